What follows belongs to an exercise in optimizing a design on an open flow for small area and a short achievable clock period; a production flow would make more cautious choices. RTL that was checked went through simulation tests only; none was proved equivalent to the original. Order is by start time. A run may have started before the one above it ended, and the first run may already hold edits. Not every run is shown, and edits may drop behaviour that the tests do not exercise. For runs 2, 4 to 9, 14, 16, 19, 20, 22 to 31, 34, 35, 39, 40, 42, 43, 45, 47, 48, 50, 51, 53 to 56, 58, 61, 72 and 76 to 79, only the layout was checked, not whether the RTL still works.

### flow/design.v
`timescale 1ns / 1ps
module mod (
    input logic clk,
    input logic reset,
    input logic [15:0] samp,
    output logic pull,
    output logic pdata
);
    localparam logic signed [39:0] THRESHOLD = 28'h14CCCCC;
    typedef enum logic {
        RESET = 1'b0,
        SET = 1'b1
    } set_rest;
    set_rest state, next_state;
    logic [7:0] oversample_counter, next_oversample_oversample_counter;
    logic signed [39:0] sample_reg, next_sample_reg;
    logic dout, next_dout;
    logic signed [39:0] integrator_1, next_integrator_1;
    logic signed [39:0] integrator_2, next_integrator_2;
    logic signed [39:0] delta_1, delta_2;
    always_ff @(posedge clk or posedge reset) begin
        if (reset) begin
            state <= RESET;
            oversample_counter <= 0;
            sample_reg <= 0;
            integrator_1 <= 0;
            integrator_2 <= 0;
            dout <= 0;
        end else begin
            state <= next_state;
            oversample_counter <= next_oversample_oversample_counter;
            sample_reg <= next_sample_reg;
            integrator_1 <= next_integrator_1;
            integrator_2 <= next_integrator_2;
            dout <= next_dout;
        end
    end
    always @(*) begin
        next_state = state;
        if (state == RESET) begin
            next_state = SET;
        end 
    end
    always @(*) begin
        next_oversample_oversample_counter = oversample_counter;
        next_sample_reg = sample_reg;
        if (state == RESET) begin
            next_sample_reg = {16'b0, samp, 8'b0};
        end else if (state == SET) begin
            if (oversample_counter == 8'b11111111) begin
                next_oversample_oversample_counter = '0;
                next_sample_reg = {16'b0, samp, 8'b0};
            end else begin
                next_oversample_oversample_counter = oversample_counter + 1;
            end
        end
    end
    always @(*) begin
        next_integrator_1 = integrator_1;
        next_integrator_2 = integrator_2;
        next_dout = dout;
        delta_1 = 0;
        delta_2 = 0;
        if (state == SET) begin
            if (integrator_2 >= THRESHOLD) begin
                delta_2 = -THRESHOLD;
                delta_1 = -(2**24);
                next_dout = 1;
            end else begin
                delta_2 = 0;
                delta_1 = 0;
                next_dout = 0;
        end
        next_integrator_2 = integrator_2 + integrator_1 + delta_2;
        next_integrator_1 = integrator_1 + sample_reg + delta_1;
        end
    end
    assign pull = (state == RESET) || (oversample_counter == 8'hFF);
    assign pdata = dout;
endmodule
### flow/run.sh
#!/bin/bash
# synth_recipe.tcl (not shown) runs the flow's synth.tcl, then flattens the netlist and writes it again
# the make line also repeats each setting of config.mk as NAME=value (left out here)
make -C /OpenROAD-flow-scripts/flow DESIGN_CONFIG=/design/flow/config.mk WORK_HOME=/design/flow/orfs CLKGATE_MAP_FILE= SYNTH_SCRIPT=/design/flow/synth_recipe.tcl finish
### flow/config.mk
export PLATFORM = sky130hd
export DESIGN_NAME = mod
export DESIGN_NICKNAME = mod
export VERILOG_FILES = /design/flow/design.v
export SDC_FILE = /design/flow/constraint.sdc
export NUM_CORES = 4
export LEC_CHECK = 0
export CAP_MARGIN = 20
export CORE_MARGIN = 2
export CORE_UTILIZATION = 40
export SLEW_MARGIN = 20
### flow/constraint.sdc
create_clock -name core_clock -period 5.2 [get_ports {clk}]
set_input_delay 1.0400 -clock core_clock [delete_from_list [all_inputs] [get_ports {clk}]]
set_output_delay 1.0400 -clock core_clock [all_outputs]
set_load 0.01 [all_outputs]
==> results of run 1 <==
## Yosys cell counts (16+ instances only)
cell | count | area (µm²)
fa_1 | 24 | 480
a21o_1 | 33 | 248
o21ai_0 | 41 | 205
clkbuf_1 | 16 | 60.1
inv_1 | 84 | 315
nor2_1 | 43 | 161
ha_1 | 78 | 976
xor2_1 | 23 | 201
xnor2_1 | 36 | 315
nand2_1 | 62 | 233
a21oi_1 | 67 | 335
mux2_2 | 41 | 462
dfrtp_1 | 96 | 2400
## per-stage QoR
step	util (%)	std cells	worst slack [ns]	cell area (µm²)	hold WS, ns
2_1_floorplan	-	845	0.0763	7860	0.446
3_3_place_gp	43.3	1119	0.245	8400	0.471
3_5_place_dp	43.3	1119	0.189	8400	0.495
4_1_cts	44.9	1135	0.124	8710	0.511
5_1_grt	45.1	1135	0.0185	8740	0.534
6_report	45.1	1135	0.306	8740	0.497
## worst paths after layout
path / start / to / slack, ns / cells past startpoint
setup reg to reg: integrator_2[32] / integrator_2[38] / 0.31 / 19
hold reg to reg: oversample_counter[7] / oversample_counter[7] / 0.50 / 1
min in group asynchronous: reset / integrator_1[34] / 1.08 / 2
max in group asynchronous: reset / integrator_2[9] / 3.29 / 3
setup / recovery: integrator_2[32] / integrator_2[38] / 0.31 / 19
hold / removal: oversample_counter[7] / oversample_counter[7] / 0.50 / 1
## area by class of cell
type / count / area, µm²
flip-flops and latches: 96 / 2410
inverters: 84 / 318
fillers: 1911 / 10700
clock inverters: 6 / 67.6
repair buffers: 32 / 288
clock buffers: 10 / 239
well taps: 265 / 332
multi-input cells: 642 / 5090
## metal layers
layer / up-vias / GRT usage [%]
li1: 3045 / -
met1: 2840 / 24.5
met2: 70 / 28.8
met3: 16 / 2.35
met4: 0 / 4.91
met5: - / 0
## critical path: stages, from the launching register on
cell     delay, ns
dfrtp_1       0.39
nor4_2        0.28
buf_4         0.16
nand4_1       0.13
nor4_2        0.35
o21ai_0       0.14
a21oi_1       0.16
a41o_2        0.12
buf_4         0.21
buf_4         0.29
fa_1          0.46
ha_1          0.38
a21oi_1       0.22
o21ai_1       0.11
a31oi_1       0.24
o21ai_0       0.17
or4b_1        0.48
a31oi_1       0.21
xor2_1        0.16
mux2i_1       0.08
## cell families (layout without fill, tap and decap cells)
family | count (synthesis) | count (layout) | share of synthesized area [%]
buf+inv | 107 | 132 | 5.14
xor+xnor | 59 | 59 | 6.57
other cells | 2 | 2 | 0.0955
mux | 52 | 52 | 7.27
simple gates | 195 | 195 | 12.1
flops | 96 | 96 | 30.6
fa+ha+maj | 102 | 102 | 18.5
compound gates | 232 | 232 | 19.7
## placed cells by master, fill, tap and decap left out, drive strengths merged, types with 3 or more instances in the layout
master and n:
clkinv 6, and2 3, ha 78, a21o 33, a221oi 3, xnor2 36, buf 13, o31ai 10
nor2 43, nor2b 5, a21oi 70, o21a 10, nand2b 7, nand3 14, a31oi 10, xor2 23
or3 6, o21bai 11, a211oi 7, nor4 6, nor3 12, and3 6, nand4 15, fa 24
mux2 41, clkbuf 10, dfrtp 96, o21ai 46, nand2 62, a21boi 4, inv 84, mux2i 11
clkdlybuf4s50 19
==> results_dict.tcl, run 1 <==
set metrics [dict create \
    status "no timing/DRC/antenna violations" \
    cts_max_level 3 \
    routed.top_layer "met4" \
    fin_crit_sh_pct 94.1 \
    syn_avg_cell_area_um2 9.30 \
    dpl.hpwl_um 12900 \
    yosysWarnings 1 \
    clk_latency_ns 0.36 \
    fmax_mhz 204 \
    setup_viol 0 \
    post_drt_wl_per_cell_um 14.9 \
    rows 51 \
    synth_cell_type_count 70 \
    critPathRequiredTime_ns 5.41 \
    routed_via_density 5.26 \
    hold_path_class "flip-flop to flip-flop" \
    final-max-slew-violation-count 0 \
    nets 985 \
    ios 20 \
    drt-pass1-iter-count 5 \
    cts_setup_buffers 0 \
    globalRouteOverflowTotal 0 \
    root_buffer "clkbuf_16" \
    async_flop_share_pct 100 \
    grt_usage_pct 17.6 \
    crit_fanout 19 \
    io_buffers 19 \
    yosys_most_used_dff "dfrtp_1" \
    route.vias.total 5971 \
    syn_inst 845 \
    cts_made_buffers 9 \
    skew_ns 0.0136 \
    diodes 0 \
    gp_congestion 0.814 \
    fp.dieW_um 144 \
    synth_edf_count 0 \
    tns_ns 0 \
    worst_pin_slew_ns 0.922 \
    wl_met1_um 8580 \
    drv_cap 0 \
    grt_max_degree 66 \
    die-area_um2 20800 \
    ys_seq_area_share_pct 30.6 \
    syn_nets 965 \
    ant_nets 0 \
    cts.sinks 96 \
    grt_pass1_vias 5879 \
    ctsResizeCount 0 \
    period_minus_slack_ns 4.89 \
    start_kind "flip-flop" \
    largest_register_ffs 38 \
    timing_hold_violations_final 0 \
    antenna_found_initial 0 \
    cts_tree "built" \
    wl_met2_um 7730 \
    coreArea_um2 19400 \
    clk_pin_slew_ns 0.08 \
    slew_headroom_pct 38.4 \
    layout-drive-gt1-share_pct 10.8 \
    worst-setup-path-type "flip-flop to flip-flop" \
    arrival_ns 5.11 \
    rsz0062_at_grt "false" \
    syn2layout_area_growth_pct 11.2 \
    ys_seq_elements 96 \
    grt_pass1_wl_um 29200 \
    cts.path.max_buffers 2 \
    synth_area_um2 7860 \
    die_h_um 144 \
    initialDrtViolationCount 342 \
    hold_buffers 0 \
    start_util_pct 40.5 \
    drc 0 \
    drt_wl_total_um 17000 \
    dr_wl_met3_um 401 \
    endpoint_kind "flip-flop" \
]
Power of run 1 is not shown: default switching activity piles up to over one toggle a cycle in this logic, so the estimate is an artifact.
==> inputs of run 2 (changes only) <==
==> flow/design.v (replaced) <==
`timescale 1ns / 1ps
module mod (
    input logic clk,
    input logic reset,
    input logic [15:0] samp,
    output logic pull,
    output logic pdata
);
    localparam logic [39:0] TH  = 40'h00014CCCCC;
    localparam logic [39:0] ONE = 40'h0001000000;
    localparam logic [39:0] K   = ~(TH + ONE) + 40'd1;    
    logic [7:0]  cnt;
    logic [15:0] sv;
    logic [39:2] x;
    logic [39:8] p;
    logic        q;
    logic        c0, c1, q_n;
    logic [39:2] x_n;
    logic [39:8] p_n;
    assign c0 = ({x, 2'b00} >= TH) && !x[39];
    assign c1 = ({x, 2'b00} >= (TH << 1)) && ({x, 2'b00} < (40'h8000000000 + TH));
    assign q_n = q ? c1 : c0;
    assign x_n = x + {p, 6'b0} + (q ? K[39:2] : 38'd0);
    assign p_n = p + {{16{q}}, sv};
    always_ff @(posedge clk or posedge reset) begin
        if (reset) begin
            cnt <= 8'hFF;
            sv  <= '0;
            x   <= '0;
            p   <= '0;
            q   <= 1'b0;
        end else begin
            cnt <= cnt + 8'd1;
            if (cnt == 8'hFF) sv <= samp;
            x <= x_n;
            p <= p_n;
            q <= q_n;
        end
    end
    assign pull  = (cnt == 8'hFF);
    assign pdata = q;
endmodule
==> run 2 against run 1 <==
  * Still clean on timing, DRC and antenna
  * Global-route usage up 0.33 points
  * Clock skew down 0.0014 ns
  * Via count down 6.8%
  * Synthesized cell count down 11%
  * Register-to-register slack better by 1.3 ns
  * Count of clock-buffer cells in the layout unchanged
  * Worst hold slack worse by 0.034 ns
  * Wire length down 3.5%
  * Area after synthesis down 8.0%
  * Highest routed layer unchanged
==> results_dict.tcl, run 2 <==
set metrics [dict create \
    status "no timing/DRC/antenna violations" \
    nets 891 \
    fin_crit_sh_pct 69.9 \
    synth_most_common_cell "dfrtp_1" \
    gp_congestion 0.874 \
    cts.path.max_buffers 2 \
    root_buffer "clkbuf_16" \
    ys_top_cells_by_area "dfrtp_1 30%, ha_1 13%, fa_1 6.6%" \
    synth_top_family_by_area "compound AO/OA/AOI/OAI gates" \
    clk_latency_ns 0.36 \
    route.vias.total 5567 \
    syn_avg_cell_area_um2 9.61 \
    synth_cell_type_count 68 \
    cts.sinks 95 \
    syn_inst 753 \
    synth-simple-area-share_pct 12.7 \
    synthAdderAreaFrac_pct 20.0 \
    worst_pin_slew_ns 0.817 \
    diodes 0 \
    max_stage_delay_ns 0.54 \
    drt_wl_total_um 16400 \
    stdcell_count 1006 \
    dpl.hpwl_um 12700 \
    final_cell_mix "86 x dfrtp_1, 77 x ha_1, 67 x a21oi_1" \
    path_cells "buf_4 -> fa_1 -> ha_1 -> nand3_1 -> a2111oi_2 -> o311ai_1 -> a32oi_1 -> nand3_1 -> a311oi_2 -> xor2_1" \
    ant_nets 0 \
    path_delay_family "compound AO/OA/AOI/OAI gates" \
    endpoint_kind "flip-flop" \
    timing_hold_violations_final 0 \
    largest_register_ffs 38 \
    grt_usage_pct 17.9 \
    grt_pass1_wl_um 27900 \
    crit_end "x[37]" \
    worst-setup-path-type "flip-flop to flip-flop" \
    cts_made_buffers 9 \
    worstReg2RegStart "q" \
    muxShareOfSynthArea_pct 2.77 \
    yosysWarnings 1 \
    drc 0 \
    synth_edf_count 0 \
    start_kind "flip-flop" \
    syn2layout_area_growth_pct 10.5 \
    mostFrequentLayoutCell "dfrtp_1" \
    final_util_pct 44.8 \
    timing.critical_path.from "q" \
    cp_slowest_cell "buf_4" \
    die-area_um2 19200 \
    ys_seq_area_share_pct 33.0 \
    ys_seq_elements 95 \
]
==> run 2: layout make-up <==
type	instances	area (µm²)	area share [%]
clock buffer	10	229	2.86
sequential	95	2390	29.9
clock inverter	6	80.1	1.00
multi-input combinational	594	4610	57.6
timing repair buffer	22	213	2.66
tap	229	287	3.58
inverter	50	190	2.38
==> run 2: worst min path at each step <==
stage	startpoint	endpoint	cells past startpoint	slack, ns
6_report	cnt[0]	cnt[0]	1	0.46
5_1_grt	cnt[0]	cnt[0]	1	0.48
4_1_cts	cnt[0]	cnt[0]	1	0.47
3_5_place_dp	cnt[0]	cnt[0]	1	0.45
3_3_place_gp	cnt[0]	cnt[0]	1	0.44
2_1_floorplan	cnt[0]	cnt[0]	1	0.43
==> run 2: layer usage <==
metal  global-route usage [%]  vias to the layer above  routed length, µm
met1                     26.8                     2675               8450
met2                     26.9                       85               7080
met4                     5.42                        0                313
met5                        0                        -                  0
met3                     2.60                       24                509
li1                         -                     2783                  -
==> run 2: worst register-to-register path, cell delays in order, from the launching register on <==
cell and delay (ns):
dfrtp_2 0.35, buf_4 0.54, fa_1 0.53, ha_1 0.40, nand3_1 0.14, a2111oi_2 0.29, o311ai_1 0.19, a32oi_1 0.53
nand3_1 0.19, a311oi_2 0.25, xor2_1 0.16
Power of run 2 is not shown: the default activity estimate is doubtful for this run.
==> inputs of run 3 (changes only) <==
==> flow/design.v (replaced) <==
`timescale 1ns / 1ps
module mod (
    input logic clk,
    input logic reset,
    input logic [15:0] samp,
    output logic pull,
    output logic pdata
);
    localparam logic [39:0] TH = 40'h00014CCCCC;
    logic [7:0]  cnt;
    logic [15:0] sv;
    logic [39:2] xb;
    logic [39:8] pb;
    logic [0:0] q;
    logic [5:1] cx, cx_n;
    logic [3:1] cp, cp_n;
    wire [39:0] xt = {xb, 2'b00} + ({39'd0, cx[1]} << 8) + ({39'd0, cx[2]} << 14) + ({39'd0, cx[3]} << 20) + ({39'd0, cx[4]} << 26) + ({39'd0, cx[5]} << 32);
    wire c0 = (xt >= TH) && !xt[39];
    wire c1 = (xt >= (TH << 1)) && (xt < (40'h8000000000 + TH));
    wire s1 = xb[8] ^ pb[8] ^ q[0];
    wire c2 = (xb[8] & pb[8]) | (xb[8] & q[0]) | (pb[8] & q[0]);
    wire s3 = xb[9] ^ pb[9] ^ q[0];
    wire c4 = (xb[9] & pb[9]) | (xb[9] & q[0]) | (pb[9] & q[0]);
    wire s5 = xb[10] ^ pb[10];
    wire c6 = xb[10] & pb[10];
    wire s7 = xb[11] ^ pb[11];
    wire c8 = xb[11] & pb[11];
    wire s9 = xb[12] ^ pb[12] ^ q[0];
    wire c10 = (xb[12] & pb[12]) | (xb[12] & q[0]) | (pb[12] & q[0]);
    wire s11 = xb[13] ^ pb[13] ^ q[0];
    wire c12 = (xb[13] & pb[13]) | (xb[13] & q[0]) | (pb[13] & q[0]);
    wire s13 = xb[14] ^ pb[14] ^ cp[1];
    wire c14 = (xb[14] & pb[14]) | (xb[14] & cp[1]) | (pb[14] & cp[1]);
    wire s15 = xb[15] ^ pb[15];
    wire c16 = xb[15] & pb[15];
    wire s17 = xb[16] ^ pb[16] ^ q[0];
    wire c18 = (xb[16] & pb[16]) | (xb[16] & q[0]) | (pb[16] & q[0]);
    wire s19 = xb[17] ^ pb[17] ^ q[0];
    wire c20 = (xb[17] & pb[17]) | (xb[17] & q[0]) | (pb[17] & q[0]);
    wire s21 = xb[18] ^ pb[18];
    wire c22 = xb[18] & pb[18];
    wire s23 = xb[19] ^ pb[19] ^ cp[2];
    wire c24 = (xb[19] & pb[19]) | (xb[19] & cp[2]) | (pb[19] & cp[2]);
    wire s25 = xb[20] ^ pb[20] ^ q[0];
    wire c26 = (xb[20] & pb[20]) | (xb[20] & q[0]) | (pb[20] & q[0]);
    wire s27 = xb[21] ^ pb[21] ^ q[0];
    wire c28 = (xb[21] & pb[21]) | (xb[21] & q[0]) | (pb[21] & q[0]);
    wire s29 = xb[22] ^ pb[22];
    wire c30 = xb[22] & pb[22];
    wire s31 = xb[23] ^ pb[23] ^ q[0];
    wire c32 = (xb[23] & pb[23]) | (xb[23] & q[0]) | (pb[23] & q[0]);
    wire s33 = xb[24] ^ pb[24] ^ q[0];
    wire c34 = (xb[24] & pb[24]) | (xb[24] & q[0]) | (pb[24] & q[0]);
    wire s35 = xb[25] ^ pb[25] ^ cp[3];
    wire c36 = (xb[25] & pb[25]) | (xb[25] & cp[3]) | (pb[25] & cp[3]);
    wire s37 = xb[26] ^ pb[26] ^ q[0];
    wire c38 = (xb[26] & pb[26]) | (xb[26] & q[0]) | (pb[26] & q[0]);
    wire s39 = xb[27] ^ pb[27] ^ q[0];
    wire c40 = (xb[27] & pb[27]) | (xb[27] & q[0]) | (pb[27] & q[0]);
    wire s41 = xb[28] ^ pb[28] ^ q[0];
    wire c42 = (xb[28] & pb[28]) | (xb[28] & q[0]) | (pb[28] & q[0]);
    wire s43 = xb[29] ^ pb[29] ^ q[0];
    wire c44 = (xb[29] & pb[29]) | (xb[29] & q[0]) | (pb[29] & q[0]);
    wire s45 = xb[30] ^ pb[30] ^ q[0];
    wire c46 = (xb[30] & pb[30]) | (xb[30] & q[0]) | (pb[30] & q[0]);
    wire s47 = xb[31] ^ pb[31] ^ q[0];
    wire c48 = (xb[31] & pb[31]) | (xb[31] & q[0]) | (pb[31] & q[0]);
    wire s49 = xb[32] ^ pb[32] ^ q[0];
    wire c50 = (xb[32] & pb[32]) | (xb[32] & q[0]) | (pb[32] & q[0]);
    wire s51 = xb[33] ^ pb[33] ^ q[0];
    wire c52 = (xb[33] & pb[33]) | (xb[33] & q[0]) | (pb[33] & q[0]);
    wire s53 = xb[34] ^ pb[34] ^ q[0];
    wire c54 = (xb[34] & pb[34]) | (xb[34] & q[0]) | (pb[34] & q[0]);
    wire s55 = xb[35] ^ pb[35] ^ q[0];
    wire c56 = (xb[35] & pb[35]) | (xb[35] & q[0]) | (pb[35] & q[0]);
    wire s57 = xb[36] ^ pb[36] ^ q[0];
    wire c58 = (xb[36] & pb[36]) | (xb[36] & q[0]) | (pb[36] & q[0]);
    wire s59 = xb[37] ^ pb[37] ^ q[0];
    wire c60 = (xb[37] & pb[37]) | (xb[37] & q[0]) | (pb[37] & q[0]);
    wire s61 = xb[38] ^ pb[38] ^ q[0];
    wire c62 = (xb[38] & pb[38]) | (xb[38] & q[0]) | (pb[38] & q[0]);
    wire s63 = xb[39] ^ pb[39] ^ q[0];
    wire c64 = (xb[39] & pb[39]) | (xb[39] & q[0]) | (pb[39] & q[0]);
    wire [6:0] xs65 = {1'b0, xb[7], xb[6], xb[5], xb[4], xb[3], xb[2]} + {1'b0, 1'b0, 1'b0, q[0], q[0], 1'b0, q[0]} + 7'(1'b0);
    assign cx_n[1] = xs65[6];
    wire [6:0] xs66 = {1'b0, s11, s9, s7, s5, s3, s1} + {1'b0, c10, c8, c6, c4, c2, 1'b0} + 7'(cx[1]);
    assign cx_n[2] = xs66[6];
    wire [6:0] xs67 = {1'b0, s23, s21, s19, s17, s15, s13} + {1'b0, c22, c20, c18, c16, c14, c12} + 7'(cx[2]);
    assign cx_n[3] = xs67[6];
    wire [6:0] xs68 = {1'b0, s35, s33, s31, s29, s27, s25} + {1'b0, c34, c32, c30, c28, c26, c24} + 7'(cx[3]);
    assign cx_n[4] = xs68[6];
    wire [6:0] xs69 = {1'b0, s47, s45, s43, s41, s39, s37} + {1'b0, c46, c44, c42, c40, c38, c36} + 7'(cx[4]);
    assign cx_n[5] = xs69[6];
    wire [8:0] xs70 = {1'b0, s63, s61, s59, s57, s55, s53, s51, s49} + {1'b0, c62, c60, c58, c56, c54, c52, c50, c48} + 9'(cx[5]);
    wire [6:0] ps71 = {1'b0, pb[13], pb[12], pb[11], pb[10], pb[9], pb[8]} + {1'b0, sv[5], sv[4], sv[3], sv[2], sv[1], sv[0]} + 7'(1'b0);
    assign cp_n[1] = ps71[6];
    wire [5:0] ps72 = {1'b0, pb[18], pb[17], pb[16], pb[15], pb[14]} + {1'b0, sv[10], sv[9], sv[8], sv[7], sv[6]} + 6'(cp[1]);
    assign cp_n[2] = ps72[5];
    wire [6:0] ps73 = {1'b0, pb[24], pb[23], pb[22], pb[21], pb[20], pb[19]} + {1'b0, q[0], sv[15], sv[14], sv[13], sv[12], sv[11]} + 7'(cp[2]);
    assign cp_n[3] = ps73[6];
    wire [15:0] ps74 = {1'b0, pb[39], pb[38], pb[37], pb[36], pb[35], pb[34], pb[33], pb[32], pb[31], pb[30], pb[29], pb[28], pb[27], pb[26], pb[25]} + {1'b0, q[0], q[0], q[0], q[0], q[0], q[0], q[0], q[0], q[0], q[0], q[0], q[0], q[0], q[0], q[0]} + 16'(cp[3]);
    wire [39:2] xb_n = {xs70[7], xs70[6], xs70[5], xs70[4], xs70[3], xs70[2], xs70[1], xs70[0], xs69[5], xs69[4], xs69[3], xs69[2], xs69[1], xs69[0], xs68[5], xs68[4], xs68[3], xs68[2], xs68[1], xs68[0], xs67[5], xs67[4], xs67[3], xs67[2], xs67[1], xs67[0], xs66[5], xs66[4], xs66[3], xs66[2], xs66[1], xs66[0], xs65[5], xs65[4], xs65[3], xs65[2], xs65[1], xs65[0]};
    wire [39:8] pb_n = {ps74[14], ps74[13], ps74[12], ps74[11], ps74[10], ps74[9], ps74[8], ps74[7], ps74[6], ps74[5], ps74[4], ps74[3], ps74[2], ps74[1], ps74[0], ps73[5], ps73[4], ps73[3], ps73[2], ps73[1], ps73[0], ps72[4], ps72[3], ps72[2], ps72[1], ps72[0], ps71[5], ps71[4], ps71[3], ps71[2], ps71[1], ps71[0]};
    always_ff @(posedge clk or posedge reset) begin
        if (reset) begin
            cnt <= 8'hFF;
            sv  <= '0;
            xb  <= '0;
            pb  <= '0;
            q   <= '0;
            cx  <= '0;
            cp  <= '0;
        end else begin
            cnt <= cnt + 8'd1;
            if (cnt == 8'hFF) sv <= samp;
            xb  <= xb_n;
            pb  <= pb_n;
            cx  <= cx_n;
            cp  <= cp_n;
            q[0] <= q[0] ? c1 : c0;
        end
    end
    assign pull  = (cnt == 8'hFF);
    assign pdata = q[0];
endmodule
==> run 3 against run 2 <==
  * Final area about the same
  * Global-route usage fell by 1.8 points
  * Worst setup slack lost 0.45 ns
  * Largest cell class unchanged
  * Wire length shrank 15%
  * Maximum frequency shrank 11%
  * Count of clock-buffer cells in the layout unchanged
  * Worst hold slack gained 0.0078 ns
  * Critical path type is now flip-flop to output pin
  * Critical path depth down 5
  * Final cell count is 5.9% lower
  * Register-to-register slack improved by 0.30 ns
==> results_dict.tcl, run 3 <==
set metrics [dict create \
    yosys-top-cells-count "95 x dfrtp_1, 72 x ha_1, 72 x inv_1" \
    wl_met2_um 6880 \
    final_util_pct 45.8 \
    antenna_found_initial 0 \
    slew_headroom_pct 37.7 \
    period_minus_slack_ns 4.08 \
    routed_via_density 5.24 \
    ys_seq_area_share_pct 36.1 \
    final-max-slew-violation-count 0 \
    worst-setup-path-type "flip-flop to output pin" \
    ys_top_cells_by_area "dfrtp_1 33%, ha_1 13%, fa_1 12%" \
    drc 0 \
    status "no timing/DRC/antenna violations" \
    syn_avg_cell_area_um2 10.3 \
    rsz0062_at_grt "false" \
    start_util_pct 41.2 \
    start_kind "flip-flop" \
    place_ws_ns 1.49 \
    crit_fanout 20 \
    cts.sinks 103 \
    yosysWarnings 1 \
    grt_usage_pct 16.2 \
    cts_setup_buffers 0 \
    ff2ff_path_depth 13 \
    endpoint_kind "output pin" \
    synth_most_common_cell "dfrtp_1" \
    grt_pass1_wl_um 24100 \
    syn2layout_area_growth_pct 11.4 \
    io_buffers 19 \
    synth_edf_count 0 \
    critPathRequiredTime_ns 4.16 \
    cp.depth 5 \
    path_delay_family "buffers and inverters" \
    die-area_um2 19000 \
    async_flop_share_pct 100 \
    num-fill-cells 1628 \
    hold_buffers 0 \
    wl_met1_um 6560 \
    initialDrtViolationCount 225 \
    timing.critical_path.from "cnt[2]" \
    top_usage_layer "met2" \
    ys_seq_elements 103 \
    clk_latency_ns 0.36 \
    synth_area_um2 7170 \
    grt_max_degree 71 \
    crit_end "pull" \
    final_cell_mix "94 x dfrtp_1, 72 x ha_1, 71 x inv_1" \
    cts_tree "built" \
    hold_path_depth 1 \
]
## run 3: cell count changes after synthesis, sizes merged, moves of 8 or more
| cell | previous run | this run |
|---|---|---|
| a21o | 24 | 35 |
| a21oi | 68 | 40 |
| clkbuf | 12 | 4 |
| dfrtp | 87 | 95 |
| fa | 24 | 42 |
| inv | 50 | 72 |
| mux2 | 16 | 1 |
| nand2 | 55 | 65 |
| nor2 | 49 | 28 |
| o211ai | 15 | 5 |
## run 3: logic make-up after synthesis
kind of cell             Yosys count  synth area share, %
adder cells (fa/ha/maj)          114                 24.3
flip-flops                       103                 36.1
buffers and inverters             80                 4.50
XOR/XNOR                          66                 8.06
AND/OR/NAND/NOR                  169                 11.8
AO/OA/AOI/OAI                    157                 14.6
multiplexers                       4                0.576
## run 3: stage by stage
step,hold WS [ns],area (µm²)
2_1_floorplan,0.440,7170
3_3_place_gp,0.453,7610
3_5_place_dp,0.459,7610
4_1_cts,0.475,7990
5_1_grt,0.481,7990
6_report,0.471,7990
## run 3: final cells by class
class	instances	area, µm²	share of cell area, %
sequential	103	2590	32.4
multi-input combinational	510	4260	53.4
clock inverter	6	138	1.72
timing repair buffer	21	205	2.57
inverter	72	273	3.42
tap	225	282	3.53
clock buffer	10	239	2.99
Power of run 3 is not shown: the default activity estimate is doubtful for this run.
==> inputs of run 4 (changes only) <==
==> flow/design.v (replaced) <==
`timescale 1ns / 1ps
module mod (
    input logic clk,
    input logic reset,
    input logic [15:0] samp,
    output logic pull,
    output logic pdata
);
    localparam logic [39:0] TH = 40'h00014CCCCC;
    logic [7:0]  cnt;
    logic [15:0] sv;
    logic [39:2] xb;
    logic [39:8] pb;
    logic [0:0] q;
    logic [1:1] cx, cx_n;
    logic [1:1] cp, cp_n;
    wire [39:0] xt = {xb, 2'b00} + ({39'd0, cx[1]} << 22);
    wire c0 = (xt >= TH) && !xt[39];
    wire c1 = (xt >= (TH << 1)) && (xt < (40'h8000000000 + TH));
    wire s1 = xb[8] ^ pb[8] ^ q[0];
    wire c2 = (xb[8] & pb[8]) | (xb[8] & q[0]) | (pb[8] & q[0]);
    wire s3 = xb[9] ^ pb[9] ^ q[0];
    wire c4 = (xb[9] & pb[9]) | (xb[9] & q[0]) | (pb[9] & q[0]);
    wire s5 = xb[10] ^ pb[10];
    wire c6 = xb[10] & pb[10];
    wire s7 = xb[11] ^ pb[11];
    wire c8 = xb[11] & pb[11];
    wire s9 = xb[12] ^ pb[12] ^ q[0];
    wire c10 = (xb[12] & pb[12]) | (xb[12] & q[0]) | (pb[12] & q[0]);
    wire s11 = xb[13] ^ pb[13] ^ q[0];
    wire c12 = (xb[13] & pb[13]) | (xb[13] & q[0]) | (pb[13] & q[0]);
    wire s13 = xb[14] ^ pb[14];
    wire c14 = xb[14] & pb[14];
    wire s15 = xb[15] ^ pb[15];
    wire c16 = xb[15] & pb[15];
    wire s17 = xb[16] ^ pb[16] ^ q[0];
    wire c18 = (xb[16] & pb[16]) | (xb[16] & q[0]) | (pb[16] & q[0]);
    wire s19 = xb[17] ^ pb[17] ^ q[0];
    wire c20 = (xb[17] & pb[17]) | (xb[17] & q[0]) | (pb[17] & q[0]);
    wire s21 = xb[18] ^ pb[18];
    wire c22 = xb[18] & pb[18];
    wire s23 = xb[19] ^ pb[19];
    wire c24 = xb[19] & pb[19];
    wire s25 = xb[20] ^ pb[20] ^ q[0];
    wire c26 = (xb[20] & pb[20]) | (xb[20] & q[0]) | (pb[20] & q[0]);
    wire s27 = xb[21] ^ pb[21] ^ q[0];
    wire c28 = (xb[21] & pb[21]) | (xb[21] & q[0]) | (pb[21] & q[0]);
    wire s29 = xb[22] ^ pb[22] ^ cp[1];
    wire c30 = (xb[22] & pb[22]) | (xb[22] & cp[1]) | (pb[22] & cp[1]);
    wire s31 = xb[23] ^ pb[23] ^ q[0];
    wire c32 = (xb[23] & pb[23]) | (xb[23] & q[0]) | (pb[23] & q[0]);
    wire s33 = xb[24] ^ pb[24] ^ q[0];
    wire c34 = (xb[24] & pb[24]) | (xb[24] & q[0]) | (pb[24] & q[0]);
    wire s35 = xb[25] ^ pb[25];
    wire c36 = xb[25] & pb[25];
    wire s37 = xb[26] ^ pb[26] ^ q[0];
    wire c38 = (xb[26] & pb[26]) | (xb[26] & q[0]) | (pb[26] & q[0]);
    wire s39 = xb[27] ^ pb[27] ^ q[0];
    wire c40 = (xb[27] & pb[27]) | (xb[27] & q[0]) | (pb[27] & q[0]);
    wire s41 = xb[28] ^ pb[28] ^ q[0];
    wire c42 = (xb[28] & pb[28]) | (xb[28] & q[0]) | (pb[28] & q[0]);
    wire s43 = xb[29] ^ pb[29] ^ q[0];
    wire c44 = (xb[29] & pb[29]) | (xb[29] & q[0]) | (pb[29] & q[0]);
    wire s45 = xb[30] ^ pb[30] ^ q[0];
    wire c46 = (xb[30] & pb[30]) | (xb[30] & q[0]) | (pb[30] & q[0]);
    wire s47 = xb[31] ^ pb[31] ^ q[0];
    wire c48 = (xb[31] & pb[31]) | (xb[31] & q[0]) | (pb[31] & q[0]);
    wire s49 = xb[32] ^ pb[32] ^ q[0];
    wire c50 = (xb[32] & pb[32]) | (xb[32] & q[0]) | (pb[32] & q[0]);
    wire s51 = xb[33] ^ pb[33] ^ q[0];
    wire c52 = (xb[33] & pb[33]) | (xb[33] & q[0]) | (pb[33] & q[0]);
    wire s53 = xb[34] ^ pb[34] ^ q[0];
    wire c54 = (xb[34] & pb[34]) | (xb[34] & q[0]) | (pb[34] & q[0]);
    wire s55 = xb[35] ^ pb[35] ^ q[0];
    wire c56 = (xb[35] & pb[35]) | (xb[35] & q[0]) | (pb[35] & q[0]);
    wire s57 = xb[36] ^ pb[36] ^ q[0];
    wire c58 = (xb[36] & pb[36]) | (xb[36] & q[0]) | (pb[36] & q[0]);
    wire s59 = xb[37] ^ pb[37] ^ q[0];
    wire c60 = (xb[37] & pb[37]) | (xb[37] & q[0]) | (pb[37] & q[0]);
    wire s61 = xb[38] ^ pb[38] ^ q[0];
    wire c62 = (xb[38] & pb[38]) | (xb[38] & q[0]) | (pb[38] & q[0]);
    wire s63 = xb[39] ^ pb[39] ^ q[0];
    wire c64 = (xb[39] & pb[39]) | (xb[39] & q[0]) | (pb[39] & q[0]);
    wire [20:0] xs65 = {1'b0, s27, s25, s23, s21, s19, s17, s15, s13, s11, s9, s7, s5, s3, s1, xb[7], xb[6], xb[5], xb[4], xb[3], xb[2]} + {1'b0, c26, c24, c22, c20, c18, c16, c14, c12, c10, c8, c6, c4, c2, 1'b0, 1'b0, 1'b0, q[0], q[0], 1'b0, q[0]} + 21'(1'b0);
    assign cx_n[1] = xs65[20];
    wire [18:0] xs66 = {1'b0, s63, s61, s59, s57, s55, s53, s51, s49, s47, s45, s43, s41, s39, s37, s35, s33, s31, s29} + {1'b0, c62, c60, c58, c56, c54, c52, c50, c48, c46, c44, c42, c40, c38, c36, c34, c32, c30, c28} + 19'(cx[1]);
    wire [14:0] ps67 = {1'b0, pb[21], pb[20], pb[19], pb[18], pb[17], pb[16], pb[15], pb[14], pb[13], pb[12], pb[11], pb[10], pb[9], pb[8]} + {1'b0, sv[13], sv[12], sv[11], sv[10], sv[9], sv[8], sv[7], sv[6], sv[5], sv[4], sv[3], sv[2], sv[1], sv[0]} + 15'(1'b0);
    assign cp_n[1] = ps67[14];
    wire [18:0] ps68 = {1'b0, pb[39], pb[38], pb[37], pb[36], pb[35], pb[34], pb[33], pb[32], pb[31], pb[30], pb[29], pb[28], pb[27], pb[26], pb[25], pb[24], pb[23], pb[22]} + {1'b0, q[0], q[0], q[0], q[0], q[0], q[0], q[0], q[0], q[0], q[0], q[0], q[0], q[0], q[0], q[0], q[0], sv[15], sv[14]} + 19'(cp[1]);
    wire [39:2] xb_n = {xs66[17], xs66[16], xs66[15], xs66[14], xs66[13], xs66[12], xs66[11], xs66[10], xs66[9], xs66[8], xs66[7], xs66[6], xs66[5], xs66[4], xs66[3], xs66[2], xs66[1], xs66[0], xs65[19], xs65[18], xs65[17], xs65[16], xs65[15], xs65[14], xs65[13], xs65[12], xs65[11], xs65[10], xs65[9], xs65[8], xs65[7], xs65[6], xs65[5], xs65[4], xs65[3], xs65[2], xs65[1], xs65[0]};
    wire [39:8] pb_n = {ps68[17], ps68[16], ps68[15], ps68[14], ps68[13], ps68[12], ps68[11], ps68[10], ps68[9], ps68[8], ps68[7], ps68[6], ps68[5], ps68[4], ps68[3], ps68[2], ps68[1], ps68[0], ps67[13], ps67[12], ps67[11], ps67[10], ps67[9], ps67[8], ps67[7], ps67[6], ps67[5], ps67[4], ps67[3], ps67[2], ps67[1], ps67[0]};
    always_ff @(posedge clk or posedge reset) begin
        if (reset) begin
            cnt <= 8'hFF;
            sv  <= '0;
            xb  <= '0;
            pb  <= '0;
            q   <= '0;
            cx  <= '0;
            cp  <= '0;
        end else begin
            cnt <= cnt + 8'd1;
            if (cnt == 8'hFF) sv <= samp;
            xb  <= xb_n;
            pb  <= pb_n;
            cx  <= cx_n;
            cp  <= cp_n;
            q[0] <= q[0] ? c1 : c0;
        end
    end
    assign pull  = (cnt == 8'hFF);
    assign pdata = q[0];
endmodule
==> run 4 against run 3 <==
  * Clock skew rose by 0.0028 ns
  * Final cell count decreased by 6.7%
  * Critical endpoint unchanged
  * Area after synthesis shrank 6.1%
  * Critical path type unchanged
  * Wire length fell by 3.7%
  * First-iteration DRC count is the same
  * Largest cell class unchanged
==> results_dict.tcl, run 4 <==
set metrics [dict create \
    status "no timing/DRC/antenna violations" \
    ios 20 \
    mostFrequentLayoutCell "dfrtp_1" \
    synth_top_family_by_area "adder cells" \
    clk_latency_ns 0.36 \
    worst-setup-path-type "flip-flop to output pin" \
    largest_register_ffs 38 \
    stdcell_area_um2 7510 \
    grt_pass1_vias 5037 \
    final-max-slew-violation-count 0 \
    die-area_um2 17900 \
    drt-pass1-iter-count 5 \
    slew_headroom_pct 40.9 \
    critPathRequiredTime_ns 4.16 \
    cts_tree "built" \
    globalRouteOverflowTotal 0 \
    cts_setup_buffers 0 \
    start_kind "flip-flop" \
    endpoint_kind "output pin" \
    tns_ns 0 \
    timing.critical_path.from "cnt[2]" \
    synth_cell_type_count 65 \
    route.vias.total 4783 \
    fmax_mhz 263 \
    whs_ns 0.473 \
    synth-simple-area-share_pct 10.6 \
    fin_crit_sh_pct 73.0 \
    max_stage_delay_ns 0.80 \
    muxShareOfSynthArea_pct 3.01 \
    layout-drive-gt1-share_pct 7.68 \
    hold_path_class "flip-flop to flip-flop" \
    final_cell_mix "88 x dfrtp_1, 73 x ha_1, 58 x a21oi_1" \
    reg2reg_to "xb[38]" \
    yosysWarnings 1 \
    cts.path.max_buffers 2 \
    crit_fanout 19 \
    die_h_um 134 \
    ys_seq_elements 97 \
    place_area_um2 7200 \
    num-fill-cells 1518 \
    skew_ns 0.0123 \
    gp_congestion 0.830 \
    hold_path_depth 1 \
    grt_max_degree 71 \
    yosysTopAreaCell "dfrtp_1" \
    start_util_pct 40.8 \
    ctsResizeCount 0 \
    synth_compound_area_share_pct 17.0 \
    dp.cells 868 \
    timing_hold_violations_final 0 \
    ys_top_cells_by_area "dfrtp_1 33%, ha_1 14%, fa_1 8.6%" \
    async_flop_share_pct 100 \
    synthAdderAreaFrac_pct 22.2 \
    min-delay-start "cnt[0]" \
    drv_cap 0 \
    diodes 0 \
    clk_pin_slew_ns 0.08 \
    setup_viol 0 \
    dpl.hpwl_um 9980 \
    cp_slowest_cell "and4_1" \
    io_buffers 19 \
    drt_wl_total_um 13400 \
    routed_via_density 5.41 \
    coreArea_um2 16500 \
    fp.dieW_um 134 \
    hold_buffers 0 \
    synth_most_common_cell "dfrtp_1" \
    worst_pin_slew_ns 0.886 \
    yosysTopAreaCellShare_pct 33.1 \
    period_minus_slack_ns 3.80 \
    syn_inst 631 \
]
-- run 4: metal layers --
layer  part of all wire [%]  global-route usage [%]  vias to the layer above
met4                    2.8                    6.03                        0
met3                    2.2                    3.23                       26
met2                     48                    27.8                       65
met5                      0                       0                        -
li1                       -                       -                     2371
met1                     47                    20.3                     2321
-- run 4: worst max path at each step --
| stage | end | slack (ns) | depth (start not counted) |
|---|---|---|---|
| 2_1_floorplan | xb[38] | 0.78 | 12 |
| 3_3_place_gp | xb[38] | 1.52 | 12 |
| 3_5_place_dp | xb[38] | 1.45 | 12 |
| 4_1_cts | pull | 1.33 | 4 |
| 5_1_grt | xb[38] | 1.13 | 12 |
| 6_report | pull | 1.40 | 4 |
-- run 4: area by class of cell --
type | instances | share of cell area, %
Multi-Input combinational cell | 492 | 55.0
Sequential cell | 97 | 32.5
Tap cell | 220 | 3.67
Clock buffer | 10 | 3.18
Timing Repair Buffer | 21 | 2.73
Inverter | 38 | 1.93
Clock inverter | 6 | 0.983
-- run 4: critical path, delay by kind of cell (launching register included) --
family        cells  cell delay, ns
simple gates      3            1.15
buf+inv           1            0.68
flops             1            0.56
Power of run 4 is not shown: the default activity estimate is doubtful for this run.
==> inputs of run 5 (changes only) <==
--- a/flow/config.mk
+++ b/flow/config.mk
@@ -9,3 +9,4 @@
 export CORE_MARGIN = 2
 export CORE_UTILIZATION = 40
+export SETUP_SLACK_MARGIN = 2.5
 export SLEW_MARGIN = 20
==> run 5 against run 4 <==
  * Still clean on timing, DRC and antenna
  * Critical path depth increased by 6
  * Area after synthesis unchanged
  * Wire length is 9.9% higher
  * Worst setup slack improved by 0.88 ns
  * Maximum frequency grew 30%
  * Critical endpoint is now xb[38]
==> results_dict.tcl, run 5 <==
set metrics [dict create \
    status "no timing/DRC/antenna violations" \
    slew_headroom_pct 61.8 \
    path_delay_family "compound AO/OA/AOI/OAI gates" \
    synth_area_um2 6730 \
    fmax_mhz 343 \
    whs_ns 0.474 \
    drt_wl_total_um 14800 \
    wl_met2_um 7470 \
    ys_seq_area_share_pct 36.2 \
    drv_cap 0 \
    fp.dieW_um 134 \
    route.vias.total 4955 \
    syn_inst 631 \
    post_drt_wl_per_cell_um 16.1 \
    dpl.hpwl_um 10600 \
    routed.top_layer "met4" \
    endpoint_kind "flip-flop" \
    synth_most_common_cell "dfrtp_1" \
    max_stage_delay_ns 0.53 \
    timing.critical_path.from "q" \
    fin_crit_sh_pct 56.1 \
    coreArea_um2 16500 \
    clk_pin_slew_ns 0.07 \
    stdcell_area_um2 8320 \
    worst-setup-path-type "flip-flop to flip-flop" \
    wl_met1_um 6530 \
    cts_max_level 3 \
    use_met1_pct 22.2 \
    root_buffer "clkbuf_16" \
    ff2ff_path_depth 10 \
    crit_end "xb[38]" \
    start_util_pct 40.8 \
    gp_congestion 0.869 \
    cts_made_buffers 9 \
    routed_via_density 5.40 \
    yosysTopAreaCell "dfrtp_1" \
    layout-drive-gt1-share_pct 23.4 \
    path_cells "buf_12 -> fa_1 -> ha_4 -> o21a_1 -> o2111ai_1 -> o311ai_2 -> nand2_1 -> a21oi_2 -> nor4_1 -> a311o_1" \
    die-area_um2 17900 \
    die_h_um 134 \
    clk_latency_ns 0.36 \
    cts.sinks 97 \
    holdPathEnd "cnt[0]" \
    ys_seq_elements 97 \
    yosysWarnings 1 \
    setup_viol 0 \
    grt_max_degree 32 \
    hold_buffers 0 \
    top_usage_layer "met2" \
]
## run 5: changes by cell type in the layout (fill, tap and decap cells not counted), moves of 7 or more
| cell | change |
|---|---|
| a21oi_1 | -18 |
| fa_1 | -9 |
| fa_2 | +9 |
| buf_4 | +28 |
| o21ai_0 | -11 |
| ha_4 | +16 |
| a21oi_2 | +17 |
| o21ai_2 | +7 |
| ha_1 | -18 |
## run 5: layout make-up
cell class | count | area (µm²)
clock buffers | 10 | 229
clock inverters | 6 | 75.1
fillers | 1460 | 8200
inverters | 38 | 149
multi-input cells | 492 | 4640
flip-flops and latches | 97 | 2440
well taps | 220 | 275
repair buffers | 55 | 515
## run 5: kinds of logic (layout without fill, tap and decap cells)
logic type	after synthesis	count (layout)	synth area share, %
AOI/OAI and AO/OA	173	173	17.0
and+or+nand+nor	133	133	10.6
adders and majority gates	102	102	22.2
DFF	97	97	36.2
xor gates and xnor gates	66	66	8.58
buffers and inverters	42	109	2.45
muxes	18	18	3.01
## run 5: worst reg2reg max path, delay by kind of cell, from the launching register on
family,cells,cell delay [ns]
AO/OA/AOI/OAI,5,1.10
adder cells (fa/ha/maj),2,0.79
flip-flops,1,0.53
AND/OR/NAND/NOR,2,0.22
buffers and inverters,1,0.16
Power of run 5 is not shown: the default activity estimate is doubtful for this run.
==> inputs of run 6 (changes only) <==
--- a/flow/config.mk
+++ b/flow/config.mk
@@ -9,4 +9,4 @@
 export CORE_MARGIN = 2
 export CORE_UTILIZATION = 40
-export SETUP_SLACK_MARGIN = 2.5
+export SETUP_SLACK_MARGIN = 1.5
 export SLEW_MARGIN = 20
==> run 6 against run 5 <==
  * Register-to-register slack lost 0.37 ns
  * First-iteration DRC count shrank 4.8%
  * Maximum frequency shrank 11%
  * Largest cell class unchanged
  * Final area shrank 8.6%
  * Die area is the same
  * Non-clock buffer count shrank 27
==> results_dict.tcl, run 6 <==
set metrics [dict create \
    dp.cells 870 \
    synth_most_common_cell "dfrtp_1" \
    dr_wl_met3_um 270 \
    timing_hold_violations_final 0 \
    worst-path-buf-inv 1 \
    place_ws_ns 1.48 \
    setup_viol 0 \
    syn_nets 751 \
    status "no timing/DRC/antenna violations" \
    place_area_um2 7210 \
    path_cells "buf_4 -> fa_1 -> ha_1 -> a211oi_1 -> o21ai_0 -> a211oi_1 -> a21oi_1 -> a41oi_1 -> mux2i_1 -> nand2_1" \
    fmax_mhz 304 \
    critPathRequiredTime_ns 5.45 \
    root_buffer "clkbuf_16" \
    met2_usage_pct 26.7 \
    grt_pass1_wl_um 23300 \
    path_delay_family "compound AO/OA/AOI/OAI gates" \
    max_stage_delay_ns 0.59 \
    die_h_um 134 \
    clk_latency_ns 0.35 \
    start_util_pct 40.8 \
    ios 20 \
    diodes 0 \
    drt_wl_total_um 13700 \
    globalRouteOverflowTotal 0 \
    cts_max_level 3 \
    ys_seq_elements 97 \
    initialDrtViolationCount 200 \
    cp_common_cell "a211oi_1" \
    hold_buffers 0 \
    yosysWarnings 1 \
    wl_met1_um 6600 \
    yosysTopAreaCellShare_pct 33.1 \
    mostFrequentLayoutCell "dfrtp_1" \
    yosys_most_used_dff "dfrtp_1" \
    period_minus_slack_ns 3.29 \
    syn_inst 631 \
    final-max-slew-violation-count 0 \
    routed.top_layer "met4" \
    grt_usage_pct 16.4 \
    rows 47 \
    cp_slowest_cell "fa_1" \
    grt_max_degree 39 \
    yosys-top-cells-count "89 x dfrtp_1, 73 x ha_1, 58 x a21oi_1" \
    crit_fanout 8 \
    post_drt_wl_per_cell_um 15.4 \
    ant_nets 0 \
    drt-pass1-iter-count 4 \
    syn2layout_area_growth_pct 13.0 \
    start_kind "flip-flop" \
    cts.sinks 97 \
    endpoint_kind "flip-flop" \
    gp_congestion 0.842 \
    io_buffers 19 \
    final_util_pct 46.0 \
    layout-drive-gt1-share_pct 8.64 \
    use_met3_pct 2.55 \
    fp.dieW_um 134 \
    cts_tree "built" \
    die-area_um2 17900 \
    antenna_found_initial 0 \
    syn_avg_cell_area_um2 10.7 \
    fin_ws_ns 1.91 \
    synth_edf_count 0 \
    tns_ns 0 \
    route.vias.total 4771 \
    dpl.hpwl_um 10600 \
    hold_path_class "flip-flop to flip-flop" \
    routed_via_density 5.35 \
    drv_cap 0 \
    yosysTopAreaCell "dfrtp_1" \
]
[run 6: worst paths after layout]
check / from / endpoint / slack (ns) / cells after the start
setup / recovery: q / xb[39] / 1.91 / 10
hold / removal: cnt[0] / cnt[0] / 0.47 / 1
setup reg to reg: q / xb[39] / 1.91 / 10
hold reg to reg: cnt[0] / cnt[0] / 0.47 / 1
max in group asynchronous: reset / q / 3.18 / 3
min in group asynchronous: reset / pb[33] / 1.11 / 2
[run 6: what timing repair did]
| item | 4_1_cts | 5_1_grt |
|---|---|---|
| setup endpoints to repair | 1 | 3 |
| resized for setup | 1 | 1 |
| setup buffers | 0 | 5 |
[run 6: cells by family (layout without fill, tap and decap cells)]
family	Yosys count	after routing	share of synthesized area [%]
AO/OA/AOI/OAI	173	173	17.0
AND/OR/NAND/NOR	133	133	10.6
adder cells (fa/ha/maj)	102	102	22.2
flip-flops	97	97	36.2
XOR/XNOR	66	66	8.58
buffers and inverters	42	82	2.45
multiplexers	18	18	3.01
[run 6: area by class of cell]
class	instances	area [µm²]
Clock buffer	10	239
Clock inverter	6	114
Fill cell	1547	8920
Inverter	38	146
Multi-Input combinational cell	492	4130
Sequential cell	97	2440
Tap cell	220	275
Timing Repair Buffer	28	262
Power of run 6 is not shown: the default activity estimate is doubtful for this run.
==> inputs of run 7 (changes only) <==
==> flow/design.v (replaced) <==
`timescale 1ns / 1ps
module mod (
    input logic clk,
    input logic reset,
    input logic [15:0] samp,
    output logic pull,
    output logic pdata
);
    localparam logic [39:0] TH  = 40'h00014CCCCC;
    localparam logic [39:0] ONE = 40'h0001000000;
    localparam logic [39:0] K   = ~(TH + ONE) + 40'd1;    
    logic [7:0]  cnt;
    logic [15:0] sv;
    logic [39:2] x;
    logic [39:8] p;
    logic        q;
    logic        c0, c1, q_n;
    logic [39:2] x_n;
    logic [39:8] p_n;
    assign c0 = ({x, 2'b00} >= TH) && !x[39];
    assign c1 = ({x, 2'b00} >= (TH << 1)) && ({x, 2'b00} < (40'h8000000000 + TH));
    assign q_n = q ? c1 : c0;
    assign x_n = x + {p, 6'b0} + (q ? K[39:2] : 38'd0);
    assign p_n = p + {{16{q}}, sv};
    always_ff @(posedge clk or posedge reset) begin
        if (reset) begin
            cnt <= 8'hFF;
            sv  <= '0;
            x   <= '0;
            p   <= '0;
            q   <= 1'b0;
        end else begin
            cnt <= cnt + 8'd1;
            if (cnt == 8'hFF) sv <= samp;
            x <= x_n;
            p <= p_n;
            q <= q_n;
        end
    end
    assign pull  = (cnt == 8'hFF);
    assign pdata = q;
endmodule
--- a/flow/config.mk
+++ b/flow/config.mk
@@ -9,4 +9,4 @@
 export CORE_MARGIN = 2
 export CORE_UTILIZATION = 40
-export SETUP_SLACK_MARGIN = 1.5
+export SETUP_SLACK_MARGIN = 2.5
 export SLEW_MARGIN = 20
==> run 7 against run 6 <==
  * Wire length rose by 33%
  * Non-clock buffer count grew 40
  * Final area grew 19%
  * Register-to-register slack improved by 0.08 ns
  * Die area rose by 7.2%
  * Sequential share of layout area fell by 5.7 points
  * Maximum frequency grew 2.5%
  * Via count up 24%
  * Utilization increased by 4.8 points
  * Area after synthesis is 7.4% higher
  * First-iteration DRC count rose by 34%
  * Largest cell class unchanged
==> results_dict.tcl, run 7 <==
set metrics [dict create \
    status "no timing/DRC/antenna violations" \
    grt_pass1_wl_um 29200 \
    ys_seq_elements 95 \
    path_cells "clkinvlp_4 -> buf_6 -> fa_1 -> inv_2 -> ha_4 -> and4_1 -> buf_4 -> buf_4 -> nand3_1 -> o21ai_2 -> a31oi_4 -> o211a_1 -> a311oi_1" \
    area_dominant_class "multi-input gates" \
    async_flop_share_pct 100 \
    post_drt_wl_per_cell_um 17.3 \
    initialDrtViolationCount 267 \
    tns_ns 0 \
    crit_end "x[39]" \
    layout-drive-gt1-share_pct 23.2 \
    drt-pass1-iter-count 5 \
    worst-setup-path-type "flip-flop to flip-flop" \
    worst_pin_slew_ns 0.657 \
    yosysTopAreaCell "dfrtp_1" \
    synth_cell_type_count 68 \
    cts_made_buffers 9 \
    cp_slowest_cell "fa_1" \
    period_minus_slack_ns 3.21 \
    path_delay_family "compound AO/OA/AOI/OAI gates" \
    hold_path_class "flip-flop to flip-flop" \
    ff_latch_area_um2 2390 \
    yosys_most_used_dff "dfrtp_1" \
    crit_fanout 6 \
    cts.path.max_buffers 2 \
    worst-path-buf-inv 5 \
    yosys-top-cells-count "87 x dfrtp_1, 77 x ha_1, 67 x a21oi_1" \
    tap_cells 229 \
    slew_headroom_pct 56.1 \
    yosysWarnings 1 \
    ys_seq_area_share_pct 33.0 \
    inverters 50 \
    globalRouteOverflowTotal 0 \
    cts.sinks 95 \
    antenna_found_initial 1 \
    nets 937 \
    grt_max_degree 41 \
    worstReg2RegStart "q" \
    sh_seq_area_pct 26.4 \
    fp.dieW_um 138 \
    drc 0 \
    r2r_slack_ns 1.99 \
    hold_path_depth 1 \
    multi_input_area_share_pct 58.4 \
    start_util_pct 40.5 \
    hold_buffers 0 \
    timing_hold_violations_final 0 \
    reg2reg_to "x[39]" \
    num-fill-cells 1545 \
]
run 7: per-layer routing:
layer / vias to the layer above / global-route usage, % / routed length, µm
met5: - / 0 / 0
met4: 0 / 7.41 / 477
met3: 27 / 2.49 / 732
met2: 147 / 28.4 / 8180
met1: 2865 / 27.4 / 8850
li1: 2881 / - / -
run 7: per-stage QoR:
stage / instances / setup WS (ns) / hold slack [ns] / util, %
after floorplan: 753 / 1.35 / 0.432 / -
after global placement: 991 / 1.51 / 0.444 / 43.1
after detailed placement: 991 / 1.38 / 0.446 / 43.1
after CTS: 1030 / 2.04 / 0.499 / 47.8
after global routing: 1052 / 1.89 / 0.518 / 50.8
final: 1053 / 1.99 / 0.503 / 50.9
run 7: repair_timing:
action / 4_1_cts / 5_1_grt
buffers inserted: 23 / 22
pin swaps: 34 / 41
endpoints found under the setup margin: 37 / 35
resized for setup: 76 / 74
run 7: logic make-up after synthesis:
group | Yosys count | share of synthesized area [%]
compound gates | 218 | 20.2
simple gates | 191 | 12.7
fa+ha+maj | 101 | 20.0
flops | 95 | 33.0
xor+xnor | 66 | 7.99
buf+inv | 64 | 3.32
mux | 18 | 2.77
Power of run 7 is not shown: the default activity estimate is doubtful for this run.
==> inputs of run 8 (changes only) <==
==> flow/design.v: back to that of run 4 <==
--- a/flow/config.mk
+++ b/flow/config.mk
@@ -9,4 +9,4 @@
 export CORE_MARGIN = 2
 export CORE_UTILIZATION = 40
-export SETUP_SLACK_MARGIN = 2.5
+export SETUP_SLACK_MARGIN = 3.0
 export SLEW_MARGIN = 20
==> run 8 against run 7 <==
  * Die area shrank 6.7%
  * Still clean
  * Register-to-register slack gained 0.24 ns
  * Critical path depth shrank 2
  * Synthesized cell count shrank 16%
  * First-iteration DRC count shrank 5.2%
  * Worst hold slack lost 0.029 ns
  * Critical endpoint is now xb[36]
==> results_dict.tcl, run 8 <==
set metrics [dict create \
    die-area_um2 17900 \
    start_util_pct 40.8 \
    fp.dieW_um 134 \
    synth-simple-area-share_pct 10.6 \
    final-max-slew-violation-count 0 \
    clk_pin_slew_ns 0.07 \
    final_cell_mix "88 x dfrtp_1, 56 x buf_4, 48 x ha_1" \
    synth_xor_xnor_area_share_pct 8.58 \
    cts_max_level 3 \
    slew_headroom_pct 53.2 \
    synth_area_um2 6730 \
    rows 47 \
    route.vias.total 5226 \
    stdcell_area_um2 8990 \
    yosysWarnings 1 \
    drt_wl_total_um 16500 \
    antenna_found_initial 0 \
    endpoint_kind "flip-flop" \
    mostFrequentLayoutCell "dfrtp_1" \
    die_h_um 134 \
    cts_tree "built" \
    yosys-top-cells-count "89 x dfrtp_1, 73 x ha_1, 58 x a21oi_1" \
    yosys_most_used_dff "dfrtp_1" \
    synth_edf_count 0 \
    synth_top_family_by_area "adder cells" \
    worst_pin_slew_ns 0.700 \
    hold_buffers 0 \
    syn_nets 751 \
    crit_fanout 2 \
    rsz0062_at_grt "true" \
    worst-setup-path-type "flip-flop to flip-flop" \
    status "no timing/DRC/antenna violations" \
    post_drt_wl_per_cell_um 17.1 \
    fin_crit_sh_pct 57.1 \
    clk_latency_ns 0.35 \
    synth_compound_area_share_pct 17.0 \
    grt_max_degree 44 \
    drv_cap 0 \
    yosysTopAreaCellShare_pct 33.1 \
    hold_path_class "flip-flop to flip-flop" \
    period_minus_slack_ns 2.97 \
    drc 0 \
    yosysTopAreaCell "dfrtp_1" \
    hold_path_depth 1 \
    drt-pass1-iter-count 4 \
    synth_cell_type_count 65 \
    diodes 0 \
    tns_ns 0 \
    cts.path.max_buffers 2 \
]
==> run 8: critical path, stage by stage, from the launching register on <==
cell and delay, ns:
dfrtp_1 0.41, fa_1 0.52, fa_2 0.39, fa_2 0.39, a211oi_2 0.28, o21a_1 0.24, o311ai_4 0.13, nand2_2 0.11
buf_4 0.10, nand2b_1 0.06, a21oi_2 0.13, xnor2_1 0.12
==> run 8: path summary, 6_finish.rpt <==
path / from / to
min reg2reg: cnt[0] / cnt[0]
max: xb[22] / xb[36]
min: cnt[0] / cnt[0]
max reg2reg: xb[22] / xb[36]
max in group asynchronous: reset / q
min in group asynchronous: reset / sv[14]
==> run 8: stage by stage <==
stage	hold slack [ns]	setup slack (ns)	util (%)	instances
after floorplan	0.440	2.01	-	631
after global placement	0.455	1.77	44.8	870
after detailed placement	0.460	1.69	44.8	870
after CTS	0.477	2.26	50.7	926
after global routing	0.495	2.11	54.4	965
final	0.474	2.23	54.4	965
==> run 8: layout make-up <==
class,count,area (µm²)
clock buffer,11,233
clock inverter,5,33.8
multi-input combinational,492,4890
inverter,38,149
sequential,97,2440
fill,1384,7530
tap,220,275
timing repair buffer,102,963
==> run 8: layer usage <==
metal / track usage, % / part of all wire, %
met2: 32.8 / 50
met4: 6.32 / 2.9
met3: 2.51 / 2.3
met1: 23.2 / 44
met5: 0 / 0
Power of run 8 is not shown: the default activity estimate is doubtful for this run.
==> inputs of run 9 (changes only) <==
--- a/flow/design.v
+++ b/flow/design.v
@@ -13,7 +13,7 @@
     logic [39:8] pb;
     logic [0:0] q;
-    logic [1:1] cx, cx_n;
-    logic [1:1] cp, cp_n;
-    wire [39:0] xt = {xb, 2'b00} + ({39'd0, cx[1]} << 22);
+    logic [2:1] cx, cx_n;
+    logic [2:1] cp, cp_n;
+    wire [39:0] xt = {xb, 2'b00} + ({39'd0, cx[1]} << 15) + ({39'd0, cx[2]} << 28);
     wire c0 = (xt >= TH) && !xt[39];
     wire c1 = (xt >= (TH << 1)) && (xt < (40'h8000000000 + TH));
@@ -32,6 +32,6 @@
     wire s13 = xb[14] ^ pb[14];
     wire c14 = xb[14] & pb[14];
-    wire s15 = xb[15] ^ pb[15];
-    wire c16 = xb[15] & pb[15];
+    wire s15 = xb[15] ^ pb[15] ^ cp[1];
+    wire c16 = (xb[15] & pb[15]) | (xb[15] & cp[1]) | (pb[15] & cp[1]);
     wire s17 = xb[16] ^ pb[16] ^ q[0];
     wire c18 = (xb[16] & pb[16]) | (xb[16] & q[0]) | (pb[16] & q[0]);
@@ -46,12 +46,12 @@
     wire s27 = xb[21] ^ pb[21] ^ q[0];
     wire c28 = (xb[21] & pb[21]) | (xb[21] & q[0]) | (pb[21] & q[0]);
-    wire s29 = xb[22] ^ pb[22] ^ cp[1];
-    wire c30 = (xb[22] & pb[22]) | (xb[22] & cp[1]) | (pb[22] & cp[1]);
+    wire s29 = xb[22] ^ pb[22];
+    wire c30 = xb[22] & pb[22];
     wire s31 = xb[23] ^ pb[23] ^ q[0];
     wire c32 = (xb[23] & pb[23]) | (xb[23] & q[0]) | (pb[23] & q[0]);
     wire s33 = xb[24] ^ pb[24] ^ q[0];
     wire c34 = (xb[24] & pb[24]) | (xb[24] & q[0]) | (pb[24] & q[0]);
-    wire s35 = xb[25] ^ pb[25];
-    wire c36 = xb[25] & pb[25];
+    wire s35 = xb[25] ^ pb[25] ^ cp[2];
+    wire c36 = (xb[25] & pb[25]) | (xb[25] & cp[2]) | (pb[25] & cp[2]);
     wire s37 = xb[26] ^ pb[26] ^ q[0];
     wire c38 = (xb[26] & pb[26]) | (xb[26] & q[0]) | (pb[26] & q[0]);
@@ -82,12 +82,16 @@
     wire s63 = xb[39] ^ pb[39] ^ q[0];
     wire c64 = (xb[39] & pb[39]) | (xb[39] & q[0]) | (pb[39] & q[0]);
-    wire [20:0] xs65 = {1'b0, s27, s25, s23, s21, s19, s17, s15, s13, s11, s9, s7, s5, s3, s1, xb[7], xb[6], xb[5], xb[4], xb[3], xb[2]} + {1'b0, c26, c24, c22, c20, c18, c16, c14, c12, c10, c8, c6, c4, c2, 1'b0, 1'b0, 1'b0, q[0], q[0], 1'b0, q[0]} + 21'(1'b0);
-    assign cx_n[1] = xs65[20];
-    wire [18:0] xs66 = {1'b0, s63, s61, s59, s57, s55, s53, s51, s49, s47, s45, s43, s41, s39, s37, s35, s33, s31, s29} + {1'b0, c62, c60, c58, c56, c54, c52, c50, c48, c46, c44, c42, c40, c38, c36, c34, c32, c30, c28} + 19'(cx[1]);
-    wire [14:0] ps67 = {1'b0, pb[21], pb[20], pb[19], pb[18], pb[17], pb[16], pb[15], pb[14], pb[13], pb[12], pb[11], pb[10], pb[9], pb[8]} + {1'b0, sv[13], sv[12], sv[11], sv[10], sv[9], sv[8], sv[7], sv[6], sv[5], sv[4], sv[3], sv[2], sv[1], sv[0]} + 15'(1'b0);
-    assign cp_n[1] = ps67[14];
-    wire [18:0] ps68 = {1'b0, pb[39], pb[38], pb[37], pb[36], pb[35], pb[34], pb[33], pb[32], pb[31], pb[30], pb[29], pb[28], pb[27], pb[26], pb[25], pb[24], pb[23], pb[22]} + {1'b0, q[0], q[0], q[0], q[0], q[0], q[0], q[0], q[0], q[0], q[0], q[0], q[0], q[0], q[0], q[0], q[0], sv[15], sv[14]} + 19'(cp[1]);
-    wire [39:2] xb_n = {xs66[17], xs66[16], xs66[15], xs66[14], xs66[13], xs66[12], xs66[11], xs66[10], xs66[9], xs66[8], xs66[7], xs66[6], xs66[5], xs66[4], xs66[3], xs66[2], xs66[1], xs66[0], xs65[19], xs65[18], xs65[17], xs65[16], xs65[15], xs65[14], xs65[13], xs65[12], xs65[11], xs65[10], xs65[9], xs65[8], xs65[7], xs65[6], xs65[5], xs65[4], xs65[3], xs65[2], xs65[1], xs65[0]};
-    wire [39:8] pb_n = {ps68[17], ps68[16], ps68[15], ps68[14], ps68[13], ps68[12], ps68[11], ps68[10], ps68[9], ps68[8], ps68[7], ps68[6], ps68[5], ps68[4], ps68[3], ps68[2], ps68[1], ps68[0], ps67[13], ps67[12], ps67[11], ps67[10], ps67[9], ps67[8], ps67[7], ps67[6], ps67[5], ps67[4], ps67[3], ps67[2], ps67[1], ps67[0]};
+    wire [13:0] xs65 = {1'b0, s13, s11, s9, s7, s5, s3, s1, xb[7], xb[6], xb[5], xb[4], xb[3], xb[2]} + {1'b0, c12, c10, c8, c6, c4, c2, 1'b0, 1'b0, 1'b0, q[0], q[0], 1'b0, q[0]} + 14'(1'b0);
+    assign cx_n[1] = xs65[13];
+    wire [13:0] xs66 = {1'b0, s39, s37, s35, s33, s31, s29, s27, s25, s23, s21, s19, s17, s15} + {1'b0, c38, c36, c34, c32, c30, c28, c26, c24, c22, c20, c18, c16, c14} + 14'(cx[1]);
+    assign cx_n[2] = xs66[13];
+    wire [12:0] xs67 = {1'b0, s63, s61, s59, s57, s55, s53, s51, s49, s47, s45, s43, s41} + {1'b0, c62, c60, c58, c56, c54, c52, c50, c48, c46, c44, c42, c40} + 13'(cx[2]);
+    wire [7:0] ps68 = {1'b0, pb[14], pb[13], pb[12], pb[11], pb[10], pb[9], pb[8]} + {1'b0, sv[6], sv[5], sv[4], sv[3], sv[2], sv[1], sv[0]} + 8'(1'b0);
+    assign cp_n[1] = ps68[7];
+    wire [10:0] ps69 = {1'b0, pb[24], pb[23], pb[22], pb[21], pb[20], pb[19], pb[18], pb[17], pb[16], pb[15]} + {1'b0, q[0], sv[15], sv[14], sv[13], sv[12], sv[11], sv[10], sv[9], sv[8], sv[7]} + 11'(cp[1]);
+    assign cp_n[2] = ps69[10];
+    wire [15:0] ps70 = {1'b0, pb[39], pb[38], pb[37], pb[36], pb[35], pb[34], pb[33], pb[32], pb[31], pb[30], pb[29], pb[28], pb[27], pb[26], pb[25]} + {1'b0, q[0], q[0], q[0], q[0], q[0], q[0], q[0], q[0], q[0], q[0], q[0], q[0], q[0], q[0], q[0]} + 16'(cp[2]);
+    wire [39:2] xb_n = {xs67[11], xs67[10], xs67[9], xs67[8], xs67[7], xs67[6], xs67[5], xs67[4], xs67[3], xs67[2], xs67[1], xs67[0], xs66[12], xs66[11], xs66[10], xs66[9], xs66[8], xs66[7], xs66[6], xs66[5], xs66[4], xs66[3], xs66[2], xs66[1], xs66[0], xs65[12], xs65[11], xs65[10], xs65[9], xs65[8], xs65[7], xs65[6], xs65[5], xs65[4], xs65[3], xs65[2], xs65[1], xs65[0]};
+    wire [39:8] pb_n = {ps70[14], ps70[13], ps70[12], ps70[11], ps70[10], ps70[9], ps70[8], ps70[7], ps70[6], ps70[5], ps70[4], ps70[3], ps70[2], ps70[1], ps70[0], ps69[9], ps69[8], ps69[7], ps69[6], ps69[5], ps69[4], ps69[3], ps69[2], ps69[1], ps69[0], ps68[6], ps68[5], ps68[4], ps68[3], ps68[2], ps68[1], ps68[0]};
     always_ff @(posedge clk or posedge reset) begin
         if (reset) begin
--- a/flow/config.mk
+++ b/flow/config.mk
@@ -9,4 +9,4 @@
 export CORE_MARGIN = 2
 export CORE_UTILIZATION = 40
-export SETUP_SLACK_MARGIN = 3.0
+export SETUP_SLACK_MARGIN = 2.5
 export SLEW_MARGIN = 20
==> run 9 against run 8 <==
  * Worst setup slack gained 0.0087 ns
  * Critical path depth unchanged
  * Final area fell by 9.3%
  * Utilization decreased by 5.1 points
  * Count of clock-buffer cells in the layout decreased by 2
  * Global-route usage shrank 1.8 points
  * Sequential cell count rose by 2
  * Non-clock buffer count decreased by 40
  * Die area up 0.27%
  * Via count decreased by 4.1%
  * Final cell count shrank 1.1%
  * Wire length fell by 14%
  * Critical path type unchanged
  * Critical endpoint is now xb[25]
==> results_dict.tcl, run 9 <==
set metrics [dict create \
    muxShareOfSynthArea_pct 0.148 \
    endpoint_kind "flip-flop" \
    synth_xor_xnor_area_share_pct 9.34 \
    grt_pass1_wl_um 24300 \
    reg2reg_to "xb[25]" \
    slew_headroom_pct 48.7 \
    routed_via_density 5.25 \
    yosysTopAreaCellShare_pct 33.7 \
    fp.dieW_um 134 \
    place_area_um2 7260 \
    min-delay-start "cnt[0]" \
    io_buffers 19 \
    synth-simple-area-share_pct 13.5 \
    cts_made_buffers 9 \
    synth_compound_area_share_pct 14.0 \
    synth_edf_count 0 \
    drt-pass1-iter-count 4 \
    drv_cap 0 \
    cts_max_level 3 \
    status "no timing/DRC/antenna violations" \
    drc 0 \
    r2r_slack_ns 2.24 \
    hold_path_depth 1 \
    tns_ns 0 \
    post_drt_wl_per_cell_um 14.9 \
    yosys-top-cells-count "91 x dfrtp_1, 80 x nand2_1, 71 x ha_1" \
    fin_crit_sh_pct 57.0 \
    worst_pin_slew_ns 0.770 \
    yosysTopAreaCell "dfrtp_1" \
    skew_ns 0.00720 \
    path_cells "fa_1 -> fa_2 -> fa_2 -> a21o_1 -> a21oi_2 -> nor2b_2 -> o211ai_1 -> nand2_1 -> a41oi_2 -> nor2b_4 -> xnor2_1" \
    cts_tree "built" \
    hold_path_class "flip-flop to flip-flop" \
    setup_viol 0 \
    start_kind "flip-flop" \
    coreArea_um2 16500 \
    yosysWarnings 1 \
    die-area_um2 17900 \
    holdPathEnd "cnt[0]" \
    max_stage_delay_ns 0.50 \
    ant_nets 0 \
    cts_setup_buffers 16 \
    ff2ff_path_depth 11 \
    ctsResizeCount 26 \
    nets 852 \
    gp_congestion 0.864 \
    grt_pass1_vias 5175 \
    ys_top_cells_by_area "dfrtp_1 34%, ha_1 13%, fa_1 10%" \
    fmax_mhz 338 \
]
-- run 9: per-layer routing --
layer  share of wire [%]  global-route usage (%)  vias to the layer above
li1                    -                       -                     2465
met1                  47                    22.3                     2450
met2                  49                    27.7                       75
met3                 2.4                    2.65                       23
met4                 1.9                    5.79                        0
met5                   0                       0                        -
-- run 9: per-stage QoR --
stage               cells  hold slack (ns)  utilization (%)  setup slack, ns
floorplan             665            0.433                -             1.71
global placement      899            0.442             43.9             1.75
detailed placement    899            0.444             43.9             1.69
CTS                   931            0.465             47.1             2.21
global route          954            0.494             49.3             2.06
finish                954            0.463             49.3             2.24
-- run 9: worst max-delay path by stage --
stage | to | slack, ns | start
floorplan | xb[38] | 1.71 | q
global placement | xb[38] | 1.75 | q
detailed placement | xb[38] | 1.69 | q
CTS | xb[38] | 2.21 | q
global route | xb[25] | 2.06 | xb[15]
finish | xb[25] | 2.24 | xb[15]
-- run 9: final cells by class --
class                   instances  area (µm²)
clock buffers                   9         225
well taps                     220         275
repair buffers                 62         578
flip-flops and latches         99        2490
inverters                      41         161
clock inverters                 7         104
fillers                      1433        8370
multi-input cells             516        4320
Power of run 9 is not shown: the default activity estimate is doubtful for this run.
==> inputs of run 10 (changes only) <==
==> flow/design.v: back to that of run 3 <==
==> run 10 against run 9 <==
  * Worst hold slack better by 0.026 ns
  * Final area up 3.9%
  * Count of clock-buffer cells in the layout unchanged
  * Non-clock buffer count down 9
  * Synthesized cell count up 4.2%
  * Wire length up 1.7%
  * Via count up 0.90%
  * Global-route usage down 0.17 points
  * Register-to-register slack better by 0.18 ns
  * Still clean on timing, DRC and antenna
==> results_dict.tcl, run 10 <==
set metrics [dict create \
    status "no timing/DRC/antenna violations" \
    skew_ns 0.0122 \
    clock_area_share_pct 3.51 \
    routed_via_density 5.16 \
    nMultiInputCombCells 510 \
    largest_register_ffs 38 \
    drc 0 \
    synth_cell_type_count 64 \
    rsz0062_at_grt "true" \
    ff_latch_area_um2 2600 \
    post_drt_wl_per_cell_um 14.8 \
    crit_fanout 5 \
    drv_cap 0 \
    rows 48 \
    start_util_pct 41.2 \
    dpl.hpwl_um 10200 \
    multi_input_area_share_pct 53.2 \
    grt_usage_pct 16.6 \
    synth_edf_count 0 \
    fp.dieW_um 138 \
    path_cells "ha_4 -> and4_4 -> a211oi_4 -> nor2_4 -> a221o_1 -> o31a_1 -> or4_4 -> o22a_1" \
    cts_made_buffers 9 \
    stdcell_count 980 \
    worst_pin_slew_ns 0.937 \
    ys_seq_elements 103 \
    hold_path_depth 1 \
    slew_headroom_pct 37.4 \
    final_cell_mix "89 x dfrtp_1, 67 x inv_1, 66 x ha_1" \
    synth-simple-area-share_pct 11.8 \
    syn_inst 693 \
    multiInputGateArea_um2 4510 \
    antenna_found_initial 0 \
    synth_most_common_cell "dfrtp_1" \
    synthAdderAreaFrac_pct 24.3 \
    place_area_um2 7680 \
    fmax_mhz 359 \
    final_util_pct 48.6 \
    die_h_um 138 \
    clk_pin_slew_ns 0.08 \
    syn2layout_area_growth_pct 18.2 \
    cts_tree "built" \
    root_buffer "clkbuf_16" \
    ys_top_cells_by_area "dfrtp_1 33%, ha_1 13%, fa_1 12%" \
    yosysTopAreaCell "dfrtp_1" \
    cts.path.max_buffers 2 \
    ios 20 \
    max_stage_delay_ns 0.54 \
    synth_area_um2 7170 \
    initialDrtViolationCount 303 \
]
## run 10: path summary, 6_finish.rpt
| kind | start | endpoint | slack [ns] |
|---|---|---|---|
| max | cx[2] | q | 2.42 |
| min | cnt[0] | cnt[0] | 0.49 |
| max reg2reg | cx[2] | q | 2.42 |
| min reg2reg | cnt[0] | cnt[0] | 0.49 |
| max in group asynchronous | reset | cnt[6] | 3.03 |
| min in group asynchronous | reset | pb[27] | 1.21 |
## run 10: timing repair
action | 4_1_cts | 5_1_grt
hold buffers | 0 | 0
gates resized for setup | 26 | 33
setup endpoints to repair | 21 | 12
pin swaps | 21 | 19
cloned | 1 | 1
setup buffers | 20 | 10
endpoints found under the hold margin | 0 | 0
## run 10: per-layer routing
layer / track usage (%) / vias up / part of all wire (%) / wire length (µm)
met5: 0 / - / 0 / 0
met1: 23.2 / 2488 / 47 / 6870
met3: 2.27 / 13 / 2.8 / 401
met4: 5.39 / 0 / 1.4 / 205
met2: 26.6 / 52 / 48 / 6990
li1: - / 2505 / - / -
## run 10: worst max-delay path: cells and delay by family, from the launching register on
| family | cells | cell delay [ns] |
|---|---|---|
| fa+ha+maj | 1 | 0.25 |
| simple gates | 3 | 0.76 |
| flops | 1 | 0.42 |
| compound gates | 4 | 1.23 |
Power of run 10 is not shown: the default activity estimate is doubtful for this run.
==> inputs of run 11 (changes only) <==
--- a/flow/config.mk
+++ b/flow/config.mk
@@ -8,5 +8,5 @@
 export CAP_MARGIN = 20
 export CORE_MARGIN = 2
-export CORE_UTILIZATION = 40
+export CORE_UTILIZATION = 60
 export SETUP_SLACK_MARGIN = 2.5
 export SLEW_MARGIN = 20
==> run 11 against run 10 <==
  * Still clean on timing, DRC and antenna
  * Non-clock buffer count grew 26
  * Final cell count shrank 5.7%
  * Sequential share of layout area shrank 0.52 points
  * Global-route usage grew 8.4 points
  * Synthesized cell count is the same
  * Utilization grew 26 points
  * Critical path depth is the same
  * First-iteration DRC count shrank 12%
  * Critical endpoint unchanged
  * Largest cell class unchanged
==> results_dict.tcl, run 11 <==
set metrics [dict create \
    clk_pin_slew_ns 0.07 \
    synth_edf_count 0 \
    dpl.hpwl_um 10100 \
    cp.depth 8 \
    fp.dieW_um 113 \
    synth_most_common_cell "dfrtp_1" \
    async_flop_share_pct 100 \
    final_cell_mix "89 x dfrtp_1, 66 x inv_1, 65 x nand2_1" \
    period_minus_slack_ns 2.77 \
    nets 908 \
    routed_via_density 5.70 \
    cts_max_level 3 \
    drv_cap 0 \
    holdPathEnd "cnt[0]" \
    worst-path-buf-inv 0 \
    fin_crit_sh_pct 53.3 \
    skew_ns 0.00899 \
    worst_pin_slew_ns 0.522 \
    post_drt_wl_per_cell_um 16.5 \
    slew_headroom_pct 65.2 \
    path_delay_family "compound AO/OA/AOI/OAI gates" \
    globalRouteOverflowTotal 0 \
    yosys_most_used_dff "dfrtp_1" \
    cts.sinks 103 \
    grt_max_degree 95 \
    status "no timing/DRC/antenna violations" \
    min-delay-start "cnt[0]" \
    ys_seq_area_share_pct 36.1 \
    mostFrequentLayoutCell "dfrtp_1" \
    coreArea_um2 11600 \
    gp_congestion 0.817 \
    rows 39 \
    antenna_found_initial 0 \
    endpoint_kind "flip-flop" \
    cts_tree "built" \
    worst-setup-path-type "flip-flop to flip-flop" \
    timing_hold_violations_final 0 \
    max_stage_delay_ns 0.53 \
    yosysWarnings 1 \
    arrival_ns 3.02 \
    worstReg2RegStart "cx[2]" \
    layout-drive-gt1-share_pct 20.9 \
    timing.critical_path.from "cx[2]" \
    rsz0062_at_grt "true" \
    ios 20 \
    drt_wl_total_um 15200 \
    grt_usage_pct 25.0 \
    yosys-top-cells-count "95 x dfrtp_1, 72 x ha_1, 72 x inv_1" \
    io_buffers 19 \
]
run 11: repair_timing:
action                     in CTS  in global routing
cloned                          1                  0
hold endpoints to repair        0                  0
setup endpoints to repair      24                 13
gates resized for setup        32                 43
setup buffers                  38                 20
pin swaps                      20                 18
run 11: layout make-up:
class	instances	area [µm²]
Timing Repair inverter	1	5.00
Fill cell	833	2950
Clock buffer	9	225
Timing Repair Buffer	79	702
Inverter	72	283
Sequential cell	103	2600
Clock inverter	7	53.8
Multi-Input combinational cell	510	4570
Tap cell	143	179
run 11: layer usage:
metal	vias up	global-route usage [%]	wire length (µm)
met1	2619	34.6	7100
met2	63	41.1	7550
met5	-	0	0
met4	0	6.67	201
li1	2565	-	-
met3	19	4.34	379
run 11: stage by stage:
step	hold WS [ns]	setup WS [ns]	utilization, %	area, µm²	instances
final	0.492	2.43	74.5	8620	924
after global routing	0.507	2.30	74.5	8620	924
after CTS	0.490	2.45	71.8	8310	904
after detailed placement	0.456	1.50	65.6	7580	849
after global placement	0.454	1.58	65.6	7580	849
after floorplan	0.440	2.12	-	7240	693
run 11: cell families after synthesis:
logic type / after synthesis / share of synthesized area, %
simple gates: 169 / 11.8
buf+inv: 80 / 4.50
flops: 103 / 36.1
mux: 4 / 0.576
fa+ha+maj: 114 / 24.3
xor+xnor: 66 / 8.06
compound gates: 157 / 14.6
Power of run 11 is not shown: the default activity estimate is doubtful for this run.
==> inputs of run 12 (changes only) <==
--- a/flow/config.mk
+++ b/flow/config.mk
@@ -8,5 +8,5 @@
 export CAP_MARGIN = 20
 export CORE_MARGIN = 2
-export CORE_UTILIZATION = 60
-export SETUP_SLACK_MARGIN = 2.5
+export CORE_UTILIZATION = 40
+export SETUP_SLACK_MARGIN = 2.0
 export SLEW_MARGIN = 20
==> run 12 against run 11 <==
  * Die area up 48%
  * Non-clock buffer count down 50
  * Final cell count up 3.5%
  * Clock skew down 0.00055 ns
  * Maximum frequency down 10%
  * Critical path depth up 5
  * First-iteration DRC count up 5.6%
  * Critical endpoint is now pb[39]
==> results_dict.tcl, run 12 <==
set metrics [dict create \
    clk_latency_ns 0.36 \
    gp_congestion 0.795 \
    largest_register_ffs 38 \
    num-fill-cells 1604 \
    yosys-top-cells-count "95 x dfrtp_1, 72 x ha_1, 72 x inv_1" \
    ff_latch_area_um2 2590 \
    timing_hold_violations_final 0 \
    coreArea_um2 17400 \
    routed_via_density 5.19 \
    synth_most_common_cell "dfrtp_1" \
    place_ws_ns 1.50 \
    hold_buffers 0 \
    dp.cells 932 \
    dpl.hpwl_um 10200 \
    yosysTopAreaCellShare_pct 33.2 \
    synth_edf_count 0 \
    yosysTopAreaCell "dfrtp_1" \
    fin_crit_sh_pct 59.2 \
    min-delay-start "cnt[0]" \
    grt_max_degree 41 \
    hold_path_depth 1 \
    r2r_slack_ns 2.12 \
    cts_made_buffers 9 \
    reg2reg_to "pb[39]" \
    root_buffer "clkbuf_16" \
    setup_viol 0 \
    wl_met1_um 6640 \
    crit_end "pb[39]" \
    endpoint_kind "flip-flop" \
    die_h_um 138 \
    worstReg2RegStart "q" \
    slew_headroom_pct 51.1 \
    grt_pass1_wl_um 24200 \
    io_buffers 19 \
    final_cell_mix "94 x dfrtp_1, 70 x ha_1, 69 x inv_1" \
    status "no timing/DRC/antenna violations" \
    globalRouteOverflowTotal 0 \
    yosys_most_used_dff "dfrtp_1" \
    async_flop_share_pct 100 \
    cts_tree "built" \
    routed.top_layer "met4" \
    drt-pass1-iter-count 4 \
    ios 20 \
    nets 858 \
    ant_nets 0 \
    diodes 0 \
    yosysWarnings 1 \
    synth_area_um2 7170 \
    hold_path_class "flip-flop to flip-flop" \
    final_util_pct 46.0 \
    cts.sinks 103 \
    use_met1_pct 22.2 \
    crit_fanout 4 \
    start_util_pct 41.2 \
    met2_usage_pct 26.0 \
    syn_inst 693 \
    holdPathEnd "cnt[0]" \
    tns_ns 0 \
    post_drt_wl_per_cell_um 14.5 \
    ctsResizeCount 3 \
    cts_max_level 3 \
    grt_usage_pct 16.1 \
    drc 0 \
    mostFrequentLayoutCell "dfrtp_1" \
    layout-drive-gt1-share_pct 8.34 \
    dr_wl_met3_um 330 \
    antenna_found_initial 0 \
    synth_cell_type_count 64 \
    syn_avg_cell_area_um2 10.3 \
    use_met3_pct 2.96 \
    cts_setup_buffers 3 \
]
[run 12: cell counts after synthesis]
Identical to the previous run, type by type.
[run 12: cell type report]
class / instances / share of cell area [%]
repair inverters: 1 / 0.0624
repair buffers: 29 / 3.34
multi-input cells: 510 / 53.6
clock buffers: 9 / 2.81
well taps: 225 / 3.51
clock inverters: 7 / 0.889
flip-flops and latches: 103 / 32.3
inverters: 72 / 3.49
[run 12: worst max-delay path, cell delays in order (launching register included)]
cell,delay [ns]
dfrtp_4,0.51
inv_4,0.12
fa_1,0.20
inv_1,0.06
fa_1,0.40
a21o_1,0.21
a21oi_2,0.18
o21bai_1,0.11
a31oi_2,0.23
o21ai_0,0.17
o41ai_2,0.37
o21bai_1,0.11
a21oi_1,0.17
xor2_1,0.16
[run 12: logic make-up after synthesis]
kind of cell,after synthesis,share of synthesized area [%]
and+or+nand+nor,169,11.8
AOI/OAI and AO/OA,157,14.6
adders and majority gates,114,24.3
DFF,103,36.1
buffers and inverters,80,4.50
xor gates and xnor gates,66,8.06
muxes,4,0.576
[run 12: through the flow]
step                hold slack (ns)  cell area, µm²
floorplan                     0.440            7180
global placement              0.451            7620
detailed placement            0.459            7620
CTS                           0.479            7960
global route                  0.494            8020
finish                        0.479            8020
Power of run 12 is not shown: the default activity estimate is doubtful for this run.
==> inputs of run 13 (changes only) <==
--- a/flow/config.mk
+++ b/flow/config.mk
@@ -9,4 +9,5 @@
 export CORE_MARGIN = 2
 export CORE_UTILIZATION = 40
-export SETUP_SLACK_MARGIN = 2.0
+export CTS_BUF_LIST = sky130_fd_sc_hd__clkbuf_4 sky130_fd_sc_hd__clkbuf_8
+export SETUP_SLACK_MARGIN = 2.5
 export SLEW_MARGIN = 20
==> run 13 against run 12 <==
  * Clock skew grew 0.0087 ns
  * Critical path depth is the same
  * Synthesized cell count is the same
  * Register-to-register slack gained 0.26 ns
  * Critical endpoint unchanged
  * Wire length grew 5.9%
  * Area after synthesis is the same
  * Count of clock-buffer cells in the layout is the same
  * Die area is the same
==> results_dict.tcl, run 13 <==
set metrics [dict create \
    synth-simple-area-share_pct 11.8 \
    period_minus_slack_ns 2.83 \
    ant_nets 0 \
    max_stage_delay_ns 0.55 \
    status "no timing/DRC/antenna violations" \
    clk_latency_ns 0.40 \
    setup_viol 0 \
    final_cell_mix "86 x dfrtp_1, 65 x nand2_1, 65 x ha_1" \
    stdcell_area_um2 8540 \
    critPathRequiredTime_ns 5.53 \
    syn_nets 825 \
    grt_pass1_wl_um 25100 \
    start_kind "flip-flop" \
    path_delay_family "compound AO/OA/AOI/OAI gates" \
    syn2layout_area_growth_pct 19.1 \
    globalRouteOverflowTotal 0 \
    antenna_found_initial 0 \
    ff2ff_path_depth 13 \
    synth_area_um2 7170 \
    final_util_pct 49.0 \
    dpl.hpwl_um 10200 \
    largest_register_ffs 38 \
    drc 0 \
    diodes 0 \
    ys_seq_elements 103 \
    fmax_mhz 354 \
    cp_common_cell "buf_4" \
    synth_cell_type_count 64 \
    routed_via_density 5.18 \
    cts.sinks 103 \
    syn_inst 693 \
    synthAdderAreaFrac_pct 24.3 \
    rows 48 \
    skew_ns 0.0171 \
    clk_pin_slew_ns 0.12 \
    cp_slowest_cell "dfrtp_4" \
    post_drt_wl_per_cell_um 14.8 \
    worst-path-buf-inv 3 \
    synth_top_family_by_area "adder cells" \
    grt_pass1_vias 5241 \
    yosys_most_used_dff "dfrtp_1" \
    cts_made_buffers 9 \
    timing_hold_violations_final 0 \
    worst-setup-path-type "flip-flop to flip-flop" \
    fin_ws_ns 2.38 \
    ff_latch_area_um2 2600 \
    cp.depth 13 \
    fp.dieW_um 138 \
    die_h_um 138 \
]
run 13: path summary, 6_finish.rpt:
path / start / endpoint / slack (ns)
worst min register to register: cnt[7] / cnt[7] / 0.51
worst max register to register: q / pb[39] / 2.38
min in group asynchronous: reset / pb[27] / 1.16
max in group asynchronous: reset / cnt[6] / 3.08
worst min-delay path: cnt[7] / cnt[7] / 0.51
worst max-delay path: q / pb[39] / 2.38
run 13: cell type report:
type | instances | area share [%]
flip-flops and latches | 103 | 30.5
inverters | 72 | 3.34
well taps | 225 | 3.30
repair inverters | 1 | 0.0586
clock inverters | 7 | 0.850
multi-input cells | 510 | 53.5
clock buffers | 9 | 1.45
repair buffers | 61 | 7.06
run 13: worst register-to-register path, delay by kind of cell, from the launching register on:
kind / cells / cell delay (ns)
flops: 1 / 0.55
fa+ha+maj: 1 / 0.35
compound gates: 8 / 1.20
buf+inv: 3 / 0.50
xor+xnor: 1 / 0.16
run 13: repair_timing:
action | 4_1_cts | 5_1_grt
resized for setup | 33 | 54
setup endpoints to repair | 21 | 18
pin swaps | 31 | 38
cloned | 2 | 0
buffers inserted | 27 | 11
run 13: layer usage:
metal	part of all wire (%)	track usage, %	vias up
li1	-	-	2520
met1	48	23.5	2532
met5	0	0	-
met4	1.6	5.84	0
met3	2.5	2.30	15
met2	48	27.1	52
Power of run 13 is not shown: the default activity estimate is doubtful for this run.
==> inputs of run 14 (changes only) <==
==> flow/design.v (replaced) <==
`timescale 1ns / 1ps
module mod (
    input logic clk,
    input logic reset,
    input logic [15:0] samp,
    output logic pull,
    output logic pdata
);
    localparam logic [39:0] TH = 40'h00014CCCCC;
    logic [7:0]  cnt;
    logic [15:0] sv;
    logic [39:2] xb;
    logic [39:8] pb;
    logic [1:0] q;
    logic [5:1] cx, cx_n;
    logic [3:1] cp, cp_n;
    logic        pull_r;    
    wire [39:0] xt = {xb, 2'b00} + ({39'd0, cx[1]} << 8) + ({39'd0, cx[2]} << 14) + ({39'd0, cx[3]} << 20) + ({39'd0, cx[4]} << 26) + ({39'd0, cx[5]} << 32);
    wire c0 = (xt >= TH) && !xt[39];
    wire c1 = (xt >= (TH << 1)) && (xt < (40'h8000000000 + TH));
    wire s1 = xb[8] ^ pb[8] ^ q[0];
    wire c2 = (xb[8] & pb[8]) | (xb[8] & q[0]) | (pb[8] & q[0]);
    wire s3 = xb[9] ^ pb[9] ^ q[1];
    wire c4 = (xb[9] & pb[9]) | (xb[9] & q[1]) | (pb[9] & q[1]);
    wire s5 = xb[10] ^ pb[10];
    wire c6 = xb[10] & pb[10];
    wire s7 = xb[11] ^ pb[11];
    wire c8 = xb[11] & pb[11];
    wire s9 = xb[12] ^ pb[12] ^ q[0];
    wire c10 = (xb[12] & pb[12]) | (xb[12] & q[0]) | (pb[12] & q[0]);
    wire s11 = xb[13] ^ pb[13] ^ q[1];
    wire c12 = (xb[13] & pb[13]) | (xb[13] & q[1]) | (pb[13] & q[1]);
    wire s13 = xb[14] ^ pb[14] ^ cp[1];
    wire c14 = (xb[14] & pb[14]) | (xb[14] & cp[1]) | (pb[14] & cp[1]);
    wire s15 = xb[15] ^ pb[15];
    wire c16 = xb[15] & pb[15];
    wire s17 = xb[16] ^ pb[16] ^ q[0];
    wire c18 = (xb[16] & pb[16]) | (xb[16] & q[0]) | (pb[16] & q[0]);
    wire s19 = xb[17] ^ pb[17] ^ q[1];
    wire c20 = (xb[17] & pb[17]) | (xb[17] & q[1]) | (pb[17] & q[1]);
    wire s21 = xb[18] ^ pb[18];
    wire c22 = xb[18] & pb[18];
    wire s23 = xb[19] ^ pb[19] ^ cp[2];
    wire c24 = (xb[19] & pb[19]) | (xb[19] & cp[2]) | (pb[19] & cp[2]);
    wire s25 = xb[20] ^ pb[20] ^ q[0];
    wire c26 = (xb[20] & pb[20]) | (xb[20] & q[0]) | (pb[20] & q[0]);
    wire s27 = xb[21] ^ pb[21] ^ q[1];
    wire c28 = (xb[21] & pb[21]) | (xb[21] & q[1]) | (pb[21] & q[1]);
    wire s29 = xb[22] ^ pb[22];
    wire c30 = xb[22] & pb[22];
    wire s31 = xb[23] ^ pb[23] ^ q[1];
    wire c32 = (xb[23] & pb[23]) | (xb[23] & q[1]) | (pb[23] & q[1]);
    wire s33 = xb[24] ^ pb[24] ^ q[0];
    wire c34 = (xb[24] & pb[24]) | (xb[24] & q[0]) | (pb[24] & q[0]);
    wire s35 = xb[25] ^ pb[25] ^ cp[3];
    wire c36 = (xb[25] & pb[25]) | (xb[25] & cp[3]) | (pb[25] & cp[3]);
    wire s37 = xb[26] ^ pb[26] ^ q[0];
    wire c38 = (xb[26] & pb[26]) | (xb[26] & q[0]) | (pb[26] & q[0]);
    wire s39 = xb[27] ^ pb[27] ^ q[1];
    wire c40 = (xb[27] & pb[27]) | (xb[27] & q[1]) | (pb[27] & q[1]);
    wire s41 = xb[28] ^ pb[28] ^ q[0];
    wire c42 = (xb[28] & pb[28]) | (xb[28] & q[0]) | (pb[28] & q[0]);
    wire s43 = xb[29] ^ pb[29] ^ q[1];
    wire c44 = (xb[29] & pb[29]) | (xb[29] & q[1]) | (pb[29] & q[1]);
    wire s45 = xb[30] ^ pb[30] ^ q[0];
    wire c46 = (xb[30] & pb[30]) | (xb[30] & q[0]) | (pb[30] & q[0]);
    wire s47 = xb[31] ^ pb[31] ^ q[1];
    wire c48 = (xb[31] & pb[31]) | (xb[31] & q[1]) | (pb[31] & q[1]);
    wire s49 = xb[32] ^ pb[32] ^ q[0];
    wire c50 = (xb[32] & pb[32]) | (xb[32] & q[0]) | (pb[32] & q[0]);
    wire s51 = xb[33] ^ pb[33] ^ q[1];
    wire c52 = (xb[33] & pb[33]) | (xb[33] & q[1]) | (pb[33] & q[1]);
    wire s53 = xb[34] ^ pb[34] ^ q[0];
    wire c54 = (xb[34] & pb[34]) | (xb[34] & q[0]) | (pb[34] & q[0]);
    wire s55 = xb[35] ^ pb[35] ^ q[1];
    wire c56 = (xb[35] & pb[35]) | (xb[35] & q[1]) | (pb[35] & q[1]);
    wire s57 = xb[36] ^ pb[36] ^ q[0];
    wire c58 = (xb[36] & pb[36]) | (xb[36] & q[0]) | (pb[36] & q[0]);
    wire s59 = xb[37] ^ pb[37] ^ q[1];
    wire c60 = (xb[37] & pb[37]) | (xb[37] & q[1]) | (pb[37] & q[1]);
    wire s61 = xb[38] ^ pb[38] ^ q[0];
    wire c62 = (xb[38] & pb[38]) | (xb[38] & q[0]) | (pb[38] & q[0]);
    wire s63 = xb[39] ^ pb[39] ^ q[1];
    wire c64 = (xb[39] & pb[39]) | (xb[39] & q[1]) | (pb[39] & q[1]);
    wire [6:0] xs65 = {1'b0, xb[7], xb[6], xb[5], xb[4], xb[3], xb[2]} + {1'b0, 1'b0, 1'b0, q[1], q[0], 1'b0, q[0]} + 7'(1'b0);
    assign cx_n[1] = xs65[6];
    wire [6:0] xs66 = {1'b0, s11, s9, s7, s5, s3, s1} + {1'b0, c10, c8, c6, c4, c2, 1'b0} + 7'(cx[1]);
    assign cx_n[2] = xs66[6];
    wire [6:0] xs67 = {1'b0, s23, s21, s19, s17, s15, s13} + {1'b0, c22, c20, c18, c16, c14, c12} + 7'(cx[2]);
    assign cx_n[3] = xs67[6];
    wire [6:0] xs68 = {1'b0, s35, s33, s31, s29, s27, s25} + {1'b0, c34, c32, c30, c28, c26, c24} + 7'(cx[3]);
    assign cx_n[4] = xs68[6];
    wire [6:0] xs69 = {1'b0, s47, s45, s43, s41, s39, s37} + {1'b0, c46, c44, c42, c40, c38, c36} + 7'(cx[4]);
    assign cx_n[5] = xs69[6];
    wire [8:0] xs70 = {1'b0, s63, s61, s59, s57, s55, s53, s51, s49} + {1'b0, c62, c60, c58, c56, c54, c52, c50, c48} + 9'(cx[5]);
    wire [6:0] ps71 = {1'b0, pb[13], pb[12], pb[11], pb[10], pb[9], pb[8]} + {1'b0, sv[5], sv[4], sv[3], sv[2], sv[1], sv[0]} + 7'(1'b0);
    assign cp_n[1] = ps71[6];
    wire [5:0] ps72 = {1'b0, pb[18], pb[17], pb[16], pb[15], pb[14]} + {1'b0, sv[10], sv[9], sv[8], sv[7], sv[6]} + 6'(cp[1]);
    assign cp_n[2] = ps72[5];
    wire [6:0] ps73 = {1'b0, pb[24], pb[23], pb[22], pb[21], pb[20], pb[19]} + {1'b0, q[1], sv[15], sv[14], sv[13], sv[12], sv[11]} + 7'(cp[2]);
    assign cp_n[3] = ps73[6];
    wire [15:0] ps74 = {1'b0, pb[39], pb[38], pb[37], pb[36], pb[35], pb[34], pb[33], pb[32], pb[31], pb[30], pb[29], pb[28], pb[27], pb[26], pb[25]} + {1'b0, q[1], q[1], q[1], q[1], q[1], q[1], q[1], q[1], q[1], q[1], q[1], q[1], q[1], q[1], q[1]} + 16'(cp[3]);
    wire [39:2] xb_n = {xs70[7], xs70[6], xs70[5], xs70[4], xs70[3], xs70[2], xs70[1], xs70[0], xs69[5], xs69[4], xs69[3], xs69[2], xs69[1], xs69[0], xs68[5], xs68[4], xs68[3], xs68[2], xs68[1], xs68[0], xs67[5], xs67[4], xs67[3], xs67[2], xs67[1], xs67[0], xs66[5], xs66[4], xs66[3], xs66[2], xs66[1], xs66[0], xs65[5], xs65[4], xs65[3], xs65[2], xs65[1], xs65[0]};
    wire [39:8] pb_n = {ps74[14], ps74[13], ps74[12], ps74[11], ps74[10], ps74[9], ps74[8], ps74[7], ps74[6], ps74[5], ps74[4], ps74[3], ps74[2], ps74[1], ps74[0], ps73[5], ps73[4], ps73[3], ps73[2], ps73[1], ps73[0], ps72[4], ps72[3], ps72[2], ps72[1], ps72[0], ps71[5], ps71[4], ps71[3], ps71[2], ps71[1], ps71[0]};
    always_ff @(posedge clk or posedge reset) begin
        if (reset) begin
            cnt <= 8'hFF;
            pull_r <= 1'b1;
            sv  <= '0;
            xb  <= '0;
            pb  <= '0;
            q   <= '0;
            cx  <= '0;
            cp  <= '0;
        end else begin
            cnt <= cnt + 8'd1;
            pull_r <= (cnt == 8'hFE);
            if (cnt == 8'hFF) sv <= samp;
            xb  <= xb_n;
            pb  <= pb_n;
            cx  <= cx_n;
            cp  <= cp_n;
            q[0] <= q[0] ? c1 : c0;
            q[1] <= q[1] ? c1 : c0;
        end
    end
    assign pull  = pull_r;
    assign pdata = q[0];
endmodule
--- a/flow/config.mk
+++ b/flow/config.mk
@@ -9,5 +9,4 @@
 export CORE_MARGIN = 2
 export CORE_UTILIZATION = 40
-export CTS_BUF_LIST = sky130_fd_sc_hd__clkbuf_4 sky130_fd_sc_hd__clkbuf_8
 export SETUP_SLACK_MARGIN = 2.5
 export SLEW_MARGIN = 20
==> run 14 against run 13 <==
  * Register-to-register slack better by 0.11 ns
  * Worst hold slack worse by 0.016 ns
  * Non-clock buffer count down 12
  * First-iteration DRC count unchanged
  * Final cell count up 6.4%
  * Area after synthesis up 8.0%
  * Clock skew down 0.0032 ns
  * Global-route usage up 1.2 points
  * Count of clock-buffer cells in the layout up 1
  * Maximum frequency up 3.9%
  * Die area up 7.8%
==> results_dict.tcl, run 14 <==
set metrics [dict create \
    status "no timing/DRC/antenna violations" \
    ant_nets 0 \
    critPathRequiredTime_ns 5.43 \
    setup_viol 0 \
    syn_avg_cell_area_um2 10.4 \
    tns_ns 0 \
    cp_slowest_cell "or3_4" \
    grt_max_degree 43 \
    fmax_mhz 368 \
    reg2reg_to "q[0]" \
    synth_most_common_cell "dfrtp_1" \
    grt_usage_pct 18.0 \
    crit_fanout 6 \
    drt-pass1-iter-count 5 \
    fp.dieW_um 143 \
    place_ws_ns 1.94 \
    yosys_most_used_dff "dfrtp_1" \
    dpl.hpwl_um 12200 \
    yosysWarnings 1 \
    holdPathEnd "cnt[6]" \
    timing_hold_violations_final 0 \
    ff2ff_path_depth 9 \
    yosysTopAreaCell "dfrtp_1" \
    start_kind "flip-flop" \
    syn2layout_area_growth_pct 15.5 \
    gp_congestion 0.879 \
    antenna_found_initial 0 \
    cts_max_level 3 \
    cts_made_buffers 9 \
    route.vias.total 5658 \
    globalRouteOverflowTotal 0 \
    ys_top_cells_by_area "dfrtp_1 31%, ha_1 12%, fa_1 11%" \
    die-area_um2 20500 \
    cts.path.max_buffers 2 \
    fin_ws_ns 2.48 \
    ios 20 \
    clk_latency_ns 0.36 \
    slew_headroom_pct 39.4 \
    die_h_um 143 \
    initialDrtViolationCount 345 \
    crit_end "q[0]" \
    final-max-slew-violation-count 0 \
    async_flop_share_pct 100 \
    ys_seq_elements 105 \
    rows 50 \
    synth_cell_type_count 69 \
    root_buffer "clkbuf_16" \
    synth_area_um2 7740 \
    routed_via_density 5.38 \
]
==> run 14: cell families (layout without fill, tap and decap cells) <==
group,after synthesis,in the layout,synth area share (%)
AO/OA/AOI/OAI,173,173,15.4
adder cells (fa/ha/maj),115,115,22.7
AND/OR/NAND/NOR,184,184,13.2
XOR/XNOR,64,64,7.24
buffers and inverters,84,129,4.52
flip-flops,105,105,34.1
multiplexers,21,21,2.97
==> run 14: layout make-up <==
type	instances	share of cell area, %
repair buffers	49	4.91
flip-flops and latches	105	29.7
clock buffers	10	2.67
well taps	260	3.64
inverters	64	2.76
multi-input cells	557	55.6
clock inverters	6	0.728
==> run 14: what timing repair did <==
action	CTS	global route
gates resized for setup	27	38
endpoints found under the setup margin	20	10
hold buffers	0	0
pin swaps	8	24
buffers inserted	16	12
hold endpoints to repair	0	0
==> run 14: through the flow <==
stage / util (%) / hold WS (ns)
after floorplan: - / 0.462
after global placement: 43.4 / 0.475
after detailed placement: 43.4 / 0.475
after CTS: 46.2 / 0.491
after global routing: 47.5 / 0.497
final: 47.5 / 0.489
==> run 14: metal layers <==
metal	up-vias	part of all wire, %	track usage [%]
met3	13	3.3	2.98
met2	81	48	28.6
met1	2812	48	25.4
met4	0	1.3	5.47
li1	2752	-	-
met5	-	0	0
Power of run 14 is not shown: the default activity estimate is doubtful for this run.
==> inputs of run 15 (changes only) <==
==> flow/design.v: back to that of run 3 <==
--- a/flow/config.mk
+++ b/flow/config.mk
@@ -6,4 +6,5 @@
 export NUM_CORES = 4
 export LEC_CHECK = 0
+export ABC_AREA = 1
 export CAP_MARGIN = 20
 export CORE_MARGIN = 2
==> run 15 against run 14 <==
  * Die area fell by 0.40%
  * Highest routed layer unchanged
  * Still clean on timing, DRC and antenna
  * Sequential share of layout area decreased by 0.14 points
  * Global-route usage is 2.0 points lower
  * Wire length decreased by 13%
  * Non-clock buffer count decreased by 16
  * Area after synthesis shrank 0.42%
==> results_dict.tcl, run 15 <==
set metrics [dict create \
    status "no timing/DRC/antenna violations" \
    r2r_slack_ns 2.66 \
    die-area_um2 20400 \
    yosysTopAreaCellShare_pct 30.8 \
    stdcell_area_um2 8770 \
    tns_ns 0 \
    fin_crit_sh_pct 51.5 \
    arrival_ns 1.64 \
    mostFrequentLayoutCell "nand2_1" \
    tap_cells 260 \
    drc 0 \
    crit_fanout 3 \
    crit_end "pull" \
    die_h_um 143 \
    stdcell_count 1236 \
    cts_made_buffers 9 \
    syn_nets 1061 \
    holdPathEnd "cnt[0]" \
    worstReg2RegStart "q" \
    async_flop_share_pct 100 \
    sh_seq_area_pct 29.5 \
    syn2layout_area_growth_pct 13.7 \
    critPathRequiredTime_ns 4.16 \
    ant_nets 0 \
    yosysTopAreaCell "dfrtp_1" \
    worst-setup-path-type "flip-flop to output pin" \
    setup_viol 0 \
    diodes 0 \
    route.vias.total 5671 \
    synth_edf_count 0 \
    ios 20 \
    num-fill-cells 1862 \
    root_buffer "clkbuf_16" \
    buf_share_pct 3.64 \
    yosys_most_used_dff "dfrtp_1" \
    drt_wl_total_um 14700 \
    globalRouteOverflowTotal 0 \
    ys_top_cells_by_area "dfrtp_1 31%, ha_1 12%, nand2_1 12%" \
    start_kind "flip-flop" \
    timing_hold_violations_final 0 \
    worst_pin_slew_ns 0.897 \
    timing.critical_path.from "cnt[0]" \
    place_area_um2 8300 \
    buffers 33 \
    fmax_mhz 374 \
    io_buffers 19 \
    layout-drive-gt1-share_pct 9.94 \
    antenna_found_initial 0 \
    hold_buffers 0 \
    rsz0062_at_grt "true" \
    nets 1103 \
    cts_max_level 3 \
    final-max-slew-violation-count 0 \
    yosysWarnings 1 \
    inverters 149 \
    clk_pin_slew_ns 0.07 \
    yosys-top-cells-count "240 x nand2_1, 145 x inv_1, 95 x dfrtp_1" \
    seq_cells 103 \
    coreArea_um2 18800 \
    cts.path.max_buffers 2 \
    period_minus_slack_ns 2.68 \
    ff_latch_area_um2 2590 \
    gp_congestion 0.857 \
    initialDrtViolationCount 246 \
    fin_ws_ns 2.52 \
    skew_ns 0.00921 \
    grt_pass1_wl_um 26200 \
    dp.cells 1208 \
    post_drt_wl_per_cell_um 11.9 \
    grt_max_degree 66 \
    grt_usage_pct 16.1 \
]
run 15: critical path, cell delays in order (launching register included):
cell and delay [ns]:
dfstp_2 0.55, ha_2 0.22, nand3_4 0.10, nor2_4 0.13, nand3_4 0.10, clkinvlp_4 0.08
clkbuf_2 0.12
run 15: repair_timing:
item,in CTS,in global routing
resized for setup,10,15
setup endpoints to repair,12,9
setup buffers,7,4
pin swaps,2,5
cloned,1,0
run 15: layer usage:
| layer | share of wire (%) | routed length (µm) | vias to the layer above | global-route usage [%] |
|---|---|---|---|---|
| met5 | 0 | 0 | - | 0 |
| met4 | 1.4 | 205 | 0 | 5.16 |
| met3 | 2.1 | 309 | 11 | 1.61 |
| met2 | 46 | 6770 | 43 | 26.3 |
| met1 | 50 | 7420 | 2591 | 22.5 |
| li1 | - | - | 3026 | - |
run 15: logic make-up (layout without fill, tap and decap cells):
| logic type | Yosys count | after routing | share of synthesized area [%] |
|---|---|---|---|
| AND/OR/NAND/NOR | 414 | 414 | 23.4 |
| buffers and inverters | 151 | 198 | 7.35 |
| adder cells (fa/ha/maj) | 114 | 114 | 22.6 |
| flip-flops | 103 | 103 | 33.6 |
| AO/OA/AOI/OAI | 86 | 86 | 6.15 |
| XOR/XNOR | 61 | 61 | 6.93 |
Power of run 15 is not shown: the default activity estimate is doubtful for this run.
==> inputs of run 16 (changes only) <==
--- a/flow/design.v
+++ b/flow/design.v
@@ -15,7 +15,99 @@
     logic [5:1] cx, cx_n;
     logic [3:1] cp, cp_n;
-    wire [39:0] xt = {xb, 2'b00} + ({39'd0, cx[1]} << 8) + ({39'd0, cx[2]} << 14) + ({39'd0, cx[3]} << 20) + ({39'd0, cx[4]} << 26) + ({39'd0, cx[5]} << 32);
-    wire c0 = (xt >= TH) && !xt[39];
-    wire c1 = (xt >= (TH << 1)) && (xt < (40'h8000000000 + TH));
+    wire [5:0] d0_0 = xb[7:2];
+    wire o0 = 1'b0;
+    wire [5:0] d1_0 = xb[13:8];
+    wire [5:0] d1_1 = xb[13:8] + 6'd1;
+    wire [5:0] d1_2 = xb[13:8] + 6'd2;
+    wire a1_1 = &xb[13:8];
+    wire a2_1 = &xb[13:9];
+    wire g1 = a1_1 & cx[1];
+    wire p1 = (a1_1 & !cx[1]) | (a2_1 & !xb[8] & cx[1]);
+    wire o1 = g1 | (p1 & o0);
+    wire [5:0] d2_0 = xb[19:14];
+    wire [5:0] d2_1 = xb[19:14] + 6'd1;
+    wire [5:0] d2_2 = xb[19:14] + 6'd2;
+    wire a1_2 = &xb[19:14];
+    wire a2_2 = &xb[19:15];
+    wire g2 = a1_2 & cx[2];
+    wire p2 = (a1_2 & !cx[2]) | (a2_2 & !xb[14] & cx[2]);
+    wire o2 = g2 | (p2 & o1);
+    wire [5:0] d3_0 = xb[25:20];
+    wire [5:0] d3_1 = xb[25:20] + 6'd1;
+    wire [5:0] d3_2 = xb[25:20] + 6'd2;
+    wire a1_3 = &xb[25:20];
+    wire a2_3 = &xb[25:21];
+    wire g3 = a1_3 & cx[3];
+    wire p3 = (a1_3 & !cx[3]) | (a2_3 & !xb[20] & cx[3]);
+    wire o3 = g3 | (p3 & o2);
+    wire [5:0] d4_0 = xb[31:26];
+    wire [5:0] d4_1 = xb[31:26] + 6'd1;
+    wire [5:0] d4_2 = xb[31:26] + 6'd2;
+    wire a1_4 = &xb[31:26];
+    wire a2_4 = &xb[31:27];
+    wire g4 = a1_4 & cx[4];
+    wire p4 = (a1_4 & !cx[4]) | (a2_4 & !xb[26] & cx[4]);
+    wire o4 = g4 | (p4 & o3);
+    wire [7:0] d5_0 = xb[39:32];
+    wire [7:0] d5_1 = xb[39:32] + 8'd1;
+    wire [7:0] d5_2 = xb[39:32] + 8'd2;
+    wire s395_0 = d5_0[7];
+    wire s395_1 = d5_1[7];
+    wire s395_2 = d5_2[7];
+    wire x39 = (o4 ? (cx[5] ? s395_2 : s395_1) : (cx[5] ? s395_1 : s395_0));
+    wire z24_0 = ~|d4_0[5:0];
+    wire z24_1 = ~|d4_1[5:0];
+    wire z24_2 = ~|d4_2[5:0];
+    wire z25_0 = ~|d5_0[6:0];
+    wire z25_1 = ~|d5_1[6:0];
+    wire z25_2 = ~|d5_2[6:0];
+    wire z2 = (o3 ? (cx[4] ? z24_2 : z24_1) : (cx[4] ? z24_1 : z24_0)) & (o4 ? (cx[5] ? z25_2 : z25_1) : (cx[5] ? z25_1 : z25_0));
+    wire z253_0 = ~|d3_0[5:5];
+    wire z253_1 = ~|d3_1[5:5];
+    wire z253_2 = ~|d3_2[5:5];
+    wire z25 = (o2 ? (cx[3] ? z253_2 : z253_1) : (cx[3] ? z253_1 : z253_0));
+    wire z1 = z2 & z25;
+    wire thge0_0 = d0_0[5:0] >= 6'd51;
+    wire thgt1_0 = d1_0[5:0] > 6'd12;
+    wire theq1_0 = d1_0[5:0] == 6'd12;
+    wire thgt1_1 = d1_1[5:0] > 6'd12;
+    wire theq1_1 = d1_1[5:0] == 6'd12;
+    wire thgt1_2 = d1_2[5:0] > 6'd12;
+    wire theq1_2 = d1_2[5:0] == 6'd12;
+    wire thgt2_0 = d2_0[5:0] > 6'd51;
+    wire theq2_0 = d2_0[5:0] == 6'd51;
+    wire thgt2_1 = d2_1[5:0] > 6'd51;
+    wire theq2_1 = d2_1[5:0] == 6'd51;
+    wire thgt2_2 = d2_2[5:0] > 6'd51;
+    wire theq2_2 = d2_2[5:0] == 6'd51;
+    wire thgt3_0 = d3_0[4:0] > 5'd20;
+    wire theq3_0 = d3_0[4:0] == 5'd20;
+    wire thgt3_1 = d3_1[4:0] > 5'd20;
+    wire theq3_1 = d3_1[4:0] == 5'd20;
+    wire thgt3_2 = d3_2[4:0] > 5'd20;
+    wire theq3_2 = d3_2[4:0] == 5'd20;
+    wire th = ((o2 ? (cx[3] ? thgt3_2 : thgt3_1) : (cx[3] ? thgt3_1 : thgt3_0)) | ((o2 ? (cx[3] ? theq3_2 : theq3_1) : (cx[3] ? theq3_1 : theq3_0)) & ((o1 ? (cx[2] ? thgt2_2 : thgt2_1) : (cx[2] ? thgt2_1 : thgt2_0)) | ((o1 ? (cx[2] ? theq2_2 : theq2_1) : (cx[2] ? theq2_1 : theq2_0)) & ((o0 ? (cx[1] ? thgt1_2 : thgt1_1) : (cx[1] ? thgt1_1 : thgt1_0)) | ((o0 ? (cx[1] ? theq1_2 : theq1_1) : (cx[1] ? theq1_1 : theq1_0)) & thge0_0))))));
+    wire ttge0_0 = d0_0[5:0] >= 6'd38;
+    wire ttgt1_0 = d1_0[5:0] > 6'd25;
+    wire tteq1_0 = d1_0[5:0] == 6'd25;
+    wire ttgt1_1 = d1_1[5:0] > 6'd25;
+    wire tteq1_1 = d1_1[5:0] == 6'd25;
+    wire ttgt1_2 = d1_2[5:0] > 6'd25;
+    wire tteq1_2 = d1_2[5:0] == 6'd25;
+    wire ttgt2_0 = d2_0[5:0] > 6'd38;
+    wire tteq2_0 = d2_0[5:0] == 6'd38;
+    wire ttgt2_1 = d2_1[5:0] > 6'd38;
+    wire tteq2_1 = d2_1[5:0] == 6'd38;
+    wire ttgt2_2 = d2_2[5:0] > 6'd38;
+    wire tteq2_2 = d2_2[5:0] == 6'd38;
+    wire ttgt3_0 = d3_0[5:0] > 6'd41;
+    wire tteq3_0 = d3_0[5:0] == 6'd41;
+    wire ttgt3_1 = d3_1[5:0] > 6'd41;
+    wire tteq3_1 = d3_1[5:0] == 6'd41;
+    wire ttgt3_2 = d3_2[5:0] > 6'd41;
+    wire tteq3_2 = d3_2[5:0] == 6'd41;
+    wire tt = ((o2 ? (cx[3] ? ttgt3_2 : ttgt3_1) : (cx[3] ? ttgt3_1 : ttgt3_0)) | ((o2 ? (cx[3] ? tteq3_2 : tteq3_1) : (cx[3] ? tteq3_1 : tteq3_0)) & ((o1 ? (cx[2] ? ttgt2_2 : ttgt2_1) : (cx[2] ? ttgt2_1 : ttgt2_0)) | ((o1 ? (cx[2] ? tteq2_2 : tteq2_1) : (cx[2] ? tteq2_1 : tteq2_0)) & ((o0 ? (cx[1] ? ttgt1_2 : ttgt1_1) : (cx[1] ? ttgt1_1 : ttgt1_0)) | ((o0 ? (cx[1] ? tteq1_2 : tteq1_1) : (cx[1] ? tteq1_1 : tteq1_0)) & ttge0_0))))));
+    wire c0 = !x39 & (!z1 | th);
+    wire c1 = (x39 | !z2 | tt) & (!x39 | (z1 & !th));
     wire s1 = xb[8] ^ pb[8] ^ q[0];
     wire c2 = (xb[8] & pb[8]) | (xb[8] & q[0]) | (pb[8] & q[0]);
--- a/flow/config.mk
+++ b/flow/config.mk
@@ -6,5 +6,4 @@
 export NUM_CORES = 4
 export LEC_CHECK = 0
-export ABC_AREA = 1
 export CAP_MARGIN = 20
 export CORE_MARGIN = 2
==> run 16 against run 15 <==
  * Still clean
  * Worst hold slack better by 0.019 ns
  * Final cell count shrank 17%
  * Area after synthesis shrank 1.1%
  * Clock skew hardly changed
  * Critical endpoint is now xb[39]
  * Highest routed layer unchanged
==> results_dict.tcl, run 16 <==
set metrics [dict create \
    status "no timing/DRC/antenna violations" \
    r2r_slack_ns 2.51 \
    synthAdderAreaFrac_pct 23.7 \
    worst-setup-path-type "flip-flop to flip-flop" \
    routed.top_layer "met4" \
    ys_top_cells_by_area "dfrtp_1 31%, ha_1 13%, fa_1 11%" \
    use_met3_pct 2.42 \
    hold_path_class "flip-flop to flip-flop" \
    die-area_um2 20200 \
    io_buffers 19 \
    grt_pass1_wl_um 27000 \
    dp.cells 978 \
    place_ws_ns 1.87 \
    syn_avg_cell_area_um2 10.3 \
    wl_met2_um 7370 \
    period_minus_slack_ns 2.69 \
    ys_seq_area_share_pct 33.9 \
    grt_max_degree 46 \
    yosys_most_used_dff "dfrtp_1" \
    final-max-slew-violation-count 0 \
    drv_cap 0 \
    slew_headroom_pct 66.1 \
    wl_met1_um 7790 \
    initialDrtViolationCount 301 \
    ff_latch_area_um2 2600 \
    final_cell_mix "89 x dfrtp_1, 72 x ha_1, 71 x inv_1" \
    drt_wl_total_um 15700 \
    mostFrequentLayoutCell "dfrtp_1" \
    fp.dieW_um 142 \
    cts.sinks 103 \
    timing_hold_violations_final 0 \
    ant_nets 0 \
    cts_max_level 3 \
    syn_nets 875 \
    synth_cell_type_count 73 \
    yosysTopAreaCell "dfrtp_1" \
    tns_ns 0 \
    met2_usage_pct 26.5 \
    yosysWarnings 1 \
    root_buffer "clkbuf_16" \
    ctsResizeCount 21 \
    skew_ns 0.00968 \
    nets 918 \
    clk_pin_slew_ns 0.08 \
    cts_setup_buffers 12 \
    cts_made_buffers 9 \
    diodes 0 \
    syn2layout_area_growth_pct 15.4 \
    dpl.hpwl_um 11400 \
    top_usage_layer "met2" \
    post_drt_wl_per_cell_um 15.4 \
    grt_pass1_vias 5640 \
    async_flop_share_pct 100 \
    critPathRequiredTime_ns 5.44 \
    globalRouteOverflowTotal 0 \
    fin_crit_sh_pct 51.8 \
    start_util_pct 40.8 \
    synth_most_common_cell "dfrtp_1" \
    muxShareOfSynthArea_pct 2.46 \
    start_kind "flip-flop" \
    largest_register_ffs 38 \
    stdcell_count 1020 \
    ios 20 \
    rows 50 \
    coreArea_um2 18700 \
    synth_area_um2 7630 \
    drt-pass1-iter-count 4 \
    num-fill-cells 1698 \
    endpoint_kind "flip-flop" \
    gp_congestion 0.818 \
    arrival_ns 2.93 \
]
[run 16: worst paths after layout]
kind	startpoint	depth (start not counted)	endpoint
worst max-delay path	q	11	xb[39]
worst min-delay path	cnt[0]	1	cnt[0]
worst max register to register	q	11	xb[39]
worst min register to register	cnt[0]	1	cnt[0]
max in group asynchronous	reset	4	xb[15]
min in group asynchronous	reset	2	xb[20]
[run 16: cells by family after synthesis]
kind of cell / Yosys count
AND/OR/NAND/NOR: 173
AO/OA/AOI/OAI: 169
adder cells (fa/ha/maj): 119
flip-flops: 103
buffers and inverters: 94
XOR/XNOR: 63
multiplexers: 17
[run 16: layout make-up]
class,count,share of cell area [%]
multi-input combinational,542,55.2
timing repair buffer,48,4.97
clock inverter,7,1.11
tap,234,3.32
inverter,77,3.37
sequential,103,29.5
clock buffer,9,2.56
[run 16: worst max-delay path, stage by stage (launching register included)]
cell	delay, ns
dfrtp_4	0.53
buf_6	0.15
fa_1	0.47
fa_2	0.38
a21o_1	0.18
a21oi_2	0.17
o21bai_1	0.10
a21oi_2	0.18
nor2b_1	0.06
o21ai_1	0.12
nand2b_1	0.08
xnor2_1	0.13
[run 16: through the flow]
stage	utilization [%]	cell area [µm²]
after floorplan	-	7720
after global routing	47.1	8810
final	47.1	8810
after CTS	46.1	8630
after detailed placement	43.5	8140
after global placement	43.5	8140
Power of run 16 is not shown: the default activity estimate is doubtful for this run.
==> inputs of run 17 (changes only) <==
==> flow/design.v: back to that of run 3 <==
--- a/flow/config.mk
+++ b/flow/config.mk
@@ -9,4 +9,4 @@
 export CORE_MARGIN = 2
 export CORE_UTILIZATION = 40
-export SETUP_SLACK_MARGIN = 2.5
+export SETUP_SLACK_MARGIN = 2.7
 export SLEW_MARGIN = 20
==> run 17 against run 16 <==
  * Still clean
  * Wire length down 5.6%
  * Critical path type unchanged
  * Die area is 5.8% lower
  * Synthesized cell count fell by 6.1%
  * Largest cell class unchanged
==> results_dict.tcl, run 17 <==
set metrics [dict create \
    status "no timing/DRC/antenna violations" \
    tns_ns 0 \
    layout-drive-gt1-share_pct 24.2 \
    cts_made_buffers 9 \
    final_cell_mix "89 x dfrtp_1, 65 x nand2_1, 60 x inv_1, 60 x ha_1, 56 x buf_4" \
    drc 0 \
    diodes 0 \
    yosysWarnings 1 \
    holdPathEnd "sv[10]" \
    drt-pass1-iter-count 4 \
    cts.sinks 103 \
    drv_cap 0 \
    die_h_um 138 \
    worst-path-buf-inv 2 \
    die-area_um2 19000 \
    yosys-top-cells-count "95 x dfrtp_1, 72 x ha_1, 72 x inv_1" \
    rsz0062_at_grt "true" \
    ff2ff_path_depth 13 \
    dpl.hpwl_um 10300 \
    final_util_pct 51.6 \
    arrival_ns 3.11 \
    max_stage_delay_ns 0.54 \
    ys_seq_elements 103 \
    synth_cell_type_count 64 \
    fmax_mhz 353 \
    cts_max_level 3 \
    worst-setup-path-type "flip-flop to flip-flop" \
    worstReg2RegStart "q" \
    hold_path_class "flip-flop to flip-flop" \
    largest_register_ffs 38 \
    fp.dieW_um 138 \
    mostFrequentLayoutCell "dfrtp_1" \
    async_flop_share_pct 100 \
    rows 48 \
    route.vias.total 5294 \
    post_drt_wl_per_cell_um 14.6 \
    yosysTopAreaCell "dfrtp_1" \
    critPathRequiredTime_ns 5.48 \
    place_ws_ns 1.52 \
    ant_nets 0 \
    timing_hold_violations_final 0 \
    yosys_most_used_dff "dfrtp_1" \
    fin_crit_sh_pct 54.5 \
    crit_fanout 4 \
    hold_buffers 0 \
    gp_congestion 0.796 \
    cp_slowest_cell "dfrtp_4" \
    antenna_found_initial 0 \
    cp.depth 13 \
    cts_tree "built" \
    path_cells "inv_8 -> fa_2 -> inv_2 -> fa_2 -> a21o_1 -> a21oi_2 -> o21bai_1 -> a31oi_1 -> o21ai_1 -> o41ai_2 -> o21bai_1 -> a21oi_2 -> xor2_1" \
    routed_via_density 5.20 \
    clk_latency_ns 0.36 \
    syn_nets 825 \
    synth_area_um2 7170 \
    grt_pass1_wl_um 25100 \
    ys_seq_area_share_pct 36.1 \
    setup_viol 0 \
    clk_pin_slew_ns 0.08 \
    crit_end "pb[39]" \
    worst_pin_slew_ns 0.795 \
    drt_wl_total_um 14900 \
    hold_path_depth 2 \
    final-max-slew-violation-count 0 \
    cts.path.max_buffers 2 \
    ys_top_cells_by_area "dfrtp_1 33%, ha_1 13%, fa_1 12%" \
    grt_max_degree 38 \
    slew_headroom_pct 46.9 \
    yosysTopAreaCellShare_pct 33.2 \
    nets 920 \
    skew_ns 0.0120 \
]
[run 17: logic make-up after synthesis]
logic type      synth area share, %
flops                          36.1
compound gates                 14.6
buf+inv                        4.50
mux                           0.576
xor+xnor                       8.06
simple gates                   11.8
fa+ha+maj                      24.3
[run 17: cell type report]
type / count / area (µm²)
repair inverters: 1 / 5.00
multi-input cells: 510 / 4640
inverters: 72 / 285
well taps: 225 / 282
repair buffers: 91 / 873
clock buffers: 9 / 225
clock inverters: 7 / 75.1
fillers: 1535 / 8430
flip-flops and latches: 103 / 2600
[run 17: timing repair]
item	CTS	global route
gates cloned	3	0
endpoints found under the setup margin	26	23
pin swaps	43	40
buffers inserted	41	26
gates resized for setup	42	39
[run 17: metal layers]
layer  track usage [%]  wire [µm]  part of all wire, %
met4              5.90        270                  1.8
met3              2.78        301                  2.0
met1              23.5       7200                   48
met2              26.5       7090                   48
met5                 0          0                    0
[run 17: per-stage QoR]
stage	cell area [µm²]	hold slack [ns]	std cells
after floorplan	7310	0.440	693
after global placement	7750	0.453	932
after detailed placement	7750	0.454	932
after CTS	8610	0.478	992
after global routing	8990	0.515	1018
final	8990	0.492	1018
Power of run 17 is not shown: the default activity estimate is doubtful for this run.
==> inputs of run 18 (changes only) <==
--- a/flow/config.mk
+++ b/flow/config.mk
@@ -9,4 +9,5 @@
 export CORE_MARGIN = 2
 export CORE_UTILIZATION = 40
-export SETUP_SLACK_MARGIN = 2.7
+export PLACE_DENSITY = 0.75
+export SETUP_SLACK_MARGIN = 2.5
 export SLEW_MARGIN = 20
==> run 18 against run 17 <==
  * Count of clock-buffer cells in the layout up 2
  * Area after synthesis unchanged
  * Clock skew shrank 0.0024 ns
  * First-iteration DRC count is 39% higher
  * Critical endpoint unchanged
  * Sequential cell count unchanged
  * Synthesized cell count is the same
  * Worst setup slack better by 0.030 ns
  * Sequential share of layout area is 1.0 points higher
  * Die area is the same
  * Utilization is 1.7 points lower
  * Global-route usage shrank 0.61 points
  * Critical path depth unchanged
==> results_dict.tcl, run 18 <==
set metrics [dict create \
    status "no timing/DRC/antenna violations" \
    start_util_pct 41.2 \
    clk_pin_slew_ns 0.07 \
    io_buffers 19 \
    ant_nets 0 \
    yosys-top-cells-count "95 x dfrtp_1, 72 x ha_1, 72 x inv_1" \
    mostFrequentLayoutCell "dfrtp_1" \
    rsz0062_at_grt "true" \
    stdcell_count 1001 \
    drt-pass1-iter-count 6 \
    synth_most_common_cell "dfrtp_1" \
    syn_inst 693 \
    grt_usage_pct 16.2 \
    synth_area_um2 7170 \
    holdPathEnd "sv[4]" \
    largest_register_ffs 38 \
    nMultiInputCombCells 510 \
    crit_fanout 5 \
    dp.cells 933 \
    timing_hold_violations_final 0 \
    initialDrtViolationCount 326 \
    syn_avg_cell_area_um2 10.3 \
    timing.critical_path.from "q" \
    nets 903 \
    place_ws_ns 2.02 \
    tap_cells 225 \
    ys_top_cells_by_area "dfrtp_1 33%, ha_1 13%, fa_1 12%" \
    start_kind "flip-flop" \
    multi_input_area_share_pct 52.2 \
    root_buffer "clkbuf_16" \
    r2r_slack_ns 2.40 \
    dr_wl_met3_um 283 \
    rows 48 \
    yosysTopAreaCellShare_pct 33.2 \
    die_h_um 138 \
    final_cell_mix "86 x dfrtp_1, 67 x inv_1, 64 x nand2_1" \
    die-area_um2 19000 \
    place_area_um2 7700 \
    dpl.hpwl_um 9810 \
    cts_made_buffers 9 \
    slew_headroom_pct 70.7 \
    num-fill-cells 1513 \
    final_util_pct 49.9 \
    buf_share_pct 7.64 \
    ff_latch_area_um2 2600 \
    drt_wl_total_um 14600 \
    yosysWarnings 1 \
    clock_area_share_pct 3.80 \
    synth_edf_count 0 \
    fin_ws_ns 2.40 \
    grt_pass1_vias 5266 \
    ios 20 \
    wl_met1_um 6660 \
    cts_max_level 3 \
    cts.path.max_buffers 2 \
    seq_cells 103 \
    hold_path_depth 2 \
    route.vias.total 5225 \
    syn_nets 825 \
    diodes 0 \
    hold_path_class "flip-flop to flip-flop" \
    top_usage_layer "met2" \
    drc 0 \
    buffers 75 \
    antenna_found_initial 0 \
    area_dominant_class "multi-input gates" \
    met2_usage_pct 27.1 \
    sh_seq_area_pct 29.9 \
    worst_pin_slew_ns 0.438 \
    use_met1_pct 21.7 \
    endpoint_kind "flip-flop" \
]
[run 18: cell counts after synthesis]
Identical to the previous run, type by type.
[run 18: cell families after synthesis]
| logic type | Yosys count | share of synthesized area, % |
|---|---|---|
| flip-flops | 103 | 36.1 |
| buffers and inverters | 80 | 4.50 |
| adder cells (fa/ha/maj) | 114 | 24.3 |
| XOR/XNOR | 66 | 8.06 |
| AO/OA/AOI/OAI | 157 | 14.6 |
| multiplexers | 4 | 0.576 |
| AND/OR/NAND/NOR | 169 | 11.8 |
[run 18: critical path, stage by stage, from the launching register on]
cell and delay, ns:
dfrtp_4 0.53, clkinv_4 0.07, fa_2 0.20, inv_2 0.04, fa_2 0.33, a21o_1 0.17, a21oi_2 0.15, o21bai_1 0.10
a31oi_1 0.22, o21ai_1 0.13, o41ai_2 0.27, o21bai_1 0.16, a21oi_1 0.20, xor2_1 0.17
[run 18: what timing repair did]
| item | CTS | global route |
|---|---|---|
| setup endpoints to repair | 28 | 11 |
| setup buffers | 33 | 18 |
| cloned | 0 | 0 |
| gates resized for setup | 34 | 36 |
| endpoints found under the hold margin | 0 | 0 |
| pin swaps | 24 | 17 |
Power of run 18 is not shown: the default activity estimate is doubtful for this run.
==> inputs of run 19 (changes only) <==
==> flow/design.v: back to that of run 9 <==
--- a/flow/config.mk
+++ b/flow/config.mk
@@ -6,8 +6,8 @@
 export NUM_CORES = 4
 export LEC_CHECK = 0
+export ABC_AREA = 1
 export CAP_MARGIN = 20
 export CORE_MARGIN = 2
 export CORE_UTILIZATION = 40
-export PLACE_DENSITY = 0.75
 export SETUP_SLACK_MARGIN = 2.5
 export SLEW_MARGIN = 20
==> run 19 against run 18 <==
  * Global-route usage up 0.19 points
  * Sequential share of layout area down 0.56 points
  * Count of clock-buffer cells in the layout down 1
  * Worst hold slack worse by 0.0072 ns
  * Register-to-register slack better by 0.02 ns
  * Final area down 2.4%
  * Critical path depth down 7
  * Non-clock buffer count down 11
  * Maximum frequency down 2.7%
  * First-iteration DRC count down 44%
==> results_dict.tcl, run 19 <==
set metrics [dict create \
    cts.sinks 99 \
    hold_path_depth 2 \
    root_buffer "clkbuf_16" \
    skew_ns 0.0112 \
    clk_latency_ns 0.37 \
    stdcell_count 1090 \
    cts.path.max_buffers 2 \
    cts_made_buffers 9 \
    hold_path_class "flip-flop to flip-flop" \
    timing.critical_path.from "cnt[1]" \
    setup_viol 0 \
    antenna_found_initial 0 \
    synth_compound_area_share_pct 8.84 \
    worst_pin_slew_ns 0.948 \
    grt_pass1_vias 5063 \
    reg2reg_to "sv[12]" \
    nets 983 \
    grt_usage_pct 16.4 \
    crit_end "pull" \
    dpl.hpwl_um 10200 \
    synth_most_common_cell "nand2_1" \
    cp_slowest_cell "dfstp_2" \
    synth_xor_xnor_area_share_pct 9.21 \
    worst-setup-path-type "flip-flop to output pin" \
    status "no timing/DRC/antenna violations" \
    drt_wl_total_um 14100 \
    synth-simple-area-share_pct 19.2 \
    yosys_most_used_dff "dfrtp_1" \
    critPathRequiredTime_ns 4.16 \
    arrival_ns 1.84 \
    syn_inst 788 \
    min-delay-start "sv[10]" \
    async_flop_share_pct 100 \
    routed_via_density 4.77 \
    clk_pin_slew_ns 0.08 \
    yosys-top-cells-count "180 x nand2_1, 91 x dfrtp_1, 88 x inv_1" \
    rsz0062_at_grt "true" \
    ios 20 \
    synth_cell_type_count 39 \
    synthAdderAreaFrac_pct 22.3 \
    grt_pass1_wl_um 23900 \
    start_util_pct 40.8 \
    slew_headroom_pct 36.7 \
    drc 0 \
    endpoint_kind "output pin" \
    stdcell_area_um2 8490 \
    place_area_um2 7610 \
    fin_crit_sh_pct 55.4 \
    path_delay_family "flip-flops" \
]
-- run 19: changes by cell type after synthesis, moves of 11 or more --
cell / previous run / this run
a21o_1: 34 / 3
a21oi_1: 40 / 53
inv_1: 72 / 88
nand2_1: 65 / 180
nand2_2: 0 / 11
nand3_1: 13 / 35
nor2_1: 27 / 47
xnor2_1: 43 / 20
xor2_1: 23 / 54
-- run 19: cells by family after synthesis --
group | after synthesis
fa+ha+maj | 105
simple gates | 307
flops | 99
buf+inv | 95
xor+xnor | 74
compound gates | 108
-- run 19: layer usage --
metal | part of all wire, % | GRT usage, % | routed length [µm]
met2 | 44 | 25.0 | 6190
met3 | 2.8 | 2.52 | 388
met4 | 1.6 | 5.79 | 227
met5 | 0 | 0 | 0
met1 | 52 | 23.7 | 7280
-- run 19: layout make-up --
| class | count | area (µm²) |
|---|---|---|
| Multi-Input combinational cell | 594 | 4420 |
| Inverter | 92 | 354 |
| Clock buffer | 10 | 239 |
| Clock inverter | 6 | 53.8 |
| Sequential cell | 99 | 2490 |
| Fill cell | 1571 | 8750 |
| Timing Repair Buffer | 64 | 647 |
| Tap cell | 225 | 282 |
-- run 19: repair_timing --
action	4_1_cts	5_1_grt
gates resized for setup	12	55
endpoints found under the setup margin	31	20
gates cloned	1	1
pin swaps	2	16
buffers inserted	21	18
Power of run 19 is not shown: the default activity estimate is doubtful for this run.
==> inputs of run 20 (changes only) <==
==> flow/design.v: back to that of run 16 <==
==> run 20 against run 19 <==
  * Worst setup slack gained 0.19 ns
  * Clock skew down 0.0028 ns
  * Maximum frequency up 6.9%
  * Die area rose by 9.8%
  * Non-clock buffer count down 24
  * Count of clock-buffer cells in the layout down 1
  * Worst hold slack worse by 0.00069 ns
  * Sequential share of layout area rose by 0.22 points
  * Global-route usage down 0.24 points
  * Largest cell class unchanged
==> results_dict.tcl, run 20 <==
set metrics [dict create \
    syn_nets 1038 \
    fmax_mhz 371 \
    reg2reg_to "xb[38]" \
    dpl.hpwl_um 11300 \
    final_util_pct 46.5 \
    clk_pin_slew_ns 0.07 \
    yosys_most_used_dff "dfrtp_1" \
    globalRouteOverflowTotal 0 \
    holdPathEnd "sv[13]" \
    die_h_um 143 \
    diodes 0 \
    routed_via_density 4.75 \
    worst-setup-path-type "flip-flop to output pin" \
    start_kind "flip-flop" \
    r2r_slack_ns 2.59 \
    cts_tree "built" \
    timing_hold_violations_final 0 \
    endpoint_kind "output pin" \
    status "no timing/DRC/antenna violations" \
    route.vias.total 5745 \
    cts.sinks 103 \
    synthAdderAreaFrac_pct 23.3 \
    drv_cap 0 \
    final-max-slew-violation-count 0 \
    min-delay-start "sv[13]" \
    worst_pin_slew_ns 0.908 \
    rows 50 \
    mostFrequentLayoutCell "nand2_1" \
    ys_seq_elements 103 \
    rsz0062_at_grt "true" \
    synth-simple-area-share_pct 20.1 \
    ant_nets 0 \
    yosysWarnings 1 \
    ys_seq_area_share_pct 33.4 \
    grt_usage_pct 16.2 \
    stdcell_count 1210 \
    dp.cells 1178 \
    arrival_ns 1.65 \
    syn_inst 901 \
    ys_top_cells_by_area "dfrtp_1 31%, ha_1 12%, fa_1 11%" \
    drt_wl_total_um 14700 \
    coreArea_um2 18800 \
    async_flop_share_pct 100 \
    grt_pass1_wl_um 26700 \
    worstReg2RegStart "q" \
    place_ws_ns 2.36 \
    synth_area_um2 7740 \
    muxShareOfSynthArea_pct 0 \
    ios 20 \
]
## run 20: worst max path at each step
stage | startpoint | endpoint | slack (ns) | cells after the start
5_1_grt | q | pdata | 2.44 | 2
3_5_place_dp | cnt[0] | pull | 2.36 | 6
3_3_place_gp | cnt[0] | pull | 2.40 | 6
4_1_cts | cnt[1] | pull | 2.43 | 6
2_1_floorplan | q | pb[37] | 1.95 | 15
6_report | q | pdata | 2.51 | 2
## run 20: critical path, cell delays in order (launching register included)
cell and delay (ns):
dfrtp_2 0.43, buf_6 0.26, clkdlybuf4s50_1 0.59
## run 20: area by class of cell
class	instances	area, µm²
clock buffer	9	225
clock inverter	7	63.8
fill	1790	10100
inverter	140	533
multi-input combinational	651	4670
sequential	103	2590
tap	260	325
timing repair buffer	40	359
## run 20: layer usage
layer | part of all wire, % | global-route usage (%) | routed length, µm | vias up
met4 | 1.7 | 5.78 | 255 | 0
met3 | 2.1 | 1.64 | 302 | 16
li1 | - | - | - | 3001
met2 | 43 | 24.7 | 6370 | 64
met5 | 0 | 0 | 0 | -
met1 | 53 | 23.8 | 7730 | 2664
## run 20: timing repair
action | in CTS | in global routing
setup endpoints to repair | 4 | 7
gates resized for setup | 12 | 13
buffers inserted | 12 | 4
pin swaps | 4 | 7
Power of run 20 is not shown: the default activity estimate is doubtful for this run.
==> inputs of run 21 (changes only) <==
==> flow/design.v: back to that of run 3 <==
--- a/flow/config.mk
+++ b/flow/config.mk
@@ -10,4 +10,4 @@
 export CORE_MARGIN = 2
 export CORE_UTILIZATION = 40
-export SETUP_SLACK_MARGIN = 2.5
+export SETUP_SLACK_MARGIN = 2.7
 export SLEW_MARGIN = 20
==> run 21 against run 20 <==
  * Register-to-register slack better by 0.13 ns
  * Area after synthesis down 0.42%
  * Final area up 3.7%
  * Worst setup slack better by 0.086 ns
  * Final cell count up 3.0%
  * Worst hold slack better by 0.0067 ns
  * Count of clock-buffer cells in the layout unchanged
  * Sequential share of layout area down 1.0 points
==> results_dict.tcl, run 21 <==
set metrics [dict create \
    gp_congestion 0.897 \
    fmax_mhz 384 \
    critPathRequiredTime_ns 4.16 \
    yosys_most_used_dff "dfrtp_1" \
    holdPathEnd "sv[9]" \
    clock_area_share_pct 3.58 \
    yosys-top-cells-count "240 x nand2_1, 145 x inv_1, 95 x dfrtp_1" \
    syn_inst 929 \
    cp_slowest_cell "dfstp_2" \
    tap_cells 260 \
    stdcell_area_um2 9080 \
    multiInputGateArea_um2 4850 \
    stdcell_count 1246 \
    yosysTopAreaCellShare_pct 30.8 \
    slew_headroom_pct 54.5 \
    dpl.hpwl_um 12200 \
    routed_via_density 4.70 \
    status "no timing/DRC/antenna violations" \
    cp.depth 6 \
    inverters 149 \
    ff_latch_area_um2 2590 \
    worst-path-buf-inv 2 \
    coreArea_um2 18800 \
    period_minus_slack_ns 2.61 \
    cts.sinks 103 \
    drc 0 \
    reg2reg_to "xb[38]" \
    setup_viol 0 \
    synth_edf_count 0 \
    num-fill-cells 1805 \
    endpoint_kind "output pin" \
    yosysWarnings 1 \
    arrival_ns 1.57 \
    timing.critical_path.from "cnt[1]" \
    io_buffers 19 \
    post_drt_wl_per_cell_um 12.9 \
    async_flop_share_pct 100 \
    area_dominant_class "multi-input gates" \
    drt-pass1-iter-count 4 \
    ant_nets 0 \
    top_usage_layer "met2" \
    cts_tree "built" \
    drt_wl_total_um 16100 \
    cp_common_cell "nand3_4" \
    synth_area_um2 7710 \
    tns_ns 0 \
    route.vias.total 5855 \
    yosysTopAreaCell "dfrtp_1" \
    layout-drive-gt1-share_pct 14.1 \
    largest_register_ffs 38 \
    ff2ff_path_depth 11 \
    use_met3_pct 1.98 \
    ys_top_cells_by_area "dfrtp_1 31%, ha_1 12%, nand2_1 12%" \
    grt_max_degree 43 \
    worstReg2RegStart "q" \
    grt_pass1_vias 5739 \
    syn_avg_cell_area_um2 8.30 \
    nMultiInputCombCells 675 \
    syn_nets 1061 \
    clk_pin_slew_ns 0.08 \
    synth_cell_type_count 31 \
    ios 20 \
    path_delay_family "flip-flops" \
    buffers 43 \
    skew_ns 0.0114 \
    whs_ns 0.490 \
    clock_buffers 9 \
    place_area_um2 8350 \
    diodes 0 \
    fin_crit_sh_pct 50.1 \
    sh_seq_area_pct 28.5 \
]
## run 21: changes by cell type after synthesis, sizes merged, moves of 9 or more
cell	before	now
nand2	194	252
nor2	55	78
o21ai	37	24
xor2	62	50
nand4	20	9
inv	139	148
nor3	15	6
## run 21: repair_timing
item                                    CTS  global route
hold buffers                              0             0
resized for setup                        26            33
cloned                                    1             0
endpoints found under the hold margin     0             0
buffers inserted                         10            11
pin swaps                                 6            18
endpoints found under the setup margin   34            14
## run 21: per-layer routing
metal,part of all wire [%],up-vias,routed length (µm)
met3,2.3,13,372
met4,1.5,0,245
li1,-,3050,-
met1,50,2726,8020
met2,46,66,7420
met5,0,-,0
## run 21: tightest hold or removal path: stages, from the launching register on
cell and delay, ns:
dfrtp_1 0.35, nand2_1 0.06, nand2_1 0.05
## run 21: kinds of logic (layout without fill, tap and decap cells)
logic type      count (synthesis)  count (layout)  share of synthesized area, %
flops                         103             103                          33.6
simple gates                  414             414                          23.4
buf+inv                       151             208                          7.35
compound gates                 86              86                          6.15
xor+xnor                       61              61                          6.93
fa+ha+maj                     114             114                          22.6
Power of run 21 is not shown: the default activity estimate is doubtful for this run.
==> inputs of run 22 (changes only) <==
==> flow/design.v: back to that of run 4 <==
--- a/flow/config.mk
+++ b/flow/config.mk
@@ -10,4 +10,4 @@
 export CORE_MARGIN = 2
 export CORE_UTILIZATION = 40
-export SETUP_SLACK_MARGIN = 2.7
+export SETUP_SLACK_MARGIN = 2.5
 export SLEW_MARGIN = 20
==> run 22 against run 21 <==
  * Still clean
  * Via count down 0.97%
  * Final area down 5.6%
  * First-iteration DRC count up 19%
  * Non-clock buffer count is 4 lower
  * Die area down 5.6%
  * Final cell count shrank 7.9%
  * Synthesized cell count shrank 6.6%
  * Maximum frequency decreased by 4.1%
  * Worst setup slack worse by 0.11 ns
  * Critical endpoint unchanged
  * Largest cell class unchanged
  * Highest routed layer unchanged
==> results_dict.tcl, run 22 <==
set metrics [dict create \
    status "no timing/DRC/antenna violations" \
    setup_viol 0 \
    wl_met1_um 8670 \
    drc 0 \
    grt_pass1_wl_um 28600 \
    grt_max_degree 42 \
    met2_usage_pct 28.0 \
    nets 1034 \
    arrival_ns 1.68 \
    routed.top_layer "met4" \
    diodes 0 \
    clk_pin_slew_ns 0.07 \
    yosysTopAreaCellShare_pct 30.7 \
    cts_tree "built" \
    synth_cell_type_count 35 \
    route.vias.total 5798 \
    gp_congestion 0.838 \
    worst_pin_slew_ns 0.928 \
    timing_hold_violations_final 0 \
    final_util_pct 47.9 \
    ys_top_cells_by_area "dfrtp_1 31%, ha_1 13%, nand2_1 11%" \
    syn_avg_cell_area_um2 8.37 \
    use_met1_pct 27.2 \
    grt_pass1_vias 5823 \
    hold_path_class "flip-flop to flip-flop" \
    tns_ns 0 \
    critPathRequiredTime_ns 4.16 \
    dr_wl_met3_um 476 \
    dpl.hpwl_um 12500 \
    routed_via_density 5.05 \
    globalRouteOverflowTotal 0 \
    holdPathEnd "cnt[0]" \
    clk_latency_ns 0.36 \
    fmax_mhz 368 \
    crit_fanout 3 \
    place_area_um2 7930 \
    synth_area_um2 7270 \
    rsz0062_at_grt "true" \
    slew_headroom_pct 38.0 \
    cts.path.max_buffers 2 \
    post_drt_wl_per_cell_um 14.5 \
    yosys_most_used_dff "dfrtp_1" \
    syn_inst 868 \
    drt-pass1-iter-count 4 \
    start_kind "flip-flop" \
    synthAdderAreaFrac_pct 20.6 \
    drt_wl_total_um 16700 \
    worstReg2RegStart "pb[22]" \
    reg2reg_to "xb[38]" \
]
==> run 22: layout make-up <==
type | count | area (µm²) | share of cell area, %
timing repair buffer | 39 | 370 | 4.32
multi-input combinational | 679 | 4820 | 56.2
clock buffer | 10 | 239 | 2.79
tap | 229 | 287 | 3.34
sequential | 97 | 2440 | 28.5
inverter | 88 | 339 | 3.95
clock inverter | 6 | 80.1 | 0.933
==> run 22: worst max-delay path: stages, from the launching register on <==
cell	delay [ns]
dfstp_2	0.56
ha_4	0.14
nand2_2	0.06
nor2_4	0.11
nand3_4	0.09
nor3_4	0.15
buf_6	0.13
buf_6	0.09
==> run 22: worst max path at each step <==
stage	start	slack (ns)	to
final	cnt[0]	2.48	pull
after global routing	cnt[0]	2.40	pull
after CTS	cnt[0]	2.41	pull
after detailed placement	q	2.00	xb[36]
after global placement	q	2.06	xb[36]
after floorplan	q	2.40	xb[38]
==> run 22: per-stage QoR <==
step                std cells  setup slack, ns  hold slack, ns
floorplan                 868             2.40           0.425
global placement         1116             2.06           0.435
detailed placement       1116             2.00           0.440
CTS                      1142             2.41           0.475
global route             1148             2.40           0.488
finish                   1148             2.48           0.471
==> run 22: what timing repair did <==
item,4_1_cts,5_1_grt
hold buffers,0,0
gates cloned,1,0
resized for setup,14,23
buffers inserted,9,6
pin swaps,5,6
endpoints found under the setup margin,35,19
Power of run 22 is not shown: the default activity estimate is doubtful for this run.
==> inputs of run 23 (changes only) <==
==> flow/design.v (replaced) <==
`timescale 1ns / 1ps
module mod (
    input logic clk,
    input logic reset,
    input logic [15:0] samp,
    output logic pull,
    output logic pdata
);
    localparam logic [39:0] TH = 40'h00014CCCCC;
    logic [7:0]  cnt;
    logic [15:0] sv;
    logic [39:2] xb;
    logic [39:8] pb;
    logic [0:0] q;
    logic [5:1] cx, cx_n;
    logic [3:1] cp, cp_n;
    logic        q_out;     
    logic        pull_r;    
    wire [39:0] xt = {xb, 2'b00} + ({39'd0, cx[1]} << 8) + ({39'd0, cx[2]} << 14) + ({39'd0, cx[3]} << 20) + ({39'd0, cx[4]} << 26) + ({39'd0, cx[5]} << 32);
    wire c0 = (xt >= TH) && !xt[39];
    wire c1 = (xt >= (TH << 1)) && (xt < (40'h8000000000 + TH));
    wire s1 = xb[8] ^ pb[8] ^ q[0];
    wire c2 = (xb[8] & pb[8]) | (xb[8] & q[0]) | (pb[8] & q[0]);
    wire s3 = xb[9] ^ pb[9] ^ q[0];
    wire c4 = (xb[9] & pb[9]) | (xb[9] & q[0]) | (pb[9] & q[0]);
    wire s5 = xb[10] ^ pb[10];
    wire c6 = xb[10] & pb[10];
    wire s7 = xb[11] ^ pb[11];
    wire c8 = xb[11] & pb[11];
    wire s9 = xb[12] ^ pb[12] ^ q[0];
    wire c10 = (xb[12] & pb[12]) | (xb[12] & q[0]) | (pb[12] & q[0]);
    wire s11 = xb[13] ^ pb[13] ^ q[0];
    wire c12 = (xb[13] & pb[13]) | (xb[13] & q[0]) | (pb[13] & q[0]);
    wire s13 = xb[14] ^ pb[14] ^ cp[1];
    wire c14 = (xb[14] & pb[14]) | (xb[14] & cp[1]) | (pb[14] & cp[1]);
    wire s15 = xb[15] ^ pb[15];
    wire c16 = xb[15] & pb[15];
    wire s17 = xb[16] ^ pb[16] ^ q[0];
    wire c18 = (xb[16] & pb[16]) | (xb[16] & q[0]) | (pb[16] & q[0]);
    wire s19 = xb[17] ^ pb[17] ^ q[0];
    wire c20 = (xb[17] & pb[17]) | (xb[17] & q[0]) | (pb[17] & q[0]);
    wire s21 = xb[18] ^ pb[18];
    wire c22 = xb[18] & pb[18];
    wire s23 = xb[19] ^ pb[19] ^ cp[2];
    wire c24 = (xb[19] & pb[19]) | (xb[19] & cp[2]) | (pb[19] & cp[2]);
    wire s25 = xb[20] ^ pb[20] ^ q[0];
    wire c26 = (xb[20] & pb[20]) | (xb[20] & q[0]) | (pb[20] & q[0]);
    wire s27 = xb[21] ^ pb[21] ^ q[0];
    wire c28 = (xb[21] & pb[21]) | (xb[21] & q[0]) | (pb[21] & q[0]);
    wire s29 = xb[22] ^ pb[22];
    wire c30 = xb[22] & pb[22];
    wire s31 = xb[23] ^ pb[23] ^ q[0];
    wire c32 = (xb[23] & pb[23]) | (xb[23] & q[0]) | (pb[23] & q[0]);
    wire s33 = xb[24] ^ pb[24] ^ q[0];
    wire c34 = (xb[24] & pb[24]) | (xb[24] & q[0]) | (pb[24] & q[0]);
    wire s35 = xb[25] ^ pb[25] ^ cp[3];
    wire c36 = (xb[25] & pb[25]) | (xb[25] & cp[3]) | (pb[25] & cp[3]);
    wire s37 = xb[26] ^ pb[26] ^ q[0];
    wire c38 = (xb[26] & pb[26]) | (xb[26] & q[0]) | (pb[26] & q[0]);
    wire s39 = xb[27] ^ pb[27] ^ q[0];
    wire c40 = (xb[27] & pb[27]) | (xb[27] & q[0]) | (pb[27] & q[0]);
    wire s41 = xb[28] ^ pb[28] ^ q[0];
    wire c42 = (xb[28] & pb[28]) | (xb[28] & q[0]) | (pb[28] & q[0]);
    wire s43 = xb[29] ^ pb[29] ^ q[0];
    wire c44 = (xb[29] & pb[29]) | (xb[29] & q[0]) | (pb[29] & q[0]);
    wire s45 = xb[30] ^ pb[30] ^ q[0];
    wire c46 = (xb[30] & pb[30]) | (xb[30] & q[0]) | (pb[30] & q[0]);
    wire s47 = xb[31] ^ pb[31] ^ q[0];
    wire c48 = (xb[31] & pb[31]) | (xb[31] & q[0]) | (pb[31] & q[0]);
    wire s49 = xb[32] ^ pb[32] ^ q[0];
    wire c50 = (xb[32] & pb[32]) | (xb[32] & q[0]) | (pb[32] & q[0]);
    wire s51 = xb[33] ^ pb[33] ^ q[0];
    wire c52 = (xb[33] & pb[33]) | (xb[33] & q[0]) | (pb[33] & q[0]);
    wire s53 = xb[34] ^ pb[34] ^ q[0];
    wire c54 = (xb[34] & pb[34]) | (xb[34] & q[0]) | (pb[34] & q[0]);
    wire s55 = xb[35] ^ pb[35] ^ q[0];
    wire c56 = (xb[35] & pb[35]) | (xb[35] & q[0]) | (pb[35] & q[0]);
    wire s57 = xb[36] ^ pb[36] ^ q[0];
    wire c58 = (xb[36] & pb[36]) | (xb[36] & q[0]) | (pb[36] & q[0]);
    wire s59 = xb[37] ^ pb[37] ^ q[0];
    wire c60 = (xb[37] & pb[37]) | (xb[37] & q[0]) | (pb[37] & q[0]);
    wire s61 = xb[38] ^ pb[38] ^ q[0];
    wire c62 = (xb[38] & pb[38]) | (xb[38] & q[0]) | (pb[38] & q[0]);
    wire s63 = xb[39] ^ pb[39] ^ q[0];
    wire c64 = (xb[39] & pb[39]) | (xb[39] & q[0]) | (pb[39] & q[0]);
    wire [6:0] xs65 = {1'b0, xb[7], xb[6], xb[5], xb[4], xb[3], xb[2]} + {1'b0, 1'b0, 1'b0, q[0], q[0], 1'b0, q[0]} + 7'(1'b0);
    assign cx_n[1] = xs65[6];
    wire [6:0] xs66 = {1'b0, s11, s9, s7, s5, s3, s1} + {1'b0, c10, c8, c6, c4, c2, 1'b0} + 7'(cx[1]);
    assign cx_n[2] = xs66[6];
    wire [6:0] xs67 = {1'b0, s23, s21, s19, s17, s15, s13} + {1'b0, c22, c20, c18, c16, c14, c12} + 7'(cx[2]);
    assign cx_n[3] = xs67[6];
    wire [6:0] xs68 = {1'b0, s35, s33, s31, s29, s27, s25} + {1'b0, c34, c32, c30, c28, c26, c24} + 7'(cx[3]);
    assign cx_n[4] = xs68[6];
    wire [6:0] xs69 = {1'b0, s47, s45, s43, s41, s39, s37} + {1'b0, c46, c44, c42, c40, c38, c36} + 7'(cx[4]);
    assign cx_n[5] = xs69[6];
    wire [8:0] xs70 = {1'b0, s63, s61, s59, s57, s55, s53, s51, s49} + {1'b0, c62, c60, c58, c56, c54, c52, c50, c48} + 9'(cx[5]);
    wire [6:0] ps71 = {1'b0, pb[13], pb[12], pb[11], pb[10], pb[9], pb[8]} + {1'b0, sv[5], sv[4], sv[3], sv[2], sv[1], sv[0]} + 7'(1'b0);
    assign cp_n[1] = ps71[6];
    wire [5:0] ps72 = {1'b0, pb[18], pb[17], pb[16], pb[15], pb[14]} + {1'b0, sv[10], sv[9], sv[8], sv[7], sv[6]} + 6'(cp[1]);
    assign cp_n[2] = ps72[5];
    wire [6:0] ps73 = {1'b0, pb[24], pb[23], pb[22], pb[21], pb[20], pb[19]} + {1'b0, q[0], sv[15], sv[14], sv[13], sv[12], sv[11]} + 7'(cp[2]);
    assign cp_n[3] = ps73[6];
    wire [15:0] ps74 = {1'b0, pb[39], pb[38], pb[37], pb[36], pb[35], pb[34], pb[33], pb[32], pb[31], pb[30], pb[29], pb[28], pb[27], pb[26], pb[25]} + {1'b0, q[0], q[0], q[0], q[0], q[0], q[0], q[0], q[0], q[0], q[0], q[0], q[0], q[0], q[0], q[0]} + 16'(cp[3]);
    wire [39:2] xb_n = {xs70[7], xs70[6], xs70[5], xs70[4], xs70[3], xs70[2], xs70[1], xs70[0], xs69[5], xs69[4], xs69[3], xs69[2], xs69[1], xs69[0], xs68[5], xs68[4], xs68[3], xs68[2], xs68[1], xs68[0], xs67[5], xs67[4], xs67[3], xs67[2], xs67[1], xs67[0], xs66[5], xs66[4], xs66[3], xs66[2], xs66[1], xs66[0], xs65[5], xs65[4], xs65[3], xs65[2], xs65[1], xs65[0]};
    wire [39:8] pb_n = {ps74[14], ps74[13], ps74[12], ps74[11], ps74[10], ps74[9], ps74[8], ps74[7], ps74[6], ps74[5], ps74[4], ps74[3], ps74[2], ps74[1], ps74[0], ps73[5], ps73[4], ps73[3], ps73[2], ps73[1], ps73[0], ps72[4], ps72[3], ps72[2], ps72[1], ps72[0], ps71[5], ps71[4], ps71[3], ps71[2], ps71[1], ps71[0]};
    always_ff @(posedge clk or posedge reset) begin
        if (reset) begin
            cnt <= 8'hFF;
            pull_r <= 1'b1;
            sv  <= '0;
            xb  <= '0;
            pb  <= '0;
            q   <= '0;
            q_out <= 1'b0;
            cx  <= '0;
            cp  <= '0;
        end else begin
            cnt <= cnt + 8'd1;
            pull_r <= (cnt == 8'hFE);
            if (cnt == 8'hFF) sv <= samp;
            xb  <= xb_n;
            pb  <= pb_n;
            cx  <= cx_n;
            cp  <= cp_n;
            q[0] <= q[0] ? c1 : c0;
            q_out <= q_out ? c1 : c0;
        end
    end
    assign pull  = pull_r;
    assign pdata = q_out;
endmodule
==> run 23 against run 22 <==
  * Still clean
  * Maximum frequency increased by 4.9%
  * Sequential cell count grew 8
  * Synthesized cell count grew 4.5%
  * Global-route usage decreased by 1.8 points
  * Critical path type is now flip-flop to flip-flop
  * Highest routed layer unchanged
==> results_dict.tcl, run 23 <==
set metrics [dict create \
    grt_pass1_wl_um 26700 \
    endpoint_kind "flip-flop" \
    layout-drive-gt1-share_pct 8.11 \
    cts_tree "built" \
    min-delay-start "cnt[0]" \
    route.vias.total 5683 \
    synth_most_common_cell "nand2_1" \
    yosys-top-cells-count "207 x nand2_1, 136 x inv_1, 96 x dfrtp_1" \
    start_util_pct 41.1 \
    whs_ns 0.477 \
    cp_common_cell "fa_2" \
    tns_ns 0 \
    period_minus_slack_ns 2.59 \
    cts_made_buffers 9 \
    worst_pin_slew_ns 0.922 \
    hold_path_class "flip-flop to flip-flop" \
    status "no timing/DRC/antenna violations" \
    yosys_most_used_dff "dfrtp_1" \
    timing.critical_path.from "q" \
    worst-setup-path-type "flip-flop to flip-flop" \
    die-area_um2 20500 \
    fmax_mhz 386 \
    post_drt_wl_per_cell_um 12.2 \
    fp.dieW_um 143 \
    antenna_found_initial 0 \
    drc 0 \
    final_util_pct 46.0 \
    synth_cell_type_count 31 \
    ios 20 \
    yosysWarnings 1 \
    timing_hold_violations_final 0 \
    nets 1077 \
    synth_xor_xnor_area_share_pct 7.47 \
    place_ws_ns 2.27 \
    drv_cap 0 \
    clk_latency_ns 0.36 \
    cts_max_level 3 \
    worst-path-buf-inv 1 \
    coreArea_um2 18800 \
    ant_nets 0 \
    max_stage_delay_ns 0.53 \
    skew_ns 0.00979 \
    synth_area_um2 7740 \
    drt-pass1-iter-count 4 \
    routed.top_layer "met4" \
    synth_edf_count 0 \
    ys_seq_area_share_pct 34.1 \
    slew_headroom_pct 38.3 \
    largest_register_ffs 38 \
]
[run 23: cell count changes in the layout (fill, tap and decap cells not counted), sizes merged, moves of 6 or more]
cell	previous run	this run
o21ai	33	20
nor3	15	4
mux2	0	13
o21bai	13	4
fa	29	42
buf	21	8
nor2	73	86
a21oi	68	51
nand2	206	214
dfrtp	89	96
nor4	6	0
o31ai	8	1
inv	91	141
[run 23: repair_timing]
action | CTS | global route
pin swaps | 0 | 1
gates resized for setup | 2 | 8
endpoints found under the setup margin | 8 | 10
buffers inserted | 2 | 3
[run 23: final timing paths]
check	endpoint	slack (ns)	depth (start not counted)
max	xb[38]	2.61	9
min	cnt[0]	0.48	1
max reg2reg	xb[38]	2.61	9
min reg2reg	cnt[0]	0.48	1
max in group asynchronous	q	3.30	3
min in group asynchronous	sv[10]	0.98	2
[run 23: area by class of cell]
type	instances	area, µm²
tap	260	325
timing repair buffer	27	258
inverter	139	526
fill	1859	10200
multi-input combinational	662	4610
sequential	105	2640
clock buffer	9	225
clock inverter	7	72.6
[run 23: kinds of logic after synthesis]
logic type | count (synthesis)
AO/OA/AOI/OAI | 91
AND/OR/NAND/NOR | 377
flip-flops | 105
adder cells (fa/ha/maj) | 115
buffers and inverters | 140
XOR/XNOR | 66
multiplexers | 13
Power of run 23 is not shown: the default activity estimate is doubtful for this run.
==> inputs of run 24 (changes only) <==
--- a/flow/config.mk
+++ b/flow/config.mk
@@ -10,4 +10,4 @@
 export CORE_MARGIN = 2
 export CORE_UTILIZATION = 40
-export SETUP_SLACK_MARGIN = 2.5
+export SETUP_SLACK_MARGIN = 2.8
 export SLEW_MARGIN = 20
==> run 24 against run 23 <==
  * Still clean on timing, DRC and antenna
  * Area after synthesis stayed put
  * Utilization grew 4.3 points
  * Die area did not move
  * First-iteration DRC count shrank 19%
  * Non-clock buffer count is 30 higher
  * Via count up 1.7%
  * Final cell count increased by 2.5%
  * Sequential share of layout area down 2.6 points
  * Sequential cell count unchanged
  * Critical endpoint is now xb[39]
  * Highest routed layer unchanged
==> results_dict.tcl, run 24 <==
set metrics [dict create \
    hold_path_class "flip-flop to flip-flop" \
    use_met1_pct 23.7 \
    place_area_um2 8340 \
    ys_seq_area_share_pct 34.1 \
    syn_avg_cell_area_um2 8.53 \
    wl_met1_um 8080 \
    layout-drive-gt1-share_pct 19.7 \
    multiInputGateArea_um2 5070 \
    clock_area_share_pct 3.26 \
    root_buffer "clkbuf_16" \
    timing_hold_violations_final 0 \
    seq_cells 105 \
    area_dominant_class "multi-input gates" \
    synth_top_family_by_area "adder cells" \
    syn_inst 907 \
    synth_edf_count 0 \
    cts_made_buffers 9 \
    yosysWarnings 1 \
    skew_ns 0.0124 \
    mostFrequentLayoutCell "nand2_1" \
    wl_met2_um 7240 \
    largest_register_ffs 38 \
    synth_area_um2 7740 \
    dpl.hpwl_um 11900 \
    yosysTopAreaCellShare_pct 31.0 \
    clk_latency_ns 0.36 \
    cts_max_level 3 \
    status "no timing/DRC/antenna violations" \
    start_kind "flip-flop" \
    initialDrtViolationCount 215 \
    slew_headroom_pct 66.9 \
    nets 1107 \
    drc 0 \
    grt_pass1_vias 5591 \
    antenna_found_initial 0 \
    final-max-slew-violation-count 0 \
    drt_wl_total_um 15900 \
    start_util_pct 41.1 \
    sh_seq_area_pct 28.0 \
    dr_wl_met3_um 300 \
    synth-simple-area-share_pct 20.7 \
    rsz0062_at_grt "true" \
    grt_max_degree 33 \
    routed.top_layer "met4" \
    tap_cells 260 \
    synth_xor_xnor_area_share_pct 7.47 \
    ios 20 \
    fp.dieW_um 143 \
    nMultiInputCombCells 662 \
]
run 24: worst paths after layout:
path                       slack, ns     end  startpoint  depth (start not counted)
max in group asynchronous       3.41  cnt[0]       reset                          3
min reg2reg                     0.48  cnt[0]      cnt[0]                          1
max                             2.68  xb[39]           q                         11
max reg2reg                     2.68  xb[39]           q                         11
min                             0.48  cnt[0]      cnt[0]                          1
min in group asynchronous       1.04  pb[30]       reset                          2
run 24: worst max-delay path: stages (launching register included):
cell and delay (ns):
dfrtp_4 0.54, buf_12 0.16, fa_2 0.56, ha_4 0.23
a21oi_2 0.13, nand2_1 0.09, a21oi_1 0.15, nor2_1 0.05
nor2_1 0.14, o21ai_1 0.08, a21oi_1 0.18, xnor2_1 0.13
run 24: stage by stage:
step	instances	util (%)	hold WS [ns]
2_1_floorplan	907	-	0.448
3_3_place_gp	1188	44.2	0.461
3_5_place_dp	1189	44.3	0.465
4_1_cts	1210	46.6	0.484
5_1_grt	1239	50.3	0.499
6_report	1239	50.3	0.480
run 24: what timing repair did:
| action | in CTS | in global routing |
|---|---|---|
| setup endpoints to repair | 37 | 32 |
| cloned | 0 | 2 |
| pin swaps | 2 | 46 |
| buffers inserted | 5 | 27 |
| resized for setup | 23 | 106 |
Power of run 24 is left out: the tool's default activity adds up to more than one toggle a clock period on the data nets, which glitch-free logic cannot reach.
==> inputs of run 25 (changes only) <==
==> flow/flow/run.sh (new file) <==
#!/bin/bash
# The standard layout (standard.sh), but without Yosys's full-adder
# extraction (ADDER_MAP_FILE empty): ABC then maps the adders itself, into
# faster gates than the fixed sky130 fa/ha cells. Registers are unchanged.
set -euo pipefail
bash standard.sh ADDER_MAP_FILE=  finish > standard_flow.log 2>&1
==> flow/standard.sh (new file) <==
#!/bin/bash
# synth_recipe.tcl (not shown) runs the flow's synth.tcl, then flattens the netlist and writes it again
# the make line also repeats each setting of config.mk as NAME=value (left out here)
make -C /OpenROAD-flow-scripts/flow DESIGN_CONFIG=/design/flow/config.mk WORK_HOME=/design/flow/orfs CLKGATE_MAP_FILE= SYNTH_SCRIPT=/design/flow/synth_recipe.tcl "${@:-finish}"
--- a/flow/config.mk
+++ b/flow/config.mk
@@ -10,4 +10,4 @@
 export CORE_MARGIN = 2
 export CORE_UTILIZATION = 40
-export SETUP_SLACK_MARGIN = 2.8
+export SETUP_SLACK_MARGIN = 2.5
 export SLEW_MARGIN = 20
removed: flow/run.sh
==> run 25 against run 24 <==
  * Non-clock buffer count shrank 35
  * Still clean
  * Final area shrank 6.8%
  * Largest cell class unchanged
  * Maximum frequency grew 1.1%
  * First-iteration DRC count grew 51%
==> results_dict.tcl, run 25 <==
set metrics [dict create \
    min-delay-start "cnt[0]" \
    drt-pass1-iter-count 5 \
    initialDrtViolationCount 325 \
    timing.critical_path.from "xb[19]" \
    top_usage_layer "met2" \
    use_met3_pct 2.70 \
    ys_seq_area_share_pct 32.8 \
    endpoint_kind "flip-flop" \
    nets 1240 \
    synth_xor_xnor_area_share_pct 11.2 \
    hold_path_class "flip-flop to flip-flop" \
    start_kind "flip-flop" \
    synth_area_um2 8050 \
    fmax_mhz 401 \
    io_buffers 19 \
    drc 0 \
    stdcell_area_um2 8830 \
    stdcell_count 1492 \
    cp_slowest_cell "dfrtp_1" \
    diodes 0 \
    period_minus_slack_ns 2.49 \
    cts_tree "built" \
    wl_met1_um 8510 \
    async_flop_share_pct 100 \
    mostFrequentLayoutCell "nand2_1" \
    cts_setup_buffers 0 \
    synth-simple-area-share_pct 40.3 \
    yosys-top-cells-count "401 x nand2_1, 145 x nor2_1, 135 x inv_1" \
    hold_buffers 0 \
    clk_latency_ns 0.36 \
    synth_compound_area_share_pct 6.17 \
    met2_usage_pct 26.9 \
    cts.path.max_buffers 2 \
    clk_pin_slew_ns 0.08 \
    die-area_um2 21300 \
    ant_nets 0 \
    place_area_um2 8510 \
    ys_seq_elements 105 \
    use_met1_pct 23.5 \
    muxShareOfSynthArea_pct 0 \
    slew_headroom_pct 43.0 \
    num-fill-cells 2000 \
    synth_most_common_cell "nand2_1" \
    synth_cell_type_count 45 \
    fin_crit_sh_pct 47.9 \
    ios 20 \
    layout-drive-gt1-share_pct 12.1 \
    post_drt_wl_per_cell_um 11.2 \
    grt_pass1_vias 6468 \
    ff2ff_path_depth 15 \
    skew_ns 0.0104 \
    wl_met2_um 7290 \
    status "no timing/DRC/antenna violations" \
    routed_via_density 4.66 \
    grt_usage_pct 16.9 \
    cts.sinks 105 \
    drv_cap 0 \
    final_cell_mix "401 x nand2_1, 145 x nor2_1, 134 x inv_1" \
    dp.cells 1476 \
    route.vias.total 6954 \
    worst-setup-path-type "flip-flop to flip-flop" \
    cts_made_buffers 9 \
    yosysTopAreaCellShare_pct 29.8 \
    dpl.hpwl_um 13100 \
    yosys_most_used_dff "dfrtp_1" \
    final-max-slew-violation-count 0 \
    grt_pass1_wl_um 30000 \
    hold_path_depth 1 \
    synth_edf_count 0 \
    dr_wl_met3_um 526 \
    coreArea_um2 19600 \
]
run 25: cell count changes after synthesis, sizes merged, moves of 15 or more:
| cell | delta |
|---|---|
| xor2 | +31 |
| nor2 | +89 |
| ha | -73 |
| inv | +19 |
| fa | -42 |
| or2 | +16 |
| nor3 | +15 |
| nand2 | +215 |
run 25: worst max-delay path, delay by kind of cell (launching register included):
kind                   cells  cell delay (ns)
buffers and inverters      1             0.07
AND/OR/NAND/NOR           14             1.69
flip-flops                 1             0.58
run 25: metrics by stage:
step                      hold slack [ns]  setup WS, ns  util [%]
final                               0.491          2.71      45.1
after global routing                0.502          2.52      45.1
after CTS                           0.490          2.58      45.0
after detailed placement            0.468          2.60      43.4
after global placement              0.463          2.65      43.4
after floorplan                     0.454          2.91         -
run 25: final cells by class:
type	instances	area, µm²	area share (%)
clock buffers	9	225	2.55
clock inverters	7	87.6	0.992
inverters	162	616	6.97
multi-input cells	922	4700	53.2
flip-flops and latches	105	2640	29.9
well taps	265	332	3.76
repair buffers	22	229	2.59
run 25: worst paths after layout:
kind,end,slack [ns]
max in group asynchronous,cnt[7],3.17
min reg2reg,cnt[0],0.49
max reg2reg,q,2.71
max,q,2.71
min in group asynchronous,pb[9],1.19
min,cnt[0],0.49
Power of run 25 is not shown: the default activity estimate is doubtful for this run.
==> inputs of run 26 (changes only) <==
--- a/flow/config.mk
+++ b/flow/config.mk
@@ -6,5 +6,4 @@
 export NUM_CORES = 4
 export LEC_CHECK = 0
-export ABC_AREA = 1
 export CAP_MARGIN = 20
 export CORE_MARGIN = 2
==> run 26 against run 25 <==
  * Final area is 1.8% higher
  * Non-clock buffer count is 84 higher
  * Clock skew is 0.0020 ns lower
  * First-iteration DRC count is 14% lower
  * Maximum frequency is 18% lower
  * Worst hold slack worse by 0.0061 ns
  * Highest routed layer unchanged
  * Critical path depth is 5 lower
  * Sequential share of layout area is 0.29 points lower
  * Count of clock-buffer cells in the layout is 1 higher
==> results_dict.tcl, run 26 <==
set metrics [dict create \
    globalRouteOverflowTotal 0 \
    initialDrtViolationCount 281 \
    worstReg2RegStart "pb[14]" \
    hold_path_class "flip-flop to flip-flop" \
    ff_latch_area_um2 2660 \
    route.vias.total 5925 \
    r2r_slack_ns 2.17 \
    rsz0062_at_grt "true" \
    synth_xor_xnor_area_share_pct 20.4 \
    top_usage_layer "met2" \
    synth-simple-area-share_pct 14.6 \
    rows 48 \
    worst_pin_slew_ns 0.911 \
    synth_edf_count 0 \
    path_cells "xor3_1 -> maj3_2 -> or2_4 -> o21a_1 -> a22o_1 -> maj3_2 -> o21a_4 -> maj3_2 -> o221ai_2 -> xnor2_1" \
    mostFrequentLayoutCell "xnor2_1" \
    drt-pass1-iter-count 5 \
    grt_usage_pct 17.1 \
    num-fill-cells 1530 \
    gp_congestion 0.792 \
    met2_usage_pct 28.4 \
    start_util_pct 41.1 \
    dr_wl_met3_um 476 \
    drt_wl_total_um 16600 \
    cp_common_cell "maj3_2" \
    timing_hold_violations_final 0 \
    synth_top_family_by_area "XOR/XNOR gates" \
    routed_via_density 5.50 \
    die_h_um 137 \
    nets 866 \
    synth_most_common_cell "xnor2_1" \
    syn_inst 782 \
    cts.sinks 105 \
    yosysWarnings 1 \
    ff2ff_path_depth 10 \
    synth_area_um2 7130 \
    crit_fanout 5 \
    min-delay-start "cnt[3]" \
    status "no timing/DRC/antenna violations" \
    yosys-top-cells-count "122 x xnor2_1, 96 x dfrtp_1, 69 x nand2_1" \
    routed.top_layer "met4" \
    dpl.hpwl_um 10000 \
    yosysTopAreaCellShare_pct 33.7 \
    fp.dieW_um 137 \
    final_cell_mix "121 x xnor2_1, 78 x dfrtp_1, 72 x buf_4" \
    period_minus_slack_ns 3.03 \
    skew_ns 0.00836 \
    ant_nets 0 \
    place_area_um2 7530 \
]
==> run 26: changes by cell type after synthesis, moves of 17 or more <==
cell and delta:
mux2_2 +17, o21ai_0 +33, inv_2 -21, xor2_1 -43, maj3_1 +35, xnor2_1 +101, nand2_2 -22, nor2_2 -22
inv_1 -121, nor2_1 -83, nand2_1 -332, nand3_1 -43, clkbuf_1 +29
==> run 26: logic make-up (layout without fill, tap and decap cells) <==
group,count (synthesis),count (layout)
and+or+nand+nor,221,221
AOI/OAI and AO/OA,170,170
xor gates and xnor gates,162,162
DFF,105,105
buffers and inverters,65,136
adders and majority gates,40,40
muxes,19,19
==> run 26: stage by stage <==
stage	setup slack, ns	utilization, %
after detailed placement	1.65	43.4
after global routing	2.02	51.8
after CTS	2.19	47.5
final	2.17	51.8
after global placement	1.82	43.4
after floorplan	2.22	-
==> run 26: what timing repair did <==
item,in CTS,in global routing
endpoints found under the setup margin,25,19
gates cloned,0,5
pin swaps,15,35
buffers inserted,30,46
gates resized for setup,50,62
==> run 26: cell type report <==
type | instances | area share, %
well taps | 225 | 3.13
clock inverters | 6 | 0.933
inverters | 14 | 0.668
multi-input cells | 612 | 51.7
clock buffers | 10 | 2.55
repair buffers | 106 | 11.4
flip-flops and latches | 105 | 29.6
Power of run 26 is not shown: default switching activity piles up to over one toggle a cycle in this logic, so the estimate is an artifact.
==> inputs of run 27 (changes only) <==
--- a/flow/config.mk
+++ b/flow/config.mk
@@ -6,7 +6,8 @@
 export NUM_CORES = 4
 export LEC_CHECK = 0
+export ABC_AREA = 1
 export CAP_MARGIN = 20
 export CORE_MARGIN = 2
 export CORE_UTILIZATION = 40
-export SETUP_SLACK_MARGIN = 2.5
+export SETUP_SLACK_MARGIN = 2.8
 export SLEW_MARGIN = 20
==> run 27 against run 26 <==
  * Utilization is 5.0 points lower
  * Count of clock-buffer cells in the layout down 1
  * Final cell count rose by 41%
  * Still clean on timing, DRC and antenna
  * Worst hold slack improved by 0.0060 ns
  * Sequential share of layout area shrank 0.55 points
  * Register-to-register slack gained 0.76 ns
  * Wire length rose by 2.7%
  * Highest routed layer unchanged
  * Critical endpoint is now pdata
  * Area after synthesis rose by 13%
==> results_dict.tcl, run 27 <==
set metrics [dict create \
    syn_avg_cell_area_um2 6.70 \
    dr_wl_met3_um 605 \
    use_met3_pct 2.70 \
    worst_pin_slew_ns 0.853 \
    yosysWarnings 1 \
    die_h_um 146 \
    crit_fanout 3 \
    yosysTopAreaCell "dfrtp_1" \
    yosys-top-cells-count "401 x nand2_1, 145 x nor2_1, 135 x inv_1" \
    slew_headroom_pct 43.0 \
    diodes 0 \
    syn_nets 1219 \
    ys_top_cells_by_area "dfrtp_1 30%, nand2_1 19%, xor2_1 8.7%" \
    arrival_ns 1.26 \
    synth_edf_count 0 \
    ios 20 \
    worstReg2RegStart "q" \
    cts_made_buffers 9 \
    cts.sinks 105 \
    ys_seq_elements 105 \
    start_kind "flip-flop" \
    critPathRequiredTime_ns 4.16 \
    status "no timing/DRC/antenna violations" \
    ys_seq_area_share_pct 32.8 \
    grt_pass1_wl_um 30000 \
    cts_max_level 3 \
    rows 51 \
    hold_buffers 0 \
    grt_usage_pct 16.9 \
    wl_met1_um 8550 \
    yosys_most_used_dff "dfrtp_1" \
    grt_max_degree 71 \
    route.vias.total 7051 \
    min-delay-start "cnt[0]" \
    dpl.hpwl_um 13100 \
    path_delay_family "buffers and inverters" \
    synth-simple-area-share_pct 40.3 \
    syn_inst 1201 \
    skew_ns 0.0101 \
    antenna_found_initial 0 \
    yosysTopAreaCellShare_pct 29.8 \
    grt_pass1_vias 6484 \
    routed.top_layer "met4" \
    use_met1_pct 23.5 \
    drt-pass1-iter-count 5 \
    timing.critical_path.from "q_out" \
    drt_wl_total_um 17100 \
    ant_nets 0 \
    period_minus_slack_ns 2.30 \
]
## run 27: cell count changes after synthesis, sizes merged, moves of 14 or more
cell	previous run	this run
nand2	69	429
inv	14	157
nor2	62	175
xnor2	122	21
nand3	15	67
xor2	38	81
maj3	40	5
clkbuf	33	2
o21ai	44	20
mux2	17	0
a21oi	40	54
## run 27: layout make-up
class                      instances  area [µm²]
clock buffer                       9         225
clock inverter                     7        87.6
fill                            1978       10400
inverter                         162         618
multi-input combinational        922        4810
sequential                       105        2670
tap                              265         332
timing repair buffer              45         428
## run 27: per-stage QoR
step / instance area (µm²) / setup slack, ns / hold WS (ns) / utilization (%) / std cells
global route: 9160 / 2.77 / 0.502 / 46.8 / 1515
global placement: 8510 / 2.65 / 0.463 / 43.4 / 1476
detailed placement: 8510 / 2.60 / 0.468 / 43.4 / 1476
finish: 9160 / 2.90 / 0.491 / 46.8 / 1515
CTS: 8830 / 2.79 / 0.490 / 45.1 / 1492
floorplan: 8050 / 2.91 / 0.454 / - / 1201
## run 27: timing repair
action | CTS | global route
resized for setup | 5 | 52
setup endpoints to repair | 14 | 20
hold endpoints to repair | 0 | 0
buffers inserted | 0 | 23
pin swaps | 0 | 14
Power of run 27 is not shown: the default activity estimate is doubtful for this run.
==> inputs of run 28 (changes only) <==
--- a/flow/config.mk
+++ b/flow/config.mk
@@ -10,4 +10,4 @@
 export CORE_MARGIN = 2
 export CORE_UTILIZATION = 40
-export SETUP_SLACK_MARGIN = 2.8
+export SETUP_SLACK_MARGIN = 3.1
 export SLEW_MARGIN = 20
==> run 28 against run 27 <==
  * Utilization rose by 9.0 points
  * Highest routed layer unchanged
  * Area after synthesis did not move
  * Global-route usage rose by 0.86 points
  * Largest cell class unchanged
  * Sequential cell count did not move
  * Die area did not move
  * Worst setup slack improved by 0.089 ns
  * Non-clock buffer count rose by 101
==> results_dict.tcl, run 28 <==
set metrics [dict create \
    status "no timing/DRC/antenna violations" \
    gp_congestion 0.936 \
    final-max-slew-violation-count 0 \
    yosysTopAreaCellShare_pct 29.8 \
    cp_slowest_cell "dfrtp_4" \
    crit_end "xb[39]" \
    yosysTopAreaCell "dfrtp_1" \
    synth-simple-area-share_pct 40.3 \
    yosysWarnings 1 \
    largest_register_ffs 38 \
    reg2reg_to "xb[39]" \
    drt_wl_total_um 20900 \
    io_buffers 19 \
    grt_max_degree 71 \
    arrival_ns 2.50 \
    post_drt_wl_per_cell_um 12.9 \
    layout-drive-gt1-share_pct 35.2 \
    route.vias.total 7773 \
    muxShareOfSynthArea_pct 0 \
    rsz0062_at_grt "true" \
    slew_headroom_pct 37.1 \
    max_stage_delay_ns 0.53 \
    worst_pin_slew_ns 0.938 \
    coreArea_um2 19600 \
    syn_avg_cell_area_um2 6.70 \
    synth_edf_count 0 \
    hold_buffers 0 \
    yosys_most_used_dff "dfrtp_1" \
    ant_nets 0 \
    clk_latency_ns 0.36 \
    drv_cap 0 \
    timing_hold_violations_final 0 \
    syn_nets 1219 \
    synth_top_family_by_area "simple AND/OR/NAND/NOR gates" \
    cts_max_level 3 \
    diodes 0 \
    critPathRequiredTime_ns 5.49 \
    r2r_slack_ns 2.99 \
    synth_xor_xnor_area_share_pct 11.2 \
    ys_seq_area_share_pct 32.8 \
    syn2layout_area_growth_pct 35.7 \
    drc 0 \
    hold_path_class "flip-flop to flip-flop" \
    dpl.hpwl_um 13100 \
    yosys-top-cells-count "401 x nand2_1, 145 x nor2_1, 135 x inv_1" \
    root_buffer "clkbuf_16" \
    grt_usage_pct 17.8 \
    drt-pass1-iter-count 5 \
    initialDrtViolationCount 433 \
    fp.dieW_um 146 \
    ys_seq_elements 105 \
    die_h_um 146 \
    start_kind "flip-flop" \
    start_util_pct 41.1 \
    synthAdderAreaFrac_pct 0.668 \
    async_flop_share_pct 100 \
    worst-path-buf-inv 3 \
    crit_fanout 7 \
    synth_compound_area_share_pct 6.17 \
    cts_setup_buffers 37 \
    cts.sinks 105 \
    routed_via_density 4.80 \
    endpoint_kind "flip-flop" \
    ios 20 \
    ctsResizeCount 82 \
    synth_area_um2 8050 \
    grt_pass1_wl_um 31400 \
    syn_inst 1201 \
    period_minus_slack_ns 2.21 \
    worstReg2RegStart "q" \
    clk_pin_slew_ns 0.08 \
]
[run 28: cell counts after synthesis]
No cell type changed its count.
[run 28: layout make-up]
cell class / count / area (µm²)
Fill cell: 1763 / 8670
Multi-Input combinational cell: 922 / 5570
Sequential cell: 105 / 2670
Timing Repair Buffer: 146 / 1360
Inverter: 162 / 651
Tap cell: 265 / 332
Clock buffer: 9 / 225
Clock inverter: 7 / 87.6
Timing Repair inverter: 3 / 32.5
[run 28: metrics by stage]
stage | worst slack, ns | cell area, µm² | instances | utilization (%) | hold WS, ns
after floorplan | 2.91 | 8050 | 1201 | - | 0.454
after CTS | 3.04 | 9370 | 1530 | 47.8 | 0.490
final | 2.99 | 10900 | 1619 | 55.8 | 0.489
after global placement | 2.65 | 8510 | 1476 | 43.4 | 0.463
after detailed placement | 2.60 | 8510 | 1476 | 43.4 | 0.468
after global routing | 2.88 | 10900 | 1619 | 55.8 | 0.503
[run 28: metal layers]
metal / share of wire, % / vias up / global-route usage, %
li1: - / 4002 / -
met1: 46 / 3577 / 24.0
met2: 48 / 158 / 29.1
met3: 3.6 / 36 / 2.73
met4: 2.4 / 0 / 5.78
met5: 0 / - / 0
Power of run 28 is not shown: the default activity estimate is doubtful for this run.
==> inputs of run 29 (changes only) <==
--- a/flow/design.v
+++ b/flow/design.v
@@ -13,9 +13,9 @@
     logic [39:8] pb;
     logic [0:0] q;
-    logic [5:1] cx, cx_n;
+    logic [4:1] cx, cx_n;
     logic [3:1] cp, cp_n;
     logic        q_out;     
     logic        pull_r;    
-    wire [39:0] xt = {xb, 2'b00} + ({39'd0, cx[1]} << 8) + ({39'd0, cx[2]} << 14) + ({39'd0, cx[3]} << 20) + ({39'd0, cx[4]} << 26) + ({39'd0, cx[5]} << 32);
+    wire [39:0] xt = {xb, 2'b00} + ({39'd0, cx[1]} << 10) + ({39'd0, cx[2]} << 18) + ({39'd0, cx[3]} << 26) + ({39'd0, cx[4]} << 33);
     wire c0 = (xt >= TH) && !xt[39];
     wire c1 = (xt >= (TH << 1)) && (xt < (40'h8000000000 + TH));
@@ -32,8 +32,8 @@
     wire s11 = xb[13] ^ pb[13] ^ q[0];
     wire c12 = (xb[13] & pb[13]) | (xb[13] & q[0]) | (pb[13] & q[0]);
-    wire s13 = xb[14] ^ pb[14] ^ cp[1];
-    wire c14 = (xb[14] & pb[14]) | (xb[14] & cp[1]) | (pb[14] & cp[1]);
-    wire s15 = xb[15] ^ pb[15];
-    wire c16 = xb[15] & pb[15];
+    wire s13 = xb[14] ^ pb[14];
+    wire c14 = xb[14] & pb[14];
+    wire s15 = xb[15] ^ pb[15] ^ cp[1];
+    wire c16 = (xb[15] & pb[15]) | (xb[15] & cp[1]) | (pb[15] & cp[1]);
     wire s17 = xb[16] ^ pb[16] ^ q[0];
     wire c18 = (xb[16] & pb[16]) | (xb[16] & q[0]) | (pb[16] & q[0]);
@@ -42,12 +42,12 @@
     wire s21 = xb[18] ^ pb[18];
     wire c22 = xb[18] & pb[18];
-    wire s23 = xb[19] ^ pb[19] ^ cp[2];
-    wire c24 = (xb[19] & pb[19]) | (xb[19] & cp[2]) | (pb[19] & cp[2]);
+    wire s23 = xb[19] ^ pb[19];
+    wire c24 = xb[19] & pb[19];
     wire s25 = xb[20] ^ pb[20] ^ q[0];
     wire c26 = (xb[20] & pb[20]) | (xb[20] & q[0]) | (pb[20] & q[0]);
     wire s27 = xb[21] ^ pb[21] ^ q[0];
     wire c28 = (xb[21] & pb[21]) | (xb[21] & q[0]) | (pb[21] & q[0]);
-    wire s29 = xb[22] ^ pb[22];
-    wire c30 = xb[22] & pb[22];
+    wire s29 = xb[22] ^ pb[22] ^ cp[2];
+    wire c30 = (xb[22] & pb[22]) | (xb[22] & cp[2]) | (pb[22] & cp[2]);
     wire s31 = xb[23] ^ pb[23] ^ q[0];
     wire c32 = (xb[23] & pb[23]) | (xb[23] & q[0]) | (pb[23] & q[0]);
@@ -84,24 +84,22 @@
     wire s63 = xb[39] ^ pb[39] ^ q[0];
     wire c64 = (xb[39] & pb[39]) | (xb[39] & q[0]) | (pb[39] & q[0]);
-    wire [6:0] xs65 = {1'b0, xb[7], xb[6], xb[5], xb[4], xb[3], xb[2]} + {1'b0, 1'b0, 1'b0, q[0], q[0], 1'b0, q[0]} + 7'(1'b0);
-    assign cx_n[1] = xs65[6];
-    wire [6:0] xs66 = {1'b0, s11, s9, s7, s5, s3, s1} + {1'b0, c10, c8, c6, c4, c2, 1'b0} + 7'(cx[1]);
-    assign cx_n[2] = xs66[6];
-    wire [6:0] xs67 = {1'b0, s23, s21, s19, s17, s15, s13} + {1'b0, c22, c20, c18, c16, c14, c12} + 7'(cx[2]);
-    assign cx_n[3] = xs67[6];
-    wire [6:0] xs68 = {1'b0, s35, s33, s31, s29, s27, s25} + {1'b0, c34, c32, c30, c28, c26, c24} + 7'(cx[3]);
-    assign cx_n[4] = xs68[6];
-    wire [6:0] xs69 = {1'b0, s47, s45, s43, s41, s39, s37} + {1'b0, c46, c44, c42, c40, c38, c36} + 7'(cx[4]);
-    assign cx_n[5] = xs69[6];
-    wire [8:0] xs70 = {1'b0, s63, s61, s59, s57, s55, s53, s51, s49} + {1'b0, c62, c60, c58, c56, c54, c52, c50, c48} + 9'(cx[5]);
-    wire [6:0] ps71 = {1'b0, pb[13], pb[12], pb[11], pb[10], pb[9], pb[8]} + {1'b0, sv[5], sv[4], sv[3], sv[2], sv[1], sv[0]} + 7'(1'b0);
-    assign cp_n[1] = ps71[6];
-    wire [5:0] ps72 = {1'b0, pb[18], pb[17], pb[16], pb[15], pb[14]} + {1'b0, sv[10], sv[9], sv[8], sv[7], sv[6]} + 6'(cp[1]);
-    assign cp_n[2] = ps72[5];
-    wire [6:0] ps73 = {1'b0, pb[24], pb[23], pb[22], pb[21], pb[20], pb[19]} + {1'b0, q[0], sv[15], sv[14], sv[13], sv[12], sv[11]} + 7'(cp[2]);
-    assign cp_n[3] = ps73[6];
-    wire [15:0] ps74 = {1'b0, pb[39], pb[38], pb[37], pb[36], pb[35], pb[34], pb[33], pb[32], pb[31], pb[30], pb[29], pb[28], pb[27], pb[26], pb[25]} + {1'b0, q[0], q[0], q[0], q[0], q[0], q[0], q[0], q[0], q[0], q[0], q[0], q[0], q[0], q[0], q[0]} + 16'(cp[3]);
-    wire [39:2] xb_n = {xs70[7], xs70[6], xs70[5], xs70[4], xs70[3], xs70[2], xs70[1], xs70[0], xs69[5], xs69[4], xs69[3], xs69[2], xs69[1], xs69[0], xs68[5], xs68[4], xs68[3], xs68[2], xs68[1], xs68[0], xs67[5], xs67[4], xs67[3], xs67[2], xs67[1], xs67[0], xs66[5], xs66[4], xs66[3], xs66[2], xs66[1], xs66[0], xs65[5], xs65[4], xs65[3], xs65[2], xs65[1], xs65[0]};
-    wire [39:8] pb_n = {ps74[14], ps74[13], ps74[12], ps74[11], ps74[10], ps74[9], ps74[8], ps74[7], ps74[6], ps74[5], ps74[4], ps74[3], ps74[2], ps74[1], ps74[0], ps73[5], ps73[4], ps73[3], ps73[2], ps73[1], ps73[0], ps72[4], ps72[3], ps72[2], ps72[1], ps72[0], ps71[5], ps71[4], ps71[3], ps71[2], ps71[1], ps71[0]};
+    wire [8:0] xs65 = {1'b0, s3, s1, xb[7], xb[6], xb[5], xb[4], xb[3], xb[2]} + {1'b0, c2, 1'b0, 1'b0, 1'b0, q[0], q[0], 1'b0, q[0]} + 9'(1'b0);
+    assign cx_n[1] = xs65[8];
+    wire [8:0] xs66 = {1'b0, s19, s17, s15, s13, s11, s9, s7, s5} + {1'b0, c18, c16, c14, c12, c10, c8, c6, c4} + 9'(cx[1]);
+    assign cx_n[2] = xs66[8];
+    wire [8:0] xs67 = {1'b0, s35, s33, s31, s29, s27, s25, s23, s21} + {1'b0, c34, c32, c30, c28, c26, c24, c22, c20} + 9'(cx[2]);
+    assign cx_n[3] = xs67[8];
+    wire [7:0] xs68 = {1'b0, s49, s47, s45, s43, s41, s39, s37} + {1'b0, c48, c46, c44, c42, c40, c38, c36} + 8'(cx[3]);
+    assign cx_n[4] = xs68[7];
+    wire [7:0] xs69 = {1'b0, s63, s61, s59, s57, s55, s53, s51} + {1'b0, c62, c60, c58, c56, c54, c52, c50} + 8'(cx[4]);
+    wire [7:0] ps70 = {1'b0, pb[14], pb[13], pb[12], pb[11], pb[10], pb[9], pb[8]} + {1'b0, sv[6], sv[5], sv[4], sv[3], sv[2], sv[1], sv[0]} + 8'(1'b0);
+    assign cp_n[1] = ps70[7];
+    wire [7:0] ps71 = {1'b0, pb[21], pb[20], pb[19], pb[18], pb[17], pb[16], pb[15]} + {1'b0, sv[13], sv[12], sv[11], sv[10], sv[9], sv[8], sv[7]} + 8'(cp[1]);
+    assign cp_n[2] = ps71[7];
+    wire [3:0] ps72 = {1'b0, pb[24], pb[23], pb[22]} + {1'b0, q[0], sv[15], sv[14]} + 4'(cp[2]);
+    assign cp_n[3] = ps72[3];
+    wire [15:0] ps73 = {1'b0, pb[39], pb[38], pb[37], pb[36], pb[35], pb[34], pb[33], pb[32], pb[31], pb[30], pb[29], pb[28], pb[27], pb[26], pb[25]} + {1'b0, q[0], q[0], q[0], q[0], q[0], q[0], q[0], q[0], q[0], q[0], q[0], q[0], q[0], q[0], q[0]} + 16'(cp[3]);
+    wire [39:2] xb_n = {xs69[6], xs69[5], xs69[4], xs69[3], xs69[2], xs69[1], xs69[0], xs68[6], xs68[5], xs68[4], xs68[3], xs68[2], xs68[1], xs68[0], xs67[7], xs67[6], xs67[5], xs67[4], xs67[3], xs67[2], xs67[1], xs67[0], xs66[7], xs66[6], xs66[5], xs66[4], xs66[3], xs66[2], xs66[1], xs66[0], xs65[7], xs65[6], xs65[5], xs65[4], xs65[3], xs65[2], xs65[1], xs65[0]};
+    wire [39:8] pb_n = {ps73[14], ps73[13], ps73[12], ps73[11], ps73[10], ps73[9], ps73[8], ps73[7], ps73[6], ps73[5], ps73[4], ps73[3], ps73[2], ps73[1], ps73[0], ps72[2], ps72[1], ps72[0], ps71[6], ps71[5], ps71[4], ps71[3], ps71[2], ps71[1], ps71[0], ps70[6], ps70[5], ps70[4], ps70[3], ps70[2], ps70[1], ps70[0]};
     always_ff @(posedge clk or posedge reset) begin
         if (reset) begin
--- a/flow/config.mk
+++ b/flow/config.mk
@@ -10,4 +10,4 @@
 export CORE_MARGIN = 2
 export CORE_UTILIZATION = 40
-export SETUP_SLACK_MARGIN = 3.1
+export SETUP_SLACK_MARGIN = 2.8
 export SLEW_MARGIN = 20
==> run 29 against run 28 <==
  * Still clean
  * Clock skew decreased by 0.0050 ns
  * Sequential share of layout area rose by 5.6 points
  * First-iteration DRC count decreased by 31%
  * Maximum frequency fell by 5.3%
  * Non-clock buffer count down 115
  * Utilization is 11 points lower
  * Via count down 12%
  * Largest cell class unchanged
  * Highest routed layer unchanged
==> results_dict.tcl, run 29 <==
set metrics [dict create \
    cts_made_buffers 9 \
    stdcell_count 1464 \
    ant_nets 0 \
    final_util_pct 45.3 \
    syn_nets 1182 \
    yosysTopAreaCell "dfrtp_1" \
    ys_seq_area_share_pct 33.3 \
    num-fill-cells 2005 \
    route.vias.total 6814 \
    reg2reg_to "xb[32]" \
    worst-setup-path-type "flip-flop to output pin" \
    diodes 0 \
    largest_register_ffs 38 \
    antenna_found_initial 0 \
    post_drt_wl_per_cell_um 11.5 \
    cts.path.max_buffers 2 \
    hold_path_depth 1 \
    rsz0062_at_grt "true" \
    skew_ns 0.00655 \
    min-delay-start "cnt[0]" \
    hold_path_class "flip-flop to flip-flop" \
    grt_pass1_wl_um 29000 \
    drt-pass1-iter-count 4 \
    clk_latency_ns 0.37 \
    grt_usage_pct 17.5 \
    ys_top_cells_by_area "dfrtp_1 30%, nand2_1 19%, xor2_1 9.3%" \
    critPathRequiredTime_ns 4.16 \
    fin_ws_ns 2.87 \
    tns_ns 0 \
    io_buffers 19 \
    r2r_slack_ns 2.96 \
    worst-path-buf-inv 1 \
    ios 20 \
    status "no timing/DRC/antenna violations" \
    drc 0 \
    yosysWarnings 1 \
    cts_max_level 3 \
    final-max-slew-violation-count 0 \
    period_minus_slack_ns 2.33 \
    timing.critical_path.from "q_out" \
    stdcell_area_um2 8750 \
    drv_cap 0 \
    grt_max_degree 67 \
    synth_edf_count 0 \
    yosysTopAreaCellShare_pct 30.3 \
    start_util_pct 40.5 \
    crit_fanout 3 \
    rows 51 \
    final_cell_mix "402 x nand2_1, 129 x inv_1, 117 x nor2_1" \
    die-area_um2 20700 \
    path_cells "clkdlybuf4s50_1" \
    timing_hold_violations_final 0 \
    cts.sinks 104 \
    ys_seq_elements 104 \
    ff_latch_area_um2 2630 \
    holdPathEnd "cnt[0]" \
    clk_pin_slew_ns 0.08 \
    layout-drive-gt1-share_pct 12.3 \
    multiInputGateArea_um2 4590 \
    die_h_um 144 \
    coreArea_um2 19300 \
    nets 1212 \
    gp_congestion 0.890 \
    syn_inst 1164 \
    root_buffer "clkbuf_16" \
    synth_area_um2 7840 \
    async_flop_share_pct 100 \
    routed.top_layer "met4" \
    start_kind "flip-flop" \
    mostFrequentLayoutCell "nand2_1" \
    cp_slowest_cell "clkdlybuf4s50_1" \
]
[run 29: cell type report]
class,count,area share [%]
clock inverter,6,0.686
tap,265,3.79
clock buffer,10,2.62
inverter,153,6.69
timing repair buffer,31,3.65
multi-input combinational,895,52.5
sequential,104,30.1
[run 29: per-layer routing]
layer,global-route usage (%),vias to the layer above
met1,22.9,3040
met4,5.73,0
met3,3.41,23
li1,-,3673
met2,29.0,78
met5,0,-
[run 29: kinds of logic after synthesis]
family,share of synthesized area (%)
adder cells (fa/ha/maj),0.255
XOR/XNOR,12.4
AO/OA/AOI/OAI,6.78
flip-flops,33.3
buffers and inverters,8.57
AND/OR/NAND/NOR,38.7
[run 29: worst max-delay path by stage]
stage,depth (start not counted),endpoint,slack [ns]
after floorplan,1,cp[1],2.92
after global placement,13,pb[36],2.64
after detailed placement,13,pb[36],2.61
after CTS,14,pb[37],2.82
after global routing,16,xb[30],2.79
final,1,pdata,2.87
[run 29: repair_timing]
| item | in CTS | in global routing |
|---|---|---|
| setup endpoints to repair | 35 | 21 |
| cloned | 0 | 0 |
| gates resized for setup | 4 | 20 |
| buffers inserted | 0 | 10 |
Power of run 29 is not shown: the default activity estimate is doubtful for this run.
--- run 30: outline of the changes from run 29 ---
flow/design.v: 129 -> 177 lines; modules unchanged: 0
  mod: edited, 128 -> 176 lines, not shown
==> run 30 against run 29 <==
  * Still clean on timing, DRC and antenna
  * Synthesized cell count fell by 3.9%
  * Wire length shrank 2.1%
  * Final area shrank 5.1%
  * Global-route usage increased by 0.20 points
  * Non-clock buffer count shrank 6
  * Worst hold slack got worse by 0.015 ns
  * Largest cell class unchanged
==> results_dict.tcl, run 30 <==
set metrics [dict create \
    stdcell_count 1380 \
    route.vias.total 6640 \
    clk_pin_slew_ns 0.08 \
    yosysWarnings 1 \
    layout-drive-gt1-share_pct 8.81 \
    holdPathEnd "pb[8]" \
    drc 0 \
    rsz0062_at_grt "false" \
    grt_pass1_vias 6387 \
    setup_viol 0 \
    worst-path-buf-inv 1 \
    mostFrequentLayoutCell "nand2_1" \
    endpoint_kind "output pin" \
    rows 50 \
    status "no timing/DRC/antenna violations" \
    path_cells "clkdlybuf4s50_1" \
    worstReg2RegStart "q" \
    period_minus_slack_ns 2.35 \
    clk_latency_ns 0.36 \
    io_buffers 19 \
    fmax_mhz 425 \
    crit_end "pdata" \
    yosysTopAreaCellShare_pct 30.7 \
    cts_tree "built" \
    cp.depth 1 \
    die-area_um2 20000 \
    final-max-slew-violation-count 0 \
    cp_slowest_cell "clkdlybuf4s50_1" \
    cts_made_buffers 9 \
    start_util_pct 40.6 \
    whs_ns 0.476 \
    num-fill-cells 1941 \
    tns_ns 0 \
    dp.cells 1361 \
    fp.dieW_um 142 \
    initialDrtViolationCount 320 \
    syn_avg_cell_area_um2 6.77 \
    ios 20 \
    antenna_found_initial 0 \
    yosys_most_used_dff "dfrtp_1" \
    place_area_um2 7970 \
    hold_path_class "flip-flop to flip-flop" \
    async_flop_share_pct 100 \
    drt-pass1-iter-count 5 \
    coreArea_um2 18600 \
    cts.path.max_buffers 2 \
    diodes 0 \
    arrival_ns 1.31 \
    ys_seq_elements 102 \
    ys_seq_area_share_pct 33.9 \
    drv_cap 0 \
    synth_edf_count 0 \
    worst_pin_slew_ns 0.668 \
    routed_via_density 4.81 \
    hold_path_depth 1 \
    crit_fanout 3 \
    dpl.hpwl_um 12600 \
    cts_max_level 3 \
    gp_congestion 0.888 \
    stdcell_area_um2 8300 \
    r2r_slack_ns 3.07 \
    syn_nets 1137 \
    ys_top_cells_by_area "dfrtp_1 31%, nand2_1 18%, xor2_1 8.2%" \
    grt_usage_pct 17.7 \
    timing_hold_violations_final 0 \
    syn_inst 1119 \
    post_drt_wl_per_cell_um 12.0 \
    fin_crit_sh_pct 45.2 \
    ff2ff_path_depth 11 \
    synth_area_um2 7570 \
    reg2reg_to "xb[24]" \
]
==> run 30: cell count changes after synthesis, moves of 13 or more <==
cell / change
nor2_1: +28
nand2_2: -13
nand2_1: -48
mux2_2: +14
==> run 30: metal layers <==
layer	vias to the layer above	global-route usage, %	part of all wire [%]	wire, µm
li1	3535	-	-	-
met1	3010	22.6	48	7940
met2	78	31.0	48	7940
met3	17	2.77	2.3	381
met4	0	4.95	1.4	238
met5	-	0	0	0
==> run 30: layout make-up <==
cell class	count	area [µm²]	share of cell area, %
clock buffer	10	239	2.88
timing repair buffer	25	245	2.95
sequential	102	2570	30.9
tap	234	293	3.53
multi-input combinational	860	4360	52.5
inverter	143	541	6.51
clock inverter	6	60.1	0.723
==> run 30: timing repair <==
action                                  CTS  global route
endpoints found under the setup margin   22            11
buffers inserted                          1             2
resized for setup                         2             2
==> run 30: logic make-up (layout without fill, tap and decap cells) <==
group | count (synthesis) | in the layout | share of synthesized area, %
AO/OA/AOI/OAI | 106 | 106 | 7.93
XOR/XNOR | 98 | 98 | 11.6
buffers and inverters | 157 | 184 | 8.59
flip-flops | 102 | 102 | 33.9
multiplexers | 14 | 14 | 2.08
AND/OR/NAND/NOR | 642 | 642 | 35.9
Power of run 30 is left out: the tool's default activity adds up to more than one toggle a clock period on the data nets, which glitch-free logic cannot reach.
==> inputs of run 31 (changes only) <==
==> flow/design.v (replaced) <==
`timescale 1ns / 1ps
module mod (
    input logic clk,
    input logic reset,
    input logic [15:0] samp,
    output logic pull,
    output logic pdata
);
    localparam logic [39:0] TH = 40'h00014CCCCC;
    logic [7:0]  cnt;
    logic [15:0] sv;
    logic [39:2] xb;
    logic [39:8] pb;
    logic [0:0] q;
    logic [2:1] cx, cx_n;
    logic [1:1] cp, cp_n;
    logic        q_out;     
    logic        pull_r;    
    wire [23:0] d0_0 = xb[25:2];
    wire o0 = 1'b0;
    wire [6:0] d1_0 = xb[32:26];
    wire [6:0] d1_1 = xb[32:26] + 7'd1;
    wire [6:0] d1_2 = xb[32:26] + 7'd2;
    wire a1_1 = &xb[32:26];
    wire a2_1 = &xb[32:27];
    wire g1 = a1_1 & cx[1];
    wire p1 = (a1_1 & !cx[1]) | (a2_1 & !xb[26] & cx[1]);
    wire o1 = g1 | (p1 & o0);
    wire [6:0] d2_0 = xb[39:33];
    wire [6:0] d2_1 = xb[39:33] + 7'd1;
    wire [6:0] d2_2 = xb[39:33] + 7'd2;
    wire s392_0 = d2_0[6];
    wire s392_1 = d2_1[6];
    wire s392_2 = d2_2[6];
    wire x39 = (o1 ? (cx[2] ? s392_2 : s392_1) : (cx[2] ? s392_1 : s392_0));
    wire z21_0 = ~|d1_0[6:0];
    wire z21_1 = ~|d1_1[6:0];
    wire z21_2 = ~|d1_2[6:0];
    wire z22_0 = ~|d2_0[5:0];
    wire z22_1 = ~|d2_1[5:0];
    wire z22_2 = ~|d2_2[5:0];
    wire z2 = (o0 ? (cx[1] ? z21_2 : z21_1) : (cx[1] ? z21_1 : z21_0)) & (o1 ? (cx[2] ? z22_2 : z22_1) : (cx[2] ? z22_1 : z22_0));
    wire z250_0 = ~|d0_0[23:23];
    wire z25 = z250_0;
    wire z1 = z2 & z25;
    wire thge0_0 = d0_0[22:0] >= 23'd5452595;
    wire th = thge0_0;
    wire ttge0_0 = d0_0[23:0] >= 24'd10905190;
    wire tt = ttge0_0;
    wire c0 = !x39 & (!z1 | th);
    wire c1 = (x39 | !z2 | tt) & (!x39 | (z1 & !th));
    wire s1 = xb[8] ^ pb[8] ^ q[0];
    wire c2 = (xb[8] & pb[8]) | (xb[8] & q[0]) | (pb[8] & q[0]);
    wire s3 = xb[9] ^ pb[9] ^ q[0];
    wire c4 = (xb[9] & pb[9]) | (xb[9] & q[0]) | (pb[9] & q[0]);
    wire s5 = xb[10] ^ pb[10];
    wire c6 = xb[10] & pb[10];
    wire s7 = xb[11] ^ pb[11];
    wire c8 = xb[11] & pb[11];
    wire s9 = xb[12] ^ pb[12] ^ q[0];
    wire c10 = (xb[12] & pb[12]) | (xb[12] & q[0]) | (pb[12] & q[0]);
    wire s11 = xb[13] ^ pb[13] ^ q[0];
    wire c12 = (xb[13] & pb[13]) | (xb[13] & q[0]) | (pb[13] & q[0]);
    wire s13 = xb[14] ^ pb[14];
    wire c14 = xb[14] & pb[14];
    wire s15 = xb[15] ^ pb[15];
    wire c16 = xb[15] & pb[15];
    wire s17 = xb[16] ^ pb[16] ^ q[0];
    wire c18 = (xb[16] & pb[16]) | (xb[16] & q[0]) | (pb[16] & q[0]);
    wire s19 = xb[17] ^ pb[17] ^ q[0];
    wire c20 = (xb[17] & pb[17]) | (xb[17] & q[0]) | (pb[17] & q[0]);
    wire s21 = xb[18] ^ pb[18];
    wire c22 = xb[18] & pb[18];
    wire s23 = xb[19] ^ pb[19];
    wire c24 = xb[19] & pb[19];
    wire s25 = xb[20] ^ pb[20] ^ q[0];
    wire c26 = (xb[20] & pb[20]) | (xb[20] & q[0]) | (pb[20] & q[0]);
    wire s27 = xb[21] ^ pb[21] ^ q[0];
    wire c28 = (xb[21] & pb[21]) | (xb[21] & q[0]) | (pb[21] & q[0]);
    wire s29 = xb[22] ^ pb[22];
    wire c30 = xb[22] & pb[22];
    wire s31 = xb[23] ^ pb[23] ^ q[0];
    wire c32 = (xb[23] & pb[23]) | (xb[23] & q[0]) | (pb[23] & q[0]);
    wire s33 = xb[24] ^ pb[24] ^ q[0];
    wire c34 = (xb[24] & pb[24]) | (xb[24] & q[0]) | (pb[24] & q[0]);
    wire s35 = xb[25] ^ pb[25] ^ cp[1];
    wire c36 = (xb[25] & pb[25]) | (xb[25] & cp[1]) | (pb[25] & cp[1]);
    wire s37 = xb[26] ^ pb[26] ^ q[0];
    wire c38 = (xb[26] & pb[26]) | (xb[26] & q[0]) | (pb[26] & q[0]);
    wire s39 = xb[27] ^ pb[27] ^ q[0];
    wire c40 = (xb[27] & pb[27]) | (xb[27] & q[0]) | (pb[27] & q[0]);
    wire s41 = xb[28] ^ pb[28] ^ q[0];
    wire c42 = (xb[28] & pb[28]) | (xb[28] & q[0]) | (pb[28] & q[0]);
    wire s43 = xb[29] ^ pb[29] ^ q[0];
    wire c44 = (xb[29] & pb[29]) | (xb[29] & q[0]) | (pb[29] & q[0]);
    wire s45 = xb[30] ^ pb[30] ^ q[0];
    wire c46 = (xb[30] & pb[30]) | (xb[30] & q[0]) | (pb[30] & q[0]);
    wire s47 = xb[31] ^ pb[31] ^ q[0];
    wire c48 = (xb[31] & pb[31]) | (xb[31] & q[0]) | (pb[31] & q[0]);
    wire s49 = xb[32] ^ pb[32] ^ q[0];
    wire c50 = (xb[32] & pb[32]) | (xb[32] & q[0]) | (pb[32] & q[0]);
    wire s51 = xb[33] ^ pb[33] ^ q[0];
    wire c52 = (xb[33] & pb[33]) | (xb[33] & q[0]) | (pb[33] & q[0]);
    wire s53 = xb[34] ^ pb[34] ^ q[0];
    wire c54 = (xb[34] & pb[34]) | (xb[34] & q[0]) | (pb[34] & q[0]);
    wire s55 = xb[35] ^ pb[35] ^ q[0];
    wire c56 = (xb[35] & pb[35]) | (xb[35] & q[0]) | (pb[35] & q[0]);
    wire s57 = xb[36] ^ pb[36] ^ q[0];
    wire c58 = (xb[36] & pb[36]) | (xb[36] & q[0]) | (pb[36] & q[0]);
    wire s59 = xb[37] ^ pb[37] ^ q[0];
    wire c60 = (xb[37] & pb[37]) | (xb[37] & q[0]) | (pb[37] & q[0]);
    wire s61 = xb[38] ^ pb[38] ^ q[0];
    wire c62 = (xb[38] & pb[38]) | (xb[38] & q[0]) | (pb[38] & q[0]);
    wire s63 = xb[39] ^ pb[39] ^ q[0];
    wire c64 = (xb[39] & pb[39]) | (xb[39] & q[0]) | (pb[39] & q[0]);
    wire [24:0] xs65 = {1'b0, s35, s33, s31, s29, s27, s25, s23, s21, s19, s17, s15, s13, s11, s9, s7, s5, s3, s1, xb[7], xb[6], xb[5], xb[4], xb[3], xb[2]} + {1'b0, c34, c32, c30, c28, c26, c24, c22, c20, c18, c16, c14, c12, c10, c8, c6, c4, c2, 1'b0, 1'b0, 1'b0, q[0], q[0], 1'b0, q[0]} + 25'(1'b0);
    assign cx_n[1] = xs65[24];
    wire [7:0] xs66 = {1'b0, s49, s47, s45, s43, s41, s39, s37} + {1'b0, c48, c46, c44, c42, c40, c38, c36} + 8'(cx[1]);
    assign cx_n[2] = xs66[7];
    wire [7:0] xs67 = {1'b0, s63, s61, s59, s57, s55, s53, s51} + {1'b0, c62, c60, c58, c56, c54, c52, c50} + 8'(cx[2]);
    wire [17:0] ps68 = {1'b0, pb[24], pb[23], pb[22], pb[21], pb[20], pb[19], pb[18], pb[17], pb[16], pb[15], pb[14], pb[13], pb[12], pb[11], pb[10], pb[9], pb[8]} + {1'b0, q[0], sv[15], sv[14], sv[13], sv[12], sv[11], sv[10], sv[9], sv[8], sv[7], sv[6], sv[5], sv[4], sv[3], sv[2], sv[1], sv[0]} + 18'(1'b0);
    assign cp_n[1] = ps68[17];
    wire [15:0] ps69 = {1'b0, pb[39], pb[38], pb[37], pb[36], pb[35], pb[34], pb[33], pb[32], pb[31], pb[30], pb[29], pb[28], pb[27], pb[26], pb[25]} + {1'b0, q[0], q[0], q[0], q[0], q[0], q[0], q[0], q[0], q[0], q[0], q[0], q[0], q[0], q[0], q[0]} + 16'(cp[1]);
    wire [39:2] xb_n = {xs67[6], xs67[5], xs67[4], xs67[3], xs67[2], xs67[1], xs67[0], xs66[6], xs66[5], xs66[4], xs66[3], xs66[2], xs66[1], xs66[0], xs65[23], xs65[22], xs65[21], xs65[20], xs65[19], xs65[18], xs65[17], xs65[16], xs65[15], xs65[14], xs65[13], xs65[12], xs65[11], xs65[10], xs65[9], xs65[8], xs65[7], xs65[6], xs65[5], xs65[4], xs65[3], xs65[2], xs65[1], xs65[0]};
    wire [39:8] pb_n = {ps69[14], ps69[13], ps69[12], ps69[11], ps69[10], ps69[9], ps69[8], ps69[7], ps69[6], ps69[5], ps69[4], ps69[3], ps69[2], ps69[1], ps69[0], ps68[16], ps68[15], ps68[14], ps68[13], ps68[12], ps68[11], ps68[10], ps68[9], ps68[8], ps68[7], ps68[6], ps68[5], ps68[4], ps68[3], ps68[2], ps68[1], ps68[0]};
    always_ff @(posedge clk or posedge reset) begin
        if (reset) begin
            cnt <= 8'hFF;
            pull_r <= 1'b1;
            sv  <= '0;
            xb  <= '0;
            pb  <= '0;
            q   <= '0;
            q_out <= 1'b0;
            cx  <= '0;
            cp  <= '0;
        end else begin
            cnt <= cnt + 8'd1;
            pull_r <= (cnt == 8'hFE);
            if (cnt == 8'hFF) sv <= samp;
            xb  <= xb_n;
            pb  <= pb_n;
            cx  <= cx_n;
            cp  <= cp_n;
            q[0] <= q[0] ? c1 : c0;
            q_out <= q_out ? c1 : c0;
        end
    end
    assign pull  = pull_r;
    assign pdata = q_out;
endmodule
==> run 31 against run 30 <==
  * Still clean
  * Wire length rose by 12%
  * Sequential share of layout area is 1.3 points lower
  * Register-to-register slack worse by 0.02 ns
  * Non-clock buffer count grew 3
  * Final cell count rose by 5.8%
  * Global-route usage up 1.4 points
  * Utilization is 0.73 points higher
  * Clock skew is essentially flat
  * Die area rose by 1.6%
  * First-iteration DRC count up 26%
  * Largest cell class unchanged
  * Highest routed layer unchanged
==> results_dict.tcl, run 31 <==
set metrics [dict create \
    status "no timing/DRC/antenna violations" \
    path_cells "clkdlybuf4s50_1" \
    min-delay-start "cnt[0]" \
    slew_headroom_pct 32.8 \
    yosysTopAreaCell "dfrtp_1" \
    arrival_ns 1.29 \
    place_area_um2 8110 \
    rsz0062_at_grt "false" \
    grt_max_degree 41 \
    skew_ns 0.0110 \
    dp.cells 1437 \
    nets 1239 \
    die_h_um 143 \
    dpl.hpwl_um 14300 \
    syn2layout_area_growth_pct 10.4 \
    hold_path_depth 1 \
    whs_ns 0.488 \
    drt-pass1-iter-count 6 \
    antenna_found_initial 0 \
    ys_seq_elements 100 \
    syn_inst 1190 \
    cts.path.max_buffers 2 \
    endpoint_kind "output pin" \
    setup_viol 0 \
    place_ws_ns 2.38 \
    routed.top_layer "met4" \
    route.vias.total 7048 \
    ant_nets 0 \
    stdcell_count 1460 \
    yosysTopAreaCellShare_pct 29.6 \
    clk_pin_slew_ns 0.08 \
    final_cell_mix "379 x nand2_1, 184 x inv_1, 156 x nor2_1" \
    use_met1_pct 24.8 \
    grt_pass1_vias 6633 \
    globalRouteOverflowTotal 0 \
    synth_area_um2 7690 \
    rows 50 \
    synth_cell_type_count 48 \
    fin_crit_sh_pct 44.8 \
    hold_buffers 0 \
    top_usage_layer "met2" \
    syn_nets 1208 \
    ys_seq_area_share_pct 32.7 \
    start_util_pct 41.0 \
    final_util_pct 45.3 \
    start_kind "flip-flop" \
    die-area_um2 20400 \
    layout-drive-gt1-share_pct 8.08 \
    post_drt_wl_per_cell_um 12.7 \
    cts_made_buffers 9 \
    diodes 0 \
    mostFrequentLayoutCell "nand2_1" \
    grt_usage_pct 19.1 \
    largest_register_ffs 38 \
    timing_hold_violations_final 0 \
    final-max-slew-violation-count 0 \
    yosysWarnings 1 \
    timing.critical_path.from "q_out" \
    drt_wl_total_um 18500 \
    synth_most_common_cell "nand2_1" \
    hold_path_class "flip-flop to flip-flop" \
    synth_edf_count 0 \
    root_buffer "clkbuf_16" \
    crit_fanout 2 \
    worst_pin_slew_ns 1.00 \
    cts_max_level 3 \
    max_stage_delay_ns 0.55 \
    crit_end "pdata" \
    async_flop_share_pct 100 \
    fp.dieW_um 143 \
    wl_met2_um 8890 \
]
[run 31: worst min-delay path by stage]
stage	slack [ns]	to
2_1_floorplan	0.45	cnt[0]
3_3_place_gp	0.46	cnt[0]
5_1_grt	0.52	pull_r
3_5_place_dp	0.47	cnt[0]
4_1_cts	0.49	cnt[0]
6_report	0.49	cnt[0]
[run 31: layout make-up]
cell class / count / area [µm²]
Fill cell: 1959 / 10300
Multi-Input combinational cell: 891 / 4380
Sequential cell: 100 / 2520
Inverter: 190 / 729
Tap cell: 234 / 293
Timing Repair Buffer: 28 / 275
Clock buffer: 9 / 225
Clock inverter: 7 / 75.1
Timing Repair inverter: 1 / 5.00
[run 31: cell families (layout without fill, tap and decap cells)]
| logic type | after synthesis | after routing | synth area share, % |
|---|---|---|---|
| simple gates | 690 | 690 | 37.9 |
| buf+inv | 199 | 235 | 10.5 |
| compound gates | 112 | 112 | 8.13 |
| flops | 100 | 100 | 32.7 |
| xor+xnor | 74 | 74 | 8.62 |
| mux | 15 | 15 | 2.20 |
[run 31: what timing repair did]
action | 4_1_cts | 5_1_grt
endpoints found under the setup margin | 40 | 66
endpoints found under the hold margin | 0 | 0
cloned | 0 | 1
buffers inserted | 1 | 5
resized for setup | 4 | 4
Power of run 31 is left out for the same reason.
==> run 32: too many edits to list; what changed since run 31 <==
flow/design.v: 151 -> 223 lines; modules unchanged: 0
  mod: edited, 150 -> 222 lines, shown in part
==> module mod, changes in run 32, first 24 of 193 lines <==
@@ -12,39 +12,101 @@
     logic [39:8] pb;
     logic [0:0] q;
-    logic [2:1] cx, cx_n;
-    logic [1:1] cp, cp_n;
+    logic [5:1] cx, cx_n;
+    logic [3:1] cp, cp_n;
     logic        q_out;     
     logic        pull_r;    
-    wire [23:0] d0_0 = xb[25:2];
+    wire [5:0] d0_0 = xb[7:2];
     wire o0 = 1'b0;
-    wire [6:0] d1_0 = xb[32:26];
-    wire [6:0] d1_1 = xb[32:26] + 7'd1;
-    wire [6:0] d1_2 = xb[32:26] + 7'd2;
-    wire a1_1 = &xb[32:26];
-    wire a2_1 = &xb[32:27];
+    wire [5:0] d1_0 = xb[13:8];
+    wire [5:0] d1_1 = xb[13:8] + 6'd1;
+    wire [5:0] d1_2 = xb[13:8] + 6'd2;
+    wire a1_1 = &xb[13:8];
+    wire a2_1 = &xb[13:9];
     wire g1 = a1_1 & cx[1];
-    wire p1 = (a1_1 & !cx[1]) | (a2_1 & !xb[26] & cx[1]);
==> run 32 against run 31 <==
  * Critical path depth did not move
  * Synthesized cell count fell by 8.2%
  * Non-clock buffer count did not move
  * Final cell count fell by 7.5%
  * Sequential share of layout area rose by 2.1 points
  * Wire length fell by 15%
  * Global-route usage fell by 2.3 points
  * Maximum frequency barely moved
  * Largest cell class unchanged
  * Highest routed layer unchanged
==> results_dict.tcl, run 32 <==
set metrics [dict create \
    synthAdderAreaFrac_pct 0.131 \
    start_kind "flip-flop" \
    timing_hold_violations_final 0 \
    syn_inst 1093 \
    stdcell_count 1350 \
    grt_max_degree 45 \
    skew_ns 0.00851 \
    root_buffer "clkbuf_16" \
    final_util_pct 44.7 \
    fin_crit_sh_pct 44.8 \
    path_cells "clkdlybuf4s50_1" \
    nets 1129 \
    yosysTopAreaCellShare_pct 31.6 \
    worst-setup-path-type "flip-flop to output pin" \
    tns_ns 0 \
    yosysTopAreaCell "dfrtp_1" \
    synth_edf_count 0 \
    multiInputGateArea_um2 4350 \
    antenna_found_initial 0 \
    setup_viol 0 \
    synth_top_family_by_area "simple AND/OR/NAND/NOR gates" \
    die-area_um2 20100 \
    critPathRequiredTime_ns 4.16 \
    place_area_um2 7990 \
    rsz0062_at_grt "true" \
    cts_made_buffers 9 \
    dp.cells 1328 \
    largest_register_ffs 38 \
    post_drt_wl_per_cell_um 11.7 \
    hold_path_depth 1 \
    cts_max_level 3 \
    drt_wl_total_um 15700 \
    place_ws_ns 2.45 \
    worst_pin_slew_ns 0.656 \
    ctsResizeCount 6 \
    ys_top_cells_by_area "dfrtp_1 32%, nand2_1 17%, xor2_1 10%" \
    yosys_most_used_dff "dfrtp_1" \
    synth_cell_type_count 48 \
    fmax_mhz 429 \
    fp.dieW_um 142 \
    drv_cap 0 \
    routed_via_density 4.79 \
    globalRouteOverflowTotal 0 \
    status "no timing/DRC/antenna violations" \
    drt-pass1-iter-count 4 \
    coreArea_um2 18700 \
    arrival_ns 1.29 \
    cp_slowest_cell "clkdlybuf4s50_1" \
    drc 0 \
]
==> run 32: cell types whose count changed after synthesis, sizes merged, moves of 8 or more <==
| cell | before | now |
|---|---|---|
| xor2 | 52 | 88 |
| a21oi | 47 | 39 |
| inv | 190 | 130 |
| or2 | 10 | 23 |
| nor2 | 166 | 124 |
| nand2 | 396 | 347 |
==> run 32: cell families (layout without fill, tap and decap cells) <==
logic type      count (synthesis)  after routing
mux                            16             16
simple gates                  608            608
fa+ha+maj                       1              1
xor+xnor                      112            112
compound gates                 98             98
flops                         105            105
buf+inv                       153            176
==> run 32: cell type report <==
type | instances | area share (%)
Clock buffer | 9 | 2.69
Clock inverter | 7 | 0.808
Inverter | 132 | 6.06
Multi-Input combinational cell | 835 | 52.1
Sequential cell | 105 | 31.7
Tap cell | 234 | 3.50
Timing Repair Buffer | 28 | 3.16
==> run 32: path summary, 6_finish.rpt <==
path	startpoint	end
setup / recovery	q_out	pdata
hold / removal	cnt[0]	cnt[0]
setup reg to reg	q	xb[39]
hold reg to reg	cnt[0]	cnt[0]
max in group asynchronous	reset	q
min in group asynchronous	reset	xb[29]
==> run 32: layer usage <==
metal	global-route usage [%]	routed length (µm)	vias to the layer above
met5	0	0	-
met4	4.68	220	0
met3	2.73	392	16
met2	27.0	7040	67
met1	23.5	8080	2917
li1	-	-	3472
Power of run 32 is not shown: the default activity estimate is doubtful for this run.
==> inputs of run 33 (changes only) <==
--- a/flow/config.mk
+++ b/flow/config.mk
@@ -10,4 +10,4 @@
 export CORE_MARGIN = 2
 export CORE_UTILIZATION = 40
-export SETUP_SLACK_MARGIN = 2.8
+export SETUP_SLACK_MARGIN = 3.0
 export SLEW_MARGIN = 20
==> run 33 against run 32 <==
  * Via count rose by 3.2%
  * Still clean
  * Critical path type is now flip-flop to flip-flop
  * Critical endpoint is now xb[30]
  * Critical path depth up 14
  * Final cell count is 2.4% higher
  * Largest cell class unchanged
  * First-iteration DRC count rose by 7.0%
  * Global-route usage up 0.084 points
  * Wire length grew 7.4%
  * Utilization up 2.8 points
  * Register-to-register slack gained 0.11 ns
  * Sequential share of layout area down 1.8 points
  * Non-clock buffer count up 31
  * Area after synthesis unchanged
==> results_dict.tcl, run 33 <==
set metrics [dict create \
    dp.cells 1328 \
    grt_pass1_wl_um 27700 \
    fp.dieW_um 142 \
    routed_via_density 4.83 \
    crit_fanout 7 \
    cts_tree "built" \
    nets 1161 \
    die-area_um2 20100 \
    synth_area_um2 7610 \
    num-fill-cells 1883 \
    critPathRequiredTime_ns 5.46 \
    place_area_um2 7990 \
    ys_top_cells_by_area "dfrtp_1 32%, nand2_1 17%, xor2_1 10%" \
    clk_latency_ns 0.36 \
    fin_ws_ns 3.02 \
    hold_path_class "flip-flop to flip-flop" \
    setup_viol 0 \
    status "no timing/DRC/antenna violations" \
    rows 50 \
    drc 0 \
    synth_cell_type_count 48 \
    whs_ns 0.488 \
    use_met3_pct 2.73 \
    reg2reg_to "xb[30]" \
    skew_ns 0.00871 \
    die_h_um 142 \
    syn_nets 1111 \
    drt-pass1-iter-count 5 \
    root_buffer "clkbuf_16" \
    hold_path_depth 1 \
    worst_pin_slew_ns 0.612 \
    mostFrequentLayoutCell "nand2_1" \
    yosysTopAreaCell "dfrtp_1" \
    cts.sinks 105 \
    final_cell_mix "318 x nand2_1, 124 x inv_1, 107 x nor2_1" \
    timing_hold_violations_final 0 \
    slew_headroom_pct 59.0 \
    use_met1_pct 23.7 \
    r2r_slack_ns 3.02 \
    final-max-slew-violation-count 0 \
    cts_made_buffers 9 \
    syn_avg_cell_area_um2 6.96 \
    ff_latch_area_um2 2660 \
    ys_seq_elements 105 \
    yosys-top-cells-count "340 x nand2_1, 129 x inv_1, 115 x nor2_1" \
    post_drt_wl_per_cell_um 12.2 \
    crit_end "xb[30]" \
    synth_most_common_cell "nand2_1" \
    async_flop_share_pct 100 \
]
==> run 33: cell counts after synthesis <==
No cell type changed its count.
==> run 33: area by class of cell <==
cell class	instances	area share [%]
flip-flops and latches	105	29.9
clock inverters	7	0.761
repair inverters	1	0.0563
repair buffers	59	6.07
multi-input cells	835	51.3
well taps	234	3.30
clock buffers	9	2.54
inverters	132	6.03
==> run 33: worst max-delay path, cell delays in order (launching register included) <==
cell,delay (ns)
dfrtp_4,0.54
buf_12,0.18
nand2_8,0.08
inv_4,0.04
nor2_4,0.13
nor2_2,0.07
o21ai_2,0.23
nand2_2,0.12
o21ai_4,0.20
nand2_1,0.07
nand2_1,0.09
nand2_1,0.07
nand2_2,0.08
nand2_2,0.06
nand4_1,0.07
nand2_1,0.05
==> run 33: logic make-up after synthesis <==
family	synth area share, %
AO/OA/AOI/OAI	7.41
multiplexers	2.37
buffers and inverters	8.20
flip-flops	34.7
XOR/XNOR	13.2
AND/OR/NAND/NOR	34.0
adder cells (fa/ha/maj)	0.131
==> run 33: timing repair <==
item                       in CTS  in global routing
buffers inserted                3                 32
gates resized for setup        17                 78
gates cloned                    0                  3
pin swaps                       0                 20
setup endpoints to repair      59                 45
==> run 33: per-layer routing <==
metal	wire length, µm	vias up
li1	-	3528
met1	8400	3059
met2	7830	71
met3	415	20
met4	255	0
met5	0	-
Power of run 33 is not shown: the default activity estimate is doubtful for this run.
==> inputs of run 34 (changes only) <==
==> flow/design.v: back to that of run 31 <==
==> run 34 against run 33 <==
  * Wire length rose by 11%
  * Sequential share of layout area shrank 0.83 points
  * Utilization shrank 1.4 points
  * Non-clock buffer count shrank 29
  * Synthesized cell count up 8.9%
  * Final cell count rose by 5.8%
  * Worst hold slack barely moved
  * Via count up 6.7%
  * Register-to-register slack improved by 0.08 ns
  * Count of clock-buffer cells in the layout unchanged
  * Sequential cell count down 5
  * Worst setup slack gained 0.033 ns
  * Critical path type is now flip-flop to output pin
==> results_dict.tcl, run 34 <==
set metrics [dict create \
    status "no timing/DRC/antenna violations" \
    synth_area_um2 7690 \
    timing_hold_violations_final 0 \
    multi_input_area_share_pct 52.1 \
    endpoint_kind "output pin" \
    grt_pass1_wl_um 31400 \
    area_dominant_class "multi-input gates" \
    period_minus_slack_ns 2.15 \
    synth_cell_type_count 48 \
    synth-simple-area-share_pct 37.9 \
    path_delay_family "flip-flops" \
    worst-path-buf-inv 1 \
    arrival_ns 1.11 \
    syn_inst 1190 \
    critPathRequiredTime_ns 4.16 \
    diodes 0 \
    worst_pin_slew_ns 0.983 \
    tap_cells 234 \
    globalRouteOverflowTotal 0 \
    fmax_mhz 466 \
    dpl.hpwl_um 14300 \
    ys_seq_area_share_pct 32.7 \
    ios 20 \
    clock_buffers 9 \
    die-area_um2 20400 \
    start_kind "flip-flop" \
    crit_fanout 1 \
    route.vias.total 7126 \
    skew_ns 0.00980 \
    max_stage_delay_ns 0.52 \
    final-max-slew-violation-count 0 \
    drv_cap 0 \
    synth_xor_xnor_area_share_pct 8.62 \
    cts_tree "built" \
    setup_viol 0 \
    ys_seq_elements 100 \
    syn_nets 1208 \
    rows 50 \
    tns_ns 0 \
    grt_pass1_vias 6660 \
    yosysWarnings 1 \
    syn2layout_area_growth_pct 12.4 \
    buf_share_pct 3.36 \
    synth_top_family_by_area "simple AND/OR/NAND/NOR gates" \
    start_util_pct 41.0 \
    yosys-top-cells-count "379 x nand2_1, 185 x inv_1, 156 x nor2_1" \
    post_drt_wl_per_cell_um 12.8 \
    layout-drive-gt1-share_pct 11.0 \
    nMultiInputCombCells 891 \
]
## run 34: cell types whose count changed in the layout (fill, tap and decap cells not counted), moves of 8 or more
cell / delta
or2_2: -13
a21oi_1: +8
buf_4: -25
xor2_1: -36
nand2_1: +47
nor2_1: +42
dfrtp_1: +9
inv_1: +59
dfrtp_2: -14
## run 34: routing by layer
layer	GRT usage, %	up-vias	part of all wire, %
met4	4.48	0	1.1
li1	-	3779	-
met1	25.2	3243	48
met3	2.98	14	2.7
met5	0	-	0
met2	34.1	90	48
## run 34: final timing paths
path	startpoint	to	cells after the start
hold reg to reg	cnt[0]	cnt[0]	1
min in group asynchronous	reset	pb[34]	2
setup reg to reg	q	xb[39]	14
hold / removal	cnt[0]	cnt[0]	1
max in group asynchronous	reset	q	3
setup / recovery	pull_r	pull	1
## run 34: per-stage QoR
| step | setup slack (ns) | util [%] | cell area, µm² | hold WS (ns) |
|---|---|---|---|---|
| after global placement | 2.45 | 43.2 | 8110 | 0.464 |
| after global routing | 2.95 | 46.1 | 8650 | 0.524 |
| after CTS | 3.00 | 45.2 | 8480 | 0.492 |
| final | 3.05 | 46.1 | 8650 | 0.488 |
| after detailed placement | 2.38 | 43.2 | 8110 | 0.470 |
| after floorplan | 2.98 | - | 7700 | 0.454 |
Power of run 34 is not shown: default switching activity piles up to over one toggle a cycle in this logic, so the estimate is an artifact.
--- run 35: outline of the changes from run 34 ---
flow/design.v: 151 -> 225 lines; modules unchanged: 0
  mod: edited, 150 -> 224 lines, shown in part
==> module mod, changes in run 35, first 20 of 265 lines <==
@@ -11,46 +11,108 @@
     logic [39:2] xb;
     logic [39:8] pb;
-    logic [0:0] q;
-    logic [2:1] cx, cx_n;
-    logic [1:1] cp, cp_n;
+    logic [2:0] q;
+    logic [5:1] cx, cx_n;
+    logic [3:1] cp, cp_n;
     logic        q_out;     
     logic        pull_r;    
-    wire [23:0] d0_0 = xb[25:2];
+    wire [5:0] d0_0 = xb[7:2];
     wire o0 = 1'b0;
-    wire [6:0] d1_0 = xb[32:26];
-    wire [6:0] d1_1 = xb[32:26] + 7'd1;
-    wire [6:0] d1_2 = xb[32:26] + 7'd2;
-    wire a1_1 = &xb[32:26];
-    wire a2_1 = &xb[32:27];
+    wire [5:0] d1_0 = xb[13:8];
--- a/flow/config.mk
+++ b/flow/config.mk
@@ -10,4 +10,4 @@
 export CORE_MARGIN = 2
 export CORE_UTILIZATION = 40
-export SETUP_SLACK_MARGIN = 3.0
+export SETUP_SLACK_MARGIN = 2.8
 export SLEW_MARGIN = 20
==> run 35 against run 34 <==
  * Maximum frequency fell by 1.5%
  * Final cell count decreased by 0.96%
  * Synthesized cell count is 2.0% lower
  * Global-route usage down 3.0 points
  * Utilization down 1.3 points
  * Critical endpoint unchanged
==> results_dict.tcl, run 35 <==
set metrics [dict create \
    drt-pass1-iter-count 5 \
    reg2reg_to "pb[39]" \
    critPathRequiredTime_ns 4.16 \
    status "no timing/DRC/antenna violations" \
    final_cell_mix "415 x nand2_1, 125 x inv_1, 118 x nor2_1" \
    hold_path_depth 1 \
    cts_tree "built" \
    synth_xor_xnor_area_share_pct 12.3 \
    layout-drive-gt1-share_pct 8.37 \
    nets 1196 \
    synth_compound_area_share_pct 6.98 \
    drc 0 \
    arrival_ns 1.14 \
    cts.sinks 107 \
    tns_ns 0 \
    fmax_mhz 459 \
    yosys_most_used_dff "dfrtp_1" \
    ys_seq_area_share_pct 33.7 \
    initialDrtViolationCount 375 \
    ios 20 \
    path_delay_family "flip-flops" \
    multiInputGateArea_um2 4640 \
    routed_via_density 4.69 \
    globalRouteOverflowTotal 0 \
    muxShareOfSynthArea_pct 2.25 \
    start_util_pct 40.9 \
    largest_register_ffs 38 \
    synth_top_family_by_area "simple AND/OR/NAND/NOR gates" \
    rows 51 \
    endpoint_kind "output pin" \
    grt_usage_pct 16.5 \
    final_util_pct 44.8 \
    yosysTopAreaCellShare_pct 30.7 \
    start_kind "flip-flop" \
    ys_top_cells_by_area "dfrtp_1 31%, nand2_1 19%, xor2_1 11%" \
    hold_path_class "flip-flop to flip-flop" \
    syn_nets 1184 \
    diodes 0 \
    io_buffers 19 \
    slew_headroom_pct 40.7 \
    drv_cap 0 \
    grt_pass1_wl_um 29000 \
    ys_seq_elements 107 \
    fp.dieW_um 145 \
    clk_pin_slew_ns 0.07 \
    worstReg2RegStart "q[2]" \
    stdcell_area_um2 8740 \
    grt_pass1_vias 6303 \
    grt_max_degree 49 \
]
## run 35: cell count changes in the layout (fill, tap and decap cells not counted), sizes merged, moves of 13 or more
cell,before,now
or2,10,28
nand2,396,426
xor2,52,96
inv,194,134
nand3,71,58
nor2,166,124
## run 35: stage by stage
stage	std cells	hold slack (ns)
after floorplan	1166	0.454
after global placement	1431	0.471
after detailed placement	1431	0.472
after CTS	1447	0.491
after global routing	1448	0.501
final	1448	0.486
## run 35: cell type report
cell class | instances | area share, %
clock buffer | 11 | 3.15
inverter | 135 | 5.86
clock inverter | 5 | 0.473
timing repair buffer | 25 | 2.81
sequential | 107 | 30.8
multi-input combinational | 900 | 53.2
tap | 265 | 3.79
## run 35: how the worst max path moves through the flow
| stage | from | endpoint | slack (ns) | depth (start not counted) |
|---|---|---|---|---|
| after CTS | reset | sv[12] | 2.89 | 3 |
| after global routing | q[2] | pb[37] | 2.80 | 12 |
| final | pull_r | pull | 3.02 | 1 |
| after global placement | reset | sv[12] | 2.50 | 3 |
| after floorplan | reset | cp[1] | 2.88 | 1 |
| after detailed placement | reset | sv[12] | 2.49 | 3 |
## run 35: layer usage
metal	vias to the layer above	track usage [%]	wire length, µm
met5	-	0	0
met4	0	4.95	257
met3	15	2.60	640
met2	85	27.0	7710
met1	3038	22.6	8160
li1	3656	-	-
Power of run 35 is not shown: the default activity estimate is doubtful for this run.
==> inputs of run 36 (changes only) <==
--- a/flow/design.v
+++ b/flow/design.v
@@ -12,5 +12,5 @@
     logic [39:2] xb;
     logic [39:8] pb;
-    logic [2:0] q;
+    logic [1:0] q;
     logic [5:1] cx, cx_n;
     logic [3:1] cp, cp_n;
@@ -114,6 +114,6 @@
     wire s1 = xb[8] ^ pb[8] ^ q[0];
     wire c2 = (xb[8] & pb[8]) | (xb[8] & q[0]) | (pb[8] & q[0]);
-    wire s3 = xb[9] ^ pb[9] ^ q[1];
-    wire c4 = (xb[9] & pb[9]) | (xb[9] & q[1]) | (pb[9] & q[1]);
+    wire s3 = xb[9] ^ pb[9] ^ q[0];
+    wire c4 = (xb[9] & pb[9]) | (xb[9] & q[0]) | (pb[9] & q[0]);
     wire s5 = xb[10] ^ pb[10];
     wire c6 = xb[10] & pb[10];
@@ -122,6 +122,6 @@
     wire s9 = xb[12] ^ pb[12] ^ q[0];
     wire c10 = (xb[12] & pb[12]) | (xb[12] & q[0]) | (pb[12] & q[0]);
-    wire s11 = xb[13] ^ pb[13] ^ q[1];
-    wire c12 = (xb[13] & pb[13]) | (xb[13] & q[1]) | (pb[13] & q[1]);
+    wire s11 = xb[13] ^ pb[13] ^ q[0];
+    wire c12 = (xb[13] & pb[13]) | (xb[13] & q[0]) | (pb[13] & q[0]);
     wire s13 = xb[14] ^ pb[14] ^ cp[1];
     wire c14 = (xb[14] & pb[14]) | (xb[14] & cp[1]) | (pb[14] & cp[1]);
@@ -130,6 +130,6 @@
     wire s17 = xb[16] ^ pb[16] ^ q[0];
     wire c18 = (xb[16] & pb[16]) | (xb[16] & q[0]) | (pb[16] & q[0]);
-    wire s19 = xb[17] ^ pb[17] ^ q[1];
-    wire c20 = (xb[17] & pb[17]) | (xb[17] & q[1]) | (pb[17] & q[1]);
+    wire s19 = xb[17] ^ pb[17] ^ q[0];
+    wire c20 = (xb[17] & pb[17]) | (xb[17] & q[0]) | (pb[17] & q[0]);
     wire s21 = xb[18] ^ pb[18];
     wire c22 = xb[18] & pb[18];
@@ -138,10 +138,10 @@
     wire s25 = xb[20] ^ pb[20] ^ q[0];
     wire c26 = (xb[20] & pb[20]) | (xb[20] & q[0]) | (pb[20] & q[0]);
-    wire s27 = xb[21] ^ pb[21] ^ q[1];
-    wire c28 = (xb[21] & pb[21]) | (xb[21] & q[1]) | (pb[21] & q[1]);
+    wire s27 = xb[21] ^ pb[21] ^ q[0];
+    wire c28 = (xb[21] & pb[21]) | (xb[21] & q[0]) | (pb[21] & q[0]);
     wire s29 = xb[22] ^ pb[22];
     wire c30 = xb[22] & pb[22];
-    wire s31 = xb[23] ^ pb[23] ^ q[1];
-    wire c32 = (xb[23] & pb[23]) | (xb[23] & q[1]) | (pb[23] & q[1]);
+    wire s31 = xb[23] ^ pb[23] ^ q[0];
+    wire c32 = (xb[23] & pb[23]) | (xb[23] & q[0]) | (pb[23] & q[0]);
     wire s33 = xb[24] ^ pb[24] ^ q[0];
     wire c34 = (xb[24] & pb[24]) | (xb[24] & q[0]) | (pb[24] & q[0]);
@@ -150,31 +150,31 @@
     wire s37 = xb[26] ^ pb[26] ^ q[0];
     wire c38 = (xb[26] & pb[26]) | (xb[26] & q[0]) | (pb[26] & q[0]);
-    wire s39 = xb[27] ^ pb[27] ^ q[1];
-    wire c40 = (xb[27] & pb[27]) | (xb[27] & q[1]) | (pb[27] & q[1]);
+    wire s39 = xb[27] ^ pb[27] ^ q[0];
+    wire c40 = (xb[27] & pb[27]) | (xb[27] & q[0]) | (pb[27] & q[0]);
     wire s41 = xb[28] ^ pb[28] ^ q[0];
     wire c42 = (xb[28] & pb[28]) | (xb[28] & q[0]) | (pb[28] & q[0]);
-    wire s43 = xb[29] ^ pb[29] ^ q[1];
-    wire c44 = (xb[29] & pb[29]) | (xb[29] & q[1]) | (pb[29] & q[1]);
+    wire s43 = xb[29] ^ pb[29] ^ q[0];
+    wire c44 = (xb[29] & pb[29]) | (xb[29] & q[0]) | (pb[29] & q[0]);
     wire s45 = xb[30] ^ pb[30] ^ q[0];
     wire c46 = (xb[30] & pb[30]) | (xb[30] & q[0]) | (pb[30] & q[0]);
-    wire s47 = xb[31] ^ pb[31] ^ q[1];
-    wire c48 = (xb[31] & pb[31]) | (xb[31] & q[1]) | (pb[31] & q[1]);
+    wire s47 = xb[31] ^ pb[31] ^ q[0];
+    wire c48 = (xb[31] & pb[31]) | (xb[31] & q[0]) | (pb[31] & q[0]);
     wire s49 = xb[32] ^ pb[32] ^ q[0];
     wire c50 = (xb[32] & pb[32]) | (xb[32] & q[0]) | (pb[32] & q[0]);
-    wire s51 = xb[33] ^ pb[33] ^ q[1];
-    wire c52 = (xb[33] & pb[33]) | (xb[33] & q[1]) | (pb[33] & q[1]);
+    wire s51 = xb[33] ^ pb[33] ^ q[0];
+    wire c52 = (xb[33] & pb[33]) | (xb[33] & q[0]) | (pb[33] & q[0]);
     wire s53 = xb[34] ^ pb[34] ^ q[0];
     wire c54 = (xb[34] & pb[34]) | (xb[34] & q[0]) | (pb[34] & q[0]);
-    wire s55 = xb[35] ^ pb[35] ^ q[1];
-    wire c56 = (xb[35] & pb[35]) | (xb[35] & q[1]) | (pb[35] & q[1]);
+    wire s55 = xb[35] ^ pb[35] ^ q[0];
+    wire c56 = (xb[35] & pb[35]) | (xb[35] & q[0]) | (pb[35] & q[0]);
     wire s57 = xb[36] ^ pb[36] ^ q[0];
     wire c58 = (xb[36] & pb[36]) | (xb[36] & q[0]) | (pb[36] & q[0]);
-    wire s59 = xb[37] ^ pb[37] ^ q[1];
-    wire c60 = (xb[37] & pb[37]) | (xb[37] & q[1]) | (pb[37] & q[1]);
+    wire s59 = xb[37] ^ pb[37] ^ q[0];
+    wire c60 = (xb[37] & pb[37]) | (xb[37] & q[0]) | (pb[37] & q[0]);
     wire s61 = xb[38] ^ pb[38] ^ q[0];
     wire c62 = (xb[38] & pb[38]) | (xb[38] & q[0]) | (pb[38] & q[0]);
-    wire s63 = xb[39] ^ pb[39] ^ q[1];
-    wire c64 = (xb[39] & pb[39]) | (xb[39] & q[1]) | (pb[39] & q[1]);
-    wire [6:0] xs65 = {1'b0, xb[7], xb[6], xb[5], xb[4], xb[3], xb[2]} + {1'b0, 1'b0, 1'b0, q[1], q[0], 1'b0, q[0]} + 7'(1'b0);
+    wire s63 = xb[39] ^ pb[39] ^ q[0];
+    wire c64 = (xb[39] & pb[39]) | (xb[39] & q[0]) | (pb[39] & q[0]);
+    wire [6:0] xs65 = {1'b0, xb[7], xb[6], xb[5], xb[4], xb[3], xb[2]} + {1'b0, 1'b0, 1'b0, q[0], q[0], 1'b0, q[0]} + 7'(1'b0);
     assign cx_n[1] = xs65[6];
     wire [6:0] xs66 = {1'b0, s11, s9, s7, s5, s3, s1} + {1'b0, c10, c8, c6, c4, c2, 1'b0} + 7'(cx[1]);
@@ -191,7 +191,7 @@
     wire [5:0] ps72 = {1'b0, pb[18], pb[17], pb[16], pb[15], pb[14]} + {1'b0, sv[10], sv[9], sv[8], sv[7], sv[6]} + 6'(cp[1]);
     assign cp_n[2] = ps72[5];
-    wire [6:0] ps73 = {1'b0, pb[24], pb[23], pb[22], pb[21], pb[20], pb[19]} + {1'b0, q[2], sv[15], sv[14], sv[13], sv[12], sv[11]} + 7'(cp[2]);
+    wire [6:0] ps73 = {1'b0, pb[24], pb[23], pb[22], pb[21], pb[20], pb[19]} + {1'b0, q[1], sv[15], sv[14], sv[13], sv[12], sv[11]} + 7'(cp[2]);
     assign cp_n[3] = ps73[6];
-    wire [15:0] ps74 = {1'b0, pb[39], pb[38], pb[37], pb[36], pb[35], pb[34], pb[33], pb[32], pb[31], pb[30], pb[29], pb[28], pb[27], pb[26], pb[25]} + {1'b0, q[2], q[2], q[2], q[2], q[2], q[2], q[2], q[2], q[2], q[2], q[2], q[2], q[2], q[2], q[2]} + 16'(cp[3]);
+    wire [15:0] ps74 = {1'b0, pb[39], pb[38], pb[37], pb[36], pb[35], pb[34], pb[33], pb[32], pb[31], pb[30], pb[29], pb[28], pb[27], pb[26], pb[25]} + {1'b0, q[1], q[1], q[1], q[1], q[1], q[1], q[1], q[1], q[1], q[1], q[1], q[1], q[1], q[1], q[1]} + 16'(cp[3]);
     wire [39:2] xb_n = {xs70[7], xs70[6], xs70[5], xs70[4], xs70[3], xs70[2], xs70[1], xs70[0], xs69[5], xs69[4], xs69[3], xs69[2], xs69[1], xs69[0], xs68[5], xs68[4], xs68[3], xs68[2], xs68[1], xs68[0], xs67[5], xs67[4], xs67[3], xs67[2], xs67[1], xs67[0], xs66[5], xs66[4], xs66[3], xs66[2], xs66[1], xs66[0], xs65[5], xs65[4], xs65[3], xs65[2], xs65[1], xs65[0]};
     wire [39:8] pb_n = {ps74[14], ps74[13], ps74[12], ps74[11], ps74[10], ps74[9], ps74[8], ps74[7], ps74[6], ps74[5], ps74[4], ps74[3], ps74[2], ps74[1], ps74[0], ps73[5], ps73[4], ps73[3], ps73[2], ps73[1], ps73[0], ps72[4], ps72[3], ps72[2], ps72[1], ps72[0], ps71[5], ps71[4], ps71[3], ps71[2], ps71[1], ps71[0]};
@@ -217,5 +217,4 @@
             q[0] <= q[0] ? c1 : c0;
             q[1] <= q[1] ? c1 : c0;
-            q[2] <= q[2] ? c1 : c0;
             q_out <= q_out ? c1 : c0;
         end
==> run 36 against run 35 <==
  * Worst setup slack worse by 0.0025 ns
  * Synthesized cell count down 1.0%
  * Still clean on timing, DRC and antenna
  * First-iteration DRC count down 2.4%
  * Wire length down 2.5%
  * Non-clock buffer count down 2
  * Via count down 0.35%
  * Clock skew up 0.0021 ns
  * Maximum frequency down 0.12%
  * Critical path depth unchanged
  * Sequential share of layout area up 1.0 points
==> results_dict.tcl, run 36 <==
set metrics [dict create \
    clk_pin_slew_ns 0.07 \
    fin_ws_ns 3.02 \
    synth_area_um2 7720 \
    syn_nets 1172 \
    mostFrequentLayoutCell "nand2_1" \
    drv_cap 0 \
    whs_ns 0.494 \
    critPathRequiredTime_ns 4.16 \
    dr_wl_met3_um 380 \
    routed_via_density 4.74 \
    diodes 0 \
    syn2layout_area_growth_pct 9.01 \
    rows 50 \
    wl_met1_um 8390 \
    route.vias.total 6770 \
    ant_nets 0 \
    syn_avg_cell_area_um2 6.69 \
    gp_congestion 0.859 \
    routed.top_layer "met4" \
    yosysTopAreaCell "dfrtp_1" \
    die-area_um2 20400 \
    yosysWarnings 1 \
    endpoint_kind "output pin" \
    status "no timing/DRC/antenna violations" \
    antenna_found_initial 0 \
    ios 20 \
    rsz0062_at_grt "false" \
    max_stage_delay_ns 0.52 \
    place_area_um2 8090 \
    place_ws_ns 2.62 \
    grt_max_degree 45 \
    worst-path-buf-inv 1 \
    die_h_um 143 \
    stdcell_count 1428 \
    drt-pass1-iter-count 7 \
    drc 0 \
    final_util_pct 44.7 \
    cts_made_buffers 9 \
    timing_hold_violations_final 0 \
    synth_cell_type_count 48 \
    grt_pass1_wl_um 28800 \
    ys_top_cells_by_area "dfrtp_1 31%, nand2_1 20%, xor2_1 8.7%" \
    start_util_pct 41.0 \
    hold_buffers 0 \
    yosys_most_used_dff "dfrtp_1" \
    cts.sinks 106 \
    period_minus_slack_ns 2.18 \
    start_kind "flip-flop" \
    largest_register_ffs 38 \
]
-- run 36: repair_timing --
action / CTS / global route
setup endpoints to repair: 19 / 6
pin swaps: 0 / 0
cloned: 0 / 0
setup buffers: 0 / 1
gates resized for setup: 3 / 9
-- run 36: final timing paths --
kind	startpoint	endpoint	slack, ns	cells past startpoint
worst max-delay path	pull_r	pull	3.02	1
worst min-delay path	xb[2]	xb[2]	0.49	1
worst max register to register	cx[2]	q[0]	3.07	12
worst min register to register	xb[2]	xb[2]	0.49	1
max in group asynchronous	reset	cnt[7]	3.11	3
min in group asynchronous	reset	pb[29]	1.13	2
-- run 36: metal layers --
layer	vias up	GRT usage (%)
met4	0	6.72
met3	12	1.78
met2	83	28.2
met5	-	0
li1	3648	-
met1	3027	23.9
-- run 36: cells by family after synthesis --
group | Yosys count | synth area share [%]
AOI/OAI and AO/OA | 114 | 8.49
xor gates and xnor gates | 96 | 10.9
adders and majority gates | 2 | 0.259
buffers and inverters | 143 | 7.94
DFF | 106 | 34.5
and+or+nand+nor | 693 | 37.9
-- run 36: layout make-up --
cell class	instances	area (µm²)
Fill cell	1967	10400
Multi-Input combinational cell	905	4450
Sequential cell	106	2670
Inverter	118	454
Tap cell	260	325
Clock buffer	10	229
Timing Repair Buffer	23	225
Clock inverter	6	55.1
Power of run 36 is not shown: the default activity estimate is doubtful for this run.
==> inputs of run 37 (changes only) <==
--- a/flow/design.v
+++ b/flow/design.v
@@ -12,5 +12,5 @@
     logic [39:2] xb;
     logic [39:8] pb;
-    logic [1:0] q;
+    logic [0:0] q;
     logic [5:1] cx, cx_n;
     logic [3:1] cp, cp_n;
@@ -191,7 +191,7 @@
     wire [5:0] ps72 = {1'b0, pb[18], pb[17], pb[16], pb[15], pb[14]} + {1'b0, sv[10], sv[9], sv[8], sv[7], sv[6]} + 6'(cp[1]);
     assign cp_n[2] = ps72[5];
-    wire [6:0] ps73 = {1'b0, pb[24], pb[23], pb[22], pb[21], pb[20], pb[19]} + {1'b0, q[1], sv[15], sv[14], sv[13], sv[12], sv[11]} + 7'(cp[2]);
+    wire [6:0] ps73 = {1'b0, pb[24], pb[23], pb[22], pb[21], pb[20], pb[19]} + {1'b0, q[0], sv[15], sv[14], sv[13], sv[12], sv[11]} + 7'(cp[2]);
     assign cp_n[3] = ps73[6];
-    wire [15:0] ps74 = {1'b0, pb[39], pb[38], pb[37], pb[36], pb[35], pb[34], pb[33], pb[32], pb[31], pb[30], pb[29], pb[28], pb[27], pb[26], pb[25]} + {1'b0, q[1], q[1], q[1], q[1], q[1], q[1], q[1], q[1], q[1], q[1], q[1], q[1], q[1], q[1], q[1]} + 16'(cp[3]);
+    wire [15:0] ps74 = {1'b0, pb[39], pb[38], pb[37], pb[36], pb[35], pb[34], pb[33], pb[32], pb[31], pb[30], pb[29], pb[28], pb[27], pb[26], pb[25]} + {1'b0, q[0], q[0], q[0], q[0], q[0], q[0], q[0], q[0], q[0], q[0], q[0], q[0], q[0], q[0], q[0]} + 16'(cp[3]);
     wire [39:2] xb_n = {xs70[7], xs70[6], xs70[5], xs70[4], xs70[3], xs70[2], xs70[1], xs70[0], xs69[5], xs69[4], xs69[3], xs69[2], xs69[1], xs69[0], xs68[5], xs68[4], xs68[3], xs68[2], xs68[1], xs68[0], xs67[5], xs67[4], xs67[3], xs67[2], xs67[1], xs67[0], xs66[5], xs66[4], xs66[3], xs66[2], xs66[1], xs66[0], xs65[5], xs65[4], xs65[3], xs65[2], xs65[1], xs65[0]};
     wire [39:8] pb_n = {ps74[14], ps74[13], ps74[12], ps74[11], ps74[10], ps74[9], ps74[8], ps74[7], ps74[6], ps74[5], ps74[4], ps74[3], ps74[2], ps74[1], ps74[0], ps73[5], ps73[4], ps73[3], ps73[2], ps73[1], ps73[0], ps72[4], ps72[3], ps72[2], ps72[1], ps72[0], ps71[5], ps71[4], ps71[3], ps71[2], ps71[1], ps71[0]};
@@ -216,5 +216,4 @@
             cp  <= cp_n;
             q[0] <= q[0] ? c1 : c0;
-            q[1] <= q[1] ? c1 : c0;
             q_out <= q_out ? c1 : c0;
         end
--- a/flow/config.mk
+++ b/flow/config.mk
@@ -10,4 +10,5 @@
 export CORE_MARGIN = 2
 export CORE_UTILIZATION = 40
+export CTS_BUF_LIST = sky130_fd_sc_hd__clkbuf_8
 export SETUP_SLACK_MARGIN = 2.8
 export SLEW_MARGIN = 20
==> run 37 against run 36 <==
  * Critical path type is now flip-flop to flip-flop
  * Still clean on timing, DRC and antenna
  * Critical endpoint is now xb[39]
  * Area after synthesis shrank 1.4%
  * Clock skew grew 0.0045 ns
  * Worst hold slack lost 0.00083 ns
==> results_dict.tcl, run 37 <==
set metrics [dict create \
    status "no timing/DRC/antenna violations" \
    dp.cells 1328 \
    post_drt_wl_per_cell_um 11.7 \
    largest_register_ffs 38 \
    ant_nets 0 \
    period_minus_slack_ns 2.29 \
    synth_cell_type_count 48 \
    ff_latch_area_um2 2650 \
    routed_via_density 4.79 \
    root_buffer "clkbuf_8" \
    die_h_um 142 \
    r2r_slack_ns 2.91 \
    arrival_ns 2.57 \
    clk_pin_slew_ns 0.11 \
    grt_usage_pct 16.7 \
    io_buffers 19 \
    globalRouteOverflowTotal 0 \
    whs_ns 0.493 \
    routed.top_layer "met4" \
    antenna_found_initial 0 \
    final_util_pct 44.3 \
    cts_max_level 3 \
    tns_ns 0 \
    worstReg2RegStart "q" \
    cp_slowest_cell "dfrtp_4" \
    yosys-top-cells-count "340 x nand2_1, 129 x inv_1, 115 x nor2_1" \
    worst-path-buf-inv 2 \
    cts_tree "built" \
    dr_wl_met3_um 338 \
    start_kind "flip-flop" \
    start_util_pct 40.7 \
    cts.path.max_buffers 2 \
    path_cells "buf_8 -> inv_8 -> nand2_1 -> nand2_1 -> nor2_1 -> o21bai_2 -> nand2_1 -> o21ai_2 -> nand2_1 -> nand2_2 -> nand2_1 -> nand2_1 -> nand3_1 -> nand3b_1 -> nand2_1" \
    drt-pass1-iter-count 5 \
    cp_common_cell "nand2_1" \
    ctsResizeCount 4 \
    min-delay-start "sv[0]" \
    syn_nets 1111 \
    drc 0 \
    gp_congestion 0.857 \
    fin_crit_sh_pct 44.0 \
    route.vias.total 6471 \
    syn_avg_cell_area_um2 6.96 \
    wl_met2_um 7070 \
    fmax_mhz 437 \
    fp.dieW_um 142 \
    ys_seq_elements 105 \
    synth_edf_count 0 \
    holdPathEnd "pb[8]" \
]
## run 37: logic make-up after synthesis
| logic type | count (synthesis) | share of synthesized area, % |
|---|---|---|
| AND/OR/NAND/NOR | 608 | 34.0 |
| buffers and inverters | 153 | 8.20 |
| XOR/XNOR | 112 | 13.2 |
| flip-flops | 105 | 34.7 |
| AO/OA/AOI/OAI | 98 | 7.41 |
| multiplexers | 16 | 2.37 |
| adder cells (fa/ha/maj) | 1 | 0.131 |
## run 37: worst max path at each step
stage / startpoint / endpoint / slack, ns
floorplan: reset / cp[1] / 2.91
global placement: q / xb[39] / 2.51
detailed placement: q / xb[39] / 2.45
CTS: q / xb[39] / 2.68
global route: q / xb[39] / 2.67
finish: q / xb[39] / 2.91
## run 37: metrics by stage
stage / setup slack, ns / cell area [µm²]
2_1_floorplan: 2.91 / 7620
5_1_grt: 2.67 / 8280
6_report: 2.91 / 8280
3_3_place_gp: 2.51 / 7990
4_1_cts: 2.68 / 8200
3_5_place_dp: 2.45 / 7990
## run 37: area by class of cell
class                   instances  share of cell area (%)
flip-flops and latches        105                    32.0
clock inverters                 7                   0.816
inverters                     132                    6.12
repair buffers                 30                    3.37
multi-input cells             835                    52.6
well taps                     234                    3.54
clock buffers                   9                    1.50
Power of run 37 is not shown: the default activity estimate is doubtful for this run.
==> inputs of run 38 (changes only) <==
--- a/flow/config.mk
+++ b/flow/config.mk
@@ -9,6 +9,5 @@
 export CAP_MARGIN = 20
 export CORE_MARGIN = 2
-export CORE_UTILIZATION = 40
-export CTS_BUF_LIST = sky130_fd_sc_hd__clkbuf_8
+export CORE_UTILIZATION = 55
 export SETUP_SLACK_MARGIN = 2.8
 export SLEW_MARGIN = 20
==> run 38 against run 37 <==
  * Via count is 0.22% higher
  * Non-clock buffer count is 6 lower
  * Wire length shrank 2.9%
  * Area after synthesis stayed put
  * Synthesized cell count unchanged
  * Utilization increased by 18 points
  * Maximum frequency fell by 1.7%
  * Global-route usage up 6.0 points
  * Critical endpoint is now pdata
  * Critical path depth shrank 14
  * Count of clock-buffer cells in the layout unchanged
  * Sequential cell count did not move
==> results_dict.tcl, run 38 <==
set metrics [dict create \
    final_cell_mix "338 x nand2_1, 128 x inv_1, 112 x nor2_1" \
    die-area_um2 14800 \
    endpoint_kind "output pin" \
    worst-setup-path-type "flip-flop to output pin" \
    skew_ns 0.0117 \
    routed.top_layer "met4" \
    fp.dieW_um 122 \
    yosys_most_used_dff "dfrtp_1" \
    yosysTopAreaCell "dfrtp_1" \
    drc 0 \
    synth_cell_type_count 48 \
    cts_made_buffers 9 \
    timing_hold_violations_final 0 \
    cts_tree "built" \
    ys_seq_elements 105 \
    rows 42 \
    ant_nets 0 \
    grt_pass1_wl_um 27100 \
    ys_top_cells_by_area "dfrtp_1 32%, nand2_1 17%, xor2_1 10%" \
    grt_max_degree 106 \
    clk_pin_slew_ns 0.08 \
    final_util_pct 61.9 \
    post_drt_wl_per_cell_um 11.9 \
    syn_inst 1093 \
    top_usage_layer "met2" \
    syn_nets 1111 \
    slew_headroom_pct 59.8 \
    final-max-slew-violation-count 0 \
    status "no timing/DRC/antenna violations" \
    synth_edf_count 0 \
    use_met3_pct 4.31 \
    place_ws_ns 2.58 \
    wl_met1_um 7930 \
    fmax_mhz 430 \
    yosys-top-cells-count "340 x nand2_1, 129 x inv_1, 115 x nor2_1" \
    path_delay_family "buffers and inverters" \
    start_kind "flip-flop" \
    period_minus_slack_ns 2.33 \
    use_met1_pct 32.0 \
    initialDrtViolationCount 414 \
    met2_usage_pct 36.6 \
    rsz0062_at_grt "true" \
    crit_fanout 2 \
    syn_avg_cell_area_um2 6.96 \
    tns_ns 0 \
    grt_pass1_vias 6030 \
    layout-drive-gt1-share_pct 9.17 \
    route.vias.total 6485 \
    path_cells "clkdlybuf4s50_1" \
]
[run 38: kinds of logic after synthesis]
logic type / synth area share, %
simple gates: 34.0
mux: 2.37
compound gates: 7.41
buf+inv: 8.20
flops: 34.7
xor+xnor: 13.2
fa+ha+maj: 0.131
[run 38: area by class of cell]
cell class	count	area, µm²
fill	1292	5100
clock buffer	9	225
sequential	105	2640
timing repair buffer	24	250
clock inverter	7	78.8
multi-input combinational	835	4370
tap	176	220
inverter	132	504
[run 38: metrics by stage]
stage / hold slack (ns) / std cells
2_1_floorplan: 0.452 / 1093
3_3_place_gp: 0.467 / 1269
3_5_place_dp: 0.470 / 1269
4_1_cts: 0.492 / 1285
5_1_grt: 0.515 / 1288
6_report: 0.488 / 1288
[run 38: final timing paths]
kind                              from     end  slack [ns]  depth (start not counted)
worst max-delay path             q_out   pdata        2.87                          1
worst min-delay path            cnt[0]  cnt[0]        0.49                          1
worst max register to register       q  xb[38]        2.97                         10
worst min register to register  cnt[0]  cnt[0]        0.49                          1
max in group asynchronous        reset  xb[11]        3.52                          3
min in group asynchronous        reset   sv[0]        1.14                          3
[run 38: timing repair]
action | CTS | global route
resized for setup | 5 | 10
cloned | 0 | 0
setup buffers | 0 | 3
pin swaps | 0 | 1
endpoints found under the setup margin | 31 | 18
Power of run 38 is not shown: the default activity estimate is doubtful for this run.
==> inputs of run 39 (changes only) <==
==> flow/design.v (replaced) <==
`timescale 1ns / 1ps
module mod (
    input logic clk,
    input logic reset,
    input logic [15:0] samp,
    output logic pull,
    output logic pdata
);
    localparam logic [39:0] TH = 40'h00014CCCCC;
    logic [7:0]  cnt;
    logic [15:0] sv;
    logic [39:2] xb;
    logic [39:8] pb;
    logic [0:0] q;
    logic [1:1] cx, cx_n;
    logic [1:1] cp, cp_n;
    logic        q_out;     
    logic        pull_r;    
    wire [23:0] d0_0 = xb[25:2];
    wire o0 = 1'b0;
    wire [13:0] d1_0 = xb[39:26];
    wire [13:0] d1_1 = xb[39:26] + 14'd1;
    wire [13:0] d1_2 = xb[39:26] + 14'd2;
    wire s391_0 = d1_0[13];
    wire s391_1 = d1_1[13];
    wire s391_2 = d1_2[13];
    wire x39 = (o0 ? (cx[1] ? s391_2 : s391_1) : (cx[1] ? s391_1 : s391_0));
    wire z21_0 = ~|d1_0[12:0];
    wire z21_1 = ~|d1_1[12:0];
    wire z21_2 = ~|d1_2[12:0];
    wire z2 = (o0 ? (cx[1] ? z21_2 : z21_1) : (cx[1] ? z21_1 : z21_0));
    wire z250_0 = ~|d0_0[23:23];
    wire z25 = z250_0;
    wire z1 = z2 & z25;
    wire thge0_0 = d0_0[22:0] >= 23'd5452595;
    wire th = thge0_0;
    wire ttge0_0 = d0_0[23:0] >= 24'd10905190;
    wire tt = ttge0_0;
    wire c0 = !x39 & (!z1 | th);
    wire c1 = (x39 | !z2 | tt) & (!x39 | (z1 & !th));
    wire s1 = xb[8] ^ pb[8] ^ q[0];
    wire c2 = (xb[8] & pb[8]) | (xb[8] & q[0]) | (pb[8] & q[0]);
    wire s3 = xb[9] ^ pb[9] ^ q[0];
    wire c4 = (xb[9] & pb[9]) | (xb[9] & q[0]) | (pb[9] & q[0]);
    wire s5 = xb[10] ^ pb[10];
    wire c6 = xb[10] & pb[10];
    wire s7 = xb[11] ^ pb[11];
    wire c8 = xb[11] & pb[11];
    wire s9 = xb[12] ^ pb[12] ^ q[0];
    wire c10 = (xb[12] & pb[12]) | (xb[12] & q[0]) | (pb[12] & q[0]);
    wire s11 = xb[13] ^ pb[13] ^ q[0];
    wire c12 = (xb[13] & pb[13]) | (xb[13] & q[0]) | (pb[13] & q[0]);
    wire s13 = xb[14] ^ pb[14];
    wire c14 = xb[14] & pb[14];
    wire s15 = xb[15] ^ pb[15];
    wire c16 = xb[15] & pb[15];
    wire s17 = xb[16] ^ pb[16] ^ q[0];
    wire c18 = (xb[16] & pb[16]) | (xb[16] & q[0]) | (pb[16] & q[0]);
    wire s19 = xb[17] ^ pb[17] ^ q[0];
    wire c20 = (xb[17] & pb[17]) | (xb[17] & q[0]) | (pb[17] & q[0]);
    wire s21 = xb[18] ^ pb[18];
    wire c22 = xb[18] & pb[18];
    wire s23 = xb[19] ^ pb[19];
    wire c24 = xb[19] & pb[19];
    wire s25 = xb[20] ^ pb[20] ^ q[0];
    wire c26 = (xb[20] & pb[20]) | (xb[20] & q[0]) | (pb[20] & q[0]);
    wire s27 = xb[21] ^ pb[21] ^ q[0];
    wire c28 = (xb[21] & pb[21]) | (xb[21] & q[0]) | (pb[21] & q[0]);
    wire s29 = xb[22] ^ pb[22];
    wire c30 = xb[22] & pb[22];
    wire s31 = xb[23] ^ pb[23] ^ q[0];
    wire c32 = (xb[23] & pb[23]) | (xb[23] & q[0]) | (pb[23] & q[0]);
    wire s33 = xb[24] ^ pb[24] ^ q[0];
    wire c34 = (xb[24] & pb[24]) | (xb[24] & q[0]) | (pb[24] & q[0]);
    wire s35 = xb[25] ^ pb[25] ^ cp[1];
    wire c36 = (xb[25] & pb[25]) | (xb[25] & cp[1]) | (pb[25] & cp[1]);
    wire s37 = xb[26] ^ pb[26] ^ q[0];
    wire c38 = (xb[26] & pb[26]) | (xb[26] & q[0]) | (pb[26] & q[0]);
    wire s39 = xb[27] ^ pb[27] ^ q[0];
    wire c40 = (xb[27] & pb[27]) | (xb[27] & q[0]) | (pb[27] & q[0]);
    wire s41 = xb[28] ^ pb[28] ^ q[0];
    wire c42 = (xb[28] & pb[28]) | (xb[28] & q[0]) | (pb[28] & q[0]);
    wire s43 = xb[29] ^ pb[29] ^ q[0];
    wire c44 = (xb[29] & pb[29]) | (xb[29] & q[0]) | (pb[29] & q[0]);
    wire s45 = xb[30] ^ pb[30] ^ q[0];
    wire c46 = (xb[30] & pb[30]) | (xb[30] & q[0]) | (pb[30] & q[0]);
    wire s47 = xb[31] ^ pb[31] ^ q[0];
    wire c48 = (xb[31] & pb[31]) | (xb[31] & q[0]) | (pb[31] & q[0]);
    wire s49 = xb[32] ^ pb[32] ^ q[0];
    wire c50 = (xb[32] & pb[32]) | (xb[32] & q[0]) | (pb[32] & q[0]);
    wire s51 = xb[33] ^ pb[33] ^ q[0];
    wire c52 = (xb[33] & pb[33]) | (xb[33] & q[0]) | (pb[33] & q[0]);
    wire s53 = xb[34] ^ pb[34] ^ q[0];
    wire c54 = (xb[34] & pb[34]) | (xb[34] & q[0]) | (pb[34] & q[0]);
    wire s55 = xb[35] ^ pb[35] ^ q[0];
    wire c56 = (xb[35] & pb[35]) | (xb[35] & q[0]) | (pb[35] & q[0]);
    wire s57 = xb[36] ^ pb[36] ^ q[0];
    wire c58 = (xb[36] & pb[36]) | (xb[36] & q[0]) | (pb[36] & q[0]);
    wire s59 = xb[37] ^ pb[37] ^ q[0];
    wire c60 = (xb[37] & pb[37]) | (xb[37] & q[0]) | (pb[37] & q[0]);
    wire s61 = xb[38] ^ pb[38] ^ q[0];
    wire c62 = (xb[38] & pb[38]) | (xb[38] & q[0]) | (pb[38] & q[0]);
    wire s63 = xb[39] ^ pb[39] ^ q[0];
    wire c64 = (xb[39] & pb[39]) | (xb[39] & q[0]) | (pb[39] & q[0]);
    wire [24:0] xs65 = {1'b0, s35, s33, s31, s29, s27, s25, s23, s21, s19, s17, s15, s13, s11, s9, s7, s5, s3, s1, xb[7], xb[6], xb[5], xb[4], xb[3], xb[2]} + {1'b0, c34, c32, c30, c28, c26, c24, c22, c20, c18, c16, c14, c12, c10, c8, c6, c4, c2, 1'b0, 1'b0, 1'b0, q[0], q[0], 1'b0, q[0]} + 25'(1'b0);
    assign cx_n[1] = xs65[24];
    wire [14:0] xs66 = {1'b0, s63, s61, s59, s57, s55, s53, s51, s49, s47, s45, s43, s41, s39, s37} + {1'b0, c62, c60, c58, c56, c54, c52, c50, c48, c46, c44, c42, c40, c38, c36} + 15'(cx[1]);
    wire [17:0] ps67 = {1'b0, pb[24], pb[23], pb[22], pb[21], pb[20], pb[19], pb[18], pb[17], pb[16], pb[15], pb[14], pb[13], pb[12], pb[11], pb[10], pb[9], pb[8]} + {1'b0, q[0], sv[15], sv[14], sv[13], sv[12], sv[11], sv[10], sv[9], sv[8], sv[7], sv[6], sv[5], sv[4], sv[3], sv[2], sv[1], sv[0]} + 18'(1'b0);
    assign cp_n[1] = ps67[17];
    wire [15:0] ps68 = {1'b0, pb[39], pb[38], pb[37], pb[36], pb[35], pb[34], pb[33], pb[32], pb[31], pb[30], pb[29], pb[28], pb[27], pb[26], pb[25]} + {1'b0, q[0], q[0], q[0], q[0], q[0], q[0], q[0], q[0], q[0], q[0], q[0], q[0], q[0], q[0], q[0]} + 16'(cp[1]);
    wire [39:2] xb_n = {xs66[13], xs66[12], xs66[11], xs66[10], xs66[9], xs66[8], xs66[7], xs66[6], xs66[5], xs66[4], xs66[3], xs66[2], xs66[1], xs66[0], xs65[23], xs65[22], xs65[21], xs65[20], xs65[19], xs65[18], xs65[17], xs65[16], xs65[15], xs65[14], xs65[13], xs65[12], xs65[11], xs65[10], xs65[9], xs65[8], xs65[7], xs65[6], xs65[5], xs65[4], xs65[3], xs65[2], xs65[1], xs65[0]};
    wire [39:8] pb_n = {ps68[14], ps68[13], ps68[12], ps68[11], ps68[10], ps68[9], ps68[8], ps68[7], ps68[6], ps68[5], ps68[4], ps68[3], ps68[2], ps68[1], ps68[0], ps67[16], ps67[15], ps67[14], ps67[13], ps67[12], ps67[11], ps67[10], ps67[9], ps67[8], ps67[7], ps67[6], ps67[5], ps67[4], ps67[3], ps67[2], ps67[1], ps67[0]};
    always_ff @(posedge clk or posedge reset) begin
        if (reset) begin
            cnt <= 8'hFF;
            pull_r <= 1'b1;
            sv  <= '0;
            xb  <= '0;
            pb  <= '0;
            q   <= '0;
            q_out <= 1'b0;
            cx  <= '0;
            cp  <= '0;
        end else begin
            cnt <= cnt + 8'd1;
            pull_r <= (cnt == 8'hFE);
            if (cnt == 8'hFF) sv <= samp;
            xb  <= xb_n;
            pb  <= pb_n;
            cx  <= cx_n;
            cp  <= cp_n;
            q[0] <= q[0] ? c1 : c0;
            q_out <= q_out ? c1 : c0;
        end
    end
    assign pull  = pull_r;
    assign pdata = q_out;
endmodule
--- a/flow/config.mk
+++ b/flow/config.mk
@@ -9,5 +9,5 @@
 export CAP_MARGIN = 20
 export CORE_MARGIN = 2
-export CORE_UTILIZATION = 55
-export SETUP_SLACK_MARGIN = 2.8
+export CORE_UTILIZATION = 40
+export SETUP_SLACK_MARGIN = 3.0
 export SLEW_MARGIN = 20
==> run 39 against run 38 <==
  * Final area rose by 16%
  * Die area grew 47%
  * Critical endpoint is now pull
  * Sequential cell count decreased by 6
  * Count of clock-buffer cells in the layout unchanged
  * Non-clock buffer count rose by 21
  * Worst hold slack better by 0.0037 ns
  * Utilization fell by 14 points
==> results_dict.tcl, run 39 <==
set metrics [dict create \
    cp.depth 1 \
    setup_viol 0 \
    start_kind "flip-flop" \
    dpl.hpwl_um 16800 \
    hold_path_class "flip-flop to flip-flop" \
    grt_usage_pct 20.8 \
    syn_nets 1353 \
    status "no timing/DRC/antenna violations" \
    cts.sinks 99 \
    ys_top_cells_by_area "dfrtp_1 27%, nand2_1 21%, inv_1 9.4%" \
    gp_congestion 0.916 \
    worstReg2RegStart "q" \
    async_flop_share_pct 100 \
    slew_headroom_pct 64.4 \
    path_delay_family "flip-flops" \
    grt_pass1_vias 7417 \
    stdcell_count 1655 \
    coreArea_um2 20200 \
    final-max-slew-violation-count 0 \
    drc 0 \
    dp.cells 1615 \
    stdcell_area_um2 9640 \
    hold_path_depth 1 \
    ff2ff_path_depth 14 \
    start_util_pct 40.7 \
    place_area_um2 8680 \
    cts.path.max_buffers 2 \
    ys_seq_elements 99 \
    grt_pass1_wl_um 36200 \
    drt_wl_total_um 22100 \
    period_minus_slack_ns 2.16 \
    min-delay-start "cnt[0]" \
    fin_ws_ns 3.04 \
    yosysWarnings 1 \
    tns_ns 0 \
    reg2reg_to "xb[39]" \
    synth_edf_count 0 \
    die_h_um 147 \
    diodes 0 \
    num-fill-cells 2107 \
    worst_pin_slew_ns 0.529 \
    rsz0062_at_grt "true" \
    initialDrtViolationCount 527 \
    clk_pin_slew_ns 0.07 \
    fmax_mhz 462 \
    grt_max_degree 60 \
    critPathRequiredTime_ns 4.16 \
    routed_via_density 4.90 \
    ant_nets 0 \
    die-area_um2 21700 \
    synth_most_common_cell "nand2_1" \
    worst-path-buf-inv 1 \
    yosysTopAreaCellShare_pct 27.4 \
    yosysTopAreaCell "dfrtp_1" \
    drv_cap 0 \
    clk_latency_ns 0.36 \
    cts_made_buffers 9 \
    timing_hold_violations_final 0 \
    antenna_found_initial 0 \
    synth_area_um2 8230 \
    route.vias.total 8114 \
    crit_end "pull" \
    mostFrequentLayoutCell "nand2_1" \
    place_ws_ns 2.35 \
    globalRouteOverflowTotal 0 \
    r2r_slack_ns 3.07 \
    post_drt_wl_per_cell_um 13.3 \
    endpoint_kind "output pin" \
    layout-drive-gt1-share_pct 15.5 \
    whs_ns 0.492 \
    cts_tree "built" \
]
## run 39: layout make-up
| class | count | area, µm² | area share (%) |
|---|---|---|---|
| multi-input combinational | 1013 | 5190 | 53.8 |
| sequential | 99 | 2490 | 25.9 |
| inverter | 212 | 826 | 8.57 |
| timing repair buffer | 45 | 507 | 5.26 |
| tap | 270 | 338 | 3.51 |
| clock buffer | 9 | 225 | 2.34 |
| clock inverter | 7 | 62.6 | 0.649 |
## run 39: repair_timing
action,4_1_cts,5_1_grt
setup endpoints to repair,63,32
hold buffers,0,0
gates resized for setup,19,124
cloned,1,1
pin swaps,1,24
setup buffers,6,15
## run 39: layer usage
layer  share of wire [%]  vias to the layer above  global-route usage [%]  wire length [µm]
li1                    -                     4289                       -                 -
met1                  50                     3672                    30.5             11000
met2                  45                      142                    33.1              9870
met3                 4.5                       11                    2.10              1000
met4                0.84                        0                    4.90               185
met5                   0                        -                       0                 0
## run 39: cell families after synthesis
family | after synthesis | synth area share, %
compound gates | 129 | 8.93
xor+xnor | 61 | 6.49
buf+inv | 223 | 11.0
flops | 99 | 30.2
mux | 16 | 2.19
simple gates | 807 | 41.1
Power of run 39 is not shown: default switching activity piles up to over one toggle a cycle in this logic, so the estimate is an artifact.
==> inputs of run 40 (changes only) <==
==> flow/design.v: back to that of run 31 <==
--- a/flow/config.mk
+++ b/flow/config.mk
@@ -10,4 +10,4 @@
 export CORE_MARGIN = 2
 export CORE_UTILIZATION = 40
-export SETUP_SLACK_MARGIN = 3.0
+export SETUP_SLACK_MARGIN = 3.2
 export SLEW_MARGIN = 20
==> run 40 against run 39 <==
  * Utilization rose by 0.74 points
  * Count of clock-buffer cells in the layout did not move
  * Global-route usage fell by 1.1 points
  * Area after synthesis fell by 6.6%
  * Final area fell by 5.8%
  * Wire length fell by 13%
  * Worst hold slack got worse by 0.0034 ns
  * Non-clock buffer count rose by 10
  * Final cell count fell by 10%
==> results_dict.tcl, run 40 <==
set metrics [dict create \
    fin_ws_ns 3.17 \
    yosysTopAreaCellShare_pct 29.6 \
    die_h_um 143 \
    wl_met2_um 9500 \
    syn_avg_cell_area_um2 6.47 \
    io_buffers 19 \
    multiInputGateArea_um2 4730 \
    initialDrtViolationCount 394 \
    synth_compound_area_share_pct 8.13 \
    top_usage_layer "met2" \
    drv_cap 0 \
    grt_usage_pct 19.7 \
    buf_share_pct 5.37 \
    coreArea_um2 18800 \
    synth_top_family_by_area "simple AND/OR/NAND/NOR gates" \
    worst_pin_slew_ns 0.973 \
    clk_pin_slew_ns 0.08 \
    fp.dieW_um 143 \
    slew_headroom_pct 34.8 \
    holdPathEnd "cnt[0]" \
    use_met1_pct 25.4 \
    sh_seq_area_pct 27.8 \
    synth_most_common_cell "nand2_1" \
    tap_cells 234 \
    area_dominant_class "multi-input gates" \
    skew_ns 0.00986 \
    status "no timing/DRC/antenna violations" \
    start_kind "flip-flop" \
    ys_seq_area_share_pct 32.7 \
    r2r_slack_ns 3.17 \
    clock_buffers 9 \
    antenna_found_initial 0 \
    multi_input_area_share_pct 52.1 \
    reg2reg_to "xb[24]" \
    ff_latch_area_um2 2520 \
    nets 1267 \
    ff2ff_path_depth 14 \
    setup_viol 0 \
    grt_pass1_wl_um 31900 \
    rsz0062_at_grt "true" \
    clk_latency_ns 0.37 \
    grt_max_degree 41 \
    cts.sinks 100 \
    yosys-top-cells-count "379 x nand2_1, 185 x inv_1, 156 x nor2_1" \
    synth_xor_xnor_area_share_pct 8.62 \
    ys_seq_elements 100 \
    synth_edf_count 0 \
    final_util_pct 48.4 \
    final-max-slew-violation-count 0 \
    die-area_um2 20400 \
    fin_crit_sh_pct 39.1 \
    hold_buffers 0 \
    endpoint_kind "flip-flop" \
    crit_fanout 6 \
    rows 50 \
    cts_made_buffers 9 \
    whs_ns 0.488 \
    gp_congestion 0.915 \
    dp.cells 1437 \
    syn_nets 1208 \
    nMultiInputCombCells 891 \
    yosysWarnings 1 \
    synthAdderAreaFrac_pct 0 \
    largest_register_ffs 38 \
    cts_max_level 3 \
    grt_pass1_vias 6788 \
    dpl.hpwl_um 14300 \
    post_drt_wl_per_cell_um 12.9 \
    place_ws_ns 2.38 \
    use_met3_pct 2.98 \
    synth_area_um2 7690 \
]
==> run 40: cell types whose count changed in the layout (fill, tap and decap cells not counted), moves of 6 or more <==
| cell | delta |
|---|---|
| inv_1 | -19 |
| nand3_1 | -31 |
| a21oi_1 | -8 |
| buf_4 | +15 |
| nand2_2 | -15 |
| a21oi_2 | -7 |
| nand2_1 | -74 |
| nand4_1 | -6 |
==> run 40: worst max path at each step <==
stage | start | to | slack [ns] | depth (start not counted)
CTS | q | xb[32] | 3.12 | 13
floorplan | reset | cp | 2.98 | 1
global route | q | xb[24] | 3.03 | 14
finish | q | xb[24] | 3.17 | 14
detailed placement | q | xb[32] | 2.38 | 14
global placement | q | xb[32] | 2.45 | 14
==> run 40: repair_timing <==
action,in CTS,in global routing
cloned,2,0
resized for setup,49,84
pin swaps,13,27
buffers inserted,15,18
endpoints found under the setup margin,116,57
==> run 40: critical path: stages (launching register included) <==
cell and delay (ns):
dfrtp_4 0.50, buf_6 0.15, buf_4 0.15, nand2_1 0.07, nand3_2 0.10, nand2_2 0.10
inv_2 0.07, nor2_4 0.13, nand2_2 0.08, o21ai_2 0.17, nand2_1 0.09, nand3_2 0.10
nand2_1 0.09, nand3_1 0.08, nand2_1 0.05
Power of run 40 is left out for the same reason.
==> inputs of run 41 (changes only) <==
==> flow/design.v: back to that of run 36 <==
--- a/flow/config.mk
+++ b/flow/config.mk
@@ -10,4 +10,4 @@
 export CORE_MARGIN = 2
 export CORE_UTILIZATION = 40
-export SETUP_SLACK_MARGIN = 3.2
+export SETUP_SLACK_MARGIN = 3.0
 export SLEW_MARGIN = 20
==> run 41 against run 40 <==
  * Still clean
  * Synthesized cell count fell by 3.0%
  * Sequential share of layout area is 3.5 points higher
  * Count of clock-buffer cells in the layout up 1
  * Global-route usage down 2.3 points
  * Maximum frequency down 5.4%
  * Utilization fell by 2.8 points
==> results_dict.tcl, run 41 <==
set metrics [dict create \
    status "no timing/DRC/antenna violations" \
    die-area_um2 20400 \
    top_usage_layer "met2" \
    cts_made_buffers 9 \
    ys_top_cells_by_area "dfrtp_1 31%, nand2_1 20%, xor2_1 8.7%" \
    skew_ns 0.00921 \
    r2r_slack_ns 3.16 \
    ff2ff_path_depth 14 \
    antenna_found_initial 0 \
    worst-setup-path-type "flip-flop to output pin" \
    grt_usage_pct 17.4 \
    hold_path_class "flip-flop to flip-flop" \
    drv_cap 0 \
    place_area_um2 8090 \
    ys_seq_elements 106 \
    path_delay_family "flip-flops" \
    stdcell_count 1445 \
    wl_met2_um 7620 \
    synth_cell_type_count 48 \
    layout-drive-gt1-share_pct 9.70 \
    drt_wl_total_um 16900 \
    wl_met1_um 8650 \
    grt_pass1_wl_um 28800 \
    grt_pass1_vias 6411 \
    yosys_most_used_dff "dfrtp_1" \
    setup_viol 0 \
    hold_path_depth 1 \
    fin_ws_ns 3.05 \
    tns_ns 0 \
    worst-path-buf-inv 1 \
    start_util_pct 41.0 \
    syn_avg_cell_area_um2 6.69 \
    crit_fanout 1 \
    mostFrequentLayoutCell "nand2_1" \
    cts_tree "built" \
    rows 50 \
    syn2layout_area_growth_pct 11.3 \
    max_stage_delay_ns 0.52 \
    final-max-slew-violation-count 0 \
    slew_headroom_pct 48.8 \
    critPathRequiredTime_ns 4.16 \
    worst_pin_slew_ns 0.764 \
    dp.cells 1411 \
    arrival_ns 1.11 \
    use_met1_pct 23.9 \
    fmax_mhz 465 \
    drt-pass1-iter-count 5 \
    post_drt_wl_per_cell_um 11.7 \
    synth_most_common_cell "nand2_1" \
    start_kind "flip-flop" \
    ios 20 \
    routed.top_layer "met4" \
    met2_usage_pct 28.2 \
    yosysTopAreaCellShare_pct 31.4 \
    endpoint_kind "output pin" \
    globalRouteOverflowTotal 0 \
    dr_wl_met3_um 418 \
    period_minus_slack_ns 2.15 \
    route.vias.total 6901 \
    worstReg2RegStart "xb[14]" \
    min-delay-start "xb[2]" \
    syn_nets 1172 \
    io_buffers 19 \
    diodes 0 \
    num-fill-cells 1954 \
    die_h_um 143 \
    use_met3_pct 1.78 \
    fp.dieW_um 143 \
    dpl.hpwl_um 12400 \
    synth_area_um2 7720 \
    ant_nets 0 \
]
==> run 41: cell type report <==
class                           count  area (µm²)  area share, %
Multi-Input combinational cell    905        4460           52.0
Sequential cell                   106        2680           31.2
Timing Repair inverter              2        13.8          0.160
Timing Repair Buffer               38         343           3.99
Tap cell                          260         325           3.79
Inverter                          118         478           5.56
Clock buffer                       10         229           2.67
Clock inverter                      6        55.1          0.641
==> run 41: worst max-delay path by stage <==
stage / cells after the start / end / startpoint
finish: 1 / pull / pull_r
global route: 10 / pb[39] / q[1]
CTS: 15 / q[0] / xb[15]
detailed placement: 3 / cnt[6] / reset
global placement: 3 / cnt[7] / reset
floorplan: 1 / cp[1] / reset
==> run 41: repair_timing <==
action	4_1_cts	5_1_grt
setup buffers	0	16
setup endpoints to repair	31	113
resized for setup	10	23
cloned	0	2
pin swaps	0	1
==> run 41: cell families (layout without fill, tap and decap cells) <==
kind of cell	after synthesis	after routing	share of synthesized area, %
adder cells (fa/ha/maj)	2	2	0.259
flip-flops	106	106	34.5
XOR/XNOR	96	96	10.9
buffers and inverters	143	174	7.94
AO/OA/AOI/OAI	114	114	8.49
AND/OR/NAND/NOR	693	693	37.9
Power of run 41 is not shown: the default activity estimate is doubtful for this run.
--- run 42: outline of the changes from run 41 ---
flow/design.v: 224 -> 152 lines; modules unchanged: 0
  mod: edited, 223 -> 151 lines, shown in part
==> module mod, changes in run 42, first 24 of 193 lines <==
@@ -12,101 +12,39 @@
     logic [39:8] pb;
     logic [1:0] q;
-    logic [5:1] cx, cx_n;
-    logic [3:1] cp, cp_n;
+    logic [2:1] cx, cx_n;
+    logic [1:1] cp, cp_n;
     logic        q_out;     
     logic        pull_r;    
-    wire [5:0] d0_0 = xb[7:2];
+    wire [23:0] d0_0 = xb[25:2];
     wire o0 = 1'b0;
-    wire [5:0] d1_0 = xb[13:8];
-    wire [5:0] d1_1 = xb[13:8] + 6'd1;
-    wire [5:0] d1_2 = xb[13:8] + 6'd2;
-    wire a1_1 = &xb[13:8];
-    wire a2_1 = &xb[13:9];
+    wire [6:0] d1_0 = xb[32:26];
+    wire [6:0] d1_1 = xb[32:26] + 7'd1;
+    wire [6:0] d1_2 = xb[32:26] + 7'd2;
+    wire a1_1 = &xb[32:26];
+    wire a2_1 = &xb[32:27];
     wire g1 = a1_1 & cx[1];
-    wire p1 = (a1_1 & !cx[1]) | (a2_1 & !xb[8] & cx[1]);
==> run 42 against run 41 <==
  * Utilization down 0.55 points
  * Global-route usage up 1.3 points
  * First-iteration DRC count down 4.8%
  * Synthesized cell count up 10%
  * Final cell count up 9.0%
  * Critical path type unchanged
  * Critical endpoint unchanged
  * Highest routed layer unchanged
==> results_dict.tcl, run 42 <==
set metrics [dict create \
    status "no timing/DRC/antenna violations" \
    inverters 200 \
    rows 52 \
    slew_headroom_pct 51.5 \
    skew_ns 0.0107 \
    grt_max_degree 48 \
    mostFrequentLayoutCell "nand2_1" \
    critPathRequiredTime_ns 4.16 \
    buf_share_pct 3.62 \
    timing_hold_violations_final 0 \
    hold_path_class "flip-flop to flip-flop" \
    initialDrtViolationCount 360 \
    root_buffer "clkbuf_16" \
    r2r_slack_ns 3.20 \
    reg2reg_to "xb[39]" \
    crit_end "pull" \
    coreArea_um2 20100 \
    diodes 0 \
    endpoint_kind "output pin" \
    syn_avg_cell_area_um2 6.42 \
    arrival_ns 1.09 \
    io_buffers 19 \
    worst_pin_slew_ns 0.721 \
    yosysWarnings 1 \
    path_delay_family "flip-flops" \
    multiInputGateArea_um2 4770 \
    start_util_pct 40.6 \
    drt-pass1-iter-count 5 \
    antenna_found_initial 0 \
    layout-drive-gt1-share_pct 11.3 \
    yosysTopAreaCellShare_pct 28.2 \
    routed_via_density 4.79 \
    clk_latency_ns 0.35 \
    ys_seq_area_share_pct 31.1 \
    setup_viol 0 \
    timing.critical_path.from "pull_r" \
    route.vias.total 7545 \
    drv_cap 0 \
    globalRouteOverflowTotal 0 \
    cts_max_level 3 \
    sh_seq_area_pct 28.1 \
    dpl.hpwl_um 15200 \
    final_cell_mix "427 x nand2_1, 184 x inv_1, 147 x nor2_1" \
    grt_pass1_vias 7181 \
    worst-setup-path-type "flip-flop to output pin" \
    max_stage_delay_ns 0.52 \
    place_ws_ns 2.69 \
    largest_register_ffs 38 \
    ios 20 \
    drc 0 \
    final-max-slew-violation-count 0 \
    grt_pass1_wl_um 32800 \
    yosys-top-cells-count "429 x nand2_1, 186 x inv_1, 147 x nor2_1" \
    min-delay-start "cnt[0]" \
    worstReg2RegStart "q[0]" \
    cp.depth 1 \
    period_minus_slack_ns 2.13 \
    cts.sinks 101 \
    syn2layout_area_growth_pct 11.0 \
    syn_inst 1271 \
    fp.dieW_um 147 \
    die-area_um2 21600 \
    hold_buffers 0 \
    synth_cell_type_count 45 \
    hold_path_depth 1 \
    syn_nets 1289 \
    yosys_most_used_dff "dfrtp_1" \
    ctsResizeCount 7 \
    rsz0062_at_grt "true" \
    gp_congestion 0.874 \
    ff2ff_path_depth 12 \
]
run 42: cell count changes in the layout (fill, tap and decap cells not counted), sizes merged, moves of 11 or more:
cell,before,now
buf,19,8
or2,25,13
mux2,0,15
nand3,64,93
xor2,77,55
nand2,420,455
nor2,137,168
inv,121,199
run 42: cells by family (layout without fill, tap and decap cells):
group                     after synthesis  count (layout)  synth area share [%]
and+or+nand+nor                       769             769                  41.1
buffers and inverters                 211             245                  10.7
AOI/OAI and AO/OA                     107             107                  7.72
DFF                                   101             101                  31.1
xor gates and xnor gates               68              68                  7.39
muxes                                  15              15                  2.07
run 42: routing by layer:
metal / global-route usage, % / wire, µm / up-vias
li1: - / - / 4007
met1: 22.7 / 9130 / 3428
met4: 5.49 / 308 / 0
met2: 34.5 / 9980 / 89
met5: 0 / 0 / -
met3: 2.36 / 404 / 21
run 42: stage by stage:
step                      instance area [µm²]  util [%]  std cells  hold slack, ns
after floorplan                          8170         -       1271           0.454
after global placement                   8600      42.8       1551           0.470
after detailed placement                 8600      42.8       1551           0.476
after CTS                                8940      44.5       1569           0.494
after global routing                     9060      45.1       1575           0.509
final                                    9060      45.1       1575           0.491
Power of run 42 is not shown: default switching activity piles up to over one toggle a cycle in this logic, so the estimate is an artifact.
==> inputs of run 43 (changes only) <==
--- a/flow/design.v
+++ b/flow/design.v
@@ -116,12 +116,25 @@
     wire [24:0] xs65 = {1'b0, s35, s33, s31, s29, s27, s25, s23, s21, s19, s17, s15, s13, s11, s9, s7, s5, s3, s1, xb[7], xb[6], xb[5], xb[4], xb[3], xb[2]} + {1'b0, c34, c32, c30, c28, c26, c24, c22, c20, c18, c16, c14, c12, c10, c8, c6, c4, c2, 1'b0, 1'b0, 1'b0, q[0], q[0], 1'b0, q[0]} + 25'(1'b0);
     assign cx_n[1] = xs65[24];
-    wire [7:0] xs66 = {1'b0, s49, s47, s45, s43, s41, s39, s37} + {1'b0, c48, c46, c44, c42, c40, c38, c36} + 8'(cx[1]);
-    assign cx_n[2] = xs66[7];
-    wire [7:0] xs67 = {1'b0, s63, s61, s59, s57, s55, s53, s51} + {1'b0, c62, c60, c58, c56, c54, c52, c50} + 8'(cx[2]);
-    wire [17:0] ps68 = {1'b0, pb[24], pb[23], pb[22], pb[21], pb[20], pb[19], pb[18], pb[17], pb[16], pb[15], pb[14], pb[13], pb[12], pb[11], pb[10], pb[9], pb[8]} + {1'b0, q[1], sv[15], sv[14], sv[13], sv[12], sv[11], sv[10], sv[9], sv[8], sv[7], sv[6], sv[5], sv[4], sv[3], sv[2], sv[1], sv[0]} + 18'(1'b0);
-    assign cp_n[1] = ps68[17];
-    wire [15:0] ps69 = {1'b0, pb[39], pb[38], pb[37], pb[36], pb[35], pb[34], pb[33], pb[32], pb[31], pb[30], pb[29], pb[28], pb[27], pb[26], pb[25]} + {1'b0, q[1], q[1], q[1], q[1], q[1], q[1], q[1], q[1], q[1], q[1], q[1], q[1], q[1], q[1], q[1]} + 16'(cp[1]);
-    wire [39:2] xb_n = {xs67[6], xs67[5], xs67[4], xs67[3], xs67[2], xs67[1], xs67[0], xs66[6], xs66[5], xs66[4], xs66[3], xs66[2], xs66[1], xs66[0], xs65[23], xs65[22], xs65[21], xs65[20], xs65[19], xs65[18], xs65[17], xs65[16], xs65[15], xs65[14], xs65[13], xs65[12], xs65[11], xs65[10], xs65[9], xs65[8], xs65[7], xs65[6], xs65[5], xs65[4], xs65[3], xs65[2], xs65[1], xs65[0]};
-    wire [39:8] pb_n = {ps69[14], ps69[13], ps69[12], ps69[11], ps69[10], ps69[9], ps69[8], ps69[7], ps69[6], ps69[5], ps69[4], ps69[3], ps69[2], ps69[1], ps69[0], ps68[16], ps68[15], ps68[14], ps68[13], ps68[12], ps68[11], ps68[10], ps68[9], ps68[8], ps68[7], ps68[6], ps68[5], ps68[4], ps68[3], ps68[2], ps68[1], ps68[0]};
+    wire s66 = s37 ^ c36 ^ cx[1];
+    wire c67 = (s37 & c36) | (s37 & cx[1]) | (c36 & cx[1]);
+    wire s68 = s39 ^ c38 ^ c67;
+    wire c69 = (s39 & c38) | (s39 & c67) | (c38 & c67);
+    wire s70 = s41 ^ c40 ^ c69;
+    wire c71 = (s41 & c40) | (s41 & c69) | (c40 & c69);
+    wire s72 = s43 ^ c42 ^ c71;
+    wire c73 = (s43 & c42) | (s43 & c71) | (c42 & c71);
+    wire s74 = s45 ^ c44 ^ c73;
+    wire c75 = (s45 & c44) | (s45 & c73) | (c44 & c73);
+    wire s76 = s47 ^ c46 ^ c75;
+    wire c77 = (s47 & c46) | (s47 & c75) | (c46 & c75);
+    wire s78 = s49 ^ c48 ^ c77;
+    wire c79 = (s49 & c48) | (s49 & c77) | (c48 & c77);
+    assign cx_n[2] = c79;
+    wire [7:0] xs80 = {1'b0, s63, s61, s59, s57, s55, s53, s51} + {1'b0, c62, c60, c58, c56, c54, c52, c50} + 8'(cx[2]);
+    wire [17:0] ps81 = {1'b0, pb[24], pb[23], pb[22], pb[21], pb[20], pb[19], pb[18], pb[17], pb[16], pb[15], pb[14], pb[13], pb[12], pb[11], pb[10], pb[9], pb[8]} + {1'b0, q[1], sv[15], sv[14], sv[13], sv[12], sv[11], sv[10], sv[9], sv[8], sv[7], sv[6], sv[5], sv[4], sv[3], sv[2], sv[1], sv[0]} + 18'(1'b0);
+    assign cp_n[1] = ps81[17];
+    wire [15:0] ps82 = {1'b0, pb[39], pb[38], pb[37], pb[36], pb[35], pb[34], pb[33], pb[32], pb[31], pb[30], pb[29], pb[28], pb[27], pb[26], pb[25]} + {1'b0, q[1], q[1], q[1], q[1], q[1], q[1], q[1], q[1], q[1], q[1], q[1], q[1], q[1], q[1], q[1]} + 16'(cp[1]);
+    wire [39:2] xb_n = {xs80[6], xs80[5], xs80[4], xs80[3], xs80[2], xs80[1], xs80[0], s78, s76, s74, s72, s70, s68, s66, xs65[23], xs65[22], xs65[21], xs65[20], xs65[19], xs65[18], xs65[17], xs65[16], xs65[15], xs65[14], xs65[13], xs65[12], xs65[11], xs65[10], xs65[9], xs65[8], xs65[7], xs65[6], xs65[5], xs65[4], xs65[3], xs65[2], xs65[1], xs65[0]};
+    wire [39:8] pb_n = {ps82[14], ps82[13], ps82[12], ps82[11], ps82[10], ps82[9], ps82[8], ps82[7], ps82[6], ps82[5], ps82[4], ps82[3], ps82[2], ps82[1], ps82[0], ps81[16], ps81[15], ps81[14], ps81[13], ps81[12], ps81[11], ps81[10], ps81[9], ps81[8], ps81[7], ps81[6], ps81[5], ps81[4], ps81[3], ps81[2], ps81[1], ps81[0]};
     always_ff @(posedge clk or posedge reset) begin
         if (reset) begin
--- a/flow/config.mk
+++ b/flow/config.mk
@@ -10,4 +10,5 @@
 export CORE_MARGIN = 2
 export CORE_UTILIZATION = 40
+export CTS_BUF_LIST = sky130_fd_sc_hd__clkbuf_8
 export SETUP_SLACK_MARGIN = 3.0
 export SLEW_MARGIN = 20
==> run 43 against run 42 <==
  * Final area down 8.6%
  * Final cell count down 12%
  * Clock skew up 0.0057 ns
  * Critical path type unchanged
  * Critical endpoint is now pdata
  * Highest routed layer unchanged
==> results_dict.tcl, run 43 <==
set metrics [dict create \
    status "no timing/DRC/antenna violations" \
    stdcell_area_um2 8280 \
    routed_via_density 4.85 \
    fp.dieW_um 141 \
    critPathRequiredTime_ns 4.16 \
    yosysTopAreaCell "dfrtp_1" \
    synth_most_common_cell "nand2_1" \
    grt_pass1_vias 6419 \
    cp.depth 1 \
    crit_end "pdata" \
    root_buffer "clkbuf_8" \
    hold_path_depth 1 \
    rsz0062_at_grt "true" \
    cts_tree "built" \
    period_minus_slack_ns 2.14 \
    final_util_pct 45.6 \
    skew_ns 0.0164 \
    place_area_um2 7880 \
    syn_inst 1116 \
    syn2layout_area_growth_pct 10.9 \
    min-delay-start "sv[0]" \
    worst-path-buf-inv 1 \
    drv_cap 0 \
    timing.critical_path.from "q_out" \
    mostFrequentLayoutCell "nand2_1" \
    clk_pin_slew_ns 0.11 \
    layout-drive-gt1-share_pct 10.6 \
    yosysWarnings 1 \
    cts_max_level 3 \
    async_flop_share_pct 100 \
    synth_cell_type_count 44 \
    initialDrtViolationCount 313 \
    largest_register_ffs 38 \
    max_stage_delay_ns 0.42 \
    cts.path.max_buffers 2 \
    ff2ff_path_depth 11 \
    reg2reg_to "xb[39]" \
    ys_seq_elements 101 \
    antenna_found_initial 0 \
    grt_usage_pct 17.9 \
    place_ws_ns 2.47 \
    ant_nets 0 \
    dp.cells 1355 \
    syn_avg_cell_area_um2 6.69 \
    hold_path_class "flip-flop to flip-flop" \
    crit_fanout 2 \
    gp_congestion 0.896 \
    drt-pass1-iter-count 4 \
    whs_ns 0.492 \
    final_cell_mix "334 x nand2_1, 157 x nor2_1, 142 x inv_1" \
    synth_edf_count 0 \
    timing_hold_violations_final 0 \
    cts_made_buffers 9 \
    post_drt_wl_per_cell_um 12.5 \
    globalRouteOverflowTotal 0 \
    io_buffers 19 \
    worst_pin_slew_ns 0.586 \
    ios 20 \
    drt_wl_total_um 17300 \
    stdcell_count 1384 \
    grt_pass1_wl_um 29000 \
    coreArea_um2 18100 \
    worst-setup-path-type "flip-flop to output pin" \
    die_h_um 141 \
    clk_latency_ns 0.40 \
    cts.sinks 101 \
    yosys-top-cells-count "338 x nand2_1, 160 x nor2_1, 142 x inv_1" \
    slew_headroom_pct 60.9 \
    setup_viol 0 \
    diodes 0 \
    yosys_most_used_dff "dfrtp_1" \
]
run 43: kinds of logic after synthesis:
| group | after synthesis | synth area share (%) |
|---|---|---|
| AND/OR/NAND/NOR | 637 | 35.8 |
| buffers and inverters | 158 | 8.69 |
| AO/OA/AOI/OAI | 126 | 10.0 |
| multiplexers | 15 | 2.26 |
| XOR/XNOR | 79 | 9.26 |
| flip-flops | 101 | 34.0 |
run 43: per-layer routing:
layer | vias to the layer above | track usage (%) | routed length [µm]
met5 | - | 0 | 0
met4 | 0 | 4.74 | 255
met3 | 19 | 3.09 | 365
met2 | 56 | 31.7 | 8400
met1 | 3040 | 22.5 | 8310
li1 | 3601 | - | -
run 43: layout make-up:
type	instances	area, µm²
Fill cell	1885	9870
Multi-Input combinational cell	857	4350
Sequential cell	101	2540
Inverter	147	568
Timing Repair Buffer	33	332
Tap cell	229	287
Clock buffer	9	124
Clock inverter	7	68.8
Timing Repair inverter	1	8.76
run 43: what timing repair did:
| action | CTS | global route |
|---|---|---|
| pin swaps | 0 | 4 |
| endpoints found under the setup margin | 37 | 47 |
| resized for setup | 10 | 29 |
| buffers inserted | 1 | 10 |
| hold buffers | 0 | 0 |
| cloned | 0 | 2 |
Power of run 43 is left out for the same reason.
==> inputs of run 44 (changes only) <==
==> flow/design.v: back to that of run 36 <==
==> run 44 against run 43 <==
  * Maximum frequency is 0.17% higher
  * Final cell count is 5.1% higher
  * Largest cell class unchanged
  * Non-clock buffer count is 14 higher
  * Still clean on timing, DRC and antenna
==> results_dict.tcl, run 44 <==
set metrics [dict create \
    drt-pass1-iter-count 5 \
    skew_ns 0.0137 \
    worst-setup-path-type "flip-flop to output pin" \
    grt_usage_pct 17.3 \
    max_stage_delay_ns 0.41 \
    syn_inst 1154 \
    fp.dieW_um 143 \
    final_util_pct 45.5 \
    tns_ns 0 \
    multi_input_area_share_pct 52.4 \
    antenna_found_initial 0 \
    multiInputGateArea_um2 4490 \
    syn_avg_cell_area_um2 6.69 \
    clk_latency_ns 0.40 \
    drc 0 \
    cts_tree "built" \
    ff_latch_area_um2 2690 \
    rsz0062_at_grt "true" \
    grt_max_degree 45 \
    stdcell_count 1454 \
    die_h_um 143 \
    syn2layout_area_growth_pct 11.1 \
    num-fill-cells 1964 \
    fmax_mhz 468 \
    grt_pass1_vias 6401 \
    yosysWarnings 1 \
    post_drt_wl_per_cell_um 11.5 \
    status "no timing/DRC/antenna violations" \
    dp.cells 1411 \
    drv_cap 0 \
    buf_share_pct 4.73 \
    grt_pass1_wl_um 28700 \
    setup_viol 0 \
    nMultiInputCombCells 905 \
    sh_seq_area_pct 31.3 \
    coreArea_um2 18800 \
    routed_via_density 4.74 \
    critPathRequiredTime_ns 4.16 \
    final-max-slew-violation-count 0 \
    io_buffers 19 \
    yosysTopAreaCellShare_pct 31.4 \
    hold_buffers 0 \
    buffers 47 \
    worst-path-buf-inv 1 \
    place_ws_ns 2.62 \
    async_flop_share_pct 100 \
    stdcell_area_um2 8570 \
    synth_edf_count 0 \
    timing_hold_violations_final 0 \
    yosysTopAreaCell "dfrtp_1" \
    synth_cell_type_count 48 \
    root_buffer "clkbuf_8" \
    largest_register_ffs 38 \
    cts.sinks 106 \
    clock_buffers 9 \
    start_kind "flip-flop" \
    layout-drive-gt1-share_pct 11.3 \
    rows 50 \
    clk_pin_slew_ns 0.10 \
    syn_nets 1172 \
    ctsResizeCount 13 \
    tap_cells 260 \
    diodes 0 \
    synth_most_common_cell "nand2_1" \
    inverters 120 \
    cts_setup_buffers 1 \
    slew_headroom_pct 49.4 \
    gp_congestion 0.859 \
    synth_area_um2 7720 \
    period_minus_slack_ns 2.14 \
    cts_max_level 3 \
]
## run 44: cell types whose count changed in the layout (fill, tap and decap cells not counted), sizes merged, moves of 8 or more
cell / before / now
nand2: 345 / 420
nor2: 168 / 137
inv: 148 / 122
xor2: 55 / 77
buf: 14 / 29
mux2: 15 / 0
a21oi: 58 / 47
o21ai: 39 / 47
## run 44: logic make-up (layout without fill, tap and decap cells)
kind of cell               count (synthesis)  count (layout)  synth area share [%]
AOI/OAI and AO/OA                        114             114                  8.49
xor gates and xnor gates                  96              96                  10.9
adders and majority gates                  2               2                 0.259
buffers and inverters                    143             183                  7.94
DFF                                      106             106                  34.5
and+or+nand+nor                          693             693                  37.9
## run 44: layer usage
metal,vias up,GRT usage [%],part of all wire [%]
li1,3697,-,-
met1,3112,23.8,52
met2,65,28.2,45
met3,13,1.58,1.9
met4,0,6.57,1.5
met5,-,0,0
## run 44: final timing paths
check                      start      to  slack, ns  depth (start not counted)
min reg2reg                xb[2]   xb[2]       0.50                          1
max in group asynchronous  reset   xb[9]       3.24                          3
max reg2reg                 q[1]  pb[39]       3.13                         10
max                        q_out   pdata       3.06                          1
min in group asynchronous  reset  xb[38]       1.12                          2
min                        xb[2]   xb[2]       0.50                          1
Power of run 44 is not shown: the default activity estimate is doubtful for this run.
--- run 45: outline of the changes from run 44 ---
flow/design.v: 224 -> 325 lines; modules unchanged: 0
  mod: edited, 223 -> 324 lines, shown in part
==> module mod, changes in run 45, first 11 of 146 lines <==
@@ -175,24 +175,125 @@
     wire s63 = xb[39] ^ pb[39] ^ q[0];
     wire c64 = (xb[39] & pb[39]) | (xb[39] & q[0]) | (pb[39] & q[0]);
-    wire [6:0] xs65 = {1'b0, xb[7], xb[6], xb[5], xb[4], xb[3], xb[2]} + {1'b0, 1'b0, 1'b0, q[0], q[0], 1'b0, q[0]} + 7'(1'b0);
-    assign cx_n[1] = xs65[6];
-    wire [6:0] xs66 = {1'b0, s11, s9, s7, s5, s3, s1} + {1'b0, c10, c8, c6, c4, c2, 1'b0} + 7'(cx[1]);
-    assign cx_n[2] = xs66[6];
-    wire [6:0] xs67 = {1'b0, s23, s21, s19, s17, s15, s13} + {1'b0, c22, c20, c18, c16, c14, c12} + 7'(cx[2]);
-    assign cx_n[3] = xs67[6];
-    wire [6:0] xs68 = {1'b0, s35, s33, s31, s29, s27, s25} + {1'b0, c34, c32, c30, c28, c26, c24} + 7'(cx[3]);
-    assign cx_n[4] = xs68[6];
==> run 45 against run 44 <==
  * Global-route usage shrank 1.2 points
  * Still clean
  * Final cell count fell by 6.1%
  * Register-to-register slack got worse by 0.05 ns
==> results_dict.tcl, run 45 <==
set metrics [dict create \
    status "no timing/DRC/antenna violations" \
    syn_nets 1096 \
    syn_inst 1078 \
    yosysWarnings 1 \
    clk_pin_slew_ns 0.11 \
    io_buffers 19 \
    setup_viol 0 \
    max_stage_delay_ns 0.43 \
    route.vias.total 6624 \
    gp_congestion 0.830 \
    critPathRequiredTime_ns 4.16 \
    cts_made_buffers 9 \
    mostFrequentLayoutCell "nand2_1" \
    layout-drive-gt1-share_pct 15.8 \
    ant_nets 0 \
    yosysTopAreaCellShare_pct 32.4 \
    drv_cap 0 \
    drt-pass1-iter-count 5 \
    worst_pin_slew_ns 0.878 \
    grt_pass1_vias 5848 \
    ys_seq_elements 106 \
    cts_tree "built" \
    stdcell_count 1365 \
    routed_via_density 4.85 \
    yosysTopAreaCell "dfrtp_1" \
    multiInputGateArea_um2 4340 \
    hold_path_class "flip-flop to flip-flop" \
    synth_compound_area_share_pct 10.6 \
    ys_top_cells_by_area "dfrtp_1 32%, nand2_1 18%, xor2_1 6.2%" \
    antenna_found_initial 0 \
    cp_slowest_cell "dfrtp_1" \
    drt_wl_total_um 15900 \
    place_ws_ns 2.49 \
    place_area_um2 7870 \
    synthAdderAreaFrac_pct 0 \
    syn2layout_area_growth_pct 13.7 \
    rsz0062_at_grt "true" \
    initialDrtViolationCount 400 \
    worst-path-buf-inv 1 \
    worst-setup-path-type "flip-flop to output pin" \
    final_util_pct 46.0 \
    post_drt_wl_per_cell_um 11.7 \
    period_minus_slack_ns 2.15 \
    whs_ns 0.498 \
    dpl.hpwl_um 11200 \
    endpoint_kind "output pin" \
    die_h_um 141 \
    grt_pass1_wl_um 26300 \
    nets 1144 \
    root_buffer "clkbuf_8" \
    skew_ns 0.0138 \
    grt_max_degree 54 \
    final_cell_mix "347 x nand2_1, 120 x nor2_1, 109 x inv_1" \
    ff_latch_area_um2 2690 \
    slew_headroom_pct 41.1 \
    synth-simple-area-share_pct 35.2 \
    drc 0 \
    fin_ws_ns 3.05 \
    timing_hold_violations_final 0 \
    diodes 0 \
    rows 50 \
    final-max-slew-violation-count 0 \
    path_cells "dlygate4sd2_1" \
    arrival_ns 1.11 \
    cts.sinks 106 \
    largest_register_ffs 38 \
    synth_cell_type_count 55 \
    synth_top_family_by_area "simple AND/OR/NAND/NOR gates" \
    ios 20 \
    hold_buffers 0 \
    fmax_mhz 466 \
]
[run 45: path summary, 6_finish.rpt]
path / startpoint / end / slack [ns] / cells past startpoint
min in group asynchronous: reset / xb[8] / 1.16 / 2
setup / recovery: q_out / pdata / 3.05 / 1
hold reg to reg: xb[2] / xb[2] / 0.50 / 1
setup reg to reg: q[1] / pb[36] / 3.08 / 9
max in group asynchronous: reset / q[0] / 3.21 / 3
hold / removal: xb[2] / xb[2] / 0.50 / 1
[run 45: repair_timing]
item / CTS / global route
cloned: 1 / 2
pin swaps: 1 / 15
setup endpoints to repair: 71 / 55
buffers inserted: 4 / 26
resized for setup: 10 / 50
[run 45: layer usage]
metal	global-route usage [%]	wire length, µm	vias up
met1	21.8	7860	3041
met5	0	0	-
met2	26.8	7560	69
met4	3.95	155	0
li1	-	-	3504
met3	2.82	335	10
[run 45: layout make-up]
class / count / share of cell area, %
multi-input cells: 836 / 51.0
inverters: 117 / 5.54
clock buffers: 9 / 1.46
clock inverters: 7 / 1.13
well taps: 234 / 3.44
flip-flops and latches: 106 / 31.6
repair buffers: 53 / 5.54
repair inverters: 3 / 0.323
Power of run 45 is not shown: the default activity estimate is doubtful for this run.
==> inputs of run 46 (changes only) <==
==> flow/design.v: back to that of run 36 <==
==> flow/flow/run.sh (replaced) <==
#!/bin/bash
# The standard layout (standard.sh), but without Yosys's full-adder
# extraction (ADDER_MAP_FILE empty): ABC then maps the adders itself, into
# faster gates than the fixed sky130 fa/ha cells. Registers are unchanged.
# The port buffers are the smallest buffer cell (buffer_ports -buffer_cell).
set -euo pipefail
bash standard.sh ADDER_MAP_FILE= 'BUFFER_PORTS_ARGS=-buffer_cell sky130_fd_sc_hd__buf_1'  finish > standard_flow.log 2>&1
==> run 46 against run 45 <==
  * Still clean
  * Maximum frequency is 1.9% higher
  * Global-route usage up 1.1 points
  * Non-clock buffer count down 11
  * Worst setup slack better by 0.040 ns
  * Synthesized cell count rose by 7.1%
  * Final cell count grew 6.0%
  * Wire length grew 2.9%
  * Die area up 3.0%
  * Worst hold slack worse by 0.0021 ns
  * Critical path type unchanged
  * Critical endpoint is now pull
==> results_dict.tcl, run 46 <==
set metrics [dict create \
    path_cells "buf_1" \
    path_delay_family "flip-flops" \
    stdcell_area_um2 8460 \
    ys_top_cells_by_area "dfrtp_1 31%, nand2_1 20%, xor2_1 8.7%" \
    nets 1200 \
    status "no timing/DRC/antenna violations" \
    cts_max_level 3 \
    die_h_um 143 \
    drv_cap 0 \
    rsz0062_at_grt "false" \
    hold_path_depth 1 \
    top_usage_layer "met2" \
    fin_crit_sh_pct 40.5 \
    clock_area_share_pct 2.56 \
    yosys-top-cells-count "411 x nand2_1, 134 x nor2_1, 115 x inv_1" \
    syn_inst 1154 \
    hold_buffers 0 \
    endpoint_kind "output pin" \
    synth_most_common_cell "nand2_1" \
    io_buffers 19 \
    synth_cell_type_count 48 \
    drt_wl_total_um 16400 \
    cts_setup_buffers 0 \
    tns_ns 0 \
    dr_wl_met3_um 429 \
    ios 20 \
    layout-drive-gt1-share_pct 11.3 \
    final_cell_mix "407 x nand2_1, 130 x nor2_1, 113 x inv_1" \
    drt-pass1-iter-count 5 \
    fp.dieW_um 143 \
    dp.cells 1411 \
    place_area_um2 7980 \
    post_drt_wl_per_cell_um 11.3 \
    globalRouteOverflowTotal 0 \
    hold_path_class "flip-flop to flip-flop" \
    sh_seq_area_pct 31.8 \
    clock_buffers 10 \
    routed.top_layer "met4" \
    multiInputGateArea_um2 4520 \
    wl_met1_um 8480 \
    cts_made_buffers 9 \
    coreArea_um2 18800 \
    syn_nets 1172 \
    antenna_found_initial 0 \
    nMultiInputCombCells 905 \
    clk_latency_ns 0.40 \
    wl_met2_um 7280 \
    area_dominant_class "multi-input gates" \
    root_buffer "clkbuf_8" \
]
==> run 46: cell count changes after synthesis, moves of 12 or more <==
cell / before / now
nand2_1: 353 / 411
xnor2_1: 36 / 19
nor2_1: 121 / 134
xor2_1: 53 / 77
nand3_1: 43 / 61
nand4_1: 10 / 22
o21ai_0: 48 / 33
==> run 46: worst paths after layout <==
| check | from | endpoint | slack [ns] |
|---|---|---|---|
| max in group asynchronous | reset | xb[23] | 3.40 |
| setup / recovery | pull_r | pull | 3.09 |
| hold / removal | xb[2] | xb[2] | 0.50 |
| min in group asynchronous | reset | xb[29] | 0.78 |
| setup reg to reg | xb[22] | q_out | 3.11 |
| hold reg to reg | xb[2] | xb[2] | 0.50 |
==> run 46: metrics by stage <==
| stage | hold slack, ns | utilization [%] | worst slack [ns] |
|---|---|---|---|
| after floorplan | 0.454 | - | 2.89 |
| after global placement | 0.476 | 42.4 | 2.71 |
| after detailed placement | 0.478 | 42.4 | 2.72 |
| after CTS | 0.502 | 43.6 | 3.01 |
| after global routing | 0.520 | 44.9 | 2.99 |
| final | 0.496 | 44.9 | 3.09 |
==> run 46: cell families after synthesis <==
kind of cell    Yosys count  synth area share (%)
flops                   106                  34.5
compound gates          114                  8.49
xor+xnor                 96                  10.9
simple gates            693                  37.9
buf+inv                 143                  7.94
fa+ha+maj                 2                 0.259
Power of run 46 is not shown: the default activity estimate is doubtful for this run.
--- run 47: outline of the changes from run 46 ---
flow/design.v: 224 -> 294 lines; modules unchanged: 0
  mod: edited, 223 -> 293 lines, not shown
==> flow/flow/run.sh (replaced) <==
#!/bin/bash
# The standard layout (standard.sh), but without Yosys's full-adder
# extraction (ADDER_MAP_FILE empty): ABC then maps the adders itself, into
# faster gates than the fixed sky130 fa/ha cells. Registers are unchanged.
set -euo pipefail
bash standard.sh ADDER_MAP_FILE=  finish > standard_flow.log 2>&1
--- a/flow/config.mk
+++ b/flow/config.mk
@@ -10,5 +10,4 @@
 export CORE_MARGIN = 2
 export CORE_UTILIZATION = 40
-export CTS_BUF_LIST = sky130_fd_sc_hd__clkbuf_8
 export SETUP_SLACK_MARGIN = 3.0
 export SLEW_MARGIN = 20
==> run 47 against run 46 <==
  * Final cell count shrank 10%
  * First-iteration DRC count fell by 37%
  * Clock skew about the same
  * Global-route usage down 1.5 points
  * Still clean on timing, DRC and antenna
  * Critical path type unchanged
  * Utilization increased by 3.2 points
  * Maximum frequency down 2.4%
==> results_dict.tcl, run 47 <==
set metrics [dict create \
    setup_viol 0 \
    diodes 0 \
    multiInputGateArea_um2 4400 \
    ctsResizeCount 10 \
    ff_latch_area_um2 2680 \
    yosysTopAreaCell "dfrtp_1" \
    ff2ff_path_depth 13 \
    cp.depth 1 \
    fin_ws_ns 3.04 \
    mostFrequentLayoutCell "nand2_1" \
    rows 49 \
    yosys_most_used_dff "dfrtp_1" \
    ios 20 \
    initialDrtViolationCount 284 \
    async_flop_share_pct 100 \
    routed_via_density 4.85 \
    ys_seq_area_share_pct 36.0 \
    fmax_mhz 463 \
    path_delay_family "flip-flops" \
    rsz0062_at_grt "true" \
    r2r_slack_ns 3.13 \
    gp_congestion 0.852 \
    path_cells "clkdlybuf4s15_1" \
    syn_avg_cell_area_um2 7.33 \
    worst_pin_slew_ns 0.766 \
    stdcell_count 1299 \
    grt_pass1_vias 5561 \
    root_buffer "clkbuf_16" \
    route.vias.total 6300 \
    cts_tree "built" \
    max_stage_delay_ns 0.52 \
    cts.path.max_buffers 2 \
    worst-setup-path-type "flip-flop to output pin" \
    ys_seq_elements 106 \
    grt_usage_pct 15.6 \
    place_area_um2 7750 \
    arrival_ns 1.12 \
    slew_headroom_pct 48.7 \
    post_drt_wl_per_cell_um 12.0 \
    cts_made_buffers 9 \
    reg2reg_to "q[1]" \
    synth_most_common_cell "nand2_1" \
    layout-drive-gt1-share_pct 19.5 \
    tns_ns 0 \
    grt_max_degree 53 \
    timing.critical_path.from "pull_r" \
    final_util_pct 48.1 \
    cts_setup_buffers 7 \
    io_buffers 19 \
    hold_buffers 0 \
    crit_end "pull" \
    syn_inst 1009 \
    ant_nets 0 \
    final_cell_mix "257 x nand2_1, 116 x nor2_1, 92 x inv_1" \
    drv_cap 0 \
    drc 0 \
    ys_top_cells_by_area "dfrtp_1 33%, nand2_1 14%, xor2_1 8.2%" \
    critPathRequiredTime_ns 4.16 \
    synth_cell_type_count 56 \
    dp.cells 1239 \
    syn2layout_area_growth_pct 17.3 \
    final-max-slew-violation-count 0 \
    status "no timing/DRC/antenna violations" \
    synth_area_um2 7390 \
    clk_latency_ns 0.37 \
    yosysTopAreaCellShare_pct 32.8 \
    nets 1083 \
    skew_ns 0.0182 \
    worstReg2RegStart "xb[11]" \
    cts.sinks 106 \
    start_kind "flip-flop" \
]
-- run 47: cell count changes in the layout (fill, tap and decap cells not counted), moves of 16 or more --
cell,delta
buf_1,-19
buf_4,+20
clkdlybuf4s50_1,+17
inv_1,-21
mux2_2,+16
nand2_1,-150
nand2_2,+21
nand4_1,-16
xnor2_1,+17
-- run 47: cell type report --
| cell class | count | area share [%] |
|---|---|---|
| well taps | 229 | 3.30 |
| clock inverters | 7 | 1.14 |
| flip-flops and latches | 106 | 30.9 |
| repair buffers | 64 | 6.29 |
| multi-input cells | 780 | 50.7 |
| inverters | 102 | 4.80 |
| repair inverters | 2 | 0.187 |
| clock buffers | 9 | 2.60 |
-- run 47: cell families after synthesis --
kind of cell / share of synthesized area [%]
adder cells (fa/ha/maj): 0.677
flip-flops: 36.0
multiplexers: 2.44
buffers and inverters: 7.16
AO/OA/AOI/OAI: 9.95
AND/OR/NAND/NOR: 30.8
XOR/XNOR: 13.0
-- run 47: layer usage --
metal  vias up  wire length [µm]  part of all wire (%)  global-route usage (%)
li1       3341                 -                     -                       -
met1      2881              7630                    49                    21.3
met2        65              7370                    47                    25.8
met3        13               392                   2.5                    2.56
met4         0               209                   1.3                    4.58
met5         -                 0                     0                       0
Power of run 47 is not shown: the default activity estimate is doubtful for this run.
==> inputs of run 48 (changes only) <==
==> flow/flow/run.sh (replaced) <==
#!/bin/bash
# The standard layout (standard.sh), but without Yosys's full-adder
# extraction (ADDER_MAP_FILE empty): ABC then maps the adders itself, into
# faster gates than the fixed sky130 fa/ha cells. Registers are unchanged.
# The port buffers are the smallest buffer cell (buffer_ports -buffer_cell).
set -euo pipefail
bash standard.sh ADDER_MAP_FILE= 'BUFFER_PORTS_ARGS=-buffer_cell sky130_fd_sc_hd__buf_1'  finish > standard_flow.log 2>&1
--- a/flow/config.mk
+++ b/flow/config.mk
@@ -10,4 +10,5 @@
 export CORE_MARGIN = 2
 export CORE_UTILIZATION = 40
+export CTS_BUF_LIST = sky130_fd_sc_hd__clkbuf_8
 export SETUP_SLACK_MARGIN = 3.0
 export SLEW_MARGIN = 20
==> run 48 against run 47 <==
  * Still clean on timing, DRC and antenna
  * Critical path depth is the same
  * Final cell count shrank 0.38%
  * Maximum frequency grew 1.8%
  * Highest routed layer unchanged
==> results_dict.tcl, run 48 <==
set metrics [dict create \
    status "no timing/DRC/antenna violations" \
    diodes 0 \
    r2r_slack_ns 3.14 \
    route.vias.total 6269 \
    cts.path.max_buffers 2 \
    grt_pass1_vias 5498 \
    die_h_um 140 \
    place_area_um2 7630 \
    syn_inst 1009 \
    drc 0 \
    slew_headroom_pct 52.5 \
    coreArea_um2 18000 \
    root_buffer "clkbuf_8" \
    cts.sinks 106 \
    final_cell_mix "266 x nand2_1, 117 x nor2_1, 91 x inv_1" \
    yosysTopAreaCellShare_pct 32.8 \
    final_util_pct 46.4 \
    skew_ns 0.0172 \
    arrival_ns 1.08 \
    cts_max_level 3 \
    worst-path-buf-inv 1 \
    clock_buffers 9 \
    period_minus_slack_ns 2.12 \
    tap_cells 229 \
    ys_seq_area_share_pct 36.0 \
    endpoint_kind "output pin" \
    globalRouteOverflowTotal 0 \
    drt-pass1-iter-count 5 \
    synth_edf_count 0 \
    rsz0062_at_grt "true" \
    worstReg2RegStart "q[0]" \
    cp_slowest_cell "dfstp_2" \
    multi_input_area_share_pct 51.6 \
    synth_cell_type_count 56 \
    place_ws_ns 2.40 \
    cts_tree "built" \
    syn2layout_area_growth_pct 13.2 \
    timing_hold_violations_final 0 \
    yosys_most_used_dff "dfrtp_1" \
    final-max-slew-violation-count 0 \
    sh_seq_area_pct 32.1 \
    inverters 104 \
    worst_pin_slew_ns 0.711 \
    mostFrequentLayoutCell "nand2_1" \
    fin_crit_sh_pct 40.8 \
    initialDrtViolationCount 299 \
    drt_wl_total_um 15500 \
    nets 1078 \
    ant_nets 0 \
    clock_area_share_pct 2.39 \
    gp_congestion 0.854 \
    timing.critical_path.from "pull_r" \
    min-delay-start "sv[0]" \
    ff_latch_area_um2 2680 \
    grt_max_degree 53 \
    die-area_um2 19600 \
    path_cells "buf_1" \
    multiInputGateArea_um2 4320 \
    setup_viol 0 \
    stdcell_area_um2 8370 \
    fmax_mhz 472 \
    dp.cells 1239 \
    buf_share_pct 5.19 \
    clk_pin_slew_ns 0.12 \
    buffers 59 \
    nMultiInputCombCells 780 \
    grt_usage_pct 15.4 \
    synth_area_um2 7390 \
    fin_ws_ns 3.08 \
    drv_cap 0 \
    start_util_pct 41.0 \
]
==> run 48: cell counts after synthesis <==
No cell type changed its count.
==> run 48: routing by layer <==
metal | GRT usage [%] | vias up | part of all wire, %
met4 | 4.05 | 0 | 1.2
met2 | 24.4 | 80 | 46
li1 | - | 3329 | -
met3 | 3.59 | 17 | 2.9
met1 | 21.2 | 2843 | 50
met5 | 0 | - | 0
==> run 48: kinds of logic (layout without fill, tap and decap cells) <==
family / count (synthesis) / count (layout) / share of synthesized area, %
buffers and inverters: 123 / 179 / 7.16
flip-flops: 106 / 106 / 36.0
AND/OR/NAND/NOR: 527 / 527 / 30.8
AO/OA/AOI/OAI: 125 / 125 / 9.95
multiplexers: 16 / 16 / 2.44
XOR/XNOR: 107 / 107 / 13.0
adder cells (fa/ha/maj): 5 / 5 / 0.677
==> run 48: worst paths after layout <==
kind	endpoint	cells past startpoint
max	pull	1
min	pb[8]	1
max reg2reg	xb[25]	14
min reg2reg	pb[8]	1
max in group asynchronous	xb[23]	3
min in group asynchronous	xb[36]	2
==> run 48: repair_timing <==
item	in CTS	in global routing
resized for setup	13	50
gates cloned	0	3
setup endpoints to repair	33	17
pin swaps	2	11
setup buffers	7	28
Power of run 48 is not shown: the default activity estimate is doubtful for this run.
--- run 49: outline of the changes from run 48 ---
flow/design.v: 294 -> 284 lines; modules unchanged: 0
  mod: edited, 293 -> 283 lines, not shown
==> flow/flow/run.sh (replaced) <==
#!/bin/bash
# The standard layout (standard.sh), but without Yosys's full-adder
# extraction (ADDER_MAP_FILE empty): ABC then maps the adders itself, into
# faster gates than the fixed sky130 fa/ha cells. Registers are unchanged.
set -euo pipefail
bash standard.sh ADDER_MAP_FILE=  finish > standard_flow.log 2>&1
==> run 49 against run 48 <==
  * Non-clock buffer count decreased by 3
  * Clock skew down 0.0074 ns
  * Critical path depth unchanged
  * Final area down 2.7%
  * Global-route usage grew 0.70 points
  * Area after synthesis shrank 4.5%
  * Critical path type unchanged
  * Critical endpoint is now pdata
  * Largest cell class unchanged
==> results_dict.tcl, run 49 <==
set metrics [dict create \
    grt_max_degree 58 \
    route.vias.total 6032 \
    mostFrequentLayoutCell "nand2_1" \
    coreArea_um2 17300 \
    crit_fanout 2 \
    syn_avg_cell_area_um2 7.18 \
    die_h_um 137 \
    hold_path_depth 1 \
    wl_met2_um 6800 \
    synth_xor_xnor_area_share_pct 12.9 \
    routed_via_density 4.77 \
    fmax_mhz 471 \
    rows 48 \
    synth-simple-area-share_pct 31.5 \
    tns_ns 0 \
    num-fill-cells 1727 \
    ant_nets 0 \
    drv_cap 0 \
    drt_wl_total_um 14400 \
    grt_pass1_wl_um 24500 \
    slew_headroom_pct 48.7 \
    ff2ff_path_depth 15 \
    cts.sinks 106 \
    path_cells "clkdlybuf4s15_1" \
    worst-path-buf-inv 1 \
    initialDrtViolationCount 314 \
    critPathRequiredTime_ns 4.16 \
    diodes 0 \
    syn_inst 983 \
    antenna_found_initial 0 \
    ys_top_cells_by_area "dfrtp_1 34%, nand2_1 17%, xor2_1 8.6%" \
    post_drt_wl_per_cell_um 11.4 \
    grt_pass1_vias 5606 \
    drc 0 \
    timing.critical_path.from "q_out" \
    fp.dieW_um 137 \
    cts_tree "built" \
    globalRouteOverflowTotal 0 \
    grt_usage_pct 16.1 \
    worst-setup-path-type "flip-flop to output pin" \
    yosysTopAreaCellShare_pct 34.4 \
    holdPathEnd "cnt[0]" \
    root_buffer "clkbuf_8" \
    fin_crit_sh_pct 40.9 \
    async_flop_share_pct 100 \
    synth_compound_area_share_pct 10.4 \
    r2r_slack_ns 3.14 \
    min-delay-start "cnt[0]" \
    status "no timing/DRC/antenna violations" \
]
run 49: cell families (layout without fill, tap and decap cells):
family,Yosys count,after routing
simple gates,534,534
compound gates,125,125
buf+inv,109,166
flops,106,106
xor+xnor,104,104
fa+ha+maj,5,5
run 49: metal layers:
metal | up-vias | global-route usage [%]
met5 | - | 0
met1 | 2700 | 20.8
met2 | 79 | 27.1
li1 | 3236 | -
met4 | 0 | 4.18
met3 | 17 | 3.67
run 49: through the flow:
step                hold WS [ns]  area (µm²)  util [%]  setup WS, ns
floorplan                  0.454        7060         -          2.89
global placement           0.469        7440      43.0          2.28
detailed placement         0.471        7440      43.0          2.18
CTS                        0.501        7690      44.5          3.00
global route               0.516        8150      47.1          2.97
finish                     0.494        8150      47.1          3.08
run 49: final cells by class:
type / count / area, µm² / share of cell area [%]
clock buffer: 9 / 124 / 1.52
clock inverter: 7 / 78.8 / 0.967
inverter: 91 / 374 / 4.59
multi-input combinational: 768 / 4090 / 50.2
sequential: 106 / 2690 / 33.0
tap: 225 / 282 / 3.46
timing repair buffer: 56 / 478 / 5.87
timing repair inverter: 3 / 33.8 / 0.415
run 49: what timing repair did:
item / in CTS / in global routing
hold endpoints to repair: 0 / 0
resized for setup: 16 / 62
gates cloned: 0 / 3
setup endpoints to repair: 44 / 19
pin swaps: 0 / 13
buffers inserted: 3 / 30
Power of run 49 is not shown: the default activity estimate is doubtful for this run.
==> inputs of run 50 (changes only) <==
--- a/flow/design.v
+++ b/flow/design.v
@@ -253,7 +253,38 @@
     wire [6:0] ps143 = {1'b0, pb[24], pb[23], pb[22], pb[21], pb[20], pb[19]} + {1'b0, q[1], sv[15], sv[14], sv[13], sv[12], sv[11]} + 7'(cp[2]);
     assign cp_n[3] = ps143[6];
-    wire [15:0] ps144 = {1'b0, pb[39], pb[38], pb[37], pb[36], pb[35], pb[34], pb[33], pb[32], pb[31], pb[30], pb[29], pb[28], pb[27], pb[26], pb[25]} + {1'b0, q[1], q[1], q[1], q[1], q[1], q[1], q[1], q[1], q[1], q[1], q[1], q[1], q[1], q[1], q[1]} + 16'(cp[3]);
+    wire inc144 = cp[3] & !q[1];
+    wire dec145 = q[1] & !cp[3];
+    wire t146 = inc144 | dec145;
+    wire s147 = pb[25] ^ t146;
+    wire t148 = (inc144 & pb[25]) | (dec145 & !(pb[25]));
+    wire s149 = pb[26] ^ t148;
+    wire t150 = (inc144 & pb[25] & pb[26]) | (dec145 & !(pb[25] | pb[26]));
+    wire s151 = pb[27] ^ t150;
+    wire t152 = (inc144 & pb[25] & pb[26] & pb[27]) | (dec145 & !(pb[25] | pb[26] | pb[27]));
+    wire s153 = pb[28] ^ t152;
+    wire t154 = (inc144 & pb[25] & pb[26] & pb[27] & pb[28]) | (dec145 & !(pb[25] | pb[26] | pb[27] | pb[28]));
+    wire s155 = pb[29] ^ t154;
+    wire t156 = (inc144 & pb[25] & pb[26] & pb[27] & pb[28] & pb[29]) | (dec145 & !(pb[25] | pb[26] | pb[27] | pb[28] | pb[29]));
+    wire s157 = pb[30] ^ t156;
+    wire t158 = (inc144 & pb[25] & pb[26] & pb[27] & pb[28] & pb[29] & pb[30]) | (dec145 & !(pb[25] | pb[26] | pb[27] | pb[28] | pb[29] | pb[30]));
+    wire s159 = pb[31] ^ t158;
+    wire t160 = (inc144 & pb[25] & pb[26] & pb[27] & pb[28] & pb[29] & pb[30] & pb[31]) | (dec145 & !(pb[25] | pb[26] | pb[27] | pb[28] | pb[29] | pb[30] | pb[31]));
+    wire s161 = pb[32] ^ t160;
+    wire t162 = (inc144 & pb[25] & pb[26] & pb[27] & pb[28] & pb[29] & pb[30] & pb[31] & pb[32]) | (dec145 & !(pb[25] | pb[26] | pb[27] | pb[28] | pb[29] | pb[30] | pb[31] | pb[32]));
+    wire s163 = pb[33] ^ t162;
+    wire t164 = (inc144 & pb[25] & pb[26] & pb[27] & pb[28] & pb[29] & pb[30] & pb[31] & pb[32] & pb[33]) | (dec145 & !(pb[25] | pb[26] | pb[27] | pb[28] | pb[29] | pb[30] | pb[31] | pb[32] | pb[33]));
+    wire s165 = pb[34] ^ t164;
+    wire t166 = (inc144 & pb[25] & pb[26] & pb[27] & pb[28] & pb[29] & pb[30] & pb[31] & pb[32] & pb[33] & pb[34]) | (dec145 & !(pb[25] | pb[26] | pb[27] | pb[28] | pb[29] | pb[30] | pb[31] | pb[32] | pb[33] | pb[34]));
+    wire s167 = pb[35] ^ t166;
+    wire t168 = (inc144 & pb[25] & pb[26] & pb[27] & pb[28] & pb[29] & pb[30] & pb[31] & pb[32] & pb[33] & pb[34] & pb[35]) | (dec145 & !(pb[25] | pb[26] | pb[27] | pb[28] | pb[29] | pb[30] | pb[31] | pb[32] | pb[33] | pb[34] | pb[35]));
+    wire s169 = pb[36] ^ t168;
+    wire t170 = (inc144 & pb[25] & pb[26] & pb[27] & pb[28] & pb[29] & pb[30] & pb[31] & pb[32] & pb[33] & pb[34] & pb[35] & pb[36]) | (dec145 & !(pb[25] | pb[26] | pb[27] | pb[28] | pb[29] | pb[30] | pb[31] | pb[32] | pb[33] | pb[34] | pb[35] | pb[36]));
+    wire s171 = pb[37] ^ t170;
+    wire t172 = (inc144 & pb[25] & pb[26] & pb[27] & pb[28] & pb[29] & pb[30] & pb[31] & pb[32] & pb[33] & pb[34] & pb[35] & pb[36] & pb[37]) | (dec145 & !(pb[25] | pb[26] | pb[27] | pb[28] | pb[29] | pb[30] | pb[31] | pb[32] | pb[33] | pb[34] | pb[35] | pb[36] | pb[37]));
+    wire s173 = pb[38] ^ t172;
+    wire t174 = (inc144 & pb[25] & pb[26] & pb[27] & pb[28] & pb[29] & pb[30] & pb[31] & pb[32] & pb[33] & pb[34] & pb[35] & pb[36] & pb[37] & pb[38]) | (dec145 & !(pb[25] | pb[26] | pb[27] | pb[28] | pb[29] | pb[30] | pb[31] | pb[32] | pb[33] | pb[34] | pb[35] | pb[36] | pb[37] | pb[38]));
+    wire s175 = pb[39] ^ t174;
     wire [39:2] xb_n = {s139, s137, s135, s133, s131, s129, s127, s125, s123, s121, s119, s117, s115, s113, s111, s109, s107, s105, s103, s101, s99, s97, s95, s93, s91, s89, s87, s85, s83, s81, s79, s77, s75, s73, s71, s69, s67, s65};
-    wire [39:8] pb_n = {ps144[14], ps144[13], ps144[12], ps144[11], ps144[10], ps144[9], ps144[8], ps144[7], ps144[6], ps144[5], ps144[4], ps144[3], ps144[2], ps144[1], ps144[0], ps143[5], ps143[4], ps143[3], ps143[2], ps143[1], ps143[0], ps142[4], ps142[3], ps142[2], ps142[1], ps142[0], ps141[5], ps141[4], ps141[3], ps141[2], ps141[1], ps141[0]};
+    wire [39:8] pb_n = {s175, s173, s171, s169, s167, s165, s163, s161, s159, s157, s155, s153, s151, s149, s147, ps143[5], ps143[4], ps143[3], ps143[2], ps143[1], ps143[0], ps142[4], ps142[3], ps142[2], ps142[1], ps142[0], ps141[5], ps141[4], ps141[3], ps141[2], ps141[1], ps141[0]};
     always_ff @(posedge clk or posedge reset) begin
         if (reset) begin
--- a/flow/config.mk
+++ b/flow/config.mk
@@ -10,5 +10,4 @@
 export CORE_MARGIN = 2
 export CORE_UTILIZATION = 40
-export CTS_BUF_LIST = sky130_fd_sc_hd__clkbuf_8
 export SETUP_SLACK_MARGIN = 3.0
 export SLEW_MARGIN = 20
==> run 50 against run 49 <==
  * Sequential cell count is the same
  * First-iteration DRC count shrank 5.1%
  * Still clean on timing, DRC and antenna
  * Largest cell class unchanged
  * Wire length shrank 5.2%
==> results_dict.tcl, run 50 <==
set metrics [dict create \
    timing_hold_violations_final 0 \
    synth_edf_count 0 \
    reg2reg_to "pb[39]" \
    rows 48 \
    setup_viol 0 \
    cts_made_buffers 9 \
    gp_congestion 0.819 \
    drc 0 \
    stdcell_area_um2 8050 \
    syn2layout_area_growth_pct 15.4 \
    slew_headroom_pct 63.1 \
    min-delay-start "sv[0]" \
    final_cell_mix "274 x nand2_1, 102 x nor2_1, 74 x dfrtp_1" \
    arrival_ns 1.10 \
    post_drt_wl_per_cell_um 11.4 \
    synth_compound_area_share_pct 9.28 \
    fin_ws_ns 3.06 \
    ff2ff_path_depth 13 \
    tns_ns 0 \
    start_kind "flip-flop" \
    cts.path.max_buffers 2 \
    grt_usage_pct 15.7 \
    async_flop_share_pct 100 \
    synth_area_um2 6970 \
    synth_cell_type_count 51 \
    synth-simple-area-share_pct 32.2 \
    clk_latency_ns 0.36 \
    ys_top_cells_by_area "dfrtp_1 35%, nand2_1 15%, xor2_1 7.3%" \
    dpl.hpwl_um 9660 \
    hold_path_depth 1 \
    die_h_um 136 \
    path_cells "clkdlybuf4s15_1" \
    root_buffer "clkbuf_16" \
    yosysWarnings 1 \
    layout-drive-gt1-share_pct 18.5 \
    rsz0062_at_grt "true" \
    synth_xor_xnor_area_share_pct 11.3 \
    status "no timing/DRC/antenna violations" \
    cts_tree "built" \
    path_delay_family "flip-flops" \
    yosysTopAreaCell "dfrtp_1" \
    place_area_um2 7350 \
    hold_buffers 0 \
    initialDrtViolationCount 298 \
    skew_ns 0.00777 \
    worst_pin_slew_ns 0.553 \
    max_stage_delay_ns 0.52 \
    antenna_found_initial 0 \
    grt_pass1_vias 5330 \
    syn_nets 950 \
    die-area_um2 18500 \
    ys_seq_area_share_pct 38.2 \
    whs_ns 0.478 \
    place_ws_ns 2.23 \
    endpoint_kind "output pin" \
    worst-setup-path-type "flip-flop to output pin" \
    period_minus_slack_ns 2.14 \
    routed_via_density 4.79 \
    muxShareOfSynthArea_pct 2.73 \
    globalRouteOverflowTotal 0 \
    critPathRequiredTime_ns 4.16 \
    nets 990 \
    worst-path-buf-inv 1 \
    diodes 0 \
    timing.critical_path.from "pull_r" \
    cp_slowest_cell "dfstp_2" \
    crit_fanout 1 \
    largest_register_ffs 38 \
    drt-pass1-iter-count 4 \
    fmax_mhz 468 \
    coreArea_um2 17200 \
]
-- run 50: cell type report --
cell class	instances	area (µm²)	share of cell area [%]
inverters	76	318	3.95
multi-input cells	730	4030	50.0
clock buffers	10	239	2.97
repair buffers	46	395	4.91
clock inverters	6	61.3	0.762
repair inverters	3	30.0	0.373
flip-flops and latches	106	2700	33.5
well taps	225	282	3.50
-- run 50: worst max path at each step --
| stage | end | cells past startpoint |
|---|---|---|
| detailed placement | xb[39] | 17 |
| finish | pull | 1 |
| floorplan | cp[1] | 1 |
| CTS | xb[39] | 17 |
| global route | pb[39] | 13 |
| global placement | xb[39] | 16 |
-- run 50: repair_timing --
item	CTS	global route
gates cloned	1	2
endpoints found under the setup margin	77	63
pin swaps	0	11
gates resized for setup	8	50
endpoints found under the hold margin	0	0
setup buffers	1	24
-- run 50: metal layers --
layer / vias up / routed length (µm) / GRT usage, %
met3: 15 / 342 / 3.02
li1: 3061 / - / -
met5: - / 0 / 0
met4: 0 / 237 / 5.38
met2: 62 / 6410 / 26.8
met1: 2624 / 6690 / 19.8
-- run 50: per-stage QoR --
step                instances  util, %
floorplan                 932        -
global placement         1158     42.8
detailed placement       1158     42.8
CTS                      1176     44.7
global route             1202     46.8
finish                   1202     46.8
Power of run 50 is not shown: the default activity estimate is doubtful for this run.
==> inputs of run 51 (changes only) <==
==> flow/flow/run.sh (replaced) <==
#!/bin/bash
# The standard layout (standard.sh), but without Yosys's full-adder
# extraction (ADDER_MAP_FILE empty): ABC then maps the adders itself, into
# faster gates than the fixed sky130 fa/ha cells. Registers are unchanged.
# The port buffers are the smallest buffer cell (buffer_ports -buffer_cell).
set -euo pipefail
bash standard.sh ADDER_MAP_FILE= 'BUFFER_PORTS_ARGS=-buffer_cell sky130_fd_sc_hd__buf_1'  finish > standard_flow.log 2>&1
==> run 51 against run 50 <==
  * Global-route usage increased by 0.10 points
  * Final cell count increased by 0.33%
  * Utilization decreased by 0.52 points
  * Non-clock buffer count increased by 4
  * Sequential share of layout area increased by 0.35 points
  * Synthesized cell count unchanged
  * Maximum frequency decreased by 2.7%
  * Register-to-register slack got worse by 0.09 ns
  * Final area decreased by 1.1%
  * Count of clock-buffer cells in the layout unchanged
  * Via count increased by 0.85%
  * Largest cell class unchanged
==> results_dict.tcl, run 51 <==
set metrics [dict create \
    max_stage_delay_ns 0.45 \
    drt_wl_total_um 14000 \
    num-fill-cells 1775 \
    rows 48 \
    dpl.hpwl_um 9580 \
    coreArea_um2 17200 \
    start_util_pct 40.6 \
    stdcell_area_um2 7960 \
    status "no timing/DRC/antenna violations" \
    synth_top_family_by_area "simple AND/OR/NAND/NOR gates" \
    die_h_um 136 \
    hold_path_class "flip-flop to flip-flop" \
    grt_pass1_vias 5278 \
    diodes 0 \
    yosys-top-cells-count "277 x nand2_1, 105 x nor2_1, 97 x dfrtp_1" \
    place_area_um2 7230 \
    grt_usage_pct 15.8 \
    io_buffers 19 \
    cp_common_cell "nor2_4" \
    arrival_ns 2.48 \
    final-max-slew-violation-count 0 \
    final_util_pct 46.3 \
    synth_compound_area_share_pct 9.28 \
    initialDrtViolationCount 330 \
    setup_viol 0 \
    worst-path-buf-inv 0 \
    grt_max_degree 44 \
    clk_latency_ns 0.35 \
    critPathRequiredTime_ns 5.48 \
    syn_avg_cell_area_um2 7.48 \
    skew_ns 0.00730 \
    root_buffer "clkbuf_16" \
    yosysWarnings 1 \
    fp.dieW_um 136 \
    route.vias.total 5811 \
    largest_register_ffs 38 \
    synth_most_common_cell "nand2_1" \
    ant_nets 0 \
    cts_max_level 3 \
    fin_crit_sh_pct 42.3 \
    synth_edf_count 0 \
    ys_seq_area_share_pct 38.2 \
    ys_top_cells_by_area "dfrtp_1 35%, nand2_1 15%, xor2_1 7.3%" \
    min-delay-start "cnt[0]" \
    mostFrequentLayoutCell "nand2_1" \
    post_drt_wl_per_cell_um 11.6 \
    async_flop_share_pct 100 \
    cts.sinks 106 \
    antenna_found_initial 0 \
]
-- run 51: cell counts after synthesis --
Identical to the previous run, type by type.
-- run 51: final cells by class --
type,count,area [µm²],area share (%)
sequential,106,2690,33.8
multi-input combinational,730,4060,51.0
clock buffer,10,229,2.88
tap,225,282,3.54
clock inverter,6,58.8,0.739
inverter,76,308,3.87
timing repair buffer,50,302,3.79
timing repair inverter,3,26.3,0.330
-- run 51: through the flow --
stage	cells	hold WS, ns
2_1_floorplan	932	0.454
3_3_place_gp	1158	0.464
3_5_place_dp	1158	0.472
4_1_cts	1175	0.489
5_1_grt	1206	0.506
6_report	1206	0.486
-- run 51: path summary, 6_finish.rpt --
kind	to	slack [ns]	cells past startpoint
min in group asynchronous	sv[8]	0.79	2
min	cnt[0]	0.49	1
max	pb[39]	3.00	13
max reg2reg	pb[39]	3.00	13
max in group asynchronous	q[0]	3.33	3
min reg2reg	cnt[0]	0.49	1
-- run 51: what timing repair did --
item	CTS	global route
hold endpoints to repair	0	0
cloned	1	2
resized for setup	8	53
setup buffers	0	29
pin swaps	0	12
endpoints found under the setup margin	36	19
-- run 51: routing by layer --
layer  GRT usage [%]  up-vias  share of wire [%]
li1                -     3081                  -
met1            20.3     2641                 47
met2            27.1       75                 49
met3            3.06       14                2.8
met4            4.40        0                1.7
met5               0        -                  0
Power of run 51 is not shown: the default activity estimate is doubtful for this run.
==> inputs of run 52 (changes only) <==
==> flow/design.v: back to that of run 49 <==
==> flow/flow/run.sh (replaced) <==
#!/bin/bash
# The standard layout (standard.sh), but without Yosys's full-adder
# extraction (ADDER_MAP_FILE empty): ABC then maps the adders itself, into
# faster gates than the fixed sky130 fa/ha cells. Registers are unchanged.
set -euo pipefail
bash standard.sh ADDER_MAP_FILE=  finish > standard_flow.log 2>&1
==> run 52 against run 51 <==
  * Critical path type is now flip-flop to output pin
  * Highest routed layer unchanged
  * Critical path depth fell by 12
  * Critical endpoint is now pull
  * Register-to-register slack improved by 0.14 ns
  * Worst hold slack is essentially flat
  * Final area up 1.6%
  * Largest cell class unchanged
  * Via count rose by 3.0%
==> results_dict.tcl, run 52 <==
set metrics [dict create \
    slew_headroom_pct 49.7 \
    endpoint_kind "output pin" \
    ff_latch_area_um2 2680 \
    grt_usage_pct 16.0 \
    fin_ws_ns 3.05 \
    cts.path.max_buffers 2 \
    root_buffer "clkbuf_16" \
    cp_slowest_cell "dfstp_2" \
    tap_cells 225 \
    yosys-top-cells-count "319 x nand2_1, 120 x nor2_1, 97 x dfrtp_1" \
    clock_area_share_pct 3.76 \
    rsz0062_at_grt "true" \
    die_h_um 137 \
    syn_avg_cell_area_um2 7.18 \
    place_ws_ns 2.18 \
    cts_tree "built" \
    cts_made_buffers 9 \
    buf_share_pct 4.89 \
    grt_max_degree 58 \
    final_util_pct 46.7 \
    syn_nets 1001 \
    synth_most_common_cell "nand2_1" \
    sh_seq_area_pct 33.2 \
    layout-drive-gt1-share_pct 13.5 \
    globalRouteOverflowTotal 0 \
    seq_cells 106 \
    worst-setup-path-type "flip-flop to output pin" \
    gp_congestion 0.835 \
    post_drt_wl_per_cell_um 11.2 \
    drt_wl_total_um 14000 \
    drc 0 \
    fin_crit_sh_pct 41.3 \
    yosysWarnings 1 \
    initialDrtViolationCount 292 \
    tns_ns 0 \
    start_util_pct 40.8 \
    synth_area_um2 7060 \
    dpl.hpwl_um 9900 \
    fp.dieW_um 137 \
    worst-path-buf-inv 1 \
    cts_max_level 3 \
    status "no timing/DRC/antenna violations" \
    area_dominant_class "multi-input gates" \
    mostFrequentLayoutCell "nand2_1" \
    dp.cells 1213 \
    yosysTopAreaCell "dfrtp_1" \
    setup_viol 0 \
    buffers 46 \
    inverters 92 \
]
==> run 52: cell count changes in the layout (fill, tap and decap cells not counted), sizes merged, moves of 5 or more <==
cell	delta
nand2	+31
buf	-23
clkdlybuf4s50	+17
mux2	-16
inv	+11
xor2	+10
nor2	+8
nand3	-5
xnor2	+5
==> run 52: repair_timing <==
item	in CTS	in global routing
gates cloned	0	1
pin swaps	0	7
resized for setup	12	45
setup endpoints to repair	44	20
buffers inserted	3	20
==> run 52: worst paths after layout <==
path | start | to | cells after the start
setup / recovery | pull_r | pull | 1
hold / removal | cnt[0] | cnt[0] | 1
setup reg to reg | q[0] | xb[39] | 17
hold reg to reg | cnt[0] | cnt[0] | 1
max in group asynchronous | reset | q[0] | 3
min in group asynchronous | reset | pb[25] | 3
==> run 52: routing by layer <==
layer | up-vias | wire [µm] | global-route usage, %
met5 | - | 0 | 0
met4 | 0 | 244 | 4.58
met3 | 18 | 354 | 3.15
met2 | 60 | 6510 | 27.1
met1 | 2700 | 6900 | 20.8
li1 | 3209 | - | -
==> run 52: cell families after synthesis <==
family	share of synthesized area, %
AO/OA/AOI/OAI	10.4
XOR/XNOR	12.9
adder cells (fa/ha/maj)	0.709
buffers and inverters	6.73
flip-flops	37.7
AND/OR/NAND/NOR	31.5
Power of run 52 is not shown: the default activity estimate is doubtful for this run.
==> inputs of run 53 (changes only) <==
==> flow/design.v: back to that of run 50 <==
--- a/flow/config.mk
+++ b/flow/config.mk
@@ -10,4 +10,4 @@
 export CORE_MARGIN = 2
 export CORE_UTILIZATION = 40
-export SETUP_SLACK_MARGIN = 3.0
+export SETUP_SLACK_MARGIN = 3.1
 export SLEW_MARGIN = 20
==> run 53 against run 52 <==
  * First-iteration DRC count shrank 0.68%
  * Largest cell class unchanged
  * Maximum frequency grew 1.7%
  * Count of clock-buffer cells in the layout stayed put
  * Wire length increased by 3.6%
  * Highest routed layer unchanged
  * Final area grew 3.4%
  * Via count down 0.84%
==> results_dict.tcl, run 53 <==
set metrics [dict create \
    status "no timing/DRC/antenna violations" \
    fin_ws_ns 3.09 \
    clk_latency_ns 0.36 \
    syn_avg_cell_area_um2 7.48 \
    grt_usage_pct 15.9 \
    ctsResizeCount 24 \
    diodes 0 \
    root_buffer "clkbuf_16" \
    grt_pass1_vias 5366 \
    path_cells "nor2_1 -> nand3_1 -> nor2_2 -> nand2_1 -> nor2_2 -> nand3_1 -> or2_4 -> nor2_4 -> nand2_2 -> nor2_1 -> nand2_1 -> mux2i_1 -> xor2_1" \
    start_util_pct 40.6 \
    fp.dieW_um 136 \
    tns_ns 0 \
    synth_cell_type_count 51 \
    worst-setup-path-type "flip-flop to flip-flop" \
    top_usage_layer "met2" \
    route.vias.total 5937 \
    die_h_um 136 \
    cts_tree "built" \
    coreArea_um2 17200 \
    final_util_pct 48.6 \
    use_met3_pct 3.06 \
    grt_max_degree 57 \
    ys_top_cells_by_area "dfrtp_1 35%, nand2_1 15%, xor2_1 7.3%" \
    fin_crit_sh_pct 40.6 \
    worst_pin_slew_ns 0.556 \
    gp_congestion 0.819 \
    globalRouteOverflowTotal 0 \
    path_delay_family "simple AND/OR/NAND/NOR gates" \
    place_area_um2 7350 \
    ant_nets 0 \
    largest_register_ffs 38 \
    met2_usage_pct 26.9 \
    setup_viol 0 \
    skew_ns 0.00761 \
    post_drt_wl_per_cell_um 11.9 \
    hold_path_class "flip-flop to flip-flop" \
    yosysTopAreaCellShare_pct 34.8 \
    critPathRequiredTime_ns 5.48 \
    syn_inst 932 \
    layout-drive-gt1-share_pct 23.9 \
    wl_met2_um 7000 \
    use_met1_pct 20.2 \
    crit_fanout 4 \
    drt-pass1-iter-count 5 \
    stdcell_area_um2 8350 \
    yosys_most_used_dff "dfrtp_1" \
    mostFrequentLayoutCell "nand2_1" \
    dp.cells 1158 \
]
## run 53: cell count changes after synthesis, moves of 15 or more
cell	before	now
nand2_1	319	277
mux2_2	0	16
nor2_1	120	105
o21ai_0	27	42
## run 53: cell families (layout without fill, tap and decap cells)
group                    after synthesis  count (layout)  synth area share (%)
multiplexers                          17              17                  2.73
buffers and inverters                 96             160                  5.72
AND/OR/NAND/NOR                      504             504                  32.2
flip-flops                           106             106                  38.2
adder cells (fa/ha/maj)                4               4                 0.574
XOR/XNOR                              89              89                  11.3
AO/OA/AOI/OAI                        116             116                  9.28
## run 53: worst paths after layout
| path | start | end | slack [ns] | cells after the start |
|---|---|---|---|---|
| worst max-delay path | pb[25] | pb[39] | 3.09 | 13 |
| worst min-delay path | sv[0] | pb[8] | 0.48 | 1 |
| worst max register to register | pb[25] | pb[39] | 3.09 | 13 |
| worst min register to register | sv[0] | pb[8] | 0.48 | 1 |
| max in group asynchronous | reset | q[0] | 3.31 | 3 |
| min in group asynchronous | reset | pb[19] | 1.21 | 2 |
## run 53: layout make-up
cell class	instances	area, µm²
clock buffers	10	239
clock inverters	6	61.3
fillers	1712	8820
inverters	76	318
multi-input cells	730	4180
flip-flops and latches	106	2700
well taps	225	282
repair buffers	64	538
repair inverters	4	40.0
Power of run 53 is not shown: the default activity estimate is doubtful for this run.
==> inputs of run 54 (changes only) <==
--- a/flow/config.mk
+++ b/flow/config.mk
@@ -10,4 +10,4 @@
 export CORE_MARGIN = 2
 export CORE_UTILIZATION = 40
-export SETUP_SLACK_MARGIN = 3.1
+export SETUP_SLACK_MARGIN = 2.9
 export SLEW_MARGIN = 20
==> run 54 against run 53 <==
  * Sequential share of layout area rose by 2.0 points
  * Final cell count fell by 2.8%
  * Count of clock-buffer cells in the layout did not move
  * Clock skew fell by 0.0012 ns
  * Worst hold slack barely moved
  * First-iteration DRC count rose by 5.2%
  * Highest routed layer unchanged
==> results_dict.tcl, run 54 <==
set metrics [dict create \
    drc 0 \
    coreArea_um2 17200 \
    fin_crit_sh_pct 41.7 \
    endpoint_kind "output pin" \
    fin_ws_ns 3.03 \
    yosysTopAreaCellShare_pct 34.8 \
    post_drt_wl_per_cell_um 11.1 \
    synth-simple-area-share_pct 32.2 \
    yosysTopAreaCell "dfrtp_1" \
    rsz0062_at_grt "true" \
    grt_pass1_vias 5333 \
    use_met3_pct 3.02 \
    fp.dieW_um 136 \
    fmax_mhz 461 \
    antenna_found_initial 0 \
    ys_top_cells_by_area "dfrtp_1 35%, nand2_1 15%, xor2_1 7.3%" \
    yosysWarnings 1 \
    drt-pass1-iter-count 4 \
    cts_made_buffers 9 \
    skew_ns 0.00641 \
    synth_compound_area_share_pct 9.28 \
    globalRouteOverflowTotal 0 \
    synth_xor_xnor_area_share_pct 11.3 \
    cts.path.max_buffers 2 \
    ys_seq_elements 106 \
    ant_nets 0 \
    io_buffers 19 \
    whs_ns 0.480 \
    root_buffer "clkbuf_16" \
    die_h_um 136 \
    top_usage_layer "met2" \
    hold_buffers 0 \
    synth_area_um2 6970 \
    cts_tree "built" \
    synth_cell_type_count 51 \
    yosys-top-cells-count "277 x nand2_1, 105 x nor2_1, 97 x dfrtp_1" \
    syn2layout_area_growth_pct 12.1 \
    ys_seq_area_share_pct 38.2 \
    nets 975 \
    setup_viol 0 \
    max_stage_delay_ns 0.51 \
    grt_usage_pct 15.7 \
    dp.cells 1158 \
    clk_latency_ns 0.36 \
    place_area_um2 7350 \
    timing_hold_violations_final 0 \
    final-max-slew-violation-count 0 \
    stdcell_count 1187 \
    cts.sinks 106 \
    synth_edf_count 0 \
    clk_pin_slew_ns 0.08 \
    rows 48 \
    period_minus_slack_ns 2.17 \
    start_kind "flip-flop" \
    arrival_ns 1.13 \
    async_flop_share_pct 100 \
    drt_wl_total_um 13200 \
    final_util_pct 45.5 \
    path_cells "dlygate4sd2_1" \
    worst-setup-path-type "flip-flop to output pin" \
    grt_max_degree 57 \
    drv_cap 0 \
    status "no timing/DRC/antenna violations" \
    cts_max_level 3 \
    syn_inst 932 \
    path_delay_family "flip-flops" \
    synth_most_common_cell "nand2_1" \
    syn_nets 950 \
    routed_via_density 4.80 \
    tns_ns 0 \
    largest_register_ffs 38 \
]
-- run 54: cell count changes in the layout (fill, tap and decap cells not counted), sizes merged --
cell,change
dlygate4sd2,+2
clkdlybuf4s15,-1
buf,-32
clkinvlp,-1
clkinv,-2
-- run 54: cell type report --
type | instances | area (µm²)
timing repair inverter | 1 | 7.51
timing repair buffer | 33 | 293
sequential | 106 | 2680
inverter | 76 | 308
multi-input combinational | 730 | 3950
tap | 225 | 282
clock buffer | 10 | 239
fill | 1756 | 9360
clock inverter | 6 | 61.3
-- run 54: metal layers --
metal	vias to the layer above	part of all wire, %
met5	-	0
met3	13	1.9
met1	2600	50
li1	3035	-
met4	0	1.5
met2	45	47
-- run 54: final timing paths --
check	startpoint	to	slack, ns	cells past startpoint
setup / recovery	pull_r	pull	3.03	1
hold / removal	sv[0]	pb[8]	0.48	1
setup reg to reg	cx[1]	q[0]	3.07	13
hold reg to reg	sv[0]	pb[8]	0.48	1
max in group asynchronous	reset	q[0]	3.12	3
min in group asynchronous	reset	pb[17]	1.13	2
-- run 54: what timing repair did --
action                                  CTS  global route
endpoints found under the setup margin   74            17
cloned                                    1             0
pin swaps                                 0             5
resized for setup                         6            22
buffers inserted                          1            11
Power of run 54 is not shown: the default activity estimate is doubtful for this run.
## Run 55: large edit since run 54, in outline
flow/design.v: 315 -> 321 lines; modules unchanged: 0
  mod: edited, 314 -> 320 lines, shown in part
==> module mod as of run 55, first 23 of 320 lines <==
module mod (
    input logic clk,
    input logic reset,
    input logic [15:0] samp,
    output logic pull,
    output logic pdata
);
    localparam logic [39:0] TH = 40'h00014CCCCC;
    logic [7:0]  cnt;
    logic [15:0] sv;
    logic [39:2] xb;
    logic [39:8] pb;
    logic [1:0] q;
    logic [5:1] cx, cx_n;
    logic [3:1] cp, cp_n;
    logic        q_out;     
    logic        pull_r;    
    wire [5:0] d0_0 = xb[7:2];
    wire o0 = 1'b0;
    wire [5:0] d1_0 = xb[13:8];
    wire a1_1 = &xb[13:8];
    wire a2_1 = &xb[13:9];
    wire g1 = a1_1 & cx[1];
--- a/flow/config.mk
+++ b/flow/config.mk
@@ -10,4 +10,4 @@
 export CORE_MARGIN = 2
 export CORE_UTILIZATION = 40
-export SETUP_SLACK_MARGIN = 2.9
+export SETUP_SLACK_MARGIN = 3.0
 export SLEW_MARGIN = 20
==> run 55 against run 54 <==
  * Clock skew rose by 0.0022 ns
  * Non-clock buffer count fell by 3
  * Wire length fell by 0.29%
  * Die area fell by 0.16%
  * Worst setup slack improved by 0.015 ns
  * Global-route usage fell by 0.51 points
  * First-iteration DRC count fell by 17%
  * Utilization barely moved
  * Count of clock-buffer cells in the layout did not move
  * Maximum frequency rose by 0.72%
  * Synthesized cell count rose by 7.5%
  * Largest cell class unchanged
  * Highest routed layer unchanged
==> results_dict.tcl, run 55 <==
set metrics [dict create \
    worstReg2RegStart "pb[25]" \
    die-area_um2 18500 \
    tns_ns 0 \
    hold_path_class "flip-flop to flip-flop" \
    fp.dieW_um 136 \
    fin_crit_sh_pct 41.4 \
    mostFrequentLayoutCell "nand2_1" \
    rows 48 \
    holdPathEnd "pb[8]" \
    yosysTopAreaCellShare_pct 30.5 \
    rsz0062_at_grt "false" \
    ys_seq_area_share_pct 38.5 \
    routed.top_layer "met4" \
    synth-simple-area-share_pct 33.9 \
    slew_headroom_pct 57.6 \
    die_h_um 136 \
    gp_congestion 0.797 \
    tap_cells 225 \
    yosysWarnings 1 \
    start_util_pct 40.5 \
    fmax_mhz 465 \
    route.vias.total 5852 \
    sh_seq_area_pct 34.4 \
    cts_max_level 3 \
    worst_pin_slew_ns 0.634 \
    layout-drive-gt1-share_pct 10.7 \
    synth_area_um2 6960 \
    final-max-slew-violation-count 0 \
    cts_made_buffers 9 \
    buffers 30 \
    reg2reg_to "pb[38]" \
    timing_hold_violations_final 0 \
    grt_usage_pct 15.2 \
    muxShareOfSynthArea_pct 1.44 \
    num-fill-cells 1765 \
    ys_top_cells_by_area "dfrtp_1 31%, nand2_1 15%, dfstp_2 7.9%" \
    nets 1047 \
    grt_pass1_wl_um 23000 \
    status "no timing/DRC/antenna violations" \
    synth_cell_type_count 44 \
    post_drt_wl_per_cell_um 10.4 \
    cts_tree "built" \
    drt-pass1-iter-count 4 \
    hold_buffers 0 \
    io_buffers 19 \
    synth_compound_area_share_pct 9.06 \
    cp_slowest_cell "dfstp_2" \
    seq_cells 106 \
    syn_nets 1020 \
]
-- run 55: per-stage QoR --
| stage | hold slack (ns) | util (%) | instances | cell area (µm²) | setup slack, ns |
|---|---|---|---|---|---|
| finish | 0.463 | 45.5 | 1259 | 7810 | 3.05 |
| floorplan | 0.442 | - | 1002 | 6970 | 2.90 |
| detailed placement | 0.458 | 43.0 | 1234 | 7380 | 2.62 |
| global route | 0.483 | 45.5 | 1259 | 7810 | 2.99 |
| CTS | 0.469 | 44.8 | 1251 | 7690 | 3.00 |
| global placement | 0.451 | 43.0 | 1234 | 7380 | 2.61 |
-- run 55: timing repair --
item                       4_1_cts  5_1_grt
buffers inserted                 1        8
gates resized for setup          3       20
pin swaps                        0        3
setup endpoints to repair        9       71
-- run 55: logic make-up after synthesis --
family / after synthesis
buffers and inverters: 151
AO/OA/AOI/OAI: 112
flip-flops: 106
AND/OR/NAND/NOR: 554
XOR/XNOR: 70
multiplexers: 9
-- run 55: routing by layer --
| layer | vias to the layer above | GRT usage [%] |
|---|---|---|
| met5 | - | 0 |
| met4 | 0 | 4.75 |
| met3 | 9 | 2.72 |
| met2 | 43 | 25.4 |
| met1 | 2585 | 20.0 |
| li1 | 3215 | - |
Power of run 55 is not shown: the default activity estimate is doubtful for this run.
==> inputs of run 56 (changes only) <==
--- a/flow/config.mk
+++ b/flow/config.mk
@@ -10,4 +10,4 @@
 export CORE_MARGIN = 2
 export CORE_UTILIZATION = 40
-export SETUP_SLACK_MARGIN = 3.0
+export SETUP_SLACK_MARGIN = 3.2
 export SLEW_MARGIN = 20
==> run 56 against run 55 <==
  * Area after synthesis is the same
  * Worst setup slack gained 0.13 ns
  * Sequential share of layout area down 1.0 points
  * Final cell count up 1.3%
  * Maximum frequency is 6.2% higher
  * Count of clock-buffer cells in the layout stayed put
  * Wire length grew 3.5%
  * Via count increased by 1.8%
  * Utilization grew 1.5 points
  * Largest cell class unchanged
  * Highest routed layer unchanged
==> results_dict.tcl, run 56 <==
set metrics [dict create \
    status "no timing/DRC/antenna violations" \
    async_flop_share_pct 100 \
    syn_avg_cell_area_um2 6.95 \
    wl_met2_um 6240 \
    skew_ns 0.00931 \
    synth_compound_area_share_pct 9.06 \
    rows 48 \
    top_usage_layer "met2" \
    ios 20 \
    cts.sinks 106 \
    dp.cells 1234 \
    whs_ns 0.463 \
    drc 0 \
    cts_made_buffers 9 \
    fp.dieW_um 136 \
    root_buffer "clkbuf_16" \
    final-max-slew-violation-count 0 \
    io_buffers 19 \
    final_cell_mix "259 x nand2_1, 137 x nor2_1, 127 x inv_1" \
    syn_inst 1002 \
    use_met3_pct 2.72 \
    cts_tree "built" \
    mostFrequentLayoutCell "nand2_1" \
    use_met1_pct 20.7 \
    fin_crit_sh_pct 39.0 \
    post_drt_wl_per_cell_um 10.7 \
    crit_fanout 1 \
    grt_max_degree 48 \
    worst-path-buf-inv 1 \
    dr_wl_met3_um 299 \
    antenna_found_initial 0 \
    critPathRequiredTime_ns 4.16 \
    synth_most_common_cell "nand2_1" \
    timing_hold_violations_final 0 \
    clk_latency_ns 0.36 \
    coreArea_um2 17200 \
    tns_ns 0 \
    synth_xor_xnor_area_share_pct 8.81 \
    muxShareOfSynthArea_pct 1.44 \
    stdcell_count 1275 \
    path_delay_family "flip-flops" \
    start_kind "flip-flop" \
    yosys_most_used_dff "dfrtp_1" \
    yosys-top-cells-count "277 x nand2_1, 146 x nor2_1, 131 x inv_1" \
    synth_area_um2 6960 \
    arrival_ns 0.99 \
    ant_nets 0 \
    worst-setup-path-type "flip-flop to output pin" \
    ys_seq_area_share_pct 38.5 \
]
==> run 56: changes by cell type in the layout (fill, tap and decap cells not counted), moves of 2 or more <==
cell / delta
nand2_1: -14
buf_4: +13
nand2_2: +9
nand3_1: -7
nand3_2: +7
dfrtp_1: -6
dfrtp_2: +6
nor2_1: -6
nor2_2: +6
nand2_4: +5
buf_6: +2
o21ai_0: -2
o21ai_2: +2
==> run 56: how the worst max path moves through the flow <==
stage	end	slack, ns	cells after the start
floorplan	cp[1]	2.90	1
global placement	sv[13]	2.61	3
detailed placement	sv[13]	2.62	3
CTS	pull	3.03	1
global route	q[1]	3.10	13
finish	pull	3.17	1
==> run 56: what timing repair did <==
action | CTS | global route
gates cloned | 1 | 0
endpoints found under the setup margin | 109 | 51
buffers inserted | 10 | 14
pin swaps | 1 | 19
gates resized for setup | 20 | 57
==> run 56: final cells by class <==
type / instances / area, µm²
flip-flops and latches: 106 / 2690
fillers: 1753 / 9110
well taps: 225 / 282
repair inverters: 1 / 5.00
clock buffers: 10 / 250
inverters: 137 / 524
clock inverters: 6 / 53.8
repair buffers: 45 / 397
multi-input cells: 745 / 3870
==> run 56: metrics by stage <==
step,utilization [%],instance area [µm²]
final,47.0,8070
after global routing,47.0,8070
after CTS,45.4,7790
after detailed placement,43.0,7380
after global placement,43.0,7380
after floorplan,-,6970
Power of run 56 is not shown: the default activity estimate is doubtful for this run.
## Run 57: large edit since run 56, in outline
flow/design.v: 321 -> 302 lines; modules unchanged: 0
  mod: edited, 320 -> 301 lines, shown in part
==> module mod, changes in run 57, first 19 of 237 lines <==
@@ -12,99 +12,81 @@
     logic [39:8] pb;
     logic [1:0] q;
-    logic [5:1] cx, cx_n;
+    logic [4:1] cx, cx_n;
     logic [3:1] cp, cp_n;
     logic        q_out;     
     logic        pull_r;    
-    wire [5:0] d0_0 = xb[7:2];
+    wire [7:0] d0_0 = xb[9:2];
     wire o0 = 1'b0;
-    wire [5:0] d1_0 = xb[13:8];
-    wire a1_1 = &xb[13:8];
-    wire a2_1 = &xb[13:9];
+    wire [7:0] d1_0 = xb[17:10];
+    wire a1_1 = &xb[17:10];
+    wire a2_1 = &xb[17:11];
     wire g1 = a1_1 & cx[1];
-    wire p1 = (a1_1 & !cx[1]) | (a2_1 & !xb[8] & cx[1]);
--- a/flow/config.mk
+++ b/flow/config.mk
@@ -10,4 +10,4 @@
 export CORE_MARGIN = 2
 export CORE_UTILIZATION = 40
-export SETUP_SLACK_MARGIN = 3.2
+export SETUP_SLACK_MARGIN = 3.0
 export SLEW_MARGIN = 20
==> run 57 against run 56 <==
  * Largest cell class unchanged
  * Utilization is 0.061 points lower
  * Clock skew is 0.0034 ns lower
  * Register-to-register slack worse by 0.11 ns
  * Worst setup slack worse by 0.13 ns
  * Critical path depth stayed put
==> results_dict.tcl, run 57 <==
set metrics [dict create \
    cts.path.max_buffers 2 \
    clock_buffers 11 \
    ctsResizeCount 5 \
    synth_area_um2 6620 \
    num-fill-cells 1697 \
    timing_hold_violations_final 0 \
    multi_input_area_share_pct 46.9 \
    coreArea_um2 16300 \
    max_stage_delay_ns 0.51 \
    buffers 42 \
    ys_seq_area_share_pct 40.1 \
    rsz0062_at_grt "true" \
    slew_headroom_pct 62.3 \
    ant_nets 0 \
    yosysTopAreaCell "dfrtp_1" \
    skew_ns 0.00592 \
    status "no timing/DRC/antenna violations" \
    hold_buffers 0 \
    routed.top_layer "met4" \
    final_cell_mix "249 x nand2_1, 119 x nor2_1, 107 x inv_1" \
    reg2reg_to "q[0]" \
    tap_cells 220 \
    hold_path_depth 1 \
    holdPathEnd "cnt[0]" \
    min-delay-start "cnt[0]" \
    antenna_found_initial 0 \
    syn_nets 937 \
    fmax_mhz 464 \
    die-area_um2 17600 \
    yosys_most_used_dff "dfrtp_1" \
    area_dominant_class "multi-input gates" \
    yosys-top-cells-count "258 x nand2_1, 126 x nor2_1, 112 x inv_1" \
    dp.cells 1153 \
    multiInputGateArea_um2 3600 \
    root_buffer "clkbuf_16" \
    arrival_ns 1.12 \
    setup_viol 0 \
    stdcell_area_um2 7670 \
    globalRouteOverflowTotal 0 \
    start_util_pct 40.5 \
    async_flop_share_pct 100 \
    clk_latency_ns 0.35 \
    drc 0 \
    worst_pin_slew_ns 0.565 \
    drt-pass1-iter-count 7 \
    drt_wl_total_um 13000 \
    initialDrtViolationCount 224 \
    cts.sinks 105 \
    synth_cell_type_count 41 \
    die_h_um 133 \
    path_delay_family "flip-flops" \
    dpl.hpwl_um 9530 \
    cts_max_level 3 \
    post_drt_wl_per_cell_um 10.9 \
    worstReg2RegStart "xb[10]" \
    dr_wl_met3_um 251 \
    ys_seq_elements 105 \
    io_buffers 19 \
    wl_met1_um 6320 \
    drv_cap 0 \
    seq_cells 105 \
    fin_crit_sh_pct 41.5 \
    syn_inst 919 \
    route.vias.total 5570 \
    cts_setup_buffers 2 \
    clk_pin_slew_ns 0.07 \
    final_util_pct 46.9 \
    clock_area_share_pct 4.18 \
    place_area_um2 7080 \
    yosysWarnings 1 \
    cts_tree "built" \
]
run 57: cell types whose count changed after synthesis, moves of 5 or more:
cell     previous run  this run
buf_2               7         2
nand2_1           277       258
nor3_1              9        15
nand3_1            76        45
o21ai_0            49        42
inv_1             131       112
a21oi_1            31        40
nor2_1            146       126
nor2_2              7         2
nand4_1             7        13
xnor2_1            20        30
run 57: worst register-to-register path, delay by kind of cell, from the launching register on:
kind	cells	cell delay, ns
and+or+nand+nor	11	1.11
buffers and inverters	1	0.05
DFF	1	0.60
AOI/OAI and AO/OA	1	0.20
run 57: routing by layer:
| metal | track usage, % | vias up |
|---|---|---|
| met5 | 0 | - |
| met4 | 4.90 | 0 |
| met3 | 3.14 | 14 |
| met2 | 26.3 | 34 |
| met1 | 20.2 | 2526 |
| li1 | - | 2996 |
run 57: kinds of logic after synthesis:
family	after synthesis	synth area share (%)
AOI/OAI and AO/OA	111	9.12
xor gates and xnor gates	78	10.3
adders and majority gates	2	0.303
buffers and inverters	124	7.24
DFF	105	40.1
muxes	8	1.36
and+or+nand+nor	491	31.5
run 57: per-stage QoR:
stage	worst slack (ns)	hold WS, ns
global route	2.99	0.507
global placement	2.74	0.466
finish	3.04	0.489
CTS	3.02	0.492
floorplan	2.92	0.454
detailed placement	2.70	0.473
Power of run 57 is not shown: the default activity estimate is doubtful for this run.
==> inputs of run 58 (changes only) <==
==> flow/design.v: back to that of run 55 <==
--- a/flow/config.mk
+++ b/flow/config.mk
@@ -10,4 +10,4 @@
 export CORE_MARGIN = 2
 export CORE_UTILIZATION = 40
-export SETUP_SLACK_MARGIN = 3.0
+export SETUP_SLACK_MARGIN = 3.4
 export SLEW_MARGIN = 20
==> run 58 against run 57 <==
  * Still clean
  * Clock skew rose by 0.0024 ns
  * Register-to-register slack improved by 0.11 ns
  * Sequential cell count rose by 1
  * Utilization rose by 4.6 points
  * Highest routed layer unchanged
==> results_dict.tcl, run 58 <==
set metrics [dict create \
    worst_pin_slew_ns 0.447 \
    async_flop_share_pct 100 \
    gp_congestion 0.805 \
    antenna_found_initial 0 \
    dpl.hpwl_um 9980 \
    layout-drive-gt1-share_pct 26.6 \
    routed.top_layer "met4" \
    syn_inst 1002 \
    cts.sinks 106 \
    fmax_mhz 493 \
    tns_ns 0 \
    min-delay-start "sv[0]" \
    worst-path-buf-inv 1 \
    yosysTopAreaCell "dfrtp_1" \
    yosysTopAreaCellShare_pct 30.5 \
    tap_cells 225 \
    grt_usage_pct 17.1 \
    timing_hold_violations_final 0 \
    synth_area_um2 6960 \
    wl_met1_um 7310 \
    buffers 94 \
    io_buffers 19 \
    fp.dieW_um 136 \
    drt_wl_total_um 15400 \
    grt_pass1_wl_um 25700 \
    ios 20 \
    final_cell_mix "228 x nand2_1, 126 x nor2_1, 122 x inv_1" \
    cp_slowest_cell "dfstp_2" \
    globalRouteOverflowTotal 0 \
    root_buffer "clkbuf_16" \
    path_delay_family "flip-flops" \
    worstReg2RegStart "xb[24]" \
    route.vias.total 6295 \
    coreArea_um2 17200 \
    inverters 138 \
    routed_via_density 4.75 \
    crit_fanout 1 \
    path_cells "buf_6" \
    synth_most_common_cell "nand2_1" \
    skew_ns 0.00828 \
    multi_input_area_share_pct 47.4 \
    cts_tree "built" \
    max_stage_delay_ns 0.53 \
    clock_buffers 9 \
    syn_avg_cell_area_um2 6.95 \
    r2r_slack_ns 3.25 \
    ctsResizeCount 60 \
    rsz0062_at_grt "true" \
    dr_wl_met3_um 331 \
    sh_seq_area_pct 30.5 \
    multiInputGateArea_um2 4190 \
    post_drt_wl_per_cell_um 11.6 \
    ys_seq_area_share_pct 38.5 \
    hold_buffers 0 \
    diodes 0 \
    worst-setup-path-type "flip-flop to output pin" \
    drt-pass1-iter-count 5 \
    final-max-slew-violation-count 0 \
    ys_seq_elements 106 \
    cts_max_level 3 \
    ys_top_cells_by_area "dfrtp_1 31%, nand2_1 15%, dfstp_2 7.9%" \
    start_util_pct 40.5 \
    nMultiInputCombCells 745 \
    status "no timing/DRC/antenna violations" \
    fin_crit_sh_pct 39.0 \
    initialDrtViolationCount 235 \
    drc 0 \
    clock_area_share_pct 3.66 \
    die-area_um2 18500 \
    area_dominant_class "multi-input gates" \
    drv_cap 0 \
]
-- run 58: cell types whose count changed after synthesis, sizes merged, moves of 4 or more --
cell	delta
nand4	-4
a21oi	-8
xnor2	-10
inv	+22
nor3	-6
o21ai	+7
nand3	+31
nand2	+19
nor2	+24
-- run 58: metrics by stage --
step	std cells	hold WS [ns]	worst slack, ns	utilization, %	cell area (µm²)
global route	1324	0.474	3.12	51.6	8850
CTS	1294	0.465	3.14	47.8	8210
global placement	1234	0.446	2.61	43.0	7380
finish	1324	0.465	3.17	51.6	8850
floorplan	1002	0.442	2.90	-	6970
detailed placement	1234	0.454	2.61	43.0	7380
-- run 58: layer usage --
layer | GRT usage, % | up-vias
li1 | - | 3334
met1 | 21.8 | 2884
met2 | 29.3 | 58
met3 | 3.06 | 19
met4 | 6.08 | 0
met5 | 0 | -
-- run 58: cells by family after synthesis --
kind of cell              synth area share [%]
buffers and inverters                     8.37
muxes                                     1.44
DFF                                       38.5
and+or+nand+nor                           33.9
AOI/OAI and AO/OA                         9.06
xor gates and xnor gates                  8.81
-- run 58: worst paths after layout --
kind | cells past startpoint | end
min in group asynchronous | 2 | xb[9]
min | 1 | pb[8]
max in group asynchronous | 4 | xb[18]
max | 1 | pull
max reg2reg | 14 | q[1]
min reg2reg | 1 | pb[8]
Power of run 58 is not shown: the default activity estimate is doubtful for this run.
==> inputs of run 59 (changes only) <==
==> flow/design.v: back to that of run 57 <==
--- a/flow/config.mk
+++ b/flow/config.mk
@@ -10,4 +10,4 @@
 export CORE_MARGIN = 2
 export CORE_UTILIZATION = 40
-export SETUP_SLACK_MARGIN = 3.4
+export SETUP_SLACK_MARGIN = 3.2
 export SLEW_MARGIN = 20
==> run 59 against run 58 <==
  * Wire length shrank 11%
  * Critical path depth is the same
  * Sequential share of layout area grew 2.4 points
  * Via count shrank 8.6%
  * Global-route usage shrank 1.2 points
  * Die area shrank 4.8%
  * Worst hold slack gained 0.025 ns
  * Critical endpoint unchanged
  * Final area shrank 8.3%
  * Clock skew shrank 0.0017 ns
  * Maximum frequency grew 0.86%
  * Non-clock buffer count shrank 28
  * Utilization shrank 1.9 points
==> results_dict.tcl, run 59 <==
set metrics [dict create \
    synth_compound_area_share_pct 9.12 \
    status "no timing/DRC/antenna violations" \
    skew_ns 0.00657 \
    ant_nets 0 \
    path_delay_family "flip-flops" \
    async_flop_share_pct 100 \
    muxShareOfSynthArea_pct 1.36 \
    wl_met2_um 6710 \
    use_met3_pct 3.03 \
    critPathRequiredTime_ns 4.16 \
    layout-drive-gt1-share_pct 22.9 \
    synth-simple-area-share_pct 31.5 \
    fp.dieW_um 133 \
    place_ws_ns 2.70 \
    rows 47 \
    routed.top_layer "met4" \
    ff2ff_path_depth 18 \
    cts_max_level 3 \
    globalRouteOverflowTotal 0 \
    cts_made_buffers 9 \
    drv_cap 0 \
    grt_max_degree 48 \
    slew_headroom_pct 61.4 \
    die-area_um2 17600 \
    ys_top_cells_by_area "dfrtp_1 32%, nand2_1 15%, dfstp_2 8.3%" \
    antenna_found_initial 0 \
    cts.sinks 105 \
    ios 20 \
    initialDrtViolationCount 240 \
    synth_top_family_by_area "simple AND/OR/NAND/NOR gates" \
    fin_ws_ns 3.19 \
    die_h_um 133 \
    syn2layout_area_growth_pct 22.7 \
    fmax_mhz 498 \
    yosysTopAreaCellShare_pct 31.8 \
    cp_slowest_cell "dfstp_2" \
    crit_fanout 1 \
    root_buffer "clkbuf_16" \
    yosys-top-cells-count "258 x nand2_1, 126 x nor2_1, 112 x inv_1" \
    fin_crit_sh_pct 38.6 \
    synth_area_um2 6620 \
    timing_hold_violations_final 0 \
    dpl.hpwl_um 9530 \
    rsz0062_at_grt "true" \
    syn_nets 937 \
    diodes 0 \
    hold_buffers 0 \
    final-max-slew-violation-count 0 \
    clk_latency_ns 0.35 \
]
[run 59: layout make-up]
type | count | area [µm²]
multi-input cells | 690 | 3840
repair buffers | 66 | 571
clock buffers | 11 | 253
fillers | 1651 | 8230
flip-flops and latches | 105 | 2670
clock inverters | 5 | 67.6
inverters | 115 | 442
well taps | 220 | 275
[run 59: worst min path at each step]
stage / end / slack, ns / cells past startpoint
global route: cnt[0] / 0.51 / 1
finish: cnt[0] / 0.49 / 1
floorplan: cnt[0] / 0.45 / 1
global placement: cnt[0] / 0.47 / 1
CTS: cnt[0] / 0.49 / 1
detailed placement: cnt[0] / 0.47 / 1
[run 59: cells by family after synthesis]
logic type | count (synthesis)
adders and majority gates | 2
DFF | 105
and+or+nand+nor | 491
AOI/OAI and AO/OA | 111
buffers and inverters | 124
xor gates and xnor gates | 78
muxes | 8
[run 59: per-stage QoR]
| stage | instance area, µm² | std cells | hold WS, ns |
|---|---|---|---|
| global placement | 7080 | 1153 | 0.466 |
| CTS | 7570 | 1182 | 0.492 |
| finish | 8120 | 1212 | 0.490 |
| floorplan | 6620 | 919 | 0.454 |
| global route | 8120 | 1212 | 0.507 |
| detailed placement | 7080 | 1153 | 0.473 |
[run 59: repair_timing]
item                       CTS  global route
resized for setup           33           108
setup buffers               13            30
setup endpoints to repair   38            26
pin swaps                    5            36
Power of run 59 is not shown: the default activity estimate is doubtful for this run.
==> inputs of run 60 (changes only) <==
--- a/flow/config.mk
+++ b/flow/config.mk
@@ -10,4 +10,4 @@
 export CORE_MARGIN = 2
 export CORE_UTILIZATION = 40
-export SETUP_SLACK_MARGIN = 3.2
+export SETUP_SLACK_MARGIN = 2.8
 export SLEW_MARGIN = 20
==> run 60 against run 59 <==
  * Critical path depth stayed put
  * Global-route usage is 0.35 points lower
  * Maximum frequency is 13% lower
  * Via count is 4.5% lower
  * First-iteration DRC count is 2.5% higher
  * Wire length is 7.7% lower
  * Critical path type unchanged
==> results_dict.tcl, run 60 <==
set metrics [dict create \
    syn_inst 919 \
    drt-pass1-iter-count 4 \
    ios 20 \
    synth_area_um2 6620 \
    dp.cells 1153 \
    clk_latency_ns 0.35 \
    ys_seq_area_share_pct 40.1 \
    met2_usage_pct 26.3 \
    globalRouteOverflowTotal 0 \
    diodes 0 \
    grt_max_degree 48 \
    path_cells "clkdlybuf4s50_1" \
    synth_edf_count 0 \
    timing_hold_violations_final 0 \
    wl_met2_um 6060 \
    antenna_found_initial 0 \
    wl_met1_um 6160 \
    largest_register_ffs 38 \
    setup_viol 0 \
    cts.sinks 105 \
    cts_tree "built" \
    rows 47 \
    initialDrtViolationCount 246 \
    routed_via_density 4.69 \
    grt_pass1_wl_um 22800 \
    coreArea_um2 16300 \
    yosys_most_used_dff "dfrtp_1" \
    timing.critical_path.from "q_out" \
    yosys-top-cells-count "258 x nand2_1, 126 x nor2_1, 112 x inv_1" \
    fmax_mhz 433 \
    nets 963 \
    syn2layout_area_growth_pct 12.2 \
    syn_nets 937 \
    ys_seq_elements 105 \
    ant_nets 0 \
    gp_congestion 0.816 \
    start_util_pct 40.5 \
    hold_buffers 0 \
    ys_top_cells_by_area "dfrtp_1 32%, nand2_1 15%, dfstp_2 8.3%" \
    dr_wl_met3_um 280 \
    crit_fanout 3 \
    yosysWarnings 1 \
    io_buffers 19 \
    whs_ns 0.489 \
    use_met3_pct 3.14 \
    fin_crit_sh_pct 44.4 \
    arrival_ns 1.27 \
    grt_pass1_vias 5123 \
    yosysTopAreaCell "dfrtp_1" \
    drc 0 \
    slew_headroom_pct 62.2 \
    skew_ns 0.00641 \
    top_usage_layer "met2" \
    fin_ws_ns 2.89 \
    worst_pin_slew_ns 0.565 \
    stdcell_count 1170 \
    layout-drive-gt1-share_pct 8.95 \
    hold_path_class "flip-flop to flip-flop" \
    rsz0062_at_grt "true" \
    final-max-slew-violation-count 0 \
    path_delay_family "buffers and inverters" \
    syn_avg_cell_area_um2 7.20 \
    final_util_pct 45.4 \
    dpl.hpwl_um 9530 \
    status "no timing/DRC/antenna violations" \
    cts_max_level 3 \
    drt_wl_total_um 12600 \
    cts.path.max_buffers 2 \
    worst-setup-path-type "flip-flop to output pin" \
    grt_usage_pct 15.6 \
    endpoint_kind "output pin" \
]
run 60: cell counts after synthesis:
No cell type changed its count.
run 60: kinds of logic (layout without fill, tap and decap cells):
| logic type | Yosys count | count (layout) | synth area share [%] |
|---|---|---|---|
| multiplexers | 8 | 8 | 1.36 |
| adder cells (fa/ha/maj) | 2 | 2 | 0.303 |
| XOR/XNOR | 78 | 78 | 10.3 |
| AO/OA/AOI/OAI | 111 | 111 | 9.12 |
| flip-flops | 105 | 105 | 40.1 |
| AND/OR/NAND/NOR | 491 | 491 | 31.5 |
| buffers and inverters | 124 | 155 | 7.24 |
run 60: area by class of cell:
cell class              count  share of cell area [%]
clock buffers              11                    3.40
clock inverters             5                   0.910
inverters                 115                    5.93
multi-input cells         690                    47.0
flip-flops and latches    105                    35.8
well taps                 220                    3.71
repair buffers             24                    3.22
run 60: final timing paths:
kind	endpoint	slack (ns)	depth (start not counted)
worst max-delay path	pdata	2.89	1
min in group asynchronous	xb[26]	1.10	2
worst min register to register	cnt[0]	0.49	1
worst min-delay path	cnt[0]	0.49	1
worst max register to register	q_out	3.03	11
max in group asynchronous	xb[10]	3.25	3
run 60: what timing repair did:
item | CTS | global route
gates resized for setup | 2 | 7
buffers inserted | 0 | 1
setup endpoints to repair | 8 | 12
cloned | 0 | 0
Power of run 60 is not shown: the default activity estimate is doubtful for this run.
--- run 61: outline of the changes from run 60 ---
flow/design.v: 302 -> 300 lines; modules unchanged: 0
  mod: edited, 301 -> 299 lines, not shown
--- a/flow/config.mk
+++ b/flow/config.mk
@@ -10,4 +10,4 @@
 export CORE_MARGIN = 2
 export CORE_UTILIZATION = 40
-export SETUP_SLACK_MARGIN = 2.8
+export SETUP_SLACK_MARGIN = 2.9
 export SLEW_MARGIN = 20
==> run 61 against run 60 <==
  * Die area grew 1.5%
  * Via count grew 4.9%
  * Final area grew 5.7%
  * First-iteration DRC count grew 11%
  * Maximum frequency grew 6.8%
  * Register-to-register slack is essentially flat
  * Non-clock buffer count grew 12
  * Area after synthesis grew 1.5%
  * Still clean
  * Wire length grew 5.2%
  * Sequential share of layout area shrank 2.2 points
  * Count of clock-buffer cells in the layout grew 1
==> results_dict.tcl, run 61 <==
set metrics [dict create \
    status "no timing/DRC/antenna violations" \
    globalRouteOverflowTotal 0 \
    hold_buffers 0 \
    cts.path.max_buffers 2 \
    path_delay_family "simple AND/OR/NAND/NOR gates" \
    yosysTopAreaCell "dfrtp_1" \
    timing.critical_path.from "xb[19]" \
    largest_register_ffs 38 \
    grt_max_degree 58 \
    initialDrtViolationCount 273 \
    grt_usage_pct 15.8 \
    cts_tree "built" \
    syn_inst 964 \
    async_flop_share_pct 100 \
    setup_viol 0 \
    worst-setup-path-type "flip-flop to flip-flop" \
    syn_avg_cell_area_um2 6.97 \
    hold_path_class "flip-flop to flip-flop" \
    fp.dieW_um 134 \
    route.vias.total 5762 \
    num-fill-cells 1645 \
    fin_crit_sh_pct 41.6 \
    synth_edf_count 0 \
    io_buffers 19 \
    fin_ws_ns 3.04 \
    syn_nets 982 \
    clk_latency_ns 0.35 \
    synth_most_common_cell "nand2_1" \
    critPathRequiredTime_ns 5.44 \
    place_area_um2 7140 \
    die_h_um 134 \
    drv_cap 0 \
    nets 1016 \
    final_util_pct 47.5 \
    path_cells "clkinvlp_4 -> nor2_4 -> nand2_4 -> nor2_4 -> buf_4 -> a21oi_1 -> o21ai_0 -> nand2_1 -> nand2_1 -> nand2_1 -> a31oi_1 -> nand2_2 -> nand3_1 -> nand2_1" \
    fmax_mhz 463 \
    synth_area_um2 6720 \
    ctsResizeCount 4 \
    ys_seq_area_share_pct 39.1 \
    cp_common_cell "nand2_1" \
    arrival_ns 2.40 \
    root_buffer "clkbuf_16" \
    routed_via_density 4.71 \
    diodes 0 \
    yosys_most_used_dff "dfrtp_1" \
    layout-drive-gt1-share_pct 13.5 \
    cp.depth 14 \
    yosysTopAreaCellShare_pct 30.9 \
    post_drt_wl_per_cell_um 10.8 \
]
==> run 61: cell count changes in the layout (fill, tap and decap cells not counted), moves of 5 or more <==
cell     before  now
nand2_1     257  288
nand3_1      45   31
nand3_2       1   11
nand4_1      13    3
a21oi_1      40   31
buf_4         4   13
nand2_2       6   13
inv_1       111  117
xnor2_1      30   24
dfrtp_1      83   78
dfrtp_2       0    5
nor4_1        1    6
==> run 61: cells by family (layout without fill, tap and decap cells) <==
kind of cell	Yosys count	in the layout	share of synthesized area, %
AND/OR/NAND/NOR	528	528	32.4
flip-flops	104	104	39.1
XOR/XNOR	74	74	9.65
adder cells (fa/ha/maj)	1	1	0.149
AO/OA/AOI/OAI	113	113	9.52
buffers and inverters	136	175	7.77
multiplexers	8	8	1.34
==> run 61: area by class of cell <==
| class | count | share of cell area, % |
|---|---|---|
| Clock buffer | 12 | 3.14 |
| Clock inverter | 4 | 0.988 |
| Inverter | 123 | 6.02 |
| Timing Repair Buffer | 36 | 4.56 |
| Multi-Input combinational cell | 724 | 48.2 |
| Tap cell | 220 | 3.51 |
| Sequential cell | 104 | 33.6 |
==> run 61: metal layers <==
layer	global-route usage [%]	vias to the layer above	share of wire, %
met5	0	-	0
met4	4.14	0	1.1
met3	3.77	6	1.8
met2	26.5	40	48
met1	20.6	2614	49
li1	-	3102	-
Power of run 61 is not shown: the default activity estimate is doubtful for this run.
==> inputs of run 62 (changes only) <==
==> flow/design.v: back to that of run 57 <==
--- a/flow/config.mk
+++ b/flow/config.mk
@@ -9,5 +9,5 @@
 export CAP_MARGIN = 20
 export CORE_MARGIN = 2
-export CORE_UTILIZATION = 40
+export CORE_UTILIZATION = 50
 export SETUP_SLACK_MARGIN = 2.9
 export SLEW_MARGIN = 20
==> run 62 against run 61 <==
  * Area after synthesis fell by 1.5%
  * Count of clock-buffer cells in the layout fell by 3
  * Worst setup slack got worse by 0.00093 ns
  * Wire length rose by 2.3%
  * Die area fell by 21%
  * Critical path depth fell by 13
  * Global-route usage rose by 4.3 points
==> results_dict.tcl, run 62 <==
set metrics [dict create \
    status "no timing/DRC/antenna violations" \
    mostFrequentLayoutCell "nand2_1" \
    io_buffers 19 \
    start_kind "flip-flop" \
    skew_ns 0.00826 \
    hold_buffers 0 \
    final-max-slew-violation-count 0 \
    dp.cells 1108 \
    max_stage_delay_ns 0.51 \
    cp_slowest_cell "dfstp_2" \
    ant_nets 0 \
    fmax_mhz 462 \
    antenna_found_initial 0 \
    cts_tree "built" \
    hold_path_depth 1 \
    endpoint_kind "output pin" \
    use_met3_pct 4.65 \
    post_drt_wl_per_cell_um 12.0 \
    ff2ff_path_depth 18 \
    yosysTopAreaCell "dfrtp_1" \
    r2r_slack_ns 3.06 \
    synth_most_common_cell "nand2_1" \
    arrival_ns 1.12 \
    stdcell_count 1134 \
    ctsResizeCount 4 \
    synth_top_family_by_area "simple AND/OR/NAND/NOR gates" \
    worst_pin_slew_ns 0.747 \
    path_delay_family "flip-flops" \
    gp_congestion 0.894 \
    synthAdderAreaFrac_pct 0.303 \
    worst-path-buf-inv 1 \
    yosysWarnings 1 \
    diodes 0 \
    met2_usage_pct 35.2 \
    grt_pass1_wl_um 23400 \
    cts.sinks 105 \
    ys_top_cells_by_area "dfrtp_1 32%, nand2_1 15%, dfstp_2 8.3%" \
    muxShareOfSynthArea_pct 1.36 \
    root_buffer "clkbuf_16" \
    largest_register_ffs 38 \
    reg2reg_to "xb[17]" \
    clk_latency_ns 0.36 \
    grt_pass1_vias 5309 \
    ys_seq_area_share_pct 40.1 \
    synth_xor_xnor_area_share_pct 10.3 \
    synth_compound_area_share_pct 9.12 \
    cts_max_level 3 \
    period_minus_slack_ns 2.16 \
    final_cell_mix "254 x nand2_1, 122 x nor2_1, 110 x inv_1" \
]
## run 62: worst max-delay path by stage
| stage | cells past startpoint | to | slack [ns] | start |
|---|---|---|---|---|
| 3_3_place_gp | 15 | xb[32] | 2.80 | q[0] |
| 5_1_grt | 18 | xb[17] | 2.83 | xb[10] |
| 2_1_floorplan | 1 | cp[1] | 2.92 | reset |
| 4_1_cts | 16 | cx[3] | 2.91 | q[0] |
| 3_5_place_dp | 18 | xb[17] | 2.74 | q[0] |
| 6_report | 1 | pull | 3.04 | pull_r |
## run 62: area by class of cell
| class | count | area (µm²) |
|---|---|---|
| fill | 1282 | 5620 |
| multi-input combinational | 690 | 3550 |
| sequential | 105 | 2660 |
| inverter | 115 | 447 |
| timing repair buffer | 32 | 285 |
| clock buffer | 9 | 225 |
| tap | 176 | 220 |
| clock inverter | 7 | 78.8 |
## run 62: routing by layer
| metal | part of all wire [%] | vias up | routed length, µm |
|---|---|---|---|
| met3 | 3.1 | 7 | 425 |
| li1 | - | 2976 | - |
| met5 | 0 | - | 0 |
| met1 | 47 | 2663 | 6330 |
| met4 | 0.83 | 0 | 113 |
| met2 | 49 | 79 | 6690 |
## run 62: per-stage QoR
stage	instance area (µm²)	util (%)
floorplan	6620	-
global placement	7000	53.5
detailed placement	7000	53.5
CTS	7310	55.9
global route	7470	57.1
finish	7470	57.1
Power of run 62 is not shown: the default activity estimate is doubtful for this run.
==> inputs of run 63 (changes only) <==
--- a/flow/config.mk
+++ b/flow/config.mk
@@ -9,5 +9,6 @@
 export CAP_MARGIN = 20
 export CORE_MARGIN = 2
-export CORE_UTILIZATION = 50
+export CORE_UTILIZATION = 40
+export PLACE_DENSITY = 0.7
 export SETUP_SLACK_MARGIN = 2.9
 export SLEW_MARGIN = 20
==> run 63 against run 62 <==
  * Final area increased by 1.1%
  * Register-to-register slack got worse by 0.03 ns
  * Die area increased by 24%
  * Synthesized cell count unchanged
  * Worst hold slack improved by 0.0022 ns
  * Wire length decreased by 4.4%
  * Area after synthesis unchanged
==> results_dict.tcl, run 63 <==
set metrics [dict create \
    fp.dieW_um 133 \
    hold_buffers 0 \
    ant_nets 0 \
    async_flop_share_pct 100 \
    fmax_mhz 460 \
    synth_most_common_cell "nand2_1" \
    slew_headroom_pct 66.5 \
    drc 0 \
    initialDrtViolationCount 319 \
    ff_latch_area_um2 2660 \
    synth_area_um2 6620 \
    ff2ff_path_depth 11 \
    clock_area_share_pct 3.86 \
    timing.critical_path.from "xb[24]" \
    synth_edf_count 0 \
    io_buffers 19 \
    yosys_most_used_dff "dfrtp_1" \
    endpoint_kind "flip-flop" \
    ys_top_cells_by_area "dfrtp_1 32%, nand2_1 15%, dfstp_2 8.3%" \
    arrival_ns 2.42 \
    use_met1_pct 19.7 \
    cts_max_level 3 \
    wl_met1_um 6260 \
    start_kind "flip-flop" \
    post_drt_wl_per_cell_um 10.9 \
    seq_cells 105 \
    tns_ns 0 \
    yosysWarnings 1 \
    use_met3_pct 3.30 \
    die_h_um 133 \
    final-max-slew-violation-count 0 \
    final_cell_mix "254 x nand2_1, 123 x nor2_1, 111 x inv_1" \
    reg2reg_to "q_out" \
    skew_ns 0.00951 \
    tap_cells 220 \
    globalRouteOverflowTotal 0 \
    grt_pass1_vias 5090 \
    ys_seq_elements 105 \
    grt_pass1_wl_um 22500 \
    worst-setup-path-type "flip-flop to flip-flop" \
    nMultiInputCombCells 690 \
    grt_max_degree 48 \
    crit_fanout 9 \
    multiInputGateArea_um2 3550 \
    drv_cap 0 \
    drt_wl_total_um 13000 \
    root_buffer "clkbuf_16" \
    ctsResizeCount 4 \
    coreArea_um2 16300 \
    syn_avg_cell_area_um2 7.20 \
    sh_seq_area_pct 35.2 \
    num-fill-cells 1674 \
    dpl.hpwl_um 9290 \
    route.vias.total 5625 \
    status "no timing/DRC/antenna violations" \
    cp_slowest_cell "dfstp_2" \
    syn2layout_area_growth_pct 14.1 \
    die-area_um2 17600 \
    ios 20 \
    cts.path.max_buffers 2 \
    largest_register_ffs 38 \
    buf_share_pct 4.42 \
    crit_end "q_out" \
    cts_made_buffers 9 \
    start_util_pct 40.5 \
    path_delay_family "simple AND/OR/NAND/NOR gates" \
    max_stage_delay_ns 0.63 \
    yosys-top-cells-count "258 x nand2_1, 126 x nor2_1, 112 x inv_1" \
    cts_setup_buffers 0 \
    clk_pin_slew_ns 0.07 \
    worst_pin_slew_ns 0.501 \
]
run 63: stage by stage:
| stage | instances | hold slack [ns] | setup slack (ns) | cell area [µm²] | utilization (%) |
|---|---|---|---|---|---|
| 2_1_floorplan | 919 | 0.454 | 2.92 | 6620 | - |
| 3_3_place_gp | 1153 | 0.473 | 2.43 | 7070 | 43.2 |
| 3_5_place_dp | 1153 | 0.479 | 2.45 | 7070 | 43.2 |
| 4_1_cts | 1170 | 0.497 | 2.93 | 7370 | 45.1 |
| 5_1_grt | 1185 | 0.519 | 2.82 | 7550 | 46.2 |
| 6_report | 1185 | 0.492 | 3.03 | 7550 | 46.2 |
run 63: worst min path at each step:
stage	start	endpoint	slack [ns]	cells after the start
finish	cnt[0]	cnt[0]	0.49	1
global route	xb[6]	xb[6]	0.52	1
CTS	cnt[0]	cnt[0]	0.50	1
detailed placement	cnt[0]	cnt[0]	0.48	1
global placement	cnt[0]	cnt[0]	0.47	1
floorplan	cnt[0]	cnt[0]	0.45	1
run 63: cells by family after synthesis:
group / count (synthesis) / synth area share (%)
AOI/OAI and AO/OA: 111 / 9.12
xor gates and xnor gates: 78 / 10.3
adders and majority gates: 2 / 0.303
buffers and inverters: 124 / 7.24
DFF: 105 / 40.1
muxes: 8 / 1.36
and+or+nand+nor: 491 / 31.5
Power of run 63 is not shown: the default activity estimate is doubtful for this run.
==> inputs of run 64 (changes only) <==
--- a/flow/config.mk
+++ b/flow/config.mk
@@ -10,5 +10,5 @@
 export CORE_MARGIN = 2
 export CORE_UTILIZATION = 40
-export PLACE_DENSITY = 0.7
+export CTS_CLUSTER_SIZE = 30
 export SETUP_SLACK_MARGIN = 2.9
 export SLEW_MARGIN = 20
==> run 64 against run 63 <==
  * Still clean
  * Sequential share of layout area is 0.097 points higher
  * Area after synthesis stayed put
  * Worst setup slack better by 0.016 ns
  * Die area stayed put
  * Clock skew is 0.0028 ns lower
  * Critical path depth is 10 lower
  * Worst hold slack worse by 0.0038 ns
  * Count of clock-buffer cells in the layout is 2 higher
  * Non-clock buffer count is 6 lower
  * Utilization is 0.084 points lower
  * Final area is 0.18% lower
  * Critical endpoint is now pull
  * Largest cell class unchanged
==> results_dict.tcl, run 64 <==
set metrics [dict create \
    synth_edf_count 0 \
    yosysTopAreaCell "dfrtp_1" \
    cts_max_level 3 \
    synth_most_common_cell "nand2_1" \
    grt_pass1_vias 5123 \
    cts.path.max_buffers 2 \
    synth_area_um2 6620 \
    num-fill-cells 1706 \
    ys_seq_area_share_pct 40.1 \
    path_cells "dlygate4sd2_1" \
    syn_avg_cell_area_um2 7.20 \
    period_minus_slack_ns 2.16 \
    multiInputGateArea_um2 3530 \
    layout-drive-gt1-share_pct 11.0 \
    ant_nets 0 \
    cts.sinks 105 \
    globalRouteOverflowTotal 0 \
    worst_pin_slew_ns 0.565 \
    max_stage_delay_ns 0.51 \
    path_delay_family "flip-flops" \
    cts_made_buffers 9 \
    post_drt_wl_per_cell_um 10.9 \
    status "no timing/DRC/antenna violations" \
    coreArea_um2 16300 \
    place_ws_ns 2.70 \
    worst-setup-path-type "flip-flop to output pin" \
    rows 47 \
    ff_latch_area_um2 2660 \
    die_h_um 133 \
    syn_nets 937 \
    yosysWarnings 1 \
    gp_congestion 0.816 \
    timing_hold_violations_final 0 \
    async_flop_share_pct 100 \
    diodes 0 \
    start_util_pct 40.5 \
    initialDrtViolationCount 264 \
    die-area_um2 17600 \
    crit_fanout 1 \
    hold_path_class "flip-flop to flip-flop" \
    grt_usage_pct 15.6 \
    yosysTopAreaCellShare_pct 31.8 \
    setup_viol 0 \
    yosys_most_used_dff "dfrtp_1" \
    stdcell_count 1178 \
    endpoint_kind "output pin" \
    start_kind "flip-flop" \
    arrival_ns 1.12 \
    worst-path-buf-inv 1 \
]
[run 64: cell counts after synthesis]
No cell type changed its count.
[run 64: cells by family after synthesis]
family	synth area share (%)
compound gates	9.12
xor+xnor	10.3
fa+ha+maj	0.303
buf+inv	7.24
flops	40.1
mux	1.36
simple gates	31.5
[run 64: layer usage]
layer  track usage, %  vias up  wire length [µm]
met2             26.3       47              6120
li1                 -     2975                 -
met4             4.90        0               189
met1             20.1     2506              6230
met3             3.14       14               292
met5                0        -                 0
[run 64: per-stage QoR]
stage | instance area [µm²] | util [%]
global placement | 7080 | 43.3
detailed placement | 7080 | 43.3
finish | 7540 | 46.1
CTS | 7400 | 45.3
global route | 7540 | 46.1
floorplan | 6620 | -
[run 64: final cells by class]
class,count,area share [%]
multi-input cells,690,46.8
flip-flops and latches,105,35.3
inverters,115,5.84
repair buffers,32,4.12
well taps,220,3.65
clock buffers,11,3.35
clock inverters,5,0.897
[run 64: path summary, 6_finish.rpt]
check,startpoint,to,cells after the start
max,pull_r,pull,1
min,cnt[0],cnt[0],1
max reg2reg,xb[10],q[0],13
min reg2reg,cnt[0],cnt[0],1
max in group asynchronous,reset,xb[10],3
min in group asynchronous,reset,xb[26],2
Power of run 64 is not shown: the default activity estimate is doubtful for this run.
==> inputs of run 65 (changes only) <==
--- a/flow/config.mk
+++ b/flow/config.mk
@@ -7,8 +7,7 @@
 export LEC_CHECK = 0
 export ABC_AREA = 1
-export CAP_MARGIN = 20
+export CAP_MARGIN = 10
 export CORE_MARGIN = 2
 export CORE_UTILIZATION = 40
-export CTS_CLUSTER_SIZE = 30
 export SETUP_SLACK_MARGIN = 2.9
-export SLEW_MARGIN = 20
+export SLEW_MARGIN = 10
==> run 65 against run 64 <==
  * Wire length stayed put
  * Die area stayed put
  * Synthesized cell count stayed put
  * Clock skew stayed put
  * Final area stayed put
  * First-iteration DRC count stayed put
  * Area after synthesis stayed put
  * Critical path depth stayed put
  * Global-route usage stayed put
  * Count of clock-buffer cells in the layout stayed put
  * Critical endpoint unchanged
  * Largest cell class unchanged
==> results_dict.tcl, run 65 <==
set metrics [dict create \
    hold_path_class "flip-flop to flip-flop" \
    status "no timing/DRC/antenna violations" \
    grt_usage_pct 15.6 \
    async_flop_share_pct 100 \
    fp.dieW_um 133 \
    ys_seq_elements 105 \
    period_minus_slack_ns 2.16 \
    synth_edf_count 0 \
    cts.sinks 105 \
    yosysWarnings 1 \
    syn_avg_cell_area_um2 7.20 \
    yosys-top-cells-count "258 x nand2_1, 126 x nor2_1, 112 x inv_1" \
    io_buffers 19 \
    syn2layout_area_growth_pct 13.9 \
    drt_wl_total_um 12800 \
    cts.path.max_buffers 2 \
    coreArea_um2 16300 \
    syn_nets 937 \
    yosys_most_used_dff "dfrtp_1" \
    start_util_pct 40.5 \
    drc 0 \
    top_usage_layer "met2" \
    diodes 0 \
    initialDrtViolationCount 264 \
    dr_wl_met3_um 292 \
    path_cells "dlygate4sd2_1" \
    cts_tree "built" \
    synth_cell_type_count 41 \
    die-area_um2 17600 \
    crit_fanout 1 \
    die_h_um 133 \
    final_util_pct 46.1 \
    ys_seq_area_share_pct 40.1 \
    use_met1_pct 20.1 \
    worstReg2RegStart "xb[10]" \
    setup_viol 0 \
    routed_via_density 4.70 \
    met2_usage_pct 26.3 \
    post_drt_wl_per_cell_um 10.9 \
    grt_pass1_vias 5123 \
    worst_pin_slew_ns 0.565 \
    layout-drive-gt1-share_pct 11.0 \
    fmax_mhz 464 \
    wl_met1_um 6230 \
    rows 47 \
    skew_ns 0.00666 \
    fin_crit_sh_pct 41.5 \
    ios 20 \
    place_area_um2 7080 \
    path_delay_family "flip-flops" \
    cts_setup_buffers 0 \
    tns_ns 0 \
    yosysTopAreaCellShare_pct 31.8 \
    rsz0062_at_grt "false" \
    hold_buffers 0 \
    cp_slowest_cell "dfstp_2" \
    use_met3_pct 3.14 \
    grt_max_degree 48 \
    antenna_found_initial 0 \
    timing_hold_violations_final 0 \
    final-max-slew-violation-count 0 \
    globalRouteOverflowTotal 0 \
    cts_made_buffers 9 \
    drv_cap 0 \
    cts_max_level 3 \
    gp_congestion 0.816 \
    max_stage_delay_ns 0.51 \
    nets 971 \
    mostFrequentLayoutCell "nand2_1" \
    worst-path-buf-inv 1 \
    largest_register_ffs 38 \
]
run 65: cell counts after synthesis:
Identical to the previous run, type by type.
run 65: per-stage QoR:
stage / cells / setup WS, ns
5_1_grt: 1178 / 2.91
3_5_place_dp: 1153 / 2.70
4_1_cts: 1169 / 2.92
6_report: 1178 / 3.04
3_3_place_gp: 1153 / 2.74
2_1_floorplan: 919 / 2.92
run 65: cell families after synthesis:
group | share of synthesized area (%)
simple gates | 31.5
buf+inv | 7.24
compound gates | 9.12
flops | 40.1
xor+xnor | 10.3
mux | 1.36
fa+ha+maj | 0.303
run 65: final cells by class:
type	count	area, µm²
Clock inverter	5	67.6
Clock buffer	11	253
Timing Repair Buffer	32	310
Sequential cell	105	2660
Multi-Input combinational cell	690	3530
Fill cell	1706	8810
Inverter	115	440
Tap cell	220	275
run 65: worst paths after layout:
check | endpoint | slack, ns | depth (start not counted)
setup / recovery | pull | 3.04 | 1
hold / removal | cnt[0] | 0.49 | 1
setup reg to reg | q[0] | 3.13 | 13
hold reg to reg | cnt[0] | 0.49 | 1
max in group asynchronous | xb[10] | 3.25 | 3
min in group asynchronous | xb[26] | 1.10 | 2
Power of run 65 is not shown: the default activity estimate is doubtful for this run.
==> inputs of run 66 (changes only) <==
==> flow/flow/run.sh (replaced) <==
#!/bin/bash
# The standard layout (standard.sh), but without Yosys's full-adder
# extraction (ADDER_MAP_FILE empty): ABC then maps the adders itself, into
# faster gates than the fixed sky130 fa/ha cells. Registers are unchanged.
# The port buffers are the smallest buffer cell (buffer_ports -buffer_cell).
set -euo pipefail
bash standard.sh ADDER_MAP_FILE= 'BUFFER_PORTS_ARGS=-buffer_cell sky130_fd_sc_hd__buf_1'  finish > standard_flow.log 2>&1
--- a/flow/config.mk
+++ b/flow/config.mk
@@ -7,7 +7,7 @@
 export LEC_CHECK = 0
 export ABC_AREA = 1
-export CAP_MARGIN = 10
+export CAP_MARGIN = 20
 export CORE_MARGIN = 2
 export CORE_UTILIZATION = 40
 export SETUP_SLACK_MARGIN = 2.9
-export SLEW_MARGIN = 10
+export SLEW_MARGIN = 20
==> run 66 against run 65 <==
  * Maximum frequency is 1.7% higher
  * Die area stayed put
  * Area after synthesis stayed put
  * Via count is 1.2% lower
  * Largest cell class unchanged
  * Highest routed layer unchanged
==> results_dict.tcl, run 66 <==
set metrics [dict create \
    fin_crit_sh_pct 40.8 \
    antenna_found_initial 0 \
    cts_max_level 3 \
    fmax_mhz 472 \
    final_util_pct 45.4 \
    buf_share_pct 2.95 \
    fp.dieW_um 133 \
    globalRouteOverflowTotal 0 \
    place_ws_ns 2.73 \
    endpoint_kind "flip-flop" \
    cp.depth 13 \
    syn_nets 937 \
    met2_usage_pct 25.7 \
    ios 20 \
    multiInputGateArea_um2 3530 \
    layout-drive-gt1-share_pct 11.4 \
    final_cell_mix "253 x nand2_1, 122 x nor2_1, 111 x inv_1" \
    worst-setup-path-type "flip-flop to flip-flop" \
    nMultiInputCombCells 690 \
    skew_ns 0.00981 \
    buffers 37 \
    synth_area_um2 6620 \
    diodes 0 \
    multi_input_area_share_pct 47.6 \
    grt_pass1_vias 5001 \
    worstReg2RegStart "xb[10]" \
    io_buffers 19 \
    fin_ws_ns 3.08 \
    ys_seq_elements 105 \
    status "no timing/DRC/antenna violations" \
    routed.top_layer "met4" \
    route.vias.total 5478 \
    cts.sinks 105 \
    gp_congestion 0.829 \
    timing_hold_violations_final 0 \
    syn2layout_area_growth_pct 12.1 \
    die-area_um2 17600 \
    tap_cells 220 \
    timing.critical_path.from "xb[10]" \
    clock_area_share_pct 3.91 \
    tns_ns 0 \
    routed_via_density 4.63 \
    final-max-slew-violation-count 0 \
    async_flop_share_pct 100 \
    drt_wl_total_um 12700 \
    crit_end "q[0]" \
    clk_pin_slew_ns 0.08 \
    mostFrequentLayoutCell "nand2_1" \
    ys_seq_area_share_pct 40.1 \
    wl_met2_um 5990 \
    hold_path_class "flip-flop to flip-flop" \
    setup_viol 0 \
    hold_path_depth 1 \
    num-fill-cells 1720 \
    inverters 115 \
    cp_slowest_cell "dfstp_2" \
    syn_avg_cell_area_um2 7.20 \
    critPathRequiredTime_ns 5.45 \
    start_kind "flip-flop" \
    grt_max_degree 66 \
    seq_cells 105 \
    yosysTopAreaCell "dfrtp_1" \
    use_met1_pct 19.7 \
    cp_common_cell "nand2_1" \
    top_usage_layer "met2" \
    dr_wl_met3_um 324 \
    post_drt_wl_per_cell_um 10.7 \
    r2r_slack_ns 3.08 \
    coreArea_um2 16300 \
    yosysWarnings 1 \
    ff_latch_area_um2 2660 \
]
run 66: how the worst min path moves through the flow:
stage | start | endpoint | slack [ns]
5_1_grt | cnt[0] | cnt[0] | 0.51
4_1_cts | cnt[0] | cnt[0] | 0.49
3_5_place_dp | cnt[0] | cnt[0] | 0.47
3_3_place_gp | cnt[0] | cnt[0] | 0.47
2_1_floorplan | cnt[0] | cnt[0] | 0.45
6_report | cnt[0] | cnt[0] | 0.49
run 66: per-stage QoR:
stage | instances | instance area (µm²)
4_1_cts | 1169 | 7240
2_1_floorplan | 919 | 6620
3_5_place_dp | 1153 | 6950
6_report | 1183 | 7420
3_3_place_gp | 1153 | 6950
5_1_grt | 1183 | 7420
run 66: what timing repair did:
item	CTS	global route
setup buffers	0	14
pin swaps	0	6
endpoints found under the setup margin	9	15
hold endpoints to repair	0	0
hold buffers	0	0
resized for setup	1	22
run 66: cell families (layout without fill, tap and decap cells):
logic type                 Yosys count  after routing  share of synthesized area (%)
and+or+nand+nor                    491            491                           31.5
buffers and inverters              124            168                           7.24
AOI/OAI and AO/OA                  111            111                           9.12
adders and majority gates            2              2                          0.303
DFF                                105            105                           40.1
muxes                                8              8                           1.36
xor gates and xnor gates            78             78                           10.3
Power of run 66 is not shown: the default activity estimate is doubtful for this run.
==> inputs of run 67 (changes only) <==
==> flow/flow/run.sh (replaced) <==
#!/bin/bash
# The standard layout (standard.sh), but without Yosys's full-adder
# extraction (ADDER_MAP_FILE empty): ABC then maps the adders itself, into
# faster gates than the fixed sky130 fa/ha cells. Registers are unchanged.
set -euo pipefail
bash standard.sh ADDER_MAP_FILE=  finish > standard_flow.log 2>&1
==> run 67 against run 66 <==
  * Area after synthesis unchanged
  * Maximum frequency decreased by 1.7%
  * Final area increased by 1.6%
  * Register-to-register slack improved by 0.05 ns
  * Still clean
  * Critical endpoint is now pull
  * First-iteration DRC count increased by 2.3%
==> results_dict.tcl, run 67 <==
set metrics [dict create \
    status "no timing/DRC/antenna violations" \
    gp_congestion 0.816 \
    whs_ns 0.489 \
    grt_pass1_wl_um 22800 \
    reg2reg_to "q[0]" \
    grt_max_degree 48 \
    yosysTopAreaCellShare_pct 31.8 \
    clk_latency_ns 0.35 \
    yosys-top-cells-count "258 x nand2_1, 126 x nor2_1, 112 x inv_1" \
    ant_nets 0 \
    routed_via_density 4.70 \
    synth_cell_type_count 41 \
    final_util_pct 46.1 \
    hold_path_class "flip-flop to flip-flop" \
    antenna_found_initial 0 \
    nets 971 \
    cts.path.max_buffers 2 \
    clk_pin_slew_ns 0.07 \
    yosys_most_used_dff "dfrtp_1" \
    route.vias.total 5542 \
    worst_pin_slew_ns 0.565 \
    yosysTopAreaCell "dfrtp_1" \
    worst-setup-path-type "flip-flop to output pin" \
    met2_usage_pct 26.3 \
    max_stage_delay_ns 0.51 \
    tns_ns 0 \
    arrival_ns 1.12 \
    ctsResizeCount 4 \
    slew_headroom_pct 62.2 \
    grt_usage_pct 15.6 \
    die-area_um2 17600 \
    hold_buffers 0 \
    io_buffers 19 \
    largest_register_ffs 38 \
    start_util_pct 40.5 \
    skew_ns 0.00666 \
    r2r_slack_ns 3.13 \
    top_usage_layer "met2" \
    fin_ws_ns 3.04 \
    async_flop_share_pct 100 \
    final_cell_mix "257 x nand2_1, 122 x nor2_1, 111 x inv_1" \
    yosysWarnings 1 \
    cts_max_level 3 \
    mostFrequentLayoutCell "nand2_1" \
    fmax_mhz 464 \
    rsz0062_at_grt "false" \
    syn_inst 919 \
    cts_made_buffers 9 \
    period_minus_slack_ns 2.16 \
    cp_slowest_cell "dfstp_2" \
    diodes 0 \
    fin_crit_sh_pct 41.5 \
    ff2ff_path_depth 13 \
    start_kind "flip-flop" \
    place_area_um2 7080 \
    critPathRequiredTime_ns 4.16 \
    timing.critical_path.from "pull_r" \
    endpoint_kind "output pin" \
    synth_area_um2 6620 \
    ys_seq_area_share_pct 40.1 \
    crit_end "pull" \
    crit_fanout 1 \
    grt_pass1_vias 5123 \
    rows 47 \
    synth_edf_count 0 \
    fp.dieW_um 133 \
    syn_avg_cell_area_um2 7.20 \
    post_drt_wl_per_cell_um 10.9 \
    cp.depth 1 \
    path_cells "dlygate4sd2_1" \
    syn_nets 937 \
]
## run 67: cell types whose count changed in the layout (fill, tap and decap cells not counted), sizes merged
cell | previous run | this run
bufinv | 0 | 1
inv | 117 | 116
clkbuf | 10 | 11
buf | 37 | 13
clkdlybuf4s50 | 0 | 17
clkinvlp | 2 | 1
dlygate4sd2 | 0 | 2
## run 67: worst min path at each step
stage / from / endpoint / cells after the start
3_5_place_dp: cnt[0] / cnt[0] / 1
6_report: cnt[0] / cnt[0] / 1
5_1_grt: cnt[0] / cnt[0] / 1
3_3_place_gp: cnt[0] / cnt[0] / 1
4_1_cts: cnt[0] / cnt[0] / 1
2_1_floorplan: cnt[0] / cnt[0] / 1
## run 67: cell families after synthesis
family | count (synthesis) | synth area share [%]
xor+xnor | 78 | 10.3
mux | 8 | 1.36
simple gates | 491 | 31.5
compound gates | 111 | 9.12
buf+inv | 124 | 7.24
flops | 105 | 40.1
fa+ha+maj | 2 | 0.303
## run 67: cell type report
cell class	count	area [µm²]
clock buffer	11	253
inverter	115	440
clock inverter	5	67.6
timing repair buffer	32	310
fill	1706	8810
multi-input combinational	690	3530
sequential	105	2660
tap	220	275
## run 67: per-layer routing
layer	up-vias	part of all wire [%]
li1	2975	-
met1	2506	49
met2	47	48
met3	14	2.3
met4	0	1.5
met5	-	0
Power of run 67 is not shown: the default activity estimate is doubtful for this run.
==> inputs of run 68 (changes only) <==
==> flow/flow/run.sh (replaced) <==
#!/bin/bash
# The standard layout (standard.sh), but without Yosys's full-adder
# extraction (ADDER_MAP_FILE empty): ABC then maps the adders itself, into
# faster gates than the fixed sky130 fa/ha cells. Registers are unchanged.
# The port buffers are the smallest buffer cell (buffer_ports -buffer_cell).
set -euo pipefail
bash standard.sh ADDER_MAP_FILE= 'BUFFER_PORTS_ARGS=-buffer_cell sky130_fd_sc_hd__buf_1'  finish > standard_flow.log 2>&1
--- a/flow/config.mk
+++ b/flow/config.mk
@@ -10,4 +10,5 @@
 export CORE_MARGIN = 2
 export CORE_UTILIZATION = 40
+export GPL_ROUTABILITY_DRIVEN = 0
 export SETUP_SLACK_MARGIN = 2.9
 export SLEW_MARGIN = 20
==> run 68 against run 67 <==
  * First-iteration DRC count fell by 2.3%
  * Die area unchanged
  * Sequential share of layout area grew 0.56 points
  * Non-clock buffer count increased by 5
  * Wire length is 1.1% lower
  * Final area shrank 1.6%
  * Global-route usage is 0.29 points lower
  * Worst setup slack improved by 0.036 ns
  * Critical path depth rose by 12
  * Highest routed layer unchanged
==> results_dict.tcl, run 68 <==
set metrics [dict create \
    globalRouteOverflowTotal 0 \
    final-max-slew-violation-count 0 \
    endpoint_kind "flip-flop" \
    root_buffer "clkbuf_16" \
    nMultiInputCombCells 690 \
    fp.dieW_um 133 \
    slew_headroom_pct 45.3 \
    yosys-top-cells-count "258 x nand2_1, 126 x nor2_1, 112 x inv_1" \
    stdcell_area_um2 7420 \
    wl_met2_um 5990 \
    synthAdderAreaFrac_pct 0.303 \
    fmax_mhz 472 \
    synth_most_common_cell "nand2_1" \
    synth_compound_area_share_pct 9.12 \
    yosysWarnings 1 \
    clock_buffers 10 \
    coreArea_um2 16300 \
    dpl.hpwl_um 9280 \
    buf_share_pct 2.95 \
    syn_nets 937 \
    cts_max_level 3 \
    antenna_found_initial 0 \
    num-fill-cells 1720 \
    fin_crit_sh_pct 40.8 \
    tns_ns 0 \
    buffers 37 \
    cts_tree "built" \
    drt-pass1-iter-count 6 \
    ant_nets 0 \
    cts.path.max_buffers 2 \
    rsz0062_at_grt "false" \
    nets 976 \
    start_kind "flip-flop" \
    rows 47 \
    sh_seq_area_pct 35.9 \
    status "no timing/DRC/antenna violations" \
    drv_cap 0 \
    worst-setup-path-type "flip-flop to flip-flop" \
    cts.sinks 105 \
    top_usage_layer "met2" \
    wl_met1_um 6210 \
    inverters 115 \
    dp.cells 1153 \
    place_ws_ns 2.73 \
    yosysTopAreaCellShare_pct 31.8 \
    final_cell_mix "253 x nand2_1, 122 x nor2_1, 111 x inv_1" \
    start_util_pct 40.5 \
    grt_pass1_vias 5001 \
    yosysTopAreaCell "dfrtp_1" \
]
==> run 68: cell counts after synthesis <==
No cell type changed its count.
==> run 68: worst paths after layout <==
path                              from      to  slack (ns)  depth (start not counted)
min in group asynchronous        reset  pb[27]        0.54                          2
worst max register to register  xb[10]    q[0]        3.08                         13
worst min-delay path            cnt[0]  cnt[0]        0.49                          1
worst max-delay path            xb[10]    q[0]        3.08                         13
worst min register to register  cnt[0]  cnt[0]        0.49                          1
max in group asynchronous        reset  pb[17]        3.64                          3
==> run 68: critical path: stages (launching register included) <==
cell and delay [ns]:
dfstp_2 0.58, nand4_1 0.12, nor3_1 0.19, nand2_2 0.14, o21ai_2 0.20, nand3_1 0.11
nand2_1 0.11, inv_1 0.07, nand2_1 0.05, nand2_1 0.05, nor3_1 0.13, nand2_1 0.11
nand3_1 0.08, nand2_1 0.06
==> run 68: through the flow <==
step | hold WS, ns | utilization, %
floorplan | 0.454 | -
global placement | 0.475 | 42.5
CTS | 0.492 | 44.3
detailed placement | 0.473 | 42.5
global route | 0.514 | 45.4
finish | 0.486 | 45.4
==> run 68: what timing repair did <==
action | in CTS | in global routing
endpoints found under the setup margin | 9 | 15
resized for setup | 1 | 22
hold endpoints to repair | 0 | 0
pin swaps | 0 | 6
setup buffers | 0 | 14
Power of run 68 is not shown: the default activity estimate is doubtful for this run.
==> inputs of run 69 (changes only) <==
--- a/flow/config.mk
+++ b/flow/config.mk
@@ -10,5 +10,5 @@
 export CORE_MARGIN = 2
 export CORE_UTILIZATION = 40
-export GPL_ROUTABILITY_DRIVEN = 0
+export GPL_TIMING_DRIVEN = 0
 export SETUP_SLACK_MARGIN = 2.9
 export SLEW_MARGIN = 20
==> run 69 against run 68 <==
  * Area after synthesis unchanged
  * Utilization up 0.39 points
  * Synthesized cell count unchanged
  * Global-route usage up 0.85 points
  * Worst hold slack better by 0.0066 ns
  * Critical path depth down 1
  * Final cell count unchanged
==> results_dict.tcl, run 69 <==
set metrics [dict create \
    r2r_slack_ns 3.12 \
    min-delay-start "cnt[0]" \
    grt_pass1_wl_um 23300 \
    grt_pass1_vias 5194 \
    routed_via_density 4.73 \
    cp_slowest_cell "dfstp_2" \
    reg2reg_to "q_out" \
    ios 20 \
    cts_made_buffers 9 \
    yosysTopAreaCellShare_pct 31.8 \
    drt-pass1-iter-count 5 \
    diodes 0 \
    fin_ws_ns 3.12 \
    arrival_ns 2.33 \
    holdPathEnd "cnt[0]" \
    synth_cell_type_count 41 \
    hold_path_class "flip-flop to flip-flop" \
    root_buffer "clkbuf_16" \
    fp.dieW_um 133 \
    antenna_found_initial 0 \
    max_stage_delay_ns 0.52 \
    io_buffers 19 \
    dpl.hpwl_um 9850 \
    status "no timing/DRC/antenna violations" \
    worst_pin_slew_ns 0.719 \
    syn_avg_cell_area_um2 7.20 \
    synth_area_um2 6620 \
    period_minus_slack_ns 2.08 \
    ys_seq_area_share_pct 40.1 \
    skew_ns 0.0107 \
    ant_nets 0 \
    start_util_pct 40.5 \
    mostFrequentLayoutCell "nand2_1" \
    rows 47 \
    dp.cells 1161 \
    rsz0062_at_grt "true" \
    syn_nets 937 \
    path_cells "clkbuf_4 -> inv_1 -> nor3_4 -> nand4_1 -> nand2_1 -> o21ai_0 -> nand2_1 -> nand3_1 -> o21ai_0 -> nand4_1 -> nand3b_1 -> nand2_1" \
    async_flop_share_pct 100 \
    initialDrtViolationCount 309 \
    die-area_um2 17600 \
    worst-path-buf-inv 2 \
    drc 0 \
    clk_pin_slew_ns 0.08 \
    path_delay_family "simple AND/OR/NAND/NOR gates" \
    place_ws_ns 2.96 \
    cts.path.max_buffers 2 \
    slew_headroom_pct 51.9 \
    grt_max_degree 29 \
]
## run 69: final cells by class
cell class | instances | area, µm²
Fill cell | 1700 | 8870
Multi-Input combinational cell | 690 | 3560
Sequential cell | 105 | 2660
Inverter | 115 | 443
Tap cell | 220 | 275
Clock buffer | 9 | 225
Timing Repair Buffer | 28 | 176
Clock inverter | 7 | 85.1
Buffer | 9 | 58.8
## run 69: kinds of logic after synthesis
group           after synthesis  synth area share [%]
compound gates              111                  9.12
flops                       105                  40.1
xor+xnor                     78                  10.3
mux                           8                  1.36
buf+inv                     124                  7.24
simple gates                491                  31.5
fa+ha+maj                     2                 0.303
## run 69: how the worst max path moves through the flow
stage,startpoint,slack [ns],cells after the start,to
after global placement,reset,2.02,2,pb[13]
after global routing,xb[10],2.88,13,q[0]
after detailed placement,xb[24],2.96,14,q[1]
after CTS,xb[24],2.95,14,q[1]
after floorplan,reset,2.92,1,cp[1]
final,xb[24],3.12,12,q_out
## run 69: layer usage
metal / global-route usage, % / vias to the layer above / routed length [µm]
li1: - / 2992 / -
met1: 20.2 / 2518 / 6290
met2: 27.8 / 64 / 6310
met3: 3.14 / 16 / 389
met4: 5.44 / 0 / 229
met5: 0 / - / 0
## run 69: repair_timing
action,in CTS,in global routing
setup buffers,0,6
endpoints found under the setup margin,0,17
hold buffers,0,0
resized for setup,0,34
Power of run 69 is not shown: the default activity estimate is doubtful for this run.
==> inputs of run 70 (changes only) <==
--- a/flow/config.mk
+++ b/flow/config.mk
@@ -10,5 +10,4 @@
 export CORE_MARGIN = 2
 export CORE_UTILIZATION = 40
-export GPL_TIMING_DRIVEN = 0
-export SETUP_SLACK_MARGIN = 2.9
+export SETUP_SLACK_MARGIN = 3.1
 export SLEW_MARGIN = 20
==> run 70 against run 69 <==
  * Global-route usage is 0.70 points lower
  * Wire length is 0.26% higher
  * Final cell count is 1.3% higher
  * Still clean on timing, DRC and antenna
  * Largest cell class unchanged
  * Highest routed layer unchanged
  * Register-to-register slack better by 0.07 ns
==> results_dict.tcl, run 70 <==
set metrics [dict create \
    dpl.hpwl_um 9280 \
    coreArea_um2 16300 \
    yosysTopAreaCell "dfrtp_1" \
    synth_edf_count 0 \
    rows 47 \
    synth_most_common_cell "nand2_1" \
    ios 20 \
    worst_pin_slew_ns 0.826 \
    place_ws_ns 2.73 \
    holdPathEnd "cnt[0]" \
    rsz0062_at_grt "true" \
    ys_seq_area_share_pct 40.1 \
    routed_via_density 4.67 \
    final_util_pct 47.4 \
    grt_pass1_wl_um 22600 \
    gp_congestion 0.829 \
    arrival_ns 1.00 \
    route.vias.total 5595 \
    globalRouteOverflowTotal 0 \
    grt_pass1_vias 5059 \
    setup_viol 0 \
    tns_ns 0 \
    endpoint_kind "output pin" \
    crit_end "pull" \
    cp.depth 1 \
    cp_slowest_cell "dfstp_2" \
    cts.sinks 105 \
    whs_ns 0.486 \
    yosys_most_used_dff "dfrtp_1" \
    stdcell_area_um2 7750 \
    cts_max_level 3 \
    start_util_pct 40.5 \
    timing_hold_violations_final 0 \
    min-delay-start "cnt[0]" \
    status "no timing/DRC/antenna violations" \
    worst-setup-path-type "flip-flop to output pin" \
    fin_ws_ns 3.16 \
    post_drt_wl_per_cell_um 11.1 \
    drv_cap 0 \
    ys_seq_elements 105 \
    final_cell_mix "233 x nand2_1, 117 x nor2_1, 106 x inv_1" \
    syn_inst 919 \
    clk_pin_slew_ns 0.08 \
    mostFrequentLayoutCell "nand2_1" \
    r2r_slack_ns 3.19 \
    yosys-top-cells-count "258 x nand2_1, 126 x nor2_1, 112 x inv_1" \
    ff2ff_path_depth 11 \
    drt-pass1-iter-count 5 \
    critPathRequiredTime_ns 4.16 \
    antenna_found_initial 0 \
    initialDrtViolationCount 277 \
    start_kind "flip-flop" \
    fin_crit_sh_pct 39.2 \
    drt_wl_total_um 13300 \
    worst-path-buf-inv 1 \
    yosysTopAreaCellShare_pct 31.8 \
    grt_usage_pct 15.4 \
    stdcell_count 1198 \
    hold_path_depth 1 \
    drc 0 \
    diodes 0 \
    period_minus_slack_ns 2.04 \
    cts_tree "built" \
    path_delay_family "flip-flops" \
    cts_made_buffers 9 \
    fp.dieW_um 133 \
    die-area_um2 17600 \
    synth_area_um2 6620 \
    final-max-slew-violation-count 0 \
    crit_fanout 1 \
    layout-drive-gt1-share_pct 18.5 \
]
## run 70: cell counts after synthesis
Identical to the previous run, type by type.
## run 70: layout make-up
type,instances,area (µm²)
Clock buffer,10,229
Clock inverter,6,61.3
Fill cell,1693,8600
Inverter,115,450
Multi-Input combinational cell,690,3720
Sequential cell,105,2670
Tap cell,220,275
Timing Repair Buffer,52,345
## run 70: kinds of logic (layout without fill, tap and decap cells)
kind of cell,Yosys count,in the layout,share of synthesized area (%)
compound gates,111,111,9.12
xor+xnor,78,78,10.3
fa+ha+maj,2,2,0.303
buf+inv,124,183,7.24
flops,105,105,40.1
mux,8,8,1.36
simple gates,491,491,31.5
## run 70: per-layer routing
metal | routed length (µm) | track usage, %
met1 | 6360 | 19.8
met2 | 6370 | 26.1
met3 | 274 | 3.10
met4 | 242 | 4.96
met5 | 0 | 0
## run 70: timing repair
item / 4_1_cts / 5_1_grt
gates cloned: 0 / 0
resized for setup: 7 / 83
endpoints found under the setup margin: 18 / 19
hold endpoints to repair: 0 / 0
buffers inserted: 5 / 24
pin swaps: 0 / 20
Power of run 70 is not shown: the default activity estimate is doubtful for this run.
==> inputs of run 71 (changes only) <==
--- a/flow/config.mk
+++ b/flow/config.mk
@@ -10,4 +10,5 @@
 export CORE_MARGIN = 2
 export CORE_UTILIZATION = 40
-export SETUP_SLACK_MARGIN = 3.1
+export GPL_TIMING_DRIVEN = 0
+export SETUP_SLACK_MARGIN = 3.0
 export SLEW_MARGIN = 20
==> run 71 against run 70 <==
  * Register-to-register slack worse by 0.15 ns
  * First-iteration DRC count is 6.5% higher
  * Worst hold slack better by 0.0066 ns
  * Via count increased by 1.5%
  * Critical path depth increased by 12
  * Die area stayed put
  * Final cell count down 0.50%
  * Largest cell class unchanged
  * Sequential cell count unchanged
  * Utilization down 0.64 points
==> results_dict.tcl, run 71 <==
set metrics [dict create \
    fmax_mhz 464 \
    ant_nets 0 \
    routed.top_layer "met4" \
    final_util_pct 46.8 \
    tns_ns 0 \
    rsz0062_at_grt "true" \
    dr_wl_met3_um 384 \
    clock_buffers 9 \
    drc 0 \
    cts_max_level 3 \
    start_kind "flip-flop" \
    ys_seq_elements 105 \
    place_area_um2 7030 \
    async_flop_share_pct 100 \
    nets 985 \
    seq_cells 105 \
    syn_inst 919 \
    die_h_um 133 \
    hold_buffers 0 \
    buf_share_pct 4.01 \
    timing_hold_violations_final 0 \
    num-fill-cells 1706 \
    status "no timing/DRC/antenna violations" \
    cts_tree "built" \
    largest_register_ffs 38 \
    syn2layout_area_growth_pct 15.5 \
    clk_pin_slew_ns 0.08 \
    stdcell_count 1192 \
    hold_path_depth 1 \
    die-area_um2 17600 \
    root_buffer "clkbuf_16" \
    yosysWarnings 1 \
    rows 47 \
    worst_pin_slew_ns 0.720 \
    clock_area_share_pct 4.06 \
    yosys_most_used_dff "dfrtp_1" \
    min-delay-start "cnt[0]" \
    multi_input_area_share_pct 47.8 \
    io_buffers 19 \
    inverters 115 \
    fin_crit_sh_pct 41.4 \
    grt_pass1_vias 5192 \
    slew_headroom_pct 51.9 \
    diodes 0 \
    syn_nets 937 \
    r2r_slack_ns 3.04 \
    ys_top_cells_by_area "dfrtp_1 32%, nand2_1 15%, dfstp_2 8.3%" \
    drt_wl_total_um 13600 \
    routed_via_density 4.76 \
    whs_ns 0.492 \
    crit_fanout 6 \
    hold_path_class "flip-flop to flip-flop" \
    initialDrtViolationCount 295 \
    sh_seq_area_pct 34.8 \
    layout-drive-gt1-share_pct 15.5 \
    critPathRequiredTime_ns 5.45 \
    place_ws_ns 2.96 \
    worst-setup-path-type "flip-flop to flip-flop" \
    endpoint_kind "flip-flop" \
    grt_pass1_wl_um 23400 \
    dp.cells 1161 \
    skew_ns 0.0102 \
    post_drt_wl_per_cell_um 11.4 \
    area_dominant_class "multi-input gates" \
    worstReg2RegStart "xb[10]" \
    yosysTopAreaCell "dfrtp_1" \
    wl_met2_um 6520 \
    final-max-slew-violation-count 0 \
    tap_cells 220 \
    grt_usage_pct 16.2 \
    clk_latency_ns 0.36 \
]
[run 71: cells by family after synthesis]
family | share of synthesized area (%)
and+or+nand+nor | 31.5
buffers and inverters | 7.24
AOI/OAI and AO/OA | 9.12
DFF | 40.1
xor gates and xnor gates | 10.3
muxes | 1.36
adders and majority gates | 0.303
[run 71: critical path, cell delays in order (launching register included)]
cell and delay [ns]:
dfstp_2 0.58, nand4_1 0.14, nor3_2 0.13, nand2_1 0.13
o21ai_2 0.25, nand3_2 0.12, nand2_2 0.11, inv_2 0.05
nand2_1 0.05, nand2_1 0.06, nor3_2 0.19, nand2_2 0.12
nand3_2 0.08, nand2_1 0.05
[run 71: layer usage]
| layer | track usage, % | up-vias |
|---|---|---|
| met4 | 5.44 | 0 |
| met3 | 3.14 | 18 |
| met1 | 20.4 | 2577 |
| met5 | 0 | - |
| met2 | 27.9 | 77 |
| li1 | - | 3007 |
[run 71: timing repair]
action / 4_1_cts / 5_1_grt
setup endpoints to repair: 5 / 28
pin swaps: 1 / 23
setup buffers: 1 / 14
resized for setup: 3 / 63
Power of run 71 is not shown: the default activity estimate is doubtful for this run.
==> inputs of run 72 (changes only) <==
--- a/flow/design.v
+++ b/flow/design.v
@@ -14,5 +14,5 @@
     logic [1:0] q;
     logic [4:1] cx, cx_n;
-    logic [3:1] cp, cp_n;
+    logic [4:1] cp, cp_n;
     logic        q_out;     
     logic        pull_r;    
@@ -136,6 +136,6 @@
     wire s43 = xb[31] ^ pb[31];
     wire c44 = xb[31] & pb[31];
-    wire s45 = xb[32] ^ pb[32];
-    wire c46 = xb[32] & pb[32];
+    wire s45 = xb[32] ^ pb[32] ^ cp[4];
+    wire c46 = (xb[32] & pb[32]) | (xb[32] & cp[4]) | (pb[32] & cp[4]);
     wire s47 = xb[33] ^ pb[33];
     wire c48 = xb[33] & pb[33];
@@ -238,40 +238,26 @@
     wire [7:0] ps139 = {1'b0, pb[23], pb[22], pb[21], pb[20], pb[19], pb[18], pb[17]} + {1'b0, ~sv[15], ~sv[14], ~sv[13], ~sv[12], ~sv[11], ~sv[10], ~sv[9]} + 8'(cp[2]);
     assign cp_n[3] = ps139[7];
-    wire inc140 = cp[3] & !(~q[1]);
-    wire dec141 = (~q[1]) & !cp[3];
-    wire t142 = inc140 | dec141;
-    wire s143 = pb[24] ^ t142;
-    wire t144 = (inc140 & pb[24]) | (dec141 & !(pb[24]));
-    wire s145 = pb[25] ^ t144;
-    wire t146 = (inc140 & pb[24] & pb[25]) | (dec141 & !(pb[24] | pb[25]));
-    wire s147 = pb[26] ^ t146;
-    wire t148 = (inc140 & pb[24] & pb[25] & pb[26]) | (dec141 & !(pb[24] | pb[25] | pb[26]));
-    wire s149 = pb[27] ^ t148;
-    wire t150 = (inc140 & pb[24] & pb[25] & pb[26] & pb[27]) | (dec141 & !(pb[24] | pb[25] | pb[26] | pb[27]));
-    wire s151 = pb[28] ^ t150;
-    wire t152 = (inc140 & pb[24] & pb[25] & pb[26] & pb[27] & pb[28]) | (dec141 & !(pb[24] | pb[25] | pb[26] | pb[27] | pb[28]));
-    wire s153 = pb[29] ^ t152;
-    wire t154 = (inc140 & pb[24] & pb[25] & pb[26] & pb[27] & pb[28] & pb[29]) | (dec141 & !(pb[24] | pb[25] | pb[26] | pb[27] | pb[28] | pb[29]));
-    wire s155 = pb[30] ^ t154;
-    wire t156 = (inc140 & pb[24] & pb[25] & pb[26] & pb[27] & pb[28] & pb[29] & pb[30]) | (dec141 & !(pb[24] | pb[25] | pb[26] | pb[27] | pb[28] | pb[29] | pb[30]));
-    wire s157 = pb[31] ^ t156;
-    wire t158 = (inc140 & pb[24] & pb[25] & pb[26] & pb[27] & pb[28] & pb[29] & pb[30] & pb[31]) | (dec141 & !(pb[24] | pb[25] | pb[26] | pb[27] | pb[28] | pb[29] | pb[30] | pb[31]));
-    wire s159 = pb[32] ^ t158;
-    wire t160 = (inc140 & pb[24] & pb[25] & pb[26] & pb[27] & pb[28] & pb[29] & pb[30] & pb[31] & pb[32]) | (dec141 & !(pb[24] | pb[25] | pb[26] | pb[27] | pb[28] | pb[29] | pb[30] | pb[31] | pb[32]));
-    wire s161 = pb[33] ^ t160;
-    wire t162 = (inc140 & pb[24] & pb[25] & pb[26] & pb[27] & pb[28] & pb[29] & pb[30] & pb[31] & pb[32] & pb[33]) | (dec141 & !(pb[24] | pb[25] | pb[26] | pb[27] | pb[28] | pb[29] | pb[30] | pb[31] | pb[32] | pb[33]));
-    wire s163 = pb[34] ^ t162;
-    wire t164 = (inc140 & pb[24] & pb[25] & pb[26] & pb[27] & pb[28] & pb[29] & pb[30] & pb[31] & pb[32] & pb[33] & pb[34]) | (dec141 & !(pb[24] | pb[25] | pb[26] | pb[27] | pb[28] | pb[29] | pb[30] | pb[31] | pb[32] | pb[33] | pb[34]));
-    wire s165 = pb[35] ^ t164;
-    wire t166 = (inc140 & pb[24] & pb[25] & pb[26] & pb[27] & pb[28] & pb[29] & pb[30] & pb[31] & pb[32] & pb[33] & pb[34] & pb[35]) | (dec141 & !(pb[24] | pb[25] | pb[26] | pb[27] | pb[28] | pb[29] | pb[30] | pb[31] | pb[32] | pb[33] | pb[34] | pb[35]));
-    wire s167 = pb[36] ^ t166;
-    wire t168 = (inc140 & pb[24] & pb[25] & pb[26] & pb[27] & pb[28] & pb[29] & pb[30] & pb[31] & pb[32] & pb[33] & pb[34] & pb[35] & pb[36]) | (dec141 & !(pb[24] | pb[25] | pb[26] | pb[27] | pb[28] | pb[29] | pb[30] | pb[31] | pb[32] | pb[33] | pb[34] | pb[35] | pb[36]));
-    wire s169 = pb[37] ^ t168;
-    wire t170 = (inc140 & pb[24] & pb[25] & pb[26] & pb[27] & pb[28] & pb[29] & pb[30] & pb[31] & pb[32] & pb[33] & pb[34] & pb[35] & pb[36] & pb[37]) | (dec141 & !(pb[24] | pb[25] | pb[26] | pb[27] | pb[28] | pb[29] | pb[30] | pb[31] | pb[32] | pb[33] | pb[34] | pb[35] | pb[36] | pb[37]));
-    wire s171 = pb[38] ^ t170;
-    wire t172 = (inc140 & pb[24] & pb[25] & pb[26] & pb[27] & pb[28] & pb[29] & pb[30] & pb[31] & pb[32] & pb[33] & pb[34] & pb[35] & pb[36] & pb[37] & pb[38]) | (dec141 & !(pb[24] | pb[25] | pb[26] | pb[27] | pb[28] | pb[29] | pb[30] | pb[31] | pb[32] | pb[33] | pb[34] | pb[35] | pb[36] | pb[37] | pb[38]));
-    wire s173 = pb[39] ^ t172;
+    wire [8:0] ps140 = {1'b0, pb[31], pb[30], pb[29], pb[28], pb[27], pb[26], pb[25], pb[24]} + {1'b0, ~q[1], ~q[1], ~q[1], ~q[1], ~q[1], ~q[1], ~q[1], ~q[1]} + 9'(cp[3]);
+    assign cp_n[4] = ps140[8];
+    wire inc141 = cp[4] & !(~q[1]);
+    wire dec142 = (~q[1]) & !cp[4];
+    wire t143 = inc141 | dec142;
+    wire s144 = pb[32] ^ t143;
+    wire t145 = (inc141 & pb[32]) | (dec142 & !(pb[32]));
+    wire s146 = pb[33] ^ t145;
+    wire t147 = (inc141 & pb[32] & pb[33]) | (dec142 & !(pb[32] | pb[33]));
+    wire s148 = pb[34] ^ t147;
+    wire t149 = (inc141 & pb[32] & pb[33] & pb[34]) | (dec142 & !(pb[32] | pb[33] | pb[34]));
+    wire s150 = pb[35] ^ t149;
+    wire t151 = (inc141 & pb[32] & pb[33] & pb[34] & pb[35]) | (dec142 & !(pb[32] | pb[33] | pb[34] | pb[35]));
+    wire s152 = pb[36] ^ t151;
+    wire t153 = (inc141 & pb[32] & pb[33] & pb[34] & pb[35] & pb[36]) | (dec142 & !(pb[32] | pb[33] | pb[34] | pb[35] | pb[36]));
+    wire s154 = pb[37] ^ t153;
+    wire t155 = (inc141 & pb[32] & pb[33] & pb[34] & pb[35] & pb[36] & pb[37]) | (dec142 & !(pb[32] | pb[33] | pb[34] | pb[35] | pb[36] | pb[37]));
+    wire s156 = pb[38] ^ t155;
+    wire t157 = (inc141 & pb[32] & pb[33] & pb[34] & pb[35] & pb[36] & pb[37] & pb[38]) | (dec142 & !(pb[32] | pb[33] | pb[34] | pb[35] | pb[36] | pb[37] | pb[38]));
+    wire s158 = pb[39] ^ t157;
     wire [39:2] xb_n = {s135, s133, s131, s129, s127, s125, s123, s121, s119, s117, s115, s113, s111, s109, s107, s105, s103, s101, s99, s97, s95, s93, s91, s89, s87, s85, s83, s81, s79, s77, s75, s73, s71, s69, s67, s65, s63, s61};
-    wire [39:8] pb_n = {s173, s171, s169, s167, s165, s163, s161, s159, s157, s155, s153, s151, s149, s147, s145, s143, ps139[6], ps139[5], ps139[4], ps139[3], ps139[2], ps139[1], ps139[0], ps138[3], ps138[2], ps138[1], ps138[0], ps137[4], ps137[3], ps137[2], ps137[1], ps137[0]};
+    wire [39:8] pb_n = {s158, s156, s154, s152, s150, s148, s146, s144, ps140[7], ps140[6], ps140[5], ps140[4], ps140[3], ps140[2], ps140[1], ps140[0], ps139[6], ps139[5], ps139[4], ps139[3], ps139[2], ps139[1], ps139[0], ps138[3], ps138[2], ps138[1], ps138[0], ps137[4], ps137[3], ps137[2], ps137[1], ps137[0]};
     always_ff @(posedge clk or posedge reset) begin
         if (reset) begin
--- a/flow/config.mk
+++ b/flow/config.mk
@@ -11,4 +11,4 @@
 export CORE_UTILIZATION = 40
 export GPL_TIMING_DRIVEN = 0
-export SETUP_SLACK_MARGIN = 3.0
+export SETUP_SLACK_MARGIN = 2.9
 export SLEW_MARGIN = 20
==> run 72 against run 71 <==
  * Via count fell by 4.7%
  * Global-route usage down 1.1 points
  * Synthesized cell count decreased by 1.3%
  * First-iteration DRC count decreased by 20%
  * Final area is 2.6% lower
  * Wire length decreased by 9.8%
  * Largest cell class unchanged
  * Clock skew down 0.0024 ns
  * Worst setup slack better by 0.021 ns
==> results_dict.tcl, run 72 <==
set metrics [dict create \
    status "no timing/DRC/antenna violations" \
    ys_top_cells_by_area "dfrtp_1 32%, nand2_1 15%, dfstp_2 8.4%" \
    drt_wl_total_um 12200 \
    final_cell_mix "252 x nand2_1, 122 x nor2_1, 103 x inv_1" \
    timing.critical_path.from "xb[24]" \
    clk_latency_ns 0.36 \
    synth_most_common_cell "nand2_1" \
    tns_ns 0 \
    ff2ff_path_depth 12 \
    cts_tree "built" \
    ff_latch_area_um2 2680 \
    ant_nets 0 \
    num-fill-cells 1660 \
    die_h_um 132 \
    globalRouteOverflowTotal 0 \
    wl_met2_um 5630 \
    io_buffers 19 \
    layout-drive-gt1-share_pct 12.0 \
    final_util_pct 46.5 \
    coreArea_um2 16000 \
    multiInputGateArea_um2 3530 \
    fin_crit_sh_pct 41.0 \
    start_util_pct 41.3 \
    hold_buffers 0 \
    fmax_mhz 469 \
    holdPathEnd "cnt[0]" \
    nets 965 \
    ios 20 \
    slew_headroom_pct 58.0 \
    synth_top_family_by_area "simple AND/OR/NAND/NOR gates" \
    yosys-top-cells-count "261 x nand2_1, 123 x nor2_1, 104 x inv_1" \
    cts.sinks 106 \
    ctsResizeCount 0 \
    place_area_um2 7010 \
    largest_register_ffs 38 \
    root_buffer "clkbuf_16" \
    use_met1_pct 20.1 \
    top_usage_layer "met2" \
    grt_pass1_wl_um 21900 \
    max_stage_delay_ns 0.51 \
    synth_cell_type_count 45 \
    worst-setup-path-type "flip-flop to flip-flop" \
    crit_fanout 8 \
    crit_end "q[1]" \
    skew_ns 0.00782 \
    rsz0062_at_grt "true" \
    cts_setup_buffers 0 \
    gp_congestion 0.839 \
    yosysTopAreaCell "dfrtp_1" \
]
==> run 72: changes by cell type after synthesis, moves of 4 or more <==
cell / change
a21oi_1: -9
nor4_1: +5
nand4_1: -10
inv_1: -8
o21ai_0: -4
buf_2: +4
==> run 72: cell families (layout without fill, tap and decap cells) <==
logic type | Yosys count | count (layout)
compound gates | 105 | 105
xor+xnor | 83 | 83
fa+ha+maj | 1 | 1
buf+inv | 119 | 164
flops | 106 | 106
mux | 10 | 10
simple gates | 483 | 483
==> run 72: final cells by class <==
type | count | area share [%]
inverter | 107 | 5.45
clock inverter | 6 | 0.992
timing repair buffer | 29 | 2.47
multi-input combinational | 682 | 47.5
clock buffer | 10 | 3.08
tap | 216 | 3.63
buffer | 12 | 0.908
sequential | 106 | 36.0
==> run 72: worst max-delay path, delay by kind of cell, from the launching register on <==
family | cells | cell delay (ns)
DFF | 1 | 0.51
and+or+nand+nor | 7 | 0.69
buffers and inverters | 1 | 0.17
xor gates and xnor gates | 1 | 0.24
AOI/OAI and AO/OA | 3 | 0.43
==> run 72: per-stage QoR <==
step                      setup WS (ns)  std cells  hold slack (ns)
after floorplan                    2.90        907            0.454
after global placement             2.07       1142            0.466
after detailed placement           3.00       1145            0.466
after CTS                          2.97       1161            0.486
after global routing               2.85       1168            0.502
final                              3.07       1168            0.483
Power of run 72 is not shown: the default activity estimate is doubtful for this run.
==> inputs of run 73 (changes only) <==
==> flow/design.v: back to that of run 57 <==
--- a/flow/config.mk
+++ b/flow/config.mk
@@ -10,4 +10,5 @@
 export CORE_MARGIN = 2
 export CORE_UTILIZATION = 40
+export CTS_BUF_LIST = sky130_fd_sc_hd__clkbuf_8 sky130_fd_sc_hd__clkbuf_16
 export GPL_TIMING_DRIVEN = 0
 export SETUP_SLACK_MARGIN = 2.9
==> run 73 against run 72 <==
  * Still clean on timing, DRC and antenna
  * Synthesized cell count increased by 1.3%
  * Final cell count increased by 1.3%
  * Register-to-register slack improved by 0.06 ns
  * Area after synthesis increased by 0.17%
  * Clock skew increased by 0.0029 ns
  * Via count increased by 3.3%
  * Die area increased by 0.17%
  * Final area increased by 0.52%
  * Critical path depth unchanged
  * Utilization decreased by 0.75 points
==> results_dict.tcl, run 73 <==
set metrics [dict create \
    grt_pass1_vias 5194 \
    die-area_um2 17600 \
    mostFrequentLayoutCell "nand2_1" \
    cts_tree "built" \
    yosysTopAreaCellShare_pct 31.8 \
    endpoint_kind "flip-flop" \
    reg2reg_to "q_out" \
    sh_seq_area_pct 35.5 \
    clk_pin_slew_ns 0.08 \
    ff_latch_area_um2 2660 \
    fp.dieW_um 133 \
    post_drt_wl_per_cell_um 11.2 \
    route.vias.total 5590 \
    fmax_mhz 481 \
    die_h_um 133 \
    yosysTopAreaCell "dfrtp_1" \
    ff2ff_path_depth 12 \
    io_buffers 19 \
    tns_ns 0 \
    drv_cap 0 \
    syn2layout_area_growth_pct 13.1 \
    start_util_pct 40.5 \
    syn_avg_cell_area_um2 7.20 \
    routed_via_density 4.73 \
    dpl.hpwl_um 9850 \
    whs_ns 0.492 \
    synth_most_common_cell "nand2_1" \
    cts.sinks 105 \
    coreArea_um2 16300 \
    layout-drive-gt1-share_pct 12.0 \
    status "no timing/DRC/antenna violations" \
    holdPathEnd "cnt[0]" \
    seq_cells 105 \
    synth-simple-area-share_pct 31.5 \
    period_minus_slack_ns 2.08 \
    stdcell_count 1183 \
    cts_made_buffers 9 \
    rsz0062_at_grt "true" \
    antenna_found_initial 0 \
    drc 0 \
    area_dominant_class "multi-input gates" \
    cts_max_level 3 \
    ios 20 \
    setup_viol 0 \
    multiInputGateArea_um2 3560 \
    grt_pass1_wl_um 23300 \
    cts.path.max_buffers 2 \
    rows 47 \
    muxShareOfSynthArea_pct 1.36 \
    buf_share_pct 3.14 \
    r2r_slack_ns 3.12 \
    nMultiInputCombCells 690 \
    hold_path_depth 1 \
    initialDrtViolationCount 309 \
    cp_common_cell "nand2_1" \
    cp.depth 12 \
    start_kind "flip-flop" \
    grt_usage_pct 16.1 \
    worst-setup-path-type "flip-flop to flip-flop" \
    dp.cells 1161 \
    yosys_most_used_dff "dfrtp_1" \
    ant_nets 0 \
    clock_area_share_pct 4.15 \
    final-max-slew-violation-count 0 \
    max_stage_delay_ns 0.52 \
    nets 976 \
    slew_headroom_pct 51.9 \
    grt_max_degree 29 \
    synthAdderAreaFrac_pct 0.303 \
    synth_top_family_by_area "simple AND/OR/NAND/NOR gates" \
    gp_congestion 0.879 \
]
## run 73: cell count changes after synthesis, sizes merged, moves of 4 or more
cell and change:
a21oi +9, buf -4, inv +7, nand2 -5, nand4 +11, nor2 +7, nor4 -5
## run 73: how the worst max path moves through the flow
stage | slack (ns) | to | from
final | 3.12 | q_out | xb[24]
after global routing | 2.88 | q[0] | xb[10]
after CTS | 2.95 | q[1] | xb[24]
after detailed placement | 2.96 | q[1] | xb[24]
after global placement | 2.02 | pb[13] | reset
after floorplan | 2.92 | cp[1] | reset
## run 73: per-stage QoR
step                      setup slack (ns)  cell area, µm²
after CTS                             2.95            7340
final                                 3.12            7480
after floorplan                       2.92            6620
after global routing                  2.88            7480
after detailed placement              2.96            7030
after global placement                2.02            6970
## run 73: per-layer routing
layer  share of wire (%)  vias up  global-route usage [%]
met5                   0        -                       0
met4                 1.7        0                    5.44
met3                 2.9       16                    3.14
met2                  48       64                    27.8
met1                  48     2518                    20.2
li1                    -     2992                       -
## run 73: repair_timing
action                     4_1_cts  5_1_grt
resized for setup                0       34
setup buffers                    0        6
hold buffers                     0        0
setup endpoints to repair        0       17
Power of run 73 is not shown: the default activity estimate is doubtful for this run.
==> inputs of run 74 (changes only) <==
--- a/flow/config.mk
+++ b/flow/config.mk
@@ -10,6 +10,4 @@
 export CORE_MARGIN = 2
 export CORE_UTILIZATION = 40
-export CTS_BUF_LIST = sky130_fd_sc_hd__clkbuf_8 sky130_fd_sc_hd__clkbuf_16
-export GPL_TIMING_DRIVEN = 0
-export SETUP_SLACK_MARGIN = 2.9
+export SETUP_SLACK_MARGIN = 2.95
 export SLEW_MARGIN = 20
==> run 74 against run 73 <==
  * Maximum frequency decreased by 0.54%
  * Count of clock-buffer cells in the layout rose by 1
  * Utilization down 0.21 points
  * Highest routed layer unchanged
  * Critical path depth is 1 higher
  * Global-route usage fell by 0.81 points
  * Critical path type unchanged
  * Die area stayed put
  * Critical endpoint is now q[0]
==> results_dict.tcl, run 74 <==
set metrics [dict create \
    worst-path-buf-inv 1 \
    path_delay_family "simple AND/OR/NAND/NOR gates" \
    worst_pin_slew_ns 0.826 \
    yosysWarnings 1 \
    root_buffer "clkbuf_16" \
    drv_cap 0 \
    timing_hold_violations_final 0 \
    synth_cell_type_count 41 \
    rsz0062_at_grt "true" \
    hold_path_depth 1 \
    syn_nets 937 \
    ff2ff_path_depth 13 \
    async_flop_share_pct 100 \
    coreArea_um2 16300 \
    die_h_um 133 \
    synth_most_common_cell "nand2_1" \
    nets 975 \
    start_util_pct 40.5 \
    status "no timing/DRC/antenna violations" \
    syn2layout_area_growth_pct 12.6 \
    period_minus_slack_ns 2.09 \
    cts_max_level 3 \
    yosys-top-cells-count "258 x nand2_1, 126 x nor2_1, 112 x inv_1" \
    cts_setup_buffers 0 \
    tns_ns 0 \
    dp.cells 1153 \
    stdcell_area_um2 7450 \
    place_ws_ns 2.73 \
    grt_pass1_wl_um 22400 \
    arrival_ns 2.35 \
    timing.critical_path.from "xb[10]" \
    hold_buffers 0 \
    path_cells "nand4_1 -> nor3_2 -> nand2_2 -> o21ai_4 -> nand3_1 -> nand2_1 -> inv_1 -> nand2_1 -> nand2_1 -> nor3_1 -> nand2_1 -> nand3_1 -> nand2_1" \
    largest_register_ffs 38 \
    grt_usage_pct 15.3 \
    skew_ns 0.0107 \
    reg2reg_to "q[0]" \
    ys_seq_elements 105 \
    grt_pass1_vias 5012 \
    r2r_slack_ns 3.11 \
    mostFrequentLayoutCell "nand2_1" \
    ios 20 \
    clk_latency_ns 0.37 \
    num-fill-cells 1725 \
    layout-drive-gt1-share_pct 12.3 \
    final_cell_mix "249 x nand2_1, 121 x nor2_1, 110 x inv_1" \
    syn_inst 919 \
    gp_congestion 0.829 \
    fmax_mhz 479 \
]
==> run 74: how the worst min path moves through the flow <==
stage	startpoint	to	slack, ns
after floorplan	cnt[0]	cnt[0]	0.45
after global placement	cnt[0]	cnt[0]	0.47
after detailed placement	cnt[0]	cnt[0]	0.47
after CTS	cnt[0]	cnt[0]	0.49
after global routing	cnt[0]	cnt[0]	0.51
final	cnt[0]	cnt[0]	0.49
==> run 74: final cells by class <==
type                            instances  area [µm²]  share of cell area [%]
Clock inverter                          6        61.3                   0.823
Timing Repair Buffer                   36         211                    2.84
Clock buffer                           10         229                    3.07
Inverter                              115         444                    5.96
Multi-Input combinational cell        690        3570                    47.9
Tap cell                              220         275                    3.70
Sequential cell                       105        2660                    35.7
==> run 74: logic make-up after synthesis <==
logic type,share of synthesized area [%]
compound gates,9.12
xor+xnor,10.3
fa+ha+maj,0.303
buf+inv,7.24
flops,40.1
mux,1.36
simple gates,31.5
==> run 74: layer usage <==
| metal | share of wire (%) | GRT usage [%] | routed length [µm] | vias up |
|---|---|---|---|---|
| met5 | 0 | 0 | 0 | - |
| met4 | 1.7 | 4.96 | 223 | 0 |
| li1 | - | - | - | 2982 |
| met1 | 48 | 19.7 | 6190 | 2450 |
| met2 | 47 | 25.8 | 6070 | 72 |
| met3 | 3.0 | 3.10 | 383 | 17 |
Power of run 74 is not shown: the default activity estimate is doubtful for this run.
## Run 75: large edit since run 74, in outline
flow/design.v: 302 -> 237 lines; modules unchanged: 0
  mod: edited, 301 -> 236 lines, shown in part
==> module mod, changes in run 75, first 19 of 335 lines <==
@@ -12,81 +12,63 @@
     logic [39:8] pb;
     logic [1:0] q;
-    logic [4:1] cx, cx_n;
+    logic [3:1] cx, cx_n;
     logic [3:1] cp, cp_n;
     logic        q_out;     
     logic        pull_r;    
-    wire [7:0] d0_0 = xb[9:2];
+    wire [11:0] d0_0 = xb[13:2];
     wire o0 = 1'b0;
-    wire [7:0] d1_0 = xb[17:10];
-    wire a1_1 = &xb[17:10];
-    wire a2_1 = &xb[17:11];
+    wire [11:0] d1_0 = xb[25:14];
+    wire a1_1 = &xb[25:14];
+    wire a2_1 = &xb[25:15];
     wire g1 = a1_1 & cx[1];
-    wire p1 = (a1_1 & !cx[1]) | (a2_1 & !xb[10] & cx[1]);
--- a/flow/config.mk
+++ b/flow/config.mk
@@ -10,4 +10,4 @@
 export CORE_MARGIN = 2
 export CORE_UTILIZATION = 40
-export SETUP_SLACK_MARGIN = 2.95
+export SETUP_SLACK_MARGIN = 3.1
 export SLEW_MARGIN = 20
==> run 75 against run 74 <==
  * Via count is 1.7% higher
  * Critical path depth down 12
  * Non-clock buffer count decreased by 3
  * Synthesized cell count is 0.98% higher
  * Utilization rose by 0.14 points
  * Highest routed layer unchanged
  * Maximum frequency up 2.0%
  * Largest cell class unchanged
  * Global-route usage rose by 0.78 points
  * Final area up 1.4%
  * Sequential share of layout area decreased by 0.79 points
  * Register-to-register slack improved by 0.14 ns
  * Area after synthesis grew 1.5%
  * Count of clock-buffer cells in the layout shrank 1
==> results_dict.tcl, run 75 <==
set metrics [dict create \
    cp.depth 1 \
    start_kind "flip-flop" \
    syn2layout_area_growth_pct 12.4 \
    syn_avg_cell_area_um2 7.24 \
    r2r_slack_ns 3.25 \
    cts.sinks 104 \
    drv_cap 0 \
    yosysTopAreaCell "dfrtp_1" \
    worst-path-buf-inv 1 \
    syn_nets 946 \
    fp.dieW_um 134 \
    fin_crit_sh_pct 39.4 \
    synth_xor_xnor_area_share_pct 10.2 \
    reg2reg_to "cx[2]" \
    worst-setup-path-type "flip-flop to output pin" \
    gp_congestion 0.832 \
    io_buffers 19 \
    skew_ns 0.0106 \
    globalRouteOverflowTotal 0 \
    yosys_most_used_dff "dfrtp_1" \
    ctsResizeCount 2 \
    max_stage_delay_ns 0.52 \
    synth_most_common_cell "nand2_1" \
    muxShareOfSynthArea_pct 1.34 \
    route.vias.total 5615 \
    cts_setup_buffers 0 \
    antenna_found_initial 0 \
    timing.critical_path.from "pull_r" \
    largest_register_ffs 38 \
    dr_wl_met3_um 386 \
    layout-drive-gt1-share_pct 13.1 \
    routed_via_density 4.72 \
    synth_cell_type_count 47 \
    start_util_pct 40.6 \
    path_delay_family "flip-flops" \
    arrival_ns 1.01 \
    final_cell_mix "258 x nand2_1, 109 x inv_1, 105 x nor2_1" \
    synth_area_um2 6720 \
    dpl.hpwl_um 10100 \
    setup_viol 0 \
    hold_buffers 0 \
    cts_made_buffers 9 \
    cts_tree "built" \
    initialDrtViolationCount 251 \
    drt-pass1-iter-count 5 \
    period_minus_slack_ns 2.05 \
    cts_max_level 3 \
    status "no timing/DRC/antenna violations" \
    die_h_um 134 \
]
## run 75: per-stage QoR
stage	util (%)	hold slack (ns)	cell area, µm²	cells	setup WS, ns
3_5_place_dp	42.5	0.476	7020	1160	2.75
5_1_grt	45.7	0.502	7550	1189	3.08
4_1_cts	44.5	0.489	7350	1176	3.10
2_1_floorplan	-	0.452	6720	928	2.93
3_3_place_gp	42.5	0.465	7020	1160	2.79
6_report	45.7	0.485	7550	1189	3.15
## run 75: logic make-up after synthesis
kind of cell | after synthesis
compound gates | 108
xor+xnor | 78
fa+ha+maj | 1
buf+inv | 126
flops | 104
mux | 8
simple gates | 503
## run 75: metal layers
layer,up-vias,GRT usage (%)
met5,-,0
met4,0,3.01
met3,8,3.58
met2,50,26.4
met1,2520,22.1
li1,3037,-
## run 75: area by class of cell
| cell class | count | area (µm²) |
|---|---|---|
| fill | 1668 | 8970 |
| multi-input combinational | 698 | 3670 |
| sequential | 104 | 2640 |
| inverter | 117 | 448 |
| tap | 220 | 275 |
| clock buffer | 9 | 225 |
| timing repair buffer | 33 | 190 |
| clock inverter | 7 | 95.1 |
| timing repair inverter | 1 | 5.00 |
Power of run 75 is not shown: the default activity estimate is doubtful for this run.
==> run 76: too many edits to list; what changed since run 75 <==
flow/design.v: 237 -> 235 lines; modules unchanged: 0
  mod: edited, 236 -> 234 lines, shown in part
==> module mod, changes in run 76, first 21 of 123 lines <==
@@ -13,5 +13,5 @@
     logic [1:0] q;
     logic [3:1] cx, cx_n;
-    logic [3:1] cp, cp_n;
+    logic [2:1] cp, cp_n;
     logic        q_out;     
     logic        pull_r;    
@@ -79,14 +79,14 @@
     wire s5 = xb[12] ^ pb[12];
     wire c6 = xb[12] & pb[12];
-    wire s7 = xb[13] ^ pb[13] ^ cp[1];
-    wire c8 = (xb[13] & pb[13]) | (xb[13] & cp[1]) | (pb[13] & cp[1]);
+    wire s7 = xb[13] ^ pb[13];
+    wire c8 = xb[13] & pb[13];
     wire s9 = xb[14] ^ pb[14] ^ q[0];
     wire c10 = (xb[14] & pb[14]) | (xb[14] & q[0]) | (pb[14] & q[0]);
     wire s11 = xb[15] ^ pb[15] ^ q[0];
     wire c12 = (xb[15] & pb[15]) | (xb[15] & q[0]) | (pb[15] & q[0]);
-    wire s13 = xb[16] ^ pb[16];
-    wire c14 = xb[16] & pb[16];
-    wire s15 = xb[17] ^ pb[17] ^ cp[2];
==> run 76 against run 75 <==
  * Worst setup slack worse by 0.0025 ns
  * Sequential share of layout area grew 0.15 points
  * Wire length is 8.4% lower
  * Utilization shrank 0.30 points
  * Critical path type unchanged
  * Worst hold slack gained 0.0046 ns
  * Still clean on timing, DRC and antenna
  * Clock skew decreased by 0.0016 ns
==> results_dict.tcl, run 76 <==
set metrics [dict create \
    path_delay_family "flip-flops" \
    route.vias.total 5460 \
    dpl.hpwl_um 9420 \
    rows 47 \
    num-fill-cells 1645 \
    setup_viol 0 \
    async_flop_share_pct 100 \
    period_minus_slack_ns 2.05 \
    stdcell_count 1185 \
    fin_crit_sh_pct 39.4 \
    drt_wl_total_um 12500 \
    cts_made_buffers 9 \
    ff_latch_area_um2 2610 \
    drc 0 \
    endpoint_kind "output pin" \
    ys_seq_elements 103 \
    initialDrtViolationCount 259 \
    diodes 0 \
    hold_buffers 0 \
    yosys_most_used_dff "dfrtp_1" \
    synth_edf_count 0 \
    grt_max_degree 47 \
    multiInputGateArea_um2 3550 \
    fin_ws_ns 3.15 \
    timing.critical_path.from "pull_r" \
    cts.path.max_buffers 2 \
    stdcell_area_um2 7450 \
    clk_pin_slew_ns 0.09 \
    syn2layout_area_growth_pct 12.4 \
    max_stage_delay_ns 0.52 \
    coreArea_um2 16400 \
    crit_fanout 1 \
    min-delay-start "cnt[0]" \
    cts.sinks 103 \
    final_util_pct 45.4 \
    final_cell_mix "286 x nand2_1, 119 x inv_1, 98 x nor2_1" \
    tns_ns 0 \
    fmax_mhz 487 \
    drv_cap 0 \
    drt-pass1-iter-count 5 \
    nets 978 \
    cp.depth 1 \
    place_ws_ns 2.88 \
    ios 20 \
    status "no timing/DRC/antenna violations" \
    layout-drive-gt1-share_pct 13.2 \
    syn_nets 943 \
    dp.cells 1157 \
    whs_ns 0.490 \
    gp_congestion 0.853 \
    ctsResizeCount 3 \
    die-area_um2 17600 \
    holdPathEnd "cnt[0]" \
    mostFrequentLayoutCell "nand2_1" \
    worst-path-buf-inv 1 \
    hold_path_class "flip-flop to flip-flop" \
    syn_avg_cell_area_um2 7.17 \
    routed_via_density 4.61 \
    start_kind "flip-flop" \
    yosysTopAreaCellShare_pct 31.0 \
    grt_usage_pct 15.2 \
    yosysWarnings 1 \
    ant_nets 0 \
    yosys-top-cells-count "290 x nand2_1, 121 x inv_1, 102 x nor2_1" \
    reg2reg_to "pb[38]" \
    ff2ff_path_depth 10 \
    cts_tree "built" \
    synth_area_um2 6630 \
    worst_pin_slew_ns 0.565 \
    grt_pass1_wl_um 22100 \
    start_util_pct 40.4 \
]
## run 76: changes by cell type after synthesis, sizes merged, moves of 5 or more
| cell | delta |
|---|---|
| nand2 | +21 |
| inv | +19 |
| a21oi | -14 |
| nor2 | -8 |
| xnor2 | -6 |
| nand3b | -5 |
| xor2 | +5 |
## run 76: per-layer routing
| metal | share of wire [%] | up-vias | track usage (%) |
|---|---|---|---|
| met4 | 1.3 | 0 | 4.60 |
| met2 | 48 | 48 | 25.5 |
| met3 | 2.2 | 12 | 2.76 |
| met5 | 0 | - | 0 |
| met1 | 49 | 2446 | 19.9 |
| li1 | - | 2954 | - |
## run 76: cells by family (layout without fill, tap and decap cells)
| family | count (synthesis) | in the layout | share of synthesized area, % |
|---|---|---|---|
| simple gates | 503 | 503 | 33.0 |
| buf+inv | 144 | 184 | 8.44 |
| flops | 103 | 103 | 39.3 |
| compound gates | 87 | 87 | 7.30 |
| xor+xnor | 77 | 77 | 10.2 |
| mux | 10 | 10 | 1.70 |
| fa+ha+maj | 1 | 1 | 0.151 |
## run 76: layout make-up
class	instances	area share, %
inverters	135	6.92
clock buffers	9	3.02
well taps	220	3.70
clock inverters	7	1.23
flip-flops and latches	103	35.1
multi-input cells	678	47.7
repair buffers	33	2.39
Power of run 76 is not shown: the default activity estimate is doubtful for this run.
--- run 77: outline of the changes from run 76 ---
flow/design.v: 235 -> 224 lines; modules unchanged: 0
  mod: edited, 234 -> 223 lines, not shown
==> run 77 against run 76 <==
  * Still clean on timing, DRC and antenna
  * Die area rose by 1.7%
  * Utilization fell by 0.22 points
  * Sequential share of layout area rose by 0.22 points
  * Clock skew rose by 0.0025 ns
  * Via count rose by 2.6%
  * Final cell count rose by 0.59%
  * First-iteration DRC count rose by 43%
  * Worst setup slack got worse by 0.020 ns
  * Register-to-register slack improved by 0.07 ns
  * Sequential cell count rose by 1
==> results_dict.tcl, run 77 <==
set metrics [dict create \
    status "no timing/DRC/antenna violations" \
    route.vias.total 5602 \
    synth_top_family_by_area "simple AND/OR/NAND/NOR gates" \
    tns_ns 0 \
    start_kind "flip-flop" \
    synth-simple-area-share_pct 34.1 \
    endpoint_kind "output pin" \
    synth_edf_count 0 \
    reg2reg_to "xb[23]" \
    grt_pass1_wl_um 24200 \
    tap_cells 220 \
    async_flop_share_pct 100 \
    root_buffer "clkbuf_16" \
    clock_area_share_pct 4.11 \
    min-delay-start "cnt[0]" \
    largest_register_ffs 38 \
    hold_path_class "flip-flop to flip-flop" \
    initialDrtViolationCount 371 \
    worst-path-buf-inv 1 \
    ff_latch_area_um2 2640 \
    drt-pass1-iter-count 5 \
    holdPathEnd "cnt[0]" \
    inverters 118 \
    synth_area_um2 6740 \
    io_buffers 19 \
    post_drt_wl_per_cell_um 11.3 \
    drt_wl_total_um 13400 \
    multi_input_area_share_pct 49.1 \
    die-area_um2 17900 \
    grt_max_degree 49 \
    synth_most_common_cell "nand2_1" \
    clk_latency_ns 0.36 \
    rows 47 \
    die_h_um 134 \
    ff2ff_path_depth 13 \
    rsz0062_at_grt "true" \
    fmax_mhz 483 \
    buffers 27 \
    setup_viol 0 \
    slew_headroom_pct 54.4 \
    syn_avg_cell_area_um2 7.18 \
    cts_setup_buffers 0 \
    fin_crit_sh_pct 39.8 \
    muxShareOfSynthArea_pct 0 \
    dr_wl_met3_um 380 \
    hold_buffers 0 \
    stdcell_area_um2 7470 \
    routed_via_density 4.70 \
    synth_xor_xnor_area_share_pct 10.0 \
]
==> run 77: cell count changes in the layout (fill, tap and decap cells not counted), moves of 6 or more <==
cell,change
or2_2,+7
inv_2,-9
o21ai_0,+8
nor2_2,+8
inv_1,-8
nand2_2,+11
mux2_2,-10
buf_4,-6
nand4_1,+7
nor2_1,-9
==> run 77: worst max path at each step <==
stage	startpoint	endpoint	slack, ns	cells past startpoint
2_1_floorplan	reset	cp[1]	2.93	1
3_3_place_gp	q[0]	xb[23]	2.88	14
3_5_place_dp	q[0]	xb[23]	2.88	14
4_1_cts	pull_r	pull	3.11	1
5_1_grt	xb[18]	xb[22]	3.10	13
6_report	pull_r	pull	3.13	1
==> run 77: kinds of logic (layout without fill, tap and decap cells) <==
family / count (synthesis) / in the layout
flops: 104 / 104
fa+ha+maj: 1 / 1
buf+inv: 128 / 161
simple gates: 525 / 525
xor+xnor: 77 / 77
compound gates: 104 / 104
==> run 77: through the flow <==
stage | setup slack, ns | instances | hold slack, ns
2_1_floorplan | 2.93 | 939 | 0.454
3_3_place_gp | 2.88 | 1172 | 0.465
3_5_place_dp | 2.88 | 1172 | 0.468
4_1_cts | 3.11 | 1188 | 0.487
5_1_grt | 3.10 | 1192 | 0.508
6_report | 3.13 | 1192 | 0.487
Power of run 77 is not shown: the default activity estimate is doubtful for this run.
## Run 78: large edit since run 77, in outline
flow/design.v: 224 -> 236 lines; modules unchanged: 0
  mod: edited, 223 -> 235 lines, shown in part
==> module mod as of run 78, first 23 of 235 lines <==
module mod (
    input logic clk,
    input logic reset,
    input logic [15:0] samp,
    output logic pull,
    output logic pdata
);
    localparam logic [39:0] TH = 40'h00014CCCCC;
    logic [7:0]  cnt;
    logic [15:0] sv;
    logic [39:2] xb;
    logic [39:8] pb;
    logic [0:0] q;
    logic [3:1] cx, cx_n;
    logic [3:1] cp, cp_n;
    logic        q_out;     
    logic        pull_r;    
    wire [11:0] d0_0 = xb[13:2];
    wire o0 = 1'b0;
    wire [11:0] d1_0 = xb[25:14];
    wire a1_1 = &xb[25:14];
    wire a2_1 = &xb[25:15];
    wire g1 = a1_1 & cx[1];
--- a/flow/config.mk
+++ b/flow/config.mk
@@ -10,4 +10,4 @@
 export CORE_MARGIN = 2
 export CORE_UTILIZATION = 40
-export SETUP_SLACK_MARGIN = 3.1
+export SETUP_SLACK_MARGIN = 3.0
 export SLEW_MARGIN = 20
==> run 78 against run 77 <==
  * Still clean on timing, DRC and antenna
  * Maximum frequency grew 1.4%
  * Final cell count shrank 2.1%
  * Wire length shrank 6.7%
  * Non-clock buffer count shrank 2
  * Die area shrank 2.4%
  * Worst setup slack gained 0.028 ns
  * Final area shrank 2.4%
  * Clock skew shrank 0.00086 ns
  * Highest routed layer unchanged
==> results_dict.tcl, run 78 <==
set metrics [dict create \
    status "no timing/DRC/antenna violations" \
    drc 0 \
    fin_crit_sh_pct 39.3 \
    clock_buffers 10 \
    root_buffer "clkbuf_16" \
    initialDrtViolationCount 275 \
    syn_avg_cell_area_um2 7.18 \
    ys_seq_elements 103 \
    nets 964 \
    die_h_um 132 \
    mostFrequentLayoutCell "nand2_1" \
    path_cells "buf_1" \
    slew_headroom_pct 49.1 \
    largest_register_ffs 38 \
    fmax_mhz 490 \
    timing_hold_violations_final 0 \
    cts.path.max_buffers 2 \
    cts_made_buffers 9 \
    yosysWarnings 1 \
    yosysTopAreaCell "dfrtp_1" \
    clk_pin_slew_ns 0.07 \
    hold_buffers 0 \
    arrival_ns 1.00 \
    cts.sinks 103 \
    coreArea_um2 16000 \
    ys_top_cells_by_area "dfrtp_1 31%, nand2_1 14%, dfstp_2 8.4%" \
    place_ws_ns 2.77 \
    ff_latch_area_um2 2610 \
    setup_viol 0 \
    fp.dieW_um 132 \
    synthAdderAreaFrac_pct 0.304 \
    route.vias.total 5410 \
    multiInputGateArea_um2 3450 \
    endpoint_kind "output pin" \
    grt_pass1_wl_um 22400 \
    whs_ns 0.488 \
    syn_nets 934 \
    routed_via_density 4.64 \
    fin_ws_ns 3.16 \
    synth_edf_count 0 \
    stdcell_count 1167 \
    critPathRequiredTime_ns 4.16 \
    yosys_most_used_dff "dfrtp_1" \
    grt_pass1_vias 5003 \
    seq_cells 103 \
    num-fill-cells 1681 \
    cts_tree "built" \
    ys_seq_area_share_pct 39.6 \
    gp_congestion 0.865 \
]
-- run 78: per-stage QoR --
stage | util [%] | area, µm²
global route | 45.5 | 7290
global placement | 43.1 | 6900
CTS | 45.2 | 7240
floorplan | - | 6580
finish | 45.5 | 7290
detailed placement | 43.1 | 6900
-- run 78: logic make-up after synthesis --
kind of cell | after synthesis
muxes | 6
DFF | 103
and+or+nand+nor | 491
buffers and inverters | 139
AOI/OAI and AO/OA | 99
adders and majority gates | 2
xor gates and xnor gates | 76
-- run 78: worst paths after layout --
kind                         from  endpoint  slack (ns)  cells past startpoint
min in group asynchronous   reset     pb[9]        0.85                      3
max in group asynchronous   reset         q        3.69                      3
hold reg to reg            cnt[0]    cnt[0]        0.49                      1
hold / removal             cnt[0]    cnt[0]        0.49                      1
setup reg to reg           xb[22]    xb[23]        3.19                     13
setup / recovery           pull_r      pull        3.16                      1
-- run 78: timing repair --
item / in CTS / in global routing
pin swaps: 0 / 0
setup buffers: 0 / 4
hold endpoints to repair: 0 / 0
endpoints found under the setup margin: 16 / 16
gates resized for setup: 1 / 6
-- run 78: routing by layer --
metal	share of wire (%)	wire length, µm	up-vias	global-route usage, %
li1	-	-	2930	-
met1	52	6480	2445	20.9
met2	45	5680	26	25.5
met3	1.8	226	9	3.00
met4	1.2	146	0	3.94
met5	0	0	-	0
Power of run 78 is not shown: the default activity estimate is doubtful for this run.
--- run 79: outline of the changes from run 78 ---
flow/design.v: 236 -> 237 lines; modules unchanged: 0
  mod: edited, 235 -> 236 lines, not shown
==> run 79 against run 78 <==
  * Critical endpoint unchanged
  * Non-clock buffer count decreased by 4
  * Via count fell by 0.41%
  * Sequential cell count is 1 higher
  * Global-route usage decreased by 0.23 points
  * Synthesized cell count shrank 0.22%
  * Critical path depth did not move
  * Wire length shrank 0.89%
  * Clock skew up 0.0013 ns
  * Sequential share of layout area increased by 0.40 points
  * Count of clock-buffer cells in the layout unchanged
==> results_dict.tcl, run 79 <==
set metrics [dict create \
    status "no timing/DRC/antenna violations" \
    fin_ws_ns 3.14 \
    worstReg2RegStart "q[0]" \
    grt_max_degree 40 \
    synth_most_common_cell "nand2_1" \
    stdcell_count 1162 \
    cts.path.max_buffers 2 \
    clk_pin_slew_ns 0.07 \
    hold_path_depth 2 \
    ctsResizeCount 1 \
    yosysTopAreaCell "dfrtp_1" \
    drv_cap 0 \
    worst_pin_slew_ns 0.827 \
    grt_usage_pct 15.2 \
    final_cell_mix "285 x nand2_1, 110 x inv_1, 105 x nor2_1" \
    routed_via_density 4.64 \
    nets 955 \
    mostFrequentLayoutCell "nand2_1" \
    cp_slowest_cell "dfstp_2" \
    dpl.hpwl_um 9460 \
    io_buffers 19 \
    yosysWarnings 1 \
    worst-setup-path-type "flip-flop to output pin" \
    holdPathEnd "pull_r" \
    crit_fanout 1 \
    route.vias.total 5388 \
    reg2reg_to "xb[24]" \
    cts_made_buffers 9 \
    synth_edf_count 0 \
    layout-drive-gt1-share_pct 11.0 \
    final-max-slew-violation-count 0 \
    post_drt_wl_per_cell_um 10.7 \
    max_stage_delay_ns 0.52 \
    ys_top_cells_by_area "dfrtp_1 31%, nand2_1 16%, dfstp_2 8.3%" \
    syn_nets 932 \
    drt_wl_total_um 12400 \
    synth_area_um2 6660 \
    cts.sinks 104 \
    period_minus_slack_ns 2.06 \
    slew_headroom_pct 44.8 \
    ys_seq_area_share_pct 39.5 \
    hold_buffers 0 \
    grt_pass1_vias 5022 \
    cts_tree "built" \
    synth_cell_type_count 45 \
    path_cells "buf_1" \
    ios 20 \
    rsz0062_at_grt "false" \
    die_h_um 133 \
]
[run 79: worst max path at each step]
stage | depth (start not counted) | start | to | slack, ns
after floorplan | 1 | reset | cp[1] | 2.93
after global placement | 14 | q[0] | xb[24] | 2.89
after detailed placement | 14 | q[0] | xb[24] | 2.83
after CTS | 14 | q[0] | xb[24] | 3.12
after global routing | 13 | q[0] | xb[15] | 3.02
final | 1 | pull_r | pull | 3.14
[run 79: metal layers]
layer	wire (µm)	GRT usage (%)
met3	271	3.26
met2	5840	25.6
met5	0	0
met1	6150	19.6
met4	161	4.78
[run 79: final cells by class]
cell class,instances,area share [%]
Sequential cell,104,36.2
Tap cell,220,3.78
Multi-Input combinational cell,685,48.6
Clock buffer,10,3.15
Timing Repair Buffer,21,1.19
Clock inverter,6,1.05
Inverter,116,6.07
[run 79: stage by stage]
step | hold slack, ns | instance area (µm²)
3_5_place_dp | 0.474 | 6960
3_3_place_gp | 0.476 | 6960
2_1_floorplan | 0.452 | 6660
4_1_cts | 0.494 | 7260
5_1_grt | 0.507 | 7270
6_report | 0.490 | 7270
[run 79: kinds of logic after synthesis]
kind of cell	Yosys count	synth area share [%]
buffers and inverters	125	7.56
AOI/OAI and AO/OA	94	7.97
and+or+nand+nor	505	33.0
muxes	13	2.42
xor gates and xnor gates	73	9.61
DFF	104	39.5
Power of run 79 is not shown: the default activity estimate is doubtful for this run.
==> inputs of run 80 (changes only) <==
==> flow/design.v: back to that of run 75 <==
--- a/flow/config.mk
+++ b/flow/config.mk
@@ -10,4 +10,4 @@
 export CORE_MARGIN = 2
 export CORE_UTILIZATION = 40
-export SETUP_SLACK_MARGIN = 3.0
+export SETUP_SLACK_MARGIN = 2.95
 export SLEW_MARGIN = 20
==> run 80 against run 79 <==
  * Still clean on timing, DRC and antenna
  * Die area grew 0.86%
  * Register-to-register slack lost 0.06 ns
  * Clock skew shrank 0.0025 ns
  * Final area grew 1.2%
==> results_dict.tcl, run 80 <==
set metrics [dict create \
    status "no timing/DRC/antenna violations" \
    fp.dieW_um 134 \
    hold_path_depth 1 \
    drt_wl_total_um 13300 \
    drc 0 \
    dp.cells 1160 \
    worst-setup-path-type "flip-flop to output pin" \
    slew_headroom_pct 41.6 \
    syn2layout_area_growth_pct 9.58 \
    period_minus_slack_ns 2.07 \
    yosysWarnings 1 \
    clk_pin_slew_ns 0.08 \
    die_h_um 134 \
    place_ws_ns 2.75 \
    ctsResizeCount 1 \
    post_drt_wl_per_cell_um 11.3 \
    synth_area_um2 6720 \
    layout-drive-gt1-share_pct 9.30 \
    cts.sinks 104 \
    yosysTopAreaCell "dfrtp_1" \
    diodes 0 \
    final_cell_mix "264 x nand2_1, 111 x inv_1, 110 x nor2_1" \
    yosys_most_used_dff "dfrtp_1" \
    start_util_pct 40.6 \
    cts_max_level 3 \
    synth_cell_type_count 47 \
    max_stage_delay_ns 0.52 \
    worst-path-buf-inv 1 \
    cp_slowest_cell "dfstp_2" \
    mostFrequentLayoutCell "nand2_1" \
    tns_ns 0 \
    ant_nets 0 \
    nets 970 \
    gp_congestion 0.832 \
    start_kind "flip-flop" \
    fmax_mhz 483 \
    crit_fanout 1 \
    syn_nets 946 \
    antenna_found_initial 0 \
    largest_register_ffs 38 \
    min-delay-start "xb[2]" \
    hold_path_class "flip-flop to flip-flop" \
    whs_ns 0.485 \
    worstReg2RegStart "cnt[0]" \
    fin_crit_sh_pct 39.9 \
    yosysTopAreaCellShare_pct 30.9 \
    dpl.hpwl_um 10100 \
    cts_made_buffers 9 \
    drt-pass1-iter-count 4 \
    critPathRequiredTime_ns 4.16 \
    place_area_um2 7020 \
    syn_avg_cell_area_um2 7.24 \
    final-max-slew-violation-count 0 \
    ff2ff_path_depth 4 \
    worst_pin_slew_ns 0.874 \
    grt_pass1_vias 5131 \
    synth_edf_count 0 \
    fin_ws_ns 3.13 \
    cp.depth 1 \
    reg2reg_to "sv[10]" \
    stdcell_count 1177 \
    routed_via_density 4.72 \
    path_cells "buf_1" \
    ios 20 \
    timing_hold_violations_final 0 \
    initialDrtViolationCount 235 \
    r2r_slack_ns 3.17 \
    async_flop_share_pct 100 \
    hold_buffers 0 \
    syn_inst 928 \
    path_delay_family "flip-flops" \
]
-- run 80: cell types whose count changed in the layout (fill, tap and decap cells not counted), moves of 7 or more --
cell / previous run / this run
a21oi_1: 26 / 39
nand2_1: 285 / 264
nand3_1: 45 / 52
nor3_1: 5 / 13
o21ai_0: 29 / 43
o21ai_1: 14 / 3
or2_2: 5 / 12
-- run 80: cells by family after synthesis --
logic type | Yosys count | share of synthesized area, %
and+or+nand+nor | 503 | 33.1
buffers and inverters | 126 | 7.38
AOI/OAI and AO/OA | 108 | 8.76
DFF | 104 | 39.1
xor gates and xnor gates | 78 | 10.2
muxes | 8 | 1.34
adders and majority gates | 1 | 0.149
-- run 80: area by class of cell --
class                           instances  area [µm²]
Timing Repair Buffer                   22        93.8
Fill cell                            1678        9170
Inverter                              117         445
Tap cell                              220         275
Sequential cell                       104        2630
Clock inverter                          7        95.1
Multi-Input combinational cell        698        3590
Clock buffer                            9         225
-- run 80: per-layer routing --
metal | part of all wire, % | track usage (%)
met4 | 0.83 | 3.01
met5 | 0 | 0
met3 | 3.0 | 3.58
met2 | 45 | 26.3
met1 | 51 | 22.2
Power of run 80 is not shown: the default activity estimate is doubtful for this run.
## Run 81: large edit since run 80, in outline
flow/design.v: 237 -> 236 lines; modules unchanged: 0
  mod: edited, 236 -> 235 lines, shown in part
==> module mod, changes in run 81, first 20 of 114 lines <==
@@ -11,16 +11,16 @@
     logic [39:2] xb;
     logic [39:8] pb;
-    logic [1:0] q;
+    logic [0:0] q;
     logic [3:1] cx, cx_n;
     logic [3:1] cp, cp_n;
     logic        q_out;     
     logic        pull_r;    
-    wire [11:0] d0_0 = xb[13:2];
+    wire [13:0] d0_0 = xb[15:2];
     wire o0 = 1'b0;
-    wire [11:0] d1_0 = xb[25:14];
-    wire a1_1 = &xb[25:14];
-    wire a2_1 = &xb[25:15];
+    wire [9:0] d1_0 = xb[25:16];
+    wire a1_1 = &xb[25:16];
+    wire a2_1 = &xb[25:17];
     wire g1 = a1_1 & cx[1];
-    wire p1 = (a1_1 & !cx[1]) | (a2_1 & !xb[14] & cx[1]);
--- a/flow/config.mk
+++ b/flow/config.mk
@@ -10,4 +10,4 @@
 export CORE_MARGIN = 2
 export CORE_UTILIZATION = 40
-export SETUP_SLACK_MARGIN = 2.95
+export SETUP_SLACK_MARGIN = 3.1
 export SLEW_MARGIN = 20
==> run 81 against run 80 <==
  * Highest routed layer unchanged
  * Critical endpoint unchanged
  * Register-to-register slack gained 0.02 ns
  * Final area fell by 0.92%
  * First-iteration DRC count fell by 34%
  * Largest cell class unchanged
  * Clock skew shrank 0.0021 ns
  * Still clean
  * Critical path type unchanged
==> results_dict.tcl, run 81 <==
set metrics [dict create \
    status "no timing/DRC/antenna violations" \
    inverters 106 \
    largest_register_ffs 38 \
    top_usage_layer "met2" \
    hold_path_depth 2 \
    arrival_ns 1.00 \
    fp.dieW_um 132 \
    num-fill-cells 1625 \
    final-max-slew-violation-count 0 \
    die-area_um2 17300 \
    post_drt_wl_per_cell_um 10.8 \
    multi_input_area_share_pct 48.2 \
    dpl.hpwl_um 9100 \
    dp.cells 1108 \
    whs_ns 0.487 \
    final_util_pct 45.9 \
    slew_headroom_pct 52.6 \
    clk_latency_ns 0.36 \
    ant_nets 0 \
    seq_cells 103 \
    stdcell_count 1136 \
    synth_cell_type_count 46 \
    tap_cells 216 \
    use_met1_pct 19.8 \
    path_cells "clkbuf_2" \
    antenna_found_initial 0 \
    yosys-top-cells-count "267 x nand2_1, 101 x nor2_1, 96 x inv_1" \
    yosysTopAreaCellShare_pct 31.5 \
    io_buffers 19 \
    yosysWarnings 1 \
    mostFrequentLayoutCell "nand2_1" \
    syn_inst 877 \
    ys_seq_area_share_pct 40.0 \
    max_stage_delay_ns 0.52 \
    die_h_um 132 \
    drt-pass1-iter-count 4 \
    cts.path.max_buffers 2 \
    async_flop_share_pct 100 \
    drv_cap 0 \
    cts_tree "built" \
    setup_viol 0 \
    drc 0 \
    route.vias.total 5268 \
    fin_ws_ns 3.16 \
    synth_area_um2 6510 \
    place_ws_ns 2.64 \
    timing_hold_violations_final 0 \
    crit_fanout 1 \
    cp_slowest_cell "dfstp_2" \
    yosysTopAreaCell "dfrtp_1" \
    cts.sinks 103 \
    cts_made_buffers 9 \
    grt_pass1_wl_um 21600 \
    multiInputGateArea_um2 3520 \
    fmax_mhz 490 \
    cp.depth 1 \
    yosys_most_used_dff "dfrtp_1" \
    worst_pin_slew_ns 0.711 \
    grt_max_degree 57 \
    nMultiInputCombCells 662 \
    cts_max_level 3 \
    wl_met2_um 5690 \
    rows 46 \
    syn_avg_cell_area_um2 7.43 \
    ff_latch_area_um2 2610 \
    clock_area_share_pct 3.93 \
    grt_usage_pct 15.0 \
    ff2ff_path_depth 12 \
    grt_pass1_vias 4919 \
    start_util_pct 41.0 \
    routed.top_layer "met4" \
]
==> run 81: cell count changes after synthesis, sizes merged, moves of 4 or more <==
cell | previous run | this run
nand3 | 54 | 40
inv | 116 | 105
a21oi | 39 | 30
nor2 | 119 | 111
mux2 | 8 | 12
nand2 | 273 | 277
nor3 | 14 | 10
==> run 81: logic make-up (layout without fill, tap and decap cells) <==
family	count (synthesis)	in the layout	synth area share [%]
AND/OR/NAND/NOR	476	476	32.0
buffers and inverters	112	155	6.84
flip-flops	103	103	40.0
AO/OA/AOI/OAI	93	93	8.07
XOR/XNOR	81	81	11.0
multiplexers	12	12	2.07
==> run 81: what timing repair did <==
| action | 4_1_cts | 5_1_grt |
|---|---|---|
| resized for setup | 4 | 19 |
| setup endpoints to repair | 46 | 29 |
| pin swaps | 0 | 9 |
| buffers inserted | 4 | 8 |
==> run 81: worst paths after layout <==
path | start | to | slack (ns)
max in group asynchronous | reset | q | 3.76
worst max-delay path | pull_r | pull | 3.16
worst min-delay path | cnt[3] | pull_r | 0.49
worst min register to register | cnt[3] | pull_r | 0.49
worst max register to register | q | pb[38] | 3.19
min in group asynchronous | reset | xb[36] | 0.85
Power of run 81 is not shown: the default activity estimate is doubtful for this run.
==> inputs of run 82 (changes only) <==
--- a/flow/config.mk
+++ b/flow/config.mk
@@ -10,4 +10,4 @@
 export CORE_MARGIN = 2
 export CORE_UTILIZATION = 40
-export SETUP_SLACK_MARGIN = 3.1
+export SETUP_SLACK_MARGIN = 3.0
 export SLEW_MARGIN = 20
==> run 82 against run 81 <==
  * Register-to-register slack lost 0.02 ns
  * Via count is 0.97% lower
  * Count of clock-buffer cells in the layout unchanged
  * Synthesized cell count did not move
  * Worst setup slack got worse by 0.017 ns
  * Clock skew decreased by 0.00065 ns
  * Die area stayed put
  * Critical path type unchanged
==> results_dict.tcl, run 82 <==
set metrics [dict create \
    cts.sinks 103 \
    grt_usage_pct 14.8 \
    wl_met1_um 6020 \
    io_buffers 19 \
    ff_latch_area_um2 2610 \
    num-fill-cells 1627 \
    clk_pin_slew_ns 0.08 \
    fin_ws_ns 3.14 \
    route.vias.total 5217 \
    arrival_ns 1.02 \
    die_h_um 132 \
    endpoint_kind "output pin" \
    syn_inst 877 \
    worst_pin_slew_ns 0.715 \
    final-max-slew-violation-count 0 \
    tns_ns 0 \
    period_minus_slack_ns 2.06 \
    setup_viol 0 \
    drc 0 \
    syn_avg_cell_area_um2 7.43 \
    root_buffer "clkbuf_16" \
    globalRouteOverflowTotal 0 \
    place_ws_ns 2.64 \
    nets 925 \
    synth_cell_type_count 46 \
    cts_made_buffers 9 \
    crit_fanout 1 \
    clk_latency_ns 0.35 \
    reg2reg_to "pb[38]" \
    largest_register_ffs 38 \
    hold_buffers 0 \
    synth_area_um2 6510 \
    fp.dieW_um 132 \
    rows 46 \
    synth_edf_count 0 \
    synth_most_common_cell "nand2_1" \
    worstReg2RegStart "q" \
    start_kind "flip-flop" \
    yosysTopAreaCellShare_pct 31.5 \
    start_util_pct 41.0 \
    routed.top_layer "met4" \
    rsz0062_at_grt "false" \
    die-area_um2 17300 \
    grt_max_degree 57 \
    worst-path-buf-inv 1 \
    drt-pass1-iter-count 4 \
    dr_wl_met3_um 281 \
    place_area_um2 6830 \
    yosysWarnings 1 \
    ff2ff_path_depth 12 \
    hold_path_class "flip-flop to flip-flop" \
    syn2layout_area_growth_pct 10.0 \
    post_drt_wl_per_cell_um 10.6 \
    max_stage_delay_ns 0.52 \
    ant_nets 0 \
    cp_slowest_cell "dfstp_2" \
    whs_ns 0.487 \
    crit_end "pull" \
    antenna_found_initial 0 \
    status "no timing/DRC/antenna violations" \
    layout-drive-gt1-share_pct 10.6 \
    drv_cap 0 \
    grt_pass1_vias 4887 \
    cts_tree "built" \
    stdcell_count 1128 \
    cts.path.max_buffers 2 \
    ys_seq_area_share_pct 40.0 \
    coreArea_um2 15900 \
    dpl.hpwl_um 9100 \
    skew_ns 0.00669 \
    yosys_most_used_dff "dfrtp_1" \
]
run 82: final cells by class:
cell class / count / area share [%]
repair buffers: 25 / 1.68
clock buffers: 10 / 3.20
clock inverters: 6 / 0.803
inverters: 106 / 5.61
multi-input cells: 662 / 48.6
well taps: 216 / 3.77
flip-flops and latches: 103 / 36.4
run 82: worst min path at each step:
stage | to | cells past startpoint | slack, ns | start
final | pull_r | 2 | 0.49 | cnt[3]
after global routing | pull_r | 2 | 0.51 | cnt[3]
after CTS | pull_r | 2 | 0.49 | cnt[3]
after detailed placement | pull_r | 2 | 0.48 | cnt[3]
after global placement | pull_r | 2 | 0.47 | cnt[3]
after floorplan | cnt[0] | 1 | 0.45 | cnt[0]
run 82: per-layer routing:
layer | vias to the layer above | track usage (%)
met1 | 2350 | 19.5
met3 | 9 | 3.16
li1 | 2826 | -
met4 | 0 | 3.62
met2 | 32 | 24.8
met5 | - | 0
run 82: cell families after synthesis:
group           count (synthesis)  synth area share [%]
simple gates                  476                  32.0
buf+inv                       112                  6.84
flops                         103                  40.0
compound gates                 93                  8.07
xor+xnor                       81                  11.0
mux                            12                  2.07
run 82: repair_timing:
item                                   CTS  global route
endpoints found under the hold margin    0             0
setup endpoints to repair               42            25
gates resized for setup                  3             3
buffers inserted                         0             4
Power of run 82 is not shown: the default activity estimate is doubtful for this run.
==> inputs of run 83 (changes only) <==
--- a/flow/config.mk
+++ b/flow/config.mk
@@ -10,4 +10,6 @@
 export CORE_MARGIN = 2
 export CORE_UTILIZATION = 40
+export CTS_CLUSTER_DIAMETER = 60
+export CTS_CLUSTER_SIZE = 40
 export SETUP_SLACK_MARGIN = 3.0
 export SLEW_MARGIN = 20
==> run 83 against run 82 <==
  * Still clean
  * Sequential share of layout area stayed put
  * Count of clock-buffer cells in the layout unchanged
  * Die area unchanged
  * Utilization unchanged
  * Sequential cell count unchanged
  * Register-to-register slack barely moved
  * Worst setup slack is the same
  * Critical endpoint unchanged
  * Largest cell class unchanged
==> results_dict.tcl, run 83 <==
set metrics [dict create \
    syn_avg_cell_area_um2 7.43 \
    syn_nets 895 \
    slew_headroom_pct 52.3 \
    nets 925 \
    skew_ns 0.00669 \
    top_usage_layer "met2" \
    hold_buffers 0 \
    clk_pin_slew_ns 0.08 \
    cts_made_buffers 9 \
    fp.dieW_um 132 \
    async_flop_share_pct 100 \
    ff2ff_path_depth 12 \
    worst-setup-path-type "flip-flop to output pin" \
    endpoint_kind "output pin" \
    wl_met2_um 5570 \
    ys_top_cells_by_area "dfrtp_1 32%, nand2_1 15%, dfstp_2 8.5%" \
    tns_ns 0 \
    grt_pass1_vias 4887 \
    initialDrtViolationCount 170 \
    hold_path_depth 2 \
    fin_crit_sh_pct 39.5 \
    syn_inst 877 \
    dr_wl_met3_um 281 \
    yosysWarnings 1 \
    dp.cells 1108 \
    reg2reg_to "pb[38]" \
    layout-drive-gt1-share_pct 10.6 \
    timing_hold_violations_final 0 \
    timing.critical_path.from "pull_r" \
    drv_cap 0 \
    post_drt_wl_per_cell_um 10.6 \
    dpl.hpwl_um 9100 \
    final-max-slew-violation-count 0 \
    yosys-top-cells-count "267 x nand2_1, 101 x nor2_1, 96 x inv_1" \
    yosys_most_used_dff "dfrtp_1" \
    yosysTopAreaCell "dfrtp_1" \
    coreArea_um2 15900 \
    grt_max_degree 57 \
    syn2layout_area_growth_pct 10.0 \
    arrival_ns 1.02 \
    io_buffers 19 \
    ctsResizeCount 3 \
    crit_fanout 1 \
    worst_pin_slew_ns 0.715 \
    root_buffer "clkbuf_16" \
    drc 0 \
    largest_register_ffs 38 \
    place_area_um2 6830 \
    crit_end "pull" \
    stdcell_area_um2 7170 \
    cts_max_level 3 \
    fmax_mhz 486 \
    ys_seq_elements 103 \
    status "no timing/DRC/antenna violations" \
    gp_congestion 0.830 \
    whs_ns 0.487 \
    use_met3_pct 3.16 \
    cts.sinks 103 \
    start_util_pct 41.0 \
    clk_latency_ns 0.35 \
    path_delay_family "flip-flops" \
    synth_edf_count 0 \
    period_minus_slack_ns 2.06 \
    antenna_found_initial 0 \
    cp.depth 1 \
    yosysTopAreaCellShare_pct 31.5 \
    ys_seq_area_share_pct 40.0 \
    routed.top_layer "met4" \
    critPathRequiredTime_ns 4.16 \
    rows 46 \
    cts_setup_buffers 0 \
]
## run 83: cell counts after synthesis
Identical to the previous run, type by type.
## run 83: cells by family (layout without fill, tap and decap cells)
family / count (synthesis) / count (layout) / share of synthesized area [%]
multiplexers: 12 / 12 / 2.07
flip-flops: 103 / 103 / 40.0
AO/OA/AOI/OAI: 93 / 93 / 8.07
XOR/XNOR: 81 / 81 / 11.0
AND/OR/NAND/NOR: 476 / 476 / 32.0
buffers and inverters: 112 / 147 / 6.84
## run 83: how the worst min path moves through the flow
stage | slack (ns) | endpoint | from
after floorplan | 0.45 | cnt[0] | cnt[0]
after global placement | 0.47 | pull_r | cnt[3]
after detailed placement | 0.48 | pull_r | cnt[3]
after CTS | 0.49 | pull_r | cnt[3]
after global routing | 0.51 | pull_r | cnt[3]
final | 0.49 | pull_r | cnt[3]
## run 83: metrics by stage
step / setup slack [ns] / util [%]
3_5_place_dp: 2.64 / 43.0
4_1_cts: 3.07 / 44.8
6_report: 3.14 / 45.1
5_1_grt: 3.01 / 45.1
3_3_place_gp: 2.65 / 43.0
2_1_floorplan: 2.95 / -
## run 83: area by class of cell
cell class,count,area [µm²]
Clock buffer,10,229
Clock inverter,6,57.6
Fill cell,1627,8720
Inverter,106,402
Multi-Input combinational cell,662,3480
Sequential cell,103,2610
Tap cell,216,270
Timing Repair Buffer,25,120
Power of run 83 is not shown: the default activity estimate is doubtful for this run.
==> inputs of run 84 (changes only) <==
--- a/flow/config.mk
+++ b/flow/config.mk
@@ -10,6 +10,6 @@
 export CORE_MARGIN = 2
 export CORE_UTILIZATION = 40
-export CTS_CLUSTER_DIAMETER = 60
-export CTS_CLUSTER_SIZE = 40
+export CTS_CLUSTER_DIAMETER = 100
+export CTS_CLUSTER_SIZE = 30
 export SETUP_SLACK_MARGIN = 3.0
 export SLEW_MARGIN = 20
==> run 84 against run 83 <==
  * Still clean on timing, DRC and antenna
  * Final cell count stayed put
  * First-iteration DRC count unchanged
  * Register-to-register slack about the same
  * Worst setup slack unchanged
  * Die area is the same
  * Critical path depth did not move
  * Sequential cell count is the same
  * Critical endpoint unchanged
==> results_dict.tcl, run 84 <==
set metrics [dict create \
    drv_cap 0 \
    final-max-slew-violation-count 0 \
    grt_max_degree 57 \
    skew_ns 0.00669 \
    start_util_pct 41.0 \
    root_buffer "clkbuf_16" \
    synth_cell_type_count 46 \
    syn_nets 895 \
    syn_inst 877 \
    largest_register_ffs 38 \
    ant_nets 0 \
    fin_crit_sh_pct 39.5 \
    hold_buffers 0 \
    syn_avg_cell_area_um2 7.43 \
    ctsResizeCount 3 \
    rows 46 \
    final_util_pct 45.1 \
    syn2layout_area_growth_pct 10.0 \
    coreArea_um2 15900 \
    die-area_um2 17300 \
    ys_seq_area_share_pct 40.0 \
    yosysTopAreaCell "dfrtp_1" \
    nets 925 \
    globalRouteOverflowTotal 0 \
    worst-path-buf-inv 1 \
    gp_congestion 0.830 \
    async_flop_share_pct 100 \
    cts_setup_buffers 0 \
    use_met1_pct 19.5 \
    critPathRequiredTime_ns 4.16 \
    arrival_ns 1.02 \
    multiInputGateArea_um2 3480 \
    top_usage_layer "met2" \
    grt_pass1_vias 4887 \
    tns_ns 0 \
    synth_area_um2 6510 \
    drt-pass1-iter-count 4 \
    setup_viol 0 \
    max_stage_delay_ns 0.52 \
    worst-setup-path-type "flip-flop to output pin" \
    worst_pin_slew_ns 0.715 \
    place_area_um2 6830 \
    status "no timing/DRC/antenna violations" \
    cts.sinks 103 \
    yosys-top-cells-count "267 x nand2_1, 101 x nor2_1, 96 x inv_1" \
    final_cell_mix "266 x nand2_1, 101 x nor2_1, 94 x inv_1" \
    yosys_most_used_dff "dfrtp_1" \
    antenna_found_initial 0 \
    dpl.hpwl_um 9100 \
    die_h_um 132 \
    yosysTopAreaCellShare_pct 31.5 \
    whs_ns 0.487 \
    num-fill-cells 1627 \
    grt_pass1_wl_um 21400 \
    place_ws_ns 2.64 \
    path_cells "buf_1" \
    cp_slowest_cell "dfstp_2" \
    initialDrtViolationCount 170 \
    clk_latency_ns 0.35 \
    hold_path_class "flip-flop to flip-flop" \
    drc 0 \
    fmax_mhz 486 \
    use_met3_pct 3.16 \
    ff_latch_area_um2 2610 \
    timing_hold_violations_final 0 \
    diodes 0 \
    slew_headroom_pct 52.3 \
    mostFrequentLayoutCell "nand2_1" \
    grt_usage_pct 14.8 \
    path_delay_family "flip-flops" \
    endpoint_kind "output pin" \
]
[run 84: cell counts in the layout (fill, tap and decap cells not counted)]
Identical to the previous run, type by type.
[run 84: worst paths after layout]
| path | from | endpoint | slack [ns] | cells after the start |
|---|---|---|---|---|
| max | pull_r | pull | 3.14 | 1 |
| min | cnt[3] | pull_r | 0.49 | 2 |
| max reg2reg | q | pb[38] | 3.17 | 12 |
| min reg2reg | cnt[3] | pull_r | 0.49 | 2 |
| max in group asynchronous | reset | q | 3.75 | 3 |
| min in group asynchronous | reset | xb[36] | 0.86 | 3 |
[run 84: final cells by class]
cell class              count  area share [%]
multi-input cells         662            48.6
flip-flops and latches    103            36.4
inverters                 106            5.61
well taps                 216            3.77
clock buffers              10            3.20
repair buffers             25            1.68
clock inverters             6           0.803
[run 84: cells by family (layout without fill, tap and decap cells)]
family	after synthesis	after routing	share of synthesized area [%]
buffers and inverters	112	147	6.84
DFF	103	103	40.0
and+or+nand+nor	476	476	32.0
xor gates and xnor gates	81	81	11.0
muxes	12	12	2.07
AOI/OAI and AO/OA	93	93	8.07
[run 84: routing by layer]
layer | vias up | routed length [µm]
met5 | - | 0
met4 | 0 | 99
met3 | 9 | 281
met2 | 32 | 5570
met1 | 2350 | 6020
li1 | 2826 | -
Power of run 84 is not shown: the default activity estimate is doubtful for this run.

re-timing with driven ports:
The flow's constraints put no driver on any port. The routed layouts listed below were extracted and timed again, unchanged, in two steps.
Step 1 assumes that a clkbuf_16 drives the clock port and a buf_2 every other input.
Step 2 adds t to the input delays and takes it off the output delays; t is the mean of the earliest and latest rising clock arrival at the registers after step 1. Input paths then give back, and output paths get back, about the clock's delay inside the block.
a / b / c = ideal / step 1 / step 2; a / b = the first two.
| run | t, ns | setup slack, ns | latest minus earliest clock arrival (ns) | worst register clock-pin slew, ns | cell pins on the clock port's net |
|---|---|---|---|---|---|
| run 1 | 0.393 | 0.306 / 0.306 / 0.306 | 0.014 / 0.014 | 0.08 / 0.08 | 1 |
| run 2 | 0.395 | 1.566 / 1.566 / 1.566 | 0.013 / 0.012 | 0.08 / 0.08 | 1 |
| run 3 | 0.398 | 1.118 / 1.074 / 1.472 | 0.013 / 0.013 | 0.08 / 0.08 | 1 |
| run 4 | 0.401 | 1.402 / 1.358 / 1.496 | 0.012 / 0.013 | 0.08 / 0.08 | 1 |
| run 5 | 0.396 | 2.282 / 2.282 / 2.282 | 0.009 / 0.009 | 0.07 / 0.07 | 1 |
| run 6 | 0.392 | 1.909 / 1.908 / 1.908 | 0.008 / 0.008 | 0.07 / 0.07 | 1 |
| run 7 | 0.396 | 1.990 / 1.990 / 1.990 | 0.008 / 0.008 | 0.07 / 0.07 | 1 |
| run 8 | 0.393 | 2.229 / 2.229 / 2.229 | 0.008 / 0.008 | 0.07 / 0.07 | 1 |
| run 9 | 0.400 | 2.237 / 2.237 / 2.237 | 0.010 / 0.011 | 0.08 / 0.08 | 1 |
| run 10 | 0.400 | 2.417 / 2.417 / 2.417 | 0.015 / 0.015 | 0.08 / 0.08 | 1 |
| run 11 | 0.395 | 2.427 / 2.427 / 2.427 | 0.009 / 0.010 | 0.08 / 0.08 | 1 |
| run 12 | 0.399 | 2.119 / 2.119 / 2.119 | 0.014 / 0.013 | 0.08 / 0.08 | 1 |
| run 13 | 0.434 | 2.375 / 2.375 / 2.375 | 0.021 / 0.022 | 0.12 / 0.12 | 1 |
| run 14 | 0.397 | 2.481 / 2.481 / 2.481 | 0.015 / 0.015 | 0.08 / 0.08 | 1 |
| run 15 | 0.385 | 2.523 / 2.482 / 2.663 | 0.009 / 0.009 | 0.07 / 0.07 | 1 |
| run 16 | 0.398 | 2.509 / 2.509 / 2.509 | 0.011 / 0.011 | 0.08 / 0.08 | 1 |
| run 17 | 0.401 | 2.368 / 2.368 / 2.368 | 0.014 / 0.014 | 0.08 / 0.08 | 1 |
| run 18 | 0.392 | 2.398 / 2.398 / 2.398 | 0.011 / 0.011 | 0.08 / 0.08 | 1 |
| run 19 | 0.401 | 2.321 / 2.275 / 2.422 | 0.017 / 0.017 | 0.08 / 0.08 | 1 |
| run 20 | 0.392 | 2.506 / 2.468 / 2.593 | 0.011 / 0.010 | 0.08 / 0.08 | 1 |
| run 21 | 0.399 | 2.593 / 2.549 / 2.719 | 0.012 / 0.012 | 0.08 / 0.08 | 1 |
| run 22 | 0.397 | 2.482 / 2.439 / 2.573 | 0.014 / 0.013 | 0.08 / 0.08 | 1 |
| run 23 | 0.401 | 2.608 / 2.608 / 2.608 | 0.012 / 0.011 | 0.08 / 0.08 | 1 |
| run 24 | 0.396 | 2.681 / 2.681 / 2.681 | 0.014 / 0.014 | 0.08 / 0.08 | 1 |
| run 25 | 0.399 | 2.709 / 2.709 / 2.709 | 0.012 / 0.012 | 0.08 / 0.08 | 1 |
| run 26 | 0.400 | 2.168 / 2.168 / 2.168 | 0.010 / 0.010 | 0.08 / 0.08 | 1 |
| run 27 | 0.400 | 2.902 / 2.856 / 2.802 | 0.012 / 0.012 | 0.08 / 0.08 | 1 |
| run 28 | 0.403 | 2.991 / 2.991 / 2.882 | 0.013 / 0.013 | 0.08 / 0.08 | 1 |
| run 29 | 0.407 | 2.868 / 2.823 / 2.723 | 0.011 / 0.011 | 0.08 / 0.08 | 1 |
| run 30 | 0.401 | 2.847 / 2.800 / 3.066 | 0.013 / 0.013 | 0.08 / 0.08 | 1 |
| run 31 | 0.407 | 2.868 / 2.824 / 2.734 | 0.011 / 0.011 | 0.08 / 0.08 | 1 |
| run 32 | 0.399 | 2.870 / 2.827 / 2.710 | 0.010 / 0.010 | 0.08 / 0.08 | 1 |
| run 33 | 0.403 | 3.022 / 3.009 / 2.970 | 0.013 / 0.012 | 0.08 / 0.08 | 1 |
| run 34 | 0.409 | 3.055 / 3.010 / 2.876 | 0.012 / 0.011 | 0.08 / 0.08 | 1 |
| run 35 | 0.399 | 3.022 / 2.978 / 3.008 | 0.009 / 0.009 | 0.08 / 0.08 | 1 |
| run 36 | 0.400 | 3.020 / 2.979 / 2.733 | 0.010 / 0.010 | 0.08 / 0.08 | 1 |
| run 37 | 0.425 | 2.913 / 2.913 / 2.687 | 0.016 / 0.016 | 0.12 / 0.12 | 1 |
| run 38 | 0.397 | 2.875 / 2.834 / 2.974 | 0.015 / 0.015 | 0.08 / 0.08 | 1 |
| run 39 | 0.401 | 3.036 / 2.994 / 3.073 | 0.008 / 0.008 | 0.08 / 0.08 | 1 |
| run 40 | 0.410 | 3.165 / 3.124 / 3.028 | 0.013 / 0.013 | 0.08 / 0.08 | 1 |
| run 41 | 0.399 | 3.048 / 3.007 / 2.830 | 0.010 / 0.009 | 0.08 / 0.08 | 1 |
| run 42 | 0.397 | 3.069 / 3.019 / 2.898 | 0.012 / 0.012 | 0.08 / 0.08 | 1 |
| run 43 | 0.427 | 3.059 / 3.019 / 3.131 | 0.017 / 0.017 | 0.11 / 0.11 | 1 |
| run 44 | 0.427 | 3.062 / 3.029 / 2.830 | 0.014 / 0.014 | 0.11 / 0.11 | 1 |
| run 45 | 0.421 | 3.054 / 3.013 / 2.814 | 0.014 / 0.014 | 0.12 / 0.12 | 1 |
| run 46 | 0.428 | 3.094 / 3.057 / 2.994 | 0.019 / 0.020 | 0.12 / 0.12 | 1 |
| run 47 | 0.406 | 3.042 / 2.995 / 2.910 | 0.019 / 0.018 | 0.09 / 0.09 | 1 |
| run 48 | 0.435 | 3.080 / 3.039 / 3.144 | 0.018 / 0.017 | 0.12 / 0.12 | 1 |
| run 49 | 0.421 | 3.075 / 3.038 / 2.967 | 0.011 / 0.011 | 0.11 / 0.11 | 1 |
| run 50 | 0.395 | 3.061 / 3.021 / 2.916 | 0.010 / 0.010 | 0.08 / 0.08 | 1 |
| run 51 | 0.393 | 3.002 / 3.002 / 2.958 | 0.011 / 0.010 | 0.08 / 0.08 | 1 |
| run 52 | 0.394 | 3.051 / 3.009 / 2.964 | 0.010 / 0.010 | 0.08 / 0.08 | 1 |
| run 53 | 0.396 | 3.087 / 3.087 / 2.929 | 0.012 / 0.012 | 0.08 / 0.08 | 1 |
| run 54 | 0.394 | 3.033 / 2.992 / 2.741 | 0.010 / 0.010 | 0.08 / 0.08 | 1 |
| run 55 | 0.395 | 3.048 / 3.010 / 2.850 | 0.011 / 0.011 | 0.08 / 0.08 | 1 |
| run 56 | 0.395 | 3.174 / 3.135 / 2.999 | 0.011 / 0.011 | 0.08 / 0.08 | 1 |
| run 57 | 0.383 | 3.045 / 3.005 / 2.881 | 0.006 / 0.006 | 0.07 / 0.07 | 1 |
| run 58 | 0.400 | 3.173 / 3.131 / 3.052 | 0.009 / 0.009 | 0.08 / 0.08 | 1 |
| run 59 | 0.388 | 3.191 / 3.149 / 2.997 | 0.008 / 0.008 | 0.07 / 0.07 | 1 |
| run 60 | 0.383 | 2.892 / 2.852 / 2.878 | 0.008 / 0.008 | 0.07 / 0.07 | 1 |
| run 61 | 0.390 | 3.038 / 2.997 / 3.038 | 0.009 / 0.009 | 0.07 / 0.07 | 1 |
| run 62 | 0.396 | 3.037 / 2.995 / 2.983 | 0.010 / 0.011 | 0.08 / 0.08 | 1 |
| run 63 | 0.399 | 3.028 / 2.991 / 2.807 | 0.012 / 0.012 | 0.08 / 0.08 | 1 |
| run 64 | 0.384 | 3.044 / 3.004 / 2.877 | 0.007 / 0.007 | 0.07 / 0.07 | 1 |
| run 65 | 0.384 | 3.044 / 3.004 / 2.877 | 0.007 / 0.007 | 0.07 / 0.07 | 1 |
| run 66 | 0.399 | 3.080 / 3.080 / 3.080 | 0.013 / 0.013 | 0.08 / 0.08 | 1 |
| run 67 | 0.384 | 3.044 / 3.004 / 2.877 | 0.007 / 0.007 | 0.07 / 0.07 | 1 |
| run 68 | 0.399 | 3.080 / 3.080 / 3.080 | 0.013 / 0.013 | 0.08 / 0.08 | 1 |
| run 69 | 0.397 | 3.122 / 3.100 / 3.122 | 0.014 / 0.013 | 0.08 / 0.08 | 1 |
| run 70 | 0.402 | 3.159 / 3.117 / 3.189 | 0.014 / 0.013 | 0.08 / 0.08 | 1 |
| run 71 | 0.396 | 3.045 / 3.045 / 3.045 | 0.013 / 0.014 | 0.08 / 0.08 | 1 |
| run 72 | 0.394 | 3.066 / 3.066 / 3.066 | 0.010 / 0.009 | 0.08 / 0.08 | 1 |
| run 73 | 0.397 | 3.122 / 3.100 / 3.122 | 0.014 / 0.013 | 0.08 / 0.08 | 1 |
| run 74 | 0.404 | 3.111 / 3.089 / 3.111 | 0.013 / 0.013 | 0.08 / 0.08 | 1 |
| run 75 | 0.399 | 3.151 / 3.109 / 3.146 | 0.015 / 0.015 | 0.08 / 0.08 | 1 |
| run 76 | 0.399 | 3.149 / 3.107 / 3.182 | 0.015 / 0.015 | 0.09 / 0.09 | 1 |
| run 77 | 0.400 | 3.129 / 3.085 / 3.065 | 0.013 / 0.013 | 0.08 / 0.08 | 1 |
| run 78 | 0.393 | 3.157 / 3.114 / 3.188 | 0.012 / 0.011 | 0.08 / 0.08 | 1 |
| run 79 | 0.397 | 3.144 / 3.102 / 3.021 | 0.014 / 0.013 | 0.08 / 0.08 | 1 |
| run 80 | 0.395 | 3.128 / 3.085 / 3.005 | 0.014 / 0.013 | 0.08 / 0.08 | 1 |
| run 81 | 0.396 | 3.161 / 3.119 / 3.189 | 0.009 / 0.010 | 0.08 / 0.08 | 1 |
| run 82 | 0.391 | 3.144 / 3.101 / 3.171 | 0.009 / 0.010 | 0.08 / 0.08 | 1 |
| run 83 | 0.391 | 3.144 / 3.101 / 3.171 | 0.009 / 0.010 | 0.08 / 0.08 | 1 |
| run 84 | 0.391 | 3.144 / 3.101 / 3.171 | 0.009 / 0.010 | 0.08 / 0.08 | 1 |
After both steps setup and hold are still met in every run listed. The setup slack of run 54, which loses most, moves by -0.041 ns with the drivers and by -0.292 ns with both steps. The worst setup slack also covers recovery checks on asynchronous resets.
